What follows belongs to an exercise in optimizing a design on an open flow for small area; a production flow would make more cautious choices.
Only simulation tests tie the RTL to the original design; equivalence was not proved.
The runs stand in the order in which they began. Some may have run side by side, so a run need not build on the results above it, and the first need not be the original design.
The series may have gaps, and a smaller design here may also do less where the tests do not look.
Power and IR drop assume default switching activity.

===== config.mk =====
export PLATFORM = sky130hd
export DESIGN_NAME = audio_mixer
export DESIGN_NICKNAME = audio_mixer
export VERILOG_FILES = /design/flow/design.v
export SDC_FILE = /design/flow/constraint.sdc
export NUM_CORES = 4
export LEC_CHECK = 0
export CAP_MARGIN = 20
export CORE_MARGIN = 2
export CORE_UTILIZATION = 45
export PLACE_DENSITY = 0.55
export SLEW_MARGIN = 20

===== constraint.sdc =====
create_clock -name core_clock -period 20.0 [get_ports {clk}]
set_input_delay 4.0000 -clock core_clock [delete_from_list [all_inputs] [get_ports {clk}]]
set_output_delay 4.0000 -clock core_clock [all_outputs]
set_load 0.01 [all_outputs]

===== design.v =====
module adder16(A,B,S,Cout);
input	[15:0]	A;
input	[15:0]	B;
output	[15:0]	S;
output			Cout;
assign	{Cout,S} = A + B;
endmodule
module	adder16_8(
					A1,
					A2,
					A3,
					A4,
					A5,
					A6,
					A7,
					A8,
					S
					);
input	[15:0]	A1;
input	[15:0]	A2;
input	[15:0]	A3;
input	[15:0]	A4;
input	[15:0]	A5;
input	[15:0]	A6;
input	[15:0]	A7;
input	[15:0]	A8;
output	[15:0]	S;
wire	[15:0]	A21;
wire	[15:0]	A22;
wire	[15:0]	A23;
wire	[15:0]	A24;
wire	[15:0]	A31;
wire	[15:0]	A32;
adder16		adder16_ins1(.A(A1),.B(A2),.S(A21));
adder16		adder16_ins2(.A(A3),.B(A4),.S(A22));
adder16		adder16_ins3(.A(A5),.B(A6),.S(A23));
adder16		adder16_ins4(.A(A7),.B(A8),.S(A24));
adder16		adder16_ins5(.A(A21),.B(A22),.S(A31));
adder16		adder16_ins6(.A(A23),.B(A24),.S(A32));
adder16		adder16_ins7(.A(A31),.B(A32),.S(S));
endmodule
module mul_gain(
				IN,
				GAIN,
				OUT
				);
input	[15:0]	IN;
input	[7:0]	GAIN;
output	[15:0]	OUT;
wire	[15:0]	adder11;
wire	[15:0]	adder12;
wire	[15:0]	adder13;
wire	[15:0]	adder14;
wire	[15:0]	adder15;
wire	[15:0]	adder16;
wire	[15:0]	adder17;
wire	[15:0]	adder18;
assign	adder11 = GAIN[7]?({IN[15],IN[15],IN[15],IN[15],IN[15:4]}):16'h0000;
assign	adder12 = GAIN[6]?({IN[15],IN[15],IN[15],IN[15],IN[15],IN[15:5]}):16'h0000;
assign	adder13 = GAIN[5]?({IN[15],IN[15],IN[15],IN[15],IN[15],IN[15],IN[15:6]}):16'h0000;
assign	adder14 = GAIN[4]?({IN[15],IN[15],IN[15],IN[15],IN[15],IN[15],IN[15],IN[15:7]}):16'h0000;
assign	adder15 = GAIN[3]?({IN[15],IN[15],IN[15],IN[15],IN[15],IN[15],IN[15],IN[15],IN[15:8]}):16'h0000;
assign	adder16 = GAIN[2]?({IN[15],IN[15],IN[15],IN[15],IN[15],IN[15],IN[15],IN[15],IN[15],IN[15:9]}):16'h0000;
assign	adder17 = GAIN[1]?({IN[15],IN[15],IN[15],IN[15],IN[15],IN[15],IN[15],IN[15],IN[15],IN[15],IN[15:10]}):16'h0000;
assign	adder18 = GAIN[0]?({IN[15],IN[15],IN[15],IN[15],IN[15],IN[15],IN[15],IN[15],IN[15],IN[15],IN[15],IN[15:11]}):16'h0000;
adder16_8	adder16_8_ins1(.A1(adder11),.A2(adder12),.A3(adder13),.A4(adder14),.A5(adder15),.A6(adder16),.A7(adder17),.A8(adder18),.S(OUT));
endmodule 
module ws_bck_gen(
					clk,
					nRst,
					ws,		 
					bck		 
					);
input	clk;
input	nRst;
output	ws;
output	bck;
parameter	CNT_WS_WIDTH = 6;				
parameter	CNT_BCK_WIDTH = 11;
parameter	DIV_VALUE = 12; 
reg	[4:0] cnt_ws;
reg	[3:0]	cnt_bck;
reg	bck_reg;
reg	ws_reg;
always@(posedge clk or negedge nRst)
begin
	if(!nRst)
	begin
		cnt_bck <= 4'b0000;
		cnt_ws  <= 5'b0_0000;
		bck_reg	<= 1'b0;
		ws_reg <= 1'b1;
	end
	else 
	begin
		if(cnt_bck < 4'b0111) 
			cnt_bck[3:0] <= cnt_bck[3:0] + 4'b0001;
		else
		begin
			cnt_bck <= 4'b0000;
			bck_reg <= ~bck_reg;
			if(bck_reg == 1'b1)
			begin
				if(cnt_ws < 5'b0_1111)	 
					cnt_ws[4:0] <= cnt_ws[4:0] + 5'b0_0001;
				else
				begin
					cnt_ws <= 5'b0_0000;
					ws_reg <= ~ws_reg;
				end
			end
		end
	end
end
assign ws = ws_reg;		 
assign bck = bck_reg;	
endmodule
module cmd_decoder(
					clk,
					nRst,
					wr_en,						 
					cmd_data_sw,				 
					data,
					ws,
					codec1_in,
					codec2_in,
					codec3_in,
					codec4_in,
					codec5_in,
					codec6_in,
					codec7_in,
					codec8_in,
					codec1_out,
					codec2_out,
					codec3_out,
					codec4_out
					);
input			clk;
input			nRst;
input			wr_en;
input			cmd_data_sw;
input	[7:0]	data;
input			ws;
input	[15:0]	codec1_in;
input	[15:0]	codec2_in;
input	[15:0]	codec3_in;
input	[15:0]	codec4_in;
input	[15:0]	codec5_in;
input	[15:0]	codec6_in;
input	[15:0]	codec7_in;
input	[15:0]	codec8_in;
output	reg	[15:0]	codec1_out;
output	reg [15:0]	codec2_out;
output	reg [15:0]	codec3_out;
output	reg [15:0]	codec4_out;
reg		[7:0]	cmd_r;
reg		[7:0]	data_r;
reg				ws_reg;
reg		[7:0]	codec_1to1_gain;
reg		[7:0]	codec_2to1_gain;
reg		[7:0]	codec_3to1_gain;
reg		[7:0]	codec_4to1_gain;
reg		[7:0]	codec_5to1_gain;
reg		[7:0]	codec_6to1_gain;
reg		[7:0]	codec_7to1_gain;
reg		[7:0]	codec_8to1_gain;
reg		[7:0]	codec_1to2_gain;
reg		[7:0]	codec_2to2_gain;
reg		[7:0]	codec_3to2_gain;
reg		[7:0]	codec_4to2_gain;
reg		[7:0]	codec_5to2_gain;
reg		[7:0]	codec_6to2_gain;
reg		[7:0]	codec_7to2_gain;
reg		[7:0]	codec_8to2_gain;
reg		[7:0]	codec_1to3_gain;
reg		[7:0]	codec_2to3_gain;
reg		[7:0]	codec_3to3_gain;
reg		[7:0]	codec_4to3_gain;
reg		[7:0]	codec_5to3_gain;
reg		[7:0]	codec_6to3_gain;
reg		[7:0]	codec_7to3_gain;
reg		[7:0]	codec_8to3_gain;
reg		[7:0]	codec_1to4_gain;
reg		[7:0]	codec_2to4_gain;
reg		[7:0]	codec_3to4_gain;
reg		[7:0]	codec_4to4_gain;
reg		[7:0]	codec_5to4_gain;
reg		[7:0]	codec_6to4_gain;
reg		[7:0]	codec_7to4_gain;
reg		[7:0]	codec_8to4_gain;
reg		[7:0]	codec_1to5_gain;
reg		[7:0]	codec_2to5_gain;
reg		[7:0]	codec_3to5_gain;
reg		[7:0]	codec_4to5_gain;
reg		[7:0]	codec_5to5_gain;
reg		[7:0]	codec_6to5_gain;
reg		[7:0]	codec_7to5_gain;
reg		[7:0]	codec_8to5_gain;
reg		[7:0]	codec_1to6_gain;
reg		[7:0]	codec_2to6_gain;
reg		[7:0]	codec_3to6_gain;
reg		[7:0]	codec_4to6_gain;
reg		[7:0]	codec_5to6_gain;
reg		[7:0]	codec_6to6_gain;
reg		[7:0]	codec_7to6_gain;
reg		[7:0]	codec_8to6_gain;
reg		[7:0]	codec_1to7_gain;
reg		[7:0]	codec_2to7_gain;
reg		[7:0]	codec_3to7_gain;
reg		[7:0]	codec_4to7_gain;
reg		[7:0]	codec_5to7_gain;
reg		[7:0]	codec_6to7_gain;
reg		[7:0]	codec_7to7_gain;
reg		[7:0]	codec_8to7_gain;
reg		[7:0]	codec_1to8_gain;
reg		[7:0]	codec_2to8_gain;
reg		[7:0]	codec_3to8_gain;
reg		[7:0]	codec_4to8_gain;
reg		[7:0]	codec_5to8_gain;
reg		[7:0]	codec_6to8_gain;
reg		[7:0]	codec_7to8_gain;
reg		[7:0]	codec_8to8_gain;
localparam LD_1TO1_GAIN = 8'b1100_0000;
localparam LD_2TO1_GAIN = 8'b1100_0001;
localparam LD_3TO1_GAIN = 8'b1100_0010;
localparam LD_4TO1_GAIN = 8'b1100_0011;
localparam LD_5TO1_GAIN = 8'b1100_0100;
localparam LD_6TO1_GAIN = 8'b1100_0101;
localparam LD_7TO1_GAIN = 8'b1100_0110;
localparam LD_8TO1_GAIN = 8'b1100_0111;
localparam LD_1TO2_GAIN = 8'b1100_1000;
localparam LD_2TO2_GAIN = 8'b1100_1001;
localparam LD_3TO2_GAIN = 8'b1100_1010;
localparam LD_4TO2_GAIN = 8'b1100_1011;
localparam LD_5TO2_GAIN = 8'b1100_1100;
localparam LD_6TO2_GAIN = 8'b1100_1101;
localparam LD_7TO2_GAIN = 8'b1100_1110;
localparam LD_8TO2_GAIN = 8'b1100_1111;
localparam LD_1TO3_GAIN = 8'b1101_0000;
localparam LD_2TO3_GAIN = 8'b1101_0001;
localparam LD_3TO3_GAIN = 8'b1101_0010;
localparam LD_4TO3_GAIN = 8'b1101_0011;
localparam LD_5TO3_GAIN = 8'b1101_0100;
localparam LD_6TO3_GAIN = 8'b1101_0101;
localparam LD_7TO3_GAIN = 8'b1101_0110;
localparam LD_8TO3_GAIN = 8'b1101_0111;
localparam LD_1TO4_GAIN = 8'b1101_1000;
localparam LD_2TO4_GAIN = 8'b1101_1001;
localparam LD_3TO4_GAIN = 8'b1101_1010;
localparam LD_4TO4_GAIN = 8'b1101_1011;
localparam LD_5TO4_GAIN = 8'b1101_1100;
localparam LD_6TO4_GAIN = 8'b1101_1101;
localparam LD_7TO4_GAIN = 8'b1101_1110;
localparam LD_8TO4_GAIN = 8'b1101_1111;
localparam LD_1TO5_GAIN = 8'b1110_0000;
localparam LD_2TO5_GAIN = 8'b1110_0001;
localparam LD_3TO5_GAIN = 8'b1110_0010;
localparam LD_4TO5_GAIN = 8'b1110_0011;
localparam LD_5TO5_GAIN = 8'b1110_0100;
localparam LD_6TO5_GAIN = 8'b1110_0101;
localparam LD_7TO5_GAIN = 8'b1110_0110;
localparam LD_8TO5_GAIN = 8'b1110_0111;
localparam LD_1TO6_GAIN = 8'b1110_1000;
localparam LD_2TO6_GAIN = 8'b1110_1001;
localparam LD_3TO6_GAIN = 8'b1110_1010;
localparam LD_4TO6_GAIN = 8'b1110_1011;
localparam LD_5TO6_GAIN = 8'b1110_1100;
localparam LD_6TO6_GAIN = 8'b1110_1101;
localparam LD_7TO6_GAIN = 8'b1110_1110;
localparam LD_8TO6_GAIN = 8'b1110_1111;
localparam LD_1TO7_GAIN = 8'b1111_0000;
localparam LD_2TO7_GAIN = 8'b1111_0001;
localparam LD_3TO7_GAIN = 8'b1111_0010;
localparam LD_4TO7_GAIN = 8'b1111_0011;
localparam LD_5TO7_GAIN = 8'b1111_0100;
localparam LD_6TO7_GAIN = 8'b1111_0101;
localparam LD_7TO7_GAIN = 8'b1111_0110;
localparam LD_8TO7_GAIN = 8'b1111_0111;
localparam LD_1TO8_GAIN = 8'b1111_1000;
localparam LD_2TO8_GAIN = 8'b1111_1001;
localparam LD_3TO8_GAIN = 8'b1111_1010;
localparam LD_4TO8_GAIN = 8'b1111_1011;
localparam LD_5TO8_GAIN = 8'b1111_1100;
localparam LD_6TO8_GAIN = 8'b1111_1101;
localparam LD_7TO8_GAIN = 8'b1111_1110;
localparam LD_8TO8_GAIN = 8'b1111_1111;
wire	[15:0]	adder11,adder12,adder13,adder14,adder15,adder16,adder17,adder18;
wire	[15:0]	adder21,adder22,adder23,adder24,adder25,adder26,adder27,adder28;
wire	[15:0]	adder31,adder32,adder33,adder34,adder35,adder36,adder37,adder38;
wire	[15:0]	adder41,adder42,adder43,adder44,adder45,adder46,adder47,adder48;
wire	[15:0]	adder51,adder52,adder53,adder54,adder55,adder56,adder57,adder58;
wire	[15:0]	adder61,adder62,adder63,adder64,adder65,adder66,adder67,adder68;
wire	[15:0]	adder71,adder72,adder73,adder74,adder75,adder76,adder77,adder78;
wire	[15:0]	adder81,adder82,adder83,adder84,adder85,adder86,adder87,adder88;
wire	[15:0]	codec1_mixer,codec2_mixer,codec3_mixer,codec4_mixer,codec5_mixer,codec6_mixer,codec7_mixer,codec8_mixer;
always@(posedge clk or negedge nRst)
begin
	if(!nRst)
		ws_reg	<= 1'b0;
	else
		ws_reg <= ws;
end
always@(posedge clk or negedge nRst)
begin
	if(!nRst)
	begin
		codec1_out	<= 16'h0000;
		codec2_out	<= 16'h0000;
		codec3_out	<= 16'h0000;
		codec4_out	<= 16'h0000;	
	end
 	else if({ws_reg,ws} == 2'b01)		 
	begin
		codec1_out <= codec2_mixer;
		codec2_out <= codec4_mixer;
		codec3_out <= codec6_mixer;
		codec4_out <= codec8_mixer;
	end
	else if({ws_reg,ws} == 2'b10)		 
	begin
		codec1_out <= codec1_mixer;
		codec2_out <= codec3_mixer;
		codec3_out <= codec5_mixer;
		codec4_out <= codec7_mixer;
	end
end
always@(posedge clk or negedge nRst)
begin
	if(!nRst)
	begin
		cmd_r <= 8'h00;
		data_r <= 8'h00;
	end
	else if(wr_en)
	begin
		if(cmd_data_sw)			 
			cmd_r <= data;
		else					 
			data_r <= data;
	end		
end					
always@(posedge clk or negedge nRst)
begin
	if(!nRst)
	begin
		codec_1to1_gain <= 8'h80;
		codec_2to1_gain <= 8'h80;
		codec_3to1_gain <= 8'h80;
		codec_4to1_gain <= 8'h80;
		codec_5to1_gain <= 8'h80;
		codec_6to1_gain <= 8'h80;
		codec_7to1_gain <= 8'h80;
		codec_8to1_gain <= 8'h80;
		codec_1to2_gain <= 8'h80;
		codec_2to2_gain <= 8'h80;
		codec_3to2_gain <= 8'h80;
		codec_4to2_gain <= 8'h80;
		codec_5to2_gain <= 8'h80;
		codec_6to2_gain <= 8'h80;
		codec_7to2_gain <= 8'h80;
		codec_8to2_gain <= 8'h80;
		codec_1to3_gain <= 8'h80;
		codec_2to3_gain <= 8'h80;
		codec_3to3_gain <= 8'h80;
		codec_4to3_gain <= 8'h80;
		codec_5to3_gain <= 8'h80;
		codec_6to3_gain <= 8'h80;
		codec_7to3_gain <= 8'h80;
		codec_8to3_gain <= 8'h80;
		codec_1to4_gain <= 8'h80;
		codec_2to4_gain <= 8'h80;
		codec_3to4_gain <= 8'h80;
		codec_4to4_gain <= 8'h80;
		codec_5to4_gain <= 8'h80;
		codec_6to4_gain <= 8'h80;
		codec_7to4_gain <= 8'h80;
		codec_8to4_gain <= 8'h80;
		codec_1to5_gain <= 8'h80;
		codec_2to5_gain <= 8'h80;
		codec_3to5_gain <= 8'h80;
		codec_4to5_gain <= 8'h80;
		codec_5to5_gain <= 8'h80;
		codec_6to5_gain <= 8'h80;
		codec_7to5_gain <= 8'h80;
		codec_8to5_gain <= 8'h80;
		codec_1to6_gain <= 8'h80;
		codec_2to6_gain <= 8'h80;
		codec_3to6_gain <= 8'h80;
		codec_4to6_gain <= 8'h80;
		codec_5to6_gain <= 8'h80;
		codec_6to6_gain <= 8'h80;
		codec_7to6_gain <= 8'h80;
		codec_8to6_gain <= 8'h80;
		codec_1to7_gain <= 8'h80;
		codec_2to7_gain <= 8'h80;
		codec_3to7_gain <= 8'h80;
		codec_4to7_gain <= 8'h80;
		codec_5to7_gain <= 8'h80;
		codec_6to7_gain <= 8'h80;
		codec_7to7_gain <= 8'h80;
		codec_8to7_gain <= 8'h80;
		codec_1to8_gain <= 8'h80;
		codec_2to8_gain <= 8'h80;
		codec_3to8_gain <= 8'h80;
		codec_4to8_gain <= 8'h80;
		codec_5to8_gain <= 8'h80;
		codec_6to8_gain <= 8'h80;
		codec_7to8_gain <= 8'h80;
		codec_8to8_gain <= 8'h80;
	end
	else if(wr_en&(!cmd_data_sw))	 
	begin
		case(cmd_r)
		LD_1TO1_GAIN:
				 codec_1to1_gain <= data;
		LD_2TO1_GAIN:
				codec_2to1_gain <= data;
		LD_3TO1_GAIN:
				codec_3to1_gain <= data;
		LD_4TO1_GAIN:
				codec_4to1_gain <= data;
		LD_5TO1_GAIN:
				codec_5to1_gain <= data;
		LD_6TO1_GAIN:
				codec_6to1_gain <= data;
		LD_7TO1_GAIN:
				codec_7to1_gain <= data;
		LD_8TO1_GAIN:
				codec_8to1_gain <= data;
		LD_1TO2_GAIN:
				 codec_1to2_gain <= data;
		LD_2TO2_GAIN:
				codec_2to2_gain <= data;
		LD_3TO2_GAIN:
				codec_3to2_gain <= data;
		LD_4TO2_GAIN:
				codec_4to2_gain <= data;
		LD_5TO2_GAIN:
				codec_5to2_gain <= data;
		LD_6TO2_GAIN:
				codec_6to2_gain <= data;
		LD_7TO2_GAIN:
				codec_7to2_gain <= data;
		LD_8TO2_GAIN:
				codec_8to2_gain <= data;
		LD_1TO3_GAIN:
				 codec_1to3_gain <= data;
		LD_2TO3_GAIN:
				codec_2to3_gain <= data;
		LD_3TO3_GAIN:
				codec_3to3_gain <= data;
		LD_4TO3_GAIN:
				codec_4to3_gain <= data;
		LD_5TO3_GAIN:
				codec_5to3_gain <= data;
		LD_6TO3_GAIN:
				codec_6to3_gain <= data;
		LD_7TO3_GAIN:
				codec_7to3_gain <= data;
		LD_8TO3_GAIN:
				codec_8to3_gain <= data;
		LD_1TO4_GAIN:
				 codec_1to4_gain <= data;
		LD_2TO4_GAIN:
				codec_2to4_gain <= data;
		LD_3TO4_GAIN:
				codec_3to4_gain <= data;
		LD_4TO4_GAIN:
				codec_4to4_gain <= data;
		LD_5TO4_GAIN:
				codec_5to4_gain <= data;
		LD_6TO4_GAIN:
				codec_6to4_gain <= data;
		LD_7TO4_GAIN:
				codec_7to4_gain <= data;
		LD_8TO4_GAIN:
				codec_8to4_gain <= data;
		LD_1TO5_GAIN:
				 codec_1to5_gain <= data;
		LD_2TO5_GAIN:
				codec_2to5_gain <= data;
		LD_3TO5_GAIN:
				codec_3to5_gain <= data;
		LD_4TO5_GAIN:
				codec_4to5_gain <= data;
		LD_5TO5_GAIN:
				codec_5to5_gain <= data;
		LD_6TO5_GAIN:
				codec_6to5_gain <= data;
		LD_7TO5_GAIN:
				codec_7to5_gain <= data;
		LD_8TO5_GAIN:
				codec_8to5_gain <= data;
		LD_1TO6_GAIN:
				 codec_1to6_gain <= data;
		LD_2TO6_GAIN:
				codec_2to6_gain <= data;
		LD_3TO6_GAIN:
				codec_3to6_gain <= data;
		LD_4TO6_GAIN:
				codec_4to6_gain <= data;
		LD_5TO6_GAIN:
				codec_5to6_gain <= data;
		LD_6TO6_GAIN:
				codec_6to6_gain <= data;
		LD_7TO6_GAIN:
				codec_7to6_gain <= data;
		LD_8TO6_GAIN:
				codec_8to6_gain <= data;
		LD_1TO7_GAIN:
				 codec_1to7_gain <= data;
		LD_2TO7_GAIN:
				codec_2to7_gain <= data;
		LD_3TO7_GAIN:
				codec_3to7_gain <= data;
		LD_4TO7_GAIN:
				codec_4to7_gain <= data;
		LD_5TO7_GAIN:
				codec_5to7_gain <= data;
		LD_6TO7_GAIN:
				codec_6to7_gain <= data;
		LD_7TO7_GAIN:
				codec_7to7_gain <= data;
		LD_8TO7_GAIN:
				codec_8to7_gain <= data;
		LD_1TO8_GAIN:
				 codec_1to8_gain <= data;
		LD_2TO8_GAIN:
				codec_2to8_gain <= data;
		LD_3TO8_GAIN:
				codec_3to8_gain <= data;
		LD_4TO8_GAIN:
				codec_4to8_gain <= data;
		LD_5TO8_GAIN:
				codec_5to8_gain <= data;
		LD_6TO8_GAIN:
				codec_6to8_gain <= data;
		LD_7TO8_GAIN:
				codec_7to8_gain <= data;
		LD_8TO8_GAIN:
				codec_8to8_gain <= data;
		default:;
		endcase
	end
end		
mul_gain	mul_gain_ins11(.IN(codec1_in),.GAIN(codec_1to1_gain),.OUT(adder11));
mul_gain	mul_gain_ins12(.IN(codec2_in),.GAIN(codec_2to1_gain),.OUT(adder12));
mul_gain	mul_gain_ins13(.IN(codec3_in),.GAIN(codec_3to1_gain),.OUT(adder13));
mul_gain	mul_gain_ins14(.IN(codec4_in),.GAIN(codec_4to1_gain),.OUT(adder14));
mul_gain	mul_gain_ins15(.IN(codec5_in),.GAIN(codec_5to1_gain),.OUT(adder15));
mul_gain	mul_gain_ins16(.IN(codec6_in),.GAIN(codec_6to1_gain),.OUT(adder16));
mul_gain	mul_gain_ins17(.IN(codec7_in),.GAIN(codec_7to1_gain),.OUT(adder17));
mul_gain	mul_gain_ins18(.IN(codec8_in),.GAIN(codec_8to1_gain),.OUT(adder18));
mul_gain	mul_gain_ins21(.IN(codec1_in),.GAIN(codec_1to2_gain),.OUT(adder21));
mul_gain	mul_gain_ins22(.IN(codec2_in),.GAIN(codec_2to2_gain),.OUT(adder22));
mul_gain	mul_gain_ins23(.IN(codec3_in),.GAIN(codec_3to2_gain),.OUT(adder23));
mul_gain	mul_gain_ins24(.IN(codec4_in),.GAIN(codec_4to2_gain),.OUT(adder24));
mul_gain	mul_gain_ins25(.IN(codec5_in),.GAIN(codec_5to2_gain),.OUT(adder25));
mul_gain	mul_gain_ins26(.IN(codec6_in),.GAIN(codec_6to2_gain),.OUT(adder26));
mul_gain	mul_gain_ins27(.IN(codec7_in),.GAIN(codec_7to2_gain),.OUT(adder27));
mul_gain	mul_gain_ins28(.IN(codec8_in),.GAIN(codec_8to2_gain),.OUT(adder28));
mul_gain	mul_gain_ins31(.IN(codec1_in),.GAIN(codec_1to3_gain),.OUT(adder31));
mul_gain	mul_gain_ins32(.IN(codec2_in),.GAIN(codec_2to3_gain),.OUT(adder32));
mul_gain	mul_gain_ins33(.IN(codec3_in),.GAIN(codec_3to3_gain),.OUT(adder33));
mul_gain	mul_gain_ins34(.IN(codec4_in),.GAIN(codec_4to3_gain),.OUT(adder34));
mul_gain	mul_gain_ins35(.IN(codec5_in),.GAIN(codec_5to3_gain),.OUT(adder35));
mul_gain	mul_gain_ins36(.IN(codec6_in),.GAIN(codec_6to3_gain),.OUT(adder36));
mul_gain	mul_gain_ins37(.IN(codec7_in),.GAIN(codec_7to3_gain),.OUT(adder37));
mul_gain	mul_gain_ins38(.IN(codec8_in),.GAIN(codec_8to3_gain),.OUT(adder38));
mul_gain	mul_gain_ins41(.IN(codec1_in),.GAIN(codec_1to4_gain),.OUT(adder41));
mul_gain	mul_gain_ins42(.IN(codec2_in),.GAIN(codec_2to4_gain),.OUT(adder42));
mul_gain	mul_gain_ins43(.IN(codec3_in),.GAIN(codec_3to4_gain),.OUT(adder43));
mul_gain	mul_gain_ins44(.IN(codec4_in),.GAIN(codec_4to4_gain),.OUT(adder44));
mul_gain	mul_gain_ins45(.IN(codec5_in),.GAIN(codec_5to4_gain),.OUT(adder45));
mul_gain	mul_gain_ins46(.IN(codec6_in),.GAIN(codec_6to4_gain),.OUT(adder46));
mul_gain	mul_gain_ins47(.IN(codec7_in),.GAIN(codec_7to4_gain),.OUT(adder47));
mul_gain	mul_gain_ins48(.IN(codec8_in),.GAIN(codec_8to4_gain),.OUT(adder48));
mul_gain	mul_gain_ins51(.IN(codec1_in),.GAIN(codec_1to5_gain),.OUT(adder51));
mul_gain	mul_gain_ins52(.IN(codec2_in),.GAIN(codec_2to5_gain),.OUT(adder52));
mul_gain	mul_gain_ins53(.IN(codec3_in),.GAIN(codec_3to5_gain),.OUT(adder53));
mul_gain	mul_gain_ins54(.IN(codec4_in),.GAIN(codec_4to5_gain),.OUT(adder54));
mul_gain	mul_gain_ins55(.IN(codec5_in),.GAIN(codec_5to5_gain),.OUT(adder55));
mul_gain	mul_gain_ins56(.IN(codec6_in),.GAIN(codec_6to5_gain),.OUT(adder56));
mul_gain	mul_gain_ins57(.IN(codec7_in),.GAIN(codec_7to5_gain),.OUT(adder57));
mul_gain	mul_gain_ins58(.IN(codec8_in),.GAIN(codec_8to5_gain),.OUT(adder58));
mul_gain	mul_gain_ins61(.IN(codec1_in),.GAIN(codec_1to6_gain),.OUT(adder61));
mul_gain	mul_gain_ins62(.IN(codec2_in),.GAIN(codec_2to6_gain),.OUT(adder62));
mul_gain	mul_gain_ins63(.IN(codec3_in),.GAIN(codec_3to6_gain),.OUT(adder63));
mul_gain	mul_gain_ins64(.IN(codec4_in),.GAIN(codec_4to6_gain),.OUT(adder64));
mul_gain	mul_gain_ins65(.IN(codec5_in),.GAIN(codec_5to6_gain),.OUT(adder65));
mul_gain	mul_gain_ins66(.IN(codec6_in),.GAIN(codec_6to6_gain),.OUT(adder66));
mul_gain	mul_gain_ins67(.IN(codec7_in),.GAIN(codec_7to6_gain),.OUT(adder67));
mul_gain	mul_gain_ins68(.IN(codec8_in),.GAIN(codec_8to6_gain),.OUT(adder68));
mul_gain	mul_gain_ins71(.IN(codec1_in),.GAIN(codec_1to7_gain),.OUT(adder71));
mul_gain	mul_gain_ins72(.IN(codec2_in),.GAIN(codec_2to7_gain),.OUT(adder72));
mul_gain	mul_gain_ins73(.IN(codec3_in),.GAIN(codec_3to7_gain),.OUT(adder73));
mul_gain	mul_gain_ins74(.IN(codec4_in),.GAIN(codec_4to7_gain),.OUT(adder74));
mul_gain	mul_gain_ins75(.IN(codec5_in),.GAIN(codec_5to7_gain),.OUT(adder75));
mul_gain	mul_gain_ins76(.IN(codec6_in),.GAIN(codec_6to7_gain),.OUT(adder76));
mul_gain	mul_gain_ins77(.IN(codec7_in),.GAIN(codec_7to7_gain),.OUT(adder77));
mul_gain	mul_gain_ins78(.IN(codec8_in),.GAIN(codec_8to7_gain),.OUT(adder78));
mul_gain	mul_gain_ins81(.IN(codec1_in),.GAIN(codec_1to8_gain),.OUT(adder81));
mul_gain	mul_gain_ins82(.IN(codec2_in),.GAIN(codec_2to8_gain),.OUT(adder82));
mul_gain	mul_gain_ins83(.IN(codec3_in),.GAIN(codec_3to8_gain),.OUT(adder83));
mul_gain	mul_gain_ins84(.IN(codec4_in),.GAIN(codec_4to8_gain),.OUT(adder84));
mul_gain	mul_gain_ins85(.IN(codec5_in),.GAIN(codec_5to8_gain),.OUT(adder85));
mul_gain	mul_gain_ins86(.IN(codec6_in),.GAIN(codec_6to8_gain),.OUT(adder86));
mul_gain	mul_gain_ins87(.IN(codec7_in),.GAIN(codec_7to8_gain),.OUT(adder87));
mul_gain	mul_gain_ins88(.IN(codec8_in),.GAIN(codec_8to8_gain),.OUT(adder88));
adder16_8	adder16_8_ins1(.A1(adder11),.A2(adder12),.A3(adder13),.A4(adder14),.A5(adder15),.A6(adder16),.A7(adder17),.A8(adder18),.S(codec1_mixer));
adder16_8	adder16_8_ins2(.A1(adder21),.A2(adder22),.A3(adder23),.A4(adder24),.A5(adder25),.A6(adder26),.A7(adder27),.A8(adder28),.S(codec2_mixer));
adder16_8	adder16_8_ins3(.A1(adder31),.A2(adder32),.A3(adder33),.A4(adder34),.A5(adder35),.A6(adder36),.A7(adder37),.A8(adder38),.S(codec3_mixer));
adder16_8	adder16_8_ins4(.A1(adder41),.A2(adder42),.A3(adder43),.A4(adder44),.A5(adder45),.A6(adder46),.A7(adder47),.A8(adder48),.S(codec4_mixer));
adder16_8	adder16_8_ins5(.A1(adder51),.A2(adder52),.A3(adder53),.A4(adder54),.A5(adder55),.A6(adder56),.A7(adder57),.A8(adder58),.S(codec5_mixer));
adder16_8	adder16_8_ins6(.A1(adder61),.A2(adder62),.A3(adder63),.A4(adder64),.A5(adder65),.A6(adder66),.A7(adder67),.A8(adder68),.S(codec6_mixer));
adder16_8	adder16_8_ins7(.A1(adder71),.A2(adder72),.A3(adder73),.A4(adder74),.A5(adder75),.A6(adder76),.A7(adder77),.A8(adder78),.S(codec7_mixer));
adder16_8	adder16_8_ins8(.A1(adder81),.A2(adder82),.A3(adder83),.A4(adder84),.A5(adder85),.A6(adder86),.A7(adder87),.A8(adder88),.S(codec8_mixer));
endmodule
module channel_tx(
			clk,
			nRst,			
			ws,
			bck,
			data_in,
			data_bit_tx
		);
input	clk;
input	nRst;		
input	ws;
input	bck;
input	[15:0] data_in;
output	data_bit_tx;
reg		[3:0] bck_reg;
reg		ws_reg;
reg		[16:0] data_reg;
always@(posedge clk or negedge nRst)
begin
	if(!nRst)
		bck_reg <= 4'b0000;
	else
		bck_reg <= {bck_reg[2:0],bck};
end
always@(posedge clk or negedge nRst)
begin
	if(!nRst)
		ws_reg <= 1'b0;
	else
		ws_reg <= ws;
end
always@(posedge clk or negedge nRst)
begin
	if(!nRst)
		data_reg <= 17'h0000000;
	else if({ws_reg,ws} == 2'b01 || {ws_reg,ws} == 2'b10)
		data_reg <= {1'b0,data_in};						 
	else if(bck_reg == 4'b1000)						 
		data_reg <= {data_reg[15:0],1'b0};			 
end
assign	data_bit_tx = data_reg[16];
endmodule 
module channel_rx(
					clk,
					nRst,		
					bck,				 
					data_out,			 
					data_bit_rx			 
				);
input	clk;
input	nRst;
input	bck;
output	[15:0]	data_out;
input	data_bit_rx;
reg		bck_reg;
reg		[15:0]	data_reg;
always@(posedge clk or negedge nRst)
begin
	if(!nRst)
		bck_reg <= 1'b0;
	else
		bck_reg <= bck;
end
assign	data_out = data_reg[15:0];
always@(posedge clk or negedge nRst)
begin
	if(!nRst)
		data_reg <= 16'h0000;		
	else if((bck_reg == 1'b0) && (bck == 1'b1))		 
		data_reg <= {data_reg[14:0],data_bit_rx};		
end
endmodule
module audio_mixer(
			clk,	 
			nRst,
			ad_ws,
			ad_bck,
			ad_di,
			ad_do,
			ad_l3md,
			ad_l3clk,
			ad_l3data,
			mcu_data,
			mcu_wr,
			mcu_cmd_data_sw,
			mcu_l3md,
			mcu_l3clk,
			mcu_l3data,
			mcu_cs1,
			mcu_cs0,		
			led	
			);
input	clk;
input	nRst;
output	[3:0] ad_ws;
output	[3:0] ad_bck;		
input	[3:0] ad_di;		
output	[3:0] ad_do;
output	[3:0] ad_l3md;
output	[3:0] ad_l3clk;
output	[3:0] ad_l3data;
input	[7:0]	mcu_data;
input 	mcu_wr;
input	mcu_cmd_data_sw;
input	mcu_l3md;
input	mcu_l3clk;
input	mcu_l3data;
input	mcu_cs1;
input	mcu_cs0;		
output	[2:0]	led;			
wire			CLK_24MHZ;
wire			ws;
wire			bck;
wire	[15:0]	data_out0;
wire	[15:0]	data_out1;
wire	[15:0]	data_out2;
wire	[15:0]	data_out3;
reg		[15:0]	data_left0;	
reg		[15:0]	data_left1;	
reg		[15:0]	data_left2;	
reg		[15:0]	data_left3;	
reg		[15:0]	data_right0;
reg		[15:0]	data_right1;
reg		[15:0]	data_right2;
reg		[15:0]	data_right3;
reg		[15:0]	data_left_buf0;	
reg		[15:0]	data_left_buf1;	
reg		[15:0]	data_left_buf2;	
reg		[15:0]	data_left_buf3;
reg		[15:0]	data_right_buf0;
reg		[15:0]	data_right_buf1;
reg		[15:0]	data_right_buf2;
reg		[15:0]	data_right_buf3;
wire	[15:0]	mixer_data0;		
wire	[15:0]	mixer_data1;		
wire	[15:0]	mixer_data2;		
wire	[15:0]	mixer_data3;		
reg				bck_reg;
reg				ws_reg;			
assign CLK_24MHZ = clk;
ws_bck_gen	ws_bck_gen_ins(
							.clk(CLK_24MHZ),
							.nRst(nRst),
							.ws(ws),					 
							.bck(bck)					 
							);					   
channel_rx	channel_rx_ins0(		
						.clk(CLK_24MHZ),
						.nRst(nRst),			
						.bck(bck),						 
						.data_out(data_out0),			 
						.data_bit_rx(ad_di[0])			 
						);
channel_tx	channel_tx_ins0(
						.clk(CLK_24MHZ),
						.nRst(nRst),
						.ws(ws),
						.bck(bck),
						.data_in(mixer_data0),
						.data_bit_tx(ad_do[0])
						);
channel_rx	channel_rx_ins1(		
						.clk(CLK_24MHZ),
						.nRst(nRst),			
						.bck(bck),						 
						.data_out(data_out1),			 
						.data_bit_rx(ad_di[1])			 
						);
channel_tx	channel_tx_ins1(
						.clk(CLK_24MHZ),
						.nRst(nRst),
						.ws(ws),
						.bck(bck),
						.data_in(mixer_data1),
						.data_bit_tx(ad_do[1])
						);
channel_rx	channel_rx_ins2(		
						.clk(CLK_24MHZ),
						.nRst(nRst),			
						.bck(bck),						 
						.data_out(data_out2),			 
						.data_bit_rx(ad_di[2])			 
						);
channel_tx	channel_tx_ins2(
						.clk(CLK_24MHZ),
						.nRst(nRst),
						.ws(ws),
						.bck(bck),
						.data_in(mixer_data2),
						.data_bit_tx(ad_do[2])
						);
channel_rx	channel_rx_ins3(		
						.clk(CLK_24MHZ),
						.nRst(nRst),			
						.bck(bck),						 
						.data_out(data_out3),			 
						.data_bit_rx(ad_di[3])			 
						);
channel_tx	channel_tx_ins3(
						.clk(CLK_24MHZ),
						.nRst(nRst),
						.ws(ws),
						.bck(bck),
						.data_in(mixer_data3),
						.data_bit_tx(ad_do[3])
						);
cmd_decoder	cmd_decoder_ins		
						(
						.clk(CLK_24MHZ),
						.nRst(nRst),
						.wr_en(mcu_wr),					 
						.cmd_data_sw(mcu_cmd_data_sw),	 
						.data(mcu_data),
						.ws(ws),
						.codec1_in(data_left_buf0),
						.codec2_in(data_right_buf0),
						.codec3_in(data_left_buf1),
						.codec4_in(data_right_buf1),
						.codec5_in(data_left_buf2),
						.codec6_in(data_right_buf2),
						.codec7_in(data_left_buf3),
						.codec8_in(data_right_buf3),
						.codec1_out(mixer_data0),
						.codec2_out(mixer_data1),
						.codec3_out(mixer_data2),
						.codec4_out(mixer_data3)
						);
always@(posedge CLK_24MHZ or negedge nRst)
begin
	if(!nRst)
		ws_reg <= 1'b0;
	else
		ws_reg <= ws;
end
always@(posedge CLK_24MHZ or negedge nRst)
begin
	if(!nRst)
		bck_reg <= 1'b0;
	else
		bck_reg <= bck;
end
always@(posedge CLK_24MHZ or negedge nRst)
begin
	if(!nRst)
	begin
		data_left0 <= 16'h0000;
		data_left1 <= 16'h0000;
		data_left2 <= 16'h0000;
		data_left3 <= 16'h0000;
	end
	else if({ws_reg,ws} == 2'b01)
	begin
		data_left0 <= data_out0;
		data_left1 <= data_out1;
		data_left2 <= data_out2;
		data_left3 <= data_out3;
	end	
end
always@(posedge CLK_24MHZ or negedge nRst)
begin
	if(!nRst)
	begin
		data_right0 <= 16'h0000;
		data_right1 <= 16'h0000;
		data_right2 <= 16'h0000;
		data_right3 <= 16'h0000;
	end
	else if({ws_reg,ws} == 2'b10)
	begin
		data_right0 <= data_out0;
		data_right1 <= data_out1;
		data_right2 <= data_out2;
		data_right3 <= data_out3;
	end	
end
always@(posedge CLK_24MHZ or negedge nRst)
begin
	if(!nRst)
	begin	
		data_left_buf0 <= 16'h0000;
		data_right_buf0 <= 16'h0000;
		data_left_buf1 <= 16'h0000;
		data_right_buf1 <= 16'h0000;
		data_left_buf2 <= 16'h0000;
		data_right_buf2 <= 16'h0000;
		data_left_buf3 <= 16'h0000;
		data_right_buf3 <= 16'h0000;
	end
	else if({bck_reg,bck} == 2'b01)
	begin
		data_left_buf0 <= data_left0;
		data_right_buf0 <= data_right0;
		data_left_buf1 <= data_left1;
		data_right_buf1 <= data_right1;
		data_left_buf2 <= data_left2;
		data_right_buf2 <= data_right2;
		data_left_buf3 <= data_left3;
		data_right_buf3 <= data_right3;
	end	
end
assign led[0] = ad_di;
assign led[1] = ad_di;
assign led[2] = ad_di;
assign ad_l3md[0] = ({mcu_cs1,mcu_cs0} == 2'b00)?mcu_l3md:2'b11;
assign ad_l3clk[0] = ({mcu_cs1,mcu_cs0} == 2'b00)?mcu_l3clk:2'b11;
assign ad_l3data[0] = ({mcu_cs1,mcu_cs0} == 2'b00)?mcu_l3data:2'b11;
assign ad_l3md[1] = ({mcu_cs1,mcu_cs0} == 2'b01)?mcu_l3md:2'b11;
assign ad_l3clk[1] = ({mcu_cs1,mcu_cs0} == 2'b01)?mcu_l3clk:2'b11;
assign ad_l3data[1] = ({mcu_cs1,mcu_cs0} == 2'b01)?mcu_l3data:2'b11;
assign ad_l3md[2] = ({mcu_cs1,mcu_cs0} == 2'b10)?mcu_l3md:2'b11;
assign ad_l3clk[2] = ({mcu_cs1,mcu_cs0} == 2'b10)?mcu_l3clk:2'b11;
assign ad_l3data[2] = ({mcu_cs1,mcu_cs0} == 2'b10)?mcu_l3data:2'b11;
assign ad_l3md[3] = ({mcu_cs1,mcu_cs0} == 2'b11)?mcu_l3md:2'b11;
assign ad_l3clk[3] = ({mcu_cs1,mcu_cs0} == 2'b11)?mcu_l3clk:2'b11;
assign ad_l3data[3] = ({mcu_cs1,mcu_cs0} == 2'b11)?mcu_l3data:2'b11;
assign ad_ws[0] = ws;
assign ad_bck[0] = bck;
assign ad_ws[1] = ws;
assign ad_bck[1] = bck;
assign ad_ws[2] = ws;
assign ad_bck[2] = bck;
assign ad_ws[3] = ws;
assign ad_bck[3] = bck;		
endmodule 

===== run.sh =====
#!/bin/bash
# synth_recipe.tcl (not shown) runs the flow's synth.tcl, then flattens the netlist and writes it again
# the make line also repeats each setting of config.mk as NAME=value (left out here)
make -C /OpenROAD-flow-scripts/flow DESIGN_CONFIG=/design/flow/config.mk WORK_HOME=/design/flow/orfs CLKGATE_MAP_FILE= SYNTH_SCRIPT=/design/flow/synth_recipe.tcl finish

==> impl_table.tex, run 1 <==
\begin{tabular}{lr}
\hline
Metric & Value \\
\hline
\multicolumn{2}{l}{\textbf{Setup path}} \\
\quad Worst EP arrival & 11.08 ns \\
\quad Bufs and invs on worst path & 7 \\
\quad CP most frequent cell & sky130\_fd\_sc\_hd\_\_fa\_1 \\
\quad Endpoint kind of the worst setup timing path & register \\
\quad Largest incremental delay on the critical path & 1.11 ns \\
\quad Worst Path Required & 20.69 ns \\
\quad Setup CP Type & register to register \\
\quad Gate family responsible for the most delay along the worst path & adder cells \\
\quad Sort of element at the start of the critical path & register \\
\quad Master of the slowest instance on the critical path & sky130\_fd\_sc\_hd\_\_dfrtp\_2 \\
\quad Largest fanout on the critical path & 25 \\
\multicolumn{2}{l}{\textbf{Floorplan}} \\
\quad Die outline height & 683 microns \\
\quad Core area & 0.459 sq mm \\
\quad Initial standard-cell utilization of the core & 45.1\% \\
\quad Die X-Extent & 683 microns \\
\quad Number of core rows & 249 \\
\quad I/O Pins & 48 \\
\quad Die ar. & 0.466 sq mm \\
\multicolumn{2}{l}{\textbf{Placement}} \\
\quad Quantity of I/O buffers inserted on ports & 47 \\
\quad Post-detail-place hpwl & 542,000 microns \\
\quad Final RePlAce weighted congestion & 0.950 \\
\multicolumn{2}{l}{\textbf{Logic synthesis}} \\
\quad Total standard cell area after synthesis & 0.207 sq mm \\
\quad FF+latch count, synth & 924 \\
\quad Library cell with the largest summed area after synthesis & sky130\_fd\_sc\_hd\_\_fa\_1 \\
\quad Most used flip-flop cell after synthesis & sky130\_fd\_sc\_hd\_\_dfrtp\_1 \\
\quad Number of instances in the synthesized netlist & 19.9k \\
\quad Leading cell types by total area after synthesis & sky130\_fd\_sc\_hd\_\_fa\_1 56\%, sky130\_fd\_sc\_hd\_\_dfrtp\_1 10\%, sky130\_fd\_sc\_hd\_\_inv\_1 10\% \\
\quad YS warnings & 5 \\
\quad Count of flip-flops with a built-in enable after synthesis & 0 \\
\quad Async SR Flop Fraction & 100\% \\
\quad Mean instance size in the synthesized netlist & 10.4 sq um \\
\quad Fraction of post-synthesis cell area in the top cell type by area & 55.9\% \\
\quad Cell with the most instances after synthesis & sky130\_fd\_sc\_hd\_\_fa\_1 \\
\quad Post-synth cell types & 63 \\
\quad Sequential-to-total area share from yosys stat & 11.2\% \\
\quad Commonest cells post-synth & 5,792 x sky130\_fd\_sc\_hd\_\_fa\_1, 5,513 x sky130\_fd\_sc\_hd\_\_inv\_1, 2,262 x sky130\_fd\_sc\_hd\_\_nand2\_1, 2,223 x sky130\_fd\_sc\_hd\_\_and2\_1, 859 x sky130\_fd\_sc\_hd\_\_dfrtp\_1 \\
\multicolumn{2}{l}{\textbf{Routing}} \\
\quad Vias & 133k \\
\quad Amount of wire on met2 after detailed routing & 315,000 microns \\
\quad WL met3 & 53,900 microns \\
\quad Initial DRC count & 11.3k \\
\quad Count of TritonRoute iterations in the first routing pass & 5 \\
\quad Average routed wire per standard cell & 26.2 microns \\
\quad Number of remaining DRC errors & 0 \\
\quad Top Metal Used & met5 \\
\quad Sum of routed wire length over all layers & 672,000 microns \\
\quad Routed metal-1 wirelength & 273,000 microns \\
\quad Mean number of vias per cell & 5.17 \\
\quad Count of nets left with antenna violations after detail routing & 0 \\
\multicolumn{2}{l}{\textbf{CTS}} \\
\quad Register clock-pin slew on the reported worst setup and hold paths & 0.06 ns \\
\quad Setup Fix Bufs, Post-CTS & 0 \\
\quad Max Root-Sink Buffers & 4 \\
\quad CTS Root Buffer Type & sky130\_fd\_sc\_hd\_\_clkbuf\_16 \\
\quad CTS Hold Buffers Added & 0 \\
\quad Clock sink count & 924 \\
\quad Clock latency on the worst-skew pair & 0.93 ns \\
\quad Number of levels the H-tree was split into & 4 \\
\quad CTS tree & yes \\
\quad Cts repair resizes & 0 \\
\quad TritonCTS buffer count & 139 \\
\multicolumn{2}{l}{\textbf{Layout}} \\
\quad Number of nets in the finished design & 25.6k \\
\quad Number of inserted filler cells in the final layout & 43.3k \\
\quad Fraction of final layout cells sized beyond drive strength 1 & 7.17\% \\
\quad Relative area change from synthesis to final layout & 5.50\% \\
\multicolumn{2}{l}{\textbf{Timing}} \\
\quad Fraction of the cycle the final worst path needs & 51.9\% \\
\quad TNS Setup & 0 ns \\
\quad Setup repair after global routing missed its margin & false \\
\quad Minimum clock period after layout & 10.39 ns \\
\quad Number of pins exceeding their max-slew limit in the final report & 0 \\
\quad Post-route worst hold slack & 0.398 ns \\
\quad Achievable Freq & 96.3 MHz \\
\quad Tightest Pin Transition & 1.22 ns \\
\quad Worst Skew & 0.115 ns \\
\quad Final setup violation count & 0 \\
\quad Number of failing hold endpoints at the final stage & 0 \\
\quad Worst slew margin relative to its limit & 18.4\% \\
\multicolumn{2}{l}{\textbf{Global route}} \\
\quad Antenna violations before repair & 107 \\
\quad Via count of the first global-routing pass & 147k \\
\quad Global-route wire length before repair & 1,010,000 microns \\
\quad Pin count of the biggest net entering global routing & 145 \\
\quad Total global routing track utilization & 30.1\% \\
\quad Global route overflow & 0 \\
\multicolumn{2}{l}{\textbf{Pwr}} \\
\quad Worst vdd ir & 0.0666 mV \\
\quad Cell area power density & 22.9 mW/mm\^{}2 \\
\quad Leakage power total & 112 nW \\
\multicolumn{2}{l}{\textbf{Worst hold path}} \\
\quad Type of the most critical hold path & register to register \\
\multicolumn{2}{l}{\textbf{Flow run}} \\
\quad Max-capacitance violation count & 0 \\
\multicolumn{2}{l}{\textbf{Run status}} \\
\quad Run status & timing/DRC/antenna clean \\
\hline
\end{tabular}
==> layout make-up <==
cell class | count | area, sq um | share of cell area, %
well taps | 6149 | 7690 | 3.52
flip-flops and latches | 924 | 23400 | 10.7
clock buffers | 189 | 3880 | 1.77
multi-input cells | 12500 | 160000 | 73.2
inverters | 5515 | 20700 | 9.47
repair buffers | 231 | 1930 | 0.883
diodes | 65 | 163 | 0.0744
clock inverters | 59 | 810 | 0.370
==> per-stage QoR <==
| step | power, mW | instance area (sq um) | utilization (%) | worst slack [ns] | std cells |
|---|---|---|---|---|---|
| 6_report | 5.00 | 219000 | 47.6 | 9.61 | 25700 |
| 5_1_grt | 5.14 | 219000 | 47.6 | 9.37 | 25600 |
| 3_5_place_dp | 2.34 | 214000 | 46.6 | 9.72 | 25400 |
| 2_1_floorplan | 2.15 | 207000 | - | 11.59 | 19900 |
| 4_1_cts | 5.05 | 219000 | 47.6 | 9.66 | 25600 |
| 3_3_place_gp | 2.34 | 214000 | 46.6 | 9.83 | 25400 |
==> final timing paths <==
| kind | from | end | slack [ns] | cells past startpoint |
|---|---|---|---|---|
| setup / recovery | data_right_buf0[9] | cmd_decoder_ins.codec4_out[15] | 9.61 | 25 |
| hold / removal | channel_tx_ins3.bck_reg[2] | channel_tx_ins0.bck_reg[3] | 0.40 | 0 |
| setup reg to reg | data_right_buf0[9] | cmd_decoder_ins.codec4_out[15] | 9.61 | 25 |
| hold reg to reg | channel_tx_ins3.bck_reg[2] | channel_tx_ins0.bck_reg[3] | 0.40 | 0 |
| max in group asynchronous | nRst | cmd_decoder_ins.codec_3to4_gain[5] | 13.02 | 5 |
| min in group asynchronous | nRst | cmd_decoder_ins.codec_2to7_gain[1] | 3.07 | 1 |
==> routing by layer <==
| metal | global-route usage [%] | vias up |
|---|---|---|
| met2 | 48.1 | 4867 |
| li1 | - | 54700 |
| met1 | 41.7 | 72400 |
| met5 | 0 | - |
| met3 | 4.75 | 886 |
| met4 | 11.1 | 18 |
==> cells by family (layout without fill, tap and decap cells) <==
family,after synthesis,count (layout),synth area share [%]
other,0,65,0
DFF,924,924,11.2
adders and majority gates,6220,6220,58.5
and+or+nand+nor,4818,4818,11.6
muxes,893,893,4.79
xor gates and xnor gates,269,269,1.19
AOI/OAI and AO/OA,347,347,1.08
buffers and inverters,6403,5994,11.6
==> report_power, final <==
group          switching [mW]  total, mW  leakage (nW)  internal, mW
combinational           0.132      0.191          97.3        0.0586
sequential              0.188       2.12          12.4          1.94
clock                    1.12       2.68          2.28          1.56
==> cell usage in the layout (no fill, tap or decap), types with 9 or more instances in the layout <==
master	count
sky130_fd_sc_hd__fa_1	5792
sky130_fd_sc_hd__inv_1	5513
sky130_fd_sc_hd__nand2_1	2262
sky130_fd_sc_hd__and2_1	2223
sky130_fd_sc_hd__mux2_2	793
sky130_fd_sc_hd__dfrtp_1	771
sky130_fd_sc_hd__ha_1	426
sky130_fd_sc_hd__xnor2_1	203
sky130_fd_sc_hd__buf_4	178
sky130_fd_sc_hd__clkbuf_16	142
sky130_fd_sc_hd__a21oi_1	140
sky130_fd_sc_hd__nor2_1	132
sky130_fd_sc_hd__mux2i_1	94
sky130_fd_sc_hd__diode_2	65
sky130_fd_sc_hd__dfstp_2	65
sky130_fd_sc_hd__xor2_1	58
sky130_fd_sc_hd__nand3_1	51
sky130_fd_sc_hd__dfrtp_4	49
sky130_fd_sc_hd__nor3_1	41
sky130_fd_sc_hd__dfrtp_2	39
sky130_fd_sc_hd__clkdlybuf4s50_1	38
sky130_fd_sc_hd__a21o_1	37
sky130_fd_sc_hd__a211o_1	35
sky130_fd_sc_hd__o21ai_0	35
sky130_fd_sc_hd__clkbuf_1	32
sky130_fd_sc_hd__nand2b_1	24
sky130_fd_sc_hd__clkinv_2	23
sky130_fd_sc_hd__a31oi_1	23
sky130_fd_sc_hd__o211ai_1	18
sky130_fd_sc_hd__nand3b_1	16
sky130_fd_sc_hd__bufinv_16	15
sky130_fd_sc_hd__clkbuf_8	15
sky130_fd_sc_hd__or2_2	13
sky130_fd_sc_hd__and3_1	13
sky130_fd_sc_hd__or3_1	12
sky130_fd_sc_hd__nor2_2	11
sky130_fd_sc_hd__buf_6	10
sky130_fd_sc_hd__a41oi_1	9
==> run 2, diff against run 1 <==
==> design.v (replaced) <==
module mac_sd(X, A, C, ACC, S);
input	[15:0]	X;
input	[7:0]	A;
input	[7:0]	C;
input	[15:0]	ACC;
output	[15:0]	S;
wire [7:0] pos = A & ~C;
wire [7:0] neg = C & ~A;
wire [4:0]  t0 = X[15:11];
wire [5:0]  t1 = X[15:10];
wire [6:0]  t2 = X[15:9];
wire [7:0]  t3 = X[15:8];
wire [8:0]  t4 = X[15:7];
wire [9:0]  t5 = X[15:6];
wire [10:0] t6 = X[15:5];
wire [11:0] t7 = X[15:4];
wire [4:0]  v0 = ((t0 & {5{pos[0]}})  | (~t0 & {5{neg[0]}}))  ^ 5'h10;
wire [5:0]  v1 = ((t1 & {6{pos[1]}})  | (~t1 & {6{neg[1]}}))  ^ 6'h20;
wire [6:0]  v2 = ((t2 & {7{pos[2]}})  | (~t2 & {7{neg[2]}}))  ^ 7'h40;
wire [7:0]  v3 = ((t3 & {8{pos[3]}})  | (~t3 & {8{neg[3]}}))  ^ 8'h80;
wire [8:0]  v4 = ((t4 & {9{pos[4]}})  | (~t4 & {9{neg[4]}}))  ^ 9'h100;
wire [9:0]  v5 = ((t5 & {10{pos[5]}}) | (~t5 & {10{neg[5]}})) ^ 10'h200;
wire [10:0] v6 = ((t6 & {11{pos[6]}}) | (~t6 & {11{neg[6]}})) ^ 11'h400;
wire [11:0] v7 = ((t7 & {12{pos[7]}}) | (~t7 & {12{neg[7]}})) ^ 12'h800;
wire [3:0] ncnt = neg[0] + neg[1] + neg[2] + neg[3] + neg[4] + neg[5] + neg[6] + neg[7];
assign S = ACC + v0 + v1 + v2 + v3 + v4 + v5 + v6 + v7 + ncnt + 16'hF010;
endmodule
module audio_mixer(
	clk,
	nRst,
	ad_ws,
	ad_bck,
	ad_di,
	ad_do,
	ad_l3md,
	ad_l3clk,
	ad_l3data,
	mcu_data,
	mcu_wr,
	mcu_cmd_data_sw,
	mcu_l3md,
	mcu_l3clk,
	mcu_l3data,
	mcu_cs1,
	mcu_cs0,
	led
);
input		clk;
input		nRst;
output	[3:0]	ad_ws;
output	[3:0]	ad_bck;
input	[3:0]	ad_di;
output	[3:0]	ad_do;
output	[3:0]	ad_l3md;
output	[3:0]	ad_l3clk;
output	[3:0]	ad_l3data;
input	[7:0]	mcu_data;
input		mcu_wr;
input		mcu_cmd_data_sw;
input		mcu_l3md;
input		mcu_l3clk;
input		mcu_l3data;
input		mcu_cs1;
input		mcu_cs0;
output	[2:0]	led;
reg	[8:0]	cnt;
always @(posedge clk or negedge nRst)
	if (!nRst)
		cnt <= 9'd0;
	else
		cnt <= cnt + 9'd1;
wire	ws_edge  = (cnt[7:0] == 8'd0);		 
wire	ws_rise  = ws_edge & ~cnt[8];
wire	ws_fall  = ws_edge &  cnt[8];
wire	bck_rise = (cnt[3:0] == 4'd8);		 
wire	tx_shift = (cnt[3:0] == 4'd3);		 
wire	par = cnt[8] ^ ws_edge;
assign ad_ws  = {4{~cnt[8]}};
assign ad_bck = {4{cnt[3]}};
wire [1:0] cs = {mcu_cs1, mcu_cs0};
genvar gk;
generate for (gk = 0; gk < 4; gk = gk + 1) begin : l3
	assign ad_l3md[gk]   = (cs == gk) ? mcu_l3md   : 1'b1;
	assign ad_l3clk[gk]  = (cs == gk) ? mcu_l3clk  : 1'b1;
	assign ad_l3data[gk] = (cs == gk) ? mcu_l3data : 1'b1;
end endgenerate
assign led = {3{ad_di[0]}};
reg	[15:0]	rx0, rx1, rx2, rx3;
reg	[15:0]	dl0, dl1, dl2, dl3;		 
reg	[15:0]	dr0, dr1, dr2, dr3;		 
always @(posedge clk or negedge nRst)
	if (!nRst) begin
		rx0 <= 16'd0; rx1 <= 16'd0; rx2 <= 16'd0; rx3 <= 16'd0;
	end else if (bck_rise) begin
		rx0 <= {rx0[14:0], ad_di[0]};
		rx1 <= {rx1[14:0], ad_di[1]};
		rx2 <= {rx2[14:0], ad_di[2]};
		rx3 <= {rx3[14:0], ad_di[3]};
	end
always @(posedge clk or negedge nRst)
	if (!nRst) begin
		dl0 <= 16'd0; dl1 <= 16'd0; dl2 <= 16'd0; dl3 <= 16'd0;
	end else if (ws_rise) begin
		dl0 <= rx0; dl1 <= rx1; dl2 <= rx2; dl3 <= rx3;
	end
always @(posedge clk or negedge nRst)
	if (!nRst) begin
		dr0 <= 16'd0; dr1 <= 16'd0; dr2 <= 16'd0; dr3 <= 16'd0;
	end else if (ws_fall) begin
		dr0 <= rx0; dr1 <= rx1; dr2 <= rx2; dr3 <= rx3;
	end
wire	cmd_wr  = mcu_wr &  mcu_cmd_data_sw;
wire	data_wr = mcu_wr & ~mcu_cmd_data_sw;
reg	[7:0]	cmd_r;
always @(posedge clk or negedge nRst)
	if (!nRst)
		cmd_r <= 8'h00;
	else if (cmd_wr)
		cmd_r <= mcu_data;
wire	tvalid = (cmd_r[7:6] == 2'b11);
wire	gain_we = data_wr & tvalid;
reg	[511:0]	gv;
genvar gi;
generate for (gi = 0; gi < 64; gi = gi + 1) begin : gain
	always @(posedge clk or negedge nRst)
		if (!nRst)
			gv[gi*8 +: 8] <= 8'h80;
		else if (gain_we && cmd_r[5:0] == gi)
			gv[gi*8 +: 8] <= mcu_data;
end endgenerate
reg	[5:0]	ecnt;		 
reg		hv;		 
reg	[7:0]	hg;		 
reg	[4:0]	hp;		 
reg		pend;		 
reg	[7:0]	cur;		 
reg	[7:0]	orig;		 
reg	[15:0]	acc0, acc1, acc2, acc3;
reg	[15:0]	out0, out1, out2, out3;
reg	[16:0]	tx0, tx1, tx2, tx3;
wire	[4:0]	tp = {cmd_r[5:4], cmd_r[2:0]};
wire		trel = tvalid & (cmd_r[3] == par);
wire		tdone = trel & ({1'b0, tp} < ecnt);
wire		capture = data_wr & tdone & ~pend;
wire		op = pend & (cmd_wr | ws_edge);
wire		proc = hv & ~op;
wire		rd = ~ecnt[5] & ~capture & (~hv | proc);
wire	[5:0]	eaddr = {ecnt[4:3], par, ecnt[2:0]};
wire	[5:0]	maddr = capture ? cmd_r[5:0] : eaddr;
wire	[7:0]	mval = gv[maddr*8 +: 8];
wire	[7:0]	rdval = (gain_we && cmd_r[5:0] == eaddr) ? mcu_data : mval;
wire	[2:0]	ui = op ? cmd_r[2:0] : hp[2:0];
wire	[1:0]	uk = op ? cmd_r[5:4] : hp[4:3];
wire	[7:0]	ua = op ? cur : hg;
wire	[7:0]	uc = op ? orig : 8'h00;
reg	[15:0]	x;
always @(*)
	case (ui)
	3'd0: x = dl0;
	3'd1: x = dr0;
	3'd2: x = dl1;
	3'd3: x = dr1;
	3'd4: x = dl2;
	3'd5: x = dr2;
	3'd6: x = dl3;
	default: x = dr3;
	endcase
reg	[15:0]	accs;
always @(*)
	case (uk)
	2'd0: accs = acc0;
	2'd1: accs = acc1;
	2'd2: accs = acc2;
	default: accs = acc3;
	endcase
wire	[15:0]	sum;
mac_sd mac(.X(x), .A(ua), .C(uc), .ACC(accs), .S(sum));
wire	wacc = op | proc;
always @(posedge clk or negedge nRst)
	if (!nRst) begin
		acc0 <= 16'd0; acc1 <= 16'd0; acc2 <= 16'd0; acc3 <= 16'd0;
		out0 <= 16'd0; out1 <= 16'd0; out2 <= 16'd0; out3 <= 16'd0;
	end else if (ws_edge) begin
		out0 <= (op && uk == 2'd0) ? sum : acc0;
		out1 <= (op && uk == 2'd1) ? sum : acc1;
		out2 <= (op && uk == 2'd2) ? sum : acc2;
		out3 <= (op && uk == 2'd3) ? sum : acc3;
		acc0 <= 16'd0; acc1 <= 16'd0; acc2 <= 16'd0; acc3 <= 16'd0;
	end else if (wacc) begin
		if (uk == 2'd0) acc0 <= sum;
		if (uk == 2'd1) acc1 <= sum;
		if (uk == 2'd2) acc2 <= sum;
		if (uk == 2'd3) acc3 <= sum;
	end
always @(posedge clk or negedge nRst)
	if (!nRst) begin
		ecnt <= 6'd0;
		hv <= 1'b0;
		hg <= 8'd0;
		hp <= 5'd0;
		pend <= 1'b0;
		orig <= 8'd0;
	end else if (ws_edge) begin
		ecnt <= 6'd0;
		hv <= 1'b0;
		pend <= 1'b0;
	end else begin
		if (rd) begin
			hv <= 1'b1;
			hg <= rdval;
			hp <= ecnt[4:0];
			ecnt <= ecnt + 6'd1;
		end else if (proc)
			hv <= 1'b0;
		if (capture) begin
			pend <= 1'b1;
			orig <= mval;
		end else if (cmd_wr)
			pend <= 1'b0;
	end
always @(posedge clk or negedge nRst)
	if (!nRst)
		cur <= 8'd0;
	else if (data_wr)
		cur <= mcu_data;
always @(posedge clk or negedge nRst)
	if (!nRst) begin
		tx0 <= 17'd0; tx1 <= 17'd0; tx2 <= 17'd0; tx3 <= 17'd0;
	end else if (ws_edge) begin
		tx0 <= {1'b0, out0}; tx1 <= {1'b0, out1};
		tx2 <= {1'b0, out2}; tx3 <= {1'b0, out3};
	end else if (tx_shift) begin
		tx0 <= {tx0[15:0], 1'b0}; tx1 <= {tx1[15:0], 1'b0};
		tx2 <= {tx2[15:0], 1'b0}; tx3 <= {tx3[15:0], 1'b0};
	end
assign ad_do = {tx3[16], tx2[16], tx1[16], tx0[16]};
endmodule
==> run 2 against run 1 <==
Still clean. Clock skew down 0.094 ns. Clock-buffer cell count down 20. Utilization is 2.7 points higher.
==> impl_table.tex, run 2 <==
\begin{tabular}{lr}
\hline
Metric & Value \\
\hline
\multicolumn{2}{l}{\textbf{Run status}} \\
\quad Run status & timing/DRC/antenna clean \\
\multicolumn{2}{l}{\textbf{Floorplan}} \\
\quad Number of core rows & 117 (-53\%) \\
\quad Core area & 0.102 sq mm (-78\%) \\
\quad Initial standard-cell utilization of the core & 45.6\% (+0.41 points) \\
\quad I/O Pins & 48 (unchanged) \\
\quad Die X-Extent & 326 microns (-52\%) \\
\quad Die ar. & 0.106 sq mm (-77\%) \\
\quad Die outline height & 326 microns (-52\%) \\
\multicolumn{2}{l}{\textbf{Layout}} \\
\quad Relative area change from synthesis to final layout & 10.4\% \\
\quad Number of inserted filler cells in the final layout & 9,305 (-78\%) \\
\quad Number of flip-flops under the largest register name & 512 \\
\quad Number of nets in the finished design & 4,115 (-84\%) \\
\quad Most used cells in the layout excluding fill and tap cells & 858 x sky130\_fd\_sc\_hd\_\_dfrtp\_1, 719 x sky130\_fd\_sc\_hd\_\_mux2\_2, 643 x sky130\_fd\_sc\_hd\_\_nand2\_1, 218 x sky130\_fd\_sc\_hd\_\_mux2i\_1, 149 x sky130\_fd\_sc\_hd\_\_nor2\_1 \\
\quad Final antenna diode count & 0 (-100\%) \\
\quad Most common library cell in the layout ignoring fill and taps & sky130\_fd\_sc\_hd\_\_dfrtp\_1 \\
\quad Register with the highest flop count & gv \\
\quad Fraction of final layout cells sized beyond drive strength 1 & 26.6\% (+19 points) \\
\multicolumn{2}{l}{\textbf{Routing}} \\
\quad Count of nets left with antenna violations after detail routing & 0 (unchanged) \\
\quad Count of TritonRoute iterations in the first routing pass & 6 (+1) \\
\quad Sum of routed wire length over all layers & 123,000 microns (-82\%) \\
\quad Vias & 31.2k (-77\%) \\
\quad Mean number of vias per cell & 5.76 (+11\%) \\
\quad Initial DRC count & 2,318 (-79\%) \\
\quad Average routed wire per standard cell & 22.7 microns (-13\%) \\
\quad Number of remaining DRC errors & 0 (unchanged) \\
\multicolumn{2}{l}{\textbf{Placement}} \\
\quad Quantity of I/O buffers inserted on ports & 47 (unchanged) \\
\quad Final RePlAce weighted congestion & 0.852 (-10\%) \\
\quad Post-detail-place hpwl & 74,100 microns (-86\%) \\
\multicolumn{2}{l}{\textbf{Timing}} \\
\quad Final setup violation count & 0 (unchanged) \\
\quad Number of failing hold endpoints at the final stage & 0 (unchanged) \\
\quad Worst slew margin relative to its limit & 25.9\% (+7.5 points) \\
\quad TNS Setup & 0 ns (unchanged) \\
\quad Number of pins exceeding their max-slew limit in the final report & 0 (unchanged) \\
\quad Fraction of the cycle the final worst path needs & 63.7\% (+12 points) \\
\quad Worst Skew & 0.0214 ns (-0.0938 ns) \\
\quad Setup repair after global routing missed its margin & false \\
\quad Tightest Pin Transition & 1.11 ns (-0.116 ns) \\
\quad Minimum clock period after layout & 12.74 ns (+2.35 ns) \\
\quad Achievable Freq & 78.5 MHz (-18\%) \\
\multicolumn{2}{l}{\textbf{CTS}} \\
\quad Clock latency on the worst-skew pair & 0.69 ns (-0.24 ns) \\
\quad CTS tree & yes \\
\quad Cts repair resizes & 0 (unchanged) \\
\quad TritonCTS buffer count & 103 (-26\%) \\
\quad Number of levels the H-tree was split into & 3 (-1) \\
\quad Setup Fix Bufs, Post-CTS & 0 (unchanged) \\
\quad Clock sink count & 922 (-0.22\%) \\
\quad CTS Root Buffer Type & sky130\_fd\_sc\_hd\_\_clkbuf\_16 \\
\quad Max Root-Sink Buffers & 3 (-1) \\
\quad Register clock-pin slew on the reported worst setup and hold paths & 0.06 ns (about the same) \\
\quad CTS Hold Buffers Added & 0 (unchanged) \\
\multicolumn{2}{l}{\textbf{Logic synthesis}} \\
\quad Mean instance size in the synthesized netlist & 11.4 sq um (+9.4\%) \\
\quad Leading cell types by total area after synthesis & sky130\_fd\_sc\_hd\_\_dfrtp\_1 46\%, sky130\_fd\_sc\_hd\_\_mux2\_2 17\%, sky130\_fd\_sc\_hd\_\_nand2\_1 5.2\% \\
\quad Fraction of post-synthesis cell area in the top cell type by area & 46.1\% (-9.8 points) \\
\quad Library cell with the largest summed area after synthesis & sky130\_fd\_sc\_hd\_\_dfrtp\_1 \\
\quad Total standard cell area after synthesis & 0.0465 sq mm (-78\%) \\
\quad Number of instances in the synthesized netlist & 4,079 (-79\%) \\
\quad Cell with the most instances after synthesis & sky130\_fd\_sc\_hd\_\_dfrtp\_1 \\
\quad Count of flip-flops with a built-in enable after synthesis & 0 (unchanged) \\
\quad Post-synth cell types & 63 (unchanged) \\
\quad Commonest cells post-synth & 858 x sky130\_fd\_sc\_hd\_\_dfrtp\_1, 719 x sky130\_fd\_sc\_hd\_\_mux2\_2, 646 x sky130\_fd\_sc\_hd\_\_nand2\_1, 236 x sky130\_fd\_sc\_hd\_\_clkbuf\_1, 223 x sky130\_fd\_sc\_hd\_\_mux2i\_1 \\
\quad FF+latch count, synth & 922 (-0.22\%) \\
\quad YS warnings & 1 (-4) \\
\quad Sequential-to-total area share from yosys stat & 49.7\% (+39 points) \\
\quad Async SR Flop Fraction & 100\% (unchanged) \\
\quad Most used flip-flop cell after synthesis & sky130\_fd\_sc\_hd\_\_dfrtp\_1 \\
\multicolumn{2}{l}{\textbf{Global route}} \\
\quad Pin count of the biggest net entering global routing & 156 (+7.6\%) \\
\quad Via count of the first global-routing pass & 31.9k (-78\%) \\
\quad Global route overflow & 0 (unchanged) \\
\quad Total global routing track utilization & 23.2\% (-6.9 points) \\
\quad Global-route wire length before repair & 194,000 microns (-81\%) \\
\quad Antenna violations before repair & 0 (-100\%) \\
\multicolumn{2}{l}{\textbf{Setup path}} \\
\quad Worst EP arrival & 13.34 ns (+2.26 ns) \\
\quad Worst Path Required & 20.61 ns (-0.08 ns) \\
\quad Largest fanout on the critical path & 26 (+4.0\%) \\
\quad Endpoint kind of the worst setup timing path & register \\
\quad Largest incremental delay on the critical path & 0.54 ns (-0.57 ns) \\
\quad Setup CP Type & input pin to register \\
\quad CP most frequent cell & sky130\_fd\_sc\_hd\_\_fa\_1 \\
\quad Bufs and invs on worst path & 7 (unchanged) \\
\quad Master of the slowest instance on the critical path & sky130\_fd\_sc\_hd\_\_fa\_1 \\
\quad Sort of element at the start of the critical path & input pin \\
\quad Gate family responsible for the most delay along the worst path & adder cells \\
\multicolumn{2}{l}{\textbf{Flow run}} \\
\quad Max-capacitance violation count & 0 (unchanged) \\
\multicolumn{2}{l}{\textbf{Worst hold path}} \\
\quad Type of the most critical hold path & register to register \\
\hline
\end{tabular}
run 2: layer usage:
layer | global-route usage, % | routed length, microns | vias to the layer above
met5 | 0 | 0 | -
met3 | 2.90 | 4220 | 172
li1 | - | - | 14300
met4 | 5.96 | 2770 | 0
met1 | 33.6 | 58400 | 16200
met2 | 36.9 | 57300 | 568
run 2: worst register-to-register path, cell delays in order (launching register included):
cell,delay [ns]
sky130_fd_sc_hd__dfrtp_1,0.42
sky130_fd_sc_hd__nor4_2,0.39
sky130_fd_sc_hd__nand3_4,0.59
sky130_fd_sc_hd__a21boi_4,0.57
sky130_fd_sc_hd__mux2_2,0.72
sky130_fd_sc_hd__nand3_1,0.47
sky130_fd_sc_hd__o22a_1,0.57
sky130_fd_sc_hd__and2_0,0.45
sky130_fd_sc_hd__a22o_1,0.32
sky130_fd_sc_hd__fa_1,0.50
sky130_fd_sc_hd__fa_1,0.52
sky130_fd_sc_hd__fa_1,0.54
sky130_fd_sc_hd__inv_1,0.05
sky130_fd_sc_hd__fa_1,0.45
sky130_fd_sc_hd__fa_1,0.49
sky130_fd_sc_hd__inv_1,0.06
sky130_fd_sc_hd__fa_1,0.39
sky130_fd_sc_hd__a21o_1,0.20
sky130_fd_sc_hd__a21oi_1,0.21
sky130_fd_sc_hd__nor2b_1,0.07
sky130_fd_sc_hd__o21a_1,0.20
sky130_fd_sc_hd__o22a_1,0.23
sky130_fd_sc_hd__a311oi_1,0.50
sky130_fd_sc_hd__nor2_1,0.13
sky130_fd_sc_hd__xor2_1,0.53
sky130_fd_sc_hd__nand2_1,0.11
sky130_fd_sc_hd__a31oi_1,0.20
run 2: final timing paths:
path                                      start        to  slack, ns  depth (start not counted)
worst min-delay path                    out2[0]    tx2[0]       0.47                          2
max in group asynchronous                  nRst    tx2[9]      12.79                          5
worst min register to register          out2[0]    tx2[0]       0.47                          2
worst max-delay path            mcu_cmd_data_sw  out0[13]       7.26                         33
min in group asynchronous                  nRst    dr0[4]       3.32                          1
worst max register to register           cnt[4]  out0[13]      10.08                         26
run 2: cell families (layout without fill, tap and decap cells):
| logic type | after synthesis | in the layout | share of synthesized area [%] |
|---|---|---|---|
| and+or+nand+nor | 1049 | 1049 | 9.65 |
| DFF | 922 | 922 | 49.7 |
| xor gates and xnor gates | 30 | 30 | 0.581 |
| adders and majority gates | 124 | 124 | 4.32 |
| AOI/OAI and AO/OA | 539 | 539 | 8.43 |
| muxes | 966 | 966 | 23.3 |
| buffers and inverters | 449 | 419 | 3.94 |
run 2: through the flow:
step	instance area, sq um	setup WS, ns	std cells	util (%)	hold slack [ns]
after global routing	51400	6.80	5417	50.3	0.486
after floorplan	46500	7.52	4079	-	0.439
after CTS	51400	7.20	5417	50.3	0.466
after global placement	48000	6.48	5233	47.0	0.447
final	51400	7.26	5417	50.3	0.467
after detailed placement	48000	6.49	5233	47.0	0.451
run 2: layout make-up:
cell class / instances / area, sq um / area share, %
clock inverter: 15 / 235 / 0.458
inverter: 123 / 464 / 0.903
timing repair buffer: 112 / 961 / 1.87
sequential: 922 / 23200 / 45.1
clock buffer: 169 / 3150 / 6.13
multi-input combinational: 2708 / 21700 / 42.3
tap: 1368 / 1710 / 3.33
Power of run 2 is not shown: the default activity estimate is doubtful for this run.
==> run 3, diff against run 2 <==
==> design.v (replaced) <==
module mac_sd(X, A, C, ACC, S);
input	[15:0]	X;
input	[7:0]	A;
input	[7:0]	C;
input	[15:0]	ACC;
output	[15:0]	S;
wire [7:0] pos = A & ~C;
wire [7:0] neg = C & ~A;
wire [4:0]  t0 = X[15:11];
wire [5:0]  t1 = X[15:10];
wire [6:0]  t2 = X[15:9];
wire [7:0]  t3 = X[15:8];
wire [8:0]  t4 = X[15:7];
wire [9:0]  t5 = X[15:6];
wire [10:0] t6 = X[15:5];
wire [11:0] t7 = X[15:4];
wire [4:0]  v0 = ((t0 & {5{pos[0]}})  | (~t0 & {5{neg[0]}}))  ^ 5'h10;
wire [5:0]  v1 = ((t1 & {6{pos[1]}})  | (~t1 & {6{neg[1]}}))  ^ 6'h20;
wire [6:0]  v2 = ((t2 & {7{pos[2]}})  | (~t2 & {7{neg[2]}}))  ^ 7'h40;
wire [7:0]  v3 = ((t3 & {8{pos[3]}})  | (~t3 & {8{neg[3]}}))  ^ 8'h80;
wire [8:0]  v4 = ((t4 & {9{pos[4]}})  | (~t4 & {9{neg[4]}}))  ^ 9'h100;
wire [9:0]  v5 = ((t5 & {10{pos[5]}}) | (~t5 & {10{neg[5]}})) ^ 10'h200;
wire [10:0] v6 = ((t6 & {11{pos[6]}}) | (~t6 & {11{neg[6]}})) ^ 11'h400;
wire [11:0] v7 = ((t7 & {12{pos[7]}}) | (~t7 & {12{neg[7]}})) ^ 12'h800;
wire [3:0] ncnt = neg[0] + neg[1] + neg[2] + neg[3] + neg[4] + neg[5] + neg[6] + neg[7];
assign S = ACC + v0 + v1 + v2 + v3 + v4 + v5 + v6 + v7 + ncnt + 16'hF010;
endmodule
module audio_mixer(
	clk,
	nRst,
	ad_ws,
	ad_bck,
	ad_di,
	ad_do,
	ad_l3md,
	ad_l3clk,
	ad_l3data,
	mcu_data,
	mcu_wr,
	mcu_cmd_data_sw,
	mcu_l3md,
	mcu_l3clk,
	mcu_l3data,
	mcu_cs1,
	mcu_cs0,
	led
);
input		clk;
input		nRst;
output	[3:0]	ad_ws;
output	[3:0]	ad_bck;
input	[3:0]	ad_di;
output	[3:0]	ad_do;
output	[3:0]	ad_l3md;
output	[3:0]	ad_l3clk;
output	[3:0]	ad_l3data;
input	[7:0]	mcu_data;
input		mcu_wr;
input		mcu_cmd_data_sw;
input		mcu_l3md;
input		mcu_l3clk;
input		mcu_l3data;
input		mcu_cs1;
input		mcu_cs0;
output	[2:0]	led;
reg	[8:0]	cnt;
reg		boot;		 
always @(posedge clk or negedge nRst)
	if (!nRst) begin
		cnt <= 9'd0;
		boot <= 1'b1;
	end else begin
		cnt <= cnt + 9'd1;
		boot <= 1'b0;
	end
wire	ws_edge  = (cnt[7:0] == 8'd0);		 
wire	ws_rise  = ws_edge & ~cnt[8];
wire	ws_fall  = ws_edge &  cnt[8];
wire	bck_rise = (cnt[3:0] == 4'd8);		 
wire	tx_shift = (cnt[3:0] == 4'd3) & (cnt[7:4] != 4'd0);
wire	tx_zero  = boot | (cnt[7:2] == 6'd0 && cnt[1:0] != 2'd0);
wire	par = cnt[8] ^ ws_edge;
assign ad_ws  = {4{~cnt[8]}};
assign ad_bck = {4{cnt[3]}};
wire [1:0] cs = {mcu_cs1, mcu_cs0};
genvar gk;
generate for (gk = 0; gk < 4; gk = gk + 1) begin : l3
	assign ad_l3md[gk]   = (cs == gk) ? mcu_l3md   : 1'b1;
	assign ad_l3clk[gk]  = (cs == gk) ? mcu_l3clk  : 1'b1;
	assign ad_l3data[gk] = (cs == gk) ? mcu_l3data : 1'b1;
end endgenerate
assign led = {3{ad_di[0]}};
reg	[15:0]	rx0, rx1, rx2, rx3;
reg	[15:0]	dl0, dl1, dl2, dl3;		 
reg	[15:0]	dr0, dr1, dr2, dr3;		 
reg		zl, zr;
always @(posedge clk)
	if (bck_rise) begin
		rx0 <= {rx0[14:0], ad_di[0]};
		rx1 <= {rx1[14:0], ad_di[1]};
		rx2 <= {rx2[14:0], ad_di[2]};
		rx3 <= {rx3[14:0], ad_di[3]};
	end
always @(posedge clk)
	if (ws_rise) begin
		dl0 <= rx0; dl1 <= rx1; dl2 <= rx2; dl3 <= rx3;
	end
always @(posedge clk)
	if (ws_fall) begin
		dr0 <= rx0; dr1 <= rx1; dr2 <= rx2; dr3 <= rx3;
	end
always @(posedge clk or negedge nRst)
	if (!nRst) begin
		zl <= 1'b1;
		zr <= 1'b1;
	end else begin
		if (ws_rise & ~boot) zl <= 1'b0;
		if (ws_fall) zr <= 1'b0;
	end
wire	cmd_wr  = mcu_wr &  mcu_cmd_data_sw;
wire	data_wr = mcu_wr & ~mcu_cmd_data_sw;
reg	[7:6]	cmd_hi;
reg	[5:0]	cmd_lo;
wire	[7:0]	cmd_r = {cmd_hi, cmd_lo};
always @(posedge clk or negedge nRst)
	if (!nRst)
		cmd_hi <= 2'b00;
	else if (cmd_wr)
		cmd_hi <= mcu_data[7:6];
always @(posedge clk)
	if (cmd_wr)
		cmd_lo <= mcu_data[5:0];
wire	tvalid = (cmd_r[7:6] == 2'b11);
wire	gain_we = data_wr & tvalid;
reg	[511:0]	gv;
reg	[63:0]	gf;
genvar gi;
generate for (gi = 0; gi < 64; gi = gi + 1) begin : gain
	always @(posedge clk)
		if (gain_we && cmd_r[5:0] == gi)
			gv[gi*8 +: 8] <= mcu_data;
	always @(posedge clk or negedge nRst)
		if (!nRst)
			gf[gi] <= 1'b0;
		else if (gain_we && cmd_r[5:0] == gi)
			gf[gi] <= 1'b1;
end endgenerate
reg	[5:0]	ecnt;		 
reg		hv;		 
reg	[7:0]	hg;		 
reg	[4:0]	hp;		 
reg		pend;		 
reg	[7:0]	cur;		 
reg	[7:0]	orig;		 
reg	[15:0]	acc0, acc1, acc2, acc3;
reg	[15:0]	out0, out1, out2, out3;
reg	[15:0]	tx0, tx1, tx2, tx3;
wire	[4:0]	tp = {cmd_r[5:4], cmd_r[2:0]};
wire		trel = tvalid & (cmd_r[3] == par);
wire		tdone = trel & ({1'b0, tp} < ecnt);
wire		capture = data_wr & tdone & ~pend;
wire		op = pend & (cmd_wr | ws_edge);
wire		proc = hv & ~op;
wire		rd = ~ecnt[5] & ~capture & (~hv | proc);
wire	[5:0]	eaddr = {ecnt[4:3], par, ecnt[2:0]};
wire	[5:0]	maddr = capture ? cmd_r[5:0] : eaddr;
wire	[7:0]	mraw = gv[maddr*8 +: 8];
wire		mflag = gf[maddr];
wire	[7:0]	mval = mflag ? mraw : 8'h80;
wire	[7:0]	rdval = (gain_we && cmd_r[5:0] == eaddr) ? mcu_data : mval;
wire	[2:0]	ui = op ? cmd_r[2:0] : hp[2:0];
wire	[1:0]	uk = op ? cmd_r[5:4] : hp[4:3];
wire	[7:0]	ua = op ? cur : hg;
wire	[7:0]	uc = op ? orig : 8'h00;
wire		first = ~op & (hp[2:0] == 3'd0);
reg	[15:0]	xm;
always @(*)
	case (ui)
	3'd0: xm = dl0;
	3'd1: xm = dr0;
	3'd2: xm = dl1;
	3'd3: xm = dr1;
	3'd4: xm = dl2;
	3'd5: xm = dr2;
	3'd6: xm = dl3;
	default: xm = dr3;
	endcase
wire	[15:0]	x = (ui[0] ? zr : zl) ? 16'd0 : xm;
reg	[15:0]	accs;
always @(*)
	case (uk)
	2'd0: accs = acc0;
	2'd1: accs = acc1;
	2'd2: accs = acc2;
	default: accs = acc3;
	endcase
wire	[15:0]	sum;
mac_sd mac(.X(x), .A(ua), .C(uc), .ACC(first ? 16'd0 : accs), .S(sum));
wire	wacc = (op | proc) & ~ws_edge;
always @(posedge clk) begin
	if (wacc && uk == 2'd0) acc0 <= sum;
	if (wacc && uk == 2'd1) acc1 <= sum;
	if (wacc && uk == 2'd2) acc2 <= sum;
	if (wacc && uk == 2'd3) acc3 <= sum;
end
always @(posedge clk or negedge nRst)
	if (!nRst) begin
		out0 <= 16'd0; out1 <= 16'd0; out2 <= 16'd0; out3 <= 16'd0;
	end else if (ws_edge & ~boot) begin
		out0 <= (op && uk == 2'd0) ? sum : acc0;
		out1 <= (op && uk == 2'd1) ? sum : acc1;
		out2 <= (op && uk == 2'd2) ? sum : acc2;
		out3 <= (op && uk == 2'd3) ? sum : acc3;
	end
always @(posedge clk)
	if (ws_edge) begin
		ecnt <= 6'd0;
		hv <= 1'b0;
		pend <= 1'b0;
	end else begin
		if (rd) begin
			hv <= 1'b1;
			ecnt <= ecnt + 6'd1;
		end else if (proc)
			hv <= 1'b0;
		if (capture)
			pend <= 1'b1;
		else if (cmd_wr)
			pend <= 1'b0;
	end
always @(posedge clk) begin
	if (rd) begin
		hg <= rdval;
		hp <= ecnt[4:0];
	end
	if (capture)
		orig <= mval;
	if (data_wr)
		cur <= mcu_data;
end
always @(posedge clk)
	if (ws_edge) begin
		tx0 <= out0; tx1 <= out1; tx2 <= out2; tx3 <= out3;
	end else if (tx_shift) begin
		tx0 <= {tx0[14:0], 1'b0}; tx1 <= {tx1[14:0], 1'b0};
		tx2 <= {tx2[14:0], 1'b0}; tx3 <= {tx3[14:0], 1'b0};
	end
assign ad_do = tx_zero ? 4'd0 : {tx3[15], tx2[15], tx1[15], tx0[15]};
endmodule
==> run 3 against run 2 <==
Worst setup slack worse by 0.19 ns. First-iteration DRC count up 12%. Fmax down 1.5%. Sequential share of layout area up 14 points. Flip-flop and latch count up 63. Die area down 5.3%.
==> impl_table.tex, run 3 <==
\begin{tabular}{lr}
\hline
Metric & Value \\
\hline
\multicolumn{2}{l}{\textbf{Floorplan}} \\
\quad Core area & 0.0969 sq mm (-5.2\%) \\
\quad I/O Pins & 48 (unchanged) \\
\quad Initial standard-cell utilization of the core & 45.5\% (-0.088 points) \\
\quad Die ar. & 0.100 sq mm (-5.3\%) \\
\quad Die outline height & 317 microns (-2.7\%) \\
\quad Number of core rows & 114 (-2.6\%) \\
\quad Die X-Extent & 317 microns (-2.7\%) \\
\multicolumn{2}{l}{\textbf{Logic synthesis}} \\
\quad Count of flip-flops with a built-in enable after synthesis & 835 (+835) \\
\quad Number of instances in the synthesized netlist & 3,542 (-13\%) \\
\quad Post-synth cell types & 85 (+35\%) \\
\quad Commonest cells post-synth & 842 x sky130\_fd\_sc\_hd\_\_nand2\_1, 835 x sky130\_fd\_sc\_hd\_\_edfxtp\_1, 213 x sky130\_fd\_sc\_hd\_\_nor2\_1, 181 x sky130\_fd\_sc\_hd\_\_nand3\_1, 139 x sky130\_fd\_sc\_hd\_\_dfrtp\_1 \\
\quad Sequential-to-total area share from yosys stat & 65.4\% (+16 points) \\
\quad Most used flip-flop cell after synthesis & sky130\_fd\_sc\_hd\_\_edfxtp\_1 \\
\quad YS warnings & 1 (unchanged) \\
\quad Fraction of post-synthesis cell area in the top cell type by area & 56.9\% (+11 points) \\
\quad FF+latch count, synth & 985 (+6.8\%) \\
\quad Cell with the most instances after synthesis & sky130\_fd\_sc\_hd\_\_nand2\_1 \\
\quad Leading cell types by total area after synthesis & sky130\_fd\_sc\_hd\_\_edfxtp\_1 57\%, sky130\_fd\_sc\_hd\_\_dfrtp\_1 7.9\%, sky130\_fd\_sc\_hd\_\_nand2\_1 7.2\% \\
\quad Mean instance size in the synthesized netlist & 12.4 sq um (+8.9\%) \\
\quad Total standard cell area after synthesis & 0.0440 sq mm (-5.4\%) \\
\quad Library cell with the largest summed area after synthesis & sky130\_fd\_sc\_hd\_\_edfxtp\_1 \\
\quad Async SR Flop Fraction & 14.4\% (-86 points) \\
\multicolumn{2}{l}{\textbf{Global route}} \\
\quad GR Layer Usage met3 & 3.61\% (+0.71 points) \\
\quad Busiest metal layer after global routing & met2 \\
\quad Met1 track demand over resource & 32.2\% (-1.4 points) \\
\quad Via count of the first global-routing pass & 28.3k (-11\%) \\
\quad Antenna violations before repair & 0 (unchanged) \\
\quad Met2 Usage GRT & 40.2\% (+3.3 points) \\
\quad Pin count of the biggest net entering global routing & 158 (+1.3\%) \\
\quad Total global routing track utilization & 23.9\% (+0.78 points) \\
\quad Global-route wire length before repair & 179,000 microns (-7.5\%) \\
\quad Global route overflow & 0 (unchanged) \\
\multicolumn{2}{l}{\textbf{Timing}} \\
\quad Tightest Pin Transition & 1.12 ns (+0.00874 ns) \\
\quad Worst slew margin relative to its limit & 25.2\% (-0.63 points) \\
\quad Number of pins exceeding their max-slew limit in the final report & 0 (unchanged) \\
\quad Achievable Freq & 77.3 MHz (-1.5\%) \\
\quad Final setup violation count & 0 (unchanged) \\
\quad TNS Setup & 0 ns (unchanged) \\
\quad Minimum clock period after layout & 12.93 ns (+0.190 ns) \\
\quad Worst Skew & 0.0694 ns (+0.0479 ns) \\
\quad Fraction of the cycle the final worst path needs & 64.6\% (+0.95 points) \\
\quad Number of failing hold endpoints at the final stage & 0 (unchanged) \\
\quad Setup repair after global routing missed its margin & false \\
\multicolumn{2}{l}{\textbf{Layout}} \\
\quad Relative area change from synthesis to final layout & 11.4\% \\
\quad Most common library cell in the layout ignoring fill and taps & sky130\_fd\_sc\_hd\_\_nand2\_1 \\
\quad Most used cells in the layout excluding fill and tap cells & 842 x sky130\_fd\_sc\_hd\_\_nand2\_1, 835 x sky130\_fd\_sc\_hd\_\_edfxtp\_1, 209 x sky130\_fd\_sc\_hd\_\_nor2\_1, 181 x sky130\_fd\_sc\_hd\_\_nand3\_1, 139 x sky130\_fd\_sc\_hd\_\_dfrtp\_1 \\
\quad Number of nets in the finished design & 3,690 (-10\%) \\
\quad Number of flip-flops under the largest register name & 512 (unchanged) \\
\quad Final antenna diode count & 0 (unchanged) \\
\quad Largest registers in the final layout & gv x512, gf x64 \\
\quad Fraction of final layout cells sized beyond drive strength 1 & 10.6\% (-16 points) \\
\quad Register with the highest flop count & gv \\
\multicolumn{2}{l}{\textbf{Placement}} \\
\quad Final RePlAce weighted congestion & 0.892 (+4.7\%) \\
\quad Post-detail-place hpwl & 75,200 microns (+1.5\%) \\
\quad Quantity of I/O buffers inserted on ports & 47 (unchanged) \\
\multicolumn{2}{l}{\textbf{Setup path}} \\
\quad Crit. Startpoint & mcu\_wr \\
\quad Endpoint kind of the worst setup timing path & register \\
\quad Worst R2R Start & cnt[0] \\
\quad Reg-to-reg critical path endpoint & acc0[14] \\
\quad Sort of element at the start of the critical path & input pin \\
\quad Register-to-Register Setup Slack & 9.89 ns (-0.19 ns) \\
\quad Worst EP arrival & 13.33 ns (about the same) \\
\quad Logic depth of the worst register-to-register path & 36 (+38\%) \\
\quad Setup CP Type & input pin to register \\
\quad CP most frequent cell & sky130\_fd\_sc\_hd\_\_fa\_1 \\
\quad Master of the slowest instance on the critical path & sky130\_fd\_sc\_hd\_\_fa\_1 \\
\quad Largest fanout on the critical path & 21 (-19\%) \\
\quad Worst Path Required & 20.40 ns (-0.21 ns) \\
\quad Largest incremental delay on the critical path & 0.56 ns (+0.02 ns) \\
\multicolumn{2}{l}{\textbf{CTS}} \\
\quad Clock latency on the worst-skew pair & 0.71 ns (+0.02 ns) \\
\quad Cts repair resizes & 0 (unchanged) \\
\quad Setup Fix Bufs, Post-CTS & 0 (unchanged) \\
\quad CTS tree & yes \\
\quad Max Root-Sink Buffers & 3 (unchanged) \\
\quad CTS Root Buffer Type & sky130\_fd\_sc\_hd\_\_clkbuf\_16 \\
\quad Clock sink count & 985 (+6.8\%) \\
\quad CTS Hold Buffers Added & 0 (unchanged) \\
\quad Register clock-pin slew on the reported worst setup and hold paths & 0.06 ns (about the same) \\
\quad Number of levels the H-tree was split into & 3 (unchanged) \\
\quad TritonCTS buffer count & 104 (+0.97\%) \\
\multicolumn{2}{l}{\textbf{Worst hold path}} \\
\quad Source of the worst hold timing path & rx1[3] \\
\quad Type of the most critical hold path & register to register \\
\quad Worst hold path depth & 0 (-2) \\
\quad Worst min-delay path endpoint & rx1[4] \\
\multicolumn{2}{l}{\textbf{Routing}} \\
\quad Vias & 28.1k (-9.9\%) \\
\quad Mean number of vias per cell & 5.72 (-0.62\%) \\
\quad Count of nets left with antenna violations after detail routing & 0 (unchanged) \\
\quad Average routed wire per standard cell & 24.2 microns (+6.7\%) \\
\quad Sum of routed wire length over all layers & 119,000 microns (-3.3\%) \\
\quad Number of remaining DRC errors & 0 (unchanged) \\
\quad Initial DRC count & 2,597 (+12\%) \\
\quad Count of TritonRoute iterations in the first routing pass & 8 (+2) \\
\multicolumn{2}{l}{\textbf{Run status}} \\
\quad Run status & timing/DRC/antenna clean \\
\multicolumn{2}{l}{\textbf{Flow run}} \\
\quad Max-capacitance violation count & 0 (unchanged) \\
\hline
\end{tabular}
-- run 3: cell types whose count changed after synthesis, moves of 59 or more --
cell / previous run / this run
sky130_fd_sc_hd__edfxtp_1: 0 / 835
sky130_fd_sc_hd__dfrtp_1: 858 / 139
sky130_fd_sc_hd__mux2_2: 719 / 17
sky130_fd_sc_hd__nand2_1: 646 / 842
sky130_fd_sc_hd__clkbuf_1: 236 / 88
sky130_fd_sc_hd__nand3_1: 37 / 181
sky130_fd_sc_hd__mux2i_1: 223 / 125
sky130_fd_sc_hd__nor2_1: 149 / 213
sky130_fd_sc_hd__dfstp_2: 64 / 3
sky130_fd_sc_hd__or2_2: 13 / 72
-- run 3: kinds of logic (layout without fill, tap and decap cells) --
logic type,count (synthesis),after routing,share of synthesized area (%)
and+or+nand+nor,1524,1524,15.4
DFF,985,985,65.4
AOI/OAI and AO/OA,417,417,6.64
buffers and inverters,296,388,3.05
muxes,163,163,4.30
adders and majority gates,124,124,4.56
xor gates and xnor gates,32,32,0.654
other,1,1,0.00852
-- run 3: through the flow --
stage / util [%] / hold slack [ns] / cell area [sq um] / cells / setup WS (ns)
5_1_grt: 50.7 / 0.427 / 49100 / 4910 / 6.52
2_1_floorplan: - / 0.400 / 44000 / 3542 / 7.79
3_5_place_dp: 47.1 / 0.406 / 45600 / 4714 / 6.37
4_1_cts: 50.6 / 0.421 / 49100 / 4909 / 7.08
6_report: 50.7 / 0.419 / 49100 / 4910 / 7.07
3_3_place_gp: 47.1 / 0.401 / 45600 / 4714 / 6.57
-- run 3: final cells by class --
type,instances,area (sq um)
Fill cell,8325,47800
Inverter,90,338
Multi-Input combinational cell,2261,14000
Clock buffer,146,2870
Clock inverter,49,573
Timing Repair Buffer,103,868
Sequential cell,985,28800
Tap cell,1276,1600
-- run 3: worst max-delay path by stage --
stage / endpoint / slack, ns / depth (start not counted)
after floorplan: acc0[14] / 7.79 / 32
after global placement: acc0[14] / 6.57 / 33
after detailed placement: acc2[14] / 6.37 / 33
after CTS: acc0[14] / 7.08 / 33
after global routing: acc0[14] / 6.52 / 33
final: acc0[14] / 7.07 / 33
-- run 3: worst max-delay path: cells and delay by family --
kind,cells,cell delay [ns]
buf+inv,8,1.42
compound gates,10,2.05
fa+ha+maj,11,4.96
xor+xnor,2,0.53
simple gates,2,0.37
-- run 3: metal layers --
metal	vias to the layer above	wire, microns	part of all wire [%]
met5	-	0	0
met4	0	3570	3.0
met3	212	7700	6.5
met2	1011	58200	49
met1	14100	49200	41
li1	12800	-	-
Power of run 3 is left out: the tool's default activity adds up to more than one toggle a clock period on the data nets, which glitch-free logic cannot reach.
==> run 4, diff against run 3 <==
--- a/design.v
+++ b/design.v
@@ -196,21 +196,17 @@
 	endcase
 wire	[15:0]	sum;
 mac_sd mac(.X(x), .A(ua), .C(uc), .ACC(first ? 16'd0 : accs), .S(sum));
-wire	wacc = (op | proc) & ~ws_edge;
+wire	wacc = op | proc;
 always @(posedge clk) begin
 	if (wacc && uk == 2'd0) acc0 <= sum;
 	if (wacc && uk == 2'd1) acc1 <= sum;
 	if (wacc && uk == 2'd2) acc2 <= sum;
 	if (wacc && uk == 2'd3) acc3 <= sum;
 end
-always @(posedge clk or negedge nRst)
-	if (!nRst) begin
-		out0 <= 16'd0; out1 <= 16'd0; out2 <= 16'd0; out3 <= 16'd0;
-	end else if (ws_edge & ~boot) begin
-		out0 <= (op && uk == 2'd0) ? sum : acc0;
-		out1 <= (op && uk == 2'd1) ? sum : acc1;
-		out2 <= (op && uk == 2'd2) ? sum : acc2;
-		out3 <= (op && uk == 2'd3) ? sum : acc3;
+wire	out_ld = (cnt[7:0] == 8'd1);
+always @(posedge clk)
+	if (out_ld) begin
+		out0 <= acc0; out1 <= acc1; out2 <= acc2; out3 <= acc3;
 	end
 always @(posedge clk)
 	if (ws_edge) begin
@@ -245,5 +241,5 @@
 		tx0 <= {tx0[14:0], 1'b0}; tx1 <= {tx1[14:0], 1'b0};
 		tx2 <= {tx2[14:0], 1'b0}; tx3 <= {tx3[14:0], 1'b0};
 	end
-assign ad_do = tx_zero ? 4'd0 : {tx3[15], tx2[15], tx1[15], tx0[15]};
+assign ad_do = (tx_zero | zl) ? 4'd0 : {tx3[15], tx2[15], tx1[15], tx0[15]};
 endmodule
--- a/config.mk
+++ b/config.mk
@@ -7,6 +7,9 @@
 export LEC_CHECK = 0
 export CAP_MARGIN = 20
 export CORE_MARGIN = 2
-export CORE_UTILIZATION = 45
-export PLACE_DENSITY = 0.55
+export CORE_UTILIZATION = 65
+export CTS_BUF_LIST = sky130_fd_sc_hd__clkbuf_8 sky130_fd_sc_hd__clkbuf_16
+export CTS_CLUSTER_DIAMETER = 70
+export CTS_CLUSTER_SIZE = 28
+export PLACE_DENSITY = 0.75
 export SLEW_MARGIN = 20
==> run 4 against run 3 <==
Via count down 9.5%. Critical path depth stayed put. Utilization rose by 19 points. Die area shrank 32%. Worst hold slack improved by 0.0062 ns.
==> impl_table.tex, run 4 <==
\begin{tabular}{lr}
\hline
Metric & Value \\
\hline
\multicolumn{2}{l}{\textbf{Run status}} \\
\quad Run status & timing/DRC/antenna clean \\
\multicolumn{2}{l}{\textbf{Layout}} \\
\quad Final antenna diode count & 0 (unchanged) \\
\quad Number of nets in the finished design & 3,189 (-14\%) \\
\quad Fraction of final layout cells sized beyond drive strength 1 & 11.0\% (+0.41 points) \\
\quad Relative area change from synthesis to final layout & 6.25\% \\
\quad Register with the highest flop count & gv \\
\quad Largest registers in the final layout & gv x512, gf x64 \\
\quad Most common library cell in the layout ignoring fill and taps & sky130\_fd\_sc\_hd\_\_edfxtp\_1 \\
\quad Most used cells in the layout excluding fill and tap cells & 899 x sky130\_fd\_sc\_hd\_\_edfxtp\_1, 478 x sky130\_fd\_sc\_hd\_\_nand2\_1, 166 x sky130\_fd\_sc\_hd\_\_nand3\_1, 146 x sky130\_fd\_sc\_hd\_\_mux2i\_1, 138 x sky130\_fd\_sc\_hd\_\_nor2\_1 \\
\quad Number of flip-flops under the largest register name & 512 (unchanged) \\
\multicolumn{2}{l}{\textbf{Global route}} \\
\quad Pin count of the biggest net entering global routing & 205 (+30\%) \\
\quad Met1 track demand over resource & 41.1\% (+8.9 points) \\
\quad Via count of the first global-routing pass & 25.0k (-12\%) \\
\quad Total global routing track utilization & 29.7\% (+5.7 points) \\
\quad Antenna violations before repair & 0 (unchanged) \\
\quad GR Layer Usage met3 & 3.57\% (-0.038 points) \\
\quad Global route overflow & 0 (unchanged) \\
\quad Busiest metal layer after global routing & met2 \\
\quad Global-route wire length before repair & 152,000 microns (-15\%) \\
\quad Met2 Usage GRT & 48.5\% (+8.3 points) \\
\multicolumn{2}{l}{\textbf{CTS}} \\
\quad CTS tree & yes \\
\quad Cts repair resizes & 0 (unchanged) \\
\quad Number of levels the H-tree was split into & 2 (-1) \\
\quad CTS Hold Buffers Added & 0 (unchanged) \\
\quad TritonCTS buffer count & 48 (-54\%) \\
\quad Register clock-pin slew on the reported worst setup and hold paths & 0.10 ns (+0.04 ns) \\
\quad Max Root-Sink Buffers & 3 (unchanged) \\
\quad Setup Fix Bufs, Post-CTS & 0 (unchanged) \\
\quad CTS Root Buffer Type & sky130\_fd\_sc\_hd\_\_clkbuf\_16 \\
\quad Clock latency on the worst-skew pair & 0.66 ns (-0.05 ns) \\
\quad Clock sink count & 985 (unchanged) \\
\multicolumn{2}{l}{\textbf{Logic synthesis}} \\
\quad Library cell with the largest summed area after synthesis & sky130\_fd\_sc\_hd\_\_edfxtp\_1 \\
\quad Cell with the most instances after synthesis & sky130\_fd\_sc\_hd\_\_edfxtp\_1 \\
\quad Mean instance size in the synthesized netlist & 14.0 sq um (+13\%) \\
\quad Number of instances in the synthesized netlist & 3,088 (-13\%) \\
\quad Leading cell types by total area after synthesis & sky130\_fd\_sc\_hd\_\_edfxtp\_1 62\%, sky130\_fd\_sc\_hd\_\_dfrtp\_1 4.3\%, sky130\_fd\_sc\_hd\_\_nand2\_1 4.2\% \\
\quad Total standard cell area after synthesis & 0.0432 sq mm (-1.9\%) \\
\quad Most used flip-flop cell after synthesis & sky130\_fd\_sc\_hd\_\_edfxtp\_1 \\
\quad Post-synth cell types & 86 (+1.2\%) \\
\quad FF+latch count, synth & 985 (unchanged) \\
\quad Async SR Flop Fraction & 7.92\% (-6.5 points) \\
\quad Count of flip-flops with a built-in enable after synthesis & 899 (+7.7\%) \\
\quad YS warnings & 1 (unchanged) \\
\quad Commonest cells post-synth & 899 x sky130\_fd\_sc\_hd\_\_edfxtp\_1, 478 x sky130\_fd\_sc\_hd\_\_nand2\_1, 167 x sky130\_fd\_sc\_hd\_\_nand3\_1, 150 x sky130\_fd\_sc\_hd\_\_mux2i\_1, 141 x sky130\_fd\_sc\_hd\_\_nor2\_1 \\
\quad Sequential-to-total area share from yosys stat & 67.4\% (+2.0 points) \\
\quad Fraction of post-synthesis cell area in the top cell type by area & 62.5\% (+5.6 points) \\
\multicolumn{2}{l}{\textbf{Setup path}} \\
\quad Crit. Startpoint & mcu\_wr \\
\quad Setup CP Type & input pin to register \\
\quad Worst R2R Start & cnt[0] \\
\quad Largest incremental delay on the critical path & 0.67 ns (+0.11 ns) \\
\quad Largest fanout on the critical path & 42 (+100\%) \\
\quad Endpoint kind of the worst setup timing path & register \\
\quad Worst Path Required & 20.43 ns (+0.03 ns) \\
\quad Worst EP arrival & 14.00 ns (+0.67 ns) \\
\quad Sort of element at the start of the critical path & input pin \\
\quad Master of the slowest instance on the critical path & sky130\_fd\_sc\_hd\_\_nor2\_4 \\
\quad CP most frequent cell & sky130\_fd\_sc\_hd\_\_fa\_1 \\
\multicolumn{2}{l}{\textbf{Placement}} \\
\quad Final RePlAce weighted congestion & 0.964 (+8.0\%) \\
\quad Worst Setup Slack post-DPL & 5.86 ns (-0.515 ns) \\
\quad Post-detail-place hpwl & 65,100 microns (-13\%) \\
\quad Quantity of I/O buffers inserted on ports & 47 (unchanged) \\
\multicolumn{2}{l}{\textbf{Timing}} \\
\quad Number of failing hold endpoints at the final stage & 0 (unchanged) \\
\quad Minimum clock period after layout & 13.57 ns (+0.638 ns) \\
\quad Post-route worst hold slack & 0.425 ns (+0.00616 ns) \\
\quad Setup repair after global routing missed its margin & false \\
\quad TNS Setup & 0 ns (unchanged) \\
\quad Worst Skew & 0.0504 ns (-0.0189 ns) \\
\quad Fin worst setup slack & 6.43 ns (-0.638 ns) \\
\quad Achievable Freq & 73.7 MHz (-4.7\%) \\
\quad Fraction of the cycle the final worst path needs & 67.8\% (+3.2 points) \\
\quad Final setup violation count & 0 (unchanged) \\
\quad Number of pins exceeding their max-slew limit in the final report & 0 (unchanged) \\
\quad Tightest Pin Transition & 1.13 ns (+0.00839 ns) \\
\quad Worst slew margin relative to its limit & 23.5\% (-1.8 points) \\
\multicolumn{2}{l}{\textbf{Floorplan}} \\
\quad Number of core rows & 94 (-18\%) \\
\quad Initial standard-cell utilization of the core & 65.7\% (+20 points) \\
\quad Die X-Extent & 262 microns (-17\%) \\
\quad Die ar. & 0.0685 sq mm (-32\%) \\
\quad Core area & 0.0657 sq mm (-32\%) \\
\quad Die outline height & 262 microns (-17\%) \\
\quad I/O Pins & 48 (unchanged) \\
\multicolumn{2}{l}{\textbf{Routing}} \\
\quad Sum of routed wire length over all layers & 100,000 microns (-15\%) \\
\quad Vias & 25.4k (-9.5\%) \\
\quad Initial DRC count & 3,111 (+20\%) \\
\quad Count of TritonRoute iterations in the first routing pass & 6 (-2) \\
\quad Mean number of vias per cell & 6.45 (+13\%) \\
\quad Count of nets left with antenna violations after detail routing & 0 (unchanged) \\
\quad Average routed wire per standard cell & 25.4 microns (+5.2\%) \\
\quad Number of remaining DRC errors & 0 (unchanged) \\
\multicolumn{2}{l}{\textbf{Flow run}} \\
\quad Max-capacitance violation count & 0 (unchanged) \\
\multicolumn{2}{l}{\textbf{Worst hold path}} \\
\quad Type of the most critical hold path & register to register \\
\quad Source of the worst hold timing path & rx3[3] \\
\hline
\end{tabular}
[run 4: changes by cell type in the layout (fill, tap and decap cells not counted), sizes merged, moves of 64 or more]
cell and delta:
a31oi -71, nor2 -74, mux2 +66, edfxtp +64
nand2 -364, clkbuf -94, dfrtp -64
[run 4: cell type report]
class | instances | area (sq um)
sequential | 985 | 29100
clock inverter | 35 | 383
timing repair buffer | 83 | 737
fill | 4346 | 19900
inverter | 120 | 450
tap | 864 | 1080
multi-input combinational | 1805 | 12900
clock buffer | 52 | 1280
[run 4: cell families after synthesis]
group / after synthesis / share of synthesized area, %
adder cells (fa/ha/maj): 125 / 4.68
other: 1 / 0.00868
AO/OA/AOI/OAI: 339 / 5.76
flip-flops: 985 / 67.4
multiplexers: 254 / 6.73
XOR/XNOR: 32 / 0.710
buffers and inverters: 298 / 3.19
AND/OR/NAND/NOR: 1054 / 11.5
[run 4: final timing paths]
kind	to	slack [ns]	depth (start not counted)
max in group asynchronous	gf[25]	16.07	1
min in group asynchronous	gf[1]	3.41	1
max	acc0[15]	6.43	33
min	rx3[4]	0.43	0
max reg2reg	acc0[15]	9.71	29
min reg2reg	rx3[4]	0.43	0
[run 4: worst max-delay path, delay by kind of cell]
family                     cells  cell delay (ns)
xor gates and xnor gates       1             0.29
adders and majority gates      6             2.88
AOI/OAI and AO/OA             13             3.37
muxes                          1             0.12
buffers and inverters          7             1.84
and+or+nand+nor                5             1.46
[run 4: metrics by stage]
| step | util (%) | instances | area, sq um |
|---|---|---|---|
| after floorplan | - | 3088 | 43200 |
| after global placement | 67.2 | 3854 | 44200 |
| after detailed placement | 67.2 | 3854 | 44200 |
| after CTS | 69.7 | 3941 | 45800 |
| after global routing | 69.8 | 3944 | 45900 |
| final | 69.8 | 3944 | 45900 |
[run 4: metal layers]
metal | up-vias | routed length (microns)
li1 | 11300 | -
met1 | 12800 | 40300
met2 | 1121 | 48900
met3 | 213 | 6760
met4 | 0 | 4390
met5 | - | 0
Power of run 4 is left out for the same reason.
==> run 5, diff against run 4 <==
--- a/design.v
+++ b/design.v
@@ -22,8 +22,7 @@
 wire [9:0]  v5 = ((t5 & {10{pos[5]}}) | (~t5 & {10{neg[5]}})) ^ 10'h200;
 wire [10:0] v6 = ((t6 & {11{pos[6]}}) | (~t6 & {11{neg[6]}})) ^ 11'h400;
 wire [11:0] v7 = ((t7 & {12{pos[7]}}) | (~t7 & {12{neg[7]}})) ^ 12'h800;
-wire [3:0] ncnt = neg[0] + neg[1] + neg[2] + neg[3] + neg[4] + neg[5] + neg[6] + neg[7];
-assign S = ACC + v0 + v1 + v2 + v3 + v4 + v5 + v6 + v7 + ncnt + 16'hF010;
+assign S = ACC + v0 + v1 + v2 + v3 + v4 + v5 + v6 + v7 + neg[0] + neg[1] + neg[2] + neg[3] + neg[4] + neg[5] + neg[6] + neg[7] + 16'hF010;
 endmodule
 module audio_mixer(
 	clk,
@@ -77,7 +76,6 @@
 wire	ws_rise  = ws_edge & ~cnt[8];
 wire	ws_fall  = ws_edge &  cnt[8];
 wire	bck_rise = (cnt[3:0] == 4'd8);		 
-wire	tx_shift = (cnt[3:0] == 4'd3) & (cnt[7:4] != 4'd0);
 wire	tx_zero  = boot | (cnt[7:2] == 6'd0 && cnt[1:0] != 2'd0);
 wire	par = cnt[8] ^ ws_edge;
 assign ad_ws  = {4{~cnt[8]}};
@@ -90,16 +88,16 @@
 	assign ad_l3data[gk] = (cs == gk) ? mcu_l3data : 1'b1;
 end endgenerate
 assign led = {3{ad_di[0]}};
-reg	[15:0]	rx0, rx1, rx2, rx3;
-reg	[15:0]	dl0, dl1, dl2, dl3;		 
-reg	[15:0]	dr0, dr1, dr2, dr3;		 
+reg	[15:4]	rx0, rx1, rx2, rx3;
+reg	[15:4]	dl0, dl1, dl2, dl3;		 
+reg	[15:4]	dr0, dr1, dr2, dr3;		 
 reg		zl, zr;
 always @(posedge clk)
-	if (bck_rise) begin
-		rx0 <= {rx0[14:0], ad_di[0]};
-		rx1 <= {rx1[14:0], ad_di[1]};
-		rx2 <= {rx2[14:0], ad_di[2]};
-		rx3 <= {rx3[14:0], ad_di[3]};
+	if (bck_rise && cnt[7:6] != 2'b11) begin
+		rx0 <= {rx0[14:4], ad_di[0]};
+		rx1 <= {rx1[14:4], ad_di[1]};
+		rx2 <= {rx2[14:4], ad_di[2]};
+		rx3 <= {rx3[14:4], ad_di[3]};
 	end
 always @(posedge clk)
 	if (ws_rise) begin
@@ -173,7 +171,7 @@
 wire	[7:0]	ua = op ? cur : hg;
 wire	[7:0]	uc = op ? orig : 8'h00;
 wire		first = ~op & (hp[2:0] == 3'd0);
-reg	[15:0]	xm;
+reg	[15:4]	xm;
 always @(*)
 	case (ui)
 	3'd0: xm = dl0;
@@ -185,7 +183,8 @@
 	3'd6: xm = dl3;
 	default: xm = dr3;
 	endcase
-wire	[15:0]	x = (ui[0] ? zr : zl) ? 16'd0 : xm;
+wire	[15:4]	xs = (ui[0] ? zr : zl) ? 12'd0 : xm;
+wire	[15:0]	x = {xs, 4'd0};
 reg	[15:0]	accs;
 always @(*)
 	case (uk)
@@ -237,9 +236,7 @@
 always @(posedge clk)
 	if (ws_edge) begin
 		tx0 <= out0; tx1 <= out1; tx2 <= out2; tx3 <= out3;
-	end else if (tx_shift) begin
-		tx0 <= {tx0[14:0], 1'b0}; tx1 <= {tx1[14:0], 1'b0};
-		tx2 <= {tx2[14:0], 1'b0}; tx3 <= {tx3[14:0], 1'b0};
-	end
-assign ad_do = (tx_zero | zl) ? 4'd0 : {tx3[15], tx2[15], tx1[15], tx0[15]};
+	end
+wire	[3:0]	bsel = ~(cnt[7:4] - {3'd0, (cnt[3:0] < 4'd4)});
+assign ad_do = (tx_zero | zl) ? 4'd0 : {tx3[bsel], tx2[bsel], tx1[bsel], tx0[bsel]};
 endmodule
==> run 5 against run 4 <==
Synthesized area fell by 2.0%. Die area shrank 2.0%. Worst hold slack improved by 0.00056 ns. Cell count fell by 2.2%. First-iteration DRC count is 8.3% lower. Synthesized cell count down 3.2%.
==> impl_table.tex, run 5 <==
\begin{tabular}{lr}
\hline
Metric & Value \\
\hline
\multicolumn{2}{l}{\textbf{Routing}} \\
\quad Sum of routed wire length over all layers & 99,500 microns (-0.83\%) \\
\quad Vias & 25.0k (-1.9\%) \\
\quad Count of TritonRoute iterations in the first routing pass & 7 (+1) \\
\quad Number of remaining DRC errors & 0 (unchanged) \\
\quad Average routed wire per standard cell & 25.8 microns (+1.4\%) \\
\quad Initial DRC count & 2,854 (-8.3\%) \\
\quad Count of nets left with antenna violations after detail routing & 0 (unchanged) \\
\quad Mean number of vias per cell & 6.47 (+0.28\%) \\
\multicolumn{2}{l}{\textbf{Timing}} \\
\quad Fin worst setup slack & 6.48 ns (+0.0515 ns) \\
\quad Achievable Freq & 74.0 MHz (+0.38\%) \\
\quad Worst slew margin relative to its limit & 18.5\% (-4.9 points) \\
\quad Number of failing hold endpoints at the final stage & 0 (unchanged) \\
\quad Number of pins exceeding their max-slew limit in the final report & 0 (unchanged) \\
\quad TNS Setup & 0 ns (unchanged) \\
\quad Fraction of the cycle the final worst path needs & 67.6\% (-0.26 points) \\
\quad Tightest Pin Transition & 1.21 ns (+0.0853 ns) \\
\quad Final setup violation count & 0 (unchanged) \\
\quad Worst Skew & 0.0468 ns (-0.00358 ns) \\
\quad Setup repair after global routing missed its margin & false \\
\quad Minimum clock period after layout & 13.52 ns (-0.0515 ns) \\
\multicolumn{2}{l}{\textbf{Floorplan}} \\
\quad Die outline height & 259 microns (-1.0\%) \\
\quad I/O Pins & 48 (unchanged) \\
\quad Number of core rows & 93 (-1.1\%) \\
\quad Initial standard-cell utilization of the core & 65.7\% (about the same) \\
\quad Die X-Extent & 259 microns (-1.0\%) \\
\quad Core area & 0.0645 sq mm (-1.9\%) \\
\quad Die ar. & 0.0672 sq mm (-2.0\%) \\
\multicolumn{2}{l}{\textbf{Logic synthesis}} \\
\quad Mean instance size in the synthesized netlist & 14.2 sq um (+1.2\%) \\
\quad Post-synthesis simple-gate area fraction & 11.9\% (+0.38 points) \\
\quad Fraction of the mapped netlist area in compound gates & 5.84\% (+0.080 points) \\
\quad Sequential-to-total area share from yosys stat & 67.7\% (+0.26 points) \\
\quad Leading cell types by total area after synthesis & sky130\_fd\_sc\_hd\_\_edfxtp\_1 63\%, sky130\_fd\_sc\_hd\_\_dfrtp\_1 4.4\%, sky130\_fd\_sc\_hd\_\_nand2\_1 4.3\% \\
\quad Mux share of post-synthesis cell area & 6.23\% (-0.51 points) \\
\quad Count of flip-flops with a built-in enable after synthesis & 883 (-1.8\%) \\
\quad Post-synth cell types & 93 (+8.1\%) \\
\quad Cell with the most instances after synthesis & sky130\_fd\_sc\_hd\_\_edfxtp\_1 \\
\quad Library cell with the largest summed area after synthesis & sky130\_fd\_sc\_hd\_\_edfxtp\_1 \\
\quad YS warnings & 1 (unchanged) \\
\quad Commonest cells post-synth & 883 x sky130\_fd\_sc\_hd\_\_edfxtp\_1, 486 x sky130\_fd\_sc\_hd\_\_nand2\_1, 213 x sky130\_fd\_sc\_hd\_\_nand3\_1, 179 x sky130\_fd\_sc\_hd\_\_mux2i\_1, 129 x sky130\_fd\_sc\_hd\_\_nor2\_1 \\
\quad Adder-Cell Fraction of Synth Area & 4.69\% (+0.0079 points) \\
\quad Most used flip-flop cell after synthesis & sky130\_fd\_sc\_hd\_\_edfxtp\_1 \\
\quad Fraction of post-synthesis cell area in the top cell type by area & 62.7\% (+0.15 points) \\
\quad Largest family of logic cells by synthesized area & simple AND/OR/NAND/NOR gates \\
\quad Xor and xnor area share after synthesis & 0.751\% (+0.041 points) \\
\quad Total standard cell area after synthesis & 0.0423 sq mm (-2.0\%) \\
\quad FF+latch count, synth & 969 (-1.6\%) \\
\quad Async SR Flop Fraction & 8.05\% (+0.13 points) \\
\quad Number of instances in the synthesized netlist & 2,990 (-3.2\%) \\
\multicolumn{2}{l}{\textbf{Global route}} \\
\quad Global route overflow & 0 (unchanged) \\
\quad Total global routing track utilization & 30.0\% (+0.28 points) \\
\quad Pin count of the biggest net entering global routing & 92 (-55\%) \\
\quad Global-route wire length before repair & 151,000 microns (-0.99\%) \\
\quad Via count of the first global-routing pass & 24.6k (-1.6\%) \\
\quad Antenna violations before repair & 1 (+1) \\
\multicolumn{2}{l}{\textbf{Setup path}} \\
\quad Endpoint kind of the worst setup timing path & register \\
\quad Worst R2R Start & cnt[2] \\
\quad Bufs and invs on worst path & 5 (-2) \\
\quad Largest incremental delay on the critical path & 0.64 ns (-0.03 ns) \\
\quad Largest fanout on the critical path & 75 (+79\%) \\
\quad Setup CP Type & input pin to register \\
\quad CP most frequent cell & sky130\_fd\_sc\_hd\_\_fa\_1 \\
\quad Master of the slowest instance on the critical path & sky130\_fd\_sc\_hd\_\_buf\_4 \\
\quad Crit. Startpoint & mcu\_cmd\_data\_sw \\
\quad Sort of element at the start of the critical path & input pin \\
\quad Gate family responsible for the most delay along the worst path & adder cells \\
\quad Worst Path Required & 20.40 ns (-0.03 ns) \\
\quad Worst EP arrival & 13.92 ns (-0.08 ns) \\
\multicolumn{2}{l}{\textbf{Run status}} \\
\quad Run status & timing/DRC/antenna clean \\
\multicolumn{2}{l}{\textbf{Layout}} \\
\quad Register with the highest flop count & gv \\
\quad Number of flip-flops under the largest register name & 512 (unchanged) \\
\quad Final Cell Area & 0.0449 sq mm (-2.1\%) \\
\quad Relative area change from synthesis to final layout & 6.20\% (about the same) \\
\quad Number of nets in the finished design & 3,109 (-2.5\%) \\
\quad Most common library cell in the layout ignoring fill and taps & sky130\_fd\_sc\_hd\_\_edfxtp\_1 \\
\quad Largest registers in the final layout & gv x512, gf x64 \\
\quad Footprint of the flip-flops and latches & 0.0286 sq mm (-1.7\%) \\
\quad Most used cells in the layout excluding fill and tap cells & 883 x sky130\_fd\_sc\_hd\_\_edfxtp\_1, 486 x sky130\_fd\_sc\_hd\_\_nand2\_1, 213 x sky130\_fd\_sc\_hd\_\_nand3\_1, 176 x sky130\_fd\_sc\_hd\_\_mux2i\_1, 128 x sky130\_fd\_sc\_hd\_\_nor2\_1 \\
\quad Number of inserted filler cells in the final layout & 4,325 (-0.48\%) \\
\quad Fraction of final layout cells sized beyond drive strength 1 & 9.56\% (-1.4 points) \\
\quad Multi-input gate area in the final layout & 0.0126 sq mm (-2.2\%) \\
\multicolumn{2}{l}{\textbf{CTS}} \\
\quad Number of levels the H-tree was split into & 2 (unchanged) \\
\quad TritonCTS buffer count & 47 (-2.1\%) \\
\quad Cts repair resizes & 0 (unchanged) \\
\quad CTS tree & yes \\
\quad CTS Hold Buffers Added & 0 (unchanged) \\
\quad Clock sink count & 969 (-1.6\%) \\
\quad Register clock-pin slew on the reported worst setup and hold paths & 0.09 ns (about the same) \\
\quad CTS Root Buffer Type & sky130\_fd\_sc\_hd\_\_clkbuf\_16 \\
\quad Max Root-Sink Buffers & 3 (unchanged) \\
\quad Setup Fix Bufs, Post-CTS & 0 (unchanged) \\
\quad Clock latency on the worst-skew pair & 0.64 ns (-0.02 ns) \\
\multicolumn{2}{l}{\textbf{Worst hold path}} \\
\quad Type of the most critical hold path & register to register \\
\quad Source of the worst hold timing path & out3[12] \\
\multicolumn{2}{l}{\textbf{Flow run}} \\
\quad Max-capacitance violation count & 0 (unchanged) \\
\multicolumn{2}{l}{\textbf{Placement}} \\
\quad Final RePlAce weighted congestion & 0.936 (-2.9\%) \\
\quad Quantity of I/O buffers inserted on ports & 47 (unchanged) \\
\quad Placement-stage cell area & 0.0433 sq mm (-1.9\%) \\
\quad Post-detail-place hpwl & 64,800 microns (-0.44\%) \\
\quad Worst Setup Slack post-DPL & 6.02 ns (+0.159 ns) \\
\hline
\end{tabular}
==> run 5: changes by cell type after synthesis, moves of 16 or more <==
cell | previous run | this run
sky130_fd_sc_hd__mux2i_1 | 150 | 179
sky130_fd_sc_hd__and2_1 | 27 | 10
sky130_fd_sc_hd__a22oi_1 | 45 | 61
sky130_fd_sc_hd__inv_1 | 120 | 76
sky130_fd_sc_hd__edfxtp_1 | 899 | 883
sky130_fd_sc_hd__nand3_1 | 167 | 213
sky130_fd_sc_hd__mux2_2 | 81 | 9
==> run 5: worst register-to-register path: cells and delay by family, from the launching register on <==
kind	cells	cell delay [ns]
compound gates	12	3.15
fa+ha+maj	7	3.02
simple gates	6	1.80
buf+inv	3	1.04
flops	1	0.47
mux	1	0.36
xor+xnor	1	0.32
==> run 5: final timing paths <==
path,endpoint,slack (ns),cells past startpoint
worst max-delay path,acc0[15],6.48,32
worst min-delay path,tx3[12],0.43,0
worst max register to register,acc0[15],9.65,30
worst min register to register,tx3[12],0.43,0
max in group asynchronous,gf[2],15.54,2
min in group asynchronous,cnt[8],3.21,1
==> run 5: cells by family (layout without fill, tap and decap cells) <==
group,after synthesis,count (layout)
adders and majority gates,122,122
xor gates and xnor gates,32,32
AOI/OAI and AO/OA,324,324
muxes,221,221
buffers and inverters,242,254
DFF,969,969
other,1,2
and+or+nand+nor,1079,1079
==> run 5: layout make-up <==
type / count / area share, %
Sequential cell: 969 / 63.7
Multi-Input combinational cell: 1779 / 28.0
Clock buffer: 49 / 2.68
Tap cell: 855 / 2.38
Timing Repair Buffer: 92 / 1.70
Clock inverter: 36 / 0.927
Inverter: 77 / 0.643
Antenna cell: 1 / 0.00557
==> run 5: through the flow <==
step,util (%),hold WS [ns],cells
global route,69.7,0.430,3857
detailed placement,67.2,0.405,3772
floorplan,-,0.400,2990
CTS,69.7,0.427,3857
global placement,67.2,0.401,3772
finish,69.7,0.426,3858
==> run 5: routing by layer <==
metal | vias to the layer above | track usage (%) | share of wire, %
li1 | 11100 | - | -
met1 | 12500 | 42.3 | 40
met2 | 1195 | 48.6 | 49
met3 | 199 | 3.95 | 7.8
met4 | 0 | 11.0 | 3.8
met5 | - | 0 | 0
Power of run 5 is left out for the same reason.
==> run 6, diff against run 5 <==
--- a/config.mk
+++ b/config.mk
@@ -7,9 +7,9 @@
 export LEC_CHECK = 0
 export CAP_MARGIN = 20
 export CORE_MARGIN = 2
-export CORE_UTILIZATION = 65
+export CORE_UTILIZATION = 60
 export CTS_BUF_LIST = sky130_fd_sc_hd__clkbuf_8 sky130_fd_sc_hd__clkbuf_16
-export CTS_CLUSTER_DIAMETER = 70
-export CTS_CLUSTER_SIZE = 28
-export PLACE_DENSITY = 0.75
+export CTS_CLUSTER_DIAMETER = 60
+export CTS_CLUSTER_SIZE = 32
+export PLACE_DENSITY = 0.7
 export SLEW_MARGIN = 20
==> run 6 against run 5 <==
Synthesized area unchanged. First-iteration DRC count is 3.5% lower. Design area up 1.7%. Worst hold slack lost 0.0091 ns. Via count shrank 0.12%. Flip-flop and latch count did not move. Non-clock buffer count up 2. Sequential share of layout area is 1.1 points lower. Cell count increased by 2.9%. Clock-buffer cell count increased by 11. Worst setup slack improved by 0.37 ns. Clock skew shrank 0.00082 ns.
==> impl_table.tex, run 6 <==
\begin{tabular}{lr}
\hline
Metric & Value \\
\hline
\multicolumn{2}{l}{\textbf{Run status}} \\
\quad Run status & timing/DRC/antenna clean \\
\multicolumn{2}{l}{\textbf{Logic synthesis}} \\
\quad Total standard cell area after synthesis & 0.0423 sq mm (unchanged) \\
\quad Library cell with the largest summed area after synthesis & sky130\_fd\_sc\_hd\_\_edfxtp\_1 \\
\quad Most used flip-flop cell after synthesis & sky130\_fd\_sc\_hd\_\_edfxtp\_1 \\
\quad FF+latch count, synth & 969 (unchanged) \\
\quad Post-synth cell types & 93 (unchanged) \\
\quad Leading cell types by total area after synthesis & sky130\_fd\_sc\_hd\_\_edfxtp\_1 63\%, sky130\_fd\_sc\_hd\_\_dfrtp\_1 4.4\%, sky130\_fd\_sc\_hd\_\_nand2\_1 4.3\% \\
\quad YS warnings & 1 (unchanged) \\
\quad Fraction of post-synthesis cell area in the top cell type by area & 62.7\% (unchanged) \\
\quad Sequential-to-total area share from yosys stat & 67.7\% (unchanged) \\
\quad Commonest cells post-synth & 883 x sky130\_fd\_sc\_hd\_\_edfxtp\_1, 486 x sky130\_fd\_sc\_hd\_\_nand2\_1, 213 x sky130\_fd\_sc\_hd\_\_nand3\_1, 179 x sky130\_fd\_sc\_hd\_\_mux2i\_1, 129 x sky130\_fd\_sc\_hd\_\_nor2\_1 \\
\quad Cell with the most instances after synthesis & sky130\_fd\_sc\_hd\_\_edfxtp\_1 \\
\quad Mean instance size in the synthesized netlist & 14.2 sq um (unchanged) \\
\quad Count of flip-flops with a built-in enable after synthesis & 883 (unchanged) \\
\quad Async SR Flop Fraction & 8.05\% (unchanged) \\
\quad Number of instances in the synthesized netlist & 2,990 (unchanged) \\
\multicolumn{2}{l}{\textbf{Setup path}} \\
\quad Sort of element at the start of the critical path & input pin \\
\quad Setup CP Type & input pin to register \\
\quad Master of the slowest instance on the critical path & sky130\_fd\_sc\_hd\_\_mux2i\_1 \\
\quad Worst EP arrival & 13.59 ns (-0.33 ns) \\
\quad CP most frequent cell & sky130\_fd\_sc\_hd\_\_fa\_1 \\
\quad Endpoint kind of the worst setup timing path & register \\
\quad Worst Path Required & 20.44 ns (+0.04 ns) \\
\quad Largest fanout on the critical path & 31 (-59\%) \\
\quad Largest incremental delay on the critical path & 0.83 ns (+0.19 ns) \\
\multicolumn{2}{l}{\textbf{Routing}} \\
\quad Average routed wire per standard cell & 25.2 microns (-2.3\%) \\
\quad Number of remaining DRC errors & 0 (unchanged) \\
\quad Sum of routed wire length over all layers & 100,000 microns (+0.50\%) \\
\quad Vias & 24.9k (-0.12\%) \\
\quad Mean number of vias per cell & 6.28 (-2.9\%) \\
\quad Count of TritonRoute iterations in the first routing pass & 6 (-1) \\
\quad Initial DRC count & 2,755 (-3.5\%) \\
\quad Count of nets left with antenna violations after detail routing & 0 (unchanged) \\
\multicolumn{2}{l}{\textbf{CTS}} \\
\quad Max Root-Sink Buffers & 3 (unchanged) \\
\quad Register clock-pin slew on the reported worst setup and hold paths & 0.10 ns (about the same) \\
\quad Setup Fix Bufs, Post-CTS & 0 (unchanged) \\
\quad Cts repair resizes & 0 (unchanged) \\
\quad CTS Root Buffer Type & sky130\_fd\_sc\_hd\_\_clkbuf\_16 \\
\quad Clock latency on the worst-skew pair & 0.67 ns (+0.03 ns) \\
\quad CTS Hold Buffers Added & 0 (unchanged) \\
\quad CTS tree & yes \\
\quad Clock sink count & 969 (unchanged) \\
\quad Number of levels the H-tree was split into & 2 (unchanged) \\
\quad TritonCTS buffer count & 58 (+23\%) \\
\multicolumn{2}{l}{\textbf{Layout}} \\
\quad Most used cells in the layout excluding fill and tap cells & 883 x sky130\_fd\_sc\_hd\_\_edfxtp\_1, 486 x sky130\_fd\_sc\_hd\_\_nand2\_1, 213 x sky130\_fd\_sc\_hd\_\_nand3\_1, 176 x sky130\_fd\_sc\_hd\_\_mux2i\_1, 128 x sky130\_fd\_sc\_hd\_\_nor2\_1 \\
\quad Largest registers in the final layout & gv x512, gf x64 \\
\quad Number of nets in the finished design & 3,122 (+0.42\%) \\
\quad Most common library cell in the layout ignoring fill and taps & sky130\_fd\_sc\_hd\_\_edfxtp\_1 \\
\quad Number of flip-flops under the largest register name & 512 (unchanged) \\
\quad Register with the highest flop count & gv \\
\quad Fraction of final layout cells sized beyond drive strength 1 & 10.7\% (+1.1 points) \\
\quad Relative area change from synthesis to final layout & 8.00\% \\
\multicolumn{2}{l}{\textbf{Timing}} \\
\quad Minimum clock period after layout & 13.14 ns (-0.372 ns) \\
\quad Fraction of the cycle the final worst path needs & 65.7\% (-1.9 points) \\
\quad Worst slew margin relative to its limit & 20.1\% (+1.6 points) \\
\quad Achievable Freq & 76.1 MHz (+2.8\%) \\
\quad Worst Skew & 0.0460 ns (-0.000823 ns) \\
\quad TNS Setup & 0 ns (unchanged) \\
\quad Final setup violation count & 0 (unchanged) \\
\quad Setup repair after global routing missed its margin & false \\
\quad Tightest Pin Transition & 1.19 ns (-0.0234 ns) \\
\quad Number of pins exceeding their max-slew limit in the final report & 0 (unchanged) \\
\quad Number of failing hold endpoints at the final stage & 0 (unchanged) \\
\multicolumn{2}{l}{\textbf{Global route}} \\
\quad Met1 track demand over resource & 38.0\% (-4.2 points) \\
\quad Pin count of the biggest net entering global routing & 77 (-16\%) \\
\quad Met2 Usage GRT & 45.4\% (-3.2 points) \\
\quad Global route overflow & 0 (unchanged) \\
\quad Busiest metal layer after global routing & met2 \\
\quad GR Layer Usage met3 & 4.29\% (+0.34 points) \\
\quad Global-route wire length before repair & 152,000 microns (+0.86\%) \\
\quad Antenna violations before repair & 1 (unchanged) \\
\quad Total global routing track utilization & 27.6\% (-2.3 points) \\
\quad Via count of the first global-routing pass & 24.8k (+0.63\%) \\
\multicolumn{2}{l}{\textbf{Floorplan}} \\
\quad Number of core rows & 97 (+4.3\%) \\
\quad Initial standard-cell utilization of the core & 60.5\% (-5.1 points) \\
\quad Die ar. & 0.0727 sq mm (+8.2\%) \\
\quad Die outline height & 270 microns (+4.0\%) \\
\quad I/O Pins & 48 (unchanged) \\
\quad Core area & 0.0699 sq mm (+8.4\%) \\
\quad Die X-Extent & 270 microns (+4.0\%) \\
\multicolumn{2}{l}{\textbf{Placement}} \\
\quad Final RePlAce weighted congestion & 0.927 (-0.89\%) \\
\quad Quantity of I/O buffers inserted on ports & 47 (unchanged) \\
\quad Post-detail-place hpwl & 65,300 microns (+0.76\%) \\
\multicolumn{2}{l}{\textbf{Flow run}} \\
\quad Max-capacitance violation count & 0 (unchanged) \\
\multicolumn{2}{l}{\textbf{Worst hold path}} \\
\quad Type of the most critical hold path & register to register \\
\hline
\end{tabular}
run 6: worst paths after layout:
check,startpoint,endpoint,slack (ns),depth (start not counted)
setup / recovery,mcu_wr,acc3[15],6.86,29
hold / removal,out1[6],tx1[6],0.42,0
setup reg to reg,cnt[2],acc3[15],10.05,28
hold reg to reg,out1[6],tx1[6],0.42,0
max in group asynchronous,nRst,gf[25],15.61,2
min in group asynchronous,nRst,cnt[2],3.17,1
run 6: cells by family (layout without fill, tap and decap cells):
logic type / after synthesis / in the layout / share of synthesized area, %
muxes: 221 / 221 / 6.23
buffers and inverters: 242 / 280 / 2.93
DFF: 969 / 969 / 67.7
adders and majority gates: 122 / 122 / 4.69
xor gates and xnor gates: 32 / 32 / 0.751
other: 1 / 3 / 0.00886
AOI/OAI and AO/OA: 324 / 324 / 5.84
and+or+nand+nor: 1079 / 1079 / 11.9
run 6: layer usage:
metal / part of all wire (%) / up-vias / routed length, microns
li1: - / 11100 / -
met5: 0 / - / 0
met3: 7.4 / 209 / 7370
met2: 49 / 1051 / 48900
met4: 3.6 / 0 / 3580
met1: 40 / 12600 / 40200
run 6: metrics by stage:
stage	cells	instance area [sq um]	hold slack, ns	util, %	setup WS (ns)
2_1_floorplan	2990	42300	0.400	-	8.69
3_3_place_gp	3859	43400	0.401	62.1	6.56
3_5_place_dp	3859	43400	0.405	62.1	6.29
4_1_cts	3968	45700	0.421	65.4	6.93
5_1_grt	3968	45700	0.425	65.4	6.30
6_report	3970	45700	0.417	65.4	6.86
run 6: final cells by class:
class,count,area (sq um)
Inverter,77,289
Clock buffer,60,1490
Multi-Input combinational cell,1779,12600
Clock inverter,49,772
Antenna cell,2,5.00
Sequential cell,969,28600
Fill cell,4955,24200
Timing Repair Buffer,94,781
Tap cell,940,1180
run 6: worst max-delay path: cells and delay by family:
kind	cells	cell delay, ns
AO/OA/AOI/OAI	12	3.13
XOR/XNOR	1	0.29
adder cells (fa/ha/maj)	7	2.99
buffers and inverters	4	1.14
multiplexers	1	0.83
AND/OR/NAND/NOR	4	1.19
Power of run 6 is left out for the same reason.
==> run 7, diff against run 6 <==
--- a/design.v
+++ b/design.v
@@ -6,23 +6,501 @@
 output	[15:0]	S;
 wire [7:0] pos = A & ~C;
 wire [7:0] neg = C & ~A;
-wire [4:0]  t0 = X[15:11];
-wire [5:0]  t1 = X[15:10];
-wire [6:0]  t2 = X[15:9];
-wire [7:0]  t3 = X[15:8];
-wire [8:0]  t4 = X[15:7];
-wire [9:0]  t5 = X[15:6];
-wire [10:0] t6 = X[15:5];
-wire [11:0] t7 = X[15:4];
-wire [4:0]  v0 = ((t0 & {5{pos[0]}})  | (~t0 & {5{neg[0]}}))  ^ 5'h10;
-wire [5:0]  v1 = ((t1 & {6{pos[1]}})  | (~t1 & {6{neg[1]}}))  ^ 6'h20;
-wire [6:0]  v2 = ((t2 & {7{pos[2]}})  | (~t2 & {7{neg[2]}}))  ^ 7'h40;
-wire [7:0]  v3 = ((t3 & {8{pos[3]}})  | (~t3 & {8{neg[3]}}))  ^ 8'h80;
-wire [8:0]  v4 = ((t4 & {9{pos[4]}})  | (~t4 & {9{neg[4]}}))  ^ 9'h100;
-wire [9:0]  v5 = ((t5 & {10{pos[5]}}) | (~t5 & {10{neg[5]}})) ^ 10'h200;
-wire [10:0] v6 = ((t6 & {11{pos[6]}}) | (~t6 & {11{neg[6]}})) ^ 11'h400;
-wire [11:0] v7 = ((t7 & {12{pos[7]}}) | (~t7 & {12{neg[7]}})) ^ 12'h800;
-assign S = ACC + v0 + v1 + v2 + v3 + v4 + v5 + v6 + v7 + neg[0] + neg[1] + neg[2] + neg[3] + neg[4] + neg[5] + neg[6] + neg[7] + 16'hF010;
+wire v1;
+wire v2;
+wire v3;
+wire v4;
+wire v5;
+wire v6;
+wire v7;
+wire v8;
+wire v9;
+wire v10;
+wire v11;
+wire v12;
+wire v13;
+wire v14;
+wire v15;
+wire v16;
+wire v17;
+wire v18;
+wire v19;
+wire v20;
+wire v21;
+wire v22;
+wire v23;
+wire v24;
+wire v25;
+wire v26;
+wire v27;
+wire v28;
+wire v29;
+wire v30;
+wire v31;
+wire v32;
+wire v33;
+wire v34;
+wire v35;
+wire v36;
+wire v37;
+wire v38;
+wire v39;
+wire v40;
+wire v41;
+wire v42;
+wire v43;
+wire v44;
+wire v45;
+wire v46;
+wire v47;
+wire v48;
+wire v49;
+wire v50;
+wire v51;
+wire v52;
+wire v53;
+wire v54;
+wire v55;
+wire v56;
+wire v57;
+wire v58;
+wire v59;
+wire v60;
+wire v61;
+wire v62;
+wire v63;
+wire v64;
+wire v65;
+wire v66;
+wire v67;
+wire v68;
+wire s69;
+wire c70;
+wire s71;
+wire c72;
+wire s73;
+wire c74;
+wire s75;
+wire c76;
+wire s77;
+wire c78;
+wire s79;
+wire c80;
+wire s81;
+wire c82;
+wire s83;
+wire c84;
+wire s85;
+wire c86;
+wire s87;
+wire c88;
+wire s89;
+wire c90;
+wire s91;
+wire c92;
+wire s93;
+wire c94;
+wire s95;
+wire c96;
+wire s97;
+wire c98;
+wire s99;
+wire c100;
+wire s101;
+wire c102;
+wire s103;
+wire c104;
+wire s105;
+wire c106;
+wire s107;
+wire c108;
+wire s109;
+wire c110;
+wire s111;
+wire c112;
+wire s113;
+wire c114;
+wire s115;
+wire c116;
+wire s117;
+wire c118;
+wire s119;
+wire c120;
+wire s121;
+wire c122;
+wire s123;
+wire c124;
+wire s125;
+wire c126;
+wire s127;
+wire c128;
+wire s129;
+wire c130;
+wire s131;
+wire c132;
+wire s133;
+wire c134;
+wire s135;
+wire c136;
+wire s137;
+wire c138;
+wire s139;
+wire c140;
+wire s141;
+wire c142;
+wire s143;
+wire c144;
+wire s145;
+wire c146;
+wire s147;
+wire c148;
+wire s149;
+wire c150;
+wire s151;
+wire c152;
+wire s153;
+wire c154;
+wire s155;
+wire c156;
+wire s157;
+wire c158;
+wire s159;
+wire c160;
+wire s161;
+wire c162;
+wire s163;
+wire c164;
+wire s165;
+wire c166;
+wire s167;
+wire c168;
+wire s169;
+wire c170;
+wire s171;
+wire c172;
+wire s173;
+wire c174;
+wire s175;
+wire c176;
+wire s177;
+wire c178;
+wire s179;
+wire c180;
+wire s181;
+wire c182;
+wire s183;
+wire c184;
+wire s185;
+wire c186;
+wire s187;
+wire c188;
+wire s189;
+wire c190;
+wire s191;
+wire c192;
+wire s193;
+wire c194;
+wire s195;
+wire c196;
+wire s197;
+wire c198;
+wire s199;
+wire c200;
+wire s201;
+wire c202;
+wire s203;
+wire c204;
+wire s205;
+wire c206;
+wire s207;
+wire c208;
+wire s209;
+wire c210;
+wire s211;
+wire c212;
+wire s213;
+wire c214;
+wire s215;
+wire c216;
+wire s217;
+wire c218;
+wire s219;
+wire c220;
+wire s221;
+wire c222;
+wire s223;
+wire c224;
+wire s225;
+wire c226;
+wire s227;
+wire c228;
+wire s229;
+wire c230;
+wire s231;
+wire c232;
+wire s233;
+wire c234;
+wire s235;
+wire c236;
+wire s237;
+wire c238;
+wire s239;
+wire c240;
+wire s241;
+wire c242;
+wire s243;
+wire c244;
+wire s245;
+wire c246;
+wire s247;
+assign v1 = X[11] ? pos[0] : neg[0];
+assign v2 = X[12] ? pos[0] : neg[0];
+assign v3 = X[13] ? pos[0] : neg[0];
+assign v4 = X[14] ? pos[0] : neg[0];
+assign v5 = X[15] ? ~pos[0] : ~neg[0];
+assign v6 = X[10] ? pos[1] : neg[1];
+assign v7 = X[11] ? pos[1] : neg[1];
+assign v8 = X[12] ? pos[1] : neg[1];
+assign v9 = X[13] ? pos[1] : neg[1];
+assign v10 = X[14] ? pos[1] : neg[1];
+assign v11 = X[15] ? ~pos[1] : ~neg[1];
+assign v12 = X[9] ? pos[2] : neg[2];
+assign v13 = X[10] ? pos[2] : neg[2];
+assign v14 = X[11] ? pos[2] : neg[2];
+assign v15 = X[12] ? pos[2] : neg[2];
+assign v16 = X[13] ? pos[2] : neg[2];
+assign v17 = X[14] ? pos[2] : neg[2];
+assign v18 = X[15] ? ~pos[2] : ~neg[2];
+assign v19 = X[8] ? pos[3] : neg[3];
+assign v20 = X[9] ? pos[3] : neg[3];
+assign v21 = X[10] ? pos[3] : neg[3];
+assign v22 = X[11] ? pos[3] : neg[3];
+assign v23 = X[12] ? pos[3] : neg[3];
+assign v24 = X[13] ? pos[3] : neg[3];
+assign v25 = X[14] ? pos[3] : neg[3];
+assign v26 = X[15] ? ~pos[3] : ~neg[3];
+assign v27 = X[7] ? pos[4] : neg[4];
+assign v28 = X[8] ? pos[4] : neg[4];
+assign v29 = X[9] ? pos[4] : neg[4];
+assign v30 = X[10] ? pos[4] : neg[4];
+assign v31 = X[11] ? pos[4] : neg[4];
+assign v32 = X[12] ? pos[4] : neg[4];
+assign v33 = X[13] ? pos[4] : neg[4];
+assign v34 = X[14] ? pos[4] : neg[4];
+assign v35 = X[15] ? ~pos[4] : ~neg[4];
+assign v36 = X[6] ? pos[5] : neg[5];
+assign v37 = X[7] ? pos[5] : neg[5];
+assign v38 = X[8] ? pos[5] : neg[5];
+assign v39 = X[9] ? pos[5] : neg[5];
+assign v40 = X[10] ? pos[5] : neg[5];
+assign v41 = X[11] ? pos[5] : neg[5];
+assign v42 = X[12] ? pos[5] : neg[5];
+assign v43 = X[13] ? pos[5] : neg[5];
+assign v44 = X[14] ? pos[5] : neg[5];
+assign v45 = X[15] ? ~pos[5] : ~neg[5];
+assign v46 = X[5] ? pos[6] : neg[6];
+assign v47 = X[6] ? pos[6] : neg[6];
+assign v48 = X[7] ? pos[6] : neg[6];
+assign v49 = X[8] ? pos[6] : neg[6];
+assign v50 = X[9] ? pos[6] : neg[6];
+assign v51 = X[10] ? pos[6] : neg[6];
+assign v52 = X[11] ? pos[6] : neg[6];
+assign v53 = X[12] ? pos[6] : neg[6];
+assign v54 = X[13] ? pos[6] : neg[6];
+assign v55 = X[14] ? pos[6] : neg[6];
+assign v56 = X[15] ? ~pos[6] : ~neg[6];
+assign v57 = X[4] ? pos[7] : neg[7];
+assign v58 = X[5] ? pos[7] : neg[7];
+assign v59 = X[6] ? pos[7] : neg[7];
+assign v60 = X[7] ? pos[7] : neg[7];
+assign v61 = X[8] ? pos[7] : neg[7];
+assign v62 = X[9] ? pos[7] : neg[7];
+assign v63 = X[10] ? pos[7] : neg[7];
+assign v64 = X[11] ? pos[7] : neg[7];
+assign v65 = X[12] ? pos[7] : neg[7];
+assign v66 = X[13] ? pos[7] : neg[7];
+assign v67 = X[14] ? pos[7] : neg[7];
+assign v68 = X[15] ? ~pos[7] : ~neg[7];
+assign s69 = ACC[0] ^ v1 ^ neg[0];
+assign c70 = (ACC[0] & v1) | (neg[0] & (ACC[0] ^ v1));
+assign s71 = v6 ^ neg[1] ^ v12;
+assign c72 = (v6 & neg[1]) | (v12 & (v6 ^ neg[1]));
+assign s73 = s69 ^ s71 ^ neg[2];
+assign c74 = (s69 & s71) | (neg[2] & (s69 ^ s71));
+assign s75 = v19 ^ neg[3] ^ v27;
+assign c76 = (v19 & neg[3]) | (v27 & (v19 ^ neg[3]));
+assign s77 = c70 ^ c72 ^ ACC[1];
+assign c78 = (c70 & c72) | (ACC[1] & (c70 ^ c72));
+assign s79 = v2 ^ v7 ^ v13;
+assign c80 = (v2 & v7) | (v13 & (v2 ^ v7));
+assign s81 = ACC[2] ^ v3 ^ v8;
+assign c82 = (ACC[2] & v3) | (v8 & (ACC[2] ^ v3));
+assign s83 = ACC[3] ^ v4;
+assign c84 = ACC[3] & v4;
+assign s85 = ACC[4] ^ v5 ^ v10;
+assign c86 = (ACC[4] & v5) | (v10 & (ACC[4] ^ v5));
+assign s87 = s73 ^ s75 ^ neg[4];
+assign c88 = (s73 & s75) | (neg[4] & (s73 ^ s75));
+assign s89 = v36 ^ neg[5];
+assign c90 = v36 & neg[5];
+assign s91 = c74 ^ c76 ^ s77;
+assign c92 = (c74 & c76) | (s77 & (c74 ^ c76));
+assign s93 = s79 ^ v20 ^ v28;
+assign c94 = (s79 & v20) | (v28 & (s79 ^ v20));
+assign s95 = v37 ^ v47;
+assign c96 = v37 & v47;
+assign s97 = c78 ^ c80 ^ s81;
+assign c98 = (c78 & c80) | (s81 & (c78 ^ c80));
+assign s99 = v14 ^ v21 ^ v29;
+assign c100 = (v14 & v21) | (v29 & (v14 ^ v21));
+assign s101 = v38 ^ v48 ^ v59;
+assign c102 = (v38 & v48) | (v59 & (v38 ^ v48));
+assign s103 = c82 ^ s83 ^ v9;
+assign c104 = (c82 & s83) | (v9 & (c82 ^ s83));
+assign s105 = v15 ^ v22 ^ v30;
+assign c106 = (v15 & v22) | (v30 & (v15 ^ v22));
+assign s107 = v39 ^ v49 ^ v60;
+assign c108 = (v39 & v49) | (v60 & (v39 ^ v49));
+assign s109 = c84 ^ s85 ^ v16;
+assign c110 = (c84 & s85) | (v16 & (c84 ^ s85));
+assign s111 = v23 ^ v31 ^ v40;
+assign c112 = (v23 & v31) | (v40 & (v23 ^ v31));
+assign s113 = v50 ^ v61 ^ 1'b1;
+assign c114 = (v50 & v61) | (1'b1 & (v50 ^ v61));
+assign s115 = c86 ^ ACC[5] ^ v11;
+assign c116 = (c86 & ACC[5]) | (v11 & (c86 ^ ACC[5]));
+assign s117 = v17 ^ v24 ^ v32;
+assign c118 = (v17 & v24) | (v32 & (v17 ^ v24));
+assign s119 = v41 ^ v51 ^ v62;
+assign c120 = (v41 & v51) | (v62 & (v41 ^ v51));
+assign s121 = ACC[6] ^ v18 ^ v25;
+assign c122 = (ACC[6] & v18) | (v25 & (ACC[6] ^ v18));
+assign s123 = v33 ^ v42 ^ v52;
+assign c124 = (v33 & v42) | (v52 & (v33 ^ v42));
+assign s125 = ACC[7] ^ v26 ^ v34;
+assign c126 = (ACC[7] & v26) | (v34 & (ACC[7] ^ v26));
+assign s127 = s87 ^ s89 ^ v46;
+assign c128 = (s87 & s89) | (v46 & (s87 ^ s89));
+assign s129 = c88 ^ c90 ^ s91;
+assign c130 = (c88 & c90) | (s91 & (c88 ^ c90));
+assign s131 = s93 ^ s95;
+assign c132 = s93 & s95;
+assign s133 = c92 ^ c94 ^ c96;
+assign c134 = (c92 & c94) | (c96 & (c92 ^ c94));
+assign s135 = s97 ^ s99 ^ s101;
+assign c136 = (s97 & s99) | (s101 & (s97 ^ s99));
+assign s137 = c98 ^ c100 ^ c102;
+assign c138 = (c98 & c100) | (c102 & (c98 ^ c100));
+assign s139 = s103 ^ s105 ^ s107;
+assign c140 = (s103 & s105) | (s107 & (s103 ^ s105));
+assign s141 = c104 ^ c106 ^ c108;
+assign c142 = (c104 & c106) | (c108 & (c104 ^ c106));
+assign s143 = s109 ^ s111 ^ s113;
+assign c144 = (s109 & s111) | (s113 & (s109 ^ s111));
+assign s145 = c110 ^ c112 ^ c114;
+assign c146 = (c110 & c112) | (c114 & (c110 ^ c112));
+assign s147 = s115 ^ s117 ^ s119;
+assign c148 = (s115 & s117) | (s119 & (s115 ^ s117));
+assign s149 = c116 ^ c118 ^ c120;
+assign c150 = (c116 & c118) | (c120 & (c116 ^ c118));
+assign s151 = s121 ^ s123 ^ v63;
+assign c152 = (s121 & s123) | (v63 & (s121 ^ s123));
+assign s153 = c122 ^ c124 ^ s125;
+assign c154 = (c122 & c124) | (s125 & (c122 ^ c124));
+assign s155 = v43 ^ v53 ^ v64;
+assign c156 = (v43 & v53) | (v64 & (v43 ^ v53));
+assign s157 = c126 ^ ACC[8] ^ v35;
+assign c158 = (c126 & ACC[8]) | (v35 & (c126 ^ ACC[8]));
+assign s159 = v44 ^ v54 ^ v65;
+assign c160 = (v44 & v54) | (v65 & (v44 ^ v54));
+assign s161 = ACC[9] ^ v45 ^ v55;
+assign c162 = (ACC[9] & v45) | (v55 & (ACC[9] ^ v45));
+assign s163 = s127 ^ neg[6];
+assign c164 = s127 & neg[6];
+assign s165 = c128 ^ s129 ^ s131;
+assign c166 = (c128 & s129) | (s131 & (c128 ^ s129));
+assign s167 = c130 ^ c132 ^ s133;
+assign c168 = (c130 & c132) | (s133 & (c130 ^ c132));
+assign s169 = c134 ^ c136 ^ s137;
+assign c170 = (c134 & c136) | (s137 & (c134 ^ c136));
+assign s171 = c138 ^ c140 ^ s141;
+assign c172 = (c138 & c140) | (s141 & (c138 ^ c140));
+assign s173 = c142 ^ c144 ^ s145;
+assign c174 = (c142 & c144) | (s145 & (c142 ^ c144));
+assign s175 = c146 ^ c148 ^ s149;
+assign c176 = (c146 & c148) | (s149 & (c146 ^ c148));
+assign s177 = c150 ^ c152 ^ s153;
+assign c178 = (c150 & c152) | (s153 & (c150 ^ c152));
+assign s179 = c154 ^ c156 ^ s157;
+assign c180 = (c154 & c156) | (s157 & (c154 ^ c156));
+assign s181 = c158 ^ c160 ^ s161;
+assign c182 = (c158 & c160) | (s161 & (c158 ^ c160));
+assign s183 = c162 ^ ACC[10] ^ v56;
+assign c184 = (c162 & ACC[10]) | (v56 & (c162 ^ ACC[10]));
+assign s185 = s163 ^ v57;
+assign c186 = s163 & v57;
+assign s187 = c164 ^ s165 ^ v58;
+assign c188 = (c164 & s165) | (v58 & (c164 ^ s165));
+assign s189 = c166 ^ s167 ^ s135;
+assign c190 = (c166 & s167) | (s135 & (c166 ^ s167));
+assign s191 = c168 ^ s169 ^ s139;
+assign c192 = (c168 & s169) | (s139 & (c168 ^ s169));
+assign s193 = c170 ^ s171 ^ s143;
+assign c194 = (c170 & s171) | (s143 & (c170 ^ s171));
+assign s195 = c172 ^ s173 ^ s147;
+assign c196 = (c172 & s173) | (s147 & (c172 ^ s173));
+assign s197 = c174 ^ s175 ^ s151;
+assign c198 = (c174 & s175) | (s151 & (c174 ^ s175));
+assign s199 = c176 ^ s177 ^ s155;
+assign c200 = (c176 & s177) | (s155 & (c176 ^ s177));
+assign s201 = c178 ^ s179 ^ s159;
+assign c202 = (c178 & s179) | (s159 & (c178 ^ s179));
+assign s203 = c180 ^ s181 ^ v66;
+assign c204 = (c180 & s181) | (v66 & (c180 ^ s181));
+assign s205 = c182 ^ s183 ^ v67;
+assign c206 = (c182 & s183) | (v67 & (c182 ^ s183));
+assign s207 = c184 ^ ACC[11] ^ v68;
+assign c208 = (c184 & ACC[11]) | (v68 & (c184 ^ ACC[11]));
+assign s209 = ACC[12] ^ 1'b1;
+assign c210 = ACC[12] & 1'b1;
+assign s211 = ACC[13] ^ 1'b1;
+assign c212 = ACC[13] & 1'b1;
+assign s213 = ACC[14] ^ 1'b1;
+assign c214 = ACC[14] & 1'b1;
+assign s215 = ACC[15] ^ 1'b1;
+assign c216 = ACC[15] & 1'b1;
+assign s217 = s185 ^ neg[7];
+assign c218 = s185 & neg[7];
+assign s219 = c186 ^ s187 ^ c218;
+assign c220 = (c186 & s187) | (c218 & (c186 ^ s187));
+assign s221 = c188 ^ s189 ^ c220;
+assign c222 = (c188 & s189) | (c220 & (c188 ^ s189));
+assign s223 = c190 ^ s191 ^ c222;
+assign c224 = (c190 & s191) | (c222 & (c190 ^ s191));
+assign s225 = c192 ^ s193 ^ c224;
+assign c226 = (c192 & s193) | (c224 & (c192 ^ s193));
+assign s227 = c194 ^ s195 ^ c226;
+assign c228 = (c194 & s195) | (c226 & (c194 ^ s195));
+assign s229 = c196 ^ s197 ^ c228;
+assign c230 = (c196 & s197) | (c228 & (c196 ^ s197));
+assign s231 = c198 ^ s199 ^ c230;
+assign c232 = (c198 & s199) | (c230 & (c198 ^ s199));
+assign s233 = c200 ^ s201 ^ c232;
+assign c234 = (c200 & s201) | (c232 & (c200 ^ s201));
+assign s235 = c202 ^ s203 ^ c234;
+assign c236 = (c202 & s203) | (c234 & (c202 ^ s203));
+assign s237 = c204 ^ s205 ^ c236;
+assign c238 = (c204 & s205) | (c236 & (c204 ^ s205));
+assign s239 = c206 ^ s207 ^ c238;
+assign c240 = (c206 & s207) | (c238 & (c206 ^ s207));
+assign s241 = c208 ^ s209 ^ c240;
+assign c242 = (c208 & s209) | (c240 & (c208 ^ s209));
+assign s243 = c210 ^ s211 ^ c242;
+assign c244 = (c210 & s211) | (c242 & (c210 ^ s211));
+assign s245 = c212 ^ s213 ^ c244;
+assign c246 = (c212 & s213) | (c244 & (c212 ^ s213));
+assign s247 = c214 ^ s215 ^ c246;
+assign S = {s247, s245, s243, s241, s239, s237, s235, s233, s231, s229, s227, s225, s223, s221, s219, s217};
 endmodule
 module audio_mixer(
 	clk,
@@ -69,7 +547,7 @@
 		cnt <= 9'd0;
 		boot <= 1'b1;
 	end else begin
-		cnt <= cnt + 9'd1;
+		cnt <= cnt ^ {&cnt[7:0], &cnt[6:0], &cnt[5:0], &cnt[4:0], &cnt[3:0], &cnt[2:0], &cnt[1:0], cnt[0], 1'b1};
 		boot <= 1'b0;
 	end
 wire	ws_edge  = (cnt[7:0] == 8'd0);		 
@@ -215,7 +693,7 @@
 	end else begin
 		if (rd) begin
 			hv <= 1'b1;
-			ecnt <= ecnt + 6'd1;
+			ecnt <= ecnt ^ {&ecnt[4:0], &ecnt[3:0], &ecnt[2:0], &ecnt[1:0], ecnt[0], 1'b1};
 		end else if (proc)
 			hv <= 1'b0;
 		if (capture)
--- a/config.mk
+++ b/config.mk
@@ -7,9 +7,9 @@
 export LEC_CHECK = 0
 export CAP_MARGIN = 20
 export CORE_MARGIN = 2
-export CORE_UTILIZATION = 60
+export CORE_UTILIZATION = 65
 export CTS_BUF_LIST = sky130_fd_sc_hd__clkbuf_8 sky130_fd_sc_hd__clkbuf_16
-export CTS_CLUSTER_DIAMETER = 60
-export CTS_CLUSTER_SIZE = 32
-export PLACE_DENSITY = 0.7
+export CTS_CLUSTER_DIAMETER = 70
+export CTS_CLUSTER_SIZE = 28
+export PLACE_DENSITY = 0.75
 export SLEW_MARGIN = 20
==> run 7 against run 6 <==
Still clean on timing, DRC and antenna. First-iteration DRC count grew 14%. Critical path depth grew 6. Flip-flop and latch count is the same. Non-clock buffer count grew 17. Sequential share of layout area grew 1.4 points. Worst hold slack gained 0.0080 ns. Synthesized cell count shrank 4.0%. Clock-buffer cell count shrank 10. Design area shrank 2.2%. Critical endpoint is now acc0[14]. Largest cell class unchanged.
==> impl_table.tex, run 7 <==
\begin{tabular}{lr}
\hline
Metric & Value \\
\hline
\multicolumn{2}{l}{\textbf{Run status}} \\
\quad Run status & timing/DRC/antenna clean \\
\multicolumn{2}{l}{\textbf{Setup path}} \\
\quad Sort of element at the start of the critical path & input pin \\
\quad Gate family responsible for the most delay along the worst path & adder cells \\
\quad Worst EP arrival & 17.12 ns (+3.53 ns) \\
\quad Master of the slowest instance on the critical path & sky130\_fd\_sc\_hd\_\_nor3\_1 \\
\quad Endpoint kind of the worst setup timing path & register \\
\quad Largest fanout on the critical path & 20 (-35\%) \\
\quad Setup CP Type & input pin to register \\
\quad CP most frequent cell & sky130\_fd\_sc\_hd\_\_fa\_1 \\
\quad Largest incremental delay on the critical path & 0.79 ns (-0.04 ns) \\
\quad Logic depth of the worst register-to-register path & 34 (+21\%) \\
\quad Worst Path Required & 20.48 ns (+0.04 ns) \\
\quad WP depth & 35 (+21\%) \\
\quad Register-to-Register Setup Slack & 6.84 ns (-3.21 ns) \\
\quad Bufs and invs on worst path & 7 (+3) \\
\multicolumn{2}{l}{\textbf{Logic synthesis}} \\
\quad Mean instance size in the synthesized netlist & 14.6 sq um (+3.1\%) \\
\quad Post-synth cell types & 96 (+3.2\%) \\
\quad Count of flip-flops with a built-in enable after synthesis & 883 (unchanged) \\
\quad Sequential-to-total area share from yosys stat & 68.4\% (+0.70 points) \\
\quad Number of instances in the synthesized netlist & 2,870 (-4.0\%) \\
\quad Library cell with the largest summed area after synthesis & sky130\_fd\_sc\_hd\_\_edfxtp\_1 \\
\quad YS warnings & 1 (unchanged) \\
\quad FF+latch count, synth & 969 (unchanged) \\
\quad Async SR Flop Fraction & 8.05\% (unchanged) \\
\quad Commonest cells post-synth & 883 x sky130\_fd\_sc\_hd\_\_edfxtp\_1, 262 x sky130\_fd\_sc\_hd\_\_nand2\_1, 150 x sky130\_fd\_sc\_hd\_\_mux2i\_1, 124 x sky130\_fd\_sc\_hd\_\_nor2\_1, 99 x sky130\_fd\_sc\_hd\_\_nand3\_1 \\
\quad Leading cell types by total area after synthesis & sky130\_fd\_sc\_hd\_\_edfxtp\_1 63\%, sky130\_fd\_sc\_hd\_\_dfrtp\_1 4.5\%, sky130\_fd\_sc\_hd\_\_fa\_1 3.7\% \\
\quad Fraction of post-synthesis cell area in the top cell type by area & 63.3\% (+0.65 points) \\
\quad Most used flip-flop cell after synthesis & sky130\_fd\_sc\_hd\_\_edfxtp\_1 \\
\quad Cell with the most instances after synthesis & sky130\_fd\_sc\_hd\_\_edfxtp\_1 \\
\quad Total standard cell area after synthesis & 0.0419 sq mm (-1.0\%) \\
\multicolumn{2}{l}{\textbf{Timing}} \\
\quad Minimum clock period after layout & 16.64 ns (+3.50 ns) \\
\quad Setup repair after global routing missed its margin & false \\
\quad Achievable Freq & 60.1 MHz (-21\%) \\
\quad Worst Skew & 0.0520 ns (+0.00594 ns) \\
\quad Tightest Pin Transition & 1.17 ns (-0.0162 ns) \\
\quad Worst slew margin relative to its limit & 21.2\% (+1.1 points) \\
\quad Final setup violation count & 0 (unchanged) \\
\quad Number of pins exceeding their max-slew limit in the final report & 0 (unchanged) \\
\quad TNS Setup & 0 ns (unchanged) \\
\quad Fraction of the cycle the final worst path needs & 83.2\% (+18 points) \\
\quad Number of failing hold endpoints at the final stage & 0 (unchanged) \\
\multicolumn{2}{l}{\textbf{Floorplan}} \\
\quad Number of core rows & 93 (-4.1\%) \\
\quad Die outline height & 258 microns (-4.4\%) \\
\quad Die ar. & 0.0665 sq mm (-8.5\%) \\
\quad I/O Pins & 48 (unchanged) \\
\quad Core area & 0.0641 sq mm (-8.3\%) \\
\quad Die X-Extent & 258 microns (-4.4\%) \\
\quad Initial standard-cell utilization of the core & 65.3\% (+4.8 points) \\
\multicolumn{2}{l}{\textbf{Layout}} \\
\quad Largest registers in the final layout & gv x512, gf x64 \\
\quad Number of nets in the finished design & 2,973 (-4.8\%) \\
\quad Number of flip-flops under the largest register name & 512 (unchanged) \\
\quad Most common library cell in the layout ignoring fill and taps & sky130\_fd\_sc\_hd\_\_edfxtp\_1 \\
\quad Post-layout instance count excluding filler cells & 3,741 (-5.8\%) \\
\quad Relative area change from synthesis to final layout & 6.76\% \\
\quad Most used cells in the layout excluding fill and tap cells & 883 x sky130\_fd\_sc\_hd\_\_edfxtp\_1, 260 x sky130\_fd\_sc\_hd\_\_nand2\_1, 149 x sky130\_fd\_sc\_hd\_\_mux2i\_1, 121 x sky130\_fd\_sc\_hd\_\_nor2\_1, 99 x sky130\_fd\_sc\_hd\_\_nand3\_1 \\
\quad Fraction of final layout cells sized beyond drive strength 1 & 11.1\% (+0.36 points) \\
\quad Register with the highest flop count & gv \\
\multicolumn{2}{l}{\textbf{Global route}} \\
\quad Antenna violations before repair & 1 (unchanged) \\
\quad Via count of the first global-routing pass & 24.6k (-0.67\%) \\
\quad Total global routing track utilization & 31.8\% (+4.1 points) \\
\quad Global route overflow & 0 (unchanged) \\
\quad Pin count of the biggest net entering global routing & 75 (-2.6\%) \\
\quad Global-route wire length before repair & 157,000 microns (+3.1\%) \\
\multicolumn{2}{l}{\textbf{CTS}} \\
\quad TritonCTS buffer count & 47 (-19\%) \\
\quad Max Root-Sink Buffers & 3 (unchanged) \\
\quad CTS tree & yes \\
\quad Register clock-pin slew on the reported worst setup and hold paths & 0.10 ns (about the same) \\
\quad Number of levels the H-tree was split into & 2 (unchanged) \\
\quad Setup Fix Bufs, Post-CTS & 0 (unchanged) \\
\quad Cts repair resizes & 0 (unchanged) \\
\quad CTS Root Buffer Type & sky130\_fd\_sc\_hd\_\_clkbuf\_16 \\
\quad CTS Hold Buffers Added & 0 (unchanged) \\
\quad Clock latency on the worst-skew pair & 0.65 ns (-0.02 ns) \\
\quad Clock sink count & 969 (unchanged) \\
\multicolumn{2}{l}{\textbf{Routing}} \\
\quad Vias & 25.2k (+0.93\%) \\
\quad Count of nets left with antenna violations after detail routing & 0 (unchanged) \\
\quad Mean number of vias per cell & 6.73 (+7.1\%) \\
\quad Number of remaining DRC errors & 0 (unchanged) \\
\quad Count of TritonRoute iterations in the first routing pass & 7 (+1) \\
\quad Sum of routed wire length over all layers & 105,000 microns (+4.6\%) \\
\quad Initial DRC count & 3,150 (+14\%) \\
\quad Average routed wire per standard cell & 28.0 microns (+11\%) \\
\multicolumn{2}{l}{\textbf{Worst hold path}} \\
\quad Type of the most critical hold path & register to register \\
\quad Worst hold path depth & 0 (unchanged) \\
\multicolumn{2}{l}{\textbf{Placement}} \\
\quad Quantity of I/O buffers inserted on ports & 47 (unchanged) \\
\quad Number of cells after detailed placement & 3,655 (-5.3\%) \\
\quad Post-detail-place hpwl & 68,600 microns (+5.0\%) \\
\quad Final RePlAce weighted congestion & 0.976 (+5.3\%) \\
\multicolumn{2}{l}{\textbf{Flow run}} \\
\quad Max-capacitance violation count & 0 (unchanged) \\
\hline
\end{tabular}
## run 7: changes by cell type after synthesis, moves of 17 or more
cell | before | now
sky130_fd_sc_hd__nand3_1 | 213 | 99
sky130_fd_sc_hd__a31oi_1 | 13 | 39
sky130_fd_sc_hd__nand2_1 | 486 | 262
sky130_fd_sc_hd__xnor2_1 | 24 | 6
sky130_fd_sc_hd__ha_1 | 61 | 25
sky130_fd_sc_hd__and3_1 | 20 | 56
sky130_fd_sc_hd__mux2i_1 | 179 | 150
sky130_fd_sc_hd__clkbuf_1 | 50 | 90
sky130_fd_sc_hd__mux2_2 | 9 | 27
sky130_fd_sc_hd__nand4_1 | 59 | 17
sky130_fd_sc_hd__o22ai_1 | 3 | 45
sky130_fd_sc_hd__nor4_1 | 9 | 26
sky130_fd_sc_hd__o21ai_0 | 24 | 81
sky130_fd_sc_hd__a21oi_1 | 34 | 80
## run 7: routing by layer
layer | up-vias | global-route usage [%] | part of all wire [%]
met1 | 12600 | 43.8 | 39
met5 | - | 0 | 0
met4 | 0 | 13.2 | 4.8
met2 | 1360 | 51.4 | 48
met3 | 285 | 5.06 | 8.5
li1 | 10900 | - | -
## run 7: area by class of cell
type | count | area, sq um
Sequential cell | 969 | 28600
Fill cell | 4252 | 19400
Multi-Input combinational cell | 1642 | 12200
Clock buffer | 50 | 1220
Tap cell | 855 | 1070
Timing Repair Buffer | 111 | 928
Clock inverter | 34 | 342
Inverter | 79 | 297
Antenna cell | 1 | 2.50
## run 7: cells by family (layout without fill, tap and decap cells)
kind of cell    count (synthesis)  count (layout)  synth area share [%]
compound gates                532             532                  8.89
xor+xnor                       13              13                 0.290
fa+ha+maj                     102             102                  4.43
buf+inv                       259             274                  2.71
flops                         969             969                  68.4
mux                           210             210                  6.06
other cells                     1               2               0.00895
simple gates                  784             784                  9.26
## run 7: per-stage QoR
| step | hold slack (ns) | setup slack (ns) | area [sq um] | utilization, % |
|---|---|---|---|---|
| after floorplan | 0.400 | 4.83 | 41900 | - |
| after global placement | 0.402 | 3.07 | 43100 | 67.2 |
| after detailed placement | 0.405 | 2.67 | 43100 | 67.3 |
| after CTS | 0.428 | 3.31 | 44700 | 69.7 |
| after global routing | 0.437 | 2.75 | 44700 | 69.7 |
| final | 0.425 | 3.36 | 44700 | 69.7 |
## run 7: path summary, 6_finish.rpt
kind / end / from
worst max register to register: acc0[14] / cnt[6]
worst max-delay path: acc0[14] / mcu_wr
worst min-delay path: tx2[13] / out2[13]
worst min register to register: tx2[13] / out2[13]
max in group asynchronous: gf[34] / nRst
min in group asynchronous: cnt[4] / nRst
Power of run 7 is not shown: the default activity estimate is doubtful for this run.
==> run 8, diff against run 7 <==
--- a/config.mk
+++ b/config.mk
@@ -8,8 +8,8 @@
 export CAP_MARGIN = 20
 export CORE_MARGIN = 2
 export CORE_UTILIZATION = 65
-export CTS_BUF_LIST = sky130_fd_sc_hd__clkbuf_8 sky130_fd_sc_hd__clkbuf_16
-export CTS_CLUSTER_DIAMETER = 70
-export CTS_CLUSTER_SIZE = 28
+export CTS_BUF_LIST = sky130_fd_sc_hd__clkbuf_16
+export CTS_CLUSTER_DIAMETER = 90
+export CTS_CLUSTER_SIZE = 32
 export PLACE_DENSITY = 0.75
 export SLEW_MARGIN = 20
==> run 8 against run 7 <==
Synthesized cell count unchanged. Utilization down 0.40 points. Clock skew down 0.018 ns. Worst hold slack better by 0.0034 ns. Global-route usage up 0.14 points. Cell count down 0.35%. Synthesized area unchanged. First-iteration DRC count up 1.1%.
==> impl_table.tex, run 8 <==
\begin{tabular}{lr}
\hline
Metric & Value \\
\hline
\multicolumn{2}{l}{\textbf{Floorplan}} \\
\quad Core area & 0.0641 sq mm (unchanged) \\
\quad Die outline height & 258 microns (unchanged) \\
\quad Number of core rows & 93 (unchanged) \\
\quad Initial standard-cell utilization of the core & 65.3\% (unchanged) \\
\quad Die X-Extent & 258 microns (unchanged) \\
\quad Die ar. & 0.0665 sq mm (unchanged) \\
\quad I/O Pins & 48 (unchanged) \\
\multicolumn{2}{l}{\textbf{Logic synthesis}} \\
\quad Adder-Cell Fraction of Synth Area & 4.43\% (unchanged) \\
\quad Post-synthesis simple-gate area fraction & 9.26\% (unchanged) \\
\quad Count of flip-flops with a built-in enable after synthesis & 883 (unchanged) \\
\quad Number of instances in the synthesized netlist & 2,870 (unchanged) \\
\quad Commonest cells post-synth & 883 x sky130\_fd\_sc\_hd\_\_edfxtp\_1, 262 x sky130\_fd\_sc\_hd\_\_nand2\_1, 150 x sky130\_fd\_sc\_hd\_\_mux2i\_1, 124 x sky130\_fd\_sc\_hd\_\_nor2\_1, 99 x sky130\_fd\_sc\_hd\_\_nand3\_1 \\
\quad Leading cell types by total area after synthesis & sky130\_fd\_sc\_hd\_\_edfxtp\_1 63\%, sky130\_fd\_sc\_hd\_\_dfrtp\_1 4.5\%, sky130\_fd\_sc\_hd\_\_fa\_1 3.7\% \\
\quad Mux share of post-synthesis cell area & 6.06\% (unchanged) \\
\quad FF+latch count, synth & 969 (unchanged) \\
\quad Fraction of post-synthesis cell area in the top cell type by area & 63.3\% (unchanged) \\
\quad Cell with the most instances after synthesis & sky130\_fd\_sc\_hd\_\_edfxtp\_1 \\
\quad Total standard cell area after synthesis & 0.0419 sq mm (unchanged) \\
\quad Largest family of logic cells by synthesized area & simple AND/OR/NAND/NOR gates \\
\quad Library cell with the largest summed area after synthesis & sky130\_fd\_sc\_hd\_\_edfxtp\_1 \\
\quad Mean instance size in the synthesized netlist & 14.6 sq um (unchanged) \\
\quad Sequential-to-total area share from yosys stat & 68.4\% (unchanged) \\
\quad Most used flip-flop cell after synthesis & sky130\_fd\_sc\_hd\_\_edfxtp\_1 \\
\quad Post-synth cell types & 96 (unchanged) \\
\quad Fraction of the mapped netlist area in compound gates & 8.89\% (unchanged) \\
\quad Async SR Flop Fraction & 8.05\% (unchanged) \\
\quad YS warnings & 1 (unchanged) \\
\quad Xor and xnor area share after synthesis & 0.290\% (unchanged) \\
\multicolumn{2}{l}{\textbf{Setup path}} \\
\quad Endpoint kind of the worst setup timing path & register \\
\quad Reg-to-reg critical path endpoint & acc1[14] \\
\quad Crit. Startpoint & mcu\_wr \\
\quad Setup CP Type & input pin to register \\
\quad Worst R2R Start & cnt[6] \\
\quad Worst Path Required & 20.47 ns (about the same) \\
\quad Master of the slowest instance on the critical path & sky130\_fd\_sc\_hd\_\_nor3\_1 \\
\quad Largest fanout on the critical path & 20 (unchanged) \\
\quad Sort of element at the start of the critical path & input pin \\
\quad Largest incremental delay on the critical path & 0.81 ns (+0.02 ns) \\
\quad Critical Path Sink & acc1[14] \\
\quad Logic depth of the worst register-to-register path & 34 (unchanged) \\
\quad CP most frequent cell & sky130\_fd\_sc\_hd\_\_fa\_1 \\
\quad Register-to-Register Setup Slack & 6.76 ns (-0.08 ns) \\
\quad Worst EP arrival & 17.22 ns (+0.10 ns) \\
\multicolumn{2}{l}{\textbf{Layout}} \\
\quad Largest registers in the final layout & gv x512, gf x64 \\
\quad Post-layout instance count excluding filler cells & 3,728 (-0.35\%) \\
\quad Number of inserted filler cells in the final layout & 4,265 (+0.31\%) \\
\quad Final antenna diode count & 0 (-1) \\
\quad Register with the highest flop count & gv \\
\quad Final Cell Area & 0.0445 sq mm (-0.58\%) \\
\quad Number of nets in the finished design & 2,966 (-0.24\%) \\
\quad Number of flip-flops under the largest register name & 512 (unchanged) \\
\quad Fraction of final layout cells sized beyond drive strength 1 & 10.3\% (-0.72 points) \\
\quad Most used cells in the layout excluding fill and tap cells & 883 x sky130\_fd\_sc\_hd\_\_edfxtp\_1, 260 x sky130\_fd\_sc\_hd\_\_nand2\_1, 149 x sky130\_fd\_sc\_hd\_\_mux2i\_1, 121 x sky130\_fd\_sc\_hd\_\_nor2\_1, 99 x sky130\_fd\_sc\_hd\_\_nand3\_1 \\
\quad Relative area change from synthesis to final layout & 6.14\% \\
\quad Footprint of the flip-flops and latches & 0.0286 sq mm (unchanged) \\
\quad Multi-input gate area in the final layout & 0.0122 sq mm (unchanged) \\
\quad Most common library cell in the layout ignoring fill and taps & sky130\_fd\_sc\_hd\_\_edfxtp\_1 \\
\multicolumn{2}{l}{\textbf{Timing}} \\
\quad Final setup violation count & 0 (unchanged) \\
\quad Number of failing hold endpoints at the final stage & 0 (unchanged) \\
\quad Achievable Freq & 59.7 MHz (-0.65\%) \\
\quad Tightest Pin Transition & 1.19 ns (+0.0212 ns) \\
\quad Worst Skew & 0.0341 ns (-0.0179 ns) \\
\quad Minimum clock period after layout & 16.75 ns (+0.108 ns) \\
\quad Worst slew margin relative to its limit & 19.8\% (-1.4 points) \\
\quad Setup repair after global routing missed its margin & false \\
\quad Fraction of the cycle the final worst path needs & 83.8\% (+0.54 points) \\
\quad TNS Setup & 0 ns (unchanged) \\
\quad Post-route worst hold slack & 0.428 ns (+0.00336 ns) \\
\quad Number of pins exceeding their max-slew limit in the final report & 0 (unchanged) \\
\multicolumn{2}{l}{\textbf{CTS}} \\
\quad Setup Fix Bufs, Post-CTS & 0 (unchanged) \\
\quad Max Root-Sink Buffers & 3 (unchanged) \\
\quad Register clock-pin slew on the reported worst setup and hold paths & 0.11 ns (about the same) \\
\quad CTS Hold Buffers Added & 0 (unchanged) \\
\quad Number of levels the H-tree was split into & 2 (unchanged) \\
\quad Cts repair resizes & 0 (unchanged) \\
\quad Clock latency on the worst-skew pair & 0.62 ns (-0.03 ns) \\
\quad TritonCTS buffer count & 40 (-15\%) \\
\quad Clock sink count & 969 (unchanged) \\
\quad CTS Root Buffer Type & sky130\_fd\_sc\_hd\_\_clkbuf\_16 \\
\quad CTS tree & yes \\
\multicolumn{2}{l}{\textbf{Routing}} \\
\quad Sum of routed wire length over all layers & 105,000 microns (+0.40\%) \\
\quad Routed metal-1 wirelength & 40,600 microns (+0.37\%) \\
\quad Amount of wire on met2 after detailed routing & 50,200 microns (about the same) \\
\quad Number of remaining DRC errors & 0 (unchanged) \\
\quad Count of nets left with antenna violations after detail routing & 0 (unchanged) \\
\quad Initial DRC count & 3,185 (+1.1\%) \\
\quad Top Metal Used & met5 \\
\quad Mean number of vias per cell & 6.74 (+0.15\%) \\
\quad Vias & 25.1k (-0.20\%) \\
\quad Count of TritonRoute iterations in the first routing pass & 6 (-1) \\
\quad WL met3 & 8910 microns (+0.25\%) \\
\quad Average routed wire per standard cell & 28.2 microns (+0.75\%) \\
\multicolumn{2}{l}{\textbf{Flow run}} \\
\quad Max-capacitance violation count & 0 (unchanged) \\
\multicolumn{2}{l}{\textbf{Placement}} \\
\quad Number of cells after detailed placement & 3,655 (unchanged) \\
\quad Final RePlAce weighted congestion & 0.976 (unchanged) \\
\quad Post-detail-place hpwl & 68,600 microns (unchanged) \\
\quad Quantity of I/O buffers inserted on ports & 47 (unchanged) \\
\quad Placement-stage cell area & 0.0431 sq mm (unchanged) \\
\multicolumn{2}{l}{\textbf{Global route}} \\
\quad Total global routing track utilization & 31.9\% (+0.14 points) \\
\quad Antenna violations before repair & 0 (-1) \\
\quad Global route overflow & 0 (unchanged) \\
\quad Global-route wire length before repair & 157,000 microns (+0.32\%) \\
\quad Pin count of the biggest net entering global routing & 75 (unchanged) \\
\quad Via count of the first global-routing pass & 24.7k (+0.11\%) \\
\multicolumn{2}{l}{\textbf{Run status}} \\
\quad Run status & timing/DRC/antenna clean \\
\multicolumn{2}{l}{\textbf{Worst hold path}} \\
\quad Type of the most critical hold path & register to register \\
\hline
\end{tabular}
-- run 8: final cells by class --
class | count | share of cell area (%)
timing repair buffer | 111 | 2.09
clock buffer | 41 | 2.31
clock inverter | 31 | 0.625
sequential | 969 | 64.4
multi-input combinational | 1642 | 27.5
inverter | 79 | 0.667
tap | 855 | 2.41
-- run 8: per-layer routing --
| metal | global-route usage (%) | vias to the layer above |
|---|---|---|
| met3 | 4.92 | 299 |
| met5 | 0 | - |
| met1 | 44.0 | 12600 |
| met4 | 13.3 | 2 |
| li1 | - | 10900 |
| met2 | 51.7 | 1376 |
-- run 8: stage by stage --
stage               utilization [%]  worst slack (ns)
floorplan                         -              4.83
global placement               67.2              3.07
detailed placement             67.3              2.67
CTS                            69.3              3.30
global route                   69.3              2.75
finish                         69.3              3.25
-- run 8: critical path: cells and delay by family --
kind	cells	cell delay [ns]
simple gates	3	1.28
fa+ha+maj	20	8.51
compound gates	4	1.55
buf+inv	7	1.24
mux	1	0.63
-- run 8: worst min-delay path by stage --
stage                   from       to  slack [ns]  cells past startpoint
floorplan            out0[0]   tx0[0]        0.40                      0
finish               out1[8]   tx1[8]        0.43                      0
CTS                  out3[3]   tx3[3]        0.43                      0
global placement     out0[0]   tx0[0]        0.40                      0
detailed placement  out2[13]  tx2[13]        0.40                      0
global route         out1[8]   tx1[8]        0.44                      0
-- run 8: cell families after synthesis --
kind of cell	Yosys count
compound gates	532
xor+xnor	13
fa+ha+maj	102
buf+inv	259
flops	969
mux	210
other cells	1
simple gates	784
Power of run 8 is not shown: the default activity estimate is doubtful for this run.
==> run 9, diff against run 8 <==
--- a/design.v
+++ b/design.v
@@ -609,18 +609,31 @@
 wire	tvalid = (cmd_r[7:6] == 2'b11);
 wire	gain_we = data_wr & tvalid;
 reg	[511:0]	gv;
-reg	[63:0]	gf;
+wire	[7:0]	gdata = boot ? 8'h80 : mcu_data;
 genvar gi;
 generate for (gi = 0; gi < 64; gi = gi + 1) begin : gain
 	always @(posedge clk)
-		if (gain_we && cmd_r[5:0] == gi)
-			gv[gi*8 +: 8] <= mcu_data;
-	always @(posedge clk or negedge nRst)
-		if (!nRst)
-			gf[gi] <= 1'b0;
-		else if (gain_we && cmd_r[5:0] == gi)
-			gf[gi] <= 1'b1;
+		if (boot || (gain_we && cmd_r[5:0] == gi))
+			gv[gi*8 +: 8] <= gdata;
 end endgenerate
+function [7:0] mux4g(input [31:0] v, input [1:0] s);
+	case (s)
+	2'd0: mux4g = v[7:0];
+	2'd1: mux4g = v[15:8];
+	2'd2: mux4g = v[23:16];
+	default: mux4g = v[31:24];
+	endcase
+endfunction
+wire	[5:0]	maddr;
+wire	[127:0]	gl1;
+wire	[31:0]	gl2;
+generate for (gi = 0; gi < 16; gi = gi + 1) begin : gmux1
+	assign gl1[gi*8 +: 8] = mux4g(gv[gi*32 +: 32], maddr[1:0]);
+end endgenerate
+generate for (gi = 0; gi < 4; gi = gi + 1) begin : gmux2
+	assign gl2[gi*8 +: 8] = mux4g(gl1[gi*32 +: 32], maddr[3:2]);
+end endgenerate
+wire	[7:0]	mval = mux4g(gl2, maddr[5:4]);
 reg	[5:0]	ecnt;		 
 reg		hv;		 
 reg	[7:0]	hg;		 
@@ -639,10 +652,7 @@
 wire		proc = hv & ~op;
 wire		rd = ~ecnt[5] & ~capture & (~hv | proc);
 wire	[5:0]	eaddr = {ecnt[4:3], par, ecnt[2:0]};
-wire	[5:0]	maddr = capture ? cmd_r[5:0] : eaddr;
-wire	[7:0]	mraw = gv[maddr*8 +: 8];
-wire		mflag = gf[maddr];
-wire	[7:0]	mval = mflag ? mraw : 8'h80;
+assign		maddr = capture ? cmd_r[5:0] : eaddr;
 wire	[7:0]	rdval = (gain_we && cmd_r[5:0] == eaddr) ? mcu_data : mval;
 wire	[2:0]	ui = op ? cmd_r[2:0] : hp[2:0];
 wire	[1:0]	uk = op ? cmd_r[5:4] : hp[4:3];
--- a/config.mk
+++ b/config.mk
@@ -8,8 +8,8 @@
 export CAP_MARGIN = 20
 export CORE_MARGIN = 2
 export CORE_UTILIZATION = 65
-export CTS_BUF_LIST = sky130_fd_sc_hd__clkbuf_16
-export CTS_CLUSTER_DIAMETER = 90
-export CTS_CLUSTER_SIZE = 32
+export CTS_BUF_LIST = sky130_fd_sc_hd__clkbuf_8 sky130_fd_sc_hd__clkbuf_16
+export CTS_CLUSTER_DIAMETER = 70
+export CTS_CLUSTER_SIZE = 28
 export PLACE_DENSITY = 0.75
 export SLEW_MARGIN = 20
==> run 9 against run 8 <==
Worst hold slack worse by 0.011 ns. Clock skew is 0.0087 ns higher. Cell count is 11% lower. Fmax is 0.24% lower. Critical path depth is 1 higher.
==> impl_table.tex, run 9 <==
\begin{tabular}{lr}
\hline
Metric & Value \\
\hline
\multicolumn{2}{l}{\textbf{Timing}} \\
\quad Setup repair after global routing missed its margin & false \\
\quad Fin worst setup slack & 3.21 ns (-0.0410 ns) \\
\quad Number of failing hold endpoints at the final stage & 0 (unchanged) \\
\quad Worst slew margin relative to its limit & 13.5\% (-6.2 points) \\
\quad Final setup violation count & 0 (unchanged) \\
\quad Achievable Freq & 59.5 MHz (-0.24\%) \\
\quad Worst Skew & 0.0428 ns (+0.00867 ns) \\
\quad TNS Setup & 0 ns (unchanged) \\
\quad Minimum clock period after layout & 16.79 ns (+0.0410 ns) \\
\quad Fraction of the cycle the final worst path needs & 84.0\% (+0.20 points) \\
\quad Number of pins exceeding their max-slew limit in the final report & 0 (unchanged) \\
\quad Tightest Pin Transition & 1.28 ns (+0.0884 ns) \\
\multicolumn{2}{l}{\textbf{Logic synthesis}} \\
\quad Cell with the most instances after synthesis & sky130\_fd\_sc\_hd\_\_edfxtp\_1 \\
\quad FF+latch count, synth & 905 (-6.6\%) \\
\quad Mean instance size in the synthesized netlist & 15.4 sq um (+5.2\%) \\
\quad Most used flip-flop cell after synthesis & sky130\_fd\_sc\_hd\_\_edfxtp\_1 \\
\quad Total standard cell area after synthesis & 0.0388 sq mm (-7.4\%) \\
\quad Number of instances in the synthesized netlist & 2,528 (-12\%) \\
\quad Fraction of post-synthesis cell area in the top cell type by area & 68.3\% (+5.0 points) \\
\quad Post-synth cell types & 92 (-4.2\%) \\
\quad Sequential-to-total area share from yosys stat & 69.7\% (+1.3 points) \\
\quad Library cell with the largest summed area after synthesis & sky130\_fd\_sc\_hd\_\_edfxtp\_1 \\
\quad Leading cell types by total area after synthesis & sky130\_fd\_sc\_hd\_\_edfxtp\_1 68\%, sky130\_fd\_sc\_hd\_\_fa\_1 4.0\%, sky130\_fd\_sc\_hd\_\_o21ai\_0 2.4\% \\
\quad Async SR Flop Fraction & 1.55\% (-6.5 points) \\
\quad Commonest cells post-synth & 883 x sky130\_fd\_sc\_hd\_\_edfxtp\_1, 189 x sky130\_fd\_sc\_hd\_\_o21ai\_0, 151 x sky130\_fd\_sc\_hd\_\_nand2\_1, 93 x sky130\_fd\_sc\_hd\_\_clkbuf\_1, 92 x sky130\_fd\_sc\_hd\_\_a22oi\_1 \\
\quad Count of flip-flops with a built-in enable after synthesis & 883 (unchanged) \\
\quad YS warnings & 1 (unchanged) \\
\multicolumn{2}{l}{\textbf{Setup path}} \\
\quad Bufs and invs on worst path & 7 (unchanged) \\
\quad CP most frequent cell & sky130\_fd\_sc\_hd\_\_fa\_1 \\
\quad Setup CP Type & input pin to register \\
\quad Master of the slowest instance on the critical path & sky130\_fd\_sc\_hd\_\_fa\_1 \\
\quad Largest fanout on the critical path & 18 (-10\%) \\
\quad Worst Path Required & 20.46 ns (about the same) \\
\quad Gate family responsible for the most delay along the worst path & adder cells \\
\quad Worst EP arrival & 17.26 ns (+0.04 ns) \\
\quad Largest incremental delay on the critical path & 0.59 ns (-0.22 ns) \\
\quad Sort of element at the start of the critical path & input pin \\
\quad Endpoint kind of the worst setup timing path & register \\
\multicolumn{2}{l}{\textbf{Worst hold path}} \\
\quad Type of the most critical hold path & register to register \\
\multicolumn{2}{l}{\textbf{CTS}} \\
\quad Clock latency on the worst-skew pair & 0.64 ns (+0.02 ns) \\
\quad Register clock-pin slew on the reported worst setup and hold paths & 0.10 ns (about the same) \\
\quad CTS Root Buffer Type & sky130\_fd\_sc\_hd\_\_clkbuf\_16 \\
\quad Max Root-Sink Buffers & 3 (unchanged) \\
\quad CTS tree & yes \\
\quad TritonCTS buffer count & 42 (+5.0\%) \\
\quad Number of levels the H-tree was split into & 2 (unchanged) \\
\quad Setup Fix Bufs, Post-CTS & 0 (unchanged) \\
\quad Clock sink count & 905 (-6.6\%) \\
\quad Cts repair resizes & 0 (unchanged) \\
\quad CTS Hold Buffers Added & 0 (unchanged) \\
\multicolumn{2}{l}{\textbf{Routing}} \\
\quad Sum of routed wire length over all layers & 97,300 microns (-7.3\%) \\
\quad Mean number of vias per cell & 6.92 (+2.8\%) \\
\quad Count of TritonRoute iterations in the first routing pass & 9 (+3) \\
\quad Vias & 22.9k (-8.6\%) \\
\quad Average routed wire per standard cell & 29.4 microns (+4.2\%) \\
\quad Number of remaining DRC errors & 0 (unchanged) \\
\quad Initial DRC count & 3,431 (+7.7\%) \\
\quad Count of nets left with antenna violations after detail routing & 0 (unchanged) \\
\multicolumn{2}{l}{\textbf{Floorplan}} \\
\quad Die outline height & 248 microns (-3.7\%) \\
\quad Number of core rows & 89 (-4.3\%) \\
\quad Die ar. & 0.0617 sq mm (-7.2\%) \\
\quad Die X-Extent & 248 microns (-3.7\%) \\
\quad Core area & 0.0590 sq mm (-7.9\%) \\
\quad I/O Pins & 48 (unchanged) \\
\quad Initial standard-cell utilization of the core & 65.8\% (+0.42 points) \\
\multicolumn{2}{l}{\textbf{Global route}} \\
\quad Antenna violations before repair & 1 (+1) \\
\quad Global route overflow & 0 (unchanged) \\
\quad Pin count of the biggest net entering global routing & 82 (+9.3\%) \\
\quad Via count of the first global-routing pass & 22.1k (-10\%) \\
\quad Global-route wire length before repair & 143,000 microns (-8.9\%) \\
\quad Total global routing track utilization & 31.9\% (about the same) \\
\multicolumn{2}{l}{\textbf{Layout}} \\
\quad Fin util & 70.2\% (+0.88 points) \\
\quad Most used cells in the layout excluding fill and tap cells & 883 x sky130\_fd\_sc\_hd\_\_edfxtp\_1, 185 x sky130\_fd\_sc\_hd\_\_o21ai\_0, 151 x sky130\_fd\_sc\_hd\_\_nand2\_1, 94 x sky130\_fd\_sc\_hd\_\_inv\_1, 92 x sky130\_fd\_sc\_hd\_\_a22oi\_1 \\
\quad Register with the highest flop count & gv \\
\quad Number of nets in the finished design & 2,636 (-11\%) \\
\quad Number of flip-flops under the largest register name & 512 (unchanged) \\
\quad Most common library cell in the layout ignoring fill and taps & sky130\_fd\_sc\_hd\_\_edfxtp\_1 \\
\quad Fraction of final layout cells sized beyond drive strength 1 & 9.68\% (-0.66 points) \\
\quad Final antenna diode count & 0 (unchanged) \\
\quad Final Cell Area & 0.0414 sq mm (-6.8\%) \\
\quad Relative area change from synthesis to final layout & 6.80\% \\
\multicolumn{2}{l}{\textbf{Placement}} \\
\quad Post-detail-place hpwl & 63,100 microns (-8.0\%) \\
\quad Final RePlAce weighted congestion & 0.955 (-2.2\%) \\
\quad Placement-stage cell area & 0.0401 sq mm (-6.9\%) \\
\quad Quantity of I/O buffers inserted on ports & 47 (unchanged) \\
\quad Worst Setup Slack post-DPL & 2.61 ns (-0.0524 ns) \\
\multicolumn{2}{l}{\textbf{Run status}} \\
\quad Run status & timing/DRC/antenna clean \\
\multicolumn{2}{l}{\textbf{Flow run}} \\
\quad Max-capacitance violation count & 0 (unchanged) \\
\hline
\end{tabular}
-- run 9: changes by cell type after synthesis, moves of 36 or more --
| cell | delta |
|---|---|
| sky130_fd_sc_hd__or2_2 | -56 |
| sky130_fd_sc_hd__nand3_1 | -65 |
| sky130_fd_sc_hd__dfrtp_1 | -64 |
| sky130_fd_sc_hd__o21ai_0 | +108 |
| sky130_fd_sc_hd__a22oi_1 | +40 |
| sky130_fd_sc_hd__nor2_1 | -38 |
| sky130_fd_sc_hd__mux2i_1 | -70 |
| sky130_fd_sc_hd__and3_1 | -36 |
| sky130_fd_sc_hd__o22ai_1 | -41 |
| sky130_fd_sc_hd__a222oi_1 | +50 |
| sky130_fd_sc_hd__nand2_1 | -111 |
-- run 9: path summary, 6_finish.rpt --
path                          start   endpoint  slack [ns]  cells after the start
setup / recovery             mcu_wr   acc0[14]        3.21                     36
hold / removal             out0[10]    tx0[10]        0.42                      0
setup reg to reg             cnt[3]   acc0[14]        6.52                     33
hold reg to reg            out0[10]    tx0[10]        0.42                      0
max in group asynchronous      nRst     cnt[5]       15.71                      1
min in group asynchronous      nRst  cmd_hi[7]        3.81                      1
-- run 9: final cells by class --
class,count,area [sq um]
Tap cell,773,967
Inverter,83,313
Timing Repair Buffer,109,936
Clock buffer,42,1050
Clock inverter,31,264
Sequential cell,905,27000
Multi-Input combinational cell,1372,10900
Fill cell,3838,17600
-- run 9: worst register-to-register path, delay by kind of cell (launching register included) --
family	cells	cell delay, ns
AOI/OAI and AO/OA	6	2.31
adders and majority gates	20	9.08
buffers and inverters	4	0.35
DFF	1	0.47
and+or+nand+nor	3	1.15
-- run 9: kinds of logic (layout without fill, tap and decap cells) --
kind of cell | after synthesis | in the layout | synth area share [%]
xor+xnor | 13 | 13 | 0.293
mux | 133 | 133 | 4.57
fa+ha+maj | 102 | 102 | 4.78
compound gates | 684 | 684 | 12.3
flops | 905 | 905 | 69.7
other cells | 1 | 1 | 0.00966
simple gates | 439 | 439 | 5.66
buf+inv | 251 | 265 | 2.75
-- run 9: stage by stage --
step	hold slack, ns	std cells
after floorplan	0.400	2528
after global placement	0.401	3242
after detailed placement	0.405	3242
after CTS	0.421	3315
after global routing	0.428	3315
final	0.417	3315
-- run 9: layer usage --
layer	global-route usage (%)	wire length, microns	share of wire (%)	up-vias
li1	-	-	-	9832
met1	44.8	37500	39	11600
met2	50.8	46000	47	1343
met3	5.23	9320	9.6	219
met4	12.7	4470	4.6	2
met5	0	13	0.013	-
Power of run 9 is not shown: the default activity estimate is doubtful for this run.
==> run 10, diff against run 9 <==
==> flow/run.sh (new file) <==
#!/bin/bash
# The standard layout (standard.sh, standard synthesis), with two
# changes to how it is built: the buffers that synthesis inserted are removed
# at floorplan (the resizer re-buffers where slew or load needs it), and
# clock tree synthesis inserts no dummy loads.
export REMOVE_ABC_BUFFERS=1
export CTS_ARGS="-sink_clustering_enable -repair_clock_nets -sink_clustering_size 28 -sink_clustering_max_diameter 70 -buf_list {sky130_fd_sc_hd__clkbuf_8 sky130_fd_sc_hd__clkbuf_16} -dont_use_dummy_load"
bash standard.sh > standard.log 2>&1
==> standard.sh (new file) <==
#!/bin/bash
# synth_recipe.tcl (not shown) runs the flow's synth.tcl, then flattens the netlist and writes it again
# the make line also repeats each setting of config.mk as NAME=value (left out here)
make -C /OpenROAD-flow-scripts/flow DESIGN_CONFIG=/design/flow/config.mk WORK_HOME=/design/flow/orfs CLKGATE_MAP_FILE= SYNTH_SCRIPT=/design/flow/synth_recipe.tcl "${@:-finish}"
removed: run.sh
==> run 10 against run 9 <==
Die area unchanged. Synthesized cell count unchanged. Critical path type unchanged. Critical endpoint is now acc1[14]. Still clean. First-iteration DRC count down 0.26%. Global-route usage up 0.32 points. Non-clock buffer count up 4. Synthesized area unchanged. Sequential share of layout area up 0.27 points.
==> impl_table.tex, run 10 <==
\begin{tabular}{lr}
\hline
Metric & Value \\
\hline
\multicolumn{2}{l}{\textbf{Routing}} \\
\quad Count of TritonRoute iterations in the first routing pass & 7 (-2) \\
\quad Count of nets left with antenna violations after detail routing & 0 (unchanged) \\
\quad Average routed wire per standard cell & 29.5 microns (+0.62\%) \\
\quad Number of remaining DRC errors & 0 (unchanged) \\
\quad Sum of routed wire length over all layers & 97,100 microns (-0.17\%) \\
\quad Mean number of vias per cell & 6.96 (+0.50\%) \\
\quad Initial DRC count & 3,422 (-0.26\%) \\
\quad Vias & 22.9k (-0.29\%) \\
\multicolumn{2}{l}{\textbf{Timing}} \\
\quad Number of pins exceeding their max-slew limit in the final report & 0 (unchanged) \\
\quad Fraction of the cycle the final worst path needs & 83.1\% (-0.82 points) \\
\quad Number of failing hold endpoints at the final stage & 0 (unchanged) \\
\quad Worst slew margin relative to its limit & 14.8\% (+1.3 points) \\
\quad Tightest Pin Transition & 1.26 ns (-0.0194 ns) \\
\quad Fin worst setup slack & 3.37 ns (+0.165 ns) \\
\quad Setup repair after global routing missed its margin & false \\
\quad TNS Setup & 0 ns (unchanged) \\
\quad Achievable Freq & 60.1 MHz (+0.99\%) \\
\quad Final setup violation count & 0 (unchanged) \\
\quad Worst Skew & 0.0786 ns (+0.0359 ns) \\
\quad Minimum clock period after layout & 16.63 ns (-0.165 ns) \\
\multicolumn{2}{l}{\textbf{Floorplan}} \\
\quad Core area & 0.0590 sq mm (unchanged) \\
\quad Die ar. & 0.0617 sq mm (unchanged) \\
\quad Initial standard-cell utilization of the core & 65.8\% (unchanged) \\
\quad I/O Pins & 48 (unchanged) \\
\quad Die X-Extent & 248 microns (unchanged) \\
\quad Number of core rows & 89 (unchanged) \\
\quad Die outline height & 248 microns (unchanged) \\
\multicolumn{2}{l}{\textbf{CTS}} \\
\quad Clock latency on the worst-skew pair & 0.64 ns (about the same) \\
\quad CTS Root Buffer Type & sky130\_fd\_sc\_hd\_\_clkbuf\_16 \\
\quad Clock sink count & 905 (unchanged) \\
\quad CTS tree & yes \\
\quad Setup Fix Bufs, Post-CTS & 0 (unchanged) \\
\quad Cts repair resizes & 0 (unchanged) \\
\quad Number of levels the H-tree was split into & 2 (unchanged) \\
\quad Max Root-Sink Buffers & 3 (unchanged) \\
\quad CTS Hold Buffers Added & 0 (unchanged) \\
\quad Register clock-pin slew on the reported worst setup and hold paths & 0.10 ns (about the same) \\
\quad TritonCTS buffer count & 43 (+2.4\%) \\
\multicolumn{2}{l}{\textbf{Layout}} \\
\quad Number of flip-flops under the largest register name & 512 (unchanged) \\
\quad Number of inserted filler cells in the final layout & 3,829 (-0.23\%) \\
\quad Number of nets in the finished design & 2,641 (+0.19\%) \\
\quad Most common library cell in the layout ignoring fill and taps & sky130\_fd\_sc\_hd\_\_edfxtp\_1 \\
\quad Relative area change from synthesis to final layout & 6.36\% \\
\quad Final antenna diode count & 0 (unchanged) \\
\quad Footprint of the flip-flops and latches & 0.0270 sq mm (unchanged) \\
\quad Register with the highest flop count & gv \\
\quad Fraction of final layout cells sized beyond drive strength 1 & 9.46\% (-0.22 points) \\
\quad Multi-input gate area in the final layout & 0.0109 sq mm (+0.22\%) \\
\quad Most used cells in the layout excluding fill and tap cells & 883 x sky130\_fd\_sc\_hd\_\_edfxtp\_1, 185 x sky130\_fd\_sc\_hd\_\_o21ai\_0, 151 x sky130\_fd\_sc\_hd\_\_nand2\_1, 92 x sky130\_fd\_sc\_hd\_\_a22oi\_1, 88 x sky130\_fd\_sc\_hd\_\_a21oi\_1 \\
\multicolumn{2}{l}{\textbf{Logic synthesis}} \\
\quad Sequential-to-total area share from yosys stat & 69.7\% (unchanged) \\
\quad Async SR Flop Fraction & 1.55\% (unchanged) \\
\quad Library cell with the largest summed area after synthesis & sky130\_fd\_sc\_hd\_\_edfxtp\_1 \\
\quad Mean instance size in the synthesized netlist & 15.4 sq um (unchanged) \\
\quad Post-synth cell types & 92 (unchanged) \\
\quad Commonest cells post-synth & 883 x sky130\_fd\_sc\_hd\_\_edfxtp\_1, 189 x sky130\_fd\_sc\_hd\_\_o21ai\_0, 151 x sky130\_fd\_sc\_hd\_\_nand2\_1, 93 x sky130\_fd\_sc\_hd\_\_clkbuf\_1, 92 x sky130\_fd\_sc\_hd\_\_a22oi\_1 \\
\quad Number of instances in the synthesized netlist & 2,528 (unchanged) \\
\quad Leading cell types by total area after synthesis & sky130\_fd\_sc\_hd\_\_edfxtp\_1 68\%, sky130\_fd\_sc\_hd\_\_fa\_1 4.0\%, sky130\_fd\_sc\_hd\_\_o21ai\_0 2.4\% \\
\quad Total standard cell area after synthesis & 0.0388 sq mm (unchanged) \\
\quad FF+latch count, synth & 905 (unchanged) \\
\quad Fraction of post-synthesis cell area in the top cell type by area & 68.3\% (unchanged) \\
\quad Cell with the most instances after synthesis & sky130\_fd\_sc\_hd\_\_edfxtp\_1 \\
\quad Count of flip-flops with a built-in enable after synthesis & 883 (unchanged) \\
\quad Most used flip-flop cell after synthesis & sky130\_fd\_sc\_hd\_\_edfxtp\_1 \\
\quad YS warnings & 1 (unchanged) \\
\multicolumn{2}{l}{\textbf{Global route}} \\
\quad Global route overflow & 0 (unchanged) \\
\quad Total global routing track utilization & 32.2\% (+0.32 points) \\
\quad Pin count of the biggest net entering global routing & 84 (+2.4\%) \\
\quad Antenna violations before repair & 0 (-1) \\
\quad Global-route wire length before repair & 144,000 microns (+0.81\%) \\
\quad Via count of the first global-routing pass & 22.5k (+1.5\%) \\
\multicolumn{2}{l}{\textbf{Flow run}} \\
\quad Max-capacitance violation count & 0 (unchanged) \\
\multicolumn{2}{l}{\textbf{Setup path}} \\
\quad Gate family responsible for the most delay along the worst path & adder cells \\
\quad Bufs and invs on worst path & 6 (-1) \\
\quad Largest fanout on the critical path & 19 (+1) \\
\quad CP most frequent cell & sky130\_fd\_sc\_hd\_\_fa\_1 \\
\quad Setup CP Type & input pin to register \\
\quad Largest incremental delay on the critical path & 0.66 ns (+0.07 ns) \\
\quad Worst EP arrival & 17.08 ns (-0.18 ns) \\
\quad Endpoint kind of the worst setup timing path & register \\
\quad Sort of element at the start of the critical path & input pin \\
\quad Crit. Startpoint & mcu\_wr \\
\quad Master of the slowest instance on the critical path & sky130\_fd\_sc\_hd\_\_o21ai\_2 \\
\quad Worst R2R Start & cnt[3] \\
\quad Worst Path Required & 20.45 ns (about the same) \\
\multicolumn{2}{l}{\textbf{Worst hold path}} \\
\quad Type of the most critical hold path & register to register \\
\quad Source of the worst hold timing path & out2[11] \\
\multicolumn{2}{l}{\textbf{Placement}} \\
\quad Quantity of I/O buffers inserted on ports & 47 (unchanged) \\
\quad Final RePlAce weighted congestion & 0.940 (-1.5\%) \\
\quad Worst Setup Slack post-DPL & 2.73 ns (+0.119 ns) \\
\quad Post-detail-place hpwl & 63,400 microns (+0.43\%) \\
\multicolumn{2}{l}{\textbf{Run status}} \\
\quad Run status & timing/DRC/antenna clean \\
\hline
\end{tabular}
-- run 10: cell count changes in the layout (fill, tap and decap cells not counted), moves of 3 or more --
cell	previous run	this run
sky130_fd_sc_hd__inv_6	4	0
sky130_fd_sc_hd__clkinv_1	3	0
sky130_fd_sc_hd__inv_1	94	81
sky130_fd_sc_hd__clkinv_2	3	0
sky130_fd_sc_hd__nor3_1	21	17
sky130_fd_sc_hd__nor3_2	0	4
-- run 10: kinds of logic (layout without fill, tap and decap cells) --
| logic type | count (synthesis) | count (layout) | synth area share, % |
|---|---|---|---|
| AOI/OAI and AO/OA | 684 | 684 | 12.3 |
| and+or+nand+nor | 439 | 439 | 5.66 |
| adders and majority gates | 102 | 102 | 4.78 |
| other | 1 | 1 | 0.00966 |
| xor gates and xnor gates | 13 | 13 | 0.293 |
| buffers and inverters | 251 | 239 | 2.75 |
| muxes | 133 | 133 | 4.57 |
| DFF | 905 | 905 | 69.7 |
-- run 10: per-layer routing --
layer / GRT usage (%) / vias to the layer above / share of wire [%]
li1: - / 9804 / -
met1: 44.1 / 11400 / 37
met2: 52.3 / 1420 / 48
met3: 5.21 / 259 / 10
met4: 13.6 / 2 / 4.9
met5: 0.636 / - / 0.049
-- run 10: final timing paths --
path / endpoint / slack, ns / cells after the start
setup reg to reg: acc1[14] / 6.65 / 33
max in group asynchronous: cnt[1] / 15.52 / 1
hold / removal: tx2[11] / 0.42 / 0
hold reg to reg: tx2[11] / 0.42 / 0
setup / recovery: acc1[14] / 3.37 / 35
min in group asynchronous: cmd_hi[7] / 3.89 / 1
-- run 10: final cells by class --
type                       instances  area share, %
sequential                       905           65.5
multi-input combinational       1372           26.4
clock buffer                      43           2.61
timing repair buffer             113           2.37
tap                              773           2.34
inverter                          83          0.755
-- run 10: per-stage QoR --
stage               util (%)  instance area (sq um)  std cells  hold WS [ns]
finish                  69.9                  41300       3289         0.422
global route            69.9                  41300       3289         0.431
CTS                     69.9                  41200       3288         0.424
detailed placement      68.1                  40200       3245         0.405
global placement        68.0                  40100       3243         0.401
floorplan                  -                  38000       2360         0.400
-- run 10: worst reg2reg max path: cells and delay by family (launching register included) --
family / cells / cell delay (ns)
AND/OR/NAND/NOR: 3 / 1.11
buffers and inverters: 4 / 0.34
flip-flops: 1 / 0.45
AO/OA/AOI/OAI: 6 / 2.28
adder cells (fa/ha/maj): 20 / 9.03
Power of run 10 is not shown: the default activity estimate is doubtful for this run.
==> run 11, diff against run 10 <==
--- a/design.v
+++ b/design.v
@@ -616,24 +616,28 @@
 		if (boot || (gain_we && cmd_r[5:0] == gi))
 			gv[gi*8 +: 8] <= gdata;
 end endgenerate
-function [7:0] mux4g(input [31:0] v, input [1:0] s);
-	case (s)
-	2'd0: mux4g = v[7:0];
-	2'd1: mux4g = v[15:8];
-	2'd2: mux4g = v[23:16];
-	default: mux4g = v[31:24];
-	endcase
-endfunction
 wire	[5:0]	maddr;
-wire	[127:0]	gl1;
-wire	[31:0]	gl2;
-generate for (gi = 0; gi < 16; gi = gi + 1) begin : gmux1
-	assign gl1[gi*8 +: 8] = mux4g(gv[gi*32 +: 32], maddr[1:0]);
+wire	[7:0]	mlo, mhi;
+wire	[63:0]	msel;
+generate for (gi = 0; gi < 8; gi = gi + 1) begin : mdec
+	assign mlo[gi] = (maddr[2:0] == gi);
+	assign mhi[gi] = (maddr[5:3] == gi);
+end endgenerate
+generate for (gi = 0; gi < 64; gi = gi + 1) begin : msl
+	assign msel[gi] = mhi[gi / 8] & mlo[gi % 8];
 end endgenerate
-generate for (gi = 0; gi < 4; gi = gi + 1) begin : gmux2
-	assign gl2[gi*8 +: 8] = mux4g(gl1[gi*32 +: 32], maddr[3:2]);
+wire	[7:0]	mval;
+genvar gb;
+generate for (gb = 0; gb < 8; gb = gb + 1) begin : mrd
+	wire [21:0] y;
+	for (gi = 0; gi < 21; gi = gi + 1) begin : t
+		aoi222 u(.A1(msel[3*gi]), .A2(gv[3*gi*8+gb]),
+			 .B1(msel[3*gi+1]), .B2(gv[(3*gi+1)*8+gb]),
+			 .C1(msel[3*gi+2]), .C2(gv[(3*gi+2)*8+gb]), .Y(y[gi]));
+	end
+	assign y[21] = ~(msel[63] & gv[63*8+gb]);
+	assign mval[gb] = ~&y;
 end endgenerate
-wire	[7:0]	mval = mux4g(gl2, maddr[5:4]);
 reg	[5:0]	ecnt;		 
 reg		hv;		 
 reg	[7:0]	hg;		 
@@ -659,18 +663,18 @@
 wire	[7:0]	ua = op ? cur : hg;
 wire	[7:0]	uc = op ? orig : 8'h00;
 wire		first = ~op & (hp[2:0] == 3'd0);
-reg	[15:4]	xm;
-always @(*)
-	case (ui)
-	3'd0: xm = dl0;
-	3'd1: xm = dr0;
-	3'd2: xm = dl1;
-	3'd3: xm = dr1;
-	3'd4: xm = dl2;
-	3'd5: xm = dr2;
-	3'd6: xm = dl3;
-	default: xm = dr3;
-	endcase
+wire	[7:0]	xsel;
+generate for (gi = 0; gi < 8; gi = gi + 1) begin : xdec
+	assign xsel[gi] = (ui == gi);
+end endgenerate
+wire	[15:4]	xm;
+generate for (gb = 4; gb < 16; gb = gb + 1) begin : xrd
+	wire [2:0] y;
+	aoi222 u0(.A1(xsel[0]), .A2(dl0[gb]), .B1(xsel[1]), .B2(dr0[gb]), .C1(xsel[2]), .C2(dl1[gb]), .Y(y[0]));
+	aoi222 u1(.A1(xsel[3]), .A2(dr1[gb]), .B1(xsel[4]), .B2(dl2[gb]), .C1(xsel[5]), .C2(dr2[gb]), .Y(y[1]));
+	assign y[2] = ~((xsel[6] & dl3[gb]) | (xsel[7] & dr3[gb]));
+	assign xm[gb] = ~&y;
+end endgenerate
 wire	[15:4]	xs = (ui[0] ? zr : zl) ? 12'd0 : xm;
 wire	[15:0]	x = {xs, 4'd0};
 reg	[15:0]	accs;
@@ -728,3 +732,8 @@
 wire	[3:0]	bsel = ~(cnt[7:4] - {3'd0, (cnt[3:0] < 4'd4)});
 assign ad_do = (tx_zero | zl) ? 4'd0 : {tx3[bsel], tx2[bsel], tx1[bsel], tx0[bsel]};
 endmodule
+module aoi222(A1, A2, B1, B2, C1, C2, Y);
+input A1, A2, B1, B2, C1, C2;
+output Y;
+assign Y = ~((A1 & A2) | (B1 & B2) | (C1 & C2));
+endmodule
==> run.sh (new file) <==
#!/bin/bash
# synth_recipe.tcl (not shown) runs the flow's synth.tcl, then flattens the netlist and writes it again
# the make line also repeats each setting of config.mk as NAME=value (left out here)
make -C /OpenROAD-flow-scripts/flow DESIGN_CONFIG=/design/flow/config.mk WORK_HOME=/design/flow/orfs CLKGATE_MAP_FILE= SYNTH_SCRIPT=/design/flow/synth_recipe.tcl finish
--- a/config.mk
+++ b/config.mk
@@ -13,3 +13,4 @@
 export CTS_CLUSTER_SIZE = 28
 export PLACE_DENSITY = 0.75
 export SLEW_MARGIN = 20
+export SYNTH_HIERARCHICAL = 1
removed: flow/run.sh
removed: standard.sh
==> run 11 against run 10 <==
Still clean. Synthesized cell count down 14%. Critical path depth did not move. Clock skew down 0.048 ns. First-iteration DRC count shrank 12%. Global-route usage decreased by 4.3 points. Worst setup slack got worse by 0.50 ns. Via count decreased by 11%. Register-to-register slack worse by 0.55 ns. Fmax down 2.9%. Non-clock buffer count shrank 22. Critical path type unchanged. Highest routed layer is now met4.
==> impl_table.tex, run 11 <==
\begin{tabular}{lr}
\hline
Metric & Value \\
\hline
\multicolumn{2}{l}{\textbf{Run status}} \\
\quad Run status & timing/DRC/antenna clean \\
\multicolumn{2}{l}{\textbf{Routing}} \\
\quad Sum of routed wire length over all layers & 81,600 microns (-16\%) \\
\quad Vias & 20.3k (-11\%) \\
\quad WL met3 & 7220 microns (-26\%) \\
\quad Average routed wire per standard cell & 27.2 microns (-7.7\%) \\
\quad Routed metal-1 wirelength & 31,700 microns (-12\%) \\
\quad Mean number of vias per cell & 6.77 (-2.6\%) \\
\quad Count of nets left with antenna violations after detail routing & 0 (unchanged) \\
\quad Initial DRC count & 3,023 (-12\%) \\
\quad Top Metal Used & met4 \\
\quad Count of TritonRoute iterations in the first routing pass & 9 (+2) \\
\quad Amount of wire on met2 after detailed routing & 39,800 microns (-14\%) \\
\quad Number of remaining DRC errors & 0 (unchanged) \\
\multicolumn{2}{l}{\textbf{Floorplan}} \\
\quad Initial standard-cell utilization of the core & 65.6\% (-0.13 points) \\
\quad Core area & 0.0563 sq mm (-4.6\%) \\
\quad Die outline height & 242 microns (-2.4\%) \\
\quad I/O Pins & 48 (unchanged) \\
\quad Die ar. & 0.0587 sq mm (-4.8\%) \\
\quad Number of core rows & 87 (-2.2\%) \\
\quad Die X-Extent & 242 microns (-2.4\%) \\
\multicolumn{2}{l}{\textbf{Layout}} \\
\quad Fraction of final layout cells sized beyond drive strength 1 & 8.71\% (-0.75 points) \\
\quad Number of nets in the finished design & 2,333 (-12\%) \\
\quad Final antenna diode count & 0 (unchanged) \\
\quad Register with the highest flop count & gv \\
\quad Most used cells in the layout excluding fill and tap cells & 883 x sky130\_fd\_sc\_hd\_\_edfxtp\_1, 192 x sky130\_fd\_sc\_hd\_\_a222oi\_1, 142 x sky130\_fd\_sc\_hd\_\_nor2\_1, 134 x sky130\_fd\_sc\_hd\_\_nand2\_1, 115 x sky130\_fd\_sc\_hd\_\_mux2i\_1 \\
\quad Most common library cell in the layout ignoring fill and taps & sky130\_fd\_sc\_hd\_\_edfxtp\_1 \\
\quad Relative area change from synthesis to final layout & 7.28\% \\
\quad Number of flip-flops under the largest register name & 512 (unchanged) \\
\multicolumn{2}{l}{\textbf{Timing}} \\
\quad Number of failing hold endpoints at the final stage & 0 (unchanged) \\
\quad Worst slew margin relative to its limit & 10.8\% (-4.1 points) \\
\quad Minimum clock period after layout & 17.13 ns (+0.497 ns) \\
\quad Achievable Freq & 58.4 MHz (-2.9\%) \\
\quad Fraction of the cycle the final worst path needs & 85.6\% (+2.5 points) \\
\quad Tightest Pin Transition & 1.33 ns (+0.0667 ns) \\
\quad Final setup violation count & 0 (unchanged) \\
\quad Number of pins exceeding their max-slew limit in the final report & 0 (unchanged) \\
\quad Worst Skew & 0.0304 ns (-0.0483 ns) \\
\quad Setup repair after global routing missed its margin & false \\
\quad TNS Setup & 0 ns (unchanged) \\
\multicolumn{2}{l}{\textbf{Setup path}} \\
\quad Worst Path Required & 20.40 ns (-0.05 ns) \\
\quad Logic depth of the worst register-to-register path & 36 (+9.1\%) \\
\quad Worst R2R Start & cnt[0] \\
\quad Setup CP Type & input pin to register \\
\quad Worst EP arrival & 17.53 ns (+0.45 ns) \\
\quad Reg-to-reg critical path endpoint & acc1[15] \\
\quad Largest incremental delay on the critical path & 0.89 ns (+0.23 ns) \\
\quad CP most frequent cell & sky130\_fd\_sc\_hd\_\_fa\_1 \\
\quad Endpoint kind of the worst setup timing path & register \\
\quad Register-to-Register Setup Slack & 6.10 ns (-0.55 ns) \\
\quad Master of the slowest instance on the critical path & sky130\_fd\_sc\_hd\_\_a31oi\_1 \\
\quad Largest fanout on the critical path & 42 (+23) \\
\quad Sort of element at the start of the critical path & input pin \\
\multicolumn{2}{l}{\textbf{Logic synthesis}} \\
\quad Post-synth cell types & 60 (-35\%) \\
\quad Number of instances in the synthesized netlist & 2,171 (-14\%) \\
\quad Commonest cells post-synth & 883 x sky130\_fd\_sc\_hd\_\_edfxtp\_1, 192 x sky130\_fd\_sc\_hd\_\_a222oi\_1, 142 x sky130\_fd\_sc\_hd\_\_nor2\_1, 134 x sky130\_fd\_sc\_hd\_\_nand2\_1, 115 x sky130\_fd\_sc\_hd\_\_mux2i\_1 \\
\quad Cell with the most instances after synthesis & sky130\_fd\_sc\_hd\_\_edfxtp\_1 \\
\quad Library cell with the largest summed area after synthesis & sky130\_fd\_sc\_hd\_\_edfxtp\_1 \\
\quad Leading cell types by total area after synthesis & sky130\_fd\_sc\_hd\_\_edfxtp\_1 72\%, sky130\_fd\_sc\_hd\_\_a222oi\_1 5.2\%, sky130\_fd\_sc\_hd\_\_fa\_1 4.2\% \\
\quad YS warnings & 7 (+6) \\
\quad Fraction of post-synthesis cell area in the top cell type by area & 71.8\% (+3.5 points) \\
\quad FF+latch count, synth & 905 (unchanged) \\
\quad Count of flip-flops with a built-in enable after synthesis & 883 (unchanged) \\
\quad Async SR Flop Fraction & 1.55\% (unchanged) \\
\quad Mean instance size in the synthesized netlist & 17.0 sq um (+11\%) \\
\quad Total standard cell area after synthesis & 0.0369 sq mm (-4.8\%) \\
\quad Most used flip-flop cell after synthesis & sky130\_fd\_sc\_hd\_\_edfxtp\_1 \\
\quad Sequential-to-total area share from yosys stat & 73.2\% (+3.5 points) \\
\multicolumn{2}{l}{\textbf{Placement}} \\
\quad Post-detail-place hpwl & 54,800 microns (-14\%) \\
\quad Final RePlAce weighted congestion & 0.926 (-1.5\%) \\
\quad Quantity of I/O buffers inserted on ports & 47 (unchanged) \\
\multicolumn{2}{l}{\textbf{Worst hold path}} \\
\quad Worst min-delay path endpoint & tx1[6] \\
\quad Type of the most critical hold path & register to register \\
\quad Worst hold path depth & 0 (unchanged) \\
\quad Source of the worst hold timing path & out1[6] \\
\multicolumn{2}{l}{\textbf{CTS}} \\
\quad Register clock-pin slew on the reported worst setup and hold paths & 0.10 ns (about the same) \\
\quad Number of levels the H-tree was split into & 2 (unchanged) \\
\quad CTS tree & yes \\
\quad Clock sink count & 905 (unchanged) \\
\quad Setup Fix Bufs, Post-CTS & 0 (unchanged) \\
\quad Max Root-Sink Buffers & 3 (unchanged) \\
\quad CTS Hold Buffers Added & 0 (unchanged) \\
\quad TritonCTS buffer count & 44 (+2.3\%) \\
\quad CTS Root Buffer Type & sky130\_fd\_sc\_hd\_\_clkbuf\_16 \\
\quad Clock latency on the worst-skew pair & 0.63 ns (about the same) \\
\quad Cts repair resizes & 0 (unchanged) \\
\multicolumn{2}{l}{\textbf{Flow run}} \\
\quad Max-capacitance violation count & 0 (unchanged) \\
\multicolumn{2}{l}{\textbf{Global route}} \\
\quad Total global routing track utilization & 28.0\% (-4.3 points) \\
\quad Via count of the first global-routing pass & 19.9k (-11\%) \\
\quad Pin count of the biggest net entering global routing & 74 (-12\%) \\
\quad Global-route wire length before repair & 123,000 microns (-15\%) \\
\quad Global route overflow & 0 (unchanged) \\
\quad Antenna violations before repair & 1 (+1) \\
\hline
\end{tabular}
==> run 11: changes by cell type after synthesis, moves of 18 or more <==
cell,before,now
sky130_fd_sc_hd__o21ai_0,189,22
sky130_fd_sc_hd__a222oi_1,50,192
sky130_fd_sc_hd__a22oi_1,92,12
sky130_fd_sc_hd__a21oi_1,88,23
sky130_fd_sc_hd__clkbuf_1,93,35
sky130_fd_sc_hd__nor2_1,86,142
sky130_fd_sc_hd__nor2b_1,20,71
sky130_fd_sc_hd__mux2i_1,80,115
sky130_fd_sc_hd__a211oi_1,34,1
sky130_fd_sc_hd__nand4_1,6,38
sky130_fd_sc_hd__buf_2,47,23
sky130_fd_sc_hd__and2_1,20,1
sky130_fd_sc_hd__o21bai_1,26,8
==> run 11: logic make-up after synthesis <==
group | count (synthesis) | share of synthesized area [%]
flops | 905 | 73.2
simple gates | 511 | 6.89
compound gates | 306 | 7.25
buf+inv | 175 | 2.32
mux | 160 | 5.04
fa+ha+maj | 102 | 5.02
xor+xnor | 11 | 0.261
other cells | 1 | 0.0102
==> run 11: modules after synthesis, one instance, submodules excluded <==
| module | flip-flops and latches | copies in the design |
|---|---|---|
| mac_sd | 0 | 1 |
| audio_mixer | 905 | 1 |
| aoi222 | 0 | 192 |
==> run 11: cell type report <==
class	count	area, sq um
clock buffer	46	1140
clock inverter	28	290
fill	3608	16700
inverter	77	289
multi-input combinational	1091	9130
sequential	905	27000
tap	756	946
timing repair buffer	91	796
==> run 11: per-layer routing <==
| layer | track usage (%) | vias up |
|---|---|---|
| met5 | 0 | - |
| met4 | 9.42 | 0 |
| met3 | 3.46 | 160 |
| met2 | 45.8 | 1201 |
| met1 | 39.8 | 10200 |
| li1 | - | 8734 |
==> run 11: worst max-delay path by stage <==
stage	startpoint	to	slack (ns)	cells after the start
detailed placement	mcu_wr	acc1[15]	2.35	35
finish	mcu_wr	acc1[15]	2.87	35
floorplan	mcu_wr	acc0[15]	4.33	37
CTS	mcu_wr	acc1[15]	2.97	35
global placement	mcu_wr	acc2[15]	2.76	35
global route	mcu_wr	acc1[15]	2.32	35
==> run 11: per-stage QoR <==
step	instance area (sq um)	setup slack [ns]	instances	hold WS [ns]	util, %
after CTS	39600	2.97	2993	0.417	70.4
after global placement	38200	2.76	2918	0.401	67.8
final	39600	2.87	2994	0.415	70.4
after detailed placement	38200	2.35	2919	0.405	67.8
after floorplan	36900	4.33	2171	0.400	-
after global routing	39600	2.32	2994	0.417	70.4
==> run 11: critical path, delay by kind of cell <==
kind | cells | cell delay [ns]
compound gates | 4 | 2.09
xor+xnor | 2 | 0.35
fa+ha+maj | 20 | 8.89
buf+inv | 6 | 1.18
mux | 2 | 0.68
simple gates | 1 | 0.27
Power of run 11 is not shown: the default activity estimate is doubtful for this run.
==> run 12, diff against run 11 <==
--- a/design.v
+++ b/design.v
@@ -730,7 +730,23 @@
 		tx0 <= out0; tx1 <= out1; tx2 <= out2; tx3 <= out3;
 	end
 wire	[3:0]	bsel = ~(cnt[7:4] - {3'd0, (cnt[3:0] < 4'd4)});
-assign ad_do = (tx_zero | zl) ? 4'd0 : {tx3[bsel], tx2[bsel], tx1[bsel], tx0[bsel]};
+wire	[15:0]	bdec;
+generate for (gi = 0; gi < 16; gi = gi + 1) begin : bdc
+	assign bdec[gi] = (bsel == gi);
+end endgenerate
+wire	[63:0]	txw = {tx3, tx2, tx1, tx0};
+wire	[3:0]	txb;
+generate for (gk = 0; gk < 4; gk = gk + 1) begin : txs
+	wire [5:0] y;
+	for (gi = 0; gi < 5; gi = gi + 1) begin : t
+		aoi222 u(.A1(bdec[3*gi]), .A2(txw[gk*16+3*gi]),
+			 .B1(bdec[3*gi+1]), .B2(txw[gk*16+3*gi+1]),
+			 .C1(bdec[3*gi+2]), .C2(txw[gk*16+3*gi+2]), .Y(y[gi]));
+	end
+	assign y[5] = ~(bdec[15] & txw[gk*16+15]);
+	assign txb[gk] = ~&y;
+end endgenerate
+assign ad_do = (tx_zero | zl) ? 4'd0 : txb;
 endmodule
 module aoi222(A1, A2, B1, B2, C1, C2, Y);
 input A1, A2, B1, B2, C1, C2;
==> run 12 against run 11 <==
Still clean on timing, DRC and antenna. Worst setup slack improved by 0.41 ns. Non-clock buffer count increased by 5. Flip-flop and latch count unchanged. Clock skew decreased by 0.0064 ns. Design area decreased by 0.23%. First-iteration DRC count increased by 13%. Clock-buffer cell count stayed put. Die area down 0.30%. Largest cell class unchanged. Highest routed layer is now met5.
==> impl_table.tex, run 12 <==
\begin{tabular}{lr}
\hline
Metric & Value \\
\hline
\multicolumn{2}{l}{\textbf{Run status}} \\
\quad Run status & timing/DRC/antenna clean \\
\multicolumn{2}{l}{\textbf{Layout}} \\
\quad Number of nets in the finished design & 2,358 (+1.1\%) \\
\quad Register with the highest flop count & gv \\
\quad Most common library cell in the layout ignoring fill and taps & sky130\_fd\_sc\_hd\_\_edfxtp\_1 \\
\quad Relative area change from synthesis to final layout & 7.36\% (about the same) \\
\quad Fraction of final layout cells sized beyond drive strength 1 & 7.99\% (-0.72 points) \\
\quad Number of inserted filler cells in the final layout & 3,602 (-0.17\%) \\
\quad Most used cells in the layout excluding fill and tap cells & 883 x sky130\_fd\_sc\_hd\_\_edfxtp\_1, 212 x sky130\_fd\_sc\_hd\_\_a222oi\_1, 154 x sky130\_fd\_sc\_hd\_\_nor2\_1, 126 x sky130\_fd\_sc\_hd\_\_nand2\_1, 107 x sky130\_fd\_sc\_hd\_\_mux2i\_1 \\
\quad Number of flip-flops under the largest register name & 512 (unchanged) \\
\multicolumn{2}{l}{\textbf{Routing}} \\
\quad Count of nets left with antenna violations after detail routing & 0 (unchanged) \\
\quad Count of TritonRoute iterations in the first routing pass & 10 (+1) \\
\quad Sum of routed wire length over all layers & 83,900 microns (+2.9\%) \\
\quad Initial DRC count & 3,427 (+13\%) \\
\quad Vias & 20.7k (+2.0\%) \\
\quad Number of remaining DRC errors & 0 (unchanged) \\
\quad Mean number of vias per cell & 6.85 (+1.1\%) \\
\quad Average routed wire per standard cell & 27.8 microns (+1.9\%) \\
\multicolumn{2}{l}{\textbf{Floorplan}} \\
\quad Die ar. & 0.0586 sq mm (-0.30\%) \\
\quad Core area & 0.0562 sq mm (-0.19\%) \\
\quad Number of core rows & 87 (unchanged) \\
\quad Initial standard-cell utilization of the core & 65.5\% (-0.073 points) \\
\quad Die X-Extent & 242 microns (-0.15\%) \\
\quad Die outline height & 242 microns (-0.15\%) \\
\quad I/O Pins & 48 (unchanged) \\
\multicolumn{2}{l}{\textbf{Setup path}} \\
\quad Endpoint kind of the worst setup timing path & register \\
\quad Gate family responsible for the most delay along the worst path & adder cells \\
\quad Largest incremental delay on the critical path & 0.87 ns (-0.02 ns) \\
\quad Sort of element at the start of the critical path & input pin \\
\quad CP most frequent cell & sky130\_fd\_sc\_hd\_\_fa\_1 \\
\quad Master of the slowest instance on the critical path & sky130\_fd\_sc\_hd\_\_a31oi\_1 \\
\quad Setup CP Type & input pin to register \\
\quad Worst Path Required & 20.42 ns (+0.02 ns) \\
\quad Largest fanout on the critical path & 41 (-2.4\%) \\
\quad Worst EP arrival & 17.14 ns (-0.39 ns) \\
\quad Bufs and invs on worst path & 6 (unchanged) \\
\multicolumn{2}{l}{\textbf{CTS}} \\
\quad Clock latency on the worst-skew pair & 0.63 ns (about the same) \\
\quad Setup Fix Bufs, Post-CTS & 0 (unchanged) \\
\quad CTS Root Buffer Type & sky130\_fd\_sc\_hd\_\_clkbuf\_16 \\
\quad Max Root-Sink Buffers & 3 (unchanged) \\
\quad TritonCTS buffer count & 43 (-2.3\%) \\
\quad Number of levels the H-tree was split into & 2 (unchanged) \\
\quad Clock sink count & 905 (unchanged) \\
\quad CTS Hold Buffers Added & 0 (unchanged) \\
\quad CTS tree & yes \\
\quad Register clock-pin slew on the reported worst setup and hold paths & 0.10 ns (about the same) \\
\quad Cts repair resizes & 0 (unchanged) \\
\multicolumn{2}{l}{\textbf{Timing}} \\
\quad Final setup violation count & 0 (unchanged) \\
\quad Number of failing hold endpoints at the final stage & 0 (unchanged) \\
\quad Minimum clock period after layout & 16.72 ns (-0.406 ns) \\
\quad Number of pins exceeding their max-slew limit in the final report & 0 (unchanged) \\
\quad Fraction of the cycle the final worst path needs & 83.6\% (-2.0 points) \\
\quad TNS Setup & 0 ns (unchanged) \\
\quad Worst Skew & 0.0240 ns (-0.00639 ns) \\
\quad Achievable Freq & 59.8 MHz (+2.4\%) \\
\quad Setup repair after global routing missed its margin & false \\
\quad Worst slew margin relative to its limit & 26.8\% (+16 points) \\
\quad Tightest Pin Transition & 1.09 ns (-0.234 ns) \\
\multicolumn{2}{l}{\textbf{Global route}} \\
\quad Antenna violations before repair & 3 (+2) \\
\quad Global-route wire length before repair & 125,000 microns (+1.6\%) \\
\quad Total global routing track utilization & 28.7\% (+0.69 points) \\
\quad Via count of the first global-routing pass & 20.1k (+0.73\%) \\
\quad Pin count of the biggest net entering global routing & 75 (+1.4\%) \\
\quad Met1 track demand over resource & 39.3\% (-0.50 points) \\
\quad Met2 Usage GRT & 47.0\% (+1.2 points) \\
\quad Global route overflow & 0 (unchanged) \\
\quad GR Layer Usage met3 & 4.82\% (+1.4 points) \\
\quad Busiest metal layer after global routing & met2 \\
\multicolumn{2}{l}{\textbf{Logic synthesis}} \\
\quad Leading cell types by total area after synthesis & sky130\_fd\_sc\_hd\_\_edfxtp\_1 72\%, sky130\_fd\_sc\_hd\_\_a222oi\_1 5.8\%, sky130\_fd\_sc\_hd\_\_fa\_1 4.2\% \\
\quad Cell with the most instances after synthesis & sky130\_fd\_sc\_hd\_\_edfxtp\_1 \\
\quad Post-synth cell types & 60 (unchanged) \\
\quad Async SR Flop Fraction & 1.55\% (unchanged) \\
\quad Number of instances in the synthesized netlist & 2,191 (+0.92\%) \\
\quad Library cell with the largest summed area after synthesis & sky130\_fd\_sc\_hd\_\_edfxtp\_1 \\
\quad FF+latch count, synth & 905 (unchanged) \\
\quad Commonest cells post-synth & 883 x sky130\_fd\_sc\_hd\_\_edfxtp\_1, 212 x sky130\_fd\_sc\_hd\_\_a222oi\_1, 154 x sky130\_fd\_sc\_hd\_\_nor2\_1, 126 x sky130\_fd\_sc\_hd\_\_nand2\_1, 107 x sky130\_fd\_sc\_hd\_\_mux2i\_1 \\
\quad Fraction of post-synthesis cell area in the top cell type by area & 72.0\% (+0.22 points) \\
\quad Sequential-to-total area share from yosys stat & 73.4\% (+0.22 points) \\
\quad Total standard cell area after synthesis & 0.0368 sq mm (-0.30\%) \\
\quad YS warnings & 7 (unchanged) \\
\quad Count of flip-flops with a built-in enable after synthesis & 883 (unchanged) \\
\quad Mean instance size in the synthesized netlist & 16.8 sq um (-1.2\%) \\
\quad Most used flip-flop cell after synthesis & sky130\_fd\_sc\_hd\_\_edfxtp\_1 \\
\multicolumn{2}{l}{\textbf{Placement}} \\
\quad Post-detail-place hpwl & 56,100 microns (+2.5\%) \\
\quad Final RePlAce weighted congestion & 0.957 (+3.4\%) \\
\quad Quantity of I/O buffers inserted on ports & 47 (unchanged) \\
\multicolumn{2}{l}{\textbf{Worst hold path}} \\
\quad Type of the most critical hold path & register to register \\
\multicolumn{2}{l}{\textbf{Flow run}} \\
\quad Max-capacitance violation count & 0 (unchanged) \\
\hline
\end{tabular}
run 12: changes by cell type in the layout (fill, tap and decap cells not counted), moves of 4 or more:
cell                       change
sky130_fd_sc_hd__o21ai_1       -5
sky130_fd_sc_hd__nand4_1       +4
sky130_fd_sc_hd__o21ai_0       +6
sky130_fd_sc_hd__and3_1        -5
sky130_fd_sc_hd__mux4_2       -16
sky130_fd_sc_hd__nand2_1       -8
sky130_fd_sc_hd__mux2i_1       -8
sky130_fd_sc_hd__buf_4         +5
sky130_fd_sc_hd__and4_1        +4
sky130_fd_sc_hd__nor2b_4       -4
sky130_fd_sc_hd__nor3_1        +6
sky130_fd_sc_hd__nor2_1       +12
sky130_fd_sc_hd__a222oi_1     +20
sky130_fd_sc_hd__a31oi_1       +7
run 12: area by class of cell:
| cell class | count | area, sq um | area share [%] |
|---|---|---|---|
| Inverter | 79 | 297 | 0.750 |
| Tap cell | 756 | 946 | 2.39 |
| Timing Repair Buffer | 96 | 833 | 2.11 |
| Clock inverter | 28 | 294 | 0.744 |
| Multi-Input combinational cell | 1110 | 8980 | 22.7 |
| Sequential cell | 905 | 27000 | 68.4 |
| Clock buffer | 46 | 1140 | 2.88 |
| Antenna cell | 2 | 5.00 | 0.0127 |
run 12: cell families after synthesis:
| kind of cell | after synthesis | share of synthesized area (%) |
|---|---|---|
| adder cells (fa/ha/maj) | 102 | 5.04 |
| AND/OR/NAND/NOR | 527 | 7.04 |
| flip-flops | 905 | 73.4 |
| multiplexers | 136 | 3.89 |
| XOR/XNOR | 9 | 0.214 |
| other | 1 | 0.0102 |
| AO/OA/AOI/OAI | 335 | 7.98 |
| buffers and inverters | 176 | 2.42 |
run 12: worst register-to-register path: cells and delay by family, from the launching register on:
kind                       cells  cell delay [ns]
adders and majority gates     20             8.75
and+or+nand+nor                3             1.49
AOI/OAI and AO/OA              4             1.44
buffers and inverters          5             0.57
DFF                            1             0.56
xor gates and xnor gates       2             0.35
muxes                          1             0.33
run 12: per-module statistics from Yosys, one instance, submodules excluded:
module       area [sq um]  flip-flops and latches  cells inside
mac_sd               2930                       0           268
aoi222               10.0                       0             1
audio_mixer         31800                     905          1711
run 12: final timing paths:
kind / startpoint / endpoint / slack (ns) / cells after the start
max: mcu_wr / acc2[15] / 3.28 / 35
min: out1[9] / tx1[9] / 0.42 / 0
max reg2reg: cnt[6] / acc2[15] / 6.31 / 35
min reg2reg: out1[9] / tx1[9] / 0.42 / 0
max in group asynchronous: nRst / cmd_hi[7] / 15.46 / 1
min in group asynchronous: nRst / cnt[6] / 3.92 / 1
run 12: through the flow:
| stage | instances | hold slack (ns) | area (sq um) | utilization (%) | setup WS [ns] |
|---|---|---|---|---|---|
| floorplan | 2191 | 0.400 | 36800 | - | 4.27 |
| global placement | 2944 | 0.401 | 38100 | 67.8 | 2.95 |
| detailed placement | 2945 | 0.405 | 38100 | 67.8 | 2.61 |
| CTS | 3019 | 0.424 | 39500 | 70.3 | 3.30 |
| global route | 3020 | 0.431 | 39500 | 70.4 | 2.61 |
| finish | 3022 | 0.422 | 39500 | 70.4 | 3.28 |
run 12: layer usage:
metal  wire length, microns  share of wire (%)
met5                     10              0.012
met4                   3420                4.1
met3                   8380                 10
met2                  40800                 49
met1                  31300                 37
Power of run 12 is not shown: the default activity estimate is doubtful for this run.
==> run 13, diff against run 12 <==
==> flow/run.sh (new file) <==
#!/bin/bash
# The standard layout (standard.sh, standard synthesis), with three
# changes to how it is built: the buffers that synthesis inserted are removed
# at floorplan (the resizer re-buffers where slew or load needs it), the
# port buffers are the smallest buffer cell, and clock tree synthesis inserts
# no dummy loads.  standard.sh's output goes to standard.log; ORFS writes each
# step's log under orfs/logs.
export REMOVE_ABC_BUFFERS=1
export BUFFER_PORTS_ARGS="-buffer_cell sky130_fd_sc_hd__buf_1"
export CTS_ARGS="-sink_clustering_enable -repair_clock_nets -sink_clustering_size 28 -sink_clustering_max_diameter 70 -buf_list {sky130_fd_sc_hd__clkbuf_8 sky130_fd_sc_hd__clkbuf_16} -dont_use_dummy_load"
bash standard.sh > standard.log 2>&1
==> standard.sh (new file) <==
#!/bin/bash
# synth_recipe.tcl (not shown) runs the flow's synth.tcl, then flattens the netlist and writes it again
# the make line also repeats each setting of config.mk as NAME=value (left out here)
make -C /OpenROAD-flow-scripts/flow DESIGN_CONFIG=/design/flow/config.mk WORK_HOME=/design/flow/orfs CLKGATE_MAP_FILE= SYNTH_SCRIPT=/design/flow/synth_recipe.tcl "${@:-finish}"
removed: run.sh
==> run 13 against run 12 <==
Worst setup slack better by 0.066 ns. Critical path depth stayed put. Flip-flop and latch count did not move. Global-route usage fell by 0.39 points. Cell count fell by 1.2%. Synthesized cell count unchanged. Via count decreased by 1.7%. Design area shrank 1.6%. First-iteration DRC count shrank 2.6%. Synthesized area stayed put. Die area is the same. Fmax up 0.39%. Critical path type unchanged. Highest routed layer is now met4.
==> impl_table.tex, run 13 <==
\begin{tabular}{lr}
\hline
Metric & Value \\
\hline
\multicolumn{2}{l}{\textbf{Run status}} \\
\quad Run status & timing/DRC/antenna clean \\
\multicolumn{2}{l}{\textbf{Logic synthesis}} \\
\quad FF+latch count, synth & 905 (unchanged) \\
\quad YS warnings & 7 (unchanged) \\
\quad Most used flip-flop cell after synthesis & sky130\_fd\_sc\_hd\_\_edfxtp\_1 \\
\quad Leading cell types by total area after synthesis & sky130\_fd\_sc\_hd\_\_edfxtp\_1 72\%, sky130\_fd\_sc\_hd\_\_a222oi\_1 5.8\%, sky130\_fd\_sc\_hd\_\_fa\_1 4.2\% \\
\quad Sequential-to-total area share from yosys stat & 73.4\% (unchanged) \\
\quad Library cell with the largest summed area after synthesis & sky130\_fd\_sc\_hd\_\_edfxtp\_1 \\
\quad Count of flip-flops with a built-in enable after synthesis & 883 (unchanged) \\
\quad Fraction of post-synthesis cell area in the top cell type by area & 72.0\% (unchanged) \\
\quad Mean instance size in the synthesized netlist & 16.8 sq um (unchanged) \\
\quad Async SR Flop Fraction & 1.55\% (unchanged) \\
\quad Commonest cells post-synth & 883 x sky130\_fd\_sc\_hd\_\_edfxtp\_1, 212 x sky130\_fd\_sc\_hd\_\_a222oi\_1, 154 x sky130\_fd\_sc\_hd\_\_nor2\_1, 126 x sky130\_fd\_sc\_hd\_\_nand2\_1, 107 x sky130\_fd\_sc\_hd\_\_mux2i\_1 \\
\quad Total standard cell area after synthesis & 0.0368 sq mm (unchanged) \\
\quad Cell with the most instances after synthesis & sky130\_fd\_sc\_hd\_\_edfxtp\_1 \\
\quad Number of instances in the synthesized netlist & 2,191 (unchanged) \\
\quad Post-synth cell types & 60 (unchanged) \\
\multicolumn{2}{l}{\textbf{Timing}} \\
\quad Achievable Freq & 60.0 MHz (+0.39\%) \\
\quad Fraction of the cycle the final worst path needs & 83.3\% (-0.33 points) \\
\quad TNS Setup & 0 ns (unchanged) \\
\quad Number of failing hold endpoints at the final stage & 0 (unchanged) \\
\quad Setup repair after global routing missed its margin & false \\
\quad Tightest Pin Transition & 1.16 ns (+0.0678 ns) \\
\quad Number of pins exceeding their max-slew limit in the final report & 0 (unchanged) \\
\quad Final setup violation count & 0 (unchanged) \\
\quad Minimum clock period after layout & 16.65 ns (-0.0658 ns) \\
\quad Worst slew margin relative to its limit & 21.9\% (-4.8 points) \\
\quad Worst Skew & 0.0653 ns (+0.0413 ns) \\
\multicolumn{2}{l}{\textbf{Setup path}} \\
\quad CP most frequent cell & sky130\_fd\_sc\_hd\_\_fa\_1 \\
\quad Sort of element at the start of the critical path & input pin \\
\quad Setup CP Type & input pin to register \\
\quad Master of the slowest instance on the critical path & sky130\_fd\_sc\_hd\_\_a21oi\_1 \\
\quad Worst EP arrival & 17.04 ns (-0.10 ns) \\
\quad Worst Path Required & 20.38 ns (-0.04 ns) \\
\quad Largest fanout on the critical path & 42 (+2.4\%) \\
\quad Largest incremental delay on the critical path & 0.82 ns (-0.05 ns) \\
\quad Endpoint kind of the worst setup timing path & register \\
\multicolumn{2}{l}{\textbf{Placement}} \\
\quad Final RePlAce weighted congestion & 0.939 (-1.9\%) \\
\quad Quantity of I/O buffers inserted on ports & 47 (unchanged) \\
\quad Number of cells after detailed placement & 2,941 (-0.14\%) \\
\quad Post-detail-place hpwl & 55,600 microns (-1.0\%) \\
\quad Placement-stage cell area & 0.0378 sq mm (-0.83\%) \\
\multicolumn{2}{l}{\textbf{Global route}} \\
\quad Via count of the first global-routing pass & 19.9k (-1.0\%) \\
\quad Global route overflow & 0 (unchanged) \\
\quad Global-route wire length before repair & 124,000 microns (-1.2\%) \\
\quad Total global routing track utilization & 28.3\% (-0.39 points) \\
\quad Antenna violations before repair & 0 (-3) \\
\quad Pin count of the biggest net entering global routing & 76 (+1.3\%) \\
\multicolumn{2}{l}{\textbf{Floorplan}} \\
\quad Core area & 0.0562 sq mm (unchanged) \\
\quad Die outline height & 242 microns (unchanged) \\
\quad I/O Pins & 48 (unchanged) \\
\quad Die X-Extent & 242 microns (unchanged) \\
\quad Die ar. & 0.0586 sq mm (unchanged) \\
\quad Initial standard-cell utilization of the core & 65.5\% (unchanged) \\
\quad Number of core rows & 87 (unchanged) \\
\multicolumn{2}{l}{\textbf{Routing}} \\
\quad Average routed wire per standard cell & 27.5 microns (-0.86\%) \\
\quad Count of TritonRoute iterations in the first routing pass & 9 (-1) \\
\quad Vias & 20.3k (-1.7\%) \\
\quad Sum of routed wire length over all layers & 82,200 microns (-2.0\%) \\
\quad Number of remaining DRC errors & 0 (unchanged) \\
\quad Count of nets left with antenna violations after detail routing & 0 (unchanged) \\
\quad Mean number of vias per cell & 6.81 (-0.53\%) \\
\quad Initial DRC count & 3,338 (-2.6\%) \\
\multicolumn{2}{l}{\textbf{Layout}} \\
\quad Final Cell Area & 0.0389 sq mm (-1.6\%) \\
\quad Post-layout instance count excluding filler cells & 2,987 (-1.2\%) \\
\quad Relative area change from synthesis to final layout & 5.59\% \\
\quad Number of nets in the finished design & 2,356 (-0.085\%) \\
\quad Number of flip-flops under the largest register name & 512 (unchanged) \\
\quad Most used cells in the layout excluding fill and tap cells & 883 x sky130\_fd\_sc\_hd\_\_edfxtp\_1, 212 x sky130\_fd\_sc\_hd\_\_a222oi\_1, 154 x sky130\_fd\_sc\_hd\_\_nor2\_1, 126 x sky130\_fd\_sc\_hd\_\_nand2\_1, 107 x sky130\_fd\_sc\_hd\_\_mux2i\_1 \\
\quad Most common library cell in the layout ignoring fill and taps & sky130\_fd\_sc\_hd\_\_edfxtp\_1 \\
\quad Fraction of final layout cells sized beyond drive strength 1 & 6.95\% (-1.0 points) \\
\quad Register with the highest flop count & gv \\
\quad Final antenna diode count & 0 (-2) \\
\multicolumn{2}{l}{\textbf{CTS}} \\
\quad TritonCTS buffer count & 44 (+2.3\%) \\
\quad Number of levels the H-tree was split into & 2 (unchanged) \\
\quad Max Root-Sink Buffers & 3 (unchanged) \\
\quad CTS Root Buffer Type & sky130\_fd\_sc\_hd\_\_clkbuf\_16 \\
\quad Cts repair resizes & 0 (unchanged) \\
\quad Clock latency on the worst-skew pair & 0.62 ns (about the same) \\
\quad Register clock-pin slew on the reported worst setup and hold paths & 0.09 ns (about the same) \\
\quad Clock sink count & 905 (unchanged) \\
\quad CTS Hold Buffers Added & 0 (unchanged) \\
\quad Setup Fix Bufs, Post-CTS & 0 (unchanged) \\
\quad CTS tree & yes \\
\multicolumn{2}{l}{\textbf{Worst hold path}} \\
\quad Type of the most critical hold path & register to register \\
\multicolumn{2}{l}{\textbf{Flow run}} \\
\quad Max-capacitance violation count & 0 (unchanged) \\
\hline
\end{tabular}
[run 13: cell count changes in the layout (fill, tap and decap cells not counted), moves of 3 or more]
cell	before	now
sky130_fd_sc_hd__o21ai_1	7	10
sky130_fd_sc_hd__inv_1	82	75
sky130_fd_sc_hd__inv_6	6	0
sky130_fd_sc_hd__o21ai_0	16	13
sky130_fd_sc_hd__clkdlybuf4s50_1	47	0
sky130_fd_sc_hd__buf_1	0	47
sky130_fd_sc_hd__clkinv_2	3	0
sky130_fd_sc_hd__inv_16	3	0
[run 13: cells by family (layout without fill, tap and decap cells)]
group | after synthesis | in the layout | synth area share (%)
DFF | 905 | 905 | 73.4
adders and majority gates | 102 | 102 | 5.04
AOI/OAI and AO/OA | 335 | 335 | 7.98
buffers and inverters | 176 | 216 | 2.42
and+or+nand+nor | 527 | 527 | 7.04
other | 1 | 1 | 0.0102
xor gates and xnor gates | 9 | 9 | 0.214
muxes | 136 | 136 | 3.89
[run 13: Yosys stat by module, one instance, submodules excluded]
module       area (sq um)  flip-flops and latches  copies in the design  cells inside
mac_sd               2930                       0                     1           268
aoi222               10.0                       0                   212             1
audio_mixer         31800                     905                     1          1711
[run 13: final timing paths]
check	start	end	slack [ns]	cells past startpoint
min	out0[12]	tx0[12]	0.42	0
max	mcu_wr	acc3[15]	3.35	35
max reg2reg	cnt[6]	acc3[15]	6.19	34
min in group asynchronous	nRst	cnt[4]	3.52	1
max in group asynchronous	nRst	cmd_hi[6]	15.80	1
min reg2reg	out0[12]	tx0[12]	0.42	0
[run 13: through the flow]
stage	util (%)	hold WS (ns)	worst slack [ns]
floorplan	-	0.400	3.55
finish	69.2	0.415	3.35
detailed placement	67.2	0.405	2.74
global placement	67.2	0.401	3.11
CTS	69.2	0.409	3.37
global route	69.2	0.414	2.86
[run 13: routing by layer]
layer	share of wire, %	vias to the layer above	global-route usage (%)
li1	-	8834	-
met1	39	10200	39.4
met2	50	1126	47.5
met3	8.1	151	3.18
met4	3.4	0	9.44
met5	0	-	0
[run 13: cell type report]
cell class	instances	area (sq um)
clock buffer	44	1100
fill	3692	17300
inverter	79	297
multi-input combinational	1110	8980
sequential	905	27000
tap	756	946
timing repair buffer	93	519
[run 13: critical path, delay by kind of cell]
family                   cells  cell delay, ns
AND/OR/NAND/NOR              1            0.25
multiplexers                 2            0.77
buffers and inverters        6            0.81
XOR/XNOR                     2            0.33
adder cells (fa/ha/maj)     20            8.82
AO/OA/AOI/OAI                4            2.01
Power of run 13 is not shown: the default activity estimate is doubtful for this run.
==> run 14, diff against run 13 <==
==> run.sh (new file) <==
#!/bin/bash
# synth_recipe.tcl (not shown) runs the flow's synth.tcl, then flattens the netlist and writes it again
# the make line also repeats each setting of config.mk as NAME=value (left out here)
make -C /OpenROAD-flow-scripts/flow DESIGN_CONFIG=/design/flow/config.mk WORK_HOME=/design/flow/orfs CLKGATE_MAP_FILE= SYNTH_SCRIPT=/design/flow/synth_recipe.tcl finish
--- a/config.mk
+++ b/config.mk
@@ -10,7 +10,7 @@
 export CORE_UTILIZATION = 65
 export CTS_BUF_LIST = sky130_fd_sc_hd__clkbuf_8 sky130_fd_sc_hd__clkbuf_16
 export CTS_CLUSTER_DIAMETER = 70
-export CTS_CLUSTER_SIZE = 28
+export CTS_CLUSTER_SIZE = 32
 export PLACE_DENSITY = 0.75
 export SLEW_MARGIN = 20
 export SYNTH_HIERARCHICAL = 1
removed: flow/run.sh
removed: standard.sh
==> run 14 against run 13 <==
Still clean on timing, DRC and antenna. Critical path depth stayed put. Sequential share of layout area shrank 1.3 points. Register-to-register slack worse by 0.02 ns.
==> impl_table.tex, run 14 <==
\begin{tabular}{lr}
\hline
Metric & Value \\
\hline
\multicolumn{2}{l}{\textbf{Global route}} \\
\quad Via count of the first global-routing pass & 20.1k (+1.1\%) \\
\quad Total global routing track utilization & 28.7\% (+0.42 points) \\
\quad Global route overflow & 0 (unchanged) \\
\quad Antenna violations before repair & 2 (+2) \\
\quad Global-route wire length before repair & 125,000 microns (+1.4\%) \\
\quad Pin count of the biggest net entering global routing & 75 (-1.3\%) \\
\multicolumn{2}{l}{\textbf{Flow run}} \\
\quad Max-capacitance violation count & 0 (unchanged) \\
\multicolumn{2}{l}{\textbf{Setup path}} \\
\quad Sort of element at the start of the critical path & input pin \\
\quad Largest incremental delay on the critical path & 0.89 ns (+0.07 ns) \\
\quad Bufs and invs on worst path & 6 (unchanged) \\
\quad Worst Path Required & 20.42 ns (+0.04 ns) \\
\quad Setup CP Type & input pin to register \\
\quad CP most frequent cell & sky130\_fd\_sc\_hd\_\_fa\_1 \\
\quad Worst EP arrival & 17.24 ns (+0.20 ns) \\
\quad Largest fanout on the critical path & 41 (-2.4\%) \\
\quad Gate family responsible for the most delay along the worst path & adder cells \\
\quad Master of the slowest instance on the critical path & sky130\_fd\_sc\_hd\_\_a31oi\_1 \\
\quad Endpoint kind of the worst setup timing path & register \\
\multicolumn{2}{l}{\textbf{Logic synthesis}} \\
\quad Cell with the most instances after synthesis & sky130\_fd\_sc\_hd\_\_edfxtp\_1 \\
\quad FF+latch count, synth & 905 (unchanged) \\
\quad Leading cell types by total area after synthesis & sky130\_fd\_sc\_hd\_\_edfxtp\_1 72\%, sky130\_fd\_sc\_hd\_\_a222oi\_1 5.8\%, sky130\_fd\_sc\_hd\_\_fa\_1 4.2\% \\
\quad Count of flip-flops with a built-in enable after synthesis & 883 (unchanged) \\
\quad Mean instance size in the synthesized netlist & 16.8 sq um (unchanged) \\
\quad YS warnings & 7 (unchanged) \\
\quad Post-synth cell types & 60 (unchanged) \\
\quad Most used flip-flop cell after synthesis & sky130\_fd\_sc\_hd\_\_edfxtp\_1 \\
\quad Async SR Flop Fraction & 1.55\% (unchanged) \\
\quad Library cell with the largest summed area after synthesis & sky130\_fd\_sc\_hd\_\_edfxtp\_1 \\
\quad Total standard cell area after synthesis & 0.0368 sq mm (unchanged) \\
\quad Sequential-to-total area share from yosys stat & 73.4\% (unchanged) \\
\quad Fraction of post-synthesis cell area in the top cell type by area & 72.0\% (unchanged) \\
\quad Commonest cells post-synth & 883 x sky130\_fd\_sc\_hd\_\_edfxtp\_1, 212 x sky130\_fd\_sc\_hd\_\_a222oi\_1, 154 x sky130\_fd\_sc\_hd\_\_nor2\_1, 126 x sky130\_fd\_sc\_hd\_\_nand2\_1, 107 x sky130\_fd\_sc\_hd\_\_mux2i\_1 \\
\quad Number of instances in the synthesized netlist & 2,191 (unchanged) \\
\multicolumn{2}{l}{\textbf{Floorplan}} \\
\quad Initial standard-cell utilization of the core & 65.5\% (unchanged) \\
\quad Die outline height & 242 microns (unchanged) \\
\quad I/O Pins & 48 (unchanged) \\
\quad Die X-Extent & 242 microns (unchanged) \\
\quad Die ar. & 0.0586 sq mm (unchanged) \\
\quad Core area & 0.0562 sq mm (unchanged) \\
\quad Number of core rows & 87 (unchanged) \\
\multicolumn{2}{l}{\textbf{Timing}} \\
\quad Minimum clock period after layout & 16.82 ns (+0.165 ns) \\
\quad Setup repair after global routing missed its margin & false \\
\quad Number of failing hold endpoints at the final stage & 0 (unchanged) \\
\quad Number of pins exceeding their max-slew limit in the final report & 0 (unchanged) \\
\quad Worst slew margin relative to its limit & 20.4\% (-1.6 points) \\
\quad Tightest Pin Transition & 1.19 ns (+0.0232 ns) \\
\quad TNS Setup & 0 ns (unchanged) \\
\quad Fraction of the cycle the final worst path needs & 84.1\% (+0.82 points) \\
\quad Achievable Freq & 59.5 MHz (-0.98\%) \\
\quad Worst Skew & 0.0328 ns (-0.0324 ns) \\
\quad Final setup violation count & 0 (unchanged) \\
\multicolumn{2}{l}{\textbf{CTS}} \\
\quad Register clock-pin slew on the reported worst setup and hold paths & 0.11 ns (+0.02 ns) \\
\quad Clock latency on the worst-skew pair & 0.63 ns (about the same) \\
\quad Setup Fix Bufs, Post-CTS & 0 (unchanged) \\
\quad CTS Hold Buffers Added & 0 (unchanged) \\
\quad Number of levels the H-tree was split into & 2 (unchanged) \\
\quad Clock sink count & 905 (unchanged) \\
\quad Cts repair resizes & 0 (unchanged) \\
\quad Max Root-Sink Buffers & 3 (unchanged) \\
\quad CTS tree & yes \\
\quad CTS Root Buffer Type & sky130\_fd\_sc\_hd\_\_clkbuf\_16 \\
\quad TritonCTS buffer count & 42 (-4.5\%) \\
\multicolumn{2}{l}{\textbf{Layout}} \\
\quad Fraction of final layout cells sized beyond drive strength 1 & 8.17\% (+1.2 points) \\
\quad Relative area change from synthesis to final layout & 7.68\% \\
\quad Most common library cell in the layout ignoring fill and taps & sky130\_fd\_sc\_hd\_\_edfxtp\_1 \\
\quad Number of nets in the finished design & 2,357 (+0.042\%) \\
\quad Number of flip-flops under the largest register name & 512 (unchanged) \\
\quad Most used cells in the layout excluding fill and tap cells & 883 x sky130\_fd\_sc\_hd\_\_edfxtp\_1, 212 x sky130\_fd\_sc\_hd\_\_a222oi\_1, 154 x sky130\_fd\_sc\_hd\_\_nor2\_1, 126 x sky130\_fd\_sc\_hd\_\_nand2\_1, 107 x sky130\_fd\_sc\_hd\_\_mux2i\_1 \\
\quad Register with the highest flop count & gv \\
\multicolumn{2}{l}{\textbf{Routing}} \\
\quad Vias & 20.6k (+1.4\%) \\
\quad Average routed wire per standard cell & 27.8 microns (+0.84\%) \\
\quad Count of TritonRoute iterations in the first routing pass & 10 (+1) \\
\quad Count of nets left with antenna violations after detail routing & 0 (unchanged) \\
\quad Sum of routed wire length over all layers & 83,800 microns (+2.0\%) \\
\quad Initial DRC count & 3,532 (+5.8\%) \\
\quad Number of remaining DRC errors & 0 (unchanged) \\
\quad Mean number of vias per cell & 6.83 (+0.24\%) \\
\multicolumn{2}{l}{\textbf{Placement}} \\
\quad Final RePlAce weighted congestion & 0.957 (+1.9\%) \\
\quad Quantity of I/O buffers inserted on ports & 47 (unchanged) \\
\quad Post-detail-place hpwl & 56,100 microns (+1.0\%) \\
\multicolumn{2}{l}{\textbf{Worst hold path}} \\
\quad Type of the most critical hold path & register to register \\
\multicolumn{2}{l}{\textbf{Run status}} \\
\quad Run status & timing/DRC/antenna clean \\
\hline
\end{tabular}
## run 14: path summary, 6_finish.rpt
path	start	to	slack, ns	cells past startpoint
max in group asynchronous	nRst	cmd_hi[6]	15.48	1
worst min register to register	out1[1]	tx1[1]	0.41	0
worst max-delay path	mcu_wr	acc2[15]	3.18	35
worst min-delay path	out1[1]	tx1[1]	0.41	0
worst max register to register	cnt[6]	acc2[15]	6.17	35
min in group asynchronous	nRst	cnt[6]	3.90	1
## run 14: worst register-to-register path: cells and delay by family (launching register included)
family                     cells  cell delay, ns
AOI/OAI and AO/OA              4            1.42
xor gates and xnor gates       2            0.34
adders and majority gates     20            8.82
buffers and inverters          5            0.57
DFF                            1            0.56
muxes                          1            0.33
and+or+nand+nor                3            1.57
## run 14: per-module statistics from Yosys, one instance, submodules excluded
module | copies in the design | cell area, sq um
mac_sd | 1 | 2930
aoi222 | 212 | 10.0
audio_mixer | 1 | 31800
## run 14: metal layers
layer,vias to the layer above,GRT usage (%),part of all wire [%]
met1,10400,39.9,38
met3,172,4.25,9.3
met2,1224,47.0,48
met5,-,0,0.012
li1,8860,-,-
met4,2,10.4,3.8
## run 14: cell families (layout without fill, tap and decap cells)
group	Yosys count	after routing	synth area share (%)
multiplexers	136	136	3.89
flip-flops	905	905	73.4
adder cells (fa/ha/maj)	102	102	5.04
AND/OR/NAND/NOR	527	527	7.04
other	1	2	0.0102
AO/OA/AOI/OAI	335	335	7.98
buffers and inverters	176	248	2.42
XOR/XNOR	9	9	0.214
## run 14: through the flow
| stage | util [%] | worst slack (ns) | instance area (sq um) | hold WS, ns | cells |
|---|---|---|---|---|---|
| floorplan | - | 4.27 | 36800 | 0.400 | 2191 |
| global placement | 67.8 | 2.95 | 38100 | 0.401 | 2944 |
| detailed placement | 67.8 | 2.61 | 38100 | 0.405 | 2945 |
| CTS | 70.6 | 3.21 | 39600 | 0.416 | 3018 |
| global route | 70.6 | 2.57 | 39600 | 0.426 | 3019 |
| finish | 70.6 | 3.18 | 39600 | 0.414 | 3020 |
## run 14: cell type report
class,instances,area (sq um)
flip-flops and latches,905,27000
clock buffers,44,1090
well taps,756,946
fillers,3597,16500
repair buffers,96,833
inverters,79,297
clock inverters,29,470
diodes,1,2.50
multi-input cells,1110,8980
Power of run 14 is not shown: the default activity estimate is doubtful for this run.
==> run 15, diff against run 14 <==
==> flow/run.sh (new file) <==
#!/bin/bash
# The standard layout (standard.sh, standard synthesis), with three
# changes to how it is built: the buffers that synthesis inserted are removed
# at floorplan (the resizer re-buffers where slew or load needs it), the
# port buffers are the smallest buffer cell, and clock tree synthesis inserts
# no dummy loads.  standard.sh's output goes to standard.log; ORFS writes each
# step's log under orfs/logs.
export REMOVE_ABC_BUFFERS=1
export BUFFER_PORTS_ARGS="-buffer_cell sky130_fd_sc_hd__buf_1"
export CTS_ARGS="-sink_clustering_enable -repair_clock_nets -sink_clustering_size 28 -sink_clustering_max_diameter 70 -buf_list {sky130_fd_sc_hd__clkbuf_8 sky130_fd_sc_hd__clkbuf_16} -dont_use_dummy_load"
bash standard.sh > standard.log 2>&1
==> standard.sh (new file) <==
#!/bin/bash
# synth_recipe.tcl (not shown) runs the flow's synth.tcl, then flattens the netlist and writes it again
# the make line also repeats each setting of config.mk as NAME=value (left out here)
make -C /OpenROAD-flow-scripts/flow DESIGN_CONFIG=/design/flow/config.mk WORK_HOME=/design/flow/orfs CLKGATE_MAP_FILE= SYNTH_SCRIPT=/design/flow/synth_recipe.tcl "${@:-finish}"
--- a/config.mk
+++ b/config.mk
@@ -5,12 +5,12 @@
 export SDC_FILE = /design/flow/constraint.sdc
 export NUM_CORES = 4
 export LEC_CHECK = 0
-export CAP_MARGIN = 20
+export CAP_MARGIN = 5
 export CORE_MARGIN = 2
 export CORE_UTILIZATION = 65
 export CTS_BUF_LIST = sky130_fd_sc_hd__clkbuf_8 sky130_fd_sc_hd__clkbuf_16
 export CTS_CLUSTER_DIAMETER = 70
-export CTS_CLUSTER_SIZE = 32
+export CTS_CLUSTER_SIZE = 28
 export PLACE_DENSITY = 0.75
-export SLEW_MARGIN = 20
+export SLEW_MARGIN = 5
 export SYNTH_HIERARCHICAL = 1
removed: run.sh
==> run 15 against run 14 <==
Routed wire length down 1.9%. Die area did not move. Via count fell by 1.2%. Critical endpoint is now acc3[15]. Cell count down 1.2%. Worst hold slack worse by 0.013 ns. Synthesized cell count is the same. Critical path type unchanged.
==> impl_table.tex, run 15 <==
\begin{tabular}{lr}
\hline
Metric & Value \\
\hline
\multicolumn{2}{l}{\textbf{CTS}} \\
\quad Number of levels the H-tree was split into & 2 (unchanged) \\
\quad CTS Root Buffer Type & sky130\_fd\_sc\_hd\_\_clkbuf\_16 \\
\quad Cts repair resizes & 0 (unchanged) \\
\quad CTS tree & yes \\
\quad Clock latency on the worst-skew pair & 0.63 ns (about the same) \\
\quad Setup Fix Bufs, Post-CTS & 0 (unchanged) \\
\quad CTS Hold Buffers Added & 0 (unchanged) \\
\quad Max Root-Sink Buffers & 3 (unchanged) \\
\quad Clock sink count & 905 (unchanged) \\
\quad Register clock-pin slew on the reported worst setup and hold paths & 0.10 ns (about the same) \\
\quad TritonCTS buffer count & 43 (+2.4\%) \\
\multicolumn{2}{l}{\textbf{Timing}} \\
\quad Worst slew margin relative to its limit & 8.34\% (-12 points) \\
\quad Number of pins exceeding their max-slew limit in the final report & 0 (unchanged) \\
\quad TNS Setup & 0 ns (unchanged) \\
\quad Achievable Freq & 59.8 MHz (+0.64\%) \\
\quad Minimum clock period after layout & 16.71 ns (-0.108 ns) \\
\quad Worst Skew & 0.0899 ns (+0.0571 ns) \\
\quad Setup repair after global routing missed its margin & false \\
\quad Final setup violation count & 0 (unchanged) \\
\quad Number of failing hold endpoints at the final stage & 0 (unchanged) \\
\quad Tightest Pin Transition & 1.36 ns (+0.175 ns) \\
\quad Fraction of the cycle the final worst path needs & 83.6\% (-0.54 points) \\
\multicolumn{2}{l}{\textbf{Logic synthesis}} \\
\quad FF+latch count, synth & 905 (unchanged) \\
\quad Commonest cells post-synth & 883 x sky130\_fd\_sc\_hd\_\_edfxtp\_1, 212 x sky130\_fd\_sc\_hd\_\_a222oi\_1, 154 x sky130\_fd\_sc\_hd\_\_nor2\_1, 126 x sky130\_fd\_sc\_hd\_\_nand2\_1, 107 x sky130\_fd\_sc\_hd\_\_mux2i\_1 \\
\quad Leading cell types by total area after synthesis & sky130\_fd\_sc\_hd\_\_edfxtp\_1 72\%, sky130\_fd\_sc\_hd\_\_a222oi\_1 5.8\%, sky130\_fd\_sc\_hd\_\_fa\_1 4.2\% \\
\quad Mean instance size in the synthesized netlist & 16.8 sq um (unchanged) \\
\quad Sequential-to-total area share from yosys stat & 73.4\% (unchanged) \\
\quad Post-synth cell types & 60 (unchanged) \\
\quad Count of flip-flops with a built-in enable after synthesis & 883 (unchanged) \\
\quad Cell with the most instances after synthesis & sky130\_fd\_sc\_hd\_\_edfxtp\_1 \\
\quad YS warnings & 7 (unchanged) \\
\quad Library cell with the largest summed area after synthesis & sky130\_fd\_sc\_hd\_\_edfxtp\_1 \\
\quad Number of instances in the synthesized netlist & 2,191 (unchanged) \\
\quad Total standard cell area after synthesis & 0.0368 sq mm (unchanged) \\
\quad Fraction of post-synthesis cell area in the top cell type by area & 72.0\% (unchanged) \\
\quad Async SR Flop Fraction & 1.55\% (unchanged) \\
\quad Most used flip-flop cell after synthesis & sky130\_fd\_sc\_hd\_\_edfxtp\_1 \\
\multicolumn{2}{l}{\textbf{Layout}} \\
\quad Multi-input gate area in the final layout & 0.00898 sq mm (about the same) \\
\quad Final antenna diode count & 0 (-1) \\
\quad Most common library cell in the layout ignoring fill and taps & sky130\_fd\_sc\_hd\_\_edfxtp\_1 \\
\quad Register with the highest flop count & gv \\
\quad Number of inserted filler cells in the final layout & 3,692 (+2.6\%) \\
\quad Relative area change from synthesis to final layout & 5.49\% \\
\quad Fraction of final layout cells sized beyond drive strength 1 & 6.82\% (-1.4 points) \\
\quad Most used cells in the layout excluding fill and tap cells & 883 x sky130\_fd\_sc\_hd\_\_edfxtp\_1, 212 x sky130\_fd\_sc\_hd\_\_a222oi\_1, 154 x sky130\_fd\_sc\_hd\_\_nor2\_1, 126 x sky130\_fd\_sc\_hd\_\_nand2\_1, 107 x sky130\_fd\_sc\_hd\_\_mux2i\_1 \\
\quad Number of flip-flops under the largest register name & 512 (unchanged) \\
\quad Number of nets in the finished design & 2,353 (-0.17\%) \\
\quad Post-layout instance count excluding filler cells & 2,984 (-1.2\%) \\
\quad Footprint of the flip-flops and latches & 0.0270 sq mm (unchanged) \\
\multicolumn{2}{l}{\textbf{Routing}} \\
\quad Initial DRC count & 3,395 (-3.9\%) \\
\quad Sum of routed wire length over all layers & 82,300 microns (-1.9\%) \\
\quad Mean number of vias per cell & 6.82 (about the same) \\
\quad Vias & 20.4k (-1.2\%) \\
\quad Number of remaining DRC errors & 0 (unchanged) \\
\quad Count of TritonRoute iterations in the first routing pass & 7 (-3) \\
\quad Average routed wire per standard cell & 27.6 microns (-0.67\%) \\
\quad Count of nets left with antenna violations after detail routing & 0 (unchanged) \\
\multicolumn{2}{l}{\textbf{Setup path}} \\
\quad Crit. Startpoint & mcu\_wr \\
\quad Worst EP arrival & 17.09 ns (-0.15 ns) \\
\quad Endpoint kind of the worst setup timing path & register \\
\quad Logic depth of the worst register-to-register path & 34 (-2.9\%) \\
\quad CP most frequent cell & sky130\_fd\_sc\_hd\_\_fa\_1 \\
\quad Largest incremental delay on the critical path & 0.82 ns (-0.07 ns) \\
\quad Reg-to-reg critical path endpoint & acc3[15] \\
\quad Worst R2R Start & cnt[6] \\
\quad Setup CP Type & input pin to register \\
\quad Register-to-Register Setup Slack & 6.13 ns (-0.04 ns) \\
\quad Largest fanout on the critical path & 42 (+2.4\%) \\
\quad Master of the slowest instance on the critical path & sky130\_fd\_sc\_hd\_\_a21oi\_1 \\
\quad Worst Path Required & 20.38 ns (-0.04 ns) \\
\quad Sort of element at the start of the critical path & input pin \\
\multicolumn{2}{l}{\textbf{Global route}} \\
\quad Total global routing track utilization & 28.2\% (-0.47 points) \\
\quad Global route overflow & 0 (unchanged) \\
\quad Pin count of the biggest net entering global routing & 76 (+1.3\%) \\
\quad Antenna violations before repair & 0 (-2) \\
\quad Global-route wire length before repair & 124,000 microns (-1.2\%) \\
\quad Via count of the first global-routing pass & 20.0k (-0.48\%) \\
\multicolumn{2}{l}{\textbf{Floorplan}} \\
\quad Initial standard-cell utilization of the core & 65.5\% (unchanged) \\
\quad Die outline height & 242 microns (unchanged) \\
\quad Die X-Extent & 242 microns (unchanged) \\
\quad Number of core rows & 87 (unchanged) \\
\quad I/O Pins & 48 (unchanged) \\
\quad Die ar. & 0.0586 sq mm (unchanged) \\
\quad Core area & 0.0562 sq mm (unchanged) \\
\multicolumn{2}{l}{\textbf{Placement}} \\
\quad Final RePlAce weighted congestion & 0.939 (-1.9\%) \\
\quad Post-detail-place hpwl & 55,600 microns (-1.0\%) \\
\quad Number of cells after detailed placement & 2,941 (-0.14\%) \\
\quad Quantity of I/O buffers inserted on ports & 47 (unchanged) \\
\multicolumn{2}{l}{\textbf{Worst hold path}} \\
\quad Worst hold path depth & 0 (unchanged) \\
\quad Worst min-delay path endpoint & tx0[12] \\
\quad Source of the worst hold timing path & out0[12] \\
\quad Type of the most critical hold path & register to register \\
\multicolumn{2}{l}{\textbf{Run status}} \\
\quad Run status & timing/DRC/antenna clean \\
\multicolumn{2}{l}{\textbf{Flow run}} \\
\quad Max-capacitance violation count & 0 (unchanged) \\
\hline
\end{tabular}
==> run 15: cell counts after synthesis <==
No cell type changed its count.
==> run 15: kinds of logic (layout without fill, tap and decap cells) <==
group	Yosys count	after routing	share of synthesized area [%]
AOI/OAI and AO/OA	335	335	7.98
other	1	1	0.0102
adders and majority gates	102	102	5.04
and+or+nand+nor	527	527	7.04
buffers and inverters	176	213	2.42
xor gates and xnor gates	9	9	0.214
DFF	905	905	73.4
muxes	136	136	3.89
==> run 15: final cells by class <==
type	instances	share of cell area, %
flip-flops and latches	905	69.6
multi-input cells	1110	23.1
clock buffers	43	2.77
well taps	756	2.44
repair buffers	91	1.30
inverters	79	0.763
==> run 15: critical path, delay by kind of cell <==
| family | cells | cell delay (ns) |
|---|---|---|
| AND/OR/NAND/NOR | 1 | 0.26 |
| XOR/XNOR | 2 | 0.33 |
| buffers and inverters | 6 | 0.81 |
| multiplexers | 2 | 0.77 |
| adder cells (fa/ha/maj) | 20 | 8.84 |
| AO/OA/AOI/OAI | 4 | 2.03 |
==> run 15: Yosys stat by module, one instance, submodules excluded <==
module	flops+latches	copies in the design	cells
mac_sd	0	1	268
audio_mixer	905	1	1711
aoi222	0	212	1
==> run 15: through the flow <==
stage	worst slack (ns)	cell area, sq um	util, %	hold WS, ns
detailed placement	2.72	37800	67.2	0.405
floorplan	3.55	36200	-	0.400
finish	3.29	38800	69.1	0.401
global placement	3.11	37800	67.2	0.401
global route	2.80	38800	69.1	0.409
CTS	3.35	38800	69.1	0.403
==> run 15: how the worst max path moves through the flow <==
stage                to  slack [ns]
3_3_place_gp   acc0[15]        3.11
4_1_cts        acc1[15]        3.35
2_1_floorplan  acc0[15]        3.55
6_report       acc3[15]        3.29
3_5_place_dp   acc2[15]        2.72
5_1_grt        acc3[15]        2.80
==> run 15: routing by layer <==
layer  GRT usage, %  share of wire [%]  vias to the layer above
li1               -                  -                     8805
met1           39.6                 39                    10300
met2           47.5                 50                     1140
met3           3.26                8.3                      149
met4           8.59                3.1                        0
met5              0                  0                        -
Power of run 15 is not shown: the default activity estimate is doubtful for this run.
==> run 16, diff against run 15 <==
--- a/design.v
+++ b/design.v
@@ -665,7 +665,7 @@
 wire		first = ~op & (hp[2:0] == 3'd0);
 wire	[7:0]	xsel;
 generate for (gi = 0; gi < 8; gi = gi + 1) begin : xdec
-	assign xsel[gi] = (ui == gi);
+	assign xsel[gi] = (ui == gi) & ~((gi % 2) ? zr : zl);
 end endgenerate
 wire	[15:4]	xm;
 generate for (gb = 4; gb < 16; gb = gb + 1) begin : xrd
@@ -675,18 +675,20 @@
 	assign y[2] = ~((xsel[6] & dl3[gb]) | (xsel[7] & dr3[gb]));
 	assign xm[gb] = ~&y;
 end endgenerate
-wire	[15:4]	xs = (ui[0] ? zr : zl) ? 12'd0 : xm;
+wire	[15:4]	xs = xm;	 
 wire	[15:0]	x = {xs, 4'd0};
-reg	[15:0]	accs;
-always @(*)
-	case (uk)
-	2'd0: accs = acc0;
-	2'd1: accs = acc1;
-	2'd2: accs = acc2;
-	default: accs = acc3;
-	endcase
+wire	[3:0]	asel;
+generate for (gi = 0; gi < 4; gi = gi + 1) begin : adec
+	assign asel[gi] = (uk == gi) & ~first;
+end endgenerate
+wire	[15:0]	accs;
+generate for (gb = 0; gb < 16; gb = gb + 1) begin : ard
+	wire y0;
+	aoi222 u(.A1(asel[0]), .A2(acc0[gb]), .B1(asel[1]), .B2(acc1[gb]), .C1(asel[2]), .C2(acc2[gb]), .Y(y0));
+	assign accs[gb] = ~(y0 & ~(asel[3] & acc3[gb]));
+end endgenerate
 wire	[15:0]	sum;
-mac_sd mac(.X(x), .A(ua), .C(uc), .ACC(first ? 16'd0 : accs), .S(sum));
+mac_sd mac(.X(x), .A(ua), .C(uc), .ACC(accs), .S(sum));
 wire	wacc = op | proc;
 always @(posedge clk) begin
 	if (wacc && uk == 2'd0) acc0 <= sum;
==> run 16 against run 15 <==
Die area is 1.9% lower. Clock skew down 0.030 ns. Worst setup slack better by 0.58 ns. Via count shrank 0.92%. Critical path depth grew 2. Register-to-register slack gained 0.42 ns. Global-route usage increased by 0.50 points. Non-clock buffer count down 2. Worst hold slack improved by 0.021 ns. Sequential share of layout area rose by 1.1 points.
==> impl_table.tex, run 16 <==
\begin{tabular}{lr}
\hline
Metric & Value \\
\hline
\multicolumn{2}{l}{\textbf{Timing}} \\
\quad Final setup violation count & 0 (unchanged) \\
\quad Number of pins exceeding their max-slew limit in the final report & 0 (unchanged) \\
\quad TNS Setup & 0 ns (unchanged) \\
\quad Fin worst setup slack & 3.87 ns (+0.585 ns) \\
\quad Achievable Freq & 62.0 MHz (+3.6\%) \\
\quad Fraction of the cycle the final worst path needs & 80.6\% (-2.9 points) \\
\quad Setup repair after global routing missed its margin & false \\
\quad Number of failing hold endpoints at the final stage & 0 (unchanged) \\
\quad Worst slew margin relative to its limit & 11.2\% (+2.9 points) \\
\quad Tightest Pin Transition & 1.32 ns (-0.0406 ns) \\
\quad Worst Skew & 0.0596 ns (-0.0303 ns) \\
\quad Minimum clock period after layout & 16.13 ns (-0.585 ns) \\
\multicolumn{2}{l}{\textbf{Setup path}} \\
\quad Largest fanout on the critical path & 20 (-52\%) \\
\quad Register-to-Register Setup Slack & 6.55 ns (+0.42 ns) \\
\quad Largest incremental delay on the critical path & 0.69 ns (-0.13 ns) \\
\quad Logic depth of the worst register-to-register path & 38 (+12\%) \\
\quad Sort of element at the start of the critical path & input pin \\
\quad Worst Path Required & 20.35 ns (-0.03 ns) \\
\quad Crit. Startpoint & mcu\_cmd\_data\_sw \\
\quad Worst R2R Start & cnt[0] \\
\quad Endpoint kind of the worst setup timing path & register \\
\quad Setup CP Type & input pin to register \\
\quad Master of the slowest instance on the critical path & sky130\_fd\_sc\_hd\_\_nor2\_1 \\
\quad CP most frequent cell & sky130\_fd\_sc\_hd\_\_fa\_1 \\
\quad Worst EP arrival & 16.47 ns (-0.62 ns) \\
\multicolumn{2}{l}{\textbf{Routing}} \\
\quad Initial DRC count & 3,960 (+17\%) \\
\quad Sum of routed wire length over all layers & 80,300 microns (-2.4\%) \\
\quad Count of TritonRoute iterations in the first routing pass & 12 (+5) \\
\quad Count of nets left with antenna violations after detail routing & 0 (unchanged) \\
\quad Routed metal-1 wirelength & 32,200 microns (+0.91\%) \\
\quad Vias & 20.2k (-0.92\%) \\
\quad Average routed wire per standard cell & 27.7 microns (+0.53\%) \\
\quad WL met3 & 9430 microns (+38\%) \\
\quad Number of remaining DRC errors & 0 (unchanged) \\
\quad Top Metal Used & met4 \\
\quad Amount of wire on met2 after detailed routing & 36,300 microns (-11\%) \\
\quad Mean number of vias per cell & 6.97 (+2.1\%) \\
\multicolumn{2}{l}{\textbf{Floorplan}} \\
\quad Die outline height & 240 microns (-0.97\%) \\
\quad Initial standard-cell utilization of the core & 65.6\% (+0.10 points) \\
\quad Core area & 0.0550 sq mm (-2.1\%) \\
\quad Die X-Extent & 240 microns (-0.97\%) \\
\quad I/O Pins & 48 (unchanged) \\
\quad Number of core rows & 86 (-1.1\%) \\
\quad Die ar. & 0.0574 sq mm (-1.9\%) \\
\multicolumn{2}{l}{\textbf{Logic synthesis}} \\
\quad Total standard cell area after synthesis & 0.0361 sq mm (-2.0\%) \\
\quad Commonest cells post-synth & 883 x sky130\_fd\_sc\_hd\_\_edfxtp\_1, 228 x sky130\_fd\_sc\_hd\_\_a222oi\_1, 177 x sky130\_fd\_sc\_hd\_\_nand2\_1, 100 x sky130\_fd\_sc\_hd\_\_nor2\_1, 81 x sky130\_fd\_sc\_hd\_\_inv\_1 \\
\quad Mean instance size in the synthesized netlist & 17.2 sq um (+2.6\%) \\
\quad Sequential-to-total area share from yosys stat & 74.9\% (+1.5 points) \\
\quad Post-synth cell types & 68 (+13\%) \\
\quad Library cell with the largest summed area after synthesis & sky130\_fd\_sc\_hd\_\_edfxtp\_1 \\
\quad Leading cell types by total area after synthesis & sky130\_fd\_sc\_hd\_\_edfxtp\_1 73\%, sky130\_fd\_sc\_hd\_\_a222oi\_1 6.3\%, sky130\_fd\_sc\_hd\_\_fa\_1 4.3\% \\
\quad YS warnings & 7 (unchanged) \\
\quad Most used flip-flop cell after synthesis & sky130\_fd\_sc\_hd\_\_edfxtp\_1 \\
\quad Fraction of post-synthesis cell area in the top cell type by area & 73.5\% (+1.4 points) \\
\quad Count of flip-flops with a built-in enable after synthesis & 883 (unchanged) \\
\quad Number of instances in the synthesized netlist & 2,094 (-4.4\%) \\
\quad Async SR Flop Fraction & 1.55\% (unchanged) \\
\quad Cell with the most instances after synthesis & sky130\_fd\_sc\_hd\_\_edfxtp\_1 \\
\quad FF+latch count, synth & 905 (unchanged) \\
\multicolumn{2}{l}{\textbf{Global route}} \\
\quad Global-route wire length before repair & 122,000 microns (-1.9\%) \\
\quad Total global routing track utilization & 28.7\% (+0.50 points) \\
\quad Global route overflow & 0 (unchanged) \\
\quad Antenna violations before repair & 0 (unchanged) \\
\quad Via count of the first global-routing pass & 19.5k (-2.3\%) \\
\quad Pin count of the biggest net entering global routing & 74 (-2.6\%) \\
\multicolumn{2}{l}{\textbf{CTS}} \\
\quad CTS Root Buffer Type & sky130\_fd\_sc\_hd\_\_clkbuf\_16 \\
\quad Clock sink count & 905 (unchanged) \\
\quad Setup Fix Bufs, Post-CTS & 0 (unchanged) \\
\quad Number of levels the H-tree was split into & 2 (unchanged) \\
\quad CTS Hold Buffers Added & 0 (unchanged) \\
\quad Clock latency on the worst-skew pair & 0.63 ns (about the same) \\
\quad TritonCTS buffer count & 43 (unchanged) \\
\quad Cts repair resizes & 0 (unchanged) \\
\quad Register clock-pin slew on the reported worst setup and hold paths & 0.09 ns (about the same) \\
\quad Max Root-Sink Buffers & 3 (unchanged) \\
\quad CTS tree & yes \\
\multicolumn{2}{l}{\textbf{Layout}} \\
\quad Most used cells in the layout excluding fill and tap cells & 883 x sky130\_fd\_sc\_hd\_\_edfxtp\_1, 228 x sky130\_fd\_sc\_hd\_\_a222oi\_1, 177 x sky130\_fd\_sc\_hd\_\_nand2\_1, 100 x sky130\_fd\_sc\_hd\_\_nor2\_1, 80 x sky130\_fd\_sc\_hd\_\_inv\_1 \\
\quad Most common library cell in the layout ignoring fill and taps & sky130\_fd\_sc\_hd\_\_edfxtp\_1 \\
\quad Number of nets in the finished design & 2,272 (-3.4\%) \\
\quad Fraction of final layout cells sized beyond drive strength 1 & 6.85\% (+0.025 points) \\
\quad Number of flip-flops under the largest register name & 512 (unchanged) \\
\quad Register with the highest flop count & gv \\
\quad Relative area change from synthesis to final layout & 5.97\% \\
\multicolumn{2}{l}{\textbf{Placement}} \\
\quad Final RePlAce weighted congestion & 0.952 (+1.4\%) \\
\quad Post-detail-place hpwl & 54,100 microns (-2.7\%) \\
\quad Quantity of I/O buffers inserted on ports & 47 (unchanged) \\
\quad Worst Setup Slack post-DPL & 3.27 ns (+0.551 ns) \\
\multicolumn{2}{l}{\textbf{Flow run}} \\
\quad Max-capacitance violation count & 0 (unchanged) \\
\multicolumn{2}{l}{\textbf{Worst hold path}} \\
\quad Source of the worst hold timing path & out2[10] \\
\quad Worst hold path depth & 0 (unchanged) \\
\quad Type of the most critical hold path & register to register \\
\multicolumn{2}{l}{\textbf{Run status}} \\
\quad Run status & timing/DRC/antenna clean \\
\hline
\end{tabular}
## run 16: cell count changes after synthesis, moves of 17 or more
cell                      previous run  this run
sky130_fd_sc_hd__nor2_1            154       100
sky130_fd_sc_hd__a31oi_1            30        13
sky130_fd_sc_hd__nor2b_1            73        28
sky130_fd_sc_hd__mux2i_1           107        65
sky130_fd_sc_hd__nand2_1           126       177
## run 16: per-layer routing
metal	track usage, %	up-vias
li1	-	8596
met1	44.4	10100
met2	42.7	1333
met3	5.06	148
met4	8.48	0
met5	0	-
## run 16: area by class of cell
type	instances	area, sq um
Multi-Input combinational cell	1028	8410
Timing Repair Buffer	89	492
Antenna cell	1	2.50
Fill cell	3406	16700
Inverter	82	308
Tap cell	748	936
Sequential cell	905	27000
Clock buffer	43	1080
## run 16: metrics by stage
stage | util [%] | cell area [sq um] | hold slack, ns | std cells
floorplan | - | 35600 | 0.400 | 2015
global placement | 67.6 | 37200 | 0.401 | 2852
detailed placement | 67.6 | 37200 | 0.405 | 2852
CTS | 69.6 | 38300 | 0.422 | 2895
global route | 69.6 | 38300 | 0.428 | 2895
finish | 69.6 | 38300 | 0.422 | 2896
## run 16: modules after synthesis (local to each module, per instance)
module	copies in the design	flip-flops and latches
audio_mixer	1	905
mac_sd	1	0
aoi222	228	0
## run 16: kinds of logic after synthesis
| kind of cell | Yosys count | share of synthesized area (%) |
|---|---|---|
| AOI/OAI and AO/OA | 336 | 8.45 |
| muxes | 81 | 2.34 |
| buffers and inverters | 161 | 2.17 |
| and+or+nand+nor | 499 | 6.80 |
| DFF | 905 | 74.9 |
| other | 1 | 0.0104 |
| adders and majority gates | 102 | 5.14 |
| xor gates and xnor gates | 9 | 0.218 |
## run 16: final timing paths
kind / to
worst max-delay path: acc1[15]
worst min-delay path: tx2[10]
worst max register to register: acc1[15]
worst min register to register: tx2[10]
max in group asynchronous: cnt[8]
min in group asynchronous: cnt[7]
## run 16: critical path: cells and delay by family
| family | cells | cell delay (ns) |
|---|---|---|
| fa+ha+maj | 20 | 8.86 |
| simple gates | 4 | 1.46 |
| compound gates | 3 | 0.79 |
| buf+inv | 6 | 0.61 |
| mux | 2 | 0.47 |
| xor+xnor | 2 | 0.26 |
Power of run 16 is not shown: the default activity estimate is doubtful for this run.
==> run 17, diff against run 16 <==
==> run.sh (new file) <==
#!/bin/bash
# synth_recipe.tcl (not shown) runs the flow's synth.tcl, then flattens the netlist and writes it again
# the make line also repeats each setting of config.mk as NAME=value (left out here)
make -C /OpenROAD-flow-scripts/flow DESIGN_CONFIG=/design/flow/config.mk WORK_HOME=/design/flow/orfs CLKGATE_MAP_FILE= SYNTH_SCRIPT=/design/flow/synth_recipe.tcl finish
--- a/config.mk
+++ b/config.mk
@@ -5,12 +5,12 @@
 export SDC_FILE = /design/flow/constraint.sdc
 export NUM_CORES = 4
 export LEC_CHECK = 0
-export CAP_MARGIN = 5
+export CAP_MARGIN = 20
 export CORE_MARGIN = 2
 export CORE_UTILIZATION = 65
 export CTS_BUF_LIST = sky130_fd_sc_hd__clkbuf_8 sky130_fd_sc_hd__clkbuf_16
 export CTS_CLUSTER_DIAMETER = 70
 export CTS_CLUSTER_SIZE = 28
 export PLACE_DENSITY = 0.75
-export SLEW_MARGIN = 5
+export SLEW_MARGIN = 20
 export SYNTH_HIERARCHICAL = 1
removed: flow/run.sh
removed: standard.sh
==> run 17 against run 16 <==
Design area grew 1.8%. Sequential share of layout area shrank 1.2 points. Worst setup slack lost 0.23 ns. Utilization grew 1.2 points. Critical path type unchanged. Clock-buffer cell count grew 2. Clock skew shrank 0.025 ns. Synthesized area is the same. Register-to-register slack lost 0.04 ns. Routed wire length grew 2.8%.
==> impl_table.tex, run 17 <==
\begin{tabular}{lr}
\hline
Metric & Value \\
\hline
\multicolumn{2}{l}{\textbf{Run status}} \\
\quad Run status & timing/DRC/antenna clean \\
\multicolumn{2}{l}{\textbf{Routing}} \\
\quad Sum of routed wire length over all layers & 82,600 microns (+2.8\%) \\
\quad Count of nets left with antenna violations after detail routing & 0 (unchanged) \\
\quad Number of remaining DRC errors & 0 (unchanged) \\
\quad Vias & 20.5k (+1.4\%) \\
\quad Count of TritonRoute iterations in the first routing pass & 10 (-2) \\
\quad Average routed wire per standard cell & 28.2 microns (+1.7\%) \\
\quad Initial DRC count & 3,582 (-9.5\%) \\
\quad Mean number of vias per cell & 6.99 (+0.35\%) \\
\multicolumn{2}{l}{\textbf{Setup path}} \\
\quad Master of the slowest instance on the critical path & sky130\_fd\_sc\_hd\_\_nor2\_1 \\
\quad Setup CP Type & input pin to register \\
\quad Worst Path Required & 20.41 ns (+0.06 ns) \\
\quad Register-to-Register Setup Slack & 6.51 ns (-0.04 ns) \\
\quad Reg-to-reg critical path endpoint & acc2[15] \\
\quad Worst EP arrival & 16.76 ns (+0.29 ns) \\
\quad Largest fanout on the critical path & 20 (unchanged) \\
\quad Logic depth of the worst register-to-register path & 37 (-2.6\%) \\
\quad Endpoint kind of the worst setup timing path & register \\
\quad Worst R2R Start & cnt[6] \\
\quad Largest incremental delay on the critical path & 0.66 ns (-0.03 ns) \\
\quad Sort of element at the start of the critical path & input pin \\
\quad CP most frequent cell & sky130\_fd\_sc\_hd\_\_fa\_1 \\
\multicolumn{2}{l}{\textbf{Timing}} \\
\quad Worst slew margin relative to its limit & 17.9\% (+6.7 points) \\
\quad Number of failing hold endpoints at the final stage & 0 (unchanged) \\
\quad Number of pins exceeding their max-slew limit in the final report & 0 (unchanged) \\
\quad TNS Setup & 0 ns (unchanged) \\
\quad Final setup violation count & 0 (unchanged) \\
\quad Achievable Freq & 61.2 MHz (-1.4\%) \\
\quad Minimum clock period after layout & 16.35 ns (+0.225 ns) \\
\quad Setup repair after global routing missed its margin & false \\
\quad Tightest Pin Transition & 1.22 ns (-0.0981 ns) \\
\quad Fraction of the cycle the final worst path needs & 81.8\% (+1.1 points) \\
\quad Worst Skew & 0.0351 ns (-0.0246 ns) \\
\multicolumn{2}{l}{\textbf{CTS}} \\
\quad TritonCTS buffer count & 42 (-2.3\%) \\
\quad Clock latency on the worst-skew pair & 0.63 ns (about the same) \\
\quad Register clock-pin slew on the reported worst setup and hold paths & 0.09 ns (about the same) \\
\quad CTS tree & yes \\
\quad Max Root-Sink Buffers & 3 (unchanged) \\
\quad CTS Root Buffer Type & sky130\_fd\_sc\_hd\_\_clkbuf\_16 \\
\quad Number of levels the H-tree was split into & 2 (unchanged) \\
\quad Clock sink count & 905 (unchanged) \\
\quad Setup Fix Bufs, Post-CTS & 0 (unchanged) \\
\quad CTS Hold Buffers Added & 0 (unchanged) \\
\quad Cts repair resizes & 0 (unchanged) \\
\multicolumn{2}{l}{\textbf{Global route}} \\
\quad Via count of the first global-routing pass & 19.9k (+2.1\%) \\
\quad Global-route wire length before repair & 124,000 microns (+2.0\%) \\
\quad Total global routing track utilization & 29.3\% (+0.59 points) \\
\quad Pin count of the biggest net entering global routing & 75 (+1.4\%) \\
\quad Antenna violations before repair & 0 (unchanged) \\
\quad Global route overflow & 0 (unchanged) \\
\multicolumn{2}{l}{\textbf{Floorplan}} \\
\quad Die outline height & 240 microns (unchanged) \\
\quad Initial standard-cell utilization of the core & 65.6\% (unchanged) \\
\quad Die ar. & 0.0574 sq mm (unchanged) \\
\quad Die X-Extent & 240 microns (unchanged) \\
\quad Number of core rows & 86 (unchanged) \\
\quad I/O Pins & 48 (unchanged) \\
\quad Core area & 0.0550 sq mm (unchanged) \\
\multicolumn{2}{l}{\textbf{Logic synthesis}} \\
\quad Count of flip-flops with a built-in enable after synthesis & 883 (unchanged) \\
\quad YS warnings & 7 (unchanged) \\
\quad Most used flip-flop cell after synthesis & sky130\_fd\_sc\_hd\_\_edfxtp\_1 \\
\quad Fraction of post-synthesis cell area in the top cell type by area & 73.5\% (unchanged) \\
\quad Async SR Flop Fraction & 1.55\% (unchanged) \\
\quad Number of instances in the synthesized netlist & 2,094 (unchanged) \\
\quad FF+latch count, synth & 905 (unchanged) \\
\quad Commonest cells post-synth & 883 x sky130\_fd\_sc\_hd\_\_edfxtp\_1, 228 x sky130\_fd\_sc\_hd\_\_a222oi\_1, 177 x sky130\_fd\_sc\_hd\_\_nand2\_1, 100 x sky130\_fd\_sc\_hd\_\_nor2\_1, 81 x sky130\_fd\_sc\_hd\_\_inv\_1 \\
\quad Leading cell types by total area after synthesis & sky130\_fd\_sc\_hd\_\_edfxtp\_1 73\%, sky130\_fd\_sc\_hd\_\_a222oi\_1 6.3\%, sky130\_fd\_sc\_hd\_\_fa\_1 4.3\% \\
\quad Total standard cell area after synthesis & 0.0361 sq mm (unchanged) \\
\quad Post-synth cell types & 68 (unchanged) \\
\quad Mean instance size in the synthesized netlist & 17.2 sq um (unchanged) \\
\quad Sequential-to-total area share from yosys stat & 74.9\% (unchanged) \\
\quad Cell with the most instances after synthesis & sky130\_fd\_sc\_hd\_\_edfxtp\_1 \\
\quad Library cell with the largest summed area after synthesis & sky130\_fd\_sc\_hd\_\_edfxtp\_1 \\
\multicolumn{2}{l}{\textbf{Worst hold path}} \\
\quad Worst min-delay path endpoint & tx1[10] \\
\quad Type of the most critical hold path & register to register \\
\quad Worst hold path depth & 0 (unchanged) \\
\quad Source of the worst hold timing path & out1[10] \\
\multicolumn{2}{l}{\textbf{Placement}} \\
\quad Post-detail-place hpwl & 54,600 microns (+1.0\%) \\
\quad Quantity of I/O buffers inserted on ports & 47 (unchanged) \\
\quad Final RePlAce weighted congestion & 0.893 (-6.3\%) \\
\multicolumn{2}{l}{\textbf{Layout}} \\
\quad Fraction of final layout cells sized beyond drive strength 1 & 8.03\% (+1.2 points) \\
\quad Most common library cell in the layout ignoring fill and taps & sky130\_fd\_sc\_hd\_\_edfxtp\_1 \\
\quad Number of flip-flops under the largest register name & 512 (unchanged) \\
\quad Final antenna diode count & 0 (-1) \\
\quad Register with the highest flop count & gv \\
\quad Most used cells in the layout excluding fill and tap cells & 883 x sky130\_fd\_sc\_hd\_\_edfxtp\_1, 228 x sky130\_fd\_sc\_hd\_\_a222oi\_1, 177 x sky130\_fd\_sc\_hd\_\_nand2\_1, 100 x sky130\_fd\_sc\_hd\_\_nor2\_1, 89 x sky130\_fd\_sc\_hd\_\_inv\_1 \\
\quad Relative area change from synthesis to final layout & 7.83\% \\
\quad Number of nets in the finished design & 2,274 (+0.088\%) \\
\multicolumn{2}{l}{\textbf{Flow run}} \\
\quad Max-capacitance violation count & 0 (unchanged) \\
\hline
\end{tabular}
==> run 17: final cells by class <==
type	count	area, sq um
Timing Repair Buffer	92	806
Tap cell	748	936
Clock buffer	45	1130
Sequential cell	905	27000
Fill cell	3381	16100
Multi-Input combinational cell	1028	8440
Inverter	82	308
Clock inverter	27	275
==> run 17: per-stage QoR <==
step | setup WS [ns] | instance area (sq um) | utilization [%] | hold WS [ns] | std cells
final | 3.65 | 38900 | 70.8 | 0.427 | 2927
after global routing | 3.11 | 38900 | 70.8 | 0.431 | 2927
after CTS | 3.71 | 38900 | 70.8 | 0.424 | 2927
after detailed placement | 3.07 | 37500 | 68.2 | 0.405 | 2855
after global placement | 3.34 | 37500 | 68.2 | 0.401 | 2853
after floorplan | 4.54 | 36100 | - | 0.400 | 2094
==> run 17: cells by family after synthesis <==
kind of cell	share of synthesized area (%)
xor+xnor	0.218
fa+ha+maj	5.14
mux	2.34
simple gates	6.80
buf+inv	2.17
other cells	0.0104
compound gates	8.45
flops	74.9
==> run 17: modules after synthesis, one instance, submodules excluded <==
module / cells / copies in the design / flip-flops and latches
audio_mixer: 1598 / 1 / 905
mac_sd: 268 / 1 / 0
aoi222: 1 / 228 / 0
==> run 17: worst max-delay path by stage <==
stage / depth (start not counted) / slack [ns] / startpoint / end
finish: 38 / 3.65 / mcu_cmd_data_sw / acc2[15]
global route: 38 / 3.11 / mcu_cmd_data_sw / acc2[15]
floorplan: 38 / 4.54 / mcu_cmd_data_sw / acc0[15]
CTS: 37 / 3.71 / mcu_cmd_data_sw / acc2[15]
detailed placement: 37 / 3.07 / mcu_cmd_data_sw / acc3[15]
global placement: 37 / 3.34 / mcu_cmd_data_sw / acc0[15]
==> run 17: per-layer routing <==
metal / wire length (microns) / vias up / GRT usage (%)
li1: - / 8635 / -
met1: 32300 / 10300 / 44.1
met2: 38500 / 1362 / 45.3
met3: 9380 / 166 / 5.16
met4: 2390 / 0 / 7.73
met5: 0 / - / 0
==> run 17: worst max-delay path: cells and delay by family <==
kind / cells / cell delay (ns)
adders and majority gates: 20 / 8.81
and+or+nand+nor: 4 / 1.32
buffers and inverters: 7 / 1.07
AOI/OAI and AO/OA: 3 / 0.83
muxes: 2 / 0.35
xor gates and xnor gates: 2 / 0.34
Power of run 17 is not shown: the default activity estimate is doubtful for this run.
==> run 18, diff against run 17 <==
==> flow/run.sh (new file) <==
#!/bin/bash
# The standard layout (standard.sh, standard synthesis), with three
# changes to how it is built: the buffers that synthesis inserted are removed
# at floorplan (the resizer re-buffers where slew or load needs it), the
# port buffers are the smallest buffer cell, and clock tree synthesis inserts
# no dummy loads.  standard.sh's output goes to standard.log; ORFS writes each
# step's log under orfs/logs.
export REMOVE_ABC_BUFFERS=1
export BUFFER_PORTS_ARGS="-buffer_cell sky130_fd_sc_hd__buf_1"
export CTS_ARGS="-sink_clustering_enable -repair_clock_nets -sink_clustering_size 28 -sink_clustering_max_diameter 70 -buf_list {sky130_fd_sc_hd__clkbuf_8 sky130_fd_sc_hd__clkbuf_16} -dont_use_dummy_load"
bash standard.sh > standard.log 2>&1
==> standard.sh (new file) <==
#!/bin/bash
# synth_recipe.tcl (not shown) runs the flow's synth.tcl, then flattens the netlist and writes it again
# the make line also repeats each setting of config.mk as NAME=value (left out here)
make -C /OpenROAD-flow-scripts/flow DESIGN_CONFIG=/design/flow/config.mk WORK_HOME=/design/flow/orfs CLKGATE_MAP_FILE= SYNTH_SCRIPT=/design/flow/synth_recipe.tcl "${@:-finish}"
==> config.mk (replaced) <==
export PLATFORM = sky130hd
export DESIGN_NAME = audio_mixer
export DESIGN_NICKNAME = audio_mixer
export VERILOG_FILES = /design/flow/design.v
export SDC_FILE = /design/flow/constraint.sdc
export NUM_CORES = 4
export LEC_CHECK = 0
export CAP_MARGIN = 5
export CORE_MARGIN = 2
export CORE_UTILIZATION = 75
export CTS_BUF_LIST = sky130_fd_sc_hd__clkbuf_8 sky130_fd_sc_hd__clkbuf_16
export CTS_CLUSTER_DIAMETER = 70
export CTS_CLUSTER_SIZE = 28
export PLACE_DENSITY = 0.85
export SLEW_MARGIN = 5
export SYNTH_HIERARCHICAL = 1
removed: run.sh
==> run 18 against run 17 <==
Now fails the layout checks on max-capacitance violations, max-slew violations. Flip-flop and latch count stayed put. Die area is 13% lower. Register-to-register slack worse by 0.31 ns. Critical endpoint is now acc0[15].
==> impl_table.tex, run 18 <==
\begin{tabular}{lr}
\hline
Metric & Value \\
\hline
\multicolumn{2}{l}{\textbf{Worst hold path}} \\
\quad Type of the most critical hold path & register to register \\
\quad Worst hold path depth & 0 (unchanged) \\
\quad Worst min-delay path endpoint & tx1[7] \\
\quad Source of the worst hold timing path & out1[7] \\
\multicolumn{2}{l}{\textbf{Global route}} \\
\quad Via count of the first global-routing pass & 20.3k (+1.9\%) \\
\quad Global-route wire length before repair & 124,000 microns (about the same) \\
\quad Total global routing track utilization & 33.9\% (+4.6 points) \\
\quad Antenna violations before repair & 3 (+3) \\
\quad Global route overflow & 0 (unchanged) \\
\quad Pin count of the biggest net entering global routing & 74 (-1.3\%) \\
\multicolumn{2}{l}{\textbf{CTS}} \\
\quad TritonCTS buffer count & 42 (unchanged) \\
\quad Register clock-pin slew on the reported worst setup and hold paths & 0.10 ns (about the same) \\
\quad Clock latency on the worst-skew pair & 0.63 ns (about the same) \\
\quad Cts repair resizes & 0 (unchanged) \\
\quad CTS tree & yes \\
\quad Clock sink count & 905 (unchanged) \\
\quad CTS Root Buffer Type & sky130\_fd\_sc\_hd\_\_clkbuf\_16 \\
\quad Setup Fix Bufs, Post-CTS & 0 (unchanged) \\
\quad CTS Hold Buffers Added & 0 (unchanged) \\
\quad Max Root-Sink Buffers & 3 (unchanged) \\
\quad Number of levels the H-tree was split into & 2 (unchanged) \\
\multicolumn{2}{l}{\textbf{Setup path}} \\
\quad Worst R2R Start & cnt[0] \\
\quad Reg-to-reg critical path endpoint & acc0[15] \\
\quad Worst EP arrival & 16.87 ns (+0.11 ns) \\
\quad Setup CP Type & input pin to register \\
\quad Largest incremental delay on the critical path & 0.72 ns (+0.06 ns) \\
\quad Endpoint kind of the worst setup timing path & register \\
\quad Sort of element at the start of the critical path & input pin \\
\quad CP most frequent cell & sky130\_fd\_sc\_hd\_\_fa\_1 \\
\quad Logic depth of the worst register-to-register path & 37 (unchanged) \\
\quad Worst Path Required & 20.38 ns (-0.03 ns) \\
\quad Crit. Startpoint & mcu\_wr \\
\quad Largest fanout on the critical path & 20 (unchanged) \\
\quad Register-to-Register Setup Slack & 6.20 ns (-0.31 ns) \\
\quad Master of the slowest instance on the critical path & sky130\_fd\_sc\_hd\_\_o21a\_1 \\
\multicolumn{2}{l}{\textbf{Logic synthesis}} \\
\quad Count of flip-flops with a built-in enable after synthesis & 883 (unchanged) \\
\quad Most used flip-flop cell after synthesis & sky130\_fd\_sc\_hd\_\_edfxtp\_1 \\
\quad Mean instance size in the synthesized netlist & 17.2 sq um (unchanged) \\
\quad Sequential-to-total area share from yosys stat & 74.9\% (unchanged) \\
\quad Leading cell types by total area after synthesis & sky130\_fd\_sc\_hd\_\_edfxtp\_1 73\%, sky130\_fd\_sc\_hd\_\_a222oi\_1 6.3\%, sky130\_fd\_sc\_hd\_\_fa\_1 4.3\% \\
\quad Commonest cells post-synth & 883 x sky130\_fd\_sc\_hd\_\_edfxtp\_1, 228 x sky130\_fd\_sc\_hd\_\_a222oi\_1, 177 x sky130\_fd\_sc\_hd\_\_nand2\_1, 100 x sky130\_fd\_sc\_hd\_\_nor2\_1, 81 x sky130\_fd\_sc\_hd\_\_inv\_1 \\
\quad Fraction of post-synthesis cell area in the top cell type by area & 73.5\% (unchanged) \\
\quad Cell with the most instances after synthesis & sky130\_fd\_sc\_hd\_\_edfxtp\_1 \\
\quad Async SR Flop Fraction & 1.55\% (unchanged) \\
\quad Library cell with the largest summed area after synthesis & sky130\_fd\_sc\_hd\_\_edfxtp\_1 \\
\quad YS warnings & 7 (unchanged) \\
\quad FF+latch count, synth & 905 (unchanged) \\
\quad Total standard cell area after synthesis & 0.0361 sq mm (unchanged) \\
\quad Post-synth cell types & 68 (unchanged) \\
\quad Number of instances in the synthesized netlist & 2,094 (unchanged) \\
\multicolumn{2}{l}{\textbf{Floorplan}} \\
\quad Die ar. & 0.0499 sq mm (-13\%) \\
\quad Number of core rows & 80 (-7.0\%) \\
\quad Core area & 0.0476 sq mm (-13\%) \\
\quad Die outline height & 223 microns (-6.8\%) \\
\quad I/O Pins & 48 (unchanged) \\
\quad Initial standard-cell utilization of the core & 75.8\% (+10 points) \\
\quad Die X-Extent & 223 microns (-6.8\%) \\
\multicolumn{2}{l}{\textbf{Layout}} \\
\quad Fraction of final layout cells sized beyond drive strength 1 & 6.71\% (-1.3 points) \\
\quad Most common library cell in the layout ignoring fill and taps & sky130\_fd\_sc\_hd\_\_edfxtp\_1 \\
\quad Most used cells in the layout excluding fill and tap cells & 883 x sky130\_fd\_sc\_hd\_\_edfxtp\_1, 228 x sky130\_fd\_sc\_hd\_\_a222oi\_1, 177 x sky130\_fd\_sc\_hd\_\_nand2\_1, 100 x sky130\_fd\_sc\_hd\_\_nor2\_1, 80 x sky130\_fd\_sc\_hd\_\_inv\_1 \\
\quad Register with the highest flop count & gv \\
\quad Relative area change from synthesis to final layout & 5.40\% \\
\quad Number of flip-flops under the largest register name & 512 (unchanged) \\
\quad Number of nets in the finished design & 2,270 (-0.18\%) \\
\quad Number of inserted filler cells in the final layout & 2,366 (-30\%) \\
\multicolumn{2}{l}{\textbf{Timing}} \\
\quad Number of pins exceeding their max-slew limit in the final report & 5 (+5) \\
\quad Setup repair after global routing missed its margin & false \\
\quad Worst slew margin relative to its limit & -1.45\% (-19 points) \\
\quad Tightest Pin Transition & 1.51 ns (+0.286 ns) \\
\quad Worst Skew & 0.0683 ns (+0.0332 ns) \\
\quad Achievable Freq & 60.6 MHz (-0.85\%) \\
\quad Final setup violation count & 0 (unchanged) \\
\quad TNS Setup & 0 ns (unchanged) \\
\quad Fraction of the cycle the final worst path needs & 82.5\% (+0.70 points) \\
\quad Number of failing hold endpoints at the final stage & 0 (unchanged) \\
\quad Minimum clock period after layout & 16.49 ns (+0.141 ns) \\
\multicolumn{2}{l}{\textbf{Routing}} \\
\quad Initial DRC count & 4,511 (+26\%) \\
\quad Count of TritonRoute iterations in the first routing pass & 10 (unchanged) \\
\quad Count of nets left with antenna violations after detail routing & 0 (unchanged) \\
\quad Average routed wire per standard cell & 30.1 microns (+6.8\%) \\
\quad Top Metal Used & met5 \\
\quad WL met3 & 11,100 microns (+18\%) \\
\quad Amount of wire on met2 after detailed routing & 39,000 microns (+1.2\%) \\
\quad Number of remaining DRC errors & 0 (unchanged) \\
\quad Sum of routed wire length over all layers & 83,200 microns (+0.78\%) \\
\quad Mean number of vias per cell & 7.55 (+7.9\%) \\
\quad Routed metal-1 wirelength & 29,500 microns (-8.7\%) \\
\quad Vias & 20.8k (+1.8\%) \\
\multicolumn{2}{l}{\textbf{Placement}} \\
\quad Quantity of I/O buffers inserted on ports & 47 (unchanged) \\
\quad Post-detail-place hpwl & 55,500 microns (+1.6\%) \\
\quad Final RePlAce weighted congestion & 0.956 (+7.1\%) \\
\multicolumn{2}{l}{\textbf{Flow run}} \\
\quad Max-capacitance violation count & 1 (+1) \\
\multicolumn{2}{l}{\textbf{Run status}} \\
\quad Failed Checks & max-capacitance violations, max-slew violations \\
\quad Run status & complete, but fails checks \\
\hline
\end{tabular}
-- run 18: worst max path at each step --
stage / end / slack, ns / cells after the start
floorplan: acc0[15] / 4.37 / 35
global placement: acc1[15] / 3.43 / 36
detailed placement: acc0[15] / 3.06 / 36
CTS: acc1[15] / 3.53 / 36
global route: acc1[15] / 2.98 / 36
finish: acc0[15] / 3.51 / 36
-- run 18: kinds of logic (layout without fill, tap and decap cells) --
logic type | after synthesis | count (layout) | synth area share (%)
AO/OA/AOI/OAI | 336 | 336 | 8.45
XOR/XNOR | 9 | 9 | 0.218
adder cells (fa/ha/maj) | 102 | 102 | 5.14
buffers and inverters | 161 | 212 | 2.17
flip-flops | 905 | 905 | 74.9
multiplexers | 81 | 81 | 2.34
other | 1 | 2 | 0.0104
AND/OR/NAND/NOR | 499 | 499 | 6.80
-- run 18: area by class of cell --
cell class                      instances  area [sq um]  share of cell area [%]
Multi-Input combinational cell       1028          8400                    22.1
Tap cell                              615           769                    2.02
Sequential cell                       905         27000                    71.0
Inverter                               82           308                   0.809
Timing Repair Buffer                   88           484                    1.27
Antenna cell                            1          2.50                 0.00658
Clock buffer                           42          1050                    2.76
-- run 18: metal layers --
layer,vias to the layer above,GRT usage (%)
met2,1764,53.4
met4,6,12.7
li1,8584,-
met1,10200,47.5
met5,-,0.782
met3,282,7.76
-- run 18: metrics by stage --
| step | utilization (%) | worst slack [ns] | std cells | hold WS (ns) | area (sq um) |
|---|---|---|---|---|---|
| final | 79.9 | 3.51 | 2761 | 0.417 | 38000 |
| after global routing | 79.9 | 2.98 | 2761 | 0.432 | 38000 |
| after CTS | 79.8 | 3.53 | 2760 | 0.411 | 38000 |
| after detailed placement | 77.6 | 3.06 | 2718 | 0.405 | 37000 |
| after global placement | 77.6 | 3.43 | 2718 | 0.401 | 37000 |
| after floorplan | - | 4.37 | 2015 | 0.400 | 35600 |
-- run 18: worst max-delay path: cells and delay by family --
kind / cells / cell delay (ns)
fa+ha+maj: 20 / 8.90
compound gates: 3 / 1.31
mux: 2 / 0.52
simple gates: 4 / 1.35
buf+inv: 5 / 0.37
xor+xnor: 2 / 0.40
-- run 18: per-module statistics from Yosys (local to each module, per instance) --
| module | cells inside | flip-flops and latches |
|---|---|---|
| audio_mixer | 1598 | 905 |
| mac_sd | 268 | 0 |
| aoi222 | 1 | 0 |
Power of run 18 is not shown: the default activity estimate is doubtful for this run.
==> run 19, diff against run 18 <==
--- a/config.mk
+++ b/config.mk
@@ -7,10 +7,10 @@
 export LEC_CHECK = 0
 export CAP_MARGIN = 5
 export CORE_MARGIN = 2
-export CORE_UTILIZATION = 75
+export CORE_UTILIZATION = 70
 export CTS_BUF_LIST = sky130_fd_sc_hd__clkbuf_8 sky130_fd_sc_hd__clkbuf_16
 export CTS_CLUSTER_DIAMETER = 70
 export CTS_CLUSTER_SIZE = 28
-export PLACE_DENSITY = 0.85
+export PLACE_DENSITY = 0.8
 export SLEW_MARGIN = 5
 export SYNTH_HIERARCHICAL = 1
==> run 19 against run 18 <==
The run now finishes clean. Non-clock buffer count shrank 1. Fmax grew 0.73%. Critical path depth is the same. Via count shrank 1.5%. Worst setup slack gained 0.12 ns. Design area grew 0.22%. Synthesized area is the same. Synthesized cell count is the same. Critical endpoint unchanged. Highest routed layer unchanged.
==> impl_table.tex, run 19 <==
\begin{tabular}{lr}
\hline
Metric & Value \\
\hline
\multicolumn{2}{l}{\textbf{CTS}} \\
\quad CTS Root Buffer Type & sky130\_fd\_sc\_hd\_\_clkbuf\_16 \\
\quad Max Root-Sink Buffers & 3 (unchanged) \\
\quad CTS Hold Buffers Added & 0 (unchanged) \\
\quad Setup Fix Bufs, Post-CTS & 0 (unchanged) \\
\quad Cts repair resizes & 0 (unchanged) \\
\quad Clock latency on the worst-skew pair & 0.62 ns (about the same) \\
\quad Number of levels the H-tree was split into & 2 (unchanged) \\
\quad CTS tree & yes \\
\quad Register clock-pin slew on the reported worst setup and hold paths & 0.10 ns (about the same) \\
\quad Clock sink count & 905 (unchanged) \\
\quad TritonCTS buffer count & 42 (unchanged) \\
\multicolumn{2}{l}{\textbf{Timing}} \\
\quad Number of pins exceeding their max-slew limit in the final report & 0 (-5) \\
\quad Worst Skew & 0.0616 ns (-0.00668 ns) \\
\quad Tightest Pin Transition & 1.34 ns (-0.171 ns) \\
\quad Worst slew margin relative to its limit & 10.2\% (+12 points) \\
\quad Final setup violation count & 0 (unchanged) \\
\quad Minimum clock period after layout & 16.37 ns (-0.120 ns) \\
\quad Achievable Freq & 61.1 MHz (+0.73\%) \\
\quad TNS Setup & 0 ns (unchanged) \\
\quad Fraction of the cycle the final worst path needs & 81.9\% (-0.60 points) \\
\quad Number of failing hold endpoints at the final stage & 0 (unchanged) \\
\quad Setup repair after global routing missed its margin & false \\
\multicolumn{2}{l}{\textbf{Floorplan}} \\
\quad I/O Pins & 48 (unchanged) \\
\quad Die X-Extent & 231 microns (+3.4\%) \\
\quad Number of core rows & 83 (+3.8\%) \\
\quad Core area & 0.0512 sq mm (+7.5\%) \\
\quad Die outline height & 231 microns (+3.4\%) \\
\quad Die ar. & 0.0534 sq mm (+7.0\%) \\
\quad Initial standard-cell utilization of the core & 70.5\% (-5.3 points) \\
\multicolumn{2}{l}{\textbf{Run status}} \\
\quad Run status & timing/DRC/antenna clean \\
\multicolumn{2}{l}{\textbf{Logic synthesis}} \\
\quad Leading cell types by total area after synthesis & sky130\_fd\_sc\_hd\_\_edfxtp\_1 73\%, sky130\_fd\_sc\_hd\_\_a222oi\_1 6.3\%, sky130\_fd\_sc\_hd\_\_fa\_1 4.3\% \\
\quad YS warnings & 7 (unchanged) \\
\quad Mean instance size in the synthesized netlist & 17.2 sq um (unchanged) \\
\quad Sequential-to-total area share from yosys stat & 74.9\% (unchanged) \\
\quad FF+latch count, synth & 905 (unchanged) \\
\quad Total standard cell area after synthesis & 0.0361 sq mm (unchanged) \\
\quad Most used flip-flop cell after synthesis & sky130\_fd\_sc\_hd\_\_edfxtp\_1 \\
\quad Fraction of post-synthesis cell area in the top cell type by area & 73.5\% (unchanged) \\
\quad Count of flip-flops with a built-in enable after synthesis & 883 (unchanged) \\
\quad Number of instances in the synthesized netlist & 2,094 (unchanged) \\
\quad Library cell with the largest summed area after synthesis & sky130\_fd\_sc\_hd\_\_edfxtp\_1 \\
\quad Post-synth cell types & 68 (unchanged) \\
\quad Async SR Flop Fraction & 1.55\% (unchanged) \\
\quad Commonest cells post-synth & 883 x sky130\_fd\_sc\_hd\_\_edfxtp\_1, 228 x sky130\_fd\_sc\_hd\_\_a222oi\_1, 177 x sky130\_fd\_sc\_hd\_\_nand2\_1, 100 x sky130\_fd\_sc\_hd\_\_nor2\_1, 81 x sky130\_fd\_sc\_hd\_\_inv\_1 \\
\quad Cell with the most instances after synthesis & sky130\_fd\_sc\_hd\_\_edfxtp\_1 \\
\multicolumn{2}{l}{\textbf{Global route}} \\
\quad Met2 Usage GRT & 47.2\% (-6.2 points) \\
\quad Antenna violations before repair & 1 (-2) \\
\quad Global route overflow & 0 (unchanged) \\
\quad Via count of the first global-routing pass & 20.0k (-1.6\%) \\
\quad Total global routing track utilization & 31.2\% (-2.7 points) \\
\quad Met1 track demand over resource & 46.4\% (-1.1 points) \\
\quad Pin count of the biggest net entering global routing & 75 (+1.4\%) \\
\quad Global-route wire length before repair & 123,000 microns (-0.83\%) \\
\quad Busiest metal layer after global routing & met2 \\
\quad GR Layer Usage met3 & 6.50\% (-1.3 points) \\
\multicolumn{2}{l}{\textbf{Setup path}} \\
\quad Register-to-Register Setup Slack & 6.29 ns (+0.09 ns) \\
\quad CP most frequent cell & sky130\_fd\_sc\_hd\_\_fa\_1 \\
\quad Sort of element at the start of the critical path & input pin \\
\quad Worst Path Required & 20.40 ns (+0.02 ns) \\
\quad Worst EP arrival & 16.77 ns (-0.10 ns) \\
\quad Gate family responsible for the most delay along the worst path & adder cells \\
\quad Bufs and invs on worst path & 5 (unchanged) \\
\quad Endpoint kind of the worst setup timing path & register \\
\quad Master of the slowest instance on the critical path & sky130\_fd\_sc\_hd\_\_o21a\_1 \\
\quad Largest fanout on the critical path & 20 (unchanged) \\
\quad Setup CP Type & input pin to register \\
\quad Largest incremental delay on the critical path & 0.66 ns (-0.06 ns) \\
\multicolumn{2}{l}{\textbf{Flow run}} \\
\quad Max-capacitance violation count & 0 (-1) \\
\multicolumn{2}{l}{\textbf{Placement}} \\
\quad Quantity of I/O buffers inserted on ports & 47 (unchanged) \\
\quad Post-detail-place hpwl & 54,200 microns (-2.4\%) \\
\quad Final RePlAce weighted congestion & 0.933 (-2.4\%) \\
\quad Placement-stage cell area & 0.0371 sq mm (+0.20\%) \\
\multicolumn{2}{l}{\textbf{Routing}} \\
\quad Vias & 20.5k (-1.5\%) \\
\quad Average routed wire per standard cell & 29.0 microns (-3.8\%) \\
\quad Number of remaining DRC errors & 0 (unchanged) \\
\quad Count of TritonRoute iterations in the first routing pass & 14 (+4) \\
\quad Sum of routed wire length over all layers & 81,900 microns (-1.6\%) \\
\quad Count of nets left with antenna violations after detail routing & 0 (unchanged) \\
\quad Initial DRC count & 3,975 (-12\%) \\
\quad Mean number of vias per cell & 7.26 (-3.8\%) \\
\multicolumn{2}{l}{\textbf{Layout}} \\
\quad Relative area change from synthesis to final layout & 5.64\% \\
\quad Number of flip-flops under the largest register name & 512 (unchanged) \\
\quad Fraction of final layout cells sized beyond drive strength 1 & 6.76\% (+0.050 points) \\
\quad Register with the highest flop count & gv \\
\quad Most used cells in the layout excluding fill and tap cells & 883 x sky130\_fd\_sc\_hd\_\_edfxtp\_1, 228 x sky130\_fd\_sc\_hd\_\_a222oi\_1, 177 x sky130\_fd\_sc\_hd\_\_nand2\_1, 100 x sky130\_fd\_sc\_hd\_\_nor2\_1, 80 x sky130\_fd\_sc\_hd\_\_inv\_1 \\
\quad Final Cell Area & 0.0381 sq mm (+0.22\%) \\
\quad Number of nets in the finished design & 2,269 (-0.044\%) \\
\quad Most common library cell in the layout ignoring fill and taps & sky130\_fd\_sc\_hd\_\_edfxtp\_1 \\
\quad Number of inserted filler cells in the final layout & 2,921 (+23\%) \\
\multicolumn{2}{l}{\textbf{Worst hold path}} \\
\quad Type of the most critical hold path & register to register \\
\hline
\end{tabular}
-- run 19: worst reg2reg max path: cells and delay by family (launching register included) --
kind / cells / cell delay (ns)
AOI/OAI and AO/OA: 3 / 1.14
xor gates and xnor gates: 2 / 0.43
adders and majority gates: 20 / 8.91
buffers and inverters: 4 / 0.23
DFF: 1 / 0.56
muxes: 2 / 0.53
and+or+nand+nor: 4 / 1.72
-- run 19: worst paths after layout --
check                      depth (start not counted)            start        to
max                                               36  mcu_cmd_data_sw  acc0[15]
min                                                0          out2[2]    tx2[2]
max reg2reg                                       35           cnt[6]  acc0[15]
min reg2reg                                        0          out2[2]    tx2[2]
max in group asynchronous                          1             nRst    cnt[7]
min in group asynchronous                          1             nRst    cnt[3]
-- run 19: kinds of logic after synthesis --
| kind of cell | count (synthesis) | share of synthesized area [%] |
|---|---|---|
| xor+xnor | 9 | 0.218 |
| buf+inv | 161 | 2.17 |
| compound gates | 336 | 8.45 |
| mux | 81 | 2.34 |
| flops | 905 | 74.9 |
| fa+ha+maj | 102 | 5.14 |
| other cells | 1 | 0.0104 |
| simple gates | 499 | 6.80 |
-- run 19: modules after synthesis (local to each module, per instance) --
module       cell area, sq um  copies in the design  cells
mac_sd                   2960                     1    268
audio_mixer             30900                     1   1598
aoi222                   10.0                   228      1
-- run 19: through the flow --
stage / util, % / cells / setup slack [ns] / hold slack, ns
floorplan: - / 2015 / 4.37 / 0.400
global placement: 72.4 / 2782 / 3.48 / 0.402
detailed placement: 72.4 / 2782 / 3.13 / 0.405
CTS: 74.5 / 2824 / 3.64 / 0.423
global route: 74.5 / 2824 / 3.02 / 0.436
finish: 74.5 / 2825 / 3.63 / 0.425
-- run 19: final cells by class --
| cell class | instances | area (sq um) | share of cell area [%] |
|---|---|---|---|
| repair buffers | 87 | 477 | 1.25 |
| clock buffers | 42 | 1050 | 2.76 |
| inverters | 82 | 308 | 0.807 |
| multi-input cells | 1028 | 8410 | 22.1 |
| flip-flops and latches | 905 | 27000 | 70.9 |
| well taps | 680 | 851 | 2.23 |
| diodes | 1 | 2.50 | 0.00656 |
-- run 19: layer usage --
layer,vias to the layer above,share of wire [%]
li1,8601,-
met1,10200,38
met2,1536,46
met3,197,13
met4,2,3.4
met5,-,0.089
Power of run 19 is not shown: the default activity estimate is doubtful for this run.

-- port drivers added, routing unchanged --
In the flow no input, the clock included, has a driving cell. The finished layouts below were timed again as built, in two steps.
Step 1: set_driving_cell puts a clkbuf_16 on clk and a buf_2 on each other input, an assumption about the parent block.
Step 2 adds t to the input delays and takes it off the output delays; t is the mean of the earliest and latest rising clock arrival at the registers after step 1. Input paths then give back, and output paths get back, about the clock's delay inside the block.
Slacks: ideal ports / drivers / drivers and shift; pairs: ideal ports / drivers.
| run | t (ns) | slack for setup (ns) | hold slack, ns | clock arrival spread, ns | worst register clock-pin slew, ns |
|---|---|---|---|---|---|
| run 1 | 0.996 | 9.611 / 9.611 / 9.611 | 0.398 / 0.398 / 0.398 | 0.116 / 0.116 | 0.08 / 0.08 |
| run 2 | 0.744 | 7.261 / 7.303 / 6.558 | 0.467 / 0.467 / 0.467 | 0.025 / 0.025 | 0.06 / 0.06 |
| run 3 | 0.750 | 7.071 / 7.118 / 6.368 | 0.419 / 0.419 / 0.419 | 0.072 / 0.072 | 0.07 / 0.07 |
| run 4 | 0.704 | 6.433 / 6.465 / 5.761 | 0.425 / 0.425 / 0.425 | 0.052 / 0.052 | 0.12 / 0.12 |
| run 5 | 0.683 | 6.484 / 6.525 / 5.841 | 0.426 / 0.426 / 0.426 | 0.047 / 0.047 | 0.11 / 0.11 |
| run 6 | 0.717 | 6.856 / 6.900 / 6.183 | 0.417 / 0.417 / 0.417 | 0.046 / 0.046 | 0.11 / 0.11 |
| run 7 | 0.695 | 3.355 / 3.389 / 2.694 | 0.425 / 0.425 / 0.425 | 0.059 / 0.058 | 0.11 / 0.11 |
| run 8 | 0.681 | 3.247 / 3.283 / 2.602 | 0.428 / 0.428 / 0.428 | 0.043 / 0.043 | 0.12 / 0.12 |
| run 9 | 0.683 | 3.206 / 3.239 / 2.556 | 0.417 / 0.417 / 0.417 | 0.044 / 0.043 | 0.11 / 0.11 |
| run 10 | 0.665 | 3.371 / 3.406 / 2.741 | 0.422 / 0.422 / 0.422 | 0.079 / 0.079 | 0.11 / 0.11 |
| run 11 | 0.667 | 2.873 / 2.908 / 2.241 | 0.415 / 0.415 / 0.415 | 0.042 / 0.041 | 0.10 / 0.10 |
| run 12 | 0.679 | 3.279 / 3.316 / 2.637 | 0.422 / 0.422 / 0.422 | 0.026 / 0.026 | 0.10 / 0.10 |
| run 13 | 0.649 | 3.345 / 3.381 / 2.732 | 0.415 / 0.415 / 0.415 | 0.074 / 0.074 | 0.10 / 0.10 |
| run 14 | 0.672 | 3.180 / 3.220 / 2.547 | 0.414 / 0.414 / 0.414 | 0.034 / 0.035 | 0.11 / 0.11 |
| run 15 | 0.642 | 3.288 / 3.326 / 2.684 | 0.401 / 0.401 / 0.401 | 0.091 / 0.092 | 0.10 / 0.10 |
| run 16 | 0.656 | 3.873 / 3.907 / 3.251 | 0.422 / 0.422 / 0.422 | 0.067 / 0.068 | 0.10 / 0.10 |
| run 17 | 0.666 | 3.647 / 3.637 / 2.970 | 0.427 / 0.427 / 0.427 | 0.043 / 0.043 | 0.11 / 0.11 |
| run 18 | 0.648 | 3.507 / 3.500 / 2.852 | 0.417 / 0.417 / 0.417 | 0.079 / 0.079 | 0.11 / 0.11 |
| run 19 | 0.659 | 3.627 / 3.637 / 2.977 | 0.425 / 0.425 / 0.425 | 0.062 / 0.061 | 0.11 / 0.11 |
